Background: an optimization exercise with open tools, aiming at small area and a short achievable clock period. Do not read the settings as production practice.
At most, simulation tests tie the RTL to the original design; equivalence was not proved.
The runs stand in the order in which they began. Some may have run side by side, so a run need not build on the results above it, and the first need not be the original design.
The series may have gaps, and a smaller design here may also do less where the tests do not look.
For runs 5 to 8, 11, 13 to 16 and 19, only the layout was checked, not whether the RTL still works.
Power and IR drop assume default switching activity. No driver is modelled on the clock port, so clocking that relies on it looks cheaper here than on a real chip.

--- design.v ---
module fulladder (a,b, cin, s, cout);
input bit a, b, cin;
output bit s, cout;
always_comb
begin
	s=a^b^cin;
	cout=(a&b)|((a^b)&cin);
end
endmodule
module nbitfulladder #(parameter N= 8) (a,b, s, cout);
input bit [N-1:0] a,b;
output bit  [N-1:0] s;
output bit cout;
wire [N-1:0] w;
genvar i;
generate
	for(i=0;i<N;i++)
	begin:adder
		if(i==0)
			fulladder m( a[i],b[i],1'b0, s[i],w[i]);
		else if(i==N-1)
			fulladder m(a[i],b[i],w[i-1],s[i], cout);
		else
			fulladder m(a[i],b[i],w[i-1],s[i],w[i]);
	end
endgenerate
endmodule
module twoscomplement #(parameter N =8)(input bit [N-1:0]in,output bit [N-1:0]out);
assign out = (~(in))+1;
endmodule
module mux2_1 #(parameter N=8)(input bit [N-1:0] in_0, input bit [N-1:0] in_1, input bit sel, output bit [N-1:0] out);
assign out = sel?in_1:in_0;
endmodule
module nbitshifter #(parameter BITSHIFT = 15, parameter BITIN =8 , parameter BITOUT=23) (input bit [BITIN-1:0]in, output bit [BITOUT-1:0]out);
assign out = in<<BITSHIFT;
endmodule
module pipelinediv #(parameter DIVIDENDLEN =32, parameter DIVISORLEN=16)(clock,dividend,divisor,quotient,remainder);
localparam DATAPATHLEN = DIVIDENDLEN + DIVISORLEN -1;
localparam REGLEN = DIVISORLEN+DATAPATHLEN+DIVIDENDLEN;
input clock;
input [DIVIDENDLEN-1:0]dividend;
input [DIVISORLEN-1:0]divisor;
output [DIVIDENDLEN-1:0]quotient;
output [DIVISORLEN-1:0]remainder;
wire [DIVIDENDLEN-1:0] q = {DIVIDENDLEN{1'b0}};
reg [REGLEN*(DIVIDENDLEN+1)-1:0] register;
wire [DIVIDENDLEN*DIVIDENDLEN-1:0] w1;   
wire [DATAPATHLEN*DIVIDENDLEN-1:0] w2;   
wire [DIVISORLEN*DIVIDENDLEN-1:0] w3;    
genvar i;
generate
	for (i=0;i<=(DIVIDENDLEN)-1;i=i+1)
	begin:divider
		dividerslice #(((DIVIDENDLEN-1)-i),DIVIDENDLEN,DIVISORLEN) d(register[i*REGLEN+DIVISORLEN +: DATAPATHLEN],register[i*REGLEN +: DIVISORLEN],register[i*REGLEN+DATAPATHLEN+DIVISORLEN +: DIVIDENDLEN],w1[i*DIVIDENDLEN +: DIVIDENDLEN],w2[i*DATAPATHLEN +: DATAPATHLEN],w3[i*DIVISORLEN +: DIVISORLEN]);
	end
	for (i=0;i<=(DIVIDENDLEN);i=i+1)
	begin:stage
		if (i==0)
		begin:first
			always @(posedge clock)
				register[0 +: REGLEN] <= {q,dividend,divisor};
		end
		else
		begin:next
			always @(posedge clock)
				register[i*REGLEN +: REGLEN] <= {w1[(i-1)*DIVIDENDLEN +: DIVIDENDLEN],w2[(i-1)*DATAPATHLEN +: DATAPATHLEN],w3[(i-1)*DIVISORLEN +: DIVISORLEN]};
		end
	end
endgenerate
assign quotient=register[DIVIDENDLEN*REGLEN+DIVISORLEN+DATAPATHLEN +: DIVIDENDLEN];
assign remainder=register[DIVIDENDLEN*REGLEN+DIVISORLEN +: DIVISORLEN];
endmodule
module dividerslice #(parameter SHIFT=5 ,parameter DIVIDENDLEN=16, parameter DIVISORLEN = 8)(din,divin,qin,qout,dout,divout);
localparam DATAPATHLEN = DIVIDENDLEN + DIVISORLEN -1;
input[DATAPATHLEN-1:0]din;
input[DIVISORLEN-1:0]divin;
input[DIVIDENDLEN-1:0]qin;
output [DIVIDENDLEN-1:0] qout;
output [DATAPATHLEN-1:0] dout;
output[DIVISORLEN-1:0] divout;
wire [DATAPATHLEN-1:0] w1;
wire [DATAPATHLEN-1:0] w2;
wire [DATAPATHLEN-1:0] w3;
wire qbit;
nbitshifter #(SHIFT ,DIVISORLEN,DATAPATHLEN) s0(divin,w1);
twoscomplement#(DATAPATHLEN) t0(w1,w2);
nbitfulladder #(DATAPATHLEN) a0(din,w2,w3,qbit);
mux2_1 #(DATAPATHLEN) m0(din,w3,qbit,dout);
generate
	if (SHIFT == DIVIDENDLEN-1)
	begin:top
		if (SHIFT == 0)
			assign qout = qbit;
		else
			assign qout = {qbit, {SHIFT{1'b0}}};
	end
	else
	begin:rest
		if (SHIFT == 0)
			assign qout = {qin[DIVIDENDLEN-1:SHIFT+1], qbit};
		else
			assign qout = {qin[DIVIDENDLEN-1:SHIFT+1], qbit, {SHIFT{1'b0}}};
	end
endgenerate
assign divout = divin;
endmodule
--- run.sh ---
#!/bin/bash
# synth_recipe.tcl (not shown) runs the flow's synth.tcl, then flattens the netlist and writes it again
# the make line also repeats each setting of config.mk as NAME=value (left out here)
make -C /OpenROAD-flow-scripts/flow DESIGN_CONFIG=/design/flow/config.mk WORK_HOME=/design/flow/orfs CLKGATE_MAP_FILE= SYNTH_SCRIPT=/design/flow/synth_recipe.tcl finish
--- config.mk ---
export PLATFORM = sky130hd
export DESIGN_NAME = pipelinediv
export DESIGN_NICKNAME = pipelinediv
export VERILOG_FILES = /design/flow/design.v
export SDC_FILE = /design/flow/constraint.sdc
export NUM_CORES = 4
export LEC_CHECK = 0
export CAP_MARGIN = 20
export CORE_MARGIN = 2
export CORE_UTILIZATION = 45
export PLACE_DENSITY = 0.6
export SLEW_MARGIN = 20
--- constraint.sdc ---
create_clock -name core_clock -period 18.0 [get_ports {clock}]
set_input_delay 3.6000 -clock core_clock [delete_from_list [all_inputs] [get_ports {clock}]]
set_output_delay 3.6000 -clock core_clock [all_outputs]
set_load 0.01 [all_outputs]
==> summary.txt, run 1 <==
Placement
  – DPL Wire Length: 119000 microns
  – Placer congestion estimate: 0.791
  – Placed Instances: approximately 11000
  – Count of buffers from port buffering: 96

Synthesis
  – Synth area leaders: dfxtp_1 54%, fa_1 20%, inv_1 4.2%
  – EDFF count, synth: 0
  – Cells after synthesis: 7904
  – Largest family of logic cells by synthesized area: adder cells
  – Mux share of post-synthesis cell area: 4.91%
  – Syn_nets: 9009
  – Cell Area, Synth: 94700 sq um
  – Ys async rst share: 0%
  – Post-synthesis adder-cell area fraction: a little over a fifth
  – Largest area contributor in the synthesized netlist: dfxtp_1
  – Share of the synthesized area in the top cell type: 53.8%
  – Synth Area in Compound Gates: 3.12%
  – Register area share after synthesis: 53.8%
  – Synth unique cells: 46
  – Simple-Gate Fraction of Synth Area: 7.77%
  – #FFs+latches synth: 2545
  – Syn avg cell area: between 10 and 15 sq um
  – Ys Warns: 2
  – Post-Synth XOR/XNOR Area: 3.70%
  – Top_reg_cell synth: dfxtp_1

Final layout
  – Largest regs: register (2545)
  – Layout cells sized above 1: 8.51%
  – Area delta synth->final: 14.7%
  – Largest register by flop count: register
  – Most frequent cells in the layout: 2541 x dfxtp_1, 1063 x inv_1, 813 x fa_1
  – Commonest non-fill, non-tap cell in the layout: dfxtp_1
  – Max FFs per register: 2545
  – Cell Count, Final, Fillers Out: 11100
  – Fillers: 18200
  – Register area: 51000 sq um
  – Multi-input logic area: 39000 sq um
  – Final #Nets: 9188
  – Final Util: 51.9%

Setup path
  – Critical path capture point type: register
  – CP most frequent cell: fa_1
  – Critical path peak fanout: 13
  – Worst setup SP type: register
  – Critical-path top delay cell: fa_1
  – Crit path DAT: between 15 and 20 ns
  – Crit path required time: 18.79 ns
  – R2R depth: 45
  – Max incr delay on CP: 0.44 ns
  – Crit path kind: reg2reg

Status
  – Status: no timing/DRC/antenna violations

Floorplanning
  – Die width: 463 microns
  – Core footprint: 209000 sq um
  – Full die area: 214000 sq um
  – Initial core utilization: 45.2%
  – Die H: 463 microns
  – Ports: 97
  – Row count: about 170

Power and ir drop
  – PD cells: between 150 and 200 nW/um^2
  – Design Power: 16.6 mW
  – VDD IR max: 0.116 mV
  – Leak Pwr: 47.7 nW

Clock network
  – CTS tree: built
  – Clock Latency Late Sink: 0.93 ns
  – Sinks on Clock Net: between 2000 and 3000
  – Clk slew on worst S/H paths: about 0.060 ns
  – H-tree levels: 5
  – Root Driver: clkbuf_16
  – Clock buffer count from CTS: between 200 and 300
  – Max Root-Sink Buffers: 4

Timing
  – Min Tclk post-route: around 18 ns
  – Setup violators final: 0
  – Fmax: ~57 MHz
  – Worst-Margin Slew: 1.05 ns
  – RSZ-0062 raised after global routing: true
  – Max-slew headroom: 29.1%
  – Crit share post-route: 97.8%
  – Slew Viols, Final: 0
  – Setup TNS: 0 ns
  – Hold Violations, Final: 0
  – Worst Clk Skew: 0.0576 ns

Route
  – Wire per inst: 14.5 microns
  – Post-route ant nets: 0
  – DRT iter0 DRCs: 2254
  – Via-per-instance ratio: 4.66
  – Post-Route WL: 161000 microns
  – DR pass1 iterations: 6
  – Drt drc: 0
  – Detailed-route via count: 51700

GRT
  – Vias in the first global route: 55800
  – Largest net degree at the start of global routing: a little under 70
  – First-pass GRT wire length: about 280000 microns
  – Grt ovf: 0
  – GRT Total Usage: ~16%
  – Initial antenna violation count: 1

Hold path
  – Worst hold path class: reg2reg
  – Hold path cells: 0

Job
  – Max-cap violations: 0
[stage by stage]
stage	hold WS [ns]	worst slack [ns]	instance area, sq um
global placement	0.310	-0.711	98600
global route	0.286	-0.00981	109000
CTS	0.279	0.00394	108000
floorplan	0.310	0.00468	94700
detailed placement	0.312	-0.792	98600
finish	0.276	0.404	109000
[final timing paths]
kind	start	slack, ns	to
setup / recovery	register[2375]$_DFF_P_	0.40	register[2529]$_DFF_P_
hold / removal	register[603]$_DFF_P_	0.28	register[698]$_DFF_P_
setup reg to reg	register[2375]$_DFF_P_	0.40	register[2529]$_DFF_P_
hold reg to reg	register[603]$_DFF_P_	0.28	register[698]$_DFF_P_
[cells in the mapped netlist (5+ instances only)]
| master | n |
|---|---|
| dfxtp_1 | 2545 |
| inv_1 | 1064 |
| fa_1 | 930 |
| nand2_1 | 672 |
| o21ai_0 | 517 |
| mux2i_1 | 396 |
| nor4_1 | 286 |
| xor2_1 | 258 |
| nor2_1 | 233 |
| clkbuf_1 | 203 |
| nor3_1 | 149 |
| xnor2_1 | 142 |
| ha_1 | 126 |
| mux2_2 | 61 |
| buf_1 | 53 |
| or4_1 | 47 |
| or3_1 | 34 |
| nand3_1 | 27 |
| nand3b_1 | 25 |
| nor3b_1 | 17 |
| and2_1 | 15 |
| o41ai_1 | 13 |
| inv_2 | 12 |
| nor4b_1 | 9 |
| o31ai_1 | 8 |
| nand2b_1 | 7 |
| a21o_1 | 6 |
| clkinv_1 | 6 |
| o2111ai_1 | 6 |
| o21a_1 | 6 |
| a2111oi_0 | 5 |
| and3_1 | 5 |
[worst max-delay path, delay by kind of cell (launching register included)]
family                     cells  cell delay, ns
buffers and inverters          3            0.46
adders and majority gates     41           16.30
DFF                            1            0.40
muxes                          1            0.29
[cells by family after synthesis]
| logic type | count (synthesis) |
|---|---|
| AO/OA/AOI/OAI | 562 |
| XOR/XNOR | 400 |
| adder cells (fa/ha/maj) | 1056 |
| buffers and inverters | 1342 |
| flip-flops | 2545 |
| multiplexers | 457 |
| AND/OR/NAND/NOR | 1542 |
[metal layers]
layer  part of all wire (%)  track usage, %  routed length, microns  up-vias
li1                       -               -                       -    25300
met1                     42            18.6                   66900    25200
met2                     51            27.7                   82400      764
met3                    3.5            2.70                    5710      409
met4                    3.6            6.16                    5800        0
met5                      0               0                       0        -
[power breakdown]
group / internal, mW / leakage (nW) / total (mW) / switching [mW]
registers: 6.88 / 21.3 / 7.48 / 0.600
logic: 1.48 / 21.8 / 3.36 / 1.89
clock network: 3.56 / 4.61 / 5.75 / 2.19
[repair_timing]
action | 4_1_cts | 5_1_grt
buffers inserted | 3 | 2
endpoints found under the hold margin | 0 | 0
setup endpoints to repair | 169 | 226
resized for setup | 74 | 52
pin swaps | 13 | 16
hold buffers | 0 | 0
gates cloned | 5 | 0
[cell type report]
type                            instances  area share [%]
Sequential cell                      2545            46.9
Clock inverter                         99            1.23
Tap cell                             2805            3.23
Clock buffer                          390            7.46
Timing Repair Buffer                  152            1.50
Multi-Input combinational cell       4017            35.9
Inverter                             1082            3.74
Antenna cell                            1         0.00230
==> run 2: changes to the inputs <==
==> design.v (replaced) <==
module fulladder (a,b, cin, s, cout);
input bit a, b, cin;
output bit s, cout;
always_comb
begin
	s=a^b^cin;
	cout=(a&b)|((a^b)&cin);
end
endmodule
module nbitfulladder #(parameter N= 8) (a,b, s, cout);
input bit [N-1:0] a,b;
output bit  [N-1:0] s;
output bit cout;
wire [N-1:0] w;
genvar i;
generate
	for(i=0;i<N;i++)
	begin:adder
		if(i==0)
			fulladder m( a[i],b[i],1'b0, s[i],w[i]);
		else if(i==N-1)
			fulladder m(a[i],b[i],w[i-1],s[i], cout);
		else
			fulladder m(a[i],b[i],w[i-1],s[i],w[i]);
	end
endgenerate
endmodule
module twoscomplement #(parameter N =8)(input bit [N-1:0]in,output bit [N-1:0]out);
assign out = (~(in))+1;
endmodule
module mux2_1 #(parameter N=8)(input bit [N-1:0] in_0, input bit [N-1:0] in_1, input bit sel, output bit [N-1:0] out);
assign out = sel?in_1:in_0;
endmodule
module nbitshifter #(parameter BITSHIFT = 15, parameter BITIN =8 , parameter BITOUT=23) (input bit [BITIN-1:0]in, output bit [BITOUT-1:0]out);
assign out = in<<BITSHIFT;
endmodule
module pipelinediv (clock, dividend, divisor, quotient, remainder);
input clock;
input [31:0] dividend;
input [15:0] divisor;
output [31:0] quotient;
output [15:0] remainder;
reg [31:0] x0;
reg [15:0] d0;
always @(posedge clock) begin x0 <= dividend; d0 <= divisor; end
wire [0:0] g1s0_s = x0[31];
wire [17:0] g1s0_df = {17'd0, g1s0_s} - {2'd0, d0};
wire g1s0_q = ~g1s0_df[17];
wire [0:0] g1s0_r = g1s0_q ? g1s0_df[0:0] : g1s0_s[0:0];
wire [31:0] g1s0_x = {x0[30:0], g1s0_q};
reg [31:0] x1;
reg [15:0] d1;
reg [0:0] r1;
always @(posedge clock) begin x1 <= g1s0_x; d1 <= d0; r1 <= g1s0_r; end
wire [1:0] g2s0_s = {r1, x1[31]};
wire [17:0] g2s0_df = {16'd0, g2s0_s} - {2'd0, d1};
wire g2s0_q = ~g2s0_df[17];
wire [1:0] g2s0_r = g2s0_q ? g2s0_df[1:0] : g2s0_s[1:0];
wire [31:0] g2s0_x = {x1[30:0], g2s0_q};
reg [31:0] x2;
reg [15:0] d2;
reg [1:0] r2;
always @(posedge clock) begin x2 <= g2s0_x; d2 <= d1; r2 <= g2s0_r; end
wire [2:0] g3s0_s = {r2, x2[31]};
wire [17:0] g3s0_df = {15'd0, g3s0_s} - {2'd0, d2};
wire g3s0_q = ~g3s0_df[17];
wire [2:0] g3s0_r = g3s0_q ? g3s0_df[2:0] : g3s0_s[2:0];
wire [31:0] g3s0_x = {x2[30:0], g3s0_q};
reg [31:0] x3;
reg [15:0] d3;
reg [2:0] r3;
always @(posedge clock) begin x3 <= g3s0_x; d3 <= d2; r3 <= g3s0_r; end
wire [3:0] g4s0_s = {r3, x3[31]};
wire [17:0] g4s0_df = {14'd0, g4s0_s} - {2'd0, d3};
wire g4s0_q = ~g4s0_df[17];
wire [3:0] g4s0_r = g4s0_q ? g4s0_df[3:0] : g4s0_s[3:0];
wire [31:0] g4s0_x = {x3[30:0], g4s0_q};
reg [31:0] x4;
reg [15:0] d4;
reg [3:0] r4;
always @(posedge clock) begin x4 <= g4s0_x; d4 <= d3; r4 <= g4s0_r; end
wire [4:0] g5s0_s = {r4, x4[31]};
wire [17:0] g5s0_df = {13'd0, g5s0_s} - {2'd0, d4};
wire g5s0_q = ~g5s0_df[17];
wire [4:0] g5s0_r = g5s0_q ? g5s0_df[4:0] : g5s0_s[4:0];
wire [31:0] g5s0_x = {x4[30:0], g5s0_q};
reg [31:0] x5;
reg [15:0] d5;
reg [4:0] r5;
always @(posedge clock) begin x5 <= g5s0_x; d5 <= d4; r5 <= g5s0_r; end
wire [5:0] g6s0_s = {r5, x5[31]};
wire [17:0] g6s0_df = {12'd0, g6s0_s} - {2'd0, d5};
wire g6s0_q = ~g6s0_df[17];
wire [5:0] g6s0_r = g6s0_q ? g6s0_df[5:0] : g6s0_s[5:0];
wire [31:0] g6s0_x = {x5[30:0], g6s0_q};
reg [31:0] x6;
reg [15:0] d6;
reg [5:0] r6;
always @(posedge clock) begin x6 <= g6s0_x; d6 <= d5; r6 <= g6s0_r; end
wire [6:0] g7s0_s = {r6, x6[31]};
wire [17:0] g7s0_df = {11'd0, g7s0_s} - {2'd0, d6};
wire g7s0_q = ~g7s0_df[17];
wire [6:0] g7s0_r = g7s0_q ? g7s0_df[6:0] : g7s0_s[6:0];
wire [31:0] g7s0_x = {x6[30:0], g7s0_q};
reg [31:0] x7;
reg [15:0] d7;
reg [6:0] r7;
always @(posedge clock) begin x7 <= g7s0_x; d7 <= d6; r7 <= g7s0_r; end
wire [7:0] g8s0_s = {r7, x7[31]};
wire [17:0] g8s0_df = {10'd0, g8s0_s} - {2'd0, d7};
wire g8s0_q = ~g8s0_df[17];
wire [7:0] g8s0_r = g8s0_q ? g8s0_df[7:0] : g8s0_s[7:0];
wire [31:0] g8s0_x = {x7[30:0], g8s0_q};
reg [31:0] x8;
reg [15:0] d8;
reg [7:0] r8;
always @(posedge clock) begin x8 <= g8s0_x; d8 <= d7; r8 <= g8s0_r; end
wire [8:0] g9s0_s = {r8, x8[31]};
wire [17:0] g9s0_df = {9'd0, g9s0_s} - {2'd0, d8};
wire g9s0_q = ~g9s0_df[17];
wire [8:0] g9s0_r = g9s0_q ? g9s0_df[8:0] : g9s0_s[8:0];
wire [31:0] g9s0_x = {x8[30:0], g9s0_q};
reg [31:0] x9;
reg [15:0] d9;
reg [8:0] r9;
always @(posedge clock) begin x9 <= g9s0_x; d9 <= d8; r9 <= g9s0_r; end
wire [9:0] g10s0_s = {r9, x9[31]};
wire [17:0] g10s0_df = {8'd0, g10s0_s} - {2'd0, d9};
wire g10s0_q = ~g10s0_df[17];
wire [9:0] g10s0_r = g10s0_q ? g10s0_df[9:0] : g10s0_s[9:0];
wire [31:0] g10s0_x = {x9[30:0], g10s0_q};
reg [31:0] x10;
reg [15:0] d10;
reg [9:0] r10;
always @(posedge clock) begin x10 <= g10s0_x; d10 <= d9; r10 <= g10s0_r; end
wire [10:0] g11s0_s = {r10, x10[31]};
wire [17:0] g11s0_df = {7'd0, g11s0_s} - {2'd0, d10};
wire g11s0_q = ~g11s0_df[17];
wire [10:0] g11s0_r = g11s0_q ? g11s0_df[10:0] : g11s0_s[10:0];
wire [31:0] g11s0_x = {x10[30:0], g11s0_q};
reg [31:0] x11;
reg [15:0] d11;
reg [10:0] r11;
always @(posedge clock) begin x11 <= g11s0_x; d11 <= d10; r11 <= g11s0_r; end
wire [11:0] g12s0_s = {r11, x11[31]};
wire [17:0] g12s0_df = {6'd0, g12s0_s} - {2'd0, d11};
wire g12s0_q = ~g12s0_df[17];
wire [11:0] g12s0_r = g12s0_q ? g12s0_df[11:0] : g12s0_s[11:0];
wire [31:0] g12s0_x = {x11[30:0], g12s0_q};
reg [31:0] x12;
reg [15:0] d12;
reg [11:0] r12;
always @(posedge clock) begin x12 <= g12s0_x; d12 <= d11; r12 <= g12s0_r; end
wire [12:0] g13s0_s = {r12, x12[31]};
wire [17:0] g13s0_df = {5'd0, g13s0_s} - {2'd0, d12};
wire g13s0_q = ~g13s0_df[17];
wire [12:0] g13s0_r = g13s0_q ? g13s0_df[12:0] : g13s0_s[12:0];
wire [31:0] g13s0_x = {x12[30:0], g13s0_q};
reg [31:0] x13;
reg [15:0] d13;
reg [12:0] r13;
always @(posedge clock) begin x13 <= g13s0_x; d13 <= d12; r13 <= g13s0_r; end
wire [13:0] g14s0_s = {r13, x13[31]};
wire [17:0] g14s0_df = {4'd0, g14s0_s} - {2'd0, d13};
wire g14s0_q = ~g14s0_df[17];
wire [13:0] g14s0_r = g14s0_q ? g14s0_df[13:0] : g14s0_s[13:0];
wire [31:0] g14s0_x = {x13[30:0], g14s0_q};
reg [31:0] x14;
reg [15:0] d14;
reg [13:0] r14;
always @(posedge clock) begin x14 <= g14s0_x; d14 <= d13; r14 <= g14s0_r; end
wire [14:0] g15s0_s = {r14, x14[31]};
wire [17:0] g15s0_df = {3'd0, g15s0_s} - {2'd0, d14};
wire g15s0_q = ~g15s0_df[17];
wire [14:0] g15s0_r = g15s0_q ? g15s0_df[14:0] : g15s0_s[14:0];
wire [31:0] g15s0_x = {x14[30:0], g15s0_q};
reg [31:0] x15;
reg [15:0] d15;
reg [14:0] r15;
always @(posedge clock) begin x15 <= g15s0_x; d15 <= d14; r15 <= g15s0_r; end
wire [15:0] g16s0_s = {r15, x15[31]};
wire [17:0] g16s0_df = {2'd0, g16s0_s} - {2'd0, d15};
wire g16s0_q = ~g16s0_df[17];
wire [15:0] g16s0_r = g16s0_q ? g16s0_df[15:0] : g16s0_s[15:0];
wire [31:0] g16s0_x = {x15[30:0], g16s0_q};
reg [31:0] x16;
reg [15:0] d16;
reg [15:0] r16;
always @(posedge clock) begin x16 <= g16s0_x; d16 <= d15; r16 <= g16s0_r; end
wire [16:0] g17s0_s = {r16, x16[31]};
wire [17:0] g17s0_df = {1'd0, g17s0_s} - {2'd0, d16};
wire g17s0_q = ~g17s0_df[17];
wire [15:0] g17s0_r = g17s0_q ? g17s0_df[15:0] : g17s0_s[15:0];
wire [31:0] g17s0_x = {x16[30:0], g17s0_q};
reg [31:0] x17;
reg [15:0] d17;
reg [15:0] r17;
always @(posedge clock) begin x17 <= g17s0_x; d17 <= d16; r17 <= g17s0_r; end
wire [16:0] g18s0_s = {r17, x17[31]};
wire [17:0] g18s0_df = {1'd0, g18s0_s} - {2'd0, d17};
wire g18s0_q = ~g18s0_df[17];
wire [15:0] g18s0_r = g18s0_q ? g18s0_df[15:0] : g18s0_s[15:0];
wire [31:0] g18s0_x = {x17[30:0], g18s0_q};
reg [31:0] x18;
reg [15:0] d18;
reg [15:0] r18;
always @(posedge clock) begin x18 <= g18s0_x; d18 <= d17; r18 <= g18s0_r; end
wire [16:0] g19s0_s = {r18, x18[31]};
wire [17:0] g19s0_df = {1'd0, g19s0_s} - {2'd0, d18};
wire g19s0_q = ~g19s0_df[17];
wire [15:0] g19s0_r = g19s0_q ? g19s0_df[15:0] : g19s0_s[15:0];
wire [31:0] g19s0_x = {x18[30:0], g19s0_q};
reg [31:0] x19;
reg [15:0] d19;
reg [15:0] r19;
always @(posedge clock) begin x19 <= g19s0_x; d19 <= d18; r19 <= g19s0_r; end
wire [16:0] g20s0_s = {r19, x19[31]};
wire [17:0] g20s0_df = {1'd0, g20s0_s} - {2'd0, d19};
wire g20s0_q = ~g20s0_df[17];
wire [15:0] g20s0_r = g20s0_q ? g20s0_df[15:0] : g20s0_s[15:0];
wire [31:0] g20s0_x = {x19[30:0], g20s0_q};
reg [31:0] x20;
reg [15:0] d20;
reg [15:0] r20;
always @(posedge clock) begin x20 <= g20s0_x; d20 <= d19; r20 <= g20s0_r; end
wire [16:0] g21s0_s = {r20, x20[31]};
wire [17:0] g21s0_df = {1'd0, g21s0_s} - {2'd0, d20};
wire g21s0_q = ~g21s0_df[17];
wire [15:0] g21s0_r = g21s0_q ? g21s0_df[15:0] : g21s0_s[15:0];
wire [31:0] g21s0_x = {x20[30:0], g21s0_q};
reg [31:0] x21;
reg [15:0] d21;
reg [15:0] r21;
always @(posedge clock) begin x21 <= g21s0_x; d21 <= d20; r21 <= g21s0_r; end
wire [16:0] g22s0_s = {r21, x21[31]};
wire [17:0] g22s0_df = {1'd0, g22s0_s} - {2'd0, d21};
wire g22s0_q = ~g22s0_df[17];
wire [15:0] g22s0_r = g22s0_q ? g22s0_df[15:0] : g22s0_s[15:0];
wire [31:0] g22s0_x = {x21[30:0], g22s0_q};
reg [31:0] x22;
reg [15:0] d22;
reg [15:0] r22;
always @(posedge clock) begin x22 <= g22s0_x; d22 <= d21; r22 <= g22s0_r; end
wire [16:0] g23s0_s = {r22, x22[31]};
wire [17:0] g23s0_df = {1'd0, g23s0_s} - {2'd0, d22};
wire g23s0_q = ~g23s0_df[17];
wire [15:0] g23s0_r = g23s0_q ? g23s0_df[15:0] : g23s0_s[15:0];
wire [31:0] g23s0_x = {x22[30:0], g23s0_q};
reg [31:0] x23;
reg [15:0] d23;
reg [15:0] r23;
always @(posedge clock) begin x23 <= g23s0_x; d23 <= d22; r23 <= g23s0_r; end
wire [16:0] g24s0_s = {r23, x23[31]};
wire [17:0] g24s0_df = {1'd0, g24s0_s} - {2'd0, d23};
wire g24s0_q = ~g24s0_df[17];
wire [15:0] g24s0_r = g24s0_q ? g24s0_df[15:0] : g24s0_s[15:0];
wire [31:0] g24s0_x = {x23[30:0], g24s0_q};
reg [31:0] x24;
reg [15:0] d24;
reg [15:0] r24;
always @(posedge clock) begin x24 <= g24s0_x; d24 <= d23; r24 <= g24s0_r; end
wire [16:0] g25s0_s = {r24, x24[31]};
wire [17:0] g25s0_df = {1'd0, g25s0_s} - {2'd0, d24};
wire g25s0_q = ~g25s0_df[17];
wire [15:0] g25s0_r = g25s0_q ? g25s0_df[15:0] : g25s0_s[15:0];
wire [31:0] g25s0_x = {x24[30:0], g25s0_q};
reg [31:0] x25;
reg [15:0] d25;
reg [15:0] r25;
always @(posedge clock) begin x25 <= g25s0_x; d25 <= d24; r25 <= g25s0_r; end
wire [16:0] g26s0_s = {r25, x25[31]};
wire [17:0] g26s0_df = {1'd0, g26s0_s} - {2'd0, d25};
wire g26s0_q = ~g26s0_df[17];
wire [15:0] g26s0_r = g26s0_q ? g26s0_df[15:0] : g26s0_s[15:0];
wire [31:0] g26s0_x = {x25[30:0], g26s0_q};
reg [31:0] x26;
reg [15:0] d26;
reg [15:0] r26;
always @(posedge clock) begin x26 <= g26s0_x; d26 <= d25; r26 <= g26s0_r; end
wire [16:0] g27s0_s = {r26, x26[31]};
wire [17:0] g27s0_df = {1'd0, g27s0_s} - {2'd0, d26};
wire g27s0_q = ~g27s0_df[17];
wire [15:0] g27s0_r = g27s0_q ? g27s0_df[15:0] : g27s0_s[15:0];
wire [31:0] g27s0_x = {x26[30:0], g27s0_q};
reg [31:0] x27;
reg [15:0] d27;
reg [15:0] r27;
always @(posedge clock) begin x27 <= g27s0_x; d27 <= d26; r27 <= g27s0_r; end
wire [16:0] g28s0_s = {r27, x27[31]};
wire [17:0] g28s0_df = {1'd0, g28s0_s} - {2'd0, d27};
wire g28s0_q = ~g28s0_df[17];
wire [15:0] g28s0_r = g28s0_q ? g28s0_df[15:0] : g28s0_s[15:0];
wire [31:0] g28s0_x = {x27[30:0], g28s0_q};
reg [31:0] x28;
reg [15:0] d28;
reg [15:0] r28;
always @(posedge clock) begin x28 <= g28s0_x; d28 <= d27; r28 <= g28s0_r; end
wire [16:0] g29s0_s = {r28, x28[31]};
wire [17:0] g29s0_df = {1'd0, g29s0_s} - {2'd0, d28};
wire g29s0_q = ~g29s0_df[17];
wire [15:0] g29s0_r = g29s0_q ? g29s0_df[15:0] : g29s0_s[15:0];
wire [31:0] g29s0_x = {x28[30:0], g29s0_q};
reg [31:0] x29;
reg [15:0] d29;
reg [15:0] r29;
always @(posedge clock) begin x29 <= g29s0_x; d29 <= d28; r29 <= g29s0_r; end
wire [16:0] g30s0_s = {r29, x29[31]};
wire [17:0] g30s0_df = {1'd0, g30s0_s} - {2'd0, d29};
wire g30s0_q = ~g30s0_df[17];
wire [15:0] g30s0_r = g30s0_q ? g30s0_df[15:0] : g30s0_s[15:0];
wire [31:0] g30s0_x = {x29[30:0], g30s0_q};
reg [31:0] x30;
reg [15:0] d30;
reg [15:0] r30;
always @(posedge clock) begin x30 <= g30s0_x; d30 <= d29; r30 <= g30s0_r; end
wire [16:0] g31s0_s = {r30, x30[31]};
wire [17:0] g31s0_df = {1'd0, g31s0_s} - {2'd0, d30};
wire g31s0_q = ~g31s0_df[17];
wire [15:0] g31s0_r = g31s0_q ? g31s0_df[15:0] : g31s0_s[15:0];
wire [31:0] g31s0_x = {x30[30:0], g31s0_q};
reg [31:0] x31;
reg [15:0] d31;
reg [15:0] r31;
always @(posedge clock) begin x31 <= g31s0_x; d31 <= d30; r31 <= g31s0_r; end
wire [16:0] g32s0_s = {r31, x31[31]};
wire [17:0] g32s0_df = {1'd0, g32s0_s} - {2'd0, d31};
wire g32s0_q = ~g32s0_df[17];
wire [15:0] g32s0_r = g32s0_q ? g32s0_df[15:0] : g32s0_s[15:0];
wire [31:0] g32s0_x = {x31[30:0], g32s0_q};
reg [31:0] x32;
reg [15:0] r32;
wire nz32 = |d31;
always @(posedge clock) begin x32 <= g32s0_x & {32{nz32}}; r32 <= g32s0_r; end
assign quotient = x32;
assign remainder = r32;
endmodule
==> run 2 against run 1 <==
Against the previous run:
- clock skew rose by 0.0031 ns
- largest cell class unchanged
- routed wire length fell by 39%
- setup slack improved by 12 ns
- non-clock buffer count fell by 43
- synthesized cell count fell by 32%
- largest power group unchanged
- highest routed layer unchanged
- combinational power rose by 8.3%
- maximum frequency rose to 3.4 times the previous value
- critical path type is now reg2out
==> summary.txt, run 2 <==
Synthesis
  – Synth unique cells: 86
  – #FFs+latches synth: a little under 2000
  – Top_reg_cell synth: dfxtp_1
  – Cells after synthesis: around 5400
  – Most frequent cell after synthesis: dfxtp_1
  – Synth area leaders: dfxtp_1 62%, ha_1 7.8%, inv_1 3.1%
  – Syn_nets: just under 6000
  – Commonest cells post-synth: 1960 x dfxtp_1, 521 x inv_1, 390 x ha_1, 321 x nor2_1, 319 x a21oi_1
  – Cell Area, Synth: 62900 sq um
  – Share of the synthesized area in the top cell type: 62.4%
  – Syn avg cell area: 11.7 sq um
  – Ys async rst share: 0%
  – Ys Warns: 1
  – Largest area contributor in the synthesized netlist: dfxtp_1
  – EDFF count, synth: 0
  – Register area share after synthesis: 62.4%

Setup path
  – Family with the most delay on the worst path: buffers and inverters
  – CP Cell Sequence: clkdlybuf4s50_1
  – Worst setup SP type: register
  – Bufs and invs on worst path: 1
  – Crit path kind: reg2out
  – Critical path capture point type: primary output
  – Crit path DAT: 1.65 ns
  – Critical-path top delay cell: clkdlybuf4s50_1
  – Crit path required time: 14.40 ns
  – Critical path peak fanout: 1
  – Max incr delay on CP: 0.54 ns

Placement
  – Placer congestion estimate: 0.829
  – Count of buffers from port buffering: 96
  – DPL Wire Length: 69900 microns

Timing
  – Worst-Margin Slew: ~1 ns
  – RSZ-0062 raised after global routing: false
  – Crit share post-route: 29.2%
  – Worst Clk Skew: 0.0607 ns
  – Fmax: 190 MHz
  – Setup TNS: 0 ns
  – Slew Viols, Final: 0
  – Setup violators final: 0
  – Max-slew headroom: 33.0%
  – Min Tclk post-route: 5.25 ns
  – Hold Violations, Final: 0

Power and ir drop
  – Comb pwr share: 28.2%
  – Leak Pwr: 31.7 nW
  – Internal power: 9.03 mW
  – Sw Ratio: 30.0%
  – Psw: 3.88 mW
  – PD cells: ~180 nW/um^2
  – Clock power share: 30.5%
  – VDD IR max: 0.0871 mV
  – Sequential fraction of design power: 41.2%
  – Design Power: 12.9 mW

Floorplanning
  – Ports: 97
  – Die H: approximately 380 microns
  – Core footprint: approximately 140000 sq um
  – Die width: 378 microns
  – Initial core utilization: 45.2%
  – Full die area: 143000 sq um
  – Row count: 137

Route
  – Via-per-instance ratio: 4.74
  – Detailed-route via count: 36300
  – Post-Route WL: 98100 microns
  – DRT iter0 DRCs: 1328
  – Wire per inst: 12.8 microns
  – DR pass1 iterations: 5
  – Post-route ant nets: 0
  – Drt drc: 0

GRT
  – Grt ovf: 0
  – First-pass GRT wire length: 166000 microns
  – Initial antenna violation count: 0
  – Largest net degree at the start of global routing: 31
  – Vias in the first global route: 36100
  – GRT Total Usage: 13.9%

Clock network
  – CTS resizes: 0
  – Max Root-Sink Buffers: 3
  – CTS tree: built
  – Clock buffer count from CTS: 188
  – H-tree levels: 4
  – Clock Latency Late Sink: slightly above 0.8 ns
  – Root Driver: clkbuf_16
  – Hold_buf cts: 0
  – Post-CTS setup buffers: 0
  – Clk slew on worst S/H paths: ~0.060 ns
  – Sinks on Clock Net: 1960

Status
  – Status: no timing/DRC/antenna violations

Final layout
  – Most frequent cells in the layout: 1960 x dfxtp_1, 521 x inv_1, 390 x ha_1
  – Register area: roughly 40000 sq um
  – Area delta synth->final: 15.3%
  – Layout cells sized above 1: 7.15%
  – Fillers: 12200
  – Final #Nets: 6098
  – Commonest non-fill, non-tap cell in the layout: dfxtp_1
  – Multi-input logic area: 21400 sq um

Hold path
  – Worst hold path class: reg2reg

Job
  – Max-cap violations: 0
-- run 2: worst paths after layout --
path | from | to | slack, ns | cells after the start
worst min register to register | x15[8]$_DFF_P_ | x16[9]$_DFF_P_ | 0.28 | 0
worst min-delay path | x15[8]$_DFF_P_ | x16[9]$_DFF_P_ | 0.28 | 0
worst max register to register | x15[31]$_DFF_P_ | r16[11]$_DFF_P_ | 14.65 | 9
worst max-delay path | x32[0]$_DFF_P_ | quotient[0] | 12.75 | 1
-- run 2: kinds of logic (layout without fill, tap and decap cells) --
| group | count (synthesis) | in the layout | synth area share, % |
|---|---|---|---|
| DFF | 1960 | 1960 | 62.4 |
| AOI/OAI and AO/OA | 1064 | 1064 | 11.1 |
| and+or+nand+nor | 915 | 915 | 7.12 |
| buffers and inverters | 594 | 974 | 3.66 |
| adders and majority gates | 421 | 421 | 8.75 |
| muxes | 225 | 225 | 4.00 |
| xor gates and xnor gates | 215 | 215 | 2.99 |
| other | 0 | 1 | 0 |
-- run 2: power by group through the flow --
stage	clock network (mW)	logic [mW]	registers (mW)
final	3.94	3.64	5.32
after global placement	0	3.54	5.42
after CTS	4.09	3.65	5.34
after floorplan	0	2.90	5.33
after global routing	4.27	4.10	5.40
after detailed placement	0	3.61	5.43
-- run 2: final cells by class --
cell class	count	share of cell area, %
clock inverters	83	1.64
multi-input cells	2840	29.5
well taps	1876	3.24
flip-flops and latches	1960	54.1
inverters	529	2.74
repair buffers	109	1.47
diodes	1	0.00345
clock buffers	253	7.24
-- run 2: stage by stage --
| stage | cell area, sq um | instances | hold slack, ns | util [%] | setup slack (ns) |
|---|---|---|---|---|---|
| global route | 72500 | 7650 | 0.291 | 52.1 | 12.63 |
| floorplan | 62900 | 5394 | 0.310 | - | 14.07 |
| global placement | 66000 | 7312 | 0.310 | 47.4 | 13.59 |
| finish | 72500 | 7651 | 0.279 | 52.1 | 12.75 |
| detailed placement | 66000 | 7313 | 0.312 | 47.4 | 13.57 |
| CTS | 72500 | 7649 | 0.281 | 52.1 | 12.63 |
-- run 2: per-layer routing --
| metal | track usage [%] | up-vias | share of wire, % | wire (microns) |
|---|---|---|---|---|
| met1 | 16.1 | 16700 | 45 | 43700 |
| met3 | 3.17 | 234 | 3.7 | 3630 |
| met4 | 5.94 | 0 | 3.2 | 3100 |
| met2 | 24.3 | 516 | 49 | 47700 |
| li1 | - | 18800 | - | - |
| met5 | 0 | - | 0 | 0 |
==> run 3: changes to the inputs <==
==> design.v (replaced) <==
module fulladder (a,b, cin, s, cout);
input bit a, b, cin;
output bit s, cout;
always_comb
begin
	s=a^b^cin;
	cout=(a&b)|((a^b)&cin);
end
endmodule
module nbitfulladder #(parameter N= 8) (a,b, s, cout);
input bit [N-1:0] a,b;
output bit  [N-1:0] s;
output bit cout;
wire [N-1:0] w;
genvar i;
generate
	for(i=0;i<N;i++)
	begin:adder
		if(i==0)
			fulladder m( a[i],b[i],1'b0, s[i],w[i]);
		else if(i==N-1)
			fulladder m(a[i],b[i],w[i-1],s[i], cout);
		else
			fulladder m(a[i],b[i],w[i-1],s[i],w[i]);
	end
endgenerate
endmodule
module twoscomplement #(parameter N =8)(input bit [N-1:0]in,output bit [N-1:0]out);
assign out = (~(in))+1;
endmodule
module mux2_1 #(parameter N=8)(input bit [N-1:0] in_0, input bit [N-1:0] in_1, input bit sel, output bit [N-1:0] out);
assign out = sel?in_1:in_0;
endmodule
module nbitshifter #(parameter BITSHIFT = 15, parameter BITIN =8 , parameter BITOUT=23) (input bit [BITIN-1:0]in, output bit [BITOUT-1:0]out);
assign out = in<<BITSHIFT;
endmodule
module pipelinediv (clock, dividend, divisor, quotient, remainder);
input clock;
input [31:0] dividend;
input [15:0] divisor;
output [31:0] quotient;
output [15:0] remainder;
reg [31:0] x0;
reg [15:0] d0;
always @(posedge clock) begin x0 <= dividend; d0 <= divisor; end
wire [0:0] g1s0_s = x0[31];
wire [17:0] g1s0_df = {17'd0, g1s0_s} - {2'd0, d0};
wire g1s0_q = ~g1s0_df[17];
wire [0:0] g1s0_r = g1s0_q ? g1s0_df[0:0] : g1s0_s[0:0];
wire [31:0] g1s0_x = {x0[30:0], g1s0_q};
wire [1:0] g1s1_s = {g1s0_r, g1s0_x[31]};
wire [17:0] g1s1_df = {16'd0, g1s1_s} - {2'd0, d0};
wire g1s1_q = ~g1s1_df[17];
wire [1:0] g1s1_r = g1s1_q ? g1s1_df[1:0] : g1s1_s[1:0];
wire [31:0] g1s1_x = {g1s0_x[30:0], g1s1_q};
reg [31:0] x1;
reg [15:0] d1;
reg [1:0] r1;
always @(posedge clock) begin x1 <= g1s1_x; d1 <= d0; r1 <= g1s1_r; end
wire [2:0] g2s0_s = {r1, x1[31]};
wire [17:0] g2s0_df = {15'd0, g2s0_s} - {2'd0, d1};
wire g2s0_q = ~g2s0_df[17];
wire [2:0] g2s0_r = g2s0_q ? g2s0_df[2:0] : g2s0_s[2:0];
wire [31:0] g2s0_x = {x1[30:0], g2s0_q};
wire [3:0] g2s1_s = {g2s0_r, g2s0_x[31]};
wire [17:0] g2s1_df = {14'd0, g2s1_s} - {2'd0, d1};
wire g2s1_q = ~g2s1_df[17];
wire [3:0] g2s1_r = g2s1_q ? g2s1_df[3:0] : g2s1_s[3:0];
wire [31:0] g2s1_x = {g2s0_x[30:0], g2s1_q};
reg [31:0] x2;
reg [15:0] d2;
reg [3:0] r2;
always @(posedge clock) begin x2 <= g2s1_x; d2 <= d1; r2 <= g2s1_r; end
wire [4:0] g3s0_s = {r2, x2[31]};
wire [17:0] g3s0_df = {13'd0, g3s0_s} - {2'd0, d2};
wire g3s0_q = ~g3s0_df[17];
wire [4:0] g3s0_r = g3s0_q ? g3s0_df[4:0] : g3s0_s[4:0];
wire [31:0] g3s0_x = {x2[30:0], g3s0_q};
wire [5:0] g3s1_s = {g3s0_r, g3s0_x[31]};
wire [17:0] g3s1_df = {12'd0, g3s1_s} - {2'd0, d2};
wire g3s1_q = ~g3s1_df[17];
wire [5:0] g3s1_r = g3s1_q ? g3s1_df[5:0] : g3s1_s[5:0];
wire [31:0] g3s1_x = {g3s0_x[30:0], g3s1_q};
reg [31:0] x3;
reg [15:0] d3;
reg [5:0] r3;
always @(posedge clock) begin x3 <= g3s1_x; d3 <= d2; r3 <= g3s1_r; end
wire [6:0] g4s0_s = {r3, x3[31]};
wire [17:0] g4s0_df = {11'd0, g4s0_s} - {2'd0, d3};
wire g4s0_q = ~g4s0_df[17];
wire [6:0] g4s0_r = g4s0_q ? g4s0_df[6:0] : g4s0_s[6:0];
wire [31:0] g4s0_x = {x3[30:0], g4s0_q};
wire [7:0] g4s1_s = {g4s0_r, g4s0_x[31]};
wire [17:0] g4s1_df = {10'd0, g4s1_s} - {2'd0, d3};
wire g4s1_q = ~g4s1_df[17];
wire [7:0] g4s1_r = g4s1_q ? g4s1_df[7:0] : g4s1_s[7:0];
wire [31:0] g4s1_x = {g4s0_x[30:0], g4s1_q};
reg [31:0] x4;
reg [15:0] d4;
reg [7:0] r4;
always @(posedge clock) begin x4 <= g4s1_x; d4 <= d3; r4 <= g4s1_r; end
wire [8:0] g5s0_s = {r4, x4[31]};
wire [17:0] g5s0_df = {9'd0, g5s0_s} - {2'd0, d4};
wire g5s0_q = ~g5s0_df[17];
wire [8:0] g5s0_r = g5s0_q ? g5s0_df[8:0] : g5s0_s[8:0];
wire [31:0] g5s0_x = {x4[30:0], g5s0_q};
wire [9:0] g5s1_s = {g5s0_r, g5s0_x[31]};
wire [17:0] g5s1_df = {8'd0, g5s1_s} - {2'd0, d4};
wire g5s1_q = ~g5s1_df[17];
wire [9:0] g5s1_r = g5s1_q ? g5s1_df[9:0] : g5s1_s[9:0];
wire [31:0] g5s1_x = {g5s0_x[30:0], g5s1_q};
reg [31:0] x5;
reg [15:0] d5;
reg [9:0] r5;
always @(posedge clock) begin x5 <= g5s1_x; d5 <= d4; r5 <= g5s1_r; end
wire [10:0] g6s0_s = {r5, x5[31]};
wire [17:0] g6s0_df = {7'd0, g6s0_s} - {2'd0, d5};
wire g6s0_q = ~g6s0_df[17];
wire [10:0] g6s0_r = g6s0_q ? g6s0_df[10:0] : g6s0_s[10:0];
wire [31:0] g6s0_x = {x5[30:0], g6s0_q};
wire [11:0] g6s1_s = {g6s0_r, g6s0_x[31]};
wire [17:0] g6s1_df = {6'd0, g6s1_s} - {2'd0, d5};
wire g6s1_q = ~g6s1_df[17];
wire [11:0] g6s1_r = g6s1_q ? g6s1_df[11:0] : g6s1_s[11:0];
wire [31:0] g6s1_x = {g6s0_x[30:0], g6s1_q};
reg [31:0] x6;
reg [15:0] d6;
reg [11:0] r6;
always @(posedge clock) begin x6 <= g6s1_x; d6 <= d5; r6 <= g6s1_r; end
wire [12:0] g7s0_s = {r6, x6[31]};
wire [17:0] g7s0_df = {5'd0, g7s0_s} - {2'd0, d6};
wire g7s0_q = ~g7s0_df[17];
wire [12:0] g7s0_r = g7s0_q ? g7s0_df[12:0] : g7s0_s[12:0];
wire [31:0] g7s0_x = {x6[30:0], g7s0_q};
wire [13:0] g7s1_s = {g7s0_r, g7s0_x[31]};
wire [17:0] g7s1_df = {4'd0, g7s1_s} - {2'd0, d6};
wire g7s1_q = ~g7s1_df[17];
wire [13:0] g7s1_r = g7s1_q ? g7s1_df[13:0] : g7s1_s[13:0];
wire [31:0] g7s1_x = {g7s0_x[30:0], g7s1_q};
reg [31:0] x7;
reg [15:0] d7;
reg [13:0] r7;
always @(posedge clock) begin x7 <= g7s1_x; d7 <= d6; r7 <= g7s1_r; end
wire [14:0] g8s0_s = {r7, x7[31]};
wire [17:0] g8s0_df = {3'd0, g8s0_s} - {2'd0, d7};
wire g8s0_q = ~g8s0_df[17];
wire [14:0] g8s0_r = g8s0_q ? g8s0_df[14:0] : g8s0_s[14:0];
wire [31:0] g8s0_x = {x7[30:0], g8s0_q};
wire [15:0] g8s1_s = {g8s0_r, g8s0_x[31]};
wire [17:0] g8s1_df = {2'd0, g8s1_s} - {2'd0, d7};
wire g8s1_q = ~g8s1_df[17];
wire [15:0] g8s1_r = g8s1_q ? g8s1_df[15:0] : g8s1_s[15:0];
wire [31:0] g8s1_x = {g8s0_x[30:0], g8s1_q};
reg [31:0] x8;
reg [15:0] d8;
reg [15:0] r8;
always @(posedge clock) begin x8 <= g8s1_x; d8 <= d7; r8 <= g8s1_r; end
wire [16:0] g9s0_s = {r8, x8[31]};
wire [17:0] g9s0_df = {1'd0, g9s0_s} - {2'd0, d8};
wire g9s0_q = ~g9s0_df[17];
wire [15:0] g9s0_r = g9s0_q ? g9s0_df[15:0] : g9s0_s[15:0];
wire [31:0] g9s0_x = {x8[30:0], g9s0_q};
wire [16:0] g9s1_s = {g9s0_r, g9s0_x[31]};
wire [17:0] g9s1_df = {1'd0, g9s1_s} - {2'd0, d8};
wire g9s1_q = ~g9s1_df[17];
wire [15:0] g9s1_r = g9s1_q ? g9s1_df[15:0] : g9s1_s[15:0];
wire [31:0] g9s1_x = {g9s0_x[30:0], g9s1_q};
reg [31:0] x9;
reg [15:0] d9;
reg [15:0] r9;
always @(posedge clock) begin x9 <= g9s1_x; d9 <= d8; r9 <= g9s1_r; end
wire [16:0] g10s0_s = {r9, x9[31]};
wire [17:0] g10s0_df = {1'd0, g10s0_s} - {2'd0, d9};
wire g10s0_q = ~g10s0_df[17];
wire [15:0] g10s0_r = g10s0_q ? g10s0_df[15:0] : g10s0_s[15:0];
wire [31:0] g10s0_x = {x9[30:0], g10s0_q};
wire [16:0] g10s1_s = {g10s0_r, g10s0_x[31]};
wire [17:0] g10s1_df = {1'd0, g10s1_s} - {2'd0, d9};
wire g10s1_q = ~g10s1_df[17];
wire [15:0] g10s1_r = g10s1_q ? g10s1_df[15:0] : g10s1_s[15:0];
wire [31:0] g10s1_x = {g10s0_x[30:0], g10s1_q};
reg [31:0] x10;
reg [15:0] d10;
reg [15:0] r10;
always @(posedge clock) begin x10 <= g10s1_x; d10 <= d9; r10 <= g10s1_r; end
wire [16:0] g11s0_s = {r10, x10[31]};
wire [17:0] g11s0_df = {1'd0, g11s0_s} - {2'd0, d10};
wire g11s0_q = ~g11s0_df[17];
wire [15:0] g11s0_r = g11s0_q ? g11s0_df[15:0] : g11s0_s[15:0];
wire [31:0] g11s0_x = {x10[30:0], g11s0_q};
wire [16:0] g11s1_s = {g11s0_r, g11s0_x[31]};
wire [17:0] g11s1_df = {1'd0, g11s1_s} - {2'd0, d10};
wire g11s1_q = ~g11s1_df[17];
wire [15:0] g11s1_r = g11s1_q ? g11s1_df[15:0] : g11s1_s[15:0];
wire [31:0] g11s1_x = {g11s0_x[30:0], g11s1_q};
reg [31:0] x11;
reg [15:0] d11;
reg [15:0] r11;
always @(posedge clock) begin x11 <= g11s1_x; d11 <= d10; r11 <= g11s1_r; end
wire [16:0] g12s0_s = {r11, x11[31]};
wire [17:0] g12s0_df = {1'd0, g12s0_s} - {2'd0, d11};
wire g12s0_q = ~g12s0_df[17];
wire [15:0] g12s0_r = g12s0_q ? g12s0_df[15:0] : g12s0_s[15:0];
wire [31:0] g12s0_x = {x11[30:0], g12s0_q};
wire [16:0] g12s1_s = {g12s0_r, g12s0_x[31]};
wire [17:0] g12s1_df = {1'd0, g12s1_s} - {2'd0, d11};
wire g12s1_q = ~g12s1_df[17];
wire [15:0] g12s1_r = g12s1_q ? g12s1_df[15:0] : g12s1_s[15:0];
wire [31:0] g12s1_x = {g12s0_x[30:0], g12s1_q};
reg [31:0] x12;
reg [15:0] d12;
reg [15:0] r12;
always @(posedge clock) begin x12 <= g12s1_x; d12 <= d11; r12 <= g12s1_r; end
wire [16:0] g13s0_s = {r12, x12[31]};
wire [17:0] g13s0_df = {1'd0, g13s0_s} - {2'd0, d12};
wire g13s0_q = ~g13s0_df[17];
wire [15:0] g13s0_r = g13s0_q ? g13s0_df[15:0] : g13s0_s[15:0];
wire [31:0] g13s0_x = {x12[30:0], g13s0_q};
wire [16:0] g13s1_s = {g13s0_r, g13s0_x[31]};
wire [17:0] g13s1_df = {1'd0, g13s1_s} - {2'd0, d12};
wire g13s1_q = ~g13s1_df[17];
wire [15:0] g13s1_r = g13s1_q ? g13s1_df[15:0] : g13s1_s[15:0];
wire [31:0] g13s1_x = {g13s0_x[30:0], g13s1_q};
reg [31:0] x13;
reg [15:0] d13;
reg [15:0] r13;
always @(posedge clock) begin x13 <= g13s1_x; d13 <= d12; r13 <= g13s1_r; end
wire [16:0] g14s0_s = {r13, x13[31]};
wire [17:0] g14s0_df = {1'd0, g14s0_s} - {2'd0, d13};
wire g14s0_q = ~g14s0_df[17];
wire [15:0] g14s0_r = g14s0_q ? g14s0_df[15:0] : g14s0_s[15:0];
wire [31:0] g14s0_x = {x13[30:0], g14s0_q};
wire [16:0] g14s1_s = {g14s0_r, g14s0_x[31]};
wire [17:0] g14s1_df = {1'd0, g14s1_s} - {2'd0, d13};
wire g14s1_q = ~g14s1_df[17];
wire [15:0] g14s1_r = g14s1_q ? g14s1_df[15:0] : g14s1_s[15:0];
wire [31:0] g14s1_x = {g14s0_x[30:0], g14s1_q};
reg [31:0] x14;
reg [15:0] d14;
reg [15:0] r14;
always @(posedge clock) begin x14 <= g14s1_x; d14 <= d13; r14 <= g14s1_r; end
wire [16:0] g15s0_s = {r14, x14[31]};
wire [17:0] g15s0_df = {1'd0, g15s0_s} - {2'd0, d14};
wire g15s0_q = ~g15s0_df[17];
wire [15:0] g15s0_r = g15s0_q ? g15s0_df[15:0] : g15s0_s[15:0];
wire [31:0] g15s0_x = {x14[30:0], g15s0_q};
wire [16:0] g15s1_s = {g15s0_r, g15s0_x[31]};
wire [17:0] g15s1_df = {1'd0, g15s1_s} - {2'd0, d14};
wire g15s1_q = ~g15s1_df[17];
wire [15:0] g15s1_r = g15s1_q ? g15s1_df[15:0] : g15s1_s[15:0];
wire [31:0] g15s1_x = {g15s0_x[30:0], g15s1_q};
reg [31:0] x15;
reg [15:0] d15;
reg [15:0] r15;
always @(posedge clock) begin x15 <= g15s1_x; d15 <= d14; r15 <= g15s1_r; end
wire [16:0] g16s0_s = {r15, x15[31]};
wire [17:0] g16s0_df = {1'd0, g16s0_s} - {2'd0, d15};
wire g16s0_q = ~g16s0_df[17];
wire [15:0] g16s0_r = g16s0_q ? g16s0_df[15:0] : g16s0_s[15:0];
wire [31:0] g16s0_x = {x15[30:0], g16s0_q};
wire [16:0] g16s1_s = {g16s0_r, g16s0_x[31]};
wire [17:0] g16s1_df = {1'd0, g16s1_s} - {2'd0, d15};
wire g16s1_q = ~g16s1_df[17];
wire [15:0] g16s1_r = g16s1_q ? g16s1_df[15:0] : g16s1_s[15:0];
wire [31:0] g16s1_x = {g16s0_x[30:0], g16s1_q};
reg [31:0] x16;
reg [15:0] r16;
wire nz16 = |d15;
always @(posedge clock) begin x16 <= g16s1_x & {32{nz16}}; r16 <= g16s1_r; end
reg [31:0] x17;
reg [15:0] r17;
always @(posedge clock) begin x17 <= x16; r17 <= r16; end
reg [31:0] x18;
reg [15:0] r18;
always @(posedge clock) begin x18 <= x17; r18 <= r17; end
reg [31:0] x19;
reg [15:0] r19;
always @(posedge clock) begin x19 <= x18; r19 <= r18; end
reg [31:0] x20;
reg [15:0] r20;
always @(posedge clock) begin x20 <= x19; r20 <= r19; end
reg [31:0] x21;
reg [15:0] r21;
always @(posedge clock) begin x21 <= x20; r21 <= r20; end
reg [31:0] x22;
reg [15:0] r22;
always @(posedge clock) begin x22 <= x21; r22 <= r21; end
reg [31:0] x23;
reg [15:0] r23;
always @(posedge clock) begin x23 <= x22; r23 <= r22; end
reg [31:0] x24;
reg [15:0] r24;
always @(posedge clock) begin x24 <= x23; r24 <= r23; end
reg [31:0] x25;
reg [15:0] r25;
always @(posedge clock) begin x25 <= x24; r25 <= r24; end
reg [31:0] x26;
reg [15:0] r26;
always @(posedge clock) begin x26 <= x25; r26 <= r25; end
reg [31:0] x27;
reg [15:0] r27;
always @(posedge clock) begin x27 <= x26; r27 <= r26; end
reg [31:0] x28;
reg [15:0] r28;
always @(posedge clock) begin x28 <= x27; r28 <= r27; end
reg [31:0] x29;
reg [15:0] r29;
always @(posedge clock) begin x29 <= x28; r29 <= r28; end
reg [31:0] x30;
reg [15:0] r30;
always @(posedge clock) begin x30 <= x29; r30 <= r29; end
reg [31:0] x31;
reg [15:0] r31;
always @(posedge clock) begin x31 <= x30; r31 <= r30; end
reg [31:0] x32;
reg [15:0] r32;
always @(posedge clock) begin x32 <= x31; r32 <= r31; end
assign quotient = x32;
assign remainder = r32;
endmodule
==> run 3 against run 2 <==
Against the previous run:
- total power up 11%
- clock power is 7.1% lower
- die area down 8.9%
- critical path type is now reg2reg
- highest routed layer unchanged
- setup slack worse by 0.81 ns
- register-to-register slack worse by 2.7 ns
==> summary.txt, run 3 <==
Synthesis
  – Largest area contributor in the synthesized netlist: dfxtp_1
  – Ys Warns: 1
  – Synth unique cells: 100
  – Share of the synthesized area in the top cell type: 61.8%
  – EDFF count, synth: 0
  – Cells after synthesis: 4651
  – Synth area leaders: dfxtp_1 62%, ha_1 8.5%, mux2_2 5.3%
  – Post-synthesis adder-cell area fraction: about 9.6%
  – Syn_nets: 5121
  – Most frequent cell after synthesis: dfxtp_1
  – Largest family of logic cells by synthesized area: adder cells
  – Commonest cells post-synth: 1768 x dfxtp_1, 390 x ha_1, 311 x inv_1, 272 x mux2_2, 230 x nor2_1
  – Synth Area in Compound Gates: 9.32%
  – #FFs+latches synth: roughly 1800
  – Post-Synth XOR/XNOR Area: 3.89%
  – Cell Area, Synth: 57300 sq um
  – Syn avg cell area: around 12 sq um
  – Simple-Gate Fraction of Synth Area: 6.49%
  – Register area share after synthesis: 61.8%
  – Top_reg_cell synth: dfxtp_1
  – Mux share of post-synthesis cell area: 6.46%
  – Ys async rst share: 0%

Setup path
  – Crit path kind: reg2reg
  – Flop2flop setup slack: about 12 ns
  – R2R depth: 20
  – Critical R2R Capture: r8[5]$_DFF_P_
  – Worst r2r src: d7[0]$_DFF_P_
  – Max incr delay on CP: roughly 0.55 ns
  – Worst setup SP type: register
  – Critical path capture point type: register
  – CP Cell Sequence: ha_1, inv_1, fa_1, a211oi_1, o21ai_0, a31oi_1, o221ai_1, a21oi_1, nor2_1, buf_4, mux2_2, ha_1, nor2b_4, o31a_1, or4_4, a21bo_1, a311oi_2, nor3b_2, o22ai_4, mux2_2
  – Critical path peak fanout: 16
  – Crit path DAT: 6.71 ns
  – Crit path required time: between 15 and 20 ns
  – Critical-path top delay cell: o22ai_4

Route
  – Highest metal used: met4
  – Wire length on met2: 40700 microns
  – Detailed-route via count: 31700
  – Post-route ant nets: 0
  – DRT iter0 DRCs: between 1000 and 1500
  – DRT met1 WL: approximately 43000 microns
  – Post-Route WL: 89100 microns
  – DR pass1 iterations: 7
  – Via-per-instance ratio: ~4.7
  – Wire per inst: 13.3 microns
  – Drt drc: 0
  – WL met3: 3430 microns

Timing
  – Setup TNS: 0 ns
  – Fmax: 165 MHz
  – Worst-Margin Slew: 1.09 ns
  – Max-slew headroom: between 20 and 30%
  – WHS: 0.282 ns
  – RSZ-0062 raised after global routing: false
  – Setup violators final: 0
  – Hold Violations, Final: 0
  – Crit share post-route: 33.7%
  – Slew Viols, Final: 0
  – Worst Clk Skew: 0.0443 ns
  – Final worst-path setup slack: 11.94 ns
  – Min Tclk post-route: 6.06 ns

Placement
  – Count of buffers from port buffering: between 90 and 100
  – DP Worst Slack: roughly 12 ns
  – DPL Wire Length: 64100 microns
  – Placer congestion estimate: between 0.8 and 0.9

Hold path
  – Worst hold path class: reg2reg
  – Hold Path End: x7[18]$_DFF_P_
  – Hold Crit Start: x6[16]$_DFF_P_
  – Hold path cells: 0

Job
  – Max-cap violations: 0

Clock network
  – Clock buffer count from CTS: roughly 170
  – Post-CTS setup buffers: 0
  – H-tree levels: 4
  – Hold_buf cts: 0
  – Clock Latency Late Sink: 0.79 ns
  – Clk slew on worst S/H paths: 0.06 ns
  – Root Driver: clkbuf_16
  – Max Root-Sink Buffers: 3
  – Sinks on Clock Net: 1768
  – CTS resizes: 0
  – CTS tree: built

Final layout
  – Layout cells sized above 1: 12.7%
  – Most frequent cells in the layout: 1768 x dfxtp_1, 390 x ha_1, 311 x inv_1
  – Final #Nets: 5365
  – Commonest non-fill, non-tap cell in the layout: dfxtp_1
  – Area delta synth->final: 15.6%
  – Diodes inserted: 0
  – Final Util: 52.6%

Floorplanning
  – Row count: 130
  – Die H: 361 microns
  – Core footprint: 126000 sq um
  – Die width: 361 microns
  – Full die area: between 100000 and 150000 sq um
  – Ports: 97
  – Initial core utilization: 45.5%

GRT
  – First-pass GRT wire length: approximately 150000 microns
  – Vias in the first global route: 31100
  – Largest net degree at the start of global routing: 33
  – Initial antenna violation count: 1
  – Grt ovf: 0
  – GRT Total Usage: between 10% and 20%

Power and ir drop
  – Design Power: 14.4 mW
  – PD cells: approximately 220 nW/um^2
  – VDD IR max: 0.113 mV
  – Leak Pwr: 28.5 nW

Status
  – Status: no timing/DRC/antenna violations
run 3: logic make-up (layout without fill, tap and decap cells):
group	Yosys count	count (layout)
adders and majority gates	421	421
muxes	331	331
and+or+nand+nor	741	741
DFF	1768	1768
xor gates and xnor gates	254	254
AOI/OAI and AO/OA	787	787
buffers and inverters	349	726
run 3: per-layer routing:
metal  vias up  track usage (%)
met5         -                0
met4         0             5.13
met3       159             2.95
met2       462             22.7
met1     14500             17.7
li1      16500                -
run 3: layout make-up:
class,count,area [sq um]
clock buffer,225,4780
inverter,312,1170
fill,10800,59700
tap,1650,2060
timing repair buffer,108,1050
sequential,1768,35400
multi-input combinational,2534,20500
clock inverter,81,1240
run 3: worst max-delay path by stage:
stage                              start               to  slack, ns  cells after the start
after floorplan           d11[1]$_DFF_P_  r12[11]$_DFF_P_      12.98                     21
after global placement     d7[0]$_DFF_P_    r8[2]$_DFF_P_      12.04                     20
after detailed placement   d7[0]$_DFF_P_    r8[2]$_DFF_P_      12.02                     20
after CTS                  d7[0]$_DFF_P_    r8[5]$_DFF_P_      11.99                     20
after global routing       d7[0]$_DFF_P_    r8[7]$_DFF_P_      11.63                     20
final                      d7[0]$_DFF_P_    r8[5]$_DFF_P_      11.94                     20
run 3: stage by stage:
step | cell area [sq um] | cells
after floorplan | 57300 | 4651
after global placement | 60200 | 6372
after detailed placement | 60200 | 6372
after CTS | 66200 | 6678
after global routing | 66200 | 6678
final | 66200 | 6678
run 3: where the power goes:
group          internal, mW  leakage [nW]  switching [mW]  total, mW
Sequential             4.91          14.7           0.281       5.19
Clock                  2.18          2.92            1.48       3.66
Combinational          2.77          10.8            2.77       5.53
Total                  9.86          28.5            4.53       14.4
run 3: critical path, delay by kind of cell, from the launching register on:
family | cells | cell delay (ns)
AOI/OAI and AO/OA | 9 | 2.89
adders and majority gates | 3 | 0.94
buffers and inverters | 2 | 0.26
DFF | 1 | 0.36
muxes | 2 | 0.72
and+or+nand+nor | 4 | 0.76
==> run 4: changes to the inputs <==
==> design.v: back to that of run 2 <==
==> flow/run.sh (new file) <==
#!/bin/bash
# Standard ORFS layout (standard.sh), with plain buffers on the ports
# instead of the delay buffers buffer_ports picks by default.
set -euo pipefail
bash standard.sh "BUFFER_PORTS_ARGS=-buffer_cell sky130_fd_sc_hd__buf_2" finish > make_finish.log 2>&1
==> standard.sh (new file) <==
#!/bin/bash
# synth_recipe.tcl (not shown) runs the flow's synth.tcl, then flattens the netlist and writes it again
# the make line also repeats each setting of config.mk as NAME=value (left out here)
make -C /OpenROAD-flow-scripts/flow DESIGN_CONFIG=/design/flow/config.mk WORK_HOME=/design/flow/orfs CLKGATE_MAP_FILE= SYNTH_SCRIPT=/design/flow/synth_recipe.tcl "${@:-finish}"
--- a/config.mk
+++ b/config.mk
@@ -9,4 +9,4 @@
 export CORE_MARGIN = 2
-export CORE_UTILIZATION = 45
-export PLACE_DENSITY = 0.6
+export CORE_UTILIZATION = 60
+export PLACE_DENSITY = 0.7
 export SLEW_MARGIN = 20
removed: run.sh
==> run 4 against run 3 <==
Against the previous run:
- still clean
- clock skew hardly changed
- clock power up about 10%
- synthesized cell count up 16%
- sequential cell count grew 192
- sequential power rose by 3%
- combinational power is 35% lower
- core utilization grew 16 points
- routed wire length grew 14%
- global-route usage grew 5.2 points
- critical path depth down 19
- worst hold slack improved by 0.024 ns
- critical endpoint is now quotient[20]
- largest power group is now sequential cells
==> summary.txt, run 4 <==
Placement
  – DPL Wire Length: 70000 microns
  – DP Worst Slack: 13.97 ns
  – Count of buffers from port buffering: 96
  – Placer congestion estimate: 0.841

Setup path
  – R2R depth: 9
  – Worst setup startpoint: x32[20]$_DFF_P_
  – Critical R2R Capture: r16[10]$_DFF_P_
  – Critical-path top delay cell: dfxtp_1
  – Family with the most delay on the worst path: flip-flops
  – Critical path capture point type: primary output
  – Crit path DAT: 1.20 ns
  – Crit path required time: 14.40 ns
  – Worst setup SP type: register
  – Crit path kind: reg2out
  – CP Cell Sequence: buf_2
  – Max incr delay on CP: between 0.3 and 0.4 ns
  – Worst r2r src: x15[31]$_DFF_P_
  – Bufs and invs on worst path: 1
  – Critical path peak fanout: 1
  – Flop2flop setup slack: 14.68 ns

Timing
  – Worst Clk Skew: 0.0447 ns
  – Final worst-path setup slack: approximately 13 ns
  – Hold Violations, Final: 0
  – Setup TNS: 0 ns
  – Setup violators final: 0
  – Fmax: 208 MHz
  – RSZ-0062 raised after global routing: false
  – Crit share post-route: 26.7%
  – Min Tclk post-route: 4.80 ns
  – Slew Viols, Final: 0
  – Worst-Margin Slew: 0.991 ns
  – Max-slew headroom: 33.9%

Synthesis
  – Synth area leaders: dfxtp_1 62%, ha_1 7.8%, inv_1 3.1%
  – Largest area contributor in the synthesized netlist: dfxtp_1
  – Ys async rst share: 0%
  – Top_reg_cell synth: dfxtp_1
  – EDFF count, synth: 0
  – Ys Warns: 1
  – Commonest cells post-synth: 1960 x dfxtp_1, 521 x inv_1, 390 x ha_1, 321 x nor2_1, 319 x a21oi_1
  – Share of the synthesized area in the top cell type: 62.4%
  – #FFs+latches synth: slightly below 2000
  – Syn_nets: slightly below 6000
  – Cell Area, Synth: 62900 sq um
  – Synth unique cells: 86
  – Register area share after synthesis: between 60% and 70%
  – Cells after synthesis: 5394
  – Most frequent cell after synthesis: dfxtp_1
  – Syn avg cell area: between 10 and 15 sq um

Floorplanning
  – Die width: 328 microns
  – Die H: around 330 microns
  – Full die area: 107000 sq um
  – Initial core utilization: 60.6%
  – Ports: 97
  – Core footprint: 104000 sq um
  – Row count: roughly 120

GRT
  – Grt ovf: 0
  – Largest net degree at the start of global routing: 31
  – First-pass GRT wire length: approximately 170000 microns
  – GRT Total Usage: 19.0%
  – Vias in the first global route: ~37000
  – Initial antenna violation count: 0

Status
  – Status: no timing/DRC/antenna violations

Clock network
  – Hold_buf cts: 0
  – Clock Latency Late Sink: around 0.8 ns
  – CTS resizes: 0
  – Max Root-Sink Buffers: 3
  – Root Driver: clkbuf_16
  – Post-CTS setup buffers: 0
  – CTS tree: built
  – Sinks on Clock Net: 1960
  – Clk slew on worst S/H paths: about 0.06 ns
  – H-tree levels: 4
  – Clock buffer count from CTS: 180

Power and ir drop
  – Leak Pwr: 31.8 nW
  – VDD IR max: about 0.11 mV
  – Design Power: 13.0 mW
  – PD cells: between 150 and 200 nW/um^2

Route
  – Post-Route WL: 102000 microns
  – Drt drc: 0
  – Wire per inst: 14.2 microns
  – DRT iter0 DRCs: about 1600
  – DR pass1 iterations: 5
  – Via-per-instance ratio: roughly 5.1
  – Post-route ant nets: 0
  – Detailed-route via count: 36500

Final layout
  – Most frequent cells in the layout: 1960 x dfxtp_1, 521 x inv_1, 390 x ha_1
  – Layout cells sized above 1: 8.97%
  – Area delta synth->final: 13.7%
  – Commonest non-fill, non-tap cell in the layout: dfxtp_1
  – Diodes inserted: 0
  – Final #Nets: 6089

Job
  – Max-cap violations: 0

Hold path
  – Worst hold path class: reg2reg
  – Hold Path End: x20[7]$_DFF_P_
  – Hold path cells: 0
  – Hold Crit Start: x19[6]$_DFF_P_
[run 4: area by class of cell]
class	instances	area, sq um
Fill cell	7453	32300
Inverter	529	1990
Timing Repair Buffer	108	574
Sequential cell	1960	39200
Multi-Input combinational cell	2840	21400
Clock inverter	95	1480
Clock buffer	241	5090
Tap cell	1380	1730
[run 4: worst max path at each step]
stage / to / slack [ns] / depth (start not counted)
finish: quotient[20] / 13.20 / 1
global route: quotient[18] / 13.12 / 1
CTS: quotient[17] / 13.10 / 1
detailed placement: remainder[3] / 13.97 / 1
global placement: quotient[13] / 14.00 / 1
floorplan: quotient[0] / 14.07 / 0
[run 4: cell families (layout without fill, tap and decap cells)]
group	count (synthesis)	after routing	share of synthesized area, %
AO/OA/AOI/OAI	1064	1064	11.1
XOR/XNOR	215	215	2.99
adder cells (fa/ha/maj)	421	421	8.75
buffers and inverters	594	973	3.66
flip-flops	1960	1960	62.4
multiplexers	225	225	4.00
AND/OR/NAND/NOR	915	915	7.12
[run 4: stage by stage]
step	utilization, %	hold WS [ns]	std cells	area (sq um)
floorplan	-	0.310	5394	62900
global placement	62.5	0.310	6816	64900
detailed placement	62.5	0.312	6817	64900
CTS	68.9	0.308	7153	71500
global route	68.9	0.318	7153	71500
finish	68.9	0.306	7153	71500
[run 4: where the power goes]
group / internal [mW] / switching [mW]
logic: 1.65 / 1.96
clock network: 2.42 / 1.62
registers: 5.03 / 0.310
[run 4: per-layer routing]
layer  wire length (microns)  vias up  GRT usage [%]
met3                    3180      241           3.25
met2                   52100      524           35.0
met1                   43100    17000           21.7
met5                       0        -              0
li1                        -    18800              -
met4                    3200        0           7.73
==> run 5: too many edits to list; what changed since run 4 <==
design.v: 336 -> 1274 lines; modules unchanged: 5
  pipelinediv: edited, 300 -> 1238 lines, shown in part
==> module pipelinediv, changes in run 5, first 42 of 1226 lines <==
@@ -10,5 +10,8 @@
 wire [0:0] g1s0_s = x0[31];
-wire [17:0] g1s0_df = {17'd0, g1s0_s} - {2'd0, d0};
-wire g1s0_q = ~g1s0_df[17];
-wire [0:0] g1s0_r = g1s0_q ? g1s0_df[0:0] : g1s0_s[0:0];
+wire [0:0] g1s0_g = ~g1s0_s[0:0] & d0[0:0];
+wire [0:0] g1s0_p = ~(g1s0_s[0:0] ^ d0[0:0]);
+wire [0:0] g1s0_b = {1'b0};
+wire g1s0_q = ~g1s0_g[0] & ~|d0[15:1];
+wire [0:0] g1s0_df = ~g1s0_p[0:0] ^ g1s0_b[0:0];
+wire [0:0] g1s0_r = g1s0_q ? g1s0_df : g1s0_s[0:0];
 wire [31:0] g1s0_x = {x0[30:0], g1s0_q};
@@ -19,5 +22,9 @@
 wire [1:0] g2s0_s = {r1, x1[31]};
-wire [17:0] g2s0_df = {16'd0, g2s0_s} - {2'd0, d1};
-wire g2s0_q = ~g2s0_df[17];
-wire [1:0] g2s0_r = g2s0_q ? g2s0_df[1:0] : g2s0_s[1:0];
+wire [1:0] g2s0_g = ~g2s0_s[1:0] & d1[1:0];
+wire [1:0] g2s0_p = ~(g2s0_s[1:0] ^ d1[1:0]);
+wire g2s0_G0_1 = g2s0_g[1] | (g2s0_p[1] & g2s0_g[0]);
+wire [1:0] g2s0_b = {g2s0_g[0], 1'b0};
+wire g2s0_q = ~g2s0_G0_1 & ~|d1[15:2];
+wire [1:0] g2s0_df = ~g2s0_p[1:0] ^ g2s0_b[1:0];
+wire [1:0] g2s0_r = g2s0_q ? g2s0_df : g2s0_s[1:0];
 wire [31:0] g2s0_x = {x1[30:0], g2s0_q};
@@ -28,5 +35,10 @@
 wire [2:0] g3s0_s = {r2, x2[31]};
-wire [17:0] g3s0_df = {15'd0, g3s0_s} - {2'd0, d2};
-wire g3s0_q = ~g3s0_df[17];
-wire [2:0] g3s0_r = g3s0_q ? g3s0_df[2:0] : g3s0_s[2:0];
+wire [2:0] g3s0_g = ~g3s0_s[2:0] & d2[2:0];
+wire [2:0] g3s0_p = ~(g3s0_s[2:0] ^ d2[2:0]);
+wire g3s0_G0_1 = g3s0_g[1] | (g3s0_p[1] & g3s0_g[0]);
+wire g3s0_G2_2 = g3s0_g[2] | (g3s0_p[2] & g3s0_G0_1);
+wire [2:0] g3s0_b = {g3s0_G0_1, g3s0_g[0], 1'b0};
+wire g3s0_q = ~g3s0_G2_2 & ~|d2[15:3];
+wire [2:0] g3s0_df = ~g3s0_p[2:0] ^ g3s0_b[2:0];
+wire [2:0] g3s0_r = g3s0_q ? g3s0_df : g3s0_s[2:0];
 wire [31:0] g3s0_x = {x2[30:0], g3s0_q};
@@ -37,5 +49,13 @@
 wire [3:0] g4s0_s = {r3, x3[31]};
-wire [17:0] g4s0_df = {14'd0, g4s0_s} - {2'd0, d3};
--- a/config.mk
+++ b/config.mk
@@ -10,2 +10,3 @@
 export CORE_UTILIZATION = 60
+export CTS_BUF_LIST = sky130_fd_sc_hd__clkbuf_8 sky130_fd_sc_hd__clkbuf_4
 export PLACE_DENSITY = 0.7
==> run 5 against run 4 <==
Against the previous run:
- first-iteration DRC count down 36%
- non-clock buffer count decreased by 9
- clock-buffer cell count up 229
- critical endpoint is now quotient[24]
- highest routed layer unchanged
==> summary.txt, run 5 <==
Floorplanning
  – Initial core utilization: 60.4%
  – Die width: 318 microns
  – Full die area: 101000 sq um
  – Die H: roughly 320 microns
  – Core footprint: 98100 sq um
  – Ports: between 90 and 100
  – Row count: between 100 and 150

Setup path
  – Crit path DAT: between 1 and 1.5 ns
  – Worst setup SP type: register
  – R2R depth: 12
  – Critical-path top delay cell: dfxtp_1
  – Max incr delay on CP: between 0.3 and 0.4 ns
  – CP Cell Sequence: buf_2
  – Family with the most delay on the worst path: flip-flops
  – Critical path capture point type: primary output
  – Critical R2R Capture: r13[9]$_DFF_P_
  – Critical path peak fanout: 1
  – Crit path required time: 14.40 ns
  – Flop2flop setup slack: 14.44 ns
  – Bufs and invs on worst path: 1
  – Worst r2r src: x12[31]$_DFF_P_
  – Crit path kind: reg2out

Final layout
  – Post-route cell area: between 60000 and 70000 sq um
  – Commonest non-fill, non-tap cell in the layout: dfxtp_1
  – Most frequent cells in the layout: 1960 x dfxtp_1, 471 x inv_1, 378 x clkbuf_8
  – Final #Nets: 5366
  – Cell Count, Final, Fillers Out: around 6300
  – Fillers: approximately 7000
  – Area delta synth->final: 13.8%
  – Layout cells sized above 1: 13.2%

Synthesis
  – Share of the synthesized area in the top cell type: 66.2%
  – Synth area leaders: dfxtp_1 66%, ha_1 7.5%, fa_1 6.7%
  – EDFF count, synth: 0
  – Cell Area, Synth: 59300 sq um
  – Cells after synthesis: 4389
  – Ys Warns: 1
  – Syn_nets: 4991
  – Synth unique cells: 62
  – Top_reg_cell synth: dfxtp_1
  – Largest area contributor in the synthesized netlist: dfxtp_1
  – #FFs+latches synth: 1960
  – Syn avg cell area: 13.5 sq um
  – Commonest cells post-synth: 1960 x dfxtp_1, 471 x inv_1, 354 x ha_1, 322 x mux2i_1, 199 x fa_1
  – Most frequent cell after synthesis: dfxtp_1
  – Register area share after synthesis: 66.2%
  – Ys async rst share: 0%

Power and ir drop
  – Leak Pwr: 31.6 nW
  – Design Power: 11.7 mW
  – PD cells: 173 nW/um^2
  – VDD IR max: 0.100 mV

GRT
  – GRT Total Usage: 17.0%
  – Largest net degree at the start of global routing: 31
  – First-pass GRT wire length: 143000 microns
  – Initial antenna violation count: 2
  – Grt ovf: 0
  – Vias in the first global route: 31500

Route
  – Via-per-instance ratio: 4.70
  – Post-route ant nets: 0
  – Detailed-route via count: 29400
  – Wire per inst: 13.1 microns
  – Post-Route WL: 81900 microns
  – DRT iter0 DRCs: roughly 1000
  – DR pass1 iterations: 4
  – Drt drc: 0

Job
  – Max-cap violations: 0

Clock network
  – Hold_buf cts: 0
  – Sinks on Clock Net: between 1500 and 2000
  – Max Root-Sink Buffers: 4
  – Post-CTS setup buffers: 0
  – Clock buffer count from CTS: 308
  – Clk slew on worst S/H paths: about 0.06 ns
  – H-tree levels: 5
  – Root Driver: clkbuf_8
  – CTS resizes: 0
  – CTS tree: built
  – Clock Latency Late Sink: 0.93 ns

Placement
  – Placer congestion estimate: approximately 0.81
  – Count of buffers from port buffering: 96
  – Placed Instances: approximately 5700
  – Cell Area, Placed: around 61000 sq um
  – DPL Wire Length: roughly 57000 microns

Hold path
  – Hold Crit Start: x15[22]$_DFF_P_
  – Hold Path End: x16[23]$_DFF_P_
  – Hold path cells: 0
  – Worst hold path class: reg2reg

Status
  – Status: no timing/DRC/antenna violations

Timing
  – RSZ-0062 raised after global routing: false
  – Setup TNS: 0 ns
  – Worst-Margin Slew: roughly 1 ns
  – Hold Violations, Final: 0
  – Fmax: 203 MHz
  – Slew Viols, Final: 0
  – Max-slew headroom: between 30% and 40%
  – Setup violators final: 0
  – Crit share post-route: between 20% and 30%
  – Min Tclk post-route: 4.93 ns
  – Worst Clk Skew: 0.0474 ns
## run 5: worst max-delay path by stage
| stage | cells past startpoint | end | slack, ns | startpoint |
|---|---|---|---|---|
| 6_report | 1 | quotient[24] | 13.07 | x32[24]$_DFF_P_ |
| 5_1_grt | 1 | quotient[24] | 12.96 | x32[24]$_DFF_P_ |
| 4_1_cts | 1 | quotient[17] | 12.97 | x32[17]$_DFF_P_ |
| 3_5_place_dp | 1 | remainder[13] | 13.97 | r32[13]$_DFF_P_ |
| 3_3_place_gp | 1 | quotient[22] | 14.00 | x32[22]$_DFF_P_ |
| 2_1_floorplan | 0 | quotient[0] | 14.07 | x32[0]$_DFF_P_ |
## run 5: metal layers
metal	part of all wire (%)	global-route usage [%]	up-vias
met2	51	30.5	379
met1	43	19.3	13700
met3	3.1	3.65	196
met5	0	0	-
li1	-	-	15200
met4	2.8	7.58	0
## run 5: kinds of logic (layout without fill, tap and decap cells)
kind of cell	Yosys count	count (layout)	share of synthesized area (%)
AOI/OAI and AO/OA	477	477	5.16
xor gates and xnor gates	161	161	2.38
adders and majority gates	553	553	14.2
buffers and inverters	518	1093	3.44
DFF	1960	1960	66.2
muxes	325	325	5.49
other	0	3	0
and+or+nand+nor	395	395	3.19
## run 5: power by group
part | internal, mW | switching, mW | leakage, nW | total, mW
combinational | 1.25 | 1.52 | 11.9 | 2.77
clock | 2.16 | 1.53 | 3.33 | 3.69
sequential | 5.00 | 0.191 | 16.4 | 5.19
total | 8.41 | 3.24 | 31.6 | 11.7
## run 5: cell type report
| cell class | instances | area (sq um) | area share (%) |
|---|---|---|---|
| sequential | 1960 | 39200 | 58.1 |
| multi-input combinational | 1911 | 18000 | 26.7 |
| clock buffer | 470 | 5890 | 8.73 |
| inverter | 484 | 1820 | 2.69 |
| tap | 1287 | 1610 | 2.39 |
| timing repair buffer | 99 | 503 | 0.745 |
| clock inverter | 40 | 388 | 0.575 |
| antenna | 3 | 7.51 | 0.0111 |
## run 5: worst register-to-register path: cells and delay by family (launching register included)
| family | cells | cell delay [ns] |
|---|---|---|
| flops | 1 | 0.33 |
| simple gates | 4 | 1.25 |
| buf+inv | 2 | 0.42 |
| compound gates | 3 | 0.46 |
| fa+ha+maj | 3 | 0.97 |
## run 5: metrics by stage
stage | util (%) | hold WS, ns | setup WS, ns
2_1_floorplan | - | 0.310 | 14.07
3_3_place_gp | 62.4 | 0.310 | 14.00
3_5_place_dp | 62.4 | 0.312 | 13.97
4_1_cts | 68.8 | 0.280 | 12.97
5_1_grt | 68.8 | 0.290 | 12.96
6_report | 68.8 | 0.284 | 13.07
==> run 6: changes to the inputs <==
--- a/design.v
+++ b/design.v
@@ -44,9 +44,9 @@
 reg [15:0] d0;
-always @(posedge clock) begin x0 <= dividend; d0 <= divisor; end
+always @(posedge clock) begin x0 <= dividend; d0 <= ~divisor; end
 wire [0:0] g1s0_s = x0[31];
-wire [0:0] g1s0_g = ~g1s0_s[0:0] & d0[0:0];
-wire [0:0] g1s0_p = ~(g1s0_s[0:0] ^ d0[0:0]);
-wire [0:0] g1s0_b = {1'b0};
-wire g1s0_q = ~g1s0_g[0] & ~|d0[15:1];
-wire [0:0] g1s0_df = ~g1s0_p[0:0] ^ g1s0_b[0:0];
+wire [0:0] g1s0_g = g1s0_s[0] | d0[0];
+wire [0:0] g1s0_p = g1s0_s[0:0] ^ d0[0:0];
+wire [0:0] g1s0_b = {1'b1};
+wire g1s0_q = g1s0_g[0] & (&d0[15:1]);
+wire [0:0] g1s0_df = g1s0_p[0:0] ^ g1s0_b[0:0];
 wire [0:0] g1s0_r = g1s0_q ? g1s0_df : g1s0_s[0:0];
@@ -58,8 +58,8 @@
 wire [1:0] g2s0_s = {r1, x1[31]};
-wire [1:0] g2s0_g = ~g2s0_s[1:0] & d1[1:0];
-wire [1:0] g2s0_p = ~(g2s0_s[1:0] ^ d1[1:0]);
+wire [1:0] g2s0_g = {g2s0_s[1:1] & d1[1:1], g2s0_s[0] | d1[0]};
+wire [1:0] g2s0_p = g2s0_s[1:0] ^ d1[1:0];
 wire g2s0_G0_1 = g2s0_g[1] | (g2s0_p[1] & g2s0_g[0]);
-wire [1:0] g2s0_b = {g2s0_g[0], 1'b0};
-wire g2s0_q = ~g2s0_G0_1 & ~|d1[15:2];
-wire [1:0] g2s0_df = ~g2s0_p[1:0] ^ g2s0_b[1:0];
+wire [1:0] g2s0_b = {g2s0_g[0], 1'b1};
+wire g2s0_q = g2s0_G0_1 & (&d1[15:2]);
+wire [1:0] g2s0_df = g2s0_p[1:0] ^ g2s0_b[1:0];
 wire [1:0] g2s0_r = g2s0_q ? g2s0_df : g2s0_s[1:0];
@@ -71,9 +71,9 @@
 wire [2:0] g3s0_s = {r2, x2[31]};
-wire [2:0] g3s0_g = ~g3s0_s[2:0] & d2[2:0];
-wire [2:0] g3s0_p = ~(g3s0_s[2:0] ^ d2[2:0]);
+wire [2:0] g3s0_g = {g3s0_s[2:1] & d2[2:1], g3s0_s[0] | d2[0]};
+wire [2:0] g3s0_p = g3s0_s[2:0] ^ d2[2:0];
 wire g3s0_G0_1 = g3s0_g[1] | (g3s0_p[1] & g3s0_g[0]);
 wire g3s0_G2_2 = g3s0_g[2] | (g3s0_p[2] & g3s0_G0_1);
-wire [2:0] g3s0_b = {g3s0_G0_1, g3s0_g[0], 1'b0};
-wire g3s0_q = ~g3s0_G2_2 & ~|d2[15:3];
-wire [2:0] g3s0_df = ~g3s0_p[2:0] ^ g3s0_b[2:0];
+wire [2:0] g3s0_b = {g3s0_G0_1, g3s0_g[0], 1'b1};
+wire g3s0_q = g3s0_G2_2 & (&d2[15:3]);
+wire [2:0] g3s0_df = g3s0_p[2:0] ^ g3s0_b[2:0];
 wire [2:0] g3s0_r = g3s0_q ? g3s0_df : g3s0_s[2:0];
@@ -85,4 +85,4 @@
 wire [3:0] g4s0_s = {r3, x3[31]};
-wire [3:0] g4s0_g = ~g4s0_s[3:0] & d3[3:0];
-wire [3:0] g4s0_p = ~(g4s0_s[3:0] ^ d3[3:0]);
+wire [3:0] g4s0_g = {g4s0_s[3:1] & d3[3:1], g4s0_s[0] | d3[0]};
+wire [3:0] g4s0_p = g4s0_s[3:0] ^ d3[3:0];
 wire g4s0_G0_1 = g4s0_g[1] | (g4s0_p[1] & g4s0_g[0]);
@@ -92,5 +92,5 @@
 wire g4s0_G2_2 = g4s0_g[2] | (g4s0_p[2] & g4s0_G0_1);
-wire [3:0] g4s0_b = {g4s0_G2_2, g4s0_G0_1, g4s0_g[0], 1'b0};
-wire g4s0_q = ~g4s0_G1_3 & ~|d3[15:4];
-wire [3:0] g4s0_df = ~g4s0_p[3:0] ^ g4s0_b[3:0];
+wire [3:0] g4s0_b = {g4s0_G2_2, g4s0_G0_1, g4s0_g[0], 1'b1};
+wire g4s0_q = g4s0_G1_3 & (&d3[15:4]);
+wire [3:0] g4s0_df = g4s0_p[3:0] ^ g4s0_b[3:0];
 wire [3:0] g4s0_r = g4s0_q ? g4s0_df : g4s0_s[3:0];
@@ -102,4 +102,4 @@
 wire [4:0] g5s0_s = {r4, x4[31]};
-wire [4:0] g5s0_g = ~g5s0_s[4:0] & d4[4:0];
-wire [4:0] g5s0_p = ~(g5s0_s[4:0] ^ d4[4:0]);
+wire [4:0] g5s0_g = {g5s0_s[4:1] & d4[4:1], g5s0_s[0] | d4[0]};
+wire [4:0] g5s0_p = g5s0_s[4:0] ^ d4[4:0];
 wire g5s0_G0_1 = g5s0_g[1] | (g5s0_p[1] & g5s0_g[0]);
@@ -110,5 +110,5 @@
 wire g5s0_G3_4 = g5s0_g[4] | (g5s0_p[4] & g5s0_G1_3);
-wire [4:0] g5s0_b = {g5s0_G1_3, g5s0_G3_2, g5s0_G0_1, g5s0_g[0], 1'b0};
-wire g5s0_q = ~g5s0_G3_4 & ~|d4[15:5];
-wire [4:0] g5s0_df = ~g5s0_p[4:0] ^ g5s0_b[4:0];
+wire [4:0] g5s0_b = {g5s0_G1_3, g5s0_G3_2, g5s0_G0_1, g5s0_g[0], 1'b1};
+wire g5s0_q = g5s0_G3_4 & (&d4[15:5]);
+wire [4:0] g5s0_df = g5s0_p[4:0] ^ g5s0_b[4:0];
 wire [4:0] g5s0_r = g5s0_q ? g5s0_df : g5s0_s[4:0];
@@ -120,4 +120,4 @@
 wire [5:0] g6s0_s = {r5, x5[31]};
-wire [5:0] g6s0_g = ~g6s0_s[5:0] & d5[5:0];
-wire [5:0] g6s0_p = ~(g6s0_s[5:0] ^ d5[5:0]);
+wire [5:0] g6s0_g = {g6s0_s[5:1] & d5[5:1], g6s0_s[0] | d5[0]};
+wire [5:0] g6s0_p = g6s0_s[5:0] ^ d5[5:0];
 wire g6s0_G0_1 = g6s0_g[1] | (g6s0_p[1] & g6s0_g[0]);
@@ -131,5 +131,5 @@
 wire g6s0_G4_4 = g6s0_g[4] | (g6s0_p[4] & g6s0_G1_3);
-wire [5:0] g6s0_b = {g6s0_G4_4, g6s0_G1_3, g6s0_G4_2, g6s0_G0_1, g6s0_g[0], 1'b0};
-wire g6s0_q = ~g6s0_G3_5 & ~|d5[15:6];
-wire [5:0] g6s0_df = ~g6s0_p[5:0] ^ g6s0_b[5:0];
+wire [5:0] g6s0_b = {g6s0_G4_4, g6s0_G1_3, g6s0_G4_2, g6s0_G0_1, g6s0_g[0], 1'b1};
+wire g6s0_q = g6s0_G3_5 & (&d5[15:6]);
+wire [5:0] g6s0_df = g6s0_p[5:0] ^ g6s0_b[5:0];
 wire [5:0] g6s0_r = g6s0_q ? g6s0_df : g6s0_s[5:0];
@@ -141,4 +141,4 @@
 wire [6:0] g7s0_s = {r6, x6[31]};
-wire [6:0] g7s0_g = ~g7s0_s[6:0] & d6[6:0];
-wire [6:0] g7s0_p = ~(g7s0_s[6:0] ^ d6[6:0]);
+wire [6:0] g7s0_g = {g7s0_s[6:1] & d6[6:1], g7s0_s[0] | d6[0]};
+wire [6:0] g7s0_p = g7s0_s[6:0] ^ d6[6:0];
 wire g7s0_G0_1 = g7s0_g[1] | (g7s0_p[1] & g7s0_g[0]);
@@ -153,5 +153,5 @@
 wire g7s0_G4_6 = g7s0_g[6] | (g7s0_p[6] & g7s0_G3_5);
-wire [6:0] g7s0_b = {g7s0_G3_5, g7s0_G4_4, g7s0_G1_3, g7s0_G4_2, g7s0_G0_1, g7s0_g[0], 1'b0};
-wire g7s0_q = ~g7s0_G4_6 & ~|d6[15:7];
-wire [6:0] g7s0_df = ~g7s0_p[6:0] ^ g7s0_b[6:0];
+wire [6:0] g7s0_b = {g7s0_G3_5, g7s0_G4_4, g7s0_G1_3, g7s0_G4_2, g7s0_G0_1, g7s0_g[0], 1'b1};
+wire g7s0_q = g7s0_G4_6 & (&d6[15:7]);
+wire [6:0] g7s0_df = g7s0_p[6:0] ^ g7s0_b[6:0];
 wire [6:0] g7s0_r = g7s0_q ? g7s0_df : g7s0_s[6:0];
@@ -163,4 +163,4 @@
 wire [7:0] g8s0_s = {r7, x7[31]};
-wire [7:0] g8s0_g = ~g8s0_s[7:0] & d7[7:0];
-wire [7:0] g8s0_p = ~(g8s0_s[7:0] ^ d7[7:0]);
+wire [7:0] g8s0_g = {g8s0_s[7:1] & d7[7:1], g8s0_s[0] | d7[0]};
+wire [7:0] g8s0_p = g8s0_s[7:0] ^ d7[7:0];
 wire g8s0_G0_1 = g8s0_g[1] | (g8s0_p[1] & g8s0_g[0]);
@@ -180,5 +180,5 @@
 wire g8s0_G4_6 = g8s0_g[6] | (g8s0_p[6] & g8s0_G3_5);
-wire [7:0] g8s0_b = {g8s0_G4_6, g8s0_G3_5, g8s0_G4_4, g8s0_G1_3, g8s0_G4_2, g8s0_G0_1, g8s0_g[0], 1'b0};
-wire g8s0_q = ~g8s0_G2_7 & ~|d7[15:8];
-wire [7:0] g8s0_df = ~g8s0_p[7:0] ^ g8s0_b[7:0];
+wire [7:0] g8s0_b = {g8s0_G4_6, g8s0_G3_5, g8s0_G4_4, g8s0_G1_3, g8s0_G4_2, g8s0_G0_1, g8s0_g[0], 1'b1};
+wire g8s0_q = g8s0_G2_7 & (&d7[15:8]);
+wire [7:0] g8s0_df = g8s0_p[7:0] ^ g8s0_b[7:0];
 wire [7:0] g8s0_r = g8s0_q ? g8s0_df : g8s0_s[7:0];
@@ -190,4 +190,4 @@
 wire [8:0] g9s0_s = {r8, x8[31]};
-wire [8:0] g9s0_g = ~g9s0_s[8:0] & d8[8:0];
-wire [8:0] g9s0_p = ~(g9s0_s[8:0] ^ d8[8:0]);
+wire [8:0] g9s0_g = {g9s0_s[8:1] & d8[8:1], g9s0_s[0] | d8[0]};
+wire [8:0] g9s0_p = g9s0_s[8:0] ^ d8[8:0];
 wire g9s0_G0_1 = g9s0_g[1] | (g9s0_p[1] & g9s0_g[0]);
@@ -208,5 +208,5 @@
 wire g9s0_G5_8 = g9s0_g[8] | (g9s0_p[8] & g9s0_G2_7);
-wire [8:0] g9s0_b = {g9s0_G2_7, g9s0_G5_6, g9s0_G4_5, g9s0_G5_4, g9s0_G1_3, g9s0_G5_2, g9s0_G0_1, g9s0_g[0], 1'b0};
-wire g9s0_q = ~g9s0_G5_8 & ~|d8[15:9];
-wire [8:0] g9s0_df = ~g9s0_p[8:0] ^ g9s0_b[8:0];
+wire [8:0] g9s0_b = {g9s0_G2_7, g9s0_G5_6, g9s0_G4_5, g9s0_G5_4, g9s0_G1_3, g9s0_G5_2, g9s0_G0_1, g9s0_g[0], 1'b1};
+wire g9s0_q = g9s0_G5_8 & (&d8[15:9]);
+wire [8:0] g9s0_df = g9s0_p[8:0] ^ g9s0_b[8:0];
 wire [8:0] g9s0_r = g9s0_q ? g9s0_df : g9s0_s[8:0];
@@ -218,4 +218,4 @@
 wire [9:0] g10s0_s = {r9, x9[31]};
-wire [9:0] g10s0_g = ~g10s0_s[9:0] & d9[9:0];
-wire [9:0] g10s0_p = ~(g10s0_s[9:0] ^ d9[9:0]);
+wire [9:0] g10s0_g = {g10s0_s[9:1] & d9[9:1], g10s0_s[0] | d9[0]};
+wire [9:0] g10s0_p = g10s0_s[9:0] ^ d9[9:0];
 wire g10s0_G0_1 = g10s0_g[1] | (g10s0_p[1] & g10s0_g[0]);
@@ -239,5 +239,5 @@
 wire g10s0_G5_8 = g10s0_g[8] | (g10s0_p[8] & g10s0_G2_7);
-wire [9:0] g10s0_b = {g10s0_G5_8, g10s0_G2_7, g10s0_G5_6, g10s0_G4_5, g10s0_G5_4, g10s0_G1_3, g10s0_G5_2, g10s0_G0_1, g10s0_g[0], 1'b0};
-wire g10s0_q = ~g10s0_G4_9 & ~|d9[15:10];
-wire [9:0] g10s0_df = ~g10s0_p[9:0] ^ g10s0_b[9:0];
+wire [9:0] g10s0_b = {g10s0_G5_8, g10s0_G2_7, g10s0_G5_6, g10s0_G4_5, g10s0_G5_4, g10s0_G1_3, g10s0_G5_2, g10s0_G0_1, g10s0_g[0], 1'b1};
+wire g10s0_q = g10s0_G4_9 & (&d9[15:10]);
+wire [9:0] g10s0_df = g10s0_p[9:0] ^ g10s0_b[9:0];
 wire [9:0] g10s0_r = g10s0_q ? g10s0_df : g10s0_s[9:0];
@@ -249,4 +249,4 @@
 wire [10:0] g11s0_s = {r10, x10[31]};
-wire [10:0] g11s0_g = ~g11s0_s[10:0] & d10[10:0];
-wire [10:0] g11s0_p = ~(g11s0_s[10:0] ^ d10[10:0]);
+wire [10:0] g11s0_g = {g11s0_s[10:1] & d10[10:1], g11s0_s[0] | d10[0]};
+wire [10:0] g11s0_p = g11s0_s[10:0] ^ d10[10:0];
 wire g11s0_G0_1 = g11s0_g[1] | (g11s0_p[1] & g11s0_g[0]);
@@ -271,5 +271,5 @@
 wire g11s0_G5_10 = g11s0_g[10] | (g11s0_p[10] & g11s0_G4_9);
-wire [10:0] g11s0_b = {g11s0_G4_9, g11s0_G5_8, g11s0_G2_7, g11s0_G5_6, g11s0_G4_5, g11s0_G5_4, g11s0_G1_3, g11s0_G5_2, g11s0_G0_1, g11s0_g[0], 1'b0};
-wire g11s0_q = ~g11s0_G5_10 & ~|d10[15:11];
-wire [10:0] g11s0_df = ~g11s0_p[10:0] ^ g11s0_b[10:0];
+wire [10:0] g11s0_b = {g11s0_G4_9, g11s0_G5_8, g11s0_G2_7, g11s0_G5_6, g11s0_G4_5, g11s0_G5_4, g11s0_G1_3, g11s0_G5_2, g11s0_G0_1, g11s0_g[0], 1'b1};
+wire g11s0_q = g11s0_G5_10 & (&d10[15:11]);
+wire [10:0] g11s0_df = g11s0_p[10:0] ^ g11s0_b[10:0];
 wire [10:0] g11s0_r = g11s0_q ? g11s0_df : g11s0_s[10:0];
@@ -281,4 +281,4 @@
 wire [11:0] g12s0_s = {r11, x11[31]};
-wire [11:0] g12s0_g = ~g12s0_s[11:0] & d11[11:0];
-wire [11:0] g12s0_p = ~(g12s0_s[11:0] ^ d11[11:0]);
+wire [11:0] g12s0_g = {g12s0_s[11:1] & d11[11:1], g12s0_s[0] | d11[0]};
+wire [11:0] g12s0_p = g12s0_s[11:0] ^ d11[11:0];
 wire g12s0_G0_1 = g12s0_g[1] | (g12s0_p[1] & g12s0_g[0]);
@@ -308,5 +308,5 @@
 wire g12s0_G6_10 = g12s0_g[10] | (g12s0_p[10] & g12s0_G5_9);
-wire [11:0] g12s0_b = {g12s0_G6_10, g12s0_G5_9, g12s0_G6_8, g12s0_G2_7, g12s0_G6_6, g12s0_G5_5, g12s0_G6_4, g12s0_G1_3, g12s0_G6_2, g12s0_G0_1, g12s0_g[0], 1'b0};
-wire g12s0_q = ~g12s0_G4_11 & ~|d11[15:12];
-wire [11:0] g12s0_df = ~g12s0_p[11:0] ^ g12s0_b[11:0];
+wire [11:0] g12s0_b = {g12s0_G6_10, g12s0_G5_9, g12s0_G6_8, g12s0_G2_7, g12s0_G6_6, g12s0_G5_5, g12s0_G6_4, g12s0_G1_3, g12s0_G6_2, g12s0_G0_1, g12s0_g[0], 1'b1};
+wire g12s0_q = g12s0_G4_11 & (&d11[15:12]);
+wire [11:0] g12s0_df = g12s0_p[11:0] ^ g12s0_b[11:0];
 wire [11:0] g12s0_r = g12s0_q ? g12s0_df : g12s0_s[11:0];
@@ -318,4 +318,4 @@
 wire [12:0] g13s0_s = {r12, x12[31]};
-wire [12:0] g13s0_g = ~g13s0_s[12:0] & d12[12:0];
-wire [12:0] g13s0_p = ~(g13s0_s[12:0] ^ d12[12:0]);
+wire [12:0] g13s0_g = {g13s0_s[12:1] & d12[12:1], g13s0_s[0] | d12[0]};
+wire [12:0] g13s0_p = g13s0_s[12:0] ^ d12[12:0];
 wire g13s0_G0_1 = g13s0_g[1] | (g13s0_p[1] & g13s0_g[0]);
@@ -346,5 +346,5 @@
 wire g13s0_G6_12 = g13s0_g[12] | (g13s0_p[12] & g13s0_G4_11);
-wire [12:0] g13s0_b = {g13s0_G4_11, g13s0_G6_10, g13s0_G5_9, g13s0_G6_8, g13s0_G2_7, g13s0_G6_6, g13s0_G5_5, g13s0_G6_4, g13s0_G1_3, g13s0_G6_2, g13s0_G0_1, g13s0_g[0], 1'b0};
-wire g13s0_q = ~g13s0_G6_12 & ~|d12[15:13];
-wire [12:0] g13s0_df = ~g13s0_p[12:0] ^ g13s0_b[12:0];
+wire [12:0] g13s0_b = {g13s0_G4_11, g13s0_G6_10, g13s0_G5_9, g13s0_G6_8, g13s0_G2_7, g13s0_G6_6, g13s0_G5_5, g13s0_G6_4, g13s0_G1_3, g13s0_G6_2, g13s0_G0_1, g13s0_g[0], 1'b1};
+wire g13s0_q = g13s0_G6_12 & (&d12[15:13]);
+wire [12:0] g13s0_df = g13s0_p[12:0] ^ g13s0_b[12:0];
 wire [12:0] g13s0_r = g13s0_q ? g13s0_df : g13s0_s[12:0];
@@ -356,4 +356,4 @@
 wire [13:0] g14s0_s = {r13, x13[31]};
-wire [13:0] g14s0_g = ~g14s0_s[13:0] & d13[13:0];
-wire [13:0] g14s0_p = ~(g14s0_s[13:0] ^ d13[13:0]);
+wire [13:0] g14s0_g = {g14s0_s[13:1] & d13[13:1], g14s0_s[0] | d13[0]};
+wire [13:0] g14s0_p = g14s0_s[13:0] ^ d13[13:0];
 wire g14s0_G0_1 = g14s0_g[1] | (g14s0_p[1] & g14s0_g[0]);
@@ -387,5 +387,5 @@
 wire g14s0_G6_12 = g14s0_g[12] | (g14s0_p[12] & g14s0_G4_11);
-wire [13:0] g14s0_b = {g14s0_G6_12, g14s0_G4_11, g14s0_G6_10, g14s0_G5_9, g14s0_G6_8, g14s0_G2_7, g14s0_G6_6, g14s0_G5_5, g14s0_G6_4, g14s0_G1_3, g14s0_G6_2, g14s0_G0_1, g14s0_g[0], 1'b0};
-wire g14s0_q = ~g14s0_G5_13 & ~|d13[15:14];
-wire [13:0] g14s0_df = ~g14s0_p[13:0] ^ g14s0_b[13:0];
+wire [13:0] g14s0_b = {g14s0_G6_12, g14s0_G4_11, g14s0_G6_10, g14s0_G5_9, g14s0_G6_8, g14s0_G2_7, g14s0_G6_6, g14s0_G5_5, g14s0_G6_4, g14s0_G1_3, g14s0_G6_2, g14s0_G0_1, g14s0_g[0], 1'b1};
+wire g14s0_q = g14s0_G5_13 & (&d13[15:14]);
+wire [13:0] g14s0_df = g14s0_p[13:0] ^ g14s0_b[13:0];
 wire [13:0] g14s0_r = g14s0_q ? g14s0_df : g14s0_s[13:0];
@@ -397,4 +397,4 @@
 wire [14:0] g15s0_s = {r14, x14[31]};
-wire [14:0] g15s0_g = ~g15s0_s[14:0] & d14[14:0];
-wire [14:0] g15s0_p = ~(g15s0_s[14:0] ^ d14[14:0]);
+wire [14:0] g15s0_g = {g15s0_s[14:1] & d14[14:1], g15s0_s[0] | d14[0]};
+wire [14:0] g15s0_p = g15s0_s[14:0] ^ d14[14:0];
 wire g15s0_G0_1 = g15s0_g[1] | (g15s0_p[1] & g15s0_g[0]);
@@ -429,5 +429,5 @@
 wire g15s0_G6_14 = g15s0_g[14] | (g15s0_p[14] & g15s0_G5_13);
-wire [14:0] g15s0_b = {g15s0_G5_13, g15s0_G6_12, g15s0_G4_11, g15s0_G6_10, g15s0_G5_9, g15s0_G6_8, g15s0_G2_7, g15s0_G6_6, g15s0_G5_5, g15s0_G6_4, g15s0_G1_3, g15s0_G6_2, g15s0_G0_1, g15s0_g[0], 1'b0};
-wire g15s0_q = ~g15s0_G6_14 & ~|d14[15:15];
-wire [14:0] g15s0_df = ~g15s0_p[14:0] ^ g15s0_b[14:0];
+wire [14:0] g15s0_b = {g15s0_G5_13, g15s0_G6_12, g15s0_G4_11, g15s0_G6_10, g15s0_G5_9, g15s0_G6_8, g15s0_G2_7, g15s0_G6_6, g15s0_G5_5, g15s0_G6_4, g15s0_G1_3, g15s0_G6_2, g15s0_G0_1, g15s0_g[0], 1'b1};
+wire g15s0_q = g15s0_G6_14 & (&d14[15:15]);
+wire [14:0] g15s0_df = g15s0_p[14:0] ^ g15s0_b[14:0];
 wire [14:0] g15s0_r = g15s0_q ? g15s0_df : g15s0_s[14:0];
@@ -439,4 +439,4 @@
 wire [15:0] g16s0_s = {r15, x15[31]};
-wire [15:0] g16s0_g = ~g16s0_s[15:0] & d15[15:0];
-wire [15:0] g16s0_p = ~(g16s0_s[15:0] ^ d15[15:0]);
+wire [15:0] g16s0_g = {g16s0_s[15:1] & d15[15:1], g16s0_s[0] | d15[0]};
+wire [15:0] g16s0_p = g16s0_s[15:0] ^ d15[15:0];
 wire g16s0_G0_1 = g16s0_g[1] | (g16s0_p[1] & g16s0_g[0]);
@@ -478,5 +478,5 @@
 wire g16s0_G6_14 = g16s0_g[14] | (g16s0_p[14] & g16s0_G5_13);
-wire [15:0] g16s0_b = {g16s0_G6_14, g16s0_G5_13, g16s0_G6_12, g16s0_G4_11, g16s0_G6_10, g16s0_G5_9, g16s0_G6_8, g16s0_G2_7, g16s0_G6_6, g16s0_G5_5, g16s0_G6_4, g16s0_G1_3, g16s0_G6_2, g16s0_G0_1, g16s0_g[0], 1'b0};
-wire g16s0_q = ~g16s0_G3_15;
-wire [15:0] g16s0_df = ~g16s0_p[15:0] ^ g16s0_b[15:0];
+wire [15:0] g16s0_b = {g16s0_G6_14, g16s0_G5_13, g16s0_G6_12, g16s0_G4_11, g16s0_G6_10, g16s0_G5_9, g16s0_G6_8, g16s0_G2_7, g16s0_G6_6, g16s0_G5_5, g16s0_G6_4, g16s0_G1_3, g16s0_G6_2, g16s0_G0_1, g16s0_g[0], 1'b1};
+wire g16s0_q = g16s0_G3_15;
+wire [15:0] g16s0_df = g16s0_p[15:0] ^ g16s0_b[15:0];
 wire [15:0] g16s0_r = g16s0_q ? g16s0_df : g16s0_s[15:0];
@@ -488,4 +488,4 @@
 wire [16:0] g17s0_s = {r16, x16[31]};
-wire [15:0] g17s0_g = ~g17s0_s[15:0] & d16[15:0];
-wire [15:0] g17s0_p = ~(g17s0_s[15:0] ^ d16[15:0]);
+wire [15:0] g17s0_g = {g17s0_s[15:1] & d16[15:1], g17s0_s[0] | d16[0]};
+wire [15:0] g17s0_p = g17s0_s[15:0] ^ d16[15:0];
 wire g17s0_G0_1 = g17s0_g[1] | (g17s0_p[1] & g17s0_g[0]);
@@ -527,5 +527,5 @@
 wire g17s0_G6_14 = g17s0_g[14] | (g17s0_p[14] & g17s0_G5_13);
-wire [15:0] g17s0_b = {g17s0_G6_14, g17s0_G5_13, g17s0_G6_12, g17s0_G4_11, g17s0_G6_10, g17s0_G5_9, g17s0_G6_8, g17s0_G2_7, g17s0_G6_6, g17s0_G5_5, g17s0_G6_4, g17s0_G1_3, g17s0_G6_2, g17s0_G0_1, g17s0_g[0], 1'b0};
-wire g17s0_q = g17s0_s[16] | ~g17s0_G3_15;
-wire [15:0] g17s0_df = ~g17s0_p[15:0] ^ g17s0_b[15:0];
+wire [15:0] g17s0_b = {g17s0_G6_14, g17s0_G5_13, g17s0_G6_12, g17s0_G4_11, g17s0_G6_10, g17s0_G5_9, g17s0_G6_8, g17s0_G2_7, g17s0_G6_6, g17s0_G5_5, g17s0_G6_4, g17s0_G1_3, g17s0_G6_2, g17s0_G0_1, g17s0_g[0], 1'b1};
+wire g17s0_q = g17s0_s[16] | g17s0_G3_15;
+wire [15:0] g17s0_df = g17s0_p[15:0] ^ g17s0_b[15:0];
 wire [15:0] g17s0_r = g17s0_q ? g17s0_df : g17s0_s[15:0];
@@ -537,4 +537,4 @@
 wire [16:0] g18s0_s = {r17, x17[31]};
-wire [15:0] g18s0_g = ~g18s0_s[15:0] & d17[15:0];
-wire [15:0] g18s0_p = ~(g18s0_s[15:0] ^ d17[15:0]);
+wire [15:0] g18s0_g = {g18s0_s[15:1] & d17[15:1], g18s0_s[0] | d17[0]};
+wire [15:0] g18s0_p = g18s0_s[15:0] ^ d17[15:0];
 wire g18s0_G0_1 = g18s0_g[1] | (g18s0_p[1] & g18s0_g[0]);
@@ -576,5 +576,5 @@
 wire g18s0_G6_14 = g18s0_g[14] | (g18s0_p[14] & g18s0_G5_13);
-wire [15:0] g18s0_b = {g18s0_G6_14, g18s0_G5_13, g18s0_G6_12, g18s0_G4_11, g18s0_G6_10, g18s0_G5_9, g18s0_G6_8, g18s0_G2_7, g18s0_G6_6, g18s0_G5_5, g18s0_G6_4, g18s0_G1_3, g18s0_G6_2, g18s0_G0_1, g18s0_g[0], 1'b0};
-wire g18s0_q = g18s0_s[16] | ~g18s0_G3_15;
-wire [15:0] g18s0_df = ~g18s0_p[15:0] ^ g18s0_b[15:0];
+wire [15:0] g18s0_b = {g18s0_G6_14, g18s0_G5_13, g18s0_G6_12, g18s0_G4_11, g18s0_G6_10, g18s0_G5_9, g18s0_G6_8, g18s0_G2_7, g18s0_G6_6, g18s0_G5_5, g18s0_G6_4, g18s0_G1_3, g18s0_G6_2, g18s0_G0_1, g18s0_g[0], 1'b1};
+wire g18s0_q = g18s0_s[16] | g18s0_G3_15;
+wire [15:0] g18s0_df = g18s0_p[15:0] ^ g18s0_b[15:0];
 wire [15:0] g18s0_r = g18s0_q ? g18s0_df : g18s0_s[15:0];
@@ -586,4 +586,4 @@
 wire [16:0] g19s0_s = {r18, x18[31]};
-wire [15:0] g19s0_g = ~g19s0_s[15:0] & d18[15:0];
-wire [15:0] g19s0_p = ~(g19s0_s[15:0] ^ d18[15:0]);
+wire [15:0] g19s0_g = {g19s0_s[15:1] & d18[15:1], g19s0_s[0] | d18[0]};
+wire [15:0] g19s0_p = g19s0_s[15:0] ^ d18[15:0];
 wire g19s0_G0_1 = g19s0_g[1] | (g19s0_p[1] & g19s0_g[0]);
@@ -625,5 +625,5 @@
 wire g19s0_G6_14 = g19s0_g[14] | (g19s0_p[14] & g19s0_G5_13);
-wire [15:0] g19s0_b = {g19s0_G6_14, g19s0_G5_13, g19s0_G6_12, g19s0_G4_11, g19s0_G6_10, g19s0_G5_9, g19s0_G6_8, g19s0_G2_7, g19s0_G6_6, g19s0_G5_5, g19s0_G6_4, g19s0_G1_3, g19s0_G6_2, g19s0_G0_1, g19s0_g[0], 1'b0};
-wire g19s0_q = g19s0_s[16] | ~g19s0_G3_15;
-wire [15:0] g19s0_df = ~g19s0_p[15:0] ^ g19s0_b[15:0];
+wire [15:0] g19s0_b = {g19s0_G6_14, g19s0_G5_13, g19s0_G6_12, g19s0_G4_11, g19s0_G6_10, g19s0_G5_9, g19s0_G6_8, g19s0_G2_7, g19s0_G6_6, g19s0_G5_5, g19s0_G6_4, g19s0_G1_3, g19s0_G6_2, g19s0_G0_1, g19s0_g[0], 1'b1};
+wire g19s0_q = g19s0_s[16] | g19s0_G3_15;
+wire [15:0] g19s0_df = g19s0_p[15:0] ^ g19s0_b[15:0];
 wire [15:0] g19s0_r = g19s0_q ? g19s0_df : g19s0_s[15:0];
@@ -635,4 +635,4 @@
 wire [16:0] g20s0_s = {r19, x19[31]};
-wire [15:0] g20s0_g = ~g20s0_s[15:0] & d19[15:0];
-wire [15:0] g20s0_p = ~(g20s0_s[15:0] ^ d19[15:0]);
+wire [15:0] g20s0_g = {g20s0_s[15:1] & d19[15:1], g20s0_s[0] | d19[0]};
+wire [15:0] g20s0_p = g20s0_s[15:0] ^ d19[15:0];
 wire g20s0_G0_1 = g20s0_g[1] | (g20s0_p[1] & g20s0_g[0]);
@@ -674,5 +674,5 @@
 wire g20s0_G6_14 = g20s0_g[14] | (g20s0_p[14] & g20s0_G5_13);
-wire [15:0] g20s0_b = {g20s0_G6_14, g20s0_G5_13, g20s0_G6_12, g20s0_G4_11, g20s0_G6_10, g20s0_G5_9, g20s0_G6_8, g20s0_G2_7, g20s0_G6_6, g20s0_G5_5, g20s0_G6_4, g20s0_G1_3, g20s0_G6_2, g20s0_G0_1, g20s0_g[0], 1'b0};
-wire g20s0_q = g20s0_s[16] | ~g20s0_G3_15;
-wire [15:0] g20s0_df = ~g20s0_p[15:0] ^ g20s0_b[15:0];
+wire [15:0] g20s0_b = {g20s0_G6_14, g20s0_G5_13, g20s0_G6_12, g20s0_G4_11, g20s0_G6_10, g20s0_G5_9, g20s0_G6_8, g20s0_G2_7, g20s0_G6_6, g20s0_G5_5, g20s0_G6_4, g20s0_G1_3, g20s0_G6_2, g20s0_G0_1, g20s0_g[0], 1'b1};
+wire g20s0_q = g20s0_s[16] | g20s0_G3_15;
+wire [15:0] g20s0_df = g20s0_p[15:0] ^ g20s0_b[15:0];
 wire [15:0] g20s0_r = g20s0_q ? g20s0_df : g20s0_s[15:0];
@@ -684,4 +684,4 @@
 wire [16:0] g21s0_s = {r20, x20[31]};
-wire [15:0] g21s0_g = ~g21s0_s[15:0] & d20[15:0];
-wire [15:0] g21s0_p = ~(g21s0_s[15:0] ^ d20[15:0]);
+wire [15:0] g21s0_g = {g21s0_s[15:1] & d20[15:1], g21s0_s[0] | d20[0]};
+wire [15:0] g21s0_p = g21s0_s[15:0] ^ d20[15:0];
 wire g21s0_G0_1 = g21s0_g[1] | (g21s0_p[1] & g21s0_g[0]);
@@ -723,5 +723,5 @@
 wire g21s0_G6_14 = g21s0_g[14] | (g21s0_p[14] & g21s0_G5_13);
-wire [15:0] g21s0_b = {g21s0_G6_14, g21s0_G5_13, g21s0_G6_12, g21s0_G4_11, g21s0_G6_10, g21s0_G5_9, g21s0_G6_8, g21s0_G2_7, g21s0_G6_6, g21s0_G5_5, g21s0_G6_4, g21s0_G1_3, g21s0_G6_2, g21s0_G0_1, g21s0_g[0], 1'b0};
-wire g21s0_q = g21s0_s[16] | ~g21s0_G3_15;
-wire [15:0] g21s0_df = ~g21s0_p[15:0] ^ g21s0_b[15:0];
+wire [15:0] g21s0_b = {g21s0_G6_14, g21s0_G5_13, g21s0_G6_12, g21s0_G4_11, g21s0_G6_10, g21s0_G5_9, g21s0_G6_8, g21s0_G2_7, g21s0_G6_6, g21s0_G5_5, g21s0_G6_4, g21s0_G1_3, g21s0_G6_2, g21s0_G0_1, g21s0_g[0], 1'b1};
+wire g21s0_q = g21s0_s[16] | g21s0_G3_15;
+wire [15:0] g21s0_df = g21s0_p[15:0] ^ g21s0_b[15:0];
 wire [15:0] g21s0_r = g21s0_q ? g21s0_df : g21s0_s[15:0];
@@ -733,4 +733,4 @@
 wire [16:0] g22s0_s = {r21, x21[31]};
-wire [15:0] g22s0_g = ~g22s0_s[15:0] & d21[15:0];
-wire [15:0] g22s0_p = ~(g22s0_s[15:0] ^ d21[15:0]);
+wire [15:0] g22s0_g = {g22s0_s[15:1] & d21[15:1], g22s0_s[0] | d21[0]};
+wire [15:0] g22s0_p = g22s0_s[15:0] ^ d21[15:0];
 wire g22s0_G0_1 = g22s0_g[1] | (g22s0_p[1] & g22s0_g[0]);
@@ -772,5 +772,5 @@
 wire g22s0_G6_14 = g22s0_g[14] | (g22s0_p[14] & g22s0_G5_13);
-wire [15:0] g22s0_b = {g22s0_G6_14, g22s0_G5_13, g22s0_G6_12, g22s0_G4_11, g22s0_G6_10, g22s0_G5_9, g22s0_G6_8, g22s0_G2_7, g22s0_G6_6, g22s0_G5_5, g22s0_G6_4, g22s0_G1_3, g22s0_G6_2, g22s0_G0_1, g22s0_g[0], 1'b0};
-wire g22s0_q = g22s0_s[16] | ~g22s0_G3_15;
-wire [15:0] g22s0_df = ~g22s0_p[15:0] ^ g22s0_b[15:0];
+wire [15:0] g22s0_b = {g22s0_G6_14, g22s0_G5_13, g22s0_G6_12, g22s0_G4_11, g22s0_G6_10, g22s0_G5_9, g22s0_G6_8, g22s0_G2_7, g22s0_G6_6, g22s0_G5_5, g22s0_G6_4, g22s0_G1_3, g22s0_G6_2, g22s0_G0_1, g22s0_g[0], 1'b1};
+wire g22s0_q = g22s0_s[16] | g22s0_G3_15;
+wire [15:0] g22s0_df = g22s0_p[15:0] ^ g22s0_b[15:0];
 wire [15:0] g22s0_r = g22s0_q ? g22s0_df : g22s0_s[15:0];
@@ -782,4 +782,4 @@
 wire [16:0] g23s0_s = {r22, x22[31]};
-wire [15:0] g23s0_g = ~g23s0_s[15:0] & d22[15:0];
-wire [15:0] g23s0_p = ~(g23s0_s[15:0] ^ d22[15:0]);
+wire [15:0] g23s0_g = {g23s0_s[15:1] & d22[15:1], g23s0_s[0] | d22[0]};
+wire [15:0] g23s0_p = g23s0_s[15:0] ^ d22[15:0];
 wire g23s0_G0_1 = g23s0_g[1] | (g23s0_p[1] & g23s0_g[0]);
@@ -821,5 +821,5 @@
 wire g23s0_G6_14 = g23s0_g[14] | (g23s0_p[14] & g23s0_G5_13);
-wire [15:0] g23s0_b = {g23s0_G6_14, g23s0_G5_13, g23s0_G6_12, g23s0_G4_11, g23s0_G6_10, g23s0_G5_9, g23s0_G6_8, g23s0_G2_7, g23s0_G6_6, g23s0_G5_5, g23s0_G6_4, g23s0_G1_3, g23s0_G6_2, g23s0_G0_1, g23s0_g[0], 1'b0};
-wire g23s0_q = g23s0_s[16] | ~g23s0_G3_15;
-wire [15:0] g23s0_df = ~g23s0_p[15:0] ^ g23s0_b[15:0];
+wire [15:0] g23s0_b = {g23s0_G6_14, g23s0_G5_13, g23s0_G6_12, g23s0_G4_11, g23s0_G6_10, g23s0_G5_9, g23s0_G6_8, g23s0_G2_7, g23s0_G6_6, g23s0_G5_5, g23s0_G6_4, g23s0_G1_3, g23s0_G6_2, g23s0_G0_1, g23s0_g[0], 1'b1};
+wire g23s0_q = g23s0_s[16] | g23s0_G3_15;
+wire [15:0] g23s0_df = g23s0_p[15:0] ^ g23s0_b[15:0];
 wire [15:0] g23s0_r = g23s0_q ? g23s0_df : g23s0_s[15:0];
@@ -831,4 +831,4 @@
 wire [16:0] g24s0_s = {r23, x23[31]};
-wire [15:0] g24s0_g = ~g24s0_s[15:0] & d23[15:0];
-wire [15:0] g24s0_p = ~(g24s0_s[15:0] ^ d23[15:0]);
+wire [15:0] g24s0_g = {g24s0_s[15:1] & d23[15:1], g24s0_s[0] | d23[0]};
+wire [15:0] g24s0_p = g24s0_s[15:0] ^ d23[15:0];
 wire g24s0_G0_1 = g24s0_g[1] | (g24s0_p[1] & g24s0_g[0]);
@@ -870,5 +870,5 @@
 wire g24s0_G6_14 = g24s0_g[14] | (g24s0_p[14] & g24s0_G5_13);
-wire [15:0] g24s0_b = {g24s0_G6_14, g24s0_G5_13, g24s0_G6_12, g24s0_G4_11, g24s0_G6_10, g24s0_G5_9, g24s0_G6_8, g24s0_G2_7, g24s0_G6_6, g24s0_G5_5, g24s0_G6_4, g24s0_G1_3, g24s0_G6_2, g24s0_G0_1, g24s0_g[0], 1'b0};
-wire g24s0_q = g24s0_s[16] | ~g24s0_G3_15;
-wire [15:0] g24s0_df = ~g24s0_p[15:0] ^ g24s0_b[15:0];
+wire [15:0] g24s0_b = {g24s0_G6_14, g24s0_G5_13, g24s0_G6_12, g24s0_G4_11, g24s0_G6_10, g24s0_G5_9, g24s0_G6_8, g24s0_G2_7, g24s0_G6_6, g24s0_G5_5, g24s0_G6_4, g24s0_G1_3, g24s0_G6_2, g24s0_G0_1, g24s0_g[0], 1'b1};
+wire g24s0_q = g24s0_s[16] | g24s0_G3_15;
+wire [15:0] g24s0_df = g24s0_p[15:0] ^ g24s0_b[15:0];
 wire [15:0] g24s0_r = g24s0_q ? g24s0_df : g24s0_s[15:0];
@@ -880,4 +880,4 @@
 wire [16:0] g25s0_s = {r24, x24[31]};
-wire [15:0] g25s0_g = ~g25s0_s[15:0] & d24[15:0];
-wire [15:0] g25s0_p = ~(g25s0_s[15:0] ^ d24[15:0]);
+wire [15:0] g25s0_g = {g25s0_s[15:1] & d24[15:1], g25s0_s[0] | d24[0]};
+wire [15:0] g25s0_p = g25s0_s[15:0] ^ d24[15:0];
 wire g25s0_G0_1 = g25s0_g[1] | (g25s0_p[1] & g25s0_g[0]);
@@ -919,5 +919,5 @@
 wire g25s0_G6_14 = g25s0_g[14] | (g25s0_p[14] & g25s0_G5_13);
-wire [15:0] g25s0_b = {g25s0_G6_14, g25s0_G5_13, g25s0_G6_12, g25s0_G4_11, g25s0_G6_10, g25s0_G5_9, g25s0_G6_8, g25s0_G2_7, g25s0_G6_6, g25s0_G5_5, g25s0_G6_4, g25s0_G1_3, g25s0_G6_2, g25s0_G0_1, g25s0_g[0], 1'b0};
-wire g25s0_q = g25s0_s[16] | ~g25s0_G3_15;
-wire [15:0] g25s0_df = ~g25s0_p[15:0] ^ g25s0_b[15:0];
+wire [15:0] g25s0_b = {g25s0_G6_14, g25s0_G5_13, g25s0_G6_12, g25s0_G4_11, g25s0_G6_10, g25s0_G5_9, g25s0_G6_8, g25s0_G2_7, g25s0_G6_6, g25s0_G5_5, g25s0_G6_4, g25s0_G1_3, g25s0_G6_2, g25s0_G0_1, g25s0_g[0], 1'b1};
+wire g25s0_q = g25s0_s[16] | g25s0_G3_15;
+wire [15:0] g25s0_df = g25s0_p[15:0] ^ g25s0_b[15:0];
 wire [15:0] g25s0_r = g25s0_q ? g25s0_df : g25s0_s[15:0];
@@ -929,4 +929,4 @@
 wire [16:0] g26s0_s = {r25, x25[31]};
-wire [15:0] g26s0_g = ~g26s0_s[15:0] & d25[15:0];
-wire [15:0] g26s0_p = ~(g26s0_s[15:0] ^ d25[15:0]);
+wire [15:0] g26s0_g = {g26s0_s[15:1] & d25[15:1], g26s0_s[0] | d25[0]};
+wire [15:0] g26s0_p = g26s0_s[15:0] ^ d25[15:0];
 wire g26s0_G0_1 = g26s0_g[1] | (g26s0_p[1] & g26s0_g[0]);
@@ -968,5 +968,5 @@
 wire g26s0_G6_14 = g26s0_g[14] | (g26s0_p[14] & g26s0_G5_13);
-wire [15:0] g26s0_b = {g26s0_G6_14, g26s0_G5_13, g26s0_G6_12, g26s0_G4_11, g26s0_G6_10, g26s0_G5_9, g26s0_G6_8, g26s0_G2_7, g26s0_G6_6, g26s0_G5_5, g26s0_G6_4, g26s0_G1_3, g26s0_G6_2, g26s0_G0_1, g26s0_g[0], 1'b0};
-wire g26s0_q = g26s0_s[16] | ~g26s0_G3_15;
-wire [15:0] g26s0_df = ~g26s0_p[15:0] ^ g26s0_b[15:0];
+wire [15:0] g26s0_b = {g26s0_G6_14, g26s0_G5_13, g26s0_G6_12, g26s0_G4_11, g26s0_G6_10, g26s0_G5_9, g26s0_G6_8, g26s0_G2_7, g26s0_G6_6, g26s0_G5_5, g26s0_G6_4, g26s0_G1_3, g26s0_G6_2, g26s0_G0_1, g26s0_g[0], 1'b1};
+wire g26s0_q = g26s0_s[16] | g26s0_G3_15;
+wire [15:0] g26s0_df = g26s0_p[15:0] ^ g26s0_b[15:0];
 wire [15:0] g26s0_r = g26s0_q ? g26s0_df : g26s0_s[15:0];
@@ -978,4 +978,4 @@
 wire [16:0] g27s0_s = {r26, x26[31]};
-wire [15:0] g27s0_g = ~g27s0_s[15:0] & d26[15:0];
-wire [15:0] g27s0_p = ~(g27s0_s[15:0] ^ d26[15:0]);
+wire [15:0] g27s0_g = {g27s0_s[15:1] & d26[15:1], g27s0_s[0] | d26[0]};
+wire [15:0] g27s0_p = g27s0_s[15:0] ^ d26[15:0];
 wire g27s0_G0_1 = g27s0_g[1] | (g27s0_p[1] & g27s0_g[0]);
@@ -1017,5 +1017,5 @@
 wire g27s0_G6_14 = g27s0_g[14] | (g27s0_p[14] & g27s0_G5_13);
-wire [15:0] g27s0_b = {g27s0_G6_14, g27s0_G5_13, g27s0_G6_12, g27s0_G4_11, g27s0_G6_10, g27s0_G5_9, g27s0_G6_8, g27s0_G2_7, g27s0_G6_6, g27s0_G5_5, g27s0_G6_4, g27s0_G1_3, g27s0_G6_2, g27s0_G0_1, g27s0_g[0], 1'b0};
-wire g27s0_q = g27s0_s[16] | ~g27s0_G3_15;
-wire [15:0] g27s0_df = ~g27s0_p[15:0] ^ g27s0_b[15:0];
+wire [15:0] g27s0_b = {g27s0_G6_14, g27s0_G5_13, g27s0_G6_12, g27s0_G4_11, g27s0_G6_10, g27s0_G5_9, g27s0_G6_8, g27s0_G2_7, g27s0_G6_6, g27s0_G5_5, g27s0_G6_4, g27s0_G1_3, g27s0_G6_2, g27s0_G0_1, g27s0_g[0], 1'b1};
+wire g27s0_q = g27s0_s[16] | g27s0_G3_15;
+wire [15:0] g27s0_df = g27s0_p[15:0] ^ g27s0_b[15:0];
 wire [15:0] g27s0_r = g27s0_q ? g27s0_df : g27s0_s[15:0];
@@ -1027,4 +1027,4 @@
 wire [16:0] g28s0_s = {r27, x27[31]};
-wire [15:0] g28s0_g = ~g28s0_s[15:0] & d27[15:0];
-wire [15:0] g28s0_p = ~(g28s0_s[15:0] ^ d27[15:0]);
+wire [15:0] g28s0_g = {g28s0_s[15:1] & d27[15:1], g28s0_s[0] | d27[0]};
+wire [15:0] g28s0_p = g28s0_s[15:0] ^ d27[15:0];
 wire g28s0_G0_1 = g28s0_g[1] | (g28s0_p[1] & g28s0_g[0]);
@@ -1066,5 +1066,5 @@
 wire g28s0_G6_14 = g28s0_g[14] | (g28s0_p[14] & g28s0_G5_13);
-wire [15:0] g28s0_b = {g28s0_G6_14, g28s0_G5_13, g28s0_G6_12, g28s0_G4_11, g28s0_G6_10, g28s0_G5_9, g28s0_G6_8, g28s0_G2_7, g28s0_G6_6, g28s0_G5_5, g28s0_G6_4, g28s0_G1_3, g28s0_G6_2, g28s0_G0_1, g28s0_g[0], 1'b0};
-wire g28s0_q = g28s0_s[16] | ~g28s0_G3_15;
-wire [15:0] g28s0_df = ~g28s0_p[15:0] ^ g28s0_b[15:0];
+wire [15:0] g28s0_b = {g28s0_G6_14, g28s0_G5_13, g28s0_G6_12, g28s0_G4_11, g28s0_G6_10, g28s0_G5_9, g28s0_G6_8, g28s0_G2_7, g28s0_G6_6, g28s0_G5_5, g28s0_G6_4, g28s0_G1_3, g28s0_G6_2, g28s0_G0_1, g28s0_g[0], 1'b1};
+wire g28s0_q = g28s0_s[16] | g28s0_G3_15;
+wire [15:0] g28s0_df = g28s0_p[15:0] ^ g28s0_b[15:0];
 wire [15:0] g28s0_r = g28s0_q ? g28s0_df : g28s0_s[15:0];
@@ -1076,4 +1076,4 @@
 wire [16:0] g29s0_s = {r28, x28[31]};
-wire [15:0] g29s0_g = ~g29s0_s[15:0] & d28[15:0];
-wire [15:0] g29s0_p = ~(g29s0_s[15:0] ^ d28[15:0]);
+wire [15:0] g29s0_g = {g29s0_s[15:1] & d28[15:1], g29s0_s[0] | d28[0]};
+wire [15:0] g29s0_p = g29s0_s[15:0] ^ d28[15:0];
 wire g29s0_G0_1 = g29s0_g[1] | (g29s0_p[1] & g29s0_g[0]);
@@ -1115,5 +1115,5 @@
 wire g29s0_G6_14 = g29s0_g[14] | (g29s0_p[14] & g29s0_G5_13);
-wire [15:0] g29s0_b = {g29s0_G6_14, g29s0_G5_13, g29s0_G6_12, g29s0_G4_11, g29s0_G6_10, g29s0_G5_9, g29s0_G6_8, g29s0_G2_7, g29s0_G6_6, g29s0_G5_5, g29s0_G6_4, g29s0_G1_3, g29s0_G6_2, g29s0_G0_1, g29s0_g[0], 1'b0};
-wire g29s0_q = g29s0_s[16] | ~g29s0_G3_15;
-wire [15:0] g29s0_df = ~g29s0_p[15:0] ^ g29s0_b[15:0];
+wire [15:0] g29s0_b = {g29s0_G6_14, g29s0_G5_13, g29s0_G6_12, g29s0_G4_11, g29s0_G6_10, g29s0_G5_9, g29s0_G6_8, g29s0_G2_7, g29s0_G6_6, g29s0_G5_5, g29s0_G6_4, g29s0_G1_3, g29s0_G6_2, g29s0_G0_1, g29s0_g[0], 1'b1};
+wire g29s0_q = g29s0_s[16] | g29s0_G3_15;
+wire [15:0] g29s0_df = g29s0_p[15:0] ^ g29s0_b[15:0];
 wire [15:0] g29s0_r = g29s0_q ? g29s0_df : g29s0_s[15:0];
@@ -1125,4 +1125,4 @@
 wire [16:0] g30s0_s = {r29, x29[31]};
-wire [15:0] g30s0_g = ~g30s0_s[15:0] & d29[15:0];
-wire [15:0] g30s0_p = ~(g30s0_s[15:0] ^ d29[15:0]);
+wire [15:0] g30s0_g = {g30s0_s[15:1] & d29[15:1], g30s0_s[0] | d29[0]};
+wire [15:0] g30s0_p = g30s0_s[15:0] ^ d29[15:0];
 wire g30s0_G0_1 = g30s0_g[1] | (g30s0_p[1] & g30s0_g[0]);
@@ -1164,5 +1164,5 @@
 wire g30s0_G6_14 = g30s0_g[14] | (g30s0_p[14] & g30s0_G5_13);
-wire [15:0] g30s0_b = {g30s0_G6_14, g30s0_G5_13, g30s0_G6_12, g30s0_G4_11, g30s0_G6_10, g30s0_G5_9, g30s0_G6_8, g30s0_G2_7, g30s0_G6_6, g30s0_G5_5, g30s0_G6_4, g30s0_G1_3, g30s0_G6_2, g30s0_G0_1, g30s0_g[0], 1'b0};
-wire g30s0_q = g30s0_s[16] | ~g30s0_G3_15;
-wire [15:0] g30s0_df = ~g30s0_p[15:0] ^ g30s0_b[15:0];
+wire [15:0] g30s0_b = {g30s0_G6_14, g30s0_G5_13, g30s0_G6_12, g30s0_G4_11, g30s0_G6_10, g30s0_G5_9, g30s0_G6_8, g30s0_G2_7, g30s0_G6_6, g30s0_G5_5, g30s0_G6_4, g30s0_G1_3, g30s0_G6_2, g30s0_G0_1, g30s0_g[0], 1'b1};
+wire g30s0_q = g30s0_s[16] | g30s0_G3_15;
+wire [15:0] g30s0_df = g30s0_p[15:0] ^ g30s0_b[15:0];
 wire [15:0] g30s0_r = g30s0_q ? g30s0_df : g30s0_s[15:0];
@@ -1174,4 +1174,4 @@
 wire [16:0] g31s0_s = {r30, x30[31]};
-wire [15:0] g31s0_g = ~g31s0_s[15:0] & d30[15:0];
-wire [15:0] g31s0_p = ~(g31s0_s[15:0] ^ d30[15:0]);
+wire [15:0] g31s0_g = {g31s0_s[15:1] & d30[15:1], g31s0_s[0] | d30[0]};
+wire [15:0] g31s0_p = g31s0_s[15:0] ^ d30[15:0];
 wire g31s0_G0_1 = g31s0_g[1] | (g31s0_p[1] & g31s0_g[0]);
@@ -1213,5 +1213,5 @@
 wire g31s0_G6_14 = g31s0_g[14] | (g31s0_p[14] & g31s0_G5_13);
-wire [15:0] g31s0_b = {g31s0_G6_14, g31s0_G5_13, g31s0_G6_12, g31s0_G4_11, g31s0_G6_10, g31s0_G5_9, g31s0_G6_8, g31s0_G2_7, g31s0_G6_6, g31s0_G5_5, g31s0_G6_4, g31s0_G1_3, g31s0_G6_2, g31s0_G0_1, g31s0_g[0], 1'b0};
-wire g31s0_q = g31s0_s[16] | ~g31s0_G3_15;
-wire [15:0] g31s0_df = ~g31s0_p[15:0] ^ g31s0_b[15:0];
+wire [15:0] g31s0_b = {g31s0_G6_14, g31s0_G5_13, g31s0_G6_12, g31s0_G4_11, g31s0_G6_10, g31s0_G5_9, g31s0_G6_8, g31s0_G2_7, g31s0_G6_6, g31s0_G5_5, g31s0_G6_4, g31s0_G1_3, g31s0_G6_2, g31s0_G0_1, g31s0_g[0], 1'b1};
+wire g31s0_q = g31s0_s[16] | g31s0_G3_15;
+wire [15:0] g31s0_df = g31s0_p[15:0] ^ g31s0_b[15:0];
 wire [15:0] g31s0_r = g31s0_q ? g31s0_df : g31s0_s[15:0];
@@ -1223,4 +1223,4 @@
 wire [16:0] g32s0_s = {r31, x31[31]};
-wire [15:0] g32s0_g = ~g32s0_s[15:0] & d31[15:0];
-wire [15:0] g32s0_p = ~(g32s0_s[15:0] ^ d31[15:0]);
+wire [15:0] g32s0_g = {g32s0_s[15:1] & d31[15:1], g32s0_s[0] | d31[0]};
+wire [15:0] g32s0_p = g32s0_s[15:0] ^ d31[15:0];
 wire g32s0_G0_1 = g32s0_g[1] | (g32s0_p[1] & g32s0_g[0]);
@@ -1262,5 +1262,5 @@
 wire g32s0_G6_14 = g32s0_g[14] | (g32s0_p[14] & g32s0_G5_13);
-wire [15:0] g32s0_b = {g32s0_G6_14, g32s0_G5_13, g32s0_G6_12, g32s0_G4_11, g32s0_G6_10, g32s0_G5_9, g32s0_G6_8, g32s0_G2_7, g32s0_G6_6, g32s0_G5_5, g32s0_G6_4, g32s0_G1_3, g32s0_G6_2, g32s0_G0_1, g32s0_g[0], 1'b0};
-wire g32s0_q = g32s0_s[16] | ~g32s0_G3_15;
-wire [15:0] g32s0_df = ~g32s0_p[15:0] ^ g32s0_b[15:0];
+wire [15:0] g32s0_b = {g32s0_G6_14, g32s0_G5_13, g32s0_G6_12, g32s0_G4_11, g32s0_G6_10, g32s0_G5_9, g32s0_G6_8, g32s0_G2_7, g32s0_G6_6, g32s0_G5_5, g32s0_G6_4, g32s0_G1_3, g32s0_G6_2, g32s0_G0_1, g32s0_g[0], 1'b1};
+wire g32s0_q = g32s0_s[16] | g32s0_G3_15;
+wire [15:0] g32s0_df = g32s0_p[15:0] ^ g32s0_b[15:0];
 wire [15:0] g32s0_r = g32s0_q ? g32s0_df : g32s0_s[15:0];
@@ -1269,3 +1269,3 @@
 reg [15:0] r32;
-wire nz32 = |d31;
+wire nz32 = ~&d31;
 always @(posedge clock) begin x32 <= g32s0_x & {32{nz32}}; r32 <= g32s0_r; end
==> flow/run.sh (replaced) <==
#!/bin/bash
set -euo pipefail
bash standard.sh "BUFFER_PORTS_ARGS=-buffer_cell sky130_fd_sc_hd__buf_2" "CTS_ARGS=-sink_clustering_enable -repair_clock_nets -dont_use_dummy_load -buf_list sky130_fd_sc_hd__clkbuf_16 -sink_clustering_size 30 -sink_clustering_max_diameter 80" finish > make_finish.log 2>&1
--- a/config.mk
+++ b/config.mk
@@ -10,3 +10,2 @@
 export CORE_UTILIZATION = 60
-export CTS_BUF_LIST = sky130_fd_sc_hd__clkbuf_8 sky130_fd_sc_hd__clkbuf_4
 export PLACE_DENSITY = 0.7
==> run 6 against run 5 <==
Against the previous run:
- still clean on timing, DRC and antenna
- setup slack gained 0.19 ns
- maximum frequency rose by 4.0%
- sequential cell count unchanged
- combinational power is 2% lower
- synthesized area decreased by 0.34%
- sequential share of layout area is 4.2 points higher
- worst hold slack better by 0.019 ns
- highest routed layer unchanged
==> summary.txt, run 6 <==
Final layout
  – Commonest non-fill, non-tap cell in the layout: dfxtp_1
  – Most frequent cells in the layout: 1960 x dfxtp_1, 354 x ha_1, 344 x inv_1
  – Diodes inserted: 0
  – Area delta synth->final: 6.53%
  – Layout cells sized above 1: 9.68%
  – Final #Nets: just under 5000

Clock network
  – Clk slew on worst S/H paths: about 0.10 ns
  – H-tree levels: 3
  – Clock Latency Late Sink: 0.67 ns
  – CTS tree: built
  – Hold_buf cts: 0
  – Max Root-Sink Buffers: 3
  – Root Driver: clkbuf_16
  – CTS resizes: 0
  – Post-CTS setup buffers: 0
  – Clock buffer count from CTS: 77
  – Sinks on Clock Net: 1960

Status
  – Status: no timing/DRC/antenna violations

Setup path
  – Crit path kind: reg2out
  – Critical path capture point type: primary output
  – Critical R2R Capture: r15[1]$_DFF_P_
  – Max incr delay on CP: about 0.34 ns
  – R2R depth: 13
  – Worst setup SP type: register
  – Critical-path top delay cell: dfxtp_1
  – Worst setup startpoint: x32[10]$_DFF_P_
  – Bufs and invs on worst path: 1
  – CP Cell Sequence: buf_2
  – Flop2flop setup slack: approximately 14 ns
  – Critical path peak fanout: 1
  – Worst r2r src: x14[31]$_DFF_P_
  – Family with the most delay on the worst path: flip-flops
  – Crit path DAT: 1.14 ns
  – Crit path required time: 14.40 ns

Power and ir drop
  – Psw: 2.77 mW
  – Comb pwr share: 27.2%
  – Internal power: about 7.2 mW
  – PD cells: 159 nW/um^2
  – Sw Ratio: 27.7%
  – Clock power share: 19.5%
  – Sequential fraction of design power: about 53%
  – Leak Pwr: between 20 and 30 nW
  – Design Power: 9.99 mW
  – VDD IR max: 0.0840 mV

Route
  – Wire length on met2: about 38000 microns
  – Via-per-instance ratio: about 4.9
  – Drt drc: 0
  – Post-Route WL: 72800 microns
  – WL met3: 2320 microns
  – Post-route ant nets: 0
  – DRT iter0 DRCs: 976
  – Detailed-route via count: 27100
  – Wire per inst: 13.0 microns
  – Highest metal used: met4
  – DR pass1 iterations: 4
  – DRT met1 WL: 30800 microns

Placement
  – Placer congestion estimate: 0.743
  – Count of buffers from port buffering: 96
  – DPL Wire Length: approximately 53000 microns

Timing
  – Max-slew headroom: 35.9%
  – Crit share post-route: 26.3%
  – Hold Violations, Final: 0
  – Slew Viols, Final: 0
  – Setup TNS: 0 ns
  – Fmax: 211 MHz
  – Worst-Margin Slew: 0.961 ns
  – Worst Clk Skew: 0.0417 ns
  – Setup violators final: 0
  – RSZ-0062 raised after global routing: false
  – Min Tclk post-route: 4.74 ns

Hold path
  – Hold Path End: x5[20]$_DFF_P_
  – Worst hold path class: reg2reg
  – Hold Crit Start: x4[19]$_DFF_P_
  – Hold path cells: 0

Synthesis
  – Share of the synthesized area in the top cell type: 66.4%
  – Most frequent cell after synthesis: dfxtp_1
  – Syn_nets: 4750
  – Cells after synthesis: between 4000 and 5000
  – Ys Warns: 1
  – Register area share after synthesis: roughly 66%
  – Largest area contributor in the synthesized netlist: dfxtp_1
  – Synth unique cells: 60
  – Commonest cells post-synth: 1960 x dfxtp_1, 354 x ha_1, 344 x inv_1, 199 x fa_1, 194 x mux2_2
  – Ys async rst share: 0%
  – Cell Area, Synth: 59100 sq um
  – EDFF count, synth: 0
  – Syn avg cell area: around 14 sq um
  – Top_reg_cell synth: dfxtp_1
  – #FFs+latches synth: 1960
  – Synth area leaders: dfxtp_1 66%, ha_1 7.5%, fa_1 6.7%

GRT
  – Vias in the first global route: between 20000 and 30000
  – Initial antenna violation count: 1
  – Grt ovf: 0
  – Largest net degree at the start of global routing: 33
  – GRT Total Usage: 14.8%
  – First-pass GRT wire length: 125000 microns

Floorplanning
  – Row count: 115
  – Core footprint: slightly below 100000 sq um
  – Die width: 318 microns
  – Ports: 97
  – Initial core utilization: 60.3%
  – Full die area: 101000 sq um
  – Die H: 318 microns

Job
  – Max-cap violations: 0
## run 6: worst max path at each step
stage	cells after the start	end	slack, ns
after CTS	1	quotient[10]	13.19
final	1	quotient[10]	13.26
after floorplan	0	quotient[0]	14.07
after global routing	1	quotient[10]	13.19
after detailed placement	1	quotient[30]	13.97
after global placement	1	remainder[12]	14.00
## run 6: power by group through the flow
| stage | clock, mW | sequential (mW) | combinational (mW) |
|---|---|---|---|
| 5_1_grt | 2.19 | 5.41 | 3.12 |
| 3_3_place_gp | 0 | 5.42 | 2.69 |
| 2_1_floorplan | 0 | 5.37 | 2.26 |
| 3_5_place_dp | 0 | 5.44 | 2.77 |
| 6_report | 1.95 | 5.32 | 2.72 |
| 4_1_cts | 2.03 | 5.34 | 2.79 |
## run 6: final cells by class
cell class | count | area (sq um)
clock buffer | 77 | 1930
fill | 7289 | 35000
inverter | 344 | 1290
multi-input combinational | 1812 | 18400
sequential | 1960 | 39200
tap | 1287 | 1610
timing repair buffer | 103 | 533
## run 6: cell families after synthesis
group | share of synthesized area [%]
compound gates | 5.21
xor+xnor | 2.36
fa+ha+maj | 14.2
buf+inv | 2.59
flops | 66.4
mux | 6.39
simple gates | 2.84
## run 6: routing by layer
layer	vias up	track usage, %
li1	13900	-
met1	12800	17.1
met2	214	27.5
met3	94	2.44
met4	0	4.95
met5	-	0
## run 6: through the flow
step           hold WS, ns  cell area [sq um]  setup WS [ns]  instances  utilization [%]
2_1_floorplan        0.310              59100          14.07       4148                -
3_3_place_gp         0.309              61000          14.00       5506             62.3
3_5_place_dp         0.312              61000          13.97       5506             62.3
4_1_cts              0.306              63000          13.19       5583             64.3
5_1_grt              0.307              63000          13.19       5583             64.3
6_report             0.303              63000          13.26       5583             64.3
==> run 7: changes to the inputs <==
==> flow/run.sh (replaced) <==
#!/bin/bash
set -euo pipefail
bash standard.sh "BUFFER_PORTS_ARGS=-buffer_cell sky130_fd_sc_hd__buf_2" "CTS_ARGS=-sink_clustering_enable -repair_clock_nets -dont_use_dummy_load -buf_list sky130_fd_sc_hd__clkbuf_8 -sink_clustering_size 20 -sink_clustering_max_diameter 60" finish > make_finish.log 2>&1
==> run 7 against run 6 <==
Against the previous run:
- synthesized cell count is the same
- synthesized area is the same
- sequential share of layout area grew 0.13 points
- total power shrank 1.2%
- setup slack lost 0.14 ns
- clock-buffer cell count grew 53
- clock skew grew 0.029 ns
- largest cell class unchanged
- highest routed layer unchanged
==> summary.txt, run 7 <==
Route
  – Via-per-instance ratio: just under 5
  – Wire per inst: 12.9 microns
  – Drt drc: 0
  – DR pass1 iterations: 7
  – Detailed-route via count: 27400
  – DRT iter0 DRCs: 931
  – Post-Route WL: ~73000 microns
  – Post-route ant nets: 0

GRT
  – Largest net degree at the start of global routing: 33
  – GRT Total Usage: 14.9%
  – Vias in the first global route: 28100
  – Grt ovf: 0
  – Initial antenna violation count: 3
  – First-pass GRT wire length: 126000 microns

Clock network
  – Clock buffer count from CTS: 130
  – Clock Latency Late Sink: 0.82 ns
  – Post-CTS setup buffers: 0
  – Sinks on Clock Net: 1960
  – H-tree levels: 4
  – Root Driver: clkbuf_8
  – Clk slew on worst S/H paths: 0.11 ns
  – CTS resizes: 0
  – Max Root-Sink Buffers: 3
  – Hold_buf cts: 0
  – CTS tree: built

Status
  – Status: no timing/DRC/antenna violations

Final layout
  – Final #Nets: 4953
  – Layout cells sized above 1: 10.8%
  – Cell Count, Final, Fillers Out: 5640
  – Area delta synth->final: 6.32%
  – Multi-input logic area: 18400 sq um
  – Register area: 39200 sq um
  – Commonest non-fill, non-tap cell in the layout: dfxtp_1
  – Most frequent cells in the layout: 1960 x dfxtp_1, 354 x ha_1, 344 x inv_1
  – Fillers: 7306

Synthesis
  – Largest area contributor in the synthesized netlist: dfxtp_1
  – Most frequent cell after synthesis: dfxtp_1
  – Synth area leaders: dfxtp_1 66%, ha_1 7.5%, fa_1 6.7%
  – Share of the synthesized area in the top cell type: 66.4%
  – EDFF count, synth: 0
  – Ys async rst share: 0%
  – Top_reg_cell synth: dfxtp_1
  – Syn avg cell area: 14.3 sq um
  – Ys Warns: 1
  – Syn_nets: about 4800
  – Synth unique cells: 60
  – Cells after synthesis: a little over 4000
  – Register area share after synthesis: 66.4%
  – Commonest cells post-synth: 1960 x dfxtp_1, 354 x ha_1, 344 x inv_1, 199 x fa_1, 194 x mux2_2
  – Cell Area, Synth: 59100 sq um
  – #FFs+latches synth: between 1500 and 2000

Power and ir drop
  – Design Power: 9.88 mW
  – PD cells: 157 nW/um^2
  – VDD IR max: roughly 0.08 mV
  – Leak Pwr: 27.6 nW

Timing
  – Setup violators final: 0
  – Max-slew headroom: 36.5%
  – Worst Clk Skew: slightly above 0.07 ns
  – Min Tclk post-route: 4.88 ns
  – WHS: 0.269 ns
  – Hold Violations, Final: 0
  – Fmax: 205 MHz
  – Worst-Margin Slew: 0.952 ns
  – Crit share post-route: 27.1%
  – Slew Viols, Final: 0
  – RSZ-0062 raised after global routing: false
  – Setup TNS: 0 ns

Setup path
  – Critical path capture point type: primary output
  – CP Cell Sequence: buf_2
  – Critical path peak fanout: 1
  – Crit path required time: 14.40 ns
  – Family with the most delay on the worst path: flip-flops
  – Crit path kind: reg2out
  – Critical path depth: 1
  – Bufs and invs on worst path: 1
  – Max incr delay on CP: 0.33 ns
  – Worst setup SP type: register
  – Critical-path top delay cell: dfxtp_1
  – Crit path DAT: 1.28 ns
  – R2R depth: 13

Placement
  – Count of buffers from port buffering: 96
  – Placer congestion estimate: 0.743
  – DPL Wire Length: 52700 microns
  – Placed Instances: 5506

Floorplanning
  – Core footprint: 98000 sq um
  – Ports: 97
  – Die H: 318 microns
  – Die width: 318 microns
  – Row count: 115
  – Initial core utilization: 60.3%
  – Full die area: 101000 sq um

Hold path
  – Hold path cells: 0
  – Worst hold path class: reg2reg

Job
  – Max-cap violations: 0
run 7: routing by layer:
metal,GRT usage (%),wire length [microns],up-vias
met5,0,0,-
met4,5.32,2030,0
met3,3.48,2660,160
met2,27.3,37800,274
met1,17.0,30500,12900
li1,-,-,14000
run 7: report_power, final:
group          internal, mW  switching (mW)
Clock                 0.652            1.18
Sequential             5.03           0.296
Combinational          1.42            1.30
Total                  7.10            2.78
run 7: per-stage QoR:
step | area, sq um | setup WS, ns | utilization (%)
floorplan | 59100 | 14.07 | -
global placement | 61000 | 14.00 | 62.3
detailed placement | 61000 | 13.97 | 62.3
CTS | 62800 | 13.00 | 64.1
global route | 62800 | 13.00 | 64.1
finish | 62800 | 13.12 | 64.1
run 7: logic make-up after synthesis:
logic type,Yosys count,share of synthesized area [%]
and+or+nand+nor,326,2.84
buffers and inverters,376,2.59
adders and majority gates,553,14.2
muxes,346,6.39
xor gates and xnor gates,159,2.36
DFF,1960,66.4
AOI/OAI and AO/OA,428,5.21
run 7: path summary, 6_finish.rpt:
| check | startpoint | endpoint | slack [ns] |
|---|---|---|---|
| worst max-delay path | x32[16]$_DFF_P_ | quotient[16] | 13.12 |
| worst min-delay path | x4[19]$_DFF_P_ | x5[20]$_DFF_P_ | 0.27 |
| worst max register to register | x14[31]$_DFF_P_ | r15[1]$_DFF_P_ | 14.43 |
| worst min register to register | x4[19]$_DFF_P_ | x5[20]$_DFF_P_ | 0.27 |
run 7: layout make-up:
type	instances	area share, %
clock buffer	130	2.85
sequential	1960	62.4
inverter	344	2.05
timing repair buffer	103	0.848
antenna	4	0.0159
tap	1287	2.56
multi-input combinational	1812	29.2
run 7: worst register-to-register path, stage by stage, from the launching register on:
cell and delay (ns):
dfxtp_1 0.32, inv_1 0.05, ha_1 0.13, inv_1 0.05, fa_1 0.40, a211oi_1 0.35, o21ai_0 0.22, nand4_1 0.17
a31oi_1 0.15, nand3_1 0.12, nand2_1 0.07, fa_1 0.36, nand2_1 0.62, mux2_2 0.42
## Run 8: large edit since run 7, in outline
design.v: 1274 -> 1642 lines; modules unchanged: 5
  pipelinediv: edited, 1238 -> 1606 lines, shown in part
==> module pipelinediv, changes in run 8, first 36 of 2195 lines <==
@@ -38,5 +38,5 @@
 wire g3s0_G0_1 = g3s0_g[1] | (g3s0_p[1] & g3s0_g[0]);
-wire g3s0_G2_2 = g3s0_g[2] | (g3s0_p[2] & g3s0_G0_1);
+wire g3s0_G1_2 = g3s0_g[2] | (g3s0_p[2] & g3s0_G0_1);
 wire [2:0] g3s0_b = {g3s0_G0_1, g3s0_g[0], 1'b1};
-wire g3s0_q = g3s0_G2_2 & (&d2[15:3]);
+wire g3s0_q = g3s0_G1_2 & (&d2[15:3]);
 wire [2:0] g3s0_df = g3s0_p[2:0] ^ g3s0_b[2:0];
@@ -52,8 +52,6 @@
 wire g4s0_G0_1 = g4s0_g[1] | (g4s0_p[1] & g4s0_g[0]);
-wire g4s0_G0_3 = g4s0_g[3] | (g4s0_p[3] & g4s0_g[2]);
-wire g4s0_P0_3 = g4s0_p[3] & g4s0_p[2];
-wire g4s0_G1_3 = g4s0_G0_3 | (g4s0_P0_3 & g4s0_G0_1);
-wire g4s0_G2_2 = g4s0_g[2] | (g4s0_p[2] & g4s0_G0_1);
-wire [3:0] g4s0_b = {g4s0_G2_2, g4s0_G0_1, g4s0_g[0], 1'b1};
-wire g4s0_q = g4s0_G1_3 & (&d3[15:4]);
+wire g4s0_G1_2 = g4s0_g[2] | (g4s0_p[2] & g4s0_G0_1);
+wire g4s0_G2_3 = g4s0_g[3] | (g4s0_p[3] & g4s0_G1_2);
+wire [3:0] g4s0_b = {g4s0_G1_2, g4s0_G0_1, g4s0_g[0], 1'b1};
+wire g4s0_q = g4s0_G2_3 & (&d3[15:4]);
 wire [3:0] g4s0_df = g4s0_p[3:0] ^ g4s0_b[3:0];
@@ -69,8 +67,6 @@
 wire g5s0_G0_1 = g5s0_g[1] | (g5s0_p[1] & g5s0_g[0]);
-wire g5s0_G0_3 = g5s0_g[3] | (g5s0_p[3] & g5s0_g[2]);
-wire g5s0_P0_3 = g5s0_p[3] & g5s0_p[2];
-wire g5s0_G1_3 = g5s0_G0_3 | (g5s0_P0_3 & g5s0_G0_1);
-wire g5s0_G3_2 = g5s0_g[2] | (g5s0_p[2] & g5s0_G0_1);
-wire g5s0_G3_4 = g5s0_g[4] | (g5s0_p[4] & g5s0_G1_3);
-wire [4:0] g5s0_b = {g5s0_G1_3, g5s0_G3_2, g5s0_G0_1, g5s0_g[0], 1'b1};
+wire g5s0_G1_2 = g5s0_g[2] | (g5s0_p[2] & g5s0_G0_1);
+wire g5s0_G2_3 = g5s0_g[3] | (g5s0_p[3] & g5s0_G1_2);
+wire g5s0_G3_4 = g5s0_g[4] | (g5s0_p[4] & g5s0_G2_3);
+wire [4:0] g5s0_b = {g5s0_G2_3, g5s0_G1_2, g5s0_G0_1, g5s0_g[0], 1'b1};
 wire g5s0_q = g5s0_G3_4 & (&d4[15:5]);
@@ -87,12 +83,10 @@
 wire g6s0_G0_1 = g6s0_g[1] | (g6s0_p[1] & g6s0_g[0]);
==> flow/run.sh (replaced) <==
#!/bin/bash
set -euo pipefail
bash standard.sh "BUFFER_PORTS_ARGS=-buffer_cell sky130_fd_sc_hd__buf_2" "CTS_ARGS=-sink_clustering_enable -repair_clock_nets -dont_use_dummy_load -buf_list sky130_fd_sc_hd__clkbuf_16 -sink_clustering_size 30 -sink_clustering_max_diameter 80" finish > make_finish.log 2>&1
--- a/config.mk
+++ b/config.mk
@@ -9,4 +9,4 @@
 export CORE_MARGIN = 2
-export CORE_UTILIZATION = 60
-export PLACE_DENSITY = 0.7
+export CORE_UTILIZATION = 70
+export PLACE_DENSITY = 0.8
 export SLEW_MARGIN = 20
==> run 8 against run 7 <==
Against the previous run:
- still clean
- critical path depth stayed put
- sequential cell count is the same
- register-to-register slack got worse by 0.22 ns
- core utilization grew 11 points
- worst hold slack improved by 0.012 ns
- global-route usage grew 3.8 points
- critical path type unchanged
- critical endpoint is now quotient[13]
==> summary.txt, run 8 <==
Status
  – Status: no timing/DRC/antenna violations

Synthesis
  – Ys async rst share: 0%
  – Commonest cells post-synth: 1960 x dfxtp_1, 301 x ha_1, 275 x a21oi_1, 210 x nor2_1, 195 x mux2_2
  – Syn avg cell area: approximately 14 sq um
  – Share of the synthesized area in the top cell type: 69.0%
  – Synth unique cells: 78
  – EDFF count, synth: 0
  – Register area share after synthesis: between 60% and 70%
  – Most frequent cell after synthesis: dfxtp_1
  – #FFs+latches synth: 1960
  – Cell Area, Synth: between 50000 and 60000 sq um
  – Syn_nets: 4646
  – Top_reg_cell synth: dfxtp_1
  – Ys Warns: 1
  – Cells after synthesis: 4197
  – Synth area leaders: dfxtp_1 69%, ha_1 6.6%, mux2_2 3.9%
  – Largest area contributor in the synthesized netlist: dfxtp_1

Route
  – Post-route ant nets: 0
  – DRT iter0 DRCs: ~960
  – Detailed-route via count: between 20000 and 30000
  – Drt drc: 0
  – Wire per inst: 14.4 microns
  – DR pass1 iterations: 5
  – Post-Route WL: 77500 microns
  – Via-per-instance ratio: 5.20

Clock network
  – Clk slew on worst S/H paths: 0.10 ns
  – CTS resizes: 0
  – Post-CTS setup buffers: 0
  – H-tree levels: 3
  – Hold_buf cts: 0
  – Clock Latency Late Sink: 0.67 ns
  – CTS tree: built
  – Clock buffer count from CTS: 76
  – Root Driver: clkbuf_16
  – Max Root-Sink Buffers: 3
  – Sinks on Clock Net: 1960

Timing
  – Setup TNS: 0 ns
  – Fmax: 210 MHz
  – Max-slew headroom: 27.4%
  – RSZ-0062 raised after global routing: false
  – Crit share post-route: 26.5%
  – Worst-Margin Slew: 1.09 ns
  – Slew Viols, Final: 0
  – Setup violators final: 0
  – WHS: 0.281 ns
  – Worst Clk Skew: 0.0653 ns
  – Min Tclk post-route: 4.76 ns
  – Hold Violations, Final: 0

Final layout
  – Area delta synth->final: 6.11%
  – Final #Nets: approximately 4800
  – Diodes inserted: 0
  – Most frequent cells in the layout: 1960 x dfxtp_1, 301 x ha_1, 274 x a21oi_1
  – Layout cells sized above 1: between 10% and 20%
  – Commonest non-fill, non-tap cell in the layout: dfxtp_1
  – Post-route cell area: ~60000 sq um
  – Fillers: a little over 5000

Power and ir drop
  – PD cells: 165 nW/um^2
  – Sw Ratio: 28.4%
  – Leak Pwr: around 26 nW
  – VDD IR max: roughly 0.086 mV
  – Sequential fraction of design power: a little over half
  – Clock power share: 19.4%
  – Psw: 2.83 mW
  – Comb pwr share: 27.1%
  – Internal power: 7.11 mW

Setup path
  – Critical-path top delay cell: dfxtp_1
  – Worst r2r src: x14[31]$_DFF_P_
  – Worst setup startpoint: x32[13]$_DFF_P_
  – R2R depth: 13
  – Critical path peak fanout: 1
  – Critical path depth: 1
  – Crit path required time: 14.40 ns
  – Family with the most delay on the worst path: flip-flops
  – Max incr delay on CP: approximately 0.34 ns
  – Crit path kind: reg2out
  – Flop2flop setup slack: 14.21 ns
  – Worst setup SP type: register
  – Bufs and invs on worst path: 1
  – CP Cell Sequence: buf_2
  – Critical R2R Capture: r15[4]$_DFF_P_
  – Critical Path Sink: quotient[13]
  – Critical path capture point type: primary output
  – Crit path DAT: approximately 1.2 ns

Floorplanning
  – Full die area: around 84000 sq um
  – Die H: ~290 microns
  – Initial core utilization: 70.7%
  – Core footprint: 80400 sq um
  – Die width: 289 microns
  – Ports: 97
  – Row count: about 100

Placement
  – Count of buffers from port buffering: 96
  – Cell Area, Placed: 58400 sq um
  – Placer congestion estimate: 0.786
  – DPL Wire Length: roughly 54000 microns

GRT
  – GRT Total Usage: 18.8%
  – First-pass GRT wire length: about 130000 microns
  – Largest net degree at the start of global routing: 31
  – Grt ovf: 0
  – Initial antenna violation count: 1
  – Vias in the first global route: about 29000

Job
  – Max-cap violations: 0

Hold path
  – Worst hold path class: reg2reg
  – Hold Crit Start: x28[4]$_DFF_P_
## run 8: cell count changes in the layout (fill, tap and decap cells not counted), moves of 33 or more
cell / before / now
mux2i_1: 96 / 17
clkbuf_8: 130 / 0
nand2_1: 70 / 113
clkbuf_16: 0 / 76
a21o_1: 81 / 48
mux2_1: 56 / 0
a21oi_1: 98 / 274
xnor2_1: 87 / 133
nor2_1: 80 / 210
nor3_1: 14 / 55
ha_1: 354 / 301
inv_1: 344 / 178
fa_1: 199 / 99
## run 8: through the flow
step	setup slack [ns]	total power, mW	cells	util, %
after CTS	13.19	10.0	5392	75.0
after floorplan	14.07	7.56	4197	-
after global routing	13.20	10.6	5392	75.0
final	13.24	9.94	5392	75.0
after detailed placement	13.95	8.09	5316	72.7
after global placement	14.00	7.96	5316	72.7
## run 8: worst min path at each step
stage	endpoint	slack (ns)	depth (start not counted)
after floorplan	x10[10]$_DFF_P_	0.31	0
after global placement	x22[15]$_DFF_P_	0.31	0
after detailed placement	x6[26]$_DFF_P_	0.31	0
after CTS	x29[5]$_DFF_P_	0.28	0
after global routing	x29[5]$_DFF_P_	0.28	0
final	x29[5]$_DFF_P_	0.28	0
## run 8: power by group through the flow
| stage | sequential, mW | clock [mW] | combinational [mW] |
|---|---|---|---|
| 3_5_place_dp | 5.42 | 0 | 2.67 |
| 3_3_place_gp | 5.39 | 0 | 2.56 |
| 6_report | 5.32 | 1.93 | 2.69 |
| 4_1_cts | 5.32 | 1.99 | 2.71 |
| 5_1_grt | 5.39 | 2.15 | 3.03 |
| 2_1_floorplan | 5.35 | 0 | 2.22 |
## run 8: logic make-up after synthesis
logic type | synth area share [%]
AO/OA/AOI/OAI | 6.69
buffers and inverters | 1.65
multiplexers | 4.37
flip-flops | 69.0
adder cells (fa/ha/maj) | 10.1
AND/OR/NAND/NOR | 5.10
XOR/XNOR | 3.07
## run 8: routing by layer
| metal | vias to the layer above | global-route usage, % | share of wire (%) |
|---|---|---|---|
| met5 | - | 0 | 0 |
| met4 | 0 | 5.93 | 2.3 |
| met3 | 116 | 2.50 | 2.9 |
| met2 | 271 | 37.5 | 55 |
| met1 | 13400 | 20.1 | 40 |
| li1 | 14300 | - | - |
## run 8: final cells by class
type | count | area [sq um] | share of cell area, %
clock buffer | 76 | 1900 | 3.15
sequential | 1960 | 39200 | 65.0
multi-input combinational | 2019 | 16700 | 27.7
timing repair buffer | 99 | 503 | 0.834
inverter | 178 | 668 | 1.11
tap | 1060 | 1330 | 2.20
--- run 9: outline of the changes from run 8 ---
design.v: 1642 -> 1408 lines; modules unchanged: 5
  pipelinediv: edited, 1606 -> 1372 lines, shown in part
==> module pipelinediv, changes in run 9, first 34 of 2149 lines <==
@@ -85,7 +85,5 @@
 wire g6s0_G2_3 = g6s0_g[3] | (g6s0_p[3] & g6s0_G1_2);
-wire g6s0_G3_5 = g6s0_g[5] | (g6s0_p[5] & g6s0_g[4]);
-wire g6s0_P3_5 = g6s0_p[5] & g6s0_p[4];
-wire g6s0_G4_4 = g6s0_g[4] | (g6s0_p[4] & g6s0_G2_3);
-wire g6s0_G4_5 = g6s0_G3_5 | (g6s0_P3_5 & g6s0_G2_3);
-wire [5:0] g6s0_b = {g6s0_G4_4, g6s0_G2_3, g6s0_G1_2, g6s0_G0_1, g6s0_g[0], 1'b1};
+wire g6s0_G3_4 = g6s0_g[4] | (g6s0_p[4] & g6s0_G2_3);
+wire g6s0_G4_5 = g6s0_g[5] | (g6s0_p[5] & g6s0_G3_4);
+wire [5:0] g6s0_b = {g6s0_G3_4, g6s0_G2_3, g6s0_G1_2, g6s0_G0_1, g6s0_g[0], 1'b1};
 wire g6s0_q = g6s0_G4_5 & (&d5[15:6]);
@@ -104,10 +102,6 @@
 wire g7s0_G2_3 = g7s0_g[3] | (g7s0_p[3] & g7s0_G1_2);
-wire g7s0_G3_5 = g7s0_g[5] | (g7s0_p[5] & g7s0_g[4]);
-wire g7s0_P3_5 = g7s0_p[5] & g7s0_p[4];
-wire g7s0_G4_6 = g7s0_g[6] | (g7s0_p[6] & g7s0_G3_5);
-wire g7s0_P4_6 = g7s0_p[6] & g7s0_P3_5;
-wire g7s0_G5_4 = g7s0_g[4] | (g7s0_p[4] & g7s0_G2_3);
-wire g7s0_G5_5 = g7s0_G3_5 | (g7s0_P3_5 & g7s0_G2_3);
-wire g7s0_G5_6 = g7s0_G4_6 | (g7s0_P4_6 & g7s0_G2_3);
-wire [6:0] g7s0_b = {g7s0_G5_5, g7s0_G5_4, g7s0_G2_3, g7s0_G1_2, g7s0_G0_1, g7s0_g[0], 1'b1};
+wire g7s0_G3_4 = g7s0_g[4] | (g7s0_p[4] & g7s0_G2_3);
+wire g7s0_G4_5 = g7s0_g[5] | (g7s0_p[5] & g7s0_G3_4);
+wire g7s0_G5_6 = g7s0_g[6] | (g7s0_p[6] & g7s0_G4_5);
+wire [6:0] g7s0_b = {g7s0_G4_5, g7s0_G3_4, g7s0_G2_3, g7s0_G1_2, g7s0_G0_1, g7s0_g[0], 1'b1};
 wire g7s0_q = g7s0_G5_6 & (&d6[15:7]);
@@ -126,16 +120,10 @@
 wire g8s0_G2_3 = g8s0_g[3] | (g8s0_p[3] & g8s0_G1_2);
-wire g8s0_G3_5 = g8s0_g[5] | (g8s0_p[5] & g8s0_g[4]);
-wire g8s0_P3_5 = g8s0_p[5] & g8s0_p[4];
-wire g8s0_G3_7 = g8s0_g[7] | (g8s0_p[7] & g8s0_g[6]);
-wire g8s0_P3_7 = g8s0_p[7] & g8s0_p[6];
-wire g8s0_G4_6 = g8s0_g[6] | (g8s0_p[6] & g8s0_G3_5);
-wire g8s0_P4_6 = g8s0_p[6] & g8s0_P3_5;
==> run 9 against run 8 <==
Against the previous run:
- critical path depth stayed put
- sequential power hardly changed
- critical path type unchanged
- global-route usage is 1.5 points lower
- maximum frequency is 0.79% higher
- synthesized area is 0.86% lower
- still clean
- core utilization is 0.30 points lower
- clock-buffer cell count stayed put
- worst hold slack better by 0.011 ns
- sequential share of layout area is 0.48 points higher
==> summary.txt, run 9 <==
Floorplanning
  – Die H: 288 microns
  – Initial core utilization: between 70% and 80%
  – Die width: 288 microns
  – Core footprint: roughly 80000 sq um
  – Full die area: 82800 sq um
  – Row count: 104
  – Ports: 97

Final layout
  – Diodes inserted: 0
  – Layout cells sized above 1: 13.0%
  – Fillers: 4986
  – Area delta synth->final: 6.25%
  – Commonest non-fill, non-tap cell in the layout: dfxtp_1
  – Cell Count, Final, Fillers Out: 5019
  – Final #Nets: 4409
  – Post-route cell area: between 50000 and 60000 sq um
  – Most frequent cells in the layout: 1960 x dfxtp_1, 267 x mux2_2, 246 x ha_1

Synthesis
  – Share of the synthesized area in the top cell type: a little over two thirds
  – Synth Area in Compound Gates: 5.52%
  – Simple-Gate Fraction of Synth Area: under 10%
  – Commonest cells post-synth: 1960 x dfxtp_1, 267 x mux2_2, 246 x ha_1, 158 x inv_1, 153 x fa_1
  – Top_reg_cell synth: dfxtp_1
  – Post-Synth XOR/XNOR Area: 2.80%
  – EDFF count, synth: 0
  – #FFs+latches synth: 1960
  – Syn_nets: around 4300
  – Synth area leaders: dfxtp_1 70%, ha_1 5.5%, fa_1 5.4%
  – Mux share of post-synthesis cell area: roughly 6.5%
  – Largest family of logic cells by synthesized area: adder cells
  – Cells after synthesis: 3813
  – Syn avg cell area: 14.8 sq um
  – Ys async rst share: 0%
  – Post-synthesis adder-cell area fraction: 10.9%
  – Register area share after synthesis: a little over two thirds
  – Most frequent cell after synthesis: dfxtp_1
  – Cell Area, Synth: approximately 56000 sq um
  – Ys Warns: 1
  – Largest area contributor in the synthesized netlist: dfxtp_1
  – Synth unique cells: 67

Setup path
  – CP Cell Sequence: buf_2
  – R2R depth: 13
  – Critical path peak fanout: 1
  – Flop2flop setup slack: 13.59 ns
  – Critical-path top delay cell: dfxtp_1
  – Crit path required time: 14.40 ns
  – Bufs and invs on worst path: 1
  – Critical path capture point type: primary output
  – Crit path DAT: between 1 and 1.5 ns
  – Crit path kind: reg2out
  – Family with the most delay on the worst path: flip-flops
  – Worst setup SP type: register
  – Max incr delay on CP: 0.34 ns
  – Worst r2r src: x15[31]$_DFF_P_
  – Critical R2R Capture: r16[4]$_DFF_P_

GRT
  – Largest net degree at the start of global routing: 33
  – Grt ovf: 0
  – Initial antenna violation count: 0
  – First-pass GRT wire length: 120000 microns
  – GRT Total Usage: 17.3%
  – Vias in the first global route: 26600

Placement
  – Placed Instances: 4943
  – Cell Area, Placed: just under 60000 sq um
  – DP Worst Slack: 13.55 ns
  – Placer congestion estimate: roughly 0.78
  – DPL Wire Length: between 40000 and 50000 microns
  – Count of buffers from port buffering: 96

Timing
  – Hold Violations, Final: 0
  – Min Tclk post-route: 4.73 ns
  – WHS: just under 0.3 ns
  – Setup TNS: 0 ns
  – Max-slew headroom: between 30 and 40%
  – Worst-Margin Slew: 1.01 ns
  – Setup violators final: 0
  – Crit share post-route: between 20% and 30%
  – Fmax: between 200 and 250 MHz
  – RSZ-0062 raised after global routing: false
  – Worst Clk Skew: 0.0774 ns
  – Slew Viols, Final: 0
  – Final worst-path setup slack: 13.27 ns

Route
  – WL met3: 1990 microns
  – Wire per inst: 14.1 microns
  – Wire length on met2: ~39000 microns
  – Post-Route WL: just over 70000 microns
  – Highest metal used: met4
  – Post-route ant nets: 0
  – DRT met1 WL: 28300 microns
  – DR pass1 iterations: 5
  – Detailed-route via count: 25700
  – Via-per-instance ratio: 5.13
  – DRT iter0 DRCs: 785
  – Drt drc: 0

Clock network
  – CTS resizes: 0
  – Clk slew on worst S/H paths: ~0.1 ns
  – CTS tree: built
  – Clock buffer count from CTS: 76
  – Max Root-Sink Buffers: 3
  – Sinks on Clock Net: 1960
  – Clock Latency Late Sink: about 0.66 ns
  – Root Driver: clkbuf_16
  – H-tree levels: 3
  – Post-CTS setup buffers: 0
  – Hold_buf cts: 0

Power and ir drop
  – PD cells: ~170 nW/um^2
  – Leak Pwr: 25.6 nW
  – VDD IR max: 0.117 mV

Hold path
  – Hold Path End: x24[2]$_DFF_P_
  – Hold path cells: 0
  – Hold Crit Start: x23[1]$_DFF_P_
  – Worst hold path class: reg2reg

Status
  – Status: no timing/DRC/antenna violations

Job
  – Max-cap violations: 0
==> run 9: worst max-delay path by stage <==
stage / startpoint / endpoint / slack [ns] / cells past startpoint
after floorplan: x32[0]$_DFF_P_ / quotient[0] / 14.07 / 0
after global placement: x15[31]$_DFF_P_ / r16[1]$_DFF_P_ / 13.65 / 13
after detailed placement: d20[0]$_DFF_P_ / r21[11]$_DFF_P_ / 13.55 / 13
after CTS: x32[11]$_DFF_P_ / quotient[11] / 13.22 / 1
after global routing: x32[11]$_DFF_P_ / quotient[11] / 13.20 / 1
final: x32[11]$_DFF_P_ / quotient[11] / 13.27 / 1
==> run 9: cell type report <==
class | count | area (sq um) | share of cell area, %
sequential | 1960 | 39200 | 65.5
clock buffer | 76 | 1900 | 3.18
multi-input combinational | 1665 | 16300 | 27.3
timing repair buffer | 100 | 510 | 0.852
tap | 1060 | 1330 | 2.21
inverter | 158 | 593 | 0.990
==> run 9: logic make-up (layout without fill, tap and decap cells) <==
logic type / after synthesis / count (layout)
adders and majority gates: 399 / 399
buffers and inverters: 188 / 334
and+or+nand+nor: 353 / 353
AOI/OAI and AO/OA: 408 / 408
DFF: 1960 / 1960
muxes: 325 / 325
xor gates and xnor gates: 180 / 180
==> run 9: where the power goes <==
group          total (mW)  switching, mW  internal, mW
combinational        2.82           1.33          1.49
sequential           5.33          0.295          5.04
clock                1.93           1.17         0.764
==> run 9: per-layer routing <==
metal / global-route usage (%) / up-vias
li1: - / 13000
met1: 19.0 / 12400
met2: 34.1 / 199
met3: 2.63 / 97
met4: 5.04 / 0
met5: 0 / -
==> run 9: through the flow <==
step                      power, mW  utilization (%)
after detailed placement       8.26             72.3
final                          10.1             74.7
after global placement         8.13             72.3
after global routing           10.7             74.7
after floorplan                7.75                -
after CTS                      10.2             74.7
==> run 10: changes to the inputs <==
==> flow/run.sh (replaced) <==
#!/bin/bash
set -euo pipefail
bash standard.sh "BUFFER_PORTS_ARGS=-buffer_cell sky130_fd_sc_hd__buf_2" "CTS_ARGS=-sink_clustering_enable -repair_clock_nets -dont_use_dummy_load -buf_list sky130_fd_sc_hd__clkbuf_16 -sink_clustering_size 25 -sink_clustering_max_diameter 60" finish > make_finish.log 2>&1
--- a/config.mk
+++ b/config.mk
@@ -9,4 +9,4 @@
 export CORE_MARGIN = 2
-export CORE_UTILIZATION = 70
-export PLACE_DENSITY = 0.8
+export CORE_UTILIZATION = 75
+export PLACE_DENSITY = 0.85
 export SLEW_MARGIN = 20
==> run 10 against run 9 <==
Against the previous run:
- clock-buffer cell count rose by 19
- register-to-register slack got worse by 0.09 ns
- maximum frequency fell by 0.19%
- still clean
- synthesized area did not move
- critical path depth did not move
- sequential cell count did not move
- global-route usage rose by 3.8 points
- synthesized cell count did not move
- core utilization rose by 6.2 points
- die area fell by 6.6%
==> summary.txt, run 10 <==
Route
  – Via-per-instance ratio: ~5.3
  – DRT iter0 DRCs: between 1000 and 1500
  – DR pass1 iterations: 4
  – Detailed-route via count: 26400
  – Drt drc: 0
  – Post-Route WL: 80700 microns
  – Wire per inst: 16.3 microns
  – Post-route ant nets: 0

Setup path
  – Critical-path top delay cell: dfxtp_1
  – Bufs and invs on worst path: 1
  – Flop2flop setup slack: 13.50 ns
  – Crit path required time: 14.40 ns
  – Family with the most delay on the worst path: flip-flops
  – Worst r2r src: x15[31]$_DFF_P_
  – Critical Path Sink: quotient[14]
  – Crit path kind: reg2out
  – Critical R2R Capture: r16[2]$_DFF_P_
  – Worst setup startpoint: x32[14]$_DFF_P_
  – R2R depth: 13
  – Critical path peak fanout: 1
  – Crit path DAT: 1.14 ns
  – Critical path depth: 1
  – CP Cell Sequence: buf_2
  – Critical path capture point type: primary output
  – Max incr delay on CP: ~0.34 ns
  – Worst setup SP type: register

Hold path
  – Worst hold path class: reg2reg

Final layout
  – Final #Nets: between 4000 and 5000
  – Most frequent cells in the layout: 1960 x dfxtp_1, 267 x mux2_2, 246 x ha_1
  – Area delta synth->final: 6.90%
  – Commonest non-fill, non-tap cell in the layout: dfxtp_1
  – Layout cells sized above 1: a little over an eighth
  – Diodes inserted: 0
  – Cell Count, Final, Fillers Out: 4948
  – Final Util: 81.0%

Synthesis
  – Syn_nets: 4261
  – Cell Area, Synth: about 56000 sq um
  – Ys async rst share: 0%
  – Share of the synthesized area in the top cell type: between 60% and 70%
  – Most frequent cell after synthesis: dfxtp_1
  – Ys Warns: 1
  – #FFs+latches synth: between 1500 and 2000
  – Syn avg cell area: 14.8 sq um
  – Synth unique cells: 67
  – Largest area contributor in the synthesized netlist: dfxtp_1
  – Cells after synthesis: 3813
  – Top_reg_cell synth: dfxtp_1
  – Register area share after synthesis: 69.6%
  – EDFF count, synth: 0
  – Synth area leaders: dfxtp_1 70%, ha_1 5.5%, fa_1 5.4%
  – Commonest cells post-synth: 1960 x dfxtp_1, 267 x mux2_2, 246 x ha_1, 158 x inv_1, 153 x fa_1

Timing
  – Hold Violations, Final: 0
  – WHS: 0.308 ns
  – Final worst-path setup slack: between 10 and 15 ns
  – Setup TNS: 0 ns
  – Worst-Margin Slew: ~1.0 ns
  – Min Tclk post-route: 4.74 ns
  – Setup violators final: 0
  – Crit share post-route: between 20% and 30%
  – Fmax: 211 MHz
  – RSZ-0062 raised after global routing: false
  – Worst Clk Skew: 0.0607 ns
  – Slew Viols, Final: 0
  – Max-slew headroom: 30.7%

Power and ir drop
  – VDD IR max: 0.113 mV
  – PD cells: 173 nW/um^2
  – Leak Pwr: about 26 nW

Floorplanning
  – Ports: slightly below 100
  – Full die area: 77400 sq um
  – Die H: 278 microns
  – Initial core utilization: 75.7%
  – Core footprint: 74400 sq um
  – Die width: about 280 microns
  – Row count: 100

Clock network
  – Root Driver: clkbuf_16
  – Hold_buf cts: 0
  – Clock buffer count from CTS: 95
  – Max Root-Sink Buffers: 3
  – Post-CTS setup buffers: 0
  – CTS tree: built
  – CTS resizes: 0
  – Sinks on Clock Net: 1960
  – H-tree levels: 3
  – Clock Latency Late Sink: 0.68 ns
  – Clk slew on worst S/H paths: 0.09 ns

GRT
  – Largest net degree at the start of global routing: 33
  – Initial antenna violation count: 0
  – GRT Total Usage: 21.1%
  – Grt ovf: 0
  – First-pass GRT wire length: between 100000 and 150000 microns
  – Vias in the first global route: 28900

Placement
  – Placed Instances: slightly below 5000
  – Count of buffers from port buffering: 96
  – DPL Wire Length: 52700 microns
  – Placer congestion estimate: 0.797
  – DP Worst Slack: 13.56 ns

Job
  – Max-cap violations: 0

Status
  – Status: no timing/DRC/antenna violations
run 10: worst min-delay path by stage:
stage / cells past startpoint / from / slack, ns / to
3_5_place_dp: 0 / x10[24]$_DFF_P_ / 0.31 / x11[25]$_DFF_P_
5_1_grt: 0 / d26[8]$_DFF_P_ / 0.31 / d27[8]$_DFF_P_
6_report: 0 / x16[10]$_DFF_P_ / 0.31 / x17[11]$_DFF_P_
2_1_floorplan: 0 / x9[9]$_DFF_P_ / 0.31 / x10[10]$_DFF_P_
4_1_cts: 0 / x23[15]$_DFF_P_ / 0.31 / x24[16]$_DFF_P_
3_3_place_gp: 0 / x15[15]$_DFF_P_ / 0.31 / x16[16]$_DFF_P_
run 10: power by group:
| part | internal [mW] | total (mW) | switching (mW) |
|---|---|---|---|
| logic | 1.51 | 2.91 | 1.40 |
| clock network | 0.941 | 2.16 | 1.22 |
| registers | 5.04 | 5.36 | 0.319 |
run 10: final cells by class:
| class | instances | area [sq um] |
|---|---|---|
| fill | 3907 | 14200 |
| timing repair buffer | 101 | 518 |
| inverter | 158 | 593 |
| sequential | 1960 | 39200 |
| clock buffer | 95 | 2380 |
| multi-input combinational | 1665 | 16300 |
| tap | 969 | 1210 |
run 10: layer usage:
metal  GRT usage (%)  wire length (microns)  vias up  share of wire (%)
met1            21.2                  29800    12800                 37
met3            3.04                   1910      177                2.4
met4            7.08                   2390        0                3.0
met5               0                      0        -                  0
li1                -                      -    13100                  -
met2            43.5                  46600      309                 58
run 10: metrics by stage:
stage	power, mW	area [sq um]
3_5_place_dp	8.30	57900
2_1_floorplan	7.75	56400
6_report	10.4	60300
3_3_place_gp	8.12	57900
5_1_grt	11.0	60300
4_1_cts	10.5	60200
run 10: kinds of logic (layout without fill, tap and decap cells):
group | Yosys count | after routing | share of synthesized area [%]
buffers and inverters | 188 | 354 | 1.48
AO/OA/AOI/OAI | 408 | 408 | 5.52
flip-flops | 1960 | 1960 | 69.6
AND/OR/NAND/NOR | 353 | 353 | 3.20
XOR/XNOR | 180 | 180 | 2.80
adder cells (fa/ha/maj) | 399 | 399 | 10.9
multiplexers | 325 | 325 | 6.52
--- run 11: outline of the changes from run 10 ---
design.v: 1408 -> 1314 lines; modules unchanged: 5
  pipelinediv: edited, 1372 -> 1278 lines, shown in part
==> module pipelinediv, changes in run 11, first 32 of 1733 lines <==
@@ -122,7 +122,5 @@
 wire g8s0_G4_5 = g8s0_g[5] | (g8s0_p[5] & g8s0_G3_4);
-wire g8s0_G5_7 = g8s0_g[7] | (g8s0_p[7] & g8s0_g[6]);
-wire g8s0_P5_7 = g8s0_p[7] & g8s0_p[6];
-wire g8s0_G6_6 = g8s0_g[6] | (g8s0_p[6] & g8s0_G4_5);
-wire g8s0_G6_7 = g8s0_G5_7 | (g8s0_P5_7 & g8s0_G4_5);
-wire [7:0] g8s0_b = {g8s0_G6_6, g8s0_G4_5, g8s0_G3_4, g8s0_G2_3, g8s0_G1_2, g8s0_G0_1, g8s0_g[0], 1'b1};
+wire g8s0_G5_6 = g8s0_g[6] | (g8s0_p[6] & g8s0_G4_5);
+wire g8s0_G6_7 = g8s0_g[7] | (g8s0_p[7] & g8s0_G5_6);
+wire [7:0] g8s0_b = {g8s0_G5_6, g8s0_G4_5, g8s0_G3_4, g8s0_G2_3, g8s0_G1_2, g8s0_G0_1, g8s0_g[0], 1'b1};
 wire g8s0_q = g8s0_G6_7 & (&d7[15:8]);
@@ -143,10 +141,8 @@
 wire g9s0_G4_5 = g9s0_g[5] | (g9s0_p[5] & g9s0_G3_4);
-wire g9s0_G5_7 = g9s0_g[7] | (g9s0_p[7] & g9s0_g[6]);
-wire g9s0_P5_7 = g9s0_p[7] & g9s0_p[6];
-wire g9s0_G6_8 = g9s0_g[8] | (g9s0_p[8] & g9s0_G5_7);
-wire g9s0_P6_8 = g9s0_p[8] & g9s0_P5_7;
-wire g9s0_G7_6 = g9s0_g[6] | (g9s0_p[6] & g9s0_G4_5);
-wire g9s0_G7_7 = g9s0_G5_7 | (g9s0_P5_7 & g9s0_G4_5);
-wire g9s0_G7_8 = g9s0_G6_8 | (g9s0_P6_8 & g9s0_G4_5);
-wire [8:0] g9s0_b = {g9s0_G7_7, g9s0_G7_6, g9s0_G4_5, g9s0_G3_4, g9s0_G2_3, g9s0_G1_2, g9s0_G0_1, g9s0_g[0], 1'b1};
+wire g9s0_G5_6 = g9s0_g[6] | (g9s0_p[6] & g9s0_G4_5);
+wire g9s0_G6_8 = g9s0_g[8] | (g9s0_p[8] & g9s0_g[7]);
+wire g9s0_P6_8 = g9s0_p[8] & g9s0_p[7];
+wire g9s0_G7_7 = g9s0_g[7] | (g9s0_p[7] & g9s0_G5_6);
+wire g9s0_G7_8 = g9s0_G6_8 | (g9s0_P6_8 & g9s0_G5_6);
+wire [8:0] g9s0_b = {g9s0_G7_7, g9s0_G5_6, g9s0_G4_5, g9s0_G3_4, g9s0_G2_3, g9s0_G1_2, g9s0_G0_1, g9s0_g[0], 1'b1};
 wire g9s0_q = g9s0_G7_8 & (&d8[15:9]);
@@ -167,16 +163,12 @@
 wire g10s0_G4_5 = g10s0_g[5] | (g10s0_p[5] & g10s0_G3_4);
-wire g10s0_G5_7 = g10s0_g[7] | (g10s0_p[7] & g10s0_g[6]);
-wire g10s0_P5_7 = g10s0_p[7] & g10s0_p[6];
==> flow/run.sh (replaced) <==
#!/bin/bash
set -euo pipefail
bash standard.sh "BUFFER_PORTS_ARGS=-buffer_cell sky130_fd_sc_hd__buf_2" "CTS_ARGS=-sink_clustering_enable -repair_clock_nets -dont_use_dummy_load -buf_list sky130_fd_sc_hd__clkbuf_16 -sink_clustering_size 30 -sink_clustering_max_diameter 80" finish > make_finish.log 2>&1
--- a/config.mk
+++ b/config.mk
@@ -9,4 +9,4 @@
 export CORE_MARGIN = 2
-export CORE_UTILIZATION = 75
-export PLACE_DENSITY = 0.85
+export CORE_UTILIZATION = 70
+export PLACE_DENSITY = 0.8
 export SLEW_MARGIN = 20
==> run 11 against run 10 <==
Against the previous run:
- sequential share of layout area up 0.92 points
- total power down 5.4%
- critical endpoint is now r22[7]$_DFF_P_
- die area up 5.9%
- first-iteration DRC count down 11%
- maximum frequency down 10%
- largest cell class unchanged
- highest routed layer unchanged
==> summary.txt, run 11 <==
Power and ir drop
  – Design Power: 9.87 mW
  – VDD IR max: 0.104 mV
  – PD cells: 166 nW/um^2
  – Leak Pwr: 25.2 nW

Final layout
  – Diodes inserted: 0
  – Most frequent cells in the layout: 1960 x dfxtp_1, 239 x mux2_2, 220 x ha_1
  – Register area: approximately 40000 sq um
  – Commonest non-fill, non-tap cell in the layout: dfxtp_1
  – Area delta synth->final: 6.57%
  – Final Util: 75.3%
  – Final #Nets: 4436
  – Multi-input logic area: 15700 sq um
  – Layout cells sized above 1: 12.4%
  – Cell Count, Final, Fillers Out: 5020
  – Fillers: between 4000 and 5000

Timing
  – Min Tclk post-route: roughly 5.3 ns
  – Hold Violations, Final: 0
  – Slew Viols, Final: 0
  – Worst Clk Skew: 0.0678 ns
  – Fmax: 189 MHz
  – Crit share post-route: between 20% and 30%
  – Max-slew headroom: 24.2%
  – RSZ-0062 raised after global routing: false
  – Worst-Margin Slew: 1.13 ns
  – Setup TNS: 0 ns
  – WHS: between 0.2 and 0.3 ns
  – Setup violators final: 0

Synthesis
  – Cells after synthesis: 3820
  – Ys Warns: 1
  – Largest area contributor in the synthesized netlist: dfxtp_1
  – Syn avg cell area: 14.6 sq um
  – Register area share after synthesis: 70.4%
  – Share of the synthesized area in the top cell type: 70.4%
  – EDFF count, synth: 0
  – Commonest cells post-synth: 1960 x dfxtp_1, 239 x mux2_2, 220 x ha_1, 195 x fa_1, 181 x inv_1
  – Ys async rst share: 0%
  – Cell Area, Synth: 55800 sq um
  – #FFs+latches synth: 1960
  – Top_reg_cell synth: dfxtp_1
  – Syn_nets: between 4000 and 5000
  – Synth area leaders: dfxtp_1 70%, fa_1 7.0%, ha_1 4.9%
  – Most frequent cell after synthesis: dfxtp_1
  – Synth unique cells: 60

Hold path
  – Hold Path End: x14[2]$_DFF_P_
  – Worst hold path class: reg2reg
  – Hold path cells: 0
  – Hold Crit Start: x13[1]$_DFF_P_

Placement
  – Placed Instances: 4944
  – DPL Wire Length: 53600 microns
  – Count of buffers from port buffering: 96
  – Placer congestion estimate: approximately 0.8

Setup path
  – Critical path peak fanout: 15
  – Critical-path top delay cell: a21oi_2
  – CP most frequent cell: fa_1
  – Worst setup startpoint: d21[0]$_DFF_P_
  – R2R depth: 15
  – Critical R2R Capture: r22[7]$_DFF_P_
  – Flop2flop setup slack: 12.71 ns
  – Worst setup SP type: register
  – Critical path capture point type: register
  – Crit path kind: reg2reg
  – Max incr delay on CP: 0.68 ns
  – CP Cell Sequence: inv_1, ha_1, inv_1, fa_1, fa_1, fa_1, fa_1, fa_1, fa_1, a21o_1, a221oi_2, o21ai_0, a21o_1, a21oi_2, mux2_2
  – Crit path DAT: 5.81 ns
  – Crit path required time: 18.52 ns
  – Worst r2r src: d21[0]$_DFF_P_

Clock network
  – Max Root-Sink Buffers: 3
  – Clock Latency Late Sink: 0.66 ns
  – Root Driver: clkbuf_16
  – Clk slew on worst S/H paths: around 0.10 ns
  – Clock buffer count from CTS: 76
  – Post-CTS setup buffers: 0
  – CTS resizes: 0
  – Sinks on Clock Net: roughly 2000
  – Hold_buf cts: 0
  – H-tree levels: 3
  – CTS tree: built

Floorplanning
  – Row count: 103
  – Core footprint: 78900 sq um
  – Ports: 97
  – Initial core utilization: 70.7%
  – Die H: ~290 microns
  – Full die area: 81900 sq um
  – Die width: 286 microns

Route
  – Via-per-instance ratio: a little over 5
  – DRT iter0 DRCs: around 920
  – DR pass1 iterations: 5
  – Detailed-route via count: between 20000 and 30000
  – Post-Route WL: 76600 microns
  – Post-route ant nets: 0
  – Drt drc: 0
  – Wire per inst: roughly 15 microns

Job
  – Max-cap violations: 0

GRT
  – Grt ovf: 0
  – First-pass GRT wire length: 128000 microns
  – Largest net degree at the start of global routing: 31
  – GRT Total Usage: 19.1%
  – Vias in the first global route: about 27000
  – Initial antenna violation count: 4

Status
  – Status: no timing/DRC/antenna violations
run 11: through the flow:
step                      instance area [sq um]  setup slack (ns)
after floorplan                           55800             13.40
after global placement                    57500             12.86
after detailed placement                  57500             12.72
after CTS                                 59400             12.65
after global routing                      59400             12.42
final                                     59400             12.71
run 11: logic make-up after synthesis:
family                   synth area share, %
XOR/XNOR                                1.93
AND/OR/NAND/NOR                         3.57
flip-flops                              70.4
AO/OA/AOI/OAI                           4.93
multiplexers                            5.64
buffers and inverters                   1.62
adder cells (fa/ha/maj)                 11.9
run 11: layout make-up:
cell class	instances	share of cell area (%)
multi-input cells	1635	26.3
inverters	188	1.22
clock buffers	76	3.20
repair buffers	111	0.998
well taps	1050	2.21
flip-flops and latches	1960	66.0
run 11: how the worst max path moves through the flow:
stage	end	cells past startpoint
CTS	r22[7]$_DFF_P_	15
floorplan	r31[12]$_DFF_P_	17
finish	r22[7]$_DFF_P_	15
global placement	r22[1]$_DFF_P_	15
detailed placement	r32[3]$_DFF_P_	15
global route	r22[7]$_DFF_P_	15
run 11: report_power, final:
group / leakage [nW] / internal (mW) / switching (mW)
registers: 16.4 / 5.03 / 0.336
logic: 7.85 / 1.32 / 1.24
clock network: 0.937 / 0.764 / 1.17
run 11: layer usage:
layer	track usage (%)	routed length, microns
met1	20.7	29500
met2	38.0	42800
met3	2.95	2350
met4	5.56	1920
met5	0	0
run 11: worst max-delay path: cells and delay by family, from the launching register on:
kind | cells | cell delay [ns]
adder cells (fa/ha/maj) | 7 | 2.54
buffers and inverters | 2 | 0.11
AO/OA/AOI/OAI | 5 | 1.75
flip-flops | 1 | 0.33
multiplexers | 1 | 0.42
==> run 12: changes to the inputs <==
==> design.v: back to that of run 9 <==
==> flow/run.sh (replaced) <==
#!/bin/bash
set -euo pipefail
bash standard.sh "BUFFER_PORTS_ARGS=-buffer_cell sky130_fd_sc_hd__buf_2" "CTS_ARGS=-sink_clustering_enable -repair_clock_nets -dont_use_dummy_load -buf_list sky130_fd_sc_hd__clkbuf_16 -sink_clustering_size 30 -sink_clustering_max_diameter 80" "SETUP_SLACK_MARGIN=13.5" finish > make_finish.log 2>&1
==> run 12 against run 11 <==
Against the previous run:
- critical path depth fell by 14
- final cell count rose by 0.12%
- global-route usage fell by 1.8 points
- total power rose by 2.6%
- largest cell class unchanged
==> summary.txt, run 12 <==
Setup path
  – Worst r2r src: x17[31]$_DFF_P_
  – Flop2flop setup slack: 13.73 ns
  – Crit path kind: reg2out
  – Family with the most delay on the worst path: flip-flops
  – Critical-path top delay cell: dfxtp_2
  – Worst setup SP type: register
  – Critical path peak fanout: 1
  – Max incr delay on CP: 0.34 ns
  – R2R depth: 14
  – Critical path depth: 1
  – Crit path required time: 14.40 ns
  – CP Cell Sequence: buf_6
  – Critical R2R Capture: r18[8]$_DFF_P_
  – Critical path capture point type: primary output
  – Bufs and invs on worst path: 1
  – Crit path DAT: 1.11 ns

Hold path
  – Worst hold path class: reg2reg
  – Hold path cells: 0
  – Hold Crit Start: x23[1]$_DFF_P_
  – Hold Path End: x24[2]$_DFF_P_

Floorplanning
  – Core footprint: 80200 sq um
  – Ports: 97
  – Row count: between 100 and 150
  – Initial core utilization: 70.3%
  – Die width: 288 microns
  – Die H: about 290 microns
  – Full die area: 82800 sq um

Route
  – Via-per-instance ratio: 5.13
  – Wire per inst: between 10 and 15 microns
  – Detailed-route via count: 25800
  – Post-Route WL: 71000 microns
  – DRT iter0 DRCs: 839
  – Drt drc: 0
  – Post-route ant nets: 0
  – DR pass1 iterations: 4

Synthesis
  – Most frequent cell after synthesis: dfxtp_1
  – Syn avg cell area: 14.8 sq um
  – Cells after synthesis: 3813
  – Synth area leaders: dfxtp_1 70%, ha_1 5.5%, fa_1 5.4%
  – Largest area contributor in the synthesized netlist: dfxtp_1
  – Ys Warns: 1
  – EDFF count, synth: 0
  – Synth unique cells: 67
  – Register area share after synthesis: 69.6%
  – Top_reg_cell synth: dfxtp_1
  – Ys async rst share: 0%
  – Syn_nets: ~4300
  – Cell Area, Synth: ~56000 sq um
  – #FFs+latches synth: 1960
  – Commonest cells post-synth: 1960 x dfxtp_1, 267 x mux2_2, 246 x ha_1, 158 x inv_1, 153 x fa_1
  – Share of the synthesized area in the top cell type: 69.6%

Final layout
  – Diodes inserted: 0
  – Final #Nets: 4416
  – Commonest non-fill, non-tap cell in the layout: dfxtp_1
  – Post-route cell area: 60100 sq um
  – Most frequent cells in the layout: 1939 x dfxtp_1, 267 x mux2_2, 246 x ha_1
  – Cell Count, Final, Fillers Out: 5026
  – Final Util: 75.0%
  – Layout cells sized above 1: between 10% and 20%
  – Area delta synth->final: 6.68%

Power and ir drop
  – Psw: roughly 2.8 mW
  – VDD IR max: 0.117 mV
  – Leak Pwr: 25.6 nW
  – Internal power: 7.32 mW
  – Clock power share: 19.1%
  – Sequential fraction of design power: a little over half
  – Sw Ratio: 27.7%
  – PD cells: 168 nW/um^2
  – Comb pwr share: about 28%

Timing
  – Fmax: 212 MHz
  – Worst-Margin Slew: 1.01 ns
  – Min Tclk post-route: roughly 4.7 ns
  – Setup violators final: 0
  – Hold Violations, Final: 0
  – Max-slew headroom: 32.2%
  – Crit share post-route: about a quarter
  – Slew Viols, Final: 0
  – Setup TNS: 0 ns
  – Worst Clk Skew: 0.0817 ns
  – RSZ-0062 raised after global routing: true

Clock network
  – Clk slew on worst S/H paths: 0.11 ns
  – Max Root-Sink Buffers: 3
  – H-tree levels: 3
  – Clock Latency Late Sink: about 0.66 ns
  – Root Driver: clkbuf_16
  – Clock buffer count from CTS: 76
  – Hold_buf cts: 0
  – Sinks on Clock Net: 1960
  – CTS tree: built

GRT
  – Vias in the first global route: 26700
  – Grt ovf: 0
  – GRT Total Usage: 17.4%
  – Largest net degree at the start of global routing: 33
  – Initial antenna violation count: 0
  – First-pass GRT wire length: 120000 microns

Placement
  – DPL Wire Length: 48700 microns
  – Placed Instances: approximately 5000
  – Cell Area, Placed: between 50000 and 60000 sq um
  – Count of buffers from port buffering: between 90 and 100
  – Placer congestion estimate: 0.782

Status
  – Status: no timing/DRC/antenna violations

Job
  – Max-cap violations: 0
[run 12: layout make-up]
| type | count | area [sq um] |
|---|---|---|
| Sequential cell | 1960 | 39300 |
| Fill cell | 4932 | 20000 |
| Multi-Input combinational cell | 1665 | 16300 |
| Clock buffer | 76 | 1900 |
| Tap cell | 1060 | 1330 |
| Timing Repair Buffer | 107 | 707 |
| Inverter | 158 | 593 |
[run 12: kinds of logic after synthesis]
logic type	synth area share (%)
flip-flops	69.6
AO/OA/AOI/OAI	5.52
adder cells (fa/ha/maj)	10.9
AND/OR/NAND/NOR	3.20
multiplexers	6.52
buffers and inverters	1.48
XOR/XNOR	2.80
[run 12: repair_timing]
action | 4_1_cts | 5_1_grt
buffers inserted | 0 | 7
pin swaps | 0 | 2
gates resized for setup | 10 | 36
endpoints found under the setup margin | 48 | 84
[run 12: power groups by stage]
stage	clock network (mW)	logic (mW)	registers, mW
2_1_floorplan	0	2.38	5.37
3_3_place_gp	0	2.71	5.42
3_5_place_dp	0	2.82	5.44
4_1_cts	2.00	2.86	5.35
5_1_grt	2.15	3.18	5.42
6_report	1.94	2.85	5.34
[run 12: metal layers]
| metal | global-route usage (%) | part of all wire [%] |
|---|---|---|
| met1 | 19.0 | 40 |
| met2 | 34.2 | 55 |
| met3 | 2.63 | 2.8 |
| met4 | 5.04 | 1.9 |
| met5 | 0 | 0 |
[run 12: through the flow]
step / power, mW / hold WS, ns / setup slack [ns]
after detailed placement: 8.26 / 0.312 / 13.55
after floorplan: 7.75 / 0.310 / 14.07
after global placement: 8.13 / 0.310 / 13.65
after global routing: 10.7 / 0.294 / 13.24
after CTS: 10.2 / 0.283 / 13.24
final: 10.1 / 0.294 / 13.29
[run 12: worst max-delay path by stage]
| stage | start | to | slack [ns] |
|---|---|---|---|
| 2_1_floorplan | x32[0]$_DFF_P_ | quotient[0] | 14.07 |
| 3_3_place_gp | x15[31]$_DFF_P_ | r16[1]$_DFF_P_ | 13.65 |
| 3_5_place_dp | d20[0]$_DFF_P_ | r21[11]$_DFF_P_ | 13.55 |
| 4_1_cts | x32[15]$_DFF_P_ | quotient[15] | 13.24 |
| 5_1_grt | x32[11]$_DFF_P_ | quotient[11] | 13.24 |
| 6_report | x32[22]$_DFF_P_ | quotient[22] | 13.29 |
==> run 13: changes to the inputs <==
==> design.v: back to that of run 11 <==
==> flow/run.sh (replaced) <==
#!/bin/bash
set -euo pipefail
bash standard.sh "BUFFER_PORTS_ARGS=-buffer_cell sky130_fd_sc_hd__buf_2" "CTS_ARGS=-sink_clustering_enable -repair_clock_nets -dont_use_dummy_load -buf_list sky130_fd_sc_hd__clkbuf_16 -sink_clustering_size 30 -sink_clustering_max_diameter 80" "SETUP_SLACK_MARGIN=13.4" finish > make_finish.log 2>&1
==> run 13 against run 12 <==
Against the previous run:
- clock-buffer cell count fell by 1
- critical path depth did not move
- routed wire length rose by 17%
- largest cell class unchanged
- highest routed layer unchanged
==> summary.txt, run 13 <==
Status
  – Status: no timing/DRC/antenna violations

Final layout
  – Diodes inserted: 0
  – Most frequent cells in the layout: 1928 x dfxtp_1, 216 x ha_1, 212 x mux2_2
  – Commonest non-fill, non-tap cell in the layout: dfxtp_1
  – Area delta synth->final: 10.1%
  – Final #Nets: 4540
  – Fillers: 4498
  – Multi-input logic area: 16700 sq um
  – Layout cells sized above 1: 19.0%
  – Register area: 39300 sq um

GRT
  – Largest net degree at the start of global routing: 31
  – GRT Total Usage: 19.7%
  – Vias in the first global route: 27400
  – Initial antenna violation count: 2
  – First-pass GRT wire length: 130000 microns
  – Grt ovf: 0

Setup path
  – Crit path DAT: 1.12 ns
  – CP Cell Sequence: buf_6
  – Family with the most delay on the worst path: flip-flops
  – Max incr delay on CP: 0.37 ns
  – Bufs and invs on worst path: 1
  – Worst setup SP type: register
  – Critical path capture point type: primary output
  – Crit path kind: reg2out
  – Crit path required time: between 10 and 15 ns
  – Critical path peak fanout: 1
  – Critical-path top delay cell: dfxtp_2

Floorplanning
  – Ports: between 90 and 100
  – Initial core utilization: 70.7%
  – Full die area: 81900 sq um
  – Row count: 103
  – Die H: 286 microns
  – Die width: 286 microns
  – Core footprint: 78900 sq um

Power and ir drop
  – Sw Ratio: between 20% and 30%
  – Comb pwr share: 29.9%
  – Leak Pwr: 25.9 nW
  – Sequential fraction of design power: 51.6%
  – Psw: 3.00 mW
  – Internal power: 7.44 mW
  – Design Power: 10.4 mW
  – Clock power share: 18.5%
  – PD cells: ~170 nW/um^2
  – VDD IR max: roughly 0.11 mV

Synthesis
  – EDFF count, synth: 0
  – Synth area leaders: dfxtp_1 70%, fa_1 7.0%, ha_1 4.9%
  – #FFs+latches synth: 1960
  – Top_reg_cell synth: dfxtp_1
  – Commonest cells post-synth: 1960 x dfxtp_1, 239 x mux2_2, 220 x ha_1, 195 x fa_1, 181 x inv_1
  – Largest area contributor in the synthesized netlist: dfxtp_1
  – Syn_nets: 4284
  – Ys Warns: 1
  – Ys async rst share: 0%
  – Share of the synthesized area in the top cell type: 70.4%
  – Syn avg cell area: 14.6 sq um
  – Register area share after synthesis: between 70% and 80%
  – Cell Area, Synth: 55800 sq um
  – Cells after synthesis: 3820
  – Synth unique cells: 60
  – Most frequent cell after synthesis: dfxtp_1

Timing
  – RSZ-0062 raised after global routing: true
  – Crit share post-route: 26.2%
  – Fmax: 212 MHz
  – Setup violators final: 0
  – Min Tclk post-route: 4.72 ns
  – Slew Viols, Final: 0
  – Max-slew headroom: 26.0%
  – Setup TNS: 0 ns
  – Hold Violations, Final: 0
  – Worst Clk Skew: 0.0765 ns
  – Worst-Margin Slew: about 1.1 ns

Route
  – DR pass1 iterations: 5
  – Post-Route WL: ~83000 microns
  – WL met3: ~2800 microns
  – Wire per inst: 16.2 microns
  – DRT iter0 DRCs: between 900 and 1000
  – Highest metal used: met4
  – Detailed-route via count: 26400
  – Post-route ant nets: 0
  – Wire length on met2: ~47000 microns
  – Via-per-instance ratio: 5.15
  – Drt drc: 0
  – DRT met1 WL: 31000 microns

Placement
  – Placer congestion estimate: 0.818
  – Count of buffers from port buffering: 96
  – DPL Wire Length: 52500 microns

Clock network
  – Clk slew on worst S/H paths: 0.10 ns
  – Clock buffer count from CTS: 75
  – Max Root-Sink Buffers: 3
  – Sinks on Clock Net: 1960
  – H-tree levels: 3
  – CTS tree: built
  – Clock Latency Late Sink: 0.67 ns
  – Root Driver: clkbuf_16

Job
  – Max-cap violations: 0

Hold path
  – Worst hold path class: reg2reg
-- run 13: cell types whose count changed after synthesis, moves of 15 or more --
cell     change
inv_1       +23
nor2_1      +28
xor2_1      -15
xnor2_1     -42
a21oi_1     +50
fa_1        +42
ha_1        -26
nand4_1     -15
mux2i_1     -22
mux2_2      -28
nor3_1      +20
o21ai_0     +18
-- run 13: routing by layer --
metal	GRT usage (%)	vias to the layer above
met5	0	-
met3	3.00	164
met1	21.1	12700
met2	39.0	346
li1	-	13100
met4	6.24	0
-- run 13: kinds of logic (layout without fill, tap and decap cells) --
| logic type | after synthesis | in the layout | share of synthesized area [%] |
|---|---|---|---|
| flops | 1960 | 1960 | 70.4 |
| compound gates | 429 | 433 | 4.93 |
| fa+ha+maj | 415 | 415 | 11.9 |
| simple gates | 394 | 401 | 3.57 |
| mux | 274 | 274 | 5.64 |
| buf+inv | 225 | 468 | 1.62 |
| xor+xnor | 123 | 123 | 1.93 |
-- run 13: area by class of cell --
class	count	area share [%]
well taps	1050	2.14
multi-input cells	1646	27.2
inverters	188	1.22
clock buffers	75	3.06
repair buffers	205	2.41
flip-flops and latches	1960	64.0
-- run 13: power groups by stage --
| stage | Combinational, mW | Sequential [mW] | Clock (mW) |
|---|---|---|---|
| after floorplan | 2.05 | 5.38 | 0 |
| after global placement | 2.41 | 5.45 | 0 |
| after detailed placement | 2.54 | 5.47 | 0 |
| after CTS | 2.84 | 5.38 | 1.98 |
| after global routing | 3.44 | 5.46 | 2.13 |
| final | 3.12 | 5.39 | 1.93 |
-- run 13: final timing paths --
check | slack (ns) | end | startpoint | depth (start not counted)
setup reg to reg | 13.34 | r23[12]$_DFF_P_ | d22[0]$_DFF_P_ | 16
hold / removal | 0.29 | x1[18]$_DFF_P_ | x0[17]$_DFF_P_ | 0
hold reg to reg | 0.29 | x1[18]$_DFF_P_ | x0[17]$_DFF_P_ | 0
setup / recovery | 13.28 | quotient[12] | x32[12]$_DFF_P_ | 1
-- run 13: stage by stage --
| stage | area, sq um | std cells | worst slack [ns] | util (%) | hold slack, ns |
|---|---|---|---|---|---|
| floorplan | 55800 | 3820 | 13.41 | - | 0.310 |
| global placement | 57500 | 4944 | 12.83 | 72.9 | 0.309 |
| CTS | 60400 | 5064 | 13.24 | 76.5 | 0.299 |
| global route | 61400 | 5124 | 13.23 | 77.8 | 0.299 |
| detailed placement | 57500 | 4944 | 12.65 | 72.9 | 0.312 |
| finish | 61400 | 5124 | 13.28 | 77.8 | 0.292 |
-- run 13: timing repair --
action / 4_1_cts / 5_1_grt
pin swaps: 42 / 71
resized for setup: 131 / 165
cloned: 7 / 8
setup buffers: 38 / 52
endpoints found under the setup margin: 350 / 313
hold buffers: 0 / 0
--- run 14: outline of the changes from run 13 ---
design.v: 1314 -> 1256 lines; modules unchanged: 5
  pipelinediv: edited, 1278 -> 1220 lines, shown in part
==> module pipelinediv, changes in run 14, first 29 of 1490 lines <==
@@ -142,7 +142,5 @@
 wire g9s0_G5_6 = g9s0_g[6] | (g9s0_p[6] & g9s0_G4_5);
-wire g9s0_G6_8 = g9s0_g[8] | (g9s0_p[8] & g9s0_g[7]);
-wire g9s0_P6_8 = g9s0_p[8] & g9s0_p[7];
-wire g9s0_G7_7 = g9s0_g[7] | (g9s0_p[7] & g9s0_G5_6);
-wire g9s0_G7_8 = g9s0_G6_8 | (g9s0_P6_8 & g9s0_G5_6);
-wire [8:0] g9s0_b = {g9s0_G7_7, g9s0_G5_6, g9s0_G4_5, g9s0_G3_4, g9s0_G2_3, g9s0_G1_2, g9s0_G0_1, g9s0_g[0], 1'b1};
+wire g9s0_G6_7 = g9s0_g[7] | (g9s0_p[7] & g9s0_G5_6);
+wire g9s0_G7_8 = g9s0_g[8] | (g9s0_p[8] & g9s0_G6_7);
+wire [8:0] g9s0_b = {g9s0_G6_7, g9s0_G5_6, g9s0_G4_5, g9s0_G3_4, g9s0_G2_3, g9s0_G1_2, g9s0_G0_1, g9s0_g[0], 1'b1};
 wire g9s0_q = g9s0_G7_8 & (&d8[15:9]);
@@ -164,10 +162,8 @@
 wire g10s0_G5_6 = g10s0_g[6] | (g10s0_p[6] & g10s0_G4_5);
-wire g10s0_G6_8 = g10s0_g[8] | (g10s0_p[8] & g10s0_g[7]);
-wire g10s0_P6_8 = g10s0_p[8] & g10s0_p[7];
-wire g10s0_G7_9 = g10s0_g[9] | (g10s0_p[9] & g10s0_G6_8);
-wire g10s0_P7_9 = g10s0_p[9] & g10s0_P6_8;
-wire g10s0_G8_7 = g10s0_g[7] | (g10s0_p[7] & g10s0_G5_6);
-wire g10s0_G8_8 = g10s0_G6_8 | (g10s0_P6_8 & g10s0_G5_6);
-wire g10s0_G8_9 = g10s0_G7_9 | (g10s0_P7_9 & g10s0_G5_6);
-wire [9:0] g10s0_b = {g10s0_G8_8, g10s0_G8_7, g10s0_G5_6, g10s0_G4_5, g10s0_G3_4, g10s0_G2_3, g10s0_G1_2, g10s0_G0_1, g10s0_g[0], 1'b1};
+wire g10s0_G6_7 = g10s0_g[7] | (g10s0_p[7] & g10s0_G5_6);
+wire g10s0_G7_9 = g10s0_g[9] | (g10s0_p[9] & g10s0_g[8]);
+wire g10s0_P7_9 = g10s0_p[9] & g10s0_p[8];
+wire g10s0_G8_8 = g10s0_g[8] | (g10s0_p[8] & g10s0_G6_7);
+wire g10s0_G8_9 = g10s0_G7_9 | (g10s0_P7_9 & g10s0_G6_7);
+wire [9:0] g10s0_b = {g10s0_G8_8, g10s0_G6_7, g10s0_G5_6, g10s0_G4_5, g10s0_G3_4, g10s0_G2_3, g10s0_G1_2, g10s0_G0_1, g10s0_g[0], 1'b1};
 wire g10s0_q = g10s0_G8_9 & (&d9[15:10]);
@@ -189,16 +185,12 @@
==> run 14 against run 13 <==
Against the previous run:
- still clean
- routed wire length is 1.5% higher
- total power grew 1.6%
- maximum frequency about the same
- first-iteration DRC count up 7.5%
- die area down 0.30%
- synthesized cell count shrank 4.6%
- largest cell class unchanged
==> summary.txt, run 14 <==
Status
  – Status: no timing/DRC/antenna violations

Route
  – Drt drc: 0
  – Post-route ant nets: 0
  – DRT iter0 DRCs: 1005
  – DRT met1 WL: 30600 microns
  – Via-per-instance ratio: ~5.2
  – WL met3: 2180 microns
  – DR pass1 iterations: 6
  – Detailed-route via count: roughly 26000
  – Wire per inst: roughly 17 microns
  – Highest metal used: met4
  – Post-Route WL: 84400 microns
  – Wire length on met2: approximately 48000 microns

Timing
  – Hold Violations, Final: 0
  – RSZ-0062 raised after global routing: true
  – Slew Viols, Final: 0
  – Final worst-path setup slack: between 10 and 15 ns
  – Setup TNS: 0 ns
  – Fmax: 212 MHz
  – Crit share post-route: a little over a quarter
  – Worst Clk Skew: 0.0689 ns
  – Min Tclk post-route: 4.71 ns
  – Max-slew headroom: 27.4%
  – WHS: 0.299 ns
  – Setup violators final: 0
  – Worst-Margin Slew: about 1.1 ns

Synthesis
  – Ys async rst share: 0%
  – Commonest cells post-synth: 1960 x dfxtp_1, 271 x mux2_2, 203 x fa_1, 195 x ha_1, 144 x inv_1
  – Cell Area, Synth: ~56000 sq um
  – Largest area contributor in the synthesized netlist: dfxtp_1
  – EDFF count, synth: 0
  – Cells after synthesis: 3646
  – #FFs+latches synth: 1960
  – Syn_nets: just over 4000
  – Ys Warns: 1
  – Synth area leaders: dfxtp_1 71%, fa_1 7.3%, mux2_2 5.5%
  – Synth unique cells: 65
  – Top_reg_cell synth: dfxtp_1
  – Register area share after synthesis: a little over two thirds
  – Share of the synthesized area in the top cell type: 70.6%
  – Most frequent cell after synthesis: dfxtp_1
  – Syn avg cell area: 15.2 sq um

Job
  – Max-cap violations: 0

Final layout
  – Layout cells sized above 1: 23.7%
  – Commonest non-fill, non-tap cell in the layout: dfxtp_1
  – Final #Nets: 4383
  – Final Util: 78.5%
  – Cell Count, Final, Fillers Out: 4984
  – Diodes inserted: 0
  – Area delta synth->final: 11.2%
  – Most frequent cells in the layout: 1933 x dfxtp_1, 234 x mux2_2, 186 x ha_1

Floorplanning
  – Die H: 286 microns
  – Initial core utilization: 70.6%
  – Die width: 286 microns
  – Core footprint: between 70000 and 80000 sq um
  – Row count: 103
  – Full die area: 81700 sq um
  – Ports: 97

Setup path
  – Crit path kind: reg2out
  – Family with the most delay on the worst path: flip-flops
  – CP Cell Sequence: buf_2
  – Max incr delay on CP: 0.32 ns
  – Worst setup SP type: register
  – Critical path peak fanout: 1
  – Bufs and invs on worst path: 1
  – Critical path capture point type: primary output
  – Critical-path top delay cell: dfxtp_1
  – Crit path required time: roughly 14 ns
  – Crit path DAT: 1.11 ns

Clock network
  – Clk slew on worst S/H paths: roughly 0.1 ns
  – Clock buffer count from CTS: 75
  – Root Driver: clkbuf_16
  – Clock Latency Late Sink: 0.68 ns
  – Sinks on Clock Net: 1960
  – Hold_buf cts: 0
  – CTS tree: built
  – H-tree levels: 3
  – Max Root-Sink Buffers: 3

Placement
  – DPL Wire Length: 52000 microns
  – Count of buffers from port buffering: 96
  – Placer congestion estimate: 0.832
  – DP Worst Slack: 12.67 ns
  – Placed Instances: 4768

GRT
  – Initial antenna violation count: 0
  – Largest net degree at the start of global routing: 33
  – Grt ovf: 0
  – Vias in the first global route: between 20000 and 30000
  – GRT Total Usage: 20.7%
  – First-pass GRT wire length: 137000 microns

Power and ir drop
  – PD cells: 172 nW/um^2
  – VDD IR max: 0.0951 mV
  – Leak Pwr: 25.6 nW

Hold path
  – Worst hold path class: reg2reg
==> run 14: cell types whose count changed after synthesis, moves of 25 or more <==
cell / previous run / this run
nor2_1: 116 / 73
inv_1: 181 / 144
ha_1: 220 / 195
mux2_2: 239 / 271
a21o_1: 67 / 17
a21oi_1: 165 / 96
==> run 14: final timing paths <==
| path | cells after the start | start | to | slack (ns) |
|---|---|---|---|---|
| max | 1 | x32[9]$_DFF_P_ | quotient[9] | 13.29 |
| min | 0 | x24[5]$_DFF_P_ | x25[6]$_DFF_P_ | 0.30 |
| max reg2reg | 17 | d24[0]$_DFF_P_ | r25[6]$_DFF_P_ | 13.39 |
| min reg2reg | 0 | x24[5]$_DFF_P_ | x25[6]$_DFF_P_ | 0.30 |
==> run 14: where the power goes <==
| part | total (mW) | switching (mW) | internal (mW) |
|---|---|---|---|
| sequential | 5.36 | 0.344 | 5.02 |
| clock | 1.93 | 1.18 | 0.755 |
| combinational | 3.31 | 1.47 | 1.84 |
| total | 10.6 | 2.99 | 7.61 |
==> run 14: per-layer routing <==
metal / GRT usage, % / vias up
li1: - / 12600
met1: 21.0 / 12700
met2: 41.8 / 425
met3: 2.41 / 234
met4: 9.33 / 0
met5: 0 / -
==> run 14: stage by stage <==
step	total power [mW]	area, sq um
4_1_cts	10.4	61000
6_report	10.6	61800
3_5_place_dp	7.99	57300
2_1_floorplan	7.45	55700
3_3_place_gp	7.77	57300
5_1_grt	11.2	61800
==> run 14: kinds of logic (layout without fill, tap and decap cells) <==
group           after synthesis  count (layout)  share of synthesized area, %
compound gates              342             350                          4.31
fa+ha+maj                   398             398                          11.7
flops                      1960            1960                          70.6
simple gates                313             313                          3.03
xor+xnor                    113             113                          1.78
buf+inv                     175             455                          1.40
mux                         345             345                          7.20
==> run 14: final cells by class <==
type | instances | area [sq um]
clock buffer | 75 | 1880
fill | 4298 | 16900
inverter | 144 | 541
multi-input combinational | 1519 | 16800
sequential | 1960 | 39300
tap | 1050 | 1310
timing repair buffer | 236 | 2000
==> run 14: what timing repair did <==
action,4_1_cts,5_1_grt
setup endpoints to repair,395,375
gates cloned,16,0
setup buffers,88,37
pin swaps,89,61
resized for setup,199,162
==> run 15: too many edits to list; what changed since run 14 <==
design.v: 1256 -> 1506 lines; modules unchanged: 5
  pipelinediv: edited, 1220 -> 1470 lines, shown in part
==> module pipelinediv, changes in run 15, first 32 of 1838 lines <==
@@ -103,5 +103,7 @@
 wire g7s0_G3_4 = g7s0_g[4] | (g7s0_p[4] & g7s0_G2_3);
-wire g7s0_G4_5 = g7s0_g[5] | (g7s0_p[5] & g7s0_G3_4);
-wire g7s0_G5_6 = g7s0_g[6] | (g7s0_p[6] & g7s0_G4_5);
-wire [6:0] g7s0_b = {g7s0_G4_5, g7s0_G3_4, g7s0_G2_3, g7s0_G1_2, g7s0_G0_1, g7s0_g[0], 1'b1};
+wire g7s0_G4_6 = g7s0_g[6] | (g7s0_p[6] & g7s0_g[5]);
+wire g7s0_P4_6 = g7s0_p[6] & g7s0_p[5];
+wire g7s0_G5_5 = g7s0_g[5] | (g7s0_p[5] & g7s0_G3_4);
+wire g7s0_G5_6 = g7s0_G4_6 | (g7s0_P4_6 & g7s0_G3_4);
+wire [6:0] g7s0_b = {g7s0_G5_5, g7s0_G3_4, g7s0_G2_3, g7s0_G1_2, g7s0_G0_1, g7s0_g[0], 1'b1};
 wire g7s0_q = g7s0_G5_6 & (&d6[15:7]);
@@ -121,6 +123,10 @@
 wire g8s0_G3_4 = g8s0_g[4] | (g8s0_p[4] & g8s0_G2_3);
-wire g8s0_G4_5 = g8s0_g[5] | (g8s0_p[5] & g8s0_G3_4);
-wire g8s0_G5_6 = g8s0_g[6] | (g8s0_p[6] & g8s0_G4_5);
-wire g8s0_G6_7 = g8s0_g[7] | (g8s0_p[7] & g8s0_G5_6);
-wire [7:0] g8s0_b = {g8s0_G5_6, g8s0_G4_5, g8s0_G3_4, g8s0_G2_3, g8s0_G1_2, g8s0_G0_1, g8s0_g[0], 1'b1};
+wire g8s0_G4_6 = g8s0_g[6] | (g8s0_p[6] & g8s0_g[5]);
+wire g8s0_P4_6 = g8s0_p[6] & g8s0_p[5];
+wire g8s0_G5_7 = g8s0_g[7] | (g8s0_p[7] & g8s0_G4_6);
+wire g8s0_P5_7 = g8s0_p[7] & g8s0_P4_6;
+wire g8s0_G6_5 = g8s0_g[5] | (g8s0_p[5] & g8s0_G3_4);
+wire g8s0_G6_6 = g8s0_G4_6 | (g8s0_P4_6 & g8s0_G3_4);
+wire g8s0_G6_7 = g8s0_G5_7 | (g8s0_P5_7 & g8s0_G3_4);
+wire [7:0] g8s0_b = {g8s0_G6_6, g8s0_G6_5, g8s0_G3_4, g8s0_G2_3, g8s0_G1_2, g8s0_G0_1, g8s0_g[0], 1'b1};
 wire g8s0_q = g8s0_G6_7 & (&d7[15:8]);
@@ -140,8 +146,16 @@
 wire g9s0_G3_4 = g9s0_g[4] | (g9s0_p[4] & g9s0_G2_3);
-wire g9s0_G4_5 = g9s0_g[5] | (g9s0_p[5] & g9s0_G3_4);
-wire g9s0_G5_6 = g9s0_g[6] | (g9s0_p[6] & g9s0_G4_5);
-wire g9s0_G6_7 = g9s0_g[7] | (g9s0_p[7] & g9s0_G5_6);
-wire g9s0_G7_8 = g9s0_g[8] | (g9s0_p[8] & g9s0_G6_7);
==> flow/run.sh (replaced) <==
#!/bin/bash
set -euo pipefail
bash standard.sh "BUFFER_PORTS_ARGS=-buffer_cell sky130_fd_sc_hd__buf_2" "CTS_ARGS=-sink_clustering_enable -repair_clock_nets -dont_use_dummy_load -buf_list sky130_fd_sc_hd__clkbuf_16 -sink_clustering_size 30 -sink_clustering_max_diameter 80" finish > make_finish.log 2>&1
==> run 15 against run 14 <==
Against the previous run:
- final cell count is 4.4% higher
- still clean on timing, DRC and antenna
- sequential cell count stayed put
- maximum frequency is 2.7% lower
- non-clock buffer count is 118 lower
- routed wire length is 15% lower
- first-iteration DRC count is 8.1% lower
==> summary.txt, run 15 <==
Clock network
  – Clock buffer count from CTS: 76
  – Hold_buf cts: 0
  – Max Root-Sink Buffers: 3
  – Sinks on Clock Net: 1960
  – CTS resizes: 0
  – Post-CTS setup buffers: 0
  – Clock Latency Late Sink: 0.65 ns
  – Root Driver: clkbuf_16
  – H-tree levels: 3
  – Clk slew on worst S/H paths: around 0.1 ns
  – CTS tree: built

Setup path
  – Crit path required time: 18.52 ns
  – Crit path kind: reg2reg
  – R2R depth: 14
  – Worst setup SP type: register
  – Critical path peak fanout: 16
  – Worst r2r src: x22[31]$_DFF_P_
  – Family with the most delay on the worst path: adder cells
  – Crit path DAT: 5.37 ns
  – Critical path capture point type: register
  – Critical R2R Capture: r23[3]$_DFF_P_
  – Bufs and invs on worst path: 2
  – Flop2flop setup slack: 13.15 ns
  – CP Cell Sequence: inv_1, ha_1, inv_1, fa_1, fa_1, fa_1, fa_1, a211oi_2, nor3_1, a2111o_1, a2111o_1, and3_4, nor3_4, mux2_2
  – Max incr delay on CP: 0.70 ns
  – Critical-path top delay cell: nor3_4
  – CP most frequent cell: fa_1

Hold path
  – Hold Crit Start: d1[9]$_DFF_P_
  – Hold path cells: 0
  – Hold Path End: d2[9]$_DFF_P_
  – Worst hold path class: reg2reg

Synthesis
  – Ys async rst share: 0%
  – Syn avg cell area: 14.0 sq um
  – Ys Warns: 1
  – Most frequent cell after synthesis: dfxtp_1
  – Top_reg_cell synth: dfxtp_1
  – Commonest cells post-synth: 1960 x dfxtp_1, 273 x ha_1, 251 x mux2_2, 190 x nor2_1, 158 x inv_1
  – Cells after synthesis: 3991
  – Synth unique cells: 66
  – Cell Area, Synth: 56100 sq um
  – Synth area leaders: dfxtp_1 70%, ha_1 6.1%, mux2_2 5.0%
  – Register area share after synthesis: ~70%
  – Largest area contributor in the synthesized netlist: dfxtp_1
  – Share of the synthesized area in the top cell type: 70.0%
  – #FFs+latches synth: 1960
  – EDFF count, synth: 0
  – Syn_nets: 4439

Timing
  – Setup TNS: 0 ns
  – Worst Clk Skew: 0.0470 ns
  – Slew Viols, Final: 0
  – Hold Violations, Final: 0
  – RSZ-0062 raised after global routing: false
  – Setup violators final: 0
  – Min Tclk post-route: 4.85 ns
  – Fmax: 206 MHz
  – Max-slew headroom: 23.7%
  – Worst-Margin Slew: roughly 1.1 ns
  – Crit share post-route: between 20% and 30%
  – Final worst-path setup slack: 13.15 ns

Power and ir drop
  – Psw: 2.66 mW
  – Sw Ratio: 27.1%
  – Design Power: 9.80 mW
  – Clock power share: approximately a fifth
  – Internal power: 7.15 mW
  – PD cells: 164 nW/um^2
  – Sequential fraction of design power: 54.1%
  – Leak Pwr: 25.4 nW
  – Comb pwr share: 26.2%
  – VDD IR max: 0.0927 mV

GRT
  – Largest net degree at the start of global routing: 33
  – GRT Total Usage: 17.9%
  – Vias in the first global route: 27700
  – First-pass GRT wire length: 123000 microns
  – Grt ovf: 0
  – Initial antenna violation count: 2

Final layout
  – Most frequent cells in the layout: 1960 x dfxtp_1, 273 x ha_1, 251 x mux2_2
  – Commonest non-fill, non-tap cell in the layout: dfxtp_1
  – Layout cells sized above 1: a little under an eighth
  – Cell Count, Final, Fillers Out: 5201
  – Register area: 39200 sq um
  – Multi-input logic area: 16100 sq um
  – Area delta synth->final: 6.65%
  – Diodes inserted: 0
  – Final #Nets: 4601
  – Fillers: 4942

Placement
  – Placer congestion estimate: 0.808
  – Placed Instances: around 5000
  – DP Worst Slack: 13.12 ns
  – Count of buffers from port buffering: 96
  – DPL Wire Length: 49700 microns

Route
  – Post-Route WL: 71800 microns
  – Via-per-instance ratio: 5.09
  – DRT iter0 DRCs: 924
  – DR pass1 iterations: 5
  – Wire per inst: 13.8 microns
  – Post-route ant nets: 0
  – Detailed-route via count: about 26000
  – Drt drc: 0

Floorplanning
  – Row count: 103
  – Die width: roughly 290 microns
  – Core footprint: 79100 sq um
  – Full die area: around 82000 sq um
  – Die H: 287 microns
  – Initial core utilization: between 70% and 80%
  – Ports: 97

Job
  – Max-cap violations: 0

Status
  – Status: no timing/DRC/antenna violations
run 15: routing by layer:
layer / global-route usage [%] / wire length, microns
met1: 19.1 / 28200
met2: 35.7 / 39700
met3: 2.52 / 1790
met4: 5.52 / 2020
met5: 0 / 0
run 15: worst max path at each step:
stage / end / startpoint / slack [ns] / depth (start not counted)
5_1_grt: r23[2]$_DFF_P_ / d22[0]$_DFF_P_ / 12.86 / 14
4_1_cts: r23[3]$_DFF_P_ / x22[31]$_DFF_P_ / 13.10 / 14
2_1_floorplan: r23[10]$_DFF_P_ / x22[31]$_DFF_P_ / 13.77 / 15
3_5_place_dp: r23[3]$_DFF_P_ / x22[31]$_DFF_P_ / 13.12 / 14
6_report: r23[3]$_DFF_P_ / x22[31]$_DFF_P_ / 13.15 / 14
3_3_place_gp: r23[1]$_DFF_P_ / x22[31]$_DFF_P_ / 13.19 / 14
run 15: kinds of logic after synthesis:
family	count (synthesis)	share of synthesized area, %
compound gates	417	4.76
xor+xnor	173	2.70
fa+ha+maj	399	10.6
buf+inv	192	1.35
flops	1960	70.0
mux	283	5.68
simple gates	567	4.93
run 15: power by group through the flow:
stage	clock (mW)	combinational (mW)	sequential, mW
global route	2.14	2.91	5.38
global placement	0	2.46	5.39
floorplan	0	2.09	5.34
detailed placement	0	2.57	5.41
finish	1.92	2.57	5.31
CTS	1.99	2.61	5.32
run 15: area by class of cell:
cell class,instances,share of cell area [%]
clock buffers,76,3.18
inverters,158,0.992
multi-input cells,1839,26.9
flip-flops and latches,1960,65.6
well taps,1050,2.20
repair buffers,118,1.08
run 15: metrics by stage:
| step | hold slack [ns] | area (sq um) | utilization (%) |
|---|---|---|---|
| finish | 0.300 | 59800 | 75.6 |
| global route | 0.300 | 59800 | 75.6 |
| CTS | 0.299 | 59800 | 75.5 |
| detailed placement | 0.312 | 57900 | 73.1 |
| global placement | 0.309 | 57900 | 73.1 |
| floorplan | 0.310 | 56100 | - |
--- run 16: outline of the changes from run 15 ---
design.v: 1506 -> 1368 lines; modules unchanged: 5
  pipelinediv: edited, 1470 -> 1332 lines, shown in part
==> module pipelinediv, changes in run 16, first 33 of 1950 lines <==
@@ -103,7 +103,5 @@
 wire g7s0_G3_4 = g7s0_g[4] | (g7s0_p[4] & g7s0_G2_3);
-wire g7s0_G4_6 = g7s0_g[6] | (g7s0_p[6] & g7s0_g[5]);
-wire g7s0_P4_6 = g7s0_p[6] & g7s0_p[5];
-wire g7s0_G5_5 = g7s0_g[5] | (g7s0_p[5] & g7s0_G3_4);
-wire g7s0_G5_6 = g7s0_G4_6 | (g7s0_P4_6 & g7s0_G3_4);
-wire [6:0] g7s0_b = {g7s0_G5_5, g7s0_G3_4, g7s0_G2_3, g7s0_G1_2, g7s0_G0_1, g7s0_g[0], 1'b1};
+wire g7s0_G4_5 = g7s0_g[5] | (g7s0_p[5] & g7s0_G3_4);
+wire g7s0_G5_6 = g7s0_g[6] | (g7s0_p[6] & g7s0_G4_5);
+wire [6:0] g7s0_b = {g7s0_G4_5, g7s0_G3_4, g7s0_G2_3, g7s0_G1_2, g7s0_G0_1, g7s0_g[0], 1'b1};
 wire g7s0_q = g7s0_G5_6 & (&d6[15:7]);
@@ -123,10 +121,8 @@
 wire g8s0_G3_4 = g8s0_g[4] | (g8s0_p[4] & g8s0_G2_3);
-wire g8s0_G4_6 = g8s0_g[6] | (g8s0_p[6] & g8s0_g[5]);
-wire g8s0_P4_6 = g8s0_p[6] & g8s0_p[5];
-wire g8s0_G5_7 = g8s0_g[7] | (g8s0_p[7] & g8s0_G4_6);
-wire g8s0_P5_7 = g8s0_p[7] & g8s0_P4_6;
-wire g8s0_G6_5 = g8s0_g[5] | (g8s0_p[5] & g8s0_G3_4);
-wire g8s0_G6_6 = g8s0_G4_6 | (g8s0_P4_6 & g8s0_G3_4);
-wire g8s0_G6_7 = g8s0_G5_7 | (g8s0_P5_7 & g8s0_G3_4);
-wire [7:0] g8s0_b = {g8s0_G6_6, g8s0_G6_5, g8s0_G3_4, g8s0_G2_3, g8s0_G1_2, g8s0_G0_1, g8s0_g[0], 1'b1};
+wire g8s0_G4_5 = g8s0_g[5] | (g8s0_p[5] & g8s0_G3_4);
+wire g8s0_G5_7 = g8s0_g[7] | (g8s0_p[7] & g8s0_g[6]);
+wire g8s0_P5_7 = g8s0_p[7] & g8s0_p[6];
+wire g8s0_G6_6 = g8s0_g[6] | (g8s0_p[6] & g8s0_G4_5);
+wire g8s0_G6_7 = g8s0_G5_7 | (g8s0_P5_7 & g8s0_G4_5);
+wire [7:0] g8s0_b = {g8s0_G6_6, g8s0_G4_5, g8s0_G3_4, g8s0_G2_3, g8s0_G1_2, g8s0_G0_1, g8s0_g[0], 1'b1};
 wire g8s0_q = g8s0_G6_7 & (&d7[15:8]);
@@ -146,16 +142,12 @@
 wire g9s0_G3_4 = g9s0_g[4] | (g9s0_p[4] & g9s0_G2_3);
-wire g9s0_G4_6 = g9s0_g[6] | (g9s0_p[6] & g9s0_g[5]);
-wire g9s0_P4_6 = g9s0_p[6] & g9s0_p[5];
-wire g9s0_G4_8 = g9s0_g[8] | (g9s0_p[8] & g9s0_g[7]);
==> run 16 against run 15 <==
Against the previous run:
- non-clock buffer count down 17
- sequential share of layout area up 0.084 points
- still clean on timing, DRC and antenna
- final cell count down 0.52%
- critical endpoint is now r22[2]$_DFF_P_
==> summary.txt, run 16 <==
Status
  – Status: no timing/DRC/antenna violations

Setup path
  – Crit path DAT: 5.37 ns
  – Critical path peak fanout: 15
  – R2R depth: 14
  – CP Cell Sequence: inv_1, ha_1, inv_1, fa_1, fa_1, fa_1, fa_1, fa_1, a211oi_1, nor2_1, o211ai_1, a21oi_1, a31oi_2, mux2_2
  – Max incr delay on CP: 0.83 ns
  – Family with the most delay on the worst path: adder cells
  – CP most frequent cell: fa_1
  – Crit path kind: reg2reg
  – Crit path required time: 18.51 ns
  – Worst setup SP type: register
  – Critical path depth: 14
  – Critical-path top delay cell: a31oi_2
  – Critical path capture point type: register
  – Bufs and invs on worst path: 2

Synthesis
  – Ys Warns: 1
  – Syn avg cell area: 14.1 sq um
  – EDFF count, synth: 0
  – Cells after synthesis: around 4000
  – Commonest cells post-synth: 1960 x dfxtp_1, 255 x mux2_2, 246 x ha_1, 210 x nor2_1, 179 x inv_1
  – Largest area contributor in the synthesized netlist: dfxtp_1
  – Most frequent cell after synthesis: dfxtp_1
  – Register area share after synthesis: 69.9%
  – Top_reg_cell synth: dfxtp_1
  – Share of the synthesized area in the top cell type: a little over two thirds
  – Synth area leaders: dfxtp_1 70%, ha_1 5.5%, fa_1 5.5%
  – Cell Area, Synth: between 50000 and 60000 sq um
  – Syn_nets: ~4400
  – Synth unique cells: 69
  – Ys async rst share: 0%
  – #FFs+latches synth: 1960

Route
  – DR pass1 iterations: 5
  – Drt drc: 0
  – DRT met1 WL: ~31000 microns
  – DRT iter0 DRCs: between 1000 and 1500
  – Detailed-route via count: 26600
  – WL met3: 2370 microns
  – Wire length on met2: 41000 microns
  – Via-per-instance ratio: between 5 and 6
  – Wire per inst: 14.7 microns
  – Highest metal used: met4
  – Post-Route WL: about 76000 microns
  – Post-route ant nets: 0

Power and ir drop
  – VDD IR max: roughly 0.094 mV
  – Leak Pwr: between 20 and 30 nW
  – Design Power: between 9 and 10 mW
  – PD cells: ~160 nW/um^2

Clock network
  – Root Driver: clkbuf_16
  – Clk slew on worst S/H paths: 0.10 ns
  – CTS resizes: 0
  – Max Root-Sink Buffers: 3
  – Clock Latency Late Sink: roughly 0.66 ns
  – Post-CTS setup buffers: 0
  – Hold_buf cts: 0
  – H-tree levels: 3
  – Sinks on Clock Net: 1960
  – CTS tree: built
  – Clock buffer count from CTS: 76

Final layout
  – Layout cells sized above 1: approximately 12%
  – Area delta synth->final: 6.40%
  – Final #Nets: 4574
  – Post-route cell area: 59700 sq um
  – Cell Count, Final, Fillers Out: around 5200
  – Most frequent cells in the layout: 1960 x dfxtp_1, 255 x mux2_2, 246 x ha_1
  – Diodes inserted: 0
  – Commonest non-fill, non-tap cell in the layout: dfxtp_1

Placement
  – Placer congestion estimate: 0.827
  – Cell Area, Placed: 57800 sq um
  – Count of buffers from port buffering: 96
  – DPL Wire Length: between 50000 and 60000 microns
  – Placed Instances: 5098

Floorplanning
  – Core footprint: 79100 sq um
  – Die H: between 200 and 300 microns
  – Die width: 287 microns
  – Ports: 97
  – Initial core utilization: 70.9%
  – Full die area: 82500 sq um
  – Row count: slightly above 100

Timing
  – Worst Clk Skew: about 0.06 ns
  – Max-slew headroom: 30.0%
  – Worst-Margin Slew: approximately 1.0 ns
  – WHS: 0.280 ns
  – Min Tclk post-route: approximately 4.9 ns
  – Setup violators final: 0
  – Fmax: 206 MHz
  – Hold Violations, Final: 0
  – Slew Viols, Final: 0
  – Crit share post-route: 27.0%
  – RSZ-0062 raised after global routing: false
  – Setup TNS: 0 ns

GRT
  – Largest net degree at the start of global routing: 33
  – Initial antenna violation count: 3
  – Grt ovf: 0
  – GRT Total Usage: 19.0%
  – First-pass GRT wire length: 128000 microns
  – Vias in the first global route: 27800

Job
  – Max-cap violations: 0

Hold path
  – Worst hold path class: reg2reg
  – Hold path cells: 0
run 16: cell count changes after synthesis, moves of 11 or more:
cell	previous run	this run
a211oi_1	23	43
a21o_1	55	28
a31oi_2	0	11
and3_1	5	16
fa_1	126	153
ha_1	273	246
inv_1	158	179
nand2_1	114	102
nor2_1	190	210
nor2b_1	76	61
o21a_1	33	18
xnor2_1	110	83
xor2_1	63	49
run 16: logic make-up after synthesis:
group                    count (synthesis)  share of synthesized area (%)
multiplexers                           280                           5.62
adder cells (fa/ha/maj)                399                           10.9
buffers and inverters                  214                           1.54
flip-flops                            1960                           69.9
AND/OR/NAND/NOR                        558                           4.74
XOR/XNOR                               132                           2.06
AO/OA/AOI/OAI                          438                           5.20
run 16: worst register-to-register path, cell delays in order, from the launching register on:
cell	delay [ns]
dfxtp_1	0.32
inv_1	0.09
ha_1	0.17
inv_1	0.05
fa_1	0.38
fa_1	0.41
fa_1	0.41
fa_1	0.39
fa_1	0.43
a211oi_1	0.24
nor2_1	0.15
o211ai_1	0.27
a21oi_1	0.19
a31oi_2	0.83
mux2_2	0.43
run 16: metrics by stage:
| stage | utilization, % | setup slack [ns] |
|---|---|---|
| 2_1_floorplan | - | 13.91 |
| 3_3_place_gp | 73.0 | 13.26 |
| 3_5_place_dp | 73.0 | 13.16 |
| 4_1_cts | 75.4 | 13.05 |
| 5_1_grt | 75.5 | 12.83 |
| 6_report | 75.5 | 13.14 |
run 16: worst paths after layout:
check                                        to  slack [ns]       startpoint
worst max-delay path             r22[2]$_DFF_P_       13.14  x21[31]$_DFF_P_
worst max register to register   r22[2]$_DFF_P_       13.14  x21[31]$_DFF_P_
worst min-delay path            x31[12]$_DFF_P_        0.28  x30[11]$_DFF_P_
worst min register to register  x31[12]$_DFF_P_        0.28  x30[11]$_DFF_P_
run 16: layout make-up:
class | instances | area (sq um)
repair buffers | 101 | 518
multi-input cells | 1807 | 16100
well taps | 1050 | 1310
flip-flops and latches | 1960 | 39200
clock buffers | 76 | 1900
fillers | 4915 | 19400
inverters | 180 | 676
run 16: power breakdown:
part	total, mW	leakage, nW	internal (mW)	switching (mW)
Sequential	5.33	16.4	5.02	0.309
Combinational	2.55	7.73	1.32	1.24
Clock	1.93	0.937	0.764	1.16
Total	9.81	25.1	7.10	2.71
run 16: routing by layer:
metal / GRT usage, % / up-vias
met1: 21.5 / 12700
met2: 36.5 / 270
met3: 2.98 / 126
met5: 0 / -
li1: - / 13500
met4: 5.61 / 0
==> run 17: changes to the inputs <==
==> design.v: back to that of run 9 <==
==> flow/run.sh (replaced) <==
#!/bin/bash
set -euo pipefail
bash standard.sh "BUFFER_PORTS_ARGS=-buffer_cell sky130_fd_sc_hd__buf_2" "CTS_ARGS=-sink_clustering_enable -repair_clock_nets -dont_use_dummy_load -buf_list sky130_fd_sc_hd__clkbuf_16 -sink_clustering_size 30 -sink_clustering_max_diameter 80 -balance_levels" finish > make_finish.log 2>&1
==> run 17 against run 16 <==
Against the previous run:
- sequential share of layout area shrank 0.20 points
- setup slack better by 0.13 ns
- combinational power increased by 11%
- total power is 2.8% higher
- sequential power is essentially flat
- maximum frequency increased by 2.8%
- clock skew grew 0.016 ns
- die area grew 0.44%
- synthesized area increased by 0.44%
- sequential cell count unchanged
- clock-buffer cell count stayed put
- critical path depth fell by 13
==> summary.txt, run 17 <==
Clock network
  – CTS tree: built
  – H-tree levels: 3
  – Max Root-Sink Buffers: 3
  – Post-CTS setup buffers: 0
  – Clk slew on worst S/H paths: ~0.10 ns
  – Clock Latency Late Sink: 0.66 ns
  – Hold_buf cts: 0
  – CTS resizes: 0
  – Sinks on Clock Net: 1960
  – Root Driver: clkbuf_16
  – Clock buffer count from CTS: 76

Setup path
  – Critical path capture point type: primary output
  – CP Cell Sequence: buf_2
  – Critical-path top delay cell: dfxtp_1
  – Critical path peak fanout: 1
  – Flop2flop setup slack: around 14 ns
  – Crit path DAT: roughly 1.1 ns
  – Crit path kind: reg2out
  – Max incr delay on CP: 0.34 ns
  – Family with the most delay on the worst path: flip-flops
  – R2R depth: 13
  – Worst r2r src: x15[31]$_DFF_P_
  – Critical R2R Capture: r16[4]$_DFF_P_
  – Crit path required time: 14.40 ns
  – Bufs and invs on worst path: 1
  – Worst setup SP type: register

Hold path
  – Worst hold path class: reg2reg
  – Hold path cells: 0
  – Hold Crit Start: x23[1]$_DFF_P_
  – Hold Path End: x24[2]$_DFF_P_

Route
  – Detailed-route via count: about 26000
  – DRT iter0 DRCs: a little under 800
  – Wire per inst: 14.1 microns
  – Post-Route WL: 70600 microns
  – Via-per-instance ratio: 5.13
  – Drt drc: 0
  – DR pass1 iterations: 5
  – Post-route ant nets: 0

Placement
  – Cell Area, Placed: just under 60000 sq um
  – DPL Wire Length: 48700 microns
  – DP Worst Slack: ~14 ns
  – Placer congestion estimate: 0.782
  – Placed Instances: roughly 5000
  – Count of buffers from port buffering: 96

Final layout
  – Cell Count, Final, Fillers Out: 5019
  – Most frequent cells in the layout: 1960 x dfxtp_1, 267 x mux2_2, 246 x ha_1
  – Diodes inserted: 0
  – Final #Nets: 4409
  – Layout cells sized above 1: 13.0%
  – Area delta synth->final: 6.25%
  – Fillers: 4986
  – Post-route cell area: 59900 sq um
  – Commonest non-fill, non-tap cell in the layout: dfxtp_1

GRT
  – GRT Total Usage: approximately 17%
  – Vias in the first global route: 26600
  – First-pass GRT wire length: 120000 microns
  – Grt ovf: 0
  – Largest net degree at the start of global routing: 33
  – Initial antenna violation count: 0

Floorplanning
  – Die H: 288 microns
  – Core footprint: 80200 sq um
  – Initial core utilization: 70.3%
  – Row count: 104
  – Ports: 97
  – Full die area: 82800 sq um
  – Die width: about 290 microns

Power and ir drop
  – Leak Pwr: approximately 26 nW
  – PD cells: between 150 and 200 nW/um^2
  – VDD IR max: 0.117 mV

Synthesis
  – Cell Area, Synth: between 50000 and 60000 sq um
  – Synth Area in Compound Gates: about 5.5%
  – Post-Synth XOR/XNOR Area: approximately 2.8%
  – #FFs+latches synth: 1960
  – Synth unique cells: 67
  – Ys async rst share: 0%
  – Syn avg cell area: 14.8 sq um
  – Cells after synthesis: 3813
  – Syn_nets: 4261
  – EDFF count, synth: 0
  – Largest area contributor in the synthesized netlist: dfxtp_1
  – Ys Warns: 1
  – Top_reg_cell synth: dfxtp_1
  – Synth area leaders: dfxtp_1 70%, ha_1 5.5%, fa_1 5.4%
  – Commonest cells post-synth: 1960 x dfxtp_1, 267 x mux2_2, 246 x ha_1, 158 x inv_1, 153 x fa_1
  – Most frequent cell after synthesis: dfxtp_1
  – Mux share of post-synthesis cell area: 6.52%
  – Register area share after synthesis: 69.6%
  – Share of the synthesized area in the top cell type: 69.6%
  – Post-synthesis adder-cell area fraction: 10.9%
  – Simple-Gate Fraction of Synth Area: 3.20%
  – Largest family of logic cells by synthesized area: adder cells

Timing
  – Worst Clk Skew: roughly 0.077 ns
  – Setup violators final: 0
  – Worst-Margin Slew: 1.01 ns
  – Fmax: 212 MHz
  – Max-slew headroom: about 32%
  – RSZ-0062 raised after global routing: false
  – Crit share post-route: 26.3%
  – Hold Violations, Final: 0
  – Setup TNS: 0 ns
  – Slew Viols, Final: 0
  – Final worst-path setup slack: 13.27 ns
  – Min Tclk post-route: 4.73 ns

Status
  – Status: no timing/DRC/antenna violations

Job
  – Max-cap violations: 0
==> run 17: cell count changes after synthesis, sizes merged, moves of 33 or more <==
cell	change
a21o	+46
nand2	-41
nor2	-122
nor3	-33
o21ai	-39
xnor2	+35
==> run 17: cell type report <==
cell class	instances	area, sq um	area share (%)
clock buffer	76	1900	3.18
multi-input combinational	1665	16300	27.3
tap	1060	1330	2.21
timing repair buffer	100	510	0.852
sequential	1960	39200	65.5
inverter	158	593	0.990
==> run 17: layer usage <==
layer / vias to the layer above / routed length (microns) / global-route usage [%]
met4: 0 / 1410 / 5.04
met2: 199 / 39000 / 34.1
li1: 13000 / - / -
met3: 97 / 1990 / 2.63
met5: - / 0 / 0
met1: 12400 / 28300 / 19.0
==> run 17: worst max-delay path by stage <==
stage | depth (start not counted) | slack [ns] | start | end
floorplan | 0 | 14.07 | x32[0]$_DFF_P_ | quotient[0]
detailed placement | 13 | 13.55 | d20[0]$_DFF_P_ | r21[11]$_DFF_P_
finish | 1 | 13.27 | x32[11]$_DFF_P_ | quotient[11]
CTS | 1 | 13.22 | x32[11]$_DFF_P_ | quotient[11]
global placement | 13 | 13.65 | x15[31]$_DFF_P_ | r16[1]$_DFF_P_
global route | 1 | 13.20 | x32[11]$_DFF_P_ | quotient[11]
==> run 17: cell families (layout without fill, tap and decap cells) <==
group	after synthesis	after routing
mux	325	325
flops	1960	1960
compound gates	408	408
simple gates	353	353
buf+inv	188	334
fa+ha+maj	399	399
xor+xnor	180	180
==> run 17: stage by stage <==
stage	power, mW	hold WS (ns)	util [%]
2_1_floorplan	7.75	0.310	-
3_3_place_gp	8.13	0.310	72.3
3_5_place_dp	8.26	0.312	72.3
4_1_cts	10.2	0.283	74.7
5_1_grt	10.7	0.294	74.7
6_report	10.1	0.292	74.7
==> run 17: where the power goes <==
part	internal, mW	switching [mW]
clock network	0.764	1.17
registers	5.04	0.295
logic	1.49	1.33
total	7.29	2.79
==> run 18: changes to the inputs <==
==> flow/run.sh (replaced) <==
#!/bin/bash
set -euo pipefail
bash standard.sh "BUFFER_PORTS_ARGS=-buffer_cell sky130_fd_sc_hd__buf_2" "CTS_ARGS=-sink_clustering_enable -repair_clock_nets -dont_use_dummy_load -buf_list sky130_fd_sc_hd__clkbuf_16 -sink_clustering_size 36 -sink_clustering_max_diameter 100" finish > make_finish.log 2>&1
==> run 18 against run 17 <==
Against the previous run:
- critical path depth is the same
- design area shrank 0.67%
- routed wire length shrank 1.7%
- die area is the same
- register-to-register slack gained 0.02 ns
- setup slack lost 0.019 ns
- non-clock buffer count is the same
- core utilization shrank 0.50 points
- via count shrank 0.63%
- largest cell class unchanged
- highest routed layer unchanged
==> summary.txt, run 18 <==
Setup path
  – Worst setup SP type: register
  – Crit path DAT: 1.14 ns
  – R2R depth: 13
  – Worst r2r src: x15[31]$_DFF_P_
  – Crit path kind: reg2out
  – Crit path required time: 14.40 ns
  – Bufs and invs on worst path: 1
  – Critical R2R Capture: r16[4]$_DFF_P_
  – Critical-path top delay cell: dfxtp_1
  – Critical path peak fanout: 1
  – Max incr delay on CP: 0.35 ns
  – Family with the most delay on the worst path: flip-flops
  – CP Cell Sequence: buf_2
  – Flop2flop setup slack: 13.61 ns
  – Critical path capture point type: primary output

GRT
  – Initial antenna violation count: 0
  – GRT Total Usage: 16.9%
  – Vias in the first global route: 26400
  – Largest net degree at the start of global routing: 37
  – First-pass GRT wire length: about 120000 microns
  – Grt ovf: 0

Floorplanning
  – Row count: 104
  – Initial core utilization: between 70% and 80%
  – Core footprint: approximately 80000 sq um
  – Full die area: between 80000 and 90000 sq um
  – Die width: between 200 and 300 microns
  – Die H: 288 microns
  – Ports: 97

Placement
  – Count of buffers from port buffering: 96
  – Placer congestion estimate: 0.782
  – Cell Area, Placed: 58000 sq um
  – DP Worst Slack: 13.55 ns
  – DPL Wire Length: 48700 microns
  – Placed Instances: 4943

Synthesis
  – Synth unique cells: 67
  – Top_reg_cell synth: dfxtp_1
  – Ys Warns: 1
  – Commonest cells post-synth: 1960 x dfxtp_1, 267 x mux2_2, 246 x ha_1, 158 x inv_1, 153 x fa_1
  – Syn avg cell area: 14.8 sq um
  – Largest area contributor in the synthesized netlist: dfxtp_1
  – #FFs+latches synth: just under 2000
  – Most frequent cell after synthesis: dfxtp_1
  – Mux share of post-synthesis cell area: 6.52%
  – Cell Area, Synth: 56400 sq um
  – Cells after synthesis: 3813
  – Ys async rst share: 0%
  – Register area share after synthesis: 69.6%
  – Post-Synth XOR/XNOR Area: 2.80%
  – Post-synthesis adder-cell area fraction: 10.9%
  – Share of the synthesized area in the top cell type: 69.6%
  – Synth area leaders: dfxtp_1 70%, ha_1 5.5%, fa_1 5.4%
  – Simple-Gate Fraction of Synth Area: 3.20%
  – Largest family of logic cells by synthesized area: adder cells
  – EDFF count, synth: 0
  – Syn_nets: between 4000 and 5000
  – Synth Area in Compound Gates: 5.52%

Final layout
  – Final #Nets: 4393
  – Layout cells sized above 1: 12.7%
  – Commonest non-fill, non-tap cell in the layout: dfxtp_1
  – Cell Count, Final, Fillers Out: 5003
  – Area delta synth->final: 5.54%
  – Fillers: 5061
  – Post-route cell area: 59500 sq um
  – Final Util: 74.2%
  – Most frequent cells in the layout: 1960 x dfxtp_1, 267 x mux2_2, 246 x ha_1
  – Diodes inserted: 0

Route
  – Post-route ant nets: 0
  – Wire per inst: roughly 14 microns
  – Via-per-instance ratio: slightly above 5
  – Drt drc: 0
  – DR pass1 iterations: 4
  – DRT iter0 DRCs: roughly 750
  – Detailed-route via count: 25600
  – Post-Route WL: between 60000 and 70000 microns

Timing
  – Hold Violations, Final: 0
  – Min Tclk post-route: 4.74 ns
  – WHS: 0.297 ns
  – Max-slew headroom: 32.2%
  – Worst-Margin Slew: 1.01 ns
  – Crit share post-route: 26.4%
  – Setup TNS: 0 ns
  – Fmax: 211 MHz
  – Setup violators final: 0
  – Final worst-path setup slack: 13.26 ns
  – RSZ-0062 raised after global routing: false
  – Worst Clk Skew: 0.0536 ns
  – Slew Viols, Final: 0

Status
  – Status: no timing/DRC/antenna violations

Clock network
  – Max Root-Sink Buffers: 3
  – Clock buffer count from CTS: 60
  – Hold_buf cts: 0
  – H-tree levels: 2
  – CTS tree: built
  – Sinks on Clock Net: a little under 2000
  – Post-CTS setup buffers: 0
  – CTS resizes: 0
  – Clk slew on worst S/H paths: 0.12 ns
  – Clock Latency Late Sink: between 0.6 and 0.7 ns
  – Root Driver: clkbuf_16

Hold path
  – Hold path cells: 0
  – Hold Crit Start: x0[23]$_DFF_P_
  – Hold Path End: x1[24]$_DFF_P_
  – Worst hold path class: reg2reg

Power and ir drop
  – VDD IR max: approximately 0.10 mV
  – PD cells: between 150 and 200 nW/um^2
  – Leak Pwr: 25.4 nW
  – Design Power: 9.88 mW

Job
  – Max-cap violations: 0
[run 18: cell count changes in the layout (fill, tap and decap cells not counted)]
cell       before  now
clkbuf_16      76   60
[run 18: cell families after synthesis]
group,Yosys count
compound gates,408
buf+inv,188
xor+xnor,180
flops,1960
mux,325
fa+ha+maj,399
simple gates,353
[run 18: worst max-delay path by stage]
stage / endpoint / slack [ns] / start / cells after the start
floorplan: quotient[0] / 14.07 / x32[0]$_DFF_P_ / 0
global placement: r16[1]$_DFF_P_ / 13.65 / x15[31]$_DFF_P_ / 13
detailed placement: r21[11]$_DFF_P_ / 13.55 / d20[0]$_DFF_P_ / 13
CTS: quotient[21] / 13.20 / x32[21]$_DFF_P_ / 1
global route: quotient[21] / 13.20 / x32[21]$_DFF_P_ / 1
finish: quotient[21] / 13.26 / x32[21]$_DFF_P_ / 1
[run 18: per-layer routing]
layer | wire, microns | GRT usage [%] | vias to the layer above
met4 | 1370 | 4.09 | 0
met2 | 38400 | 33.6 | 208
met3 | 1770 | 2.32 | 101
li1 | - | - | 13000
met5 | 0 | 0 | -
met1 | 27900 | 18.6 | 12300
[run 18: cell type report]
| cell class | count | area (sq um) | area share [%] |
|---|---|---|---|
| sequential | 1960 | 39200 | 66.0 |
| clock buffer | 60 | 1500 | 2.52 |
| multi-input combinational | 1665 | 16300 | 27.4 |
| inverter | 158 | 593 | 0.997 |
| timing repair buffer | 100 | 510 | 0.858 |
| tap | 1060 | 1330 | 2.23 |
[run 18: power breakdown]
part / leakage [nW] / switching, mW / internal [mW]
logic: 8.22 / 1.32 / 1.49
clock network: 0.739 / 1.12 / 0.605
registers: 16.4 / 0.295 / 5.04
==> run 19: changes to the inputs <==
--- a/design.v
+++ b/design.v
@@ -44,7 +44,7 @@
 reg [15:0] d0;
-always @(posedge clock) begin x0 <= dividend; d0 <= ~divisor; end
+always @(posedge clock) begin x0 <= dividend; d0 <= 16'd0 - divisor; end
 wire [0:0] g1s0_s = x0[31];
-wire [0:0] g1s0_g = g1s0_s[0] | d0[0];
+wire [0:0] g1s0_g = g1s0_s[0:0] & d0[0:0];
 wire [0:0] g1s0_p = g1s0_s[0:0] ^ d0[0:0];
-wire [0:0] g1s0_b = {1'b1};
+wire [0:0] g1s0_b = {1'b0};
 wire g1s0_q = g1s0_g[0] & (&d0[15:1]);
@@ -58,6 +58,6 @@
 wire [1:0] g2s0_s = {r1, x1[31]};
-wire [1:0] g2s0_g = {g2s0_s[1:1] & d1[1:1], g2s0_s[0] | d1[0]};
+wire [1:0] g2s0_g = g2s0_s[1:0] & d1[1:0];
 wire [1:0] g2s0_p = g2s0_s[1:0] ^ d1[1:0];
 wire g2s0_G0_1 = g2s0_g[1] | (g2s0_p[1] & g2s0_g[0]);
-wire [1:0] g2s0_b = {g2s0_g[0], 1'b1};
+wire [1:0] g2s0_b = {g2s0_g[0], 1'b0};
 wire g2s0_q = g2s0_G0_1 & (&d1[15:2]);
@@ -71,3 +71,3 @@
 wire [2:0] g3s0_s = {r2, x2[31]};
-wire [2:0] g3s0_g = {g3s0_s[2:1] & d2[2:1], g3s0_s[0] | d2[0]};
+wire [2:0] g3s0_g = g3s0_s[2:0] & d2[2:0];
 wire [2:0] g3s0_p = g3s0_s[2:0] ^ d2[2:0];
@@ -75,3 +75,3 @@
 wire g3s0_G1_2 = g3s0_g[2] | (g3s0_p[2] & g3s0_G0_1);
-wire [2:0] g3s0_b = {g3s0_G0_1, g3s0_g[0], 1'b1};
+wire [2:0] g3s0_b = {g3s0_G0_1, g3s0_g[0], 1'b0};
 wire g3s0_q = g3s0_G1_2 & (&d2[15:3]);
@@ -85,3 +85,3 @@
 wire [3:0] g4s0_s = {r3, x3[31]};
-wire [3:0] g4s0_g = {g4s0_s[3:1] & d3[3:1], g4s0_s[0] | d3[0]};
+wire [3:0] g4s0_g = g4s0_s[3:0] & d3[3:0];
 wire [3:0] g4s0_p = g4s0_s[3:0] ^ d3[3:0];
@@ -90,3 +90,3 @@
 wire g4s0_G2_3 = g4s0_g[3] | (g4s0_p[3] & g4s0_G1_2);
-wire [3:0] g4s0_b = {g4s0_G1_2, g4s0_G0_1, g4s0_g[0], 1'b1};
+wire [3:0] g4s0_b = {g4s0_G1_2, g4s0_G0_1, g4s0_g[0], 1'b0};
 wire g4s0_q = g4s0_G2_3 & (&d3[15:4]);
@@ -100,3 +100,3 @@
 wire [4:0] g5s0_s = {r4, x4[31]};
-wire [4:0] g5s0_g = {g5s0_s[4:1] & d4[4:1], g5s0_s[0] | d4[0]};
+wire [4:0] g5s0_g = g5s0_s[4:0] & d4[4:0];
 wire [4:0] g5s0_p = g5s0_s[4:0] ^ d4[4:0];
@@ -106,3 +106,3 @@
 wire g5s0_G3_4 = g5s0_g[4] | (g5s0_p[4] & g5s0_G2_3);
-wire [4:0] g5s0_b = {g5s0_G2_3, g5s0_G1_2, g5s0_G0_1, g5s0_g[0], 1'b1};
+wire [4:0] g5s0_b = {g5s0_G2_3, g5s0_G1_2, g5s0_G0_1, g5s0_g[0], 1'b0};
 wire g5s0_q = g5s0_G3_4 & (&d4[15:5]);
@@ -116,3 +116,3 @@
 wire [5:0] g6s0_s = {r5, x5[31]};
-wire [5:0] g6s0_g = {g6s0_s[5:1] & d5[5:1], g6s0_s[0] | d5[0]};
+wire [5:0] g6s0_g = g6s0_s[5:0] & d5[5:0];
 wire [5:0] g6s0_p = g6s0_s[5:0] ^ d5[5:0];
@@ -123,3 +123,3 @@
 wire g6s0_G4_5 = g6s0_g[5] | (g6s0_p[5] & g6s0_G3_4);
-wire [5:0] g6s0_b = {g6s0_G3_4, g6s0_G2_3, g6s0_G1_2, g6s0_G0_1, g6s0_g[0], 1'b1};
+wire [5:0] g6s0_b = {g6s0_G3_4, g6s0_G2_3, g6s0_G1_2, g6s0_G0_1, g6s0_g[0], 1'b0};
 wire g6s0_q = g6s0_G4_5 & (&d5[15:6]);
@@ -133,3 +133,3 @@
 wire [6:0] g7s0_s = {r6, x6[31]};
-wire [6:0] g7s0_g = {g7s0_s[6:1] & d6[6:1], g7s0_s[0] | d6[0]};
+wire [6:0] g7s0_g = g7s0_s[6:0] & d6[6:0];
 wire [6:0] g7s0_p = g7s0_s[6:0] ^ d6[6:0];
@@ -141,3 +141,3 @@
 wire g7s0_G5_6 = g7s0_g[6] | (g7s0_p[6] & g7s0_G4_5);
-wire [6:0] g7s0_b = {g7s0_G4_5, g7s0_G3_4, g7s0_G2_3, g7s0_G1_2, g7s0_G0_1, g7s0_g[0], 1'b1};
+wire [6:0] g7s0_b = {g7s0_G4_5, g7s0_G3_4, g7s0_G2_3, g7s0_G1_2, g7s0_G0_1, g7s0_g[0], 1'b0};
 wire g7s0_q = g7s0_G5_6 & (&d6[15:7]);
@@ -151,3 +151,3 @@
 wire [7:0] g8s0_s = {r7, x7[31]};
-wire [7:0] g8s0_g = {g8s0_s[7:1] & d7[7:1], g8s0_s[0] | d7[0]};
+wire [7:0] g8s0_g = g8s0_s[7:0] & d7[7:0];
 wire [7:0] g8s0_p = g8s0_s[7:0] ^ d7[7:0];
@@ -162,3 +162,3 @@
 wire g8s0_G6_7 = g8s0_G5_7 | (g8s0_P5_7 & g8s0_G4_5);
-wire [7:0] g8s0_b = {g8s0_G6_6, g8s0_G4_5, g8s0_G3_4, g8s0_G2_3, g8s0_G1_2, g8s0_G0_1, g8s0_g[0], 1'b1};
+wire [7:0] g8s0_b = {g8s0_G6_6, g8s0_G4_5, g8s0_G3_4, g8s0_G2_3, g8s0_G1_2, g8s0_G0_1, g8s0_g[0], 1'b0};
 wire g8s0_q = g8s0_G6_7 & (&d7[15:8]);
@@ -172,3 +172,3 @@
 wire [8:0] g9s0_s = {r8, x8[31]};
-wire [8:0] g9s0_g = {g9s0_s[8:1] & d8[8:1], g9s0_s[0] | d8[0]};
+wire [8:0] g9s0_g = g9s0_s[8:0] & d8[8:0];
 wire [8:0] g9s0_p = g9s0_s[8:0] ^ d8[8:0];
@@ -186,3 +186,3 @@
 wire g9s0_G7_8 = g9s0_G6_8 | (g9s0_P6_8 & g9s0_G4_5);
-wire [8:0] g9s0_b = {g9s0_G7_7, g9s0_G7_6, g9s0_G4_5, g9s0_G3_4, g9s0_G2_3, g9s0_G1_2, g9s0_G0_1, g9s0_g[0], 1'b1};
+wire [8:0] g9s0_b = {g9s0_G7_7, g9s0_G7_6, g9s0_G4_5, g9s0_G3_4, g9s0_G2_3, g9s0_G1_2, g9s0_G0_1, g9s0_g[0], 1'b0};
 wire g9s0_q = g9s0_G7_8 & (&d8[15:9]);
@@ -196,3 +196,3 @@
 wire [9:0] g10s0_s = {r9, x9[31]};
-wire [9:0] g10s0_g = {g10s0_s[9:1] & d9[9:1], g10s0_s[0] | d9[0]};
+wire [9:0] g10s0_g = g10s0_s[9:0] & d9[9:0];
 wire [9:0] g10s0_p = g10s0_s[9:0] ^ d9[9:0];
@@ -215,3 +215,3 @@
 wire g10s0_G7_9 = g10s0_G6_9 | (g10s0_P6_9 & g10s0_G4_5);
-wire [9:0] g10s0_b = {g10s0_G7_8, g10s0_G7_7, g10s0_G7_6, g10s0_G4_5, g10s0_G3_4, g10s0_G2_3, g10s0_G1_2, g10s0_G0_1, g10s0_g[0], 1'b1};
+wire [9:0] g10s0_b = {g10s0_G7_8, g10s0_G7_7, g10s0_G7_6, g10s0_G4_5, g10s0_G3_4, g10s0_G2_3, g10s0_G1_2, g10s0_G0_1, g10s0_g[0], 1'b0};
 wire g10s0_q = g10s0_G7_9 & (&d9[15:10]);
@@ -225,3 +225,3 @@
 wire [10:0] g11s0_s = {r10, x10[31]};
-wire [10:0] g11s0_g = {g11s0_s[10:1] & d10[10:1], g11s0_s[0] | d10[0]};
+wire [10:0] g11s0_g = g11s0_s[10:0] & d10[10:0];
 wire [10:0] g11s0_p = g11s0_s[10:0] ^ d10[10:0];
@@ -247,3 +247,3 @@
 wire g11s0_G8_10 = g11s0_G7_10 | (g11s0_P7_10 & g11s0_G4_5);
-wire [10:0] g11s0_b = {g11s0_G8_9, g11s0_G8_8, g11s0_G8_7, g11s0_G8_6, g11s0_G4_5, g11s0_G3_4, g11s0_G2_3, g11s0_G1_2, g11s0_G0_1, g11s0_g[0], 1'b1};
+wire [10:0] g11s0_b = {g11s0_G8_9, g11s0_G8_8, g11s0_G8_7, g11s0_G8_6, g11s0_G4_5, g11s0_G3_4, g11s0_G2_3, g11s0_G1_2, g11s0_G0_1, g11s0_g[0], 1'b0};
 wire g11s0_q = g11s0_G8_10 & (&d10[15:11]);
@@ -257,3 +257,3 @@
 wire [11:0] g12s0_s = {r11, x11[31]};
-wire [11:0] g12s0_g = {g12s0_s[11:1] & d11[11:1], g12s0_s[0] | d11[0]};
+wire [11:0] g12s0_g = g12s0_s[11:0] & d11[11:0];
 wire [11:0] g12s0_p = g12s0_s[11:0] ^ d11[11:0];
@@ -284,3 +284,3 @@
 wire g12s0_G8_11 = g12s0_G7_11 | (g12s0_P7_11 & g12s0_G4_5);
-wire [11:0] g12s0_b = {g12s0_G8_10, g12s0_G8_9, g12s0_G8_8, g12s0_G8_7, g12s0_G8_6, g12s0_G4_5, g12s0_G3_4, g12s0_G2_3, g12s0_G1_2, g12s0_G0_1, g12s0_g[0], 1'b1};
+wire [11:0] g12s0_b = {g12s0_G8_10, g12s0_G8_9, g12s0_G8_8, g12s0_G8_7, g12s0_G8_6, g12s0_G4_5, g12s0_G3_4, g12s0_G2_3, g12s0_G1_2, g12s0_G0_1, g12s0_g[0], 1'b0};
 wire g12s0_q = g12s0_G8_11 & (&d11[15:12]);
@@ -294,3 +294,3 @@
 wire [12:0] g13s0_s = {r12, x12[31]};
-wire [12:0] g13s0_g = {g13s0_s[12:1] & d12[12:1], g13s0_s[0] | d12[0]};
+wire [12:0] g13s0_g = g13s0_s[12:0] & d12[12:0];
 wire [12:0] g13s0_p = g13s0_s[12:0] ^ d12[12:0];
@@ -326,3 +326,3 @@
 wire g13s0_G8_12 = g13s0_G7_12 | (g13s0_P7_12 & g13s0_G4_5);
-wire [12:0] g13s0_b = {g13s0_G8_11, g13s0_G8_10, g13s0_G8_9, g13s0_G8_8, g13s0_G8_7, g13s0_G8_6, g13s0_G4_5, g13s0_G3_4, g13s0_G2_3, g13s0_G1_2, g13s0_G0_1, g13s0_g[0], 1'b1};
+wire [12:0] g13s0_b = {g13s0_G8_11, g13s0_G8_10, g13s0_G8_9, g13s0_G8_8, g13s0_G8_7, g13s0_G8_6, g13s0_G4_5, g13s0_G3_4, g13s0_G2_3, g13s0_G1_2, g13s0_G0_1, g13s0_g[0], 1'b0};
 wire g13s0_q = g13s0_G8_12 & (&d12[15:13]);
@@ -336,3 +336,3 @@
 wire [13:0] g14s0_s = {r13, x13[31]};
-wire [13:0] g14s0_g = {g14s0_s[13:1] & d13[13:1], g14s0_s[0] | d13[0]};
+wire [13:0] g14s0_g = g14s0_s[13:0] & d13[13:0];
 wire [13:0] g14s0_p = g14s0_s[13:0] ^ d13[13:0];
@@ -375,3 +375,3 @@
 wire g14s0_G8_13 = g14s0_G7_13 | (g14s0_P7_13 & g14s0_G4_5);
-wire [13:0] g14s0_b = {g14s0_G8_12, g14s0_G8_11, g14s0_G8_10, g14s0_G8_9, g14s0_G8_8, g14s0_G8_7, g14s0_G8_6, g14s0_G4_5, g14s0_G3_4, g14s0_G2_3, g14s0_G1_2, g14s0_G0_1, g14s0_g[0], 1'b1};
+wire [13:0] g14s0_b = {g14s0_G8_12, g14s0_G8_11, g14s0_G8_10, g14s0_G8_9, g14s0_G8_8, g14s0_G8_7, g14s0_G8_6, g14s0_G4_5, g14s0_G3_4, g14s0_G2_3, g14s0_G1_2, g14s0_G0_1, g14s0_g[0], 1'b0};
 wire g14s0_q = g14s0_G8_13 & (&d13[15:14]);
@@ -385,3 +385,3 @@
 wire [14:0] g15s0_s = {r14, x14[31]};
-wire [14:0] g15s0_g = {g15s0_s[14:1] & d14[14:1], g15s0_s[0] | d14[0]};
+wire [14:0] g15s0_g = g15s0_s[14:0] & d14[14:0];
 wire [14:0] g15s0_p = g15s0_s[14:0] ^ d14[14:0];
@@ -427,3 +427,3 @@
 wire g15s0_G9_14 = g15s0_G8_14 | (g15s0_P8_14 & g15s0_G4_5);
-wire [14:0] g15s0_b = {g15s0_G9_13, g15s0_G9_12, g15s0_G9_11, g15s0_G9_10, g15s0_G9_9, g15s0_G9_8, g15s0_G9_7, g15s0_G9_6, g15s0_G4_5, g15s0_G3_4, g15s0_G2_3, g15s0_G1_2, g15s0_G0_1, g15s0_g[0], 1'b1};
+wire [14:0] g15s0_b = {g15s0_G9_13, g15s0_G9_12, g15s0_G9_11, g15s0_G9_10, g15s0_G9_9, g15s0_G9_8, g15s0_G9_7, g15s0_G9_6, g15s0_G4_5, g15s0_G3_4, g15s0_G2_3, g15s0_G1_2, g15s0_G0_1, g15s0_g[0], 1'b0};
 wire g15s0_q = g15s0_G9_14 & (&d14[15:15]);
@@ -437,3 +437,3 @@
 wire [15:0] g16s0_s = {r15, x15[31]};
-wire [15:0] g16s0_g = {g16s0_s[15:1] & d15[15:1], g16s0_s[0] | d15[0]};
+wire [15:0] g16s0_g = g16s0_s[15:0] & d15[15:0];
 wire [15:0] g16s0_p = g16s0_s[15:0] ^ d15[15:0];
@@ -484,3 +484,3 @@
 wire g16s0_G9_15 = g16s0_G8_15 | (g16s0_P8_15 & g16s0_G4_5);
-wire [15:0] g16s0_b = {g16s0_G9_14, g16s0_G9_13, g16s0_G9_12, g16s0_G9_11, g16s0_G9_10, g16s0_G9_9, g16s0_G9_8, g16s0_G9_7, g16s0_G9_6, g16s0_G4_5, g16s0_G3_4, g16s0_G2_3, g16s0_G1_2, g16s0_G0_1, g16s0_g[0], 1'b1};
+wire [15:0] g16s0_b = {g16s0_G9_14, g16s0_G9_13, g16s0_G9_12, g16s0_G9_11, g16s0_G9_10, g16s0_G9_9, g16s0_G9_8, g16s0_G9_7, g16s0_G9_6, g16s0_G4_5, g16s0_G3_4, g16s0_G2_3, g16s0_G1_2, g16s0_G0_1, g16s0_g[0], 1'b0};
 wire g16s0_q = g16s0_G9_15;
@@ -494,3 +494,3 @@
 wire [16:0] g17s0_s = {r16, x16[31]};
-wire [15:0] g17s0_g = {g17s0_s[15:1] & d16[15:1], g17s0_s[0] | d16[0]};
+wire [15:0] g17s0_g = g17s0_s[15:0] & d16[15:0];
 wire [15:0] g17s0_p = g17s0_s[15:0] ^ d16[15:0];
@@ -541,3 +541,3 @@
 wire g17s0_G9_15 = g17s0_G8_15 | (g17s0_P8_15 & g17s0_G4_5);
-wire [15:0] g17s0_b = {g17s0_G9_14, g17s0_G9_13, g17s0_G9_12, g17s0_G9_11, g17s0_G9_10, g17s0_G9_9, g17s0_G9_8, g17s0_G9_7, g17s0_G9_6, g17s0_G4_5, g17s0_G3_4, g17s0_G2_3, g17s0_G1_2, g17s0_G0_1, g17s0_g[0], 1'b1};
+wire [15:0] g17s0_b = {g17s0_G9_14, g17s0_G9_13, g17s0_G9_12, g17s0_G9_11, g17s0_G9_10, g17s0_G9_9, g17s0_G9_8, g17s0_G9_7, g17s0_G9_6, g17s0_G4_5, g17s0_G3_4, g17s0_G2_3, g17s0_G1_2, g17s0_G0_1, g17s0_g[0], 1'b0};
 wire g17s0_q = g17s0_s[16] | g17s0_G9_15;
@@ -551,3 +551,3 @@
 wire [16:0] g18s0_s = {r17, x17[31]};
-wire [15:0] g18s0_g = {g18s0_s[15:1] & d17[15:1], g18s0_s[0] | d17[0]};
+wire [15:0] g18s0_g = g18s0_s[15:0] & d17[15:0];
 wire [15:0] g18s0_p = g18s0_s[15:0] ^ d17[15:0];
@@ -598,3 +598,3 @@
 wire g18s0_G9_15 = g18s0_G8_15 | (g18s0_P8_15 & g18s0_G4_5);
-wire [15:0] g18s0_b = {g18s0_G9_14, g18s0_G9_13, g18s0_G9_12, g18s0_G9_11, g18s0_G9_10, g18s0_G9_9, g18s0_G9_8, g18s0_G9_7, g18s0_G9_6, g18s0_G4_5, g18s0_G3_4, g18s0_G2_3, g18s0_G1_2, g18s0_G0_1, g18s0_g[0], 1'b1};
+wire [15:0] g18s0_b = {g18s0_G9_14, g18s0_G9_13, g18s0_G9_12, g18s0_G9_11, g18s0_G9_10, g18s0_G9_9, g18s0_G9_8, g18s0_G9_7, g18s0_G9_6, g18s0_G4_5, g18s0_G3_4, g18s0_G2_3, g18s0_G1_2, g18s0_G0_1, g18s0_g[0], 1'b0};
 wire g18s0_q = g18s0_s[16] | g18s0_G9_15;
@@ -608,3 +608,3 @@
 wire [16:0] g19s0_s = {r18, x18[31]};
-wire [15:0] g19s0_g = {g19s0_s[15:1] & d18[15:1], g19s0_s[0] | d18[0]};
+wire [15:0] g19s0_g = g19s0_s[15:0] & d18[15:0];
 wire [15:0] g19s0_p = g19s0_s[15:0] ^ d18[15:0];
@@ -655,3 +655,3 @@
 wire g19s0_G9_15 = g19s0_G8_15 | (g19s0_P8_15 & g19s0_G4_5);
-wire [15:0] g19s0_b = {g19s0_G9_14, g19s0_G9_13, g19s0_G9_12, g19s0_G9_11, g19s0_G9_10, g19s0_G9_9, g19s0_G9_8, g19s0_G9_7, g19s0_G9_6, g19s0_G4_5, g19s0_G3_4, g19s0_G2_3, g19s0_G1_2, g19s0_G0_1, g19s0_g[0], 1'b1};
+wire [15:0] g19s0_b = {g19s0_G9_14, g19s0_G9_13, g19s0_G9_12, g19s0_G9_11, g19s0_G9_10, g19s0_G9_9, g19s0_G9_8, g19s0_G9_7, g19s0_G9_6, g19s0_G4_5, g19s0_G3_4, g19s0_G2_3, g19s0_G1_2, g19s0_G0_1, g19s0_g[0], 1'b0};
 wire g19s0_q = g19s0_s[16] | g19s0_G9_15;
@@ -665,3 +665,3 @@
 wire [16:0] g20s0_s = {r19, x19[31]};
-wire [15:0] g20s0_g = {g20s0_s[15:1] & d19[15:1], g20s0_s[0] | d19[0]};
+wire [15:0] g20s0_g = g20s0_s[15:0] & d19[15:0];
 wire [15:0] g20s0_p = g20s0_s[15:0] ^ d19[15:0];
@@ -712,3 +712,3 @@
 wire g20s0_G9_15 = g20s0_G8_15 | (g20s0_P8_15 & g20s0_G4_5);
-wire [15:0] g20s0_b = {g20s0_G9_14, g20s0_G9_13, g20s0_G9_12, g20s0_G9_11, g20s0_G9_10, g20s0_G9_9, g20s0_G9_8, g20s0_G9_7, g20s0_G9_6, g20s0_G4_5, g20s0_G3_4, g20s0_G2_3, g20s0_G1_2, g20s0_G0_1, g20s0_g[0], 1'b1};
+wire [15:0] g20s0_b = {g20s0_G9_14, g20s0_G9_13, g20s0_G9_12, g20s0_G9_11, g20s0_G9_10, g20s0_G9_9, g20s0_G9_8, g20s0_G9_7, g20s0_G9_6, g20s0_G4_5, g20s0_G3_4, g20s0_G2_3, g20s0_G1_2, g20s0_G0_1, g20s0_g[0], 1'b0};
 wire g20s0_q = g20s0_s[16] | g20s0_G9_15;
@@ -722,3 +722,3 @@
 wire [16:0] g21s0_s = {r20, x20[31]};
-wire [15:0] g21s0_g = {g21s0_s[15:1] & d20[15:1], g21s0_s[0] | d20[0]};
+wire [15:0] g21s0_g = g21s0_s[15:0] & d20[15:0];
 wire [15:0] g21s0_p = g21s0_s[15:0] ^ d20[15:0];
@@ -769,3 +769,3 @@
 wire g21s0_G9_15 = g21s0_G8_15 | (g21s0_P8_15 & g21s0_G4_5);
-wire [15:0] g21s0_b = {g21s0_G9_14, g21s0_G9_13, g21s0_G9_12, g21s0_G9_11, g21s0_G9_10, g21s0_G9_9, g21s0_G9_8, g21s0_G9_7, g21s0_G9_6, g21s0_G4_5, g21s0_G3_4, g21s0_G2_3, g21s0_G1_2, g21s0_G0_1, g21s0_g[0], 1'b1};
+wire [15:0] g21s0_b = {g21s0_G9_14, g21s0_G9_13, g21s0_G9_12, g21s0_G9_11, g21s0_G9_10, g21s0_G9_9, g21s0_G9_8, g21s0_G9_7, g21s0_G9_6, g21s0_G4_5, g21s0_G3_4, g21s0_G2_3, g21s0_G1_2, g21s0_G0_1, g21s0_g[0], 1'b0};
 wire g21s0_q = g21s0_s[16] | g21s0_G9_15;
@@ -779,3 +779,3 @@
 wire [16:0] g22s0_s = {r21, x21[31]};
-wire [15:0] g22s0_g = {g22s0_s[15:1] & d21[15:1], g22s0_s[0] | d21[0]};
+wire [15:0] g22s0_g = g22s0_s[15:0] & d21[15:0];
 wire [15:0] g22s0_p = g22s0_s[15:0] ^ d21[15:0];
@@ -826,3 +826,3 @@
 wire g22s0_G9_15 = g22s0_G8_15 | (g22s0_P8_15 & g22s0_G4_5);
-wire [15:0] g22s0_b = {g22s0_G9_14, g22s0_G9_13, g22s0_G9_12, g22s0_G9_11, g22s0_G9_10, g22s0_G9_9, g22s0_G9_8, g22s0_G9_7, g22s0_G9_6, g22s0_G4_5, g22s0_G3_4, g22s0_G2_3, g22s0_G1_2, g22s0_G0_1, g22s0_g[0], 1'b1};
+wire [15:0] g22s0_b = {g22s0_G9_14, g22s0_G9_13, g22s0_G9_12, g22s0_G9_11, g22s0_G9_10, g22s0_G9_9, g22s0_G9_8, g22s0_G9_7, g22s0_G9_6, g22s0_G4_5, g22s0_G3_4, g22s0_G2_3, g22s0_G1_2, g22s0_G0_1, g22s0_g[0], 1'b0};
 wire g22s0_q = g22s0_s[16] | g22s0_G9_15;
@@ -836,3 +836,3 @@
 wire [16:0] g23s0_s = {r22, x22[31]};
-wire [15:0] g23s0_g = {g23s0_s[15:1] & d22[15:1], g23s0_s[0] | d22[0]};
+wire [15:0] g23s0_g = g23s0_s[15:0] & d22[15:0];
 wire [15:0] g23s0_p = g23s0_s[15:0] ^ d22[15:0];
@@ -883,3 +883,3 @@
 wire g23s0_G9_15 = g23s0_G8_15 | (g23s0_P8_15 & g23s0_G4_5);
-wire [15:0] g23s0_b = {g23s0_G9_14, g23s0_G9_13, g23s0_G9_12, g23s0_G9_11, g23s0_G9_10, g23s0_G9_9, g23s0_G9_8, g23s0_G9_7, g23s0_G9_6, g23s0_G4_5, g23s0_G3_4, g23s0_G2_3, g23s0_G1_2, g23s0_G0_1, g23s0_g[0], 1'b1};
+wire [15:0] g23s0_b = {g23s0_G9_14, g23s0_G9_13, g23s0_G9_12, g23s0_G9_11, g23s0_G9_10, g23s0_G9_9, g23s0_G9_8, g23s0_G9_7, g23s0_G9_6, g23s0_G4_5, g23s0_G3_4, g23s0_G2_3, g23s0_G1_2, g23s0_G0_1, g23s0_g[0], 1'b0};
 wire g23s0_q = g23s0_s[16] | g23s0_G9_15;
@@ -893,3 +893,3 @@
 wire [16:0] g24s0_s = {r23, x23[31]};
-wire [15:0] g24s0_g = {g24s0_s[15:1] & d23[15:1], g24s0_s[0] | d23[0]};
+wire [15:0] g24s0_g = g24s0_s[15:0] & d23[15:0];
 wire [15:0] g24s0_p = g24s0_s[15:0] ^ d23[15:0];
@@ -940,3 +940,3 @@
 wire g24s0_G9_15 = g24s0_G8_15 | (g24s0_P8_15 & g24s0_G4_5);
-wire [15:0] g24s0_b = {g24s0_G9_14, g24s0_G9_13, g24s0_G9_12, g24s0_G9_11, g24s0_G9_10, g24s0_G9_9, g24s0_G9_8, g24s0_G9_7, g24s0_G9_6, g24s0_G4_5, g24s0_G3_4, g24s0_G2_3, g24s0_G1_2, g24s0_G0_1, g24s0_g[0], 1'b1};
+wire [15:0] g24s0_b = {g24s0_G9_14, g24s0_G9_13, g24s0_G9_12, g24s0_G9_11, g24s0_G9_10, g24s0_G9_9, g24s0_G9_8, g24s0_G9_7, g24s0_G9_6, g24s0_G4_5, g24s0_G3_4, g24s0_G2_3, g24s0_G1_2, g24s0_G0_1, g24s0_g[0], 1'b0};
 wire g24s0_q = g24s0_s[16] | g24s0_G9_15;
@@ -950,3 +950,3 @@
 wire [16:0] g25s0_s = {r24, x24[31]};
-wire [15:0] g25s0_g = {g25s0_s[15:1] & d24[15:1], g25s0_s[0] | d24[0]};
+wire [15:0] g25s0_g = g25s0_s[15:0] & d24[15:0];
 wire [15:0] g25s0_p = g25s0_s[15:0] ^ d24[15:0];
@@ -997,3 +997,3 @@
 wire g25s0_G9_15 = g25s0_G8_15 | (g25s0_P8_15 & g25s0_G4_5);
-wire [15:0] g25s0_b = {g25s0_G9_14, g25s0_G9_13, g25s0_G9_12, g25s0_G9_11, g25s0_G9_10, g25s0_G9_9, g25s0_G9_8, g25s0_G9_7, g25s0_G9_6, g25s0_G4_5, g25s0_G3_4, g25s0_G2_3, g25s0_G1_2, g25s0_G0_1, g25s0_g[0], 1'b1};
+wire [15:0] g25s0_b = {g25s0_G9_14, g25s0_G9_13, g25s0_G9_12, g25s0_G9_11, g25s0_G9_10, g25s0_G9_9, g25s0_G9_8, g25s0_G9_7, g25s0_G9_6, g25s0_G4_5, g25s0_G3_4, g25s0_G2_3, g25s0_G1_2, g25s0_G0_1, g25s0_g[0], 1'b0};
 wire g25s0_q = g25s0_s[16] | g25s0_G9_15;
@@ -1007,3 +1007,3 @@
 wire [16:0] g26s0_s = {r25, x25[31]};
-wire [15:0] g26s0_g = {g26s0_s[15:1] & d25[15:1], g26s0_s[0] | d25[0]};
+wire [15:0] g26s0_g = g26s0_s[15:0] & d25[15:0];
 wire [15:0] g26s0_p = g26s0_s[15:0] ^ d25[15:0];
@@ -1054,3 +1054,3 @@
 wire g26s0_G9_15 = g26s0_G8_15 | (g26s0_P8_15 & g26s0_G4_5);
-wire [15:0] g26s0_b = {g26s0_G9_14, g26s0_G9_13, g26s0_G9_12, g26s0_G9_11, g26s0_G9_10, g26s0_G9_9, g26s0_G9_8, g26s0_G9_7, g26s0_G9_6, g26s0_G4_5, g26s0_G3_4, g26s0_G2_3, g26s0_G1_2, g26s0_G0_1, g26s0_g[0], 1'b1};
+wire [15:0] g26s0_b = {g26s0_G9_14, g26s0_G9_13, g26s0_G9_12, g26s0_G9_11, g26s0_G9_10, g26s0_G9_9, g26s0_G9_8, g26s0_G9_7, g26s0_G9_6, g26s0_G4_5, g26s0_G3_4, g26s0_G2_3, g26s0_G1_2, g26s0_G0_1, g26s0_g[0], 1'b0};
 wire g26s0_q = g26s0_s[16] | g26s0_G9_15;
@@ -1064,3 +1064,3 @@
 wire [16:0] g27s0_s = {r26, x26[31]};
-wire [15:0] g27s0_g = {g27s0_s[15:1] & d26[15:1], g27s0_s[0] | d26[0]};
+wire [15:0] g27s0_g = g27s0_s[15:0] & d26[15:0];
 wire [15:0] g27s0_p = g27s0_s[15:0] ^ d26[15:0];
@@ -1111,3 +1111,3 @@
 wire g27s0_G9_15 = g27s0_G8_15 | (g27s0_P8_15 & g27s0_G4_5);
-wire [15:0] g27s0_b = {g27s0_G9_14, g27s0_G9_13, g27s0_G9_12, g27s0_G9_11, g27s0_G9_10, g27s0_G9_9, g27s0_G9_8, g27s0_G9_7, g27s0_G9_6, g27s0_G4_5, g27s0_G3_4, g27s0_G2_3, g27s0_G1_2, g27s0_G0_1, g27s0_g[0], 1'b1};
+wire [15:0] g27s0_b = {g27s0_G9_14, g27s0_G9_13, g27s0_G9_12, g27s0_G9_11, g27s0_G9_10, g27s0_G9_9, g27s0_G9_8, g27s0_G9_7, g27s0_G9_6, g27s0_G4_5, g27s0_G3_4, g27s0_G2_3, g27s0_G1_2, g27s0_G0_1, g27s0_g[0], 1'b0};
 wire g27s0_q = g27s0_s[16] | g27s0_G9_15;
@@ -1121,3 +1121,3 @@
 wire [16:0] g28s0_s = {r27, x27[31]};
-wire [15:0] g28s0_g = {g28s0_s[15:1] & d27[15:1], g28s0_s[0] | d27[0]};
+wire [15:0] g28s0_g = g28s0_s[15:0] & d27[15:0];
 wire [15:0] g28s0_p = g28s0_s[15:0] ^ d27[15:0];
@@ -1168,3 +1168,3 @@
 wire g28s0_G9_15 = g28s0_G8_15 | (g28s0_P8_15 & g28s0_G4_5);
-wire [15:0] g28s0_b = {g28s0_G9_14, g28s0_G9_13, g28s0_G9_12, g28s0_G9_11, g28s0_G9_10, g28s0_G9_9, g28s0_G9_8, g28s0_G9_7, g28s0_G9_6, g28s0_G4_5, g28s0_G3_4, g28s0_G2_3, g28s0_G1_2, g28s0_G0_1, g28s0_g[0], 1'b1};
+wire [15:0] g28s0_b = {g28s0_G9_14, g28s0_G9_13, g28s0_G9_12, g28s0_G9_11, g28s0_G9_10, g28s0_G9_9, g28s0_G9_8, g28s0_G9_7, g28s0_G9_6, g28s0_G4_5, g28s0_G3_4, g28s0_G2_3, g28s0_G1_2, g28s0_G0_1, g28s0_g[0], 1'b0};
 wire g28s0_q = g28s0_s[16] | g28s0_G9_15;
@@ -1178,3 +1178,3 @@
 wire [16:0] g29s0_s = {r28, x28[31]};
-wire [15:0] g29s0_g = {g29s0_s[15:1] & d28[15:1], g29s0_s[0] | d28[0]};
+wire [15:0] g29s0_g = g29s0_s[15:0] & d28[15:0];
 wire [15:0] g29s0_p = g29s0_s[15:0] ^ d28[15:0];
@@ -1225,3 +1225,3 @@
 wire g29s0_G9_15 = g29s0_G8_15 | (g29s0_P8_15 & g29s0_G4_5);
-wire [15:0] g29s0_b = {g29s0_G9_14, g29s0_G9_13, g29s0_G9_12, g29s0_G9_11, g29s0_G9_10, g29s0_G9_9, g29s0_G9_8, g29s0_G9_7, g29s0_G9_6, g29s0_G4_5, g29s0_G3_4, g29s0_G2_3, g29s0_G1_2, g29s0_G0_1, g29s0_g[0], 1'b1};
+wire [15:0] g29s0_b = {g29s0_G9_14, g29s0_G9_13, g29s0_G9_12, g29s0_G9_11, g29s0_G9_10, g29s0_G9_9, g29s0_G9_8, g29s0_G9_7, g29s0_G9_6, g29s0_G4_5, g29s0_G3_4, g29s0_G2_3, g29s0_G1_2, g29s0_G0_1, g29s0_g[0], 1'b0};
 wire g29s0_q = g29s0_s[16] | g29s0_G9_15;
@@ -1235,3 +1235,3 @@
 wire [16:0] g30s0_s = {r29, x29[31]};
-wire [15:0] g30s0_g = {g30s0_s[15:1] & d29[15:1], g30s0_s[0] | d29[0]};
+wire [15:0] g30s0_g = g30s0_s[15:0] & d29[15:0];
 wire [15:0] g30s0_p = g30s0_s[15:0] ^ d29[15:0];
@@ -1282,3 +1282,3 @@
 wire g30s0_G9_15 = g30s0_G8_15 | (g30s0_P8_15 & g30s0_G4_5);
-wire [15:0] g30s0_b = {g30s0_G9_14, g30s0_G9_13, g30s0_G9_12, g30s0_G9_11, g30s0_G9_10, g30s0_G9_9, g30s0_G9_8, g30s0_G9_7, g30s0_G9_6, g30s0_G4_5, g30s0_G3_4, g30s0_G2_3, g30s0_G1_2, g30s0_G0_1, g30s0_g[0], 1'b1};
+wire [15:0] g30s0_b = {g30s0_G9_14, g30s0_G9_13, g30s0_G9_12, g30s0_G9_11, g30s0_G9_10, g30s0_G9_9, g30s0_G9_8, g30s0_G9_7, g30s0_G9_6, g30s0_G4_5, g30s0_G3_4, g30s0_G2_3, g30s0_G1_2, g30s0_G0_1, g30s0_g[0], 1'b0};
 wire g30s0_q = g30s0_s[16] | g30s0_G9_15;
@@ -1292,3 +1292,3 @@
 wire [16:0] g31s0_s = {r30, x30[31]};
-wire [15:0] g31s0_g = {g31s0_s[15:1] & d30[15:1], g31s0_s[0] | d30[0]};
+wire [15:0] g31s0_g = g31s0_s[15:0] & d30[15:0];
 wire [15:0] g31s0_p = g31s0_s[15:0] ^ d30[15:0];
@@ -1339,3 +1339,3 @@
 wire g31s0_G9_15 = g31s0_G8_15 | (g31s0_P8_15 & g31s0_G4_5);
-wire [15:0] g31s0_b = {g31s0_G9_14, g31s0_G9_13, g31s0_G9_12, g31s0_G9_11, g31s0_G9_10, g31s0_G9_9, g31s0_G9_8, g31s0_G9_7, g31s0_G9_6, g31s0_G4_5, g31s0_G3_4, g31s0_G2_3, g31s0_G1_2, g31s0_G0_1, g31s0_g[0], 1'b1};
+wire [15:0] g31s0_b = {g31s0_G9_14, g31s0_G9_13, g31s0_G9_12, g31s0_G9_11, g31s0_G9_10, g31s0_G9_9, g31s0_G9_8, g31s0_G9_7, g31s0_G9_6, g31s0_G4_5, g31s0_G3_4, g31s0_G2_3, g31s0_G1_2, g31s0_G0_1, g31s0_g[0], 1'b0};
 wire g31s0_q = g31s0_s[16] | g31s0_G9_15;
@@ -1349,3 +1349,3 @@
 wire [16:0] g32s0_s = {r31, x31[31]};
-wire [15:0] g32s0_g = {g32s0_s[15:1] & d31[15:1], g32s0_s[0] | d31[0]};
+wire [15:0] g32s0_g = g32s0_s[15:0] & d31[15:0];
 wire [15:0] g32s0_p = g32s0_s[15:0] ^ d31[15:0];
@@ -1396,3 +1396,3 @@
 wire g32s0_G9_15 = g32s0_G8_15 | (g32s0_P8_15 & g32s0_G4_5);
-wire [15:0] g32s0_b = {g32s0_G9_14, g32s0_G9_13, g32s0_G9_12, g32s0_G9_11, g32s0_G9_10, g32s0_G9_9, g32s0_G9_8, g32s0_G9_7, g32s0_G9_6, g32s0_G4_5, g32s0_G3_4, g32s0_G2_3, g32s0_G1_2, g32s0_G0_1, g32s0_g[0], 1'b1};
+wire [15:0] g32s0_b = {g32s0_G9_14, g32s0_G9_13, g32s0_G9_12, g32s0_G9_11, g32s0_G9_10, g32s0_G9_9, g32s0_G9_8, g32s0_G9_7, g32s0_G9_6, g32s0_G4_5, g32s0_G3_4, g32s0_G2_3, g32s0_G1_2, g32s0_G0_1, g32s0_g[0], 1'b0};
 wire g32s0_q = g32s0_s[16] | g32s0_G9_15;
@@ -1403,3 +1403,3 @@
 reg [15:0] r32;
-wire nz32 = ~&d31;
+wire nz32 = |d31;
 always @(posedge clock) begin x32 <= g32s0_x & {32{nz32}}; r32 <= g32s0_r; end
==> flow/run.sh (replaced) <==
#!/bin/bash
set -euo pipefail
bash standard.sh "BUFFER_PORTS_ARGS=-buffer_cell sky130_fd_sc_hd__buf_2" "CTS_ARGS=-sink_clustering_enable -repair_clock_nets -dont_use_dummy_load -buf_list sky130_fd_sc_hd__clkbuf_16 -sink_clustering_size 30 -sink_clustering_max_diameter 80" finish > make_finish.log 2>&1
==> run 19 against run 18 <==
Against the previous run:
- final cell count decreased by 1.4%
- still clean
- critical path depth increased by 11
- total power increased by 1.8%
- via count decreased by 0.23%
- combinational power decreased by 2%
- clock power increased by 12%
- global-route usage increased by 1.2 points
==> summary.txt, run 19 <==
Clock network
  – Max Root-Sink Buffers: 3
  – Post-CTS setup buffers: 0
  – H-tree levels: 3
  – Sinks on Clock Net: 1960
  – Root Driver: clkbuf_16
  – Clock Latency Late Sink: 0.64 ns
  – Hold_buf cts: 0
  – CTS resizes: 0
  – Clock buffer count from CTS: 76
  – Clk slew on worst S/H paths: about 0.11 ns
  – CTS tree: built

Job
  – Max-cap violations: 0

Power and ir drop
  – VDD IR max: 0.103 mV
  – PD cells: 169 nW/um^2
  – Leak Pwr: 25.0 nW

Synthesis
  – Share of the synthesized area in the top cell type: 70.1%
  – Ys async rst share: 0%
  – Syn avg cell area: 15.0 sq um
  – Top_reg_cell synth: dfxtp_1
  – Ys Warns: 1
  – Most frequent cell after synthesis: dfxtp_1
  – EDFF count, synth: 0
  – Synth area leaders: dfxtp_1 70%, mux2_2 6.3%, ha_1 5.5%
  – Register area share after synthesis: 70.1%
  – Largest area contributor in the synthesized netlist: dfxtp_1
  – Cell Area, Synth: 56000 sq um
  – Synth unique cells: 64
  – Cells after synthesis: ~3700
  – Commonest cells post-synth: 1960 x dfxtp_1, 314 x mux2_2, 247 x ha_1, 153 x fa_1, 130 x xnor2_1
  – #FFs+latches synth: slightly below 2000
  – Syn_nets: 4187

Setup path
  – Crit path DAT: 5.27 ns
  – Critical-path top delay cell: o21ai_2
  – Max incr delay on CP: 0.64 ns
  – Crit path kind: reg2reg
  – Flop2flop setup slack: 13.28 ns
  – CP Cell Sequence: ha_1, fa_1, fa_1, fa_1, fa_1, fa_1, a211oi_1, o21bai_1, a221o_1, and2_1, o21ai_2, mux2_2
  – Bufs and invs on worst path: 0
  – Crit path required time: 18.55 ns
  – Worst setup SP type: register
  – CP most frequent cell: fa_1
  – Critical path capture point type: register
  – Family with the most delay on the worst path: adder cells
  – Critical path peak fanout: 13

Final layout
  – Fillers: 4883
  – Final Util: approximately three quarters
  – Layout cells sized above 1: 14.2%
  – Final #Nets: between 4000 and 5000
  – Area delta synth->final: 6.41%
  – Most frequent cells in the layout: 1960 x dfxtp_1, 314 x mux2_2, 247 x ha_1
  – Commonest non-fill, non-tap cell in the layout: dfxtp_1
  – Diodes inserted: 0

Floorplanning
  – Row count: around 100
  – Ports: 97
  – Core footprint: about 80000 sq um
  – Full die area: 82300 sq um
  – Die width: 287 microns
  – Initial core utilization: 70.8%
  – Die H: ~290 microns

Timing
  – Hold Violations, Final: 0
  – RSZ-0062 raised after global routing: false
  – Setup violators final: 0
  – Slew Viols, Final: 0
  – Min Tclk post-route: 4.72 ns
  – Worst-Margin Slew: 1.05 ns
  – Fmax: 212 MHz
  – Max-slew headroom: 29.3%
  – Crit share post-route: 26.2%
  – Setup TNS: 0 ns
  – Worst Clk Skew: approximately 0.037 ns

Route
  – Post-Route WL: a little over 70000 microns
  – Detailed-route via count: 25500
  – Drt drc: 0
  – DR pass1 iterations: 4
  – Via-per-instance ratio: 5.17
  – Post-route ant nets: 0
  – Wire per inst: 14.7 microns
  – DRT iter0 DRCs: 856

Placement
  – Placer congestion estimate: 0.787
  – Count of buffers from port buffering: 96
  – DPL Wire Length: around 50000 microns

Status
  – Status: no timing/DRC/antenna violations

GRT
  – Initial antenna violation count: 2
  – Grt ovf: 0
  – Largest net degree at the start of global routing: 33
  – GRT Total Usage: 18.1%
  – Vias in the first global route: 26900
  – First-pass GRT wire length: approximately 120000 microns

Hold path
  – Worst hold path class: reg2reg
-- run 19: worst register-to-register path: cells and delay by family (launching register included) --
| family | cells | cell delay, ns |
|---|---|---|
| flops | 1 | 0.34 |
| compound gates | 4 | 1.46 |
| simple gates | 1 | 0.18 |
| mux | 1 | 0.43 |
| fa+ha+maj | 6 | 2.21 |
-- run 19: final timing paths --
path	from	end	depth (start not counted)
max reg2reg	x12[31]$_DFF_P_	r13[0]$_DFF_P_	12
min reg2reg	d2[3]$_DFF_P_	d3[3]$_DFF_P_	0
max	x12[31]$_DFF_P_	r13[0]$_DFF_P_	12
min	d2[3]$_DFF_P_	d3[3]$_DFF_P_	0
-- run 19: cells by family after synthesis --
| family | synth area share (%) |
|---|---|
| compound gates | 5.06 |
| flops | 70.1 |
| xor+xnor | 2.99 |
| mux | 6.81 |
| simple gates | 3.44 |
| buf+inv | 0.637 |
| fa+ha+maj | 11.0 |
-- run 19: power breakdown --
| part | switching, mW | internal, mW |
|---|---|---|
| Sequential | 0.309 | 5.05 |
| Combinational | 1.28 | 1.48 |
| Clock | 1.17 | 0.764 |
-- run 19: layer usage --
| layer | track usage (%) | share of wire [%] |
|---|---|---|
| met3 | 2.51 | 2.2 |
| met1 | 20.7 | 42 |
| met2 | 35.1 | 54 |
| met5 | 0 | 0 |
| met4 | 5.08 | 2.3 |
-- run 19: layout make-up --
cell class / instances / area [sq um] / share of cell area, %
Clock buffer: 76 / 1900 / 3.19
Sequential cell: 1960 / 39200 / 65.9
Tap cell: 1050 / 1310 / 2.20
Timing Repair Buffer: 101 / 518 / 0.869
Inverter: 53 / 199 / 0.334
Multi-Input combinational cell: 1695 / 16400 / 27.5
-- run 19: stage by stage --
stage | std cells | hold slack, ns | power, mW | setup slack [ns] | cell area (sq um)
3_5_place_dp | 4859 | 0.312 | 8.23 | 12.96 | 57700
6_report | 4935 | 0.312 | 10.1 | 13.28 | 59600
5_1_grt | 4935 | 0.321 | 10.7 | 13.10 | 59600
2_1_floorplan | 3738 | 0.310 | 7.67 | 13.24 | 56000
3_3_place_gp | 4859 | 0.310 | 8.09 | 13.02 | 57700
4_1_cts | 4935 | 0.316 | 10.2 | 13.25 | 59600

## what the ideal ports hide
Ports are ideal in the flow. The routed layouts listed here were re-timed in OpenROAD.
Step 1 sets driving cells, clkbuf_16 on the clock port and buf_2 on the other inputs (assumed; they add their load-dependent delay and slew).
Step 2, shift: input delay + t, output delay - t, t = (earliest + latest rising clock arrival at the registers) / 2. This alone moves slack from input paths to output paths.
a / b / c = ideal / step 1 / step 2; a / b = the first two.
| run | shift t [ns] | setup WS [ns] | worst hold slack (ns) |
|---|---|---|---|
| run 1 | 0.974 | 0.404 / 0.404 / 0.404 | 0.276 / 0.276 / 0.276 |
| run 2 | 0.857 | 12.750 / 12.676 / 13.534 | 0.279 / 0.279 / 0.279 |
| run 3 | 0.830 | 11.942 / 11.942 / 11.942 | 0.282 / 0.282 / 0.282 |
| run 4 | 0.827 | 13.196 / 13.129 / 13.956 | 0.306 / 0.306 / 0.306 |
| run 5 | 0.962 | 13.074 / 13.005 / 13.967 | 0.284 / 0.284 / 0.284 |
| run 6 | 0.715 | 13.261 / 13.197 / 13.912 | 0.303 / 0.303 / 0.303 |
| run 7 | 0.855 | 13.123 / 13.062 / 13.916 | 0.269 / 0.269 / 0.269 |
| run 8 | 0.694 | 13.237 / 13.172 / 13.866 | 0.281 / 0.281 / 0.281 |
| run 9 | 0.680 | 13.274 / 13.211 / 13.594 | 0.292 / 0.292 / 0.292 |
| run 10 | 0.710 | 13.265 / 13.200 / 13.500 | 0.308 / 0.308 / 0.308 |
| run 11 | 0.694 | 12.710 / 12.710 / 12.710 | 0.287 / 0.287 / 0.287 |
| run 12 | 0.682 | 13.291 / 13.228 / 13.726 | 0.294 / 0.294 / 0.294 |
| run 13 | 0.695 | 13.283 / 13.216 / 13.339 | 0.292 / 0.292 / 0.292 |
| run 14 | 0.710 | 13.286 / 13.221 / 13.390 | 0.299 / 0.299 / 0.299 |
| run 15 | 0.696 | 13.155 / 13.155 / 13.155 | 0.300 / 0.300 / 0.300 |
| run 16 | 0.697 | 13.141 / 13.141 / 13.141 | 0.280 / 0.280 / 0.280 |
| run 17 | 0.680 | 13.274 / 13.211 / 13.594 | 0.292 / 0.292 / 0.292 |
| run 18 | 0.708 | 13.255 / 13.193 / 13.605 | 0.297 / 0.297 / 0.297 |
| run 19 | 0.689 | 13.280 / 13.252 / 12.957 | 0.312 / 0.312 / 0.312 |
After both steps every run listed still meets setup and hold. For run 19, which loses most, drivers alone change the setup slack by -0.028 ns; drivers and shift together by -0.323 ns.
